From an optimization exercise on the open Yosys and OpenROAD flow, aimed at small area, a short achievable clock period and few clock cycles per item; shortcuts taken in it are not production practice. RTL that was checked went through simulation tests only; none was proved equivalent to the original. Runs are listed by start time; runs that overlapped did not see each other's results, and the first one shown may already differ from the original design. The series may have gaps, and a smaller design here may also do less where the tests do not look. Function not checked in runs 5 to 9, 12 to 19, 21 to 24, 30 and 31: the RTL went through the layout flow alone. Power figures rest on the tool's default switching activity, not on a simulated workload.

[flow/run.sh]
#!/bin/bash
# synth_recipe.tcl (not shown) runs the flow's synth.tcl, then flattens the netlist and writes it again
# the make line also repeats each setting of config.mk as NAME=value (left out here)
make -C /OpenROAD-flow-scripts/flow DESIGN_CONFIG=/design/flow/config.mk WORK_HOME=/design/flow/orfs CLKGATE_MAP_FILE= SYNTH_SCRIPT=/design/flow/synth_recipe.tcl finish
[flow/config.mk]
export PLATFORM = sky130hd
export DESIGN_NAME = ee457_lab7_P3
export DESIGN_NICKNAME = ee457_lab7_P3
export VERILOG_FILES = /design/flow/design.v
export SDC_FILE = /design/flow/constraint.sdc
export NUM_CORES = 4
export LEC_CHECK = 0
export CAP_MARGIN = 20
export CORE_MARGIN = 2
export CORE_UTILIZATION = 40
export SLEW_MARGIN = 20
[flow/constraint.sdc]
create_clock -name core_clock -period 3.0 [get_ports {CLK}]
set_input_delay 0.6000 -clock core_clock [delete_from_list [all_inputs] [get_ports {CLK}]]
set_output_delay 0.6000 -clock core_clock [all_outputs]
set_load 0.01 [all_outputs]
[flow/design.v]
`timescale 1 ns / 100 ps
module pc (en,clk,rstb,pco);
input en,clk,rstb;
output reg [7:0] pco;
always @ (posedge clk, negedge rstb)
if (rstb == 1'b0)
begin
    pco <= 0;
end 
else if (en)
begin
    pco <= pco + 1;
end
endmodule  
`timescale 1 ns / 100 ps
module pipe_if_id_P3(rstb,clk,en,id_xa,id_ra,add1,add4,sub3,mov,instr_in,instr_out);
    input rstb,clk,en;
    input [31:0]instr_in; output reg [31:0]instr_out;
    output reg [3:0] id_xa,id_ra;
    output reg add1,add4,sub3,mov;
    always @(posedge clk, negedge rstb)
    if (rstb == 1'b0)
    begin
        id_xa<= 4'b0000;
        id_ra<= 4'b0000;
        add1<= 0;add4<= 0;sub3<= 0;mov<= 0;
		instr_out <= 32'h00000000;
    end
    else if (en)
    begin
       id_xa <= instr_in[3:0];
       id_ra <= instr_in[7:4] ;
       add1 <= instr_in[28];  
       add4 <= instr_in[29];  
       sub3 <= instr_in[30];  
	   mov  <= instr_in[31];  
	   instr_out <= {instr_in[31:28],20'h00000,instr_in[7:0]};
    end  
endmodule  
`timescale 1 ns / 100 ps
module register_file (r1a,r2a,r3a,wa,wd,reg_write,r1d,r2d,r3d,clk,rstb);
    input clk,reg_write;
	input [3:0]r1a,r2a,r3a,wa;
	input [15:0] wd;
    output[15:0] r1d,r2d,r3d;
    input rstb;
    reg [15:0] reg_file [0:15] ;
    integer i;
	assign r1d = (reg_write && (wa == r1a)) ? wd : reg_file[r1a];
    assign r2d = (reg_write && (wa == r2a)) ? wd : reg_file[r2a];
    assign r3d = (reg_write && (wa == r3a)) ? wd : reg_file[r3a];
    always @(posedge clk, negedge rstb)
    begin
        if (rstb == 1'b0)
        begin
           for (i = 0; i < 14; i = i + 1)
              reg_file[i] <= 16'h0001 << i;
           reg_file[14] <= 16'hfff8;
           reg_file[15] <= 16'hffff;
        end
        else if (reg_write)
        begin
           reg_file[wa] <= wd;
        end
    end
endmodule  
`timescale 1 ns / 100 ps
module pipe_reg2(rstb,clk,en,
vec16_in1,vec16_in2,vec16_in3,vec16_out1,vec16_out2,vec16_out3,
vec4_in1,vec4_in2,vec4_out1,vec4_out2,
bit_in1,bit_in2,bit_in3,bit_in4,bit_in5,bit_in6,bit_out1,bit_out2,bit_out3,bit_out4,bit_out5,bit_out6,instr_in,instr_out);
input rstb,clk,en;
input [15:0] vec16_in1,vec16_in2,vec16_in3;
input [3:0] vec4_in1,vec4_in2;
input bit_in1,bit_in2,bit_in3,bit_in4,bit_in5,bit_in6;
output reg  [15:0] vec16_out1,vec16_out2,vec16_out3;
output reg [3:0] vec4_out1,vec4_out2;
output reg bit_out1,bit_out2,bit_out3,bit_out4,bit_out5,bit_out6;
input [31:0]instr_in; output reg [31:0]instr_out;
always @ (posedge clk, negedge rstb)
 begin
    if (rstb == 1'b0)
	  begin
		vec16_out1 <= 16'h0000;
		vec16_out2 <= 16'h0000;
		vec16_out3 <= 16'h0000;
		vec4_out1 <= 4'b0000; 
		vec4_out2 <= 4'b0000; 
		bit_out1 <= 1'b0;
		bit_out2 <= 1'b0;
		bit_out3 <= 1'b0;
		bit_out4 <= 1'b0;
		bit_out5 <= 1'b0;
		bit_out6 <= 1'b0;
		instr_out <= 32'h00000000;
      end
    else if (en)
	  begin
		vec16_out1 <= vec16_in1;
		vec16_out2 <= vec16_in2;
		vec16_out3 <= vec16_in3;
		vec4_out1 <= vec4_in1;
		vec4_out2 <= vec4_in2;
		bit_out1 <= bit_in1;
		bit_out2 <= bit_in2;
		bit_out3 <= bit_in3;
		bit_out4 <= bit_in4;
		bit_out5 <= bit_in5;	
		bit_out6 <= bit_in6;
		instr_out <= instr_in;		
	  end
 end
endmodule  
`timescale 1 ns / 100 ps
module comp_station_P3(ex2_ra,ex1_ra,id_xa,xmex2,xmex1);
input [3:0] ex2_ra,ex1_ra,id_xa ;
output reg  xmex2,xmex1;
always @(ex2_ra,ex1_ra,id_xa) 
	begin: combinational_block
		xmex2 <= 1'b0;
		xmex1 <= 1'b0;
		if (ex2_ra == id_xa)	xmex2 <= 1'b1;
		if (ex1_ra == id_xa)	xmex1 <= 1'b1;
	end
endmodule  
`timescale 1 ns / 100 ps
module ee457_lab7_P3 (CLK,RSTB,IMEM_ADDR,IMEM_DATA,WB_WRITE,WB_RA,WB_RD);
input CLK,RSTB;
output [5:0] IMEM_ADDR;
input [31:0] IMEM_DATA;
output WB_WRITE;
output [3:0] WB_RA;
output [15:0] WB_RD;
wire [7:0] PC_OUT;
wire [31:0] IF_INSTR;
wire STALL,STALL_B,ID_MOV,ID_SUB3,ID_ADD4,ID_ADD1,ID_MOV_OUT,ID_SUB3_OUT,ID_ADD4_OUT,ID_ADD1_OUT,ID_XMEX1,ID_XMEX2;
wire [3:0] ID_XA,ID_RA;  
wire [15:0] ID_XD;
wire [31:0] ID_INSTR, ID_INSTR_or_BUBBLE;
wire EX1_MOV,EX1_SUB3,EX1_ADD4,EX1_ADD1,PRIORITY,FORW1,SKIP1,EX1_XMEX1,EX1_XMEX2;
wire [3:0] EX1_RA;  
wire [15:0] EX1_XD,EX1_PRIO_XD,EX1_ADDER_IN,EX1_ADDER_OUT,EX1_XD_OUT;
wire [31:0] EX1_INSTR;
wire EX2_MOV,EX2_SUB3,EX2_ADD4,EX2_ADD1,FORW2,SKIP2,EX2_XMEX1,EX2_WRITE;
wire [3:0] EX2_RA;  
wire [15:0] EX2_XD,EX2_ADDER_IN,EX2_ADDER_OUT,EX2_XD_OUT;
wire [31:0] EX2_INSTR;
wire [31:0] WB_INSTR;
pc PC(.en(STALL_B),.clk(CLK),.rstb(RSTB),.pco(PC_OUT[7:0]));
assign IMEM_ADDR = PC_OUT[5:0];
assign IF_INSTR = IMEM_DATA;
pipe_if_id_P3 IF_ID(.rstb(RSTB),.clk(CLK),.en(STALL_B),.id_xa(ID_XA),.id_ra(ID_RA),
                    .add1(ID_ADD1),.add4(ID_ADD4),.sub3(ID_SUB3),.mov(ID_MOV),.instr_in(IF_INSTR),.instr_out(ID_INSTR));
register_file REG_FILE(.r1a(4'b0000),.r2a(4'b0000),.r3a(ID_XA),.wa(WB_RA),.wd(WB_RD),
                       .reg_write(WB_WRITE),.r1d(),.r2d(),.r3d(ID_XD),.clk(CLK),.rstb(RSTB));
comp_station_P3 COMP_STATION (.ex2_ra(EX2_RA),.ex1_ra(EX1_RA),.id_xa(ID_XA),
                              .xmex2(ID_XMEX2),.xmex1(ID_XMEX1));
assign STALL = ID_XMEX1 & (ID_SUB3 | ID_ADD1) & (EX1_ADD4 | EX1_ADD1);
assign STALL_B = ~ STALL;
assign ID_MOV_OUT  = (STALL_B) & (ID_MOV);
assign ID_SUB3_OUT = (STALL_B) & (ID_SUB3);
assign ID_ADD4_OUT = (STALL_B) & (ID_ADD4);
assign ID_ADD1_OUT = (STALL_B) & (ID_ADD1);
assign ID_INSTR_or_BUBBLE = STALL ? 
		{ID_MOV_OUT,ID_SUB3_OUT,ID_ADD4_OUT,ID_ADD1_OUT,20'hFFFFF,ID_INSTR[7:0]}  
		: 
		{ID_MOV_OUT,ID_SUB3_OUT,ID_ADD4_OUT,ID_ADD1_OUT,ID_INSTR[27:0]};
pipe_reg2 ID_EX1(.rstb(RSTB),.clk(CLK),.en(1'b1),
	.vec16_in1(16'h0000),.vec16_in2(16'h0000),.vec16_in3(ID_XD),.vec16_out1(),.vec16_out2(),.vec16_out3(EX1_XD),
	.vec4_in1(ID_RA),.vec4_in2(4'b0000),.vec4_out1(EX1_RA),.vec4_out2(),
	.bit_in1(ID_MOV_OUT),.bit_in2(ID_SUB3_OUT),.bit_in3(ID_ADD4_OUT),.bit_in4(ID_ADD1_OUT),.bit_in5(ID_XMEX1),.bit_in6(ID_XMEX2),
	.bit_out1(EX1_MOV),.bit_out2(EX1_SUB3),.bit_out3(EX1_ADD4),.bit_out4(EX1_ADD1),.bit_out5(EX1_XMEX1),.bit_out6(EX1_XMEX2),
	.instr_in(ID_INSTR_or_BUBBLE),.instr_out(EX1_INSTR)
	);    
assign PRIORITY =  (EX2_MOV | EX2_SUB3) & EX1_XMEX1;  
assign FORW1 =  (EX1_XMEX2 & WB_WRITE) | PRIORITY;  
assign EX1_PRIO_XD = PRIORITY ? EX2_ADDER_IN : WB_RD;  
assign EX1_ADDER_IN = FORW1 ? EX1_PRIO_XD : EX1_XD;  
assign EX1_ADDER_OUT = EX1_ADDER_IN + (-3);  
assign SKIP1 = EX1_MOV | EX1_ADD4;  
assign EX1_XD_OUT = SKIP1 ? EX1_ADDER_IN : EX1_ADDER_OUT;  
pipe_reg2 EX1_EX2(.rstb(RSTB),.clk(CLK),.en(1'b1),
	.vec16_in1(16'h0000),.vec16_in2(16'h0000),.vec16_in3(EX1_XD_OUT),.vec16_out1(),.vec16_out2(),.vec16_out3(EX2_XD),
	.vec4_in1(EX1_RA),.vec4_in2(4'b0000),.vec4_out1(EX2_RA),.vec4_out2(),
	.bit_in1(EX1_MOV),.bit_in2(EX1_SUB3),.bit_in3(EX1_ADD4),.bit_in4(EX1_ADD1),.bit_in5(EX1_XMEX1),.bit_in6(1'b0),
	.bit_out1(EX2_MOV),.bit_out2(EX2_SUB3),.bit_out3(EX2_ADD4),.bit_out4(EX2_ADD1),.bit_out5(EX2_XMEX1),.bit_out6(),
	.instr_in(EX1_INSTR),.instr_out(EX2_INSTR)
	);    
assign FORW2 = EX2_XMEX1 & WB_WRITE & (EX2_ADD4 | EX2_MOV);   
assign EX2_ADDER_IN = FORW2 ? WB_RD : EX2_XD;   
assign EX2_ADDER_OUT = EX2_ADDER_IN + (+4);      
assign SKIP2 = EX2_SUB3 | EX2_MOV;   
assign EX2_XD_OUT = SKIP2 ? EX2_ADDER_IN : EX2_ADDER_OUT;   
assign EX2_WRITE = EX2_MOV | EX2_SUB3 | EX2_ADD1 | EX2_ADD4;   
pipe_reg2 EX2_WB(.rstb(RSTB),.clk(CLK),.en(1'b1),
	.vec16_in1(16'h0000),.vec16_in2(16'h0000),.vec16_in3(EX2_XD_OUT),.vec16_out1(),.vec16_out2(),.vec16_out3(WB_RD),
	.vec4_in1(EX2_RA),.vec4_in2(4'b0000),.vec4_out1(WB_RA),.vec4_out2(),
	.bit_in1(EX2_WRITE),.bit_in2(1'b0),.bit_in3(1'b0),.bit_in4(1'b0),.bit_in5(1'b0),.bit_in6(1'b0),
	.bit_out1(WB_WRITE),.bit_out2(),.bit_out3(),.bit_out4(),.bit_out5(),.bit_out6(),
	.instr_in(EX2_INSTR),.instr_out(WB_INSTR)
	);    
endmodule  
==> results.rst, run 1 <==
.. list-table::
   :header-rows: 1

   * - Metric
     - Value
   * - Worst-case vdd ir drop
     - about 0.00040 V
   * - Worst min-delay path category
     - primary input to async pin
   * - Final GP Congestion
     - slightly below 0.9
   * - Total Die Area
     - around 42000 um^2
   * - Ratio of routed vias to standard cells
     - between 5 and 6
   * - Largest buffer count on any clock path
     - 3
   * - Headroom to the max-slew limit
     - a little under 30%
   * - Count of standard-cell rows
     - 73
   * - Layout Cells excl Fill
     - 1915
   * - Cell count after synthesis
     - between 1000 and 1500
   * - Fmax
     - ~360 MHz
   * - Type of element launching the critical path
     - flip-flop
   * - WL final
     - approximately 46000 um
   * - Delay-heaviest family, CP
     - flip-flops
   * - Number of max-slew violations in the final report
     - 0
   * - Post-synthesis average cell area
     - around 13 um^2
   * - Slew at the pin closest to its max-slew limit
     - 1050 ps
   * - Delay of the slowest critical-path stage
     - between 900 and 1000 ps
   * - Number of hold violations in the final report
     - 0
   * - Leading cell type in the layout, fill and taps excluded
     - dfrtp_1
   * - Required @ worst endpoint
     - 2400 ps
   * - Path depth of the worst reg2reg path
     - 7
   * - Static Leakage
     - 8.06 nW
   * - Die width
     - 205 um
   * - Routed Antenna Nets
     - 0
   * - Final standard cell area without fillers
     - 18800 um^2
   * - Starting density of the core
     - slightly above 40%
   * - DP HPWL
     - between 30000 and 40000 um
   * - Synth Area in Simple Gates
     - between 8 and 9%
   * - Number of setup violations in the final report
     - 0
   * - Pwr dens
     - ~960 nW/um^2
   * - Top-level port count
     - 61
   * - Number of detailed-routing iterations run before antenna repair
     - 5
   * - Buffers & Inverters on Critical Path
     - 1
   * - Share of the cycle needed by the critical path after routing
     - between 90 and 100%
   * - First-pass GRT wire length
     - between 70000 and 80000 um
   * - Master of the slowest instance on the critical path
     - dfrtp_1
   * - Placed standard-cell area
     - 17600 um^2
   * - Clock edge transition at the registers on the reported setup and hold paths
     - about 60 ps
   * - Wirelength per Cell
     - between 20 and 25 um
   * - Final critical path time including I/O delays and setup
     - 2780 ps
   * - Post-synthesis compound-gate area fraction
     - under 10%
   * - Arrival time worst endpoint
     - between 2000 and 2500 ps
   * - Portion of the post-synthesis area used by sequential elements
     - a little over half
   * - Number of nets in the synthesized netlist
     - 1323
   * - Initial antenna violation count
     - 0
   * - Register bit total from synthesis
     - about 350
   * - Clk latency of the worst-skew pair
     - 530 ps
   * - Synthesized-area fraction occupied by xor and xnor cells
     - under 10%
   * - GRT overflow
     - 0
   * - Residual DRC
     - 0
   * - Die Y-Extent
     - around 200 um
   * - Crit path capture type
     - output port
   * - Main combinational cell family by area after synthesis
     - multiplexers
   * - Number of buffers created by CTS
     - 38
   * - Worst-path maximum fanout
     - 23
   * - Sink Count
     - roughly 350
   * - Total Neg Setup Slack
     - 0 ps
   * - Number of nets in the finished design
     - 1398
   * - Number of buffers inserted by port buffering
     - 40
   * - Clk root buf
     - clkbuf_16
   * - Max-capacitance violation count
     - 0
   * - Top flip-flop cell by instance count after synthesis
     - dfrtp_1
   * - Core area
     - between 30000 and 40000 um^2
   * - H-tree lvl count
     - 2
   * - Warnings from Yosys
     - 6
   * - Total power consumption of the routed design
     - 18.0 mW
   * - Worst-case clock skew
     - between 15 and 20 ps
   * - Area delta synth->final
     - 17.0%
   * - Number of synthesized flops with an enable pin
     - 0
   * - Global-route total usage across every layer
     - 22.3%
   * - Placed cells
     - 1847
   * - Setup Buffers After CTS
     - 0
   * - Worst path cell trace
     - clkdlybuf4s50_1
   * - Cell area after technology mapping
     - 16100 um^2
   * - Vias in the first global route
     - approximately 11000
   * - Adder-cell share of the synthesized area
     - less than 1%
   * - CTS tree
     - done
   * - Share of layout cells above drive strength 1
     - 38.0%
   * - WS Path Type
     - flip-flop to output port
   * - Unrepaired setup endpoints after global routing
     - no
   * - Run status
     - no timing/DRC/antenna violations
   * - Mux contribution to synthesized area
     - about 23%
   * - Diode insertion count for antenna repair
     - 0
   * - Largest net degree at the start of global routing
     - slightly above 80
   * - 1st-iter DRT viols
     - 751
   * - Cell variety after synth
     - between 70 and 80
   * - Vias
     - between 10000 and 15000
   * - Commonest cells after routing, fill and taps aside
     - dfrtp_1 (299), mux2_2 (287), buf_4 (90)
   * - Number of cells on the critical path
     - 1
   * - Fraction of registers with async set or reset after synthesis
     - 100%
## cells in the mapped netlist, types with 11 or more instances
| library cell | n | area, um^2 |
|---|---|---|
| a22o_1 | 11 | 96.3 |
| xor2_1 | 33 | 289 |
| a21oi_1 | 20 | 100 |
| dfstp_2 | 43 | 1130 |
| o22ai_1 | 15 | 93.8 |
| mux2i_1 | 33 | 330 |
| or3_1 | 12 | 75.1 |
| buf_2 | 26 | 130 |
| nand2_1 | 66 | 248 |
| a22oi_1 | 28 | 210 |
| nor2b_1 | 16 | 100 |
| xnor2_1 | 18 | 158 |
| o21ai_0 | 27 | 135 |
| nor3_1 | 22 | 110 |
| nor2_1 | 60 | 225 |
| a221oi_1 | 12 | 105 |
| mux2_2 | 287 | 3230 |
| nand4_1 | 12 | 75.1 |
| clkbuf_1 | 69 | 259 |
| dfrtp_1 | 303 | 7580 |
| nand3_1 | 26 | 130 |
## final cells by class
cell class | instances | area, um^2
Inverter | 5 | 18.8
Multi-Input combinational cell | 832 | 6960
Timing Repair Buffer | 139 | 1260
Clock buffer | 58 | 1120
Sequential cell | 346 | 8720
Clock inverter | 10 | 104
Fill cell | 3536 | 20900
Tap cell | 525 | 657
## cells by family (layout without fill, tap and decap cells)
| kind of cell | Yosys count | in the layout |
|---|---|---|
| AOI/OAI and AO/OA | 193 | 193 |
| xor gates and xnor gates | 51 | 51 |
| muxes | 324 | 324 |
| DFF | 346 | 346 |
| buffers and inverters | 109 | 212 |
| adders and majority gates | 2 | 2 |
| and+or+nand+nor | 262 | 262 |
## per-layer routing
metal	share of wire, %	wire, um	GRT usage, %
met1	44	20200	30.5
met2	47	21500	35.9
met3	5.4	2490	4.04
met4	3.2	1470	7.17
met5	0	0	0
## report_power, final
group	switching, mW	total [mW]	leakage, nW	internal [mW]
Clock	1.86	4.60	0.605	2.74
Combinational	2.19	4.90	3.26	2.71
Sequential	1.56	8.49	4.20	6.93
## through the flow
step	setup slack (ps)	utilization [%]	hold slack, ps
final	215	47.4	118
after global routing	44.7	47.4	146
after floorplan	532	-	304
after CTS	237	47.4	118
after detailed placement	258	44.3	340
after global placement	296	44.3	340
## final timing paths
check | endpoint | slack, ps | from
min | REG_FILE.reg_file[12][3] | 120 | RSTB
max | WB_RD[3] | 220 | EX2_WB.vec16_out3[3]
min reg2reg | EX1_EX2.bit_out2 | 350 | ID_EX1.bit_out2
min in group core_clock | EX1_EX2.bit_out2 | 350 | ID_EX1.bit_out2
max in group asynchronous | REG_FILE.reg_file[2][2] | 2090 | RSTB
max reg2reg | EX1_EX2.vec16_out3[15] | 240 | EX1_EX2.bit_out1
## state kept, by name, indices dropped and copies added (netlist names), 4 cells and up
name and cells:
EX2_WB.vec4_out1 4, ID_EX1.vec16_out3 16, EX1_EX2.vec4_out1 4, EX2_WB.vec16_out3 16, PC.pco 6, ID_EX1.vec4_out1 4
REG_FILE.reg_file 256, EX1_EX2.vec16_out3 16, IF_ID.id_xa 4, IF_ID.id_ra 4
## repair_timing
item                                   CTS  global route
setup endpoints to repair                0             1
endpoints found under the hold margin    0             0
hold buffers                             0             0
resized for setup                        0             1
Testbench counts, summed over its fixed seeds: cycles 14,296, instrs 11,636.
==> run 2, diff against run 1 <==
==> flow/design.v (replaced) <==
`timescale 1 ns / 100 ps
module register_file (ra, rd, wa, wd, we, clk, rstb);
  input clk, rstb, we;
  input [3:0] ra, wa;
  input [15:0] wd;
  output [15:0] rd;
  reg [15:0] regs [0:15];
  reg [15:0] written;
  function [15:0] init_val(input [3:0] k);
    init_val = (k == 4'd15) ? 16'hffff : (k == 4'd14) ? 16'hfff8 : (16'h0001 << k);
  endfunction
  integer k;
  always @(posedge clk, negedge rstb)
    if (!rstb) written <= 16'h0000;
    else if (we) written[wa] <= 1'b1;
  always @(posedge clk)
    if (we) regs[wa] <= wd;
  reg [15:0] r;
  always @* begin
    r = 16'h0000;
    for (k = 0; k < 16; k = k + 1)
      if (ra == k[3:0]) r = r | (written[k] ? regs[k] : init_val(k[3:0]));
  end
  assign rd = r;
endmodule
`timescale 1 ns / 100 ps
module ee457_lab7_P3 (CLK,RSTB,IMEM_ADDR,IMEM_DATA,WB_WRITE,WB_RA,WB_RD);
input CLK,RSTB;
output [5:0] IMEM_ADDR;
input [31:0] IMEM_DATA;
output reg WB_WRITE;
output reg [3:0] WB_RA;
output reg [15:0] WB_RD;
reg [5:0] pc;
assign IMEM_ADDR = pc;
always @(posedge CLK, negedge RSTB)
  if (!RSTB) pc <= 6'd0;
  else pc <= pc + 6'd1;
reg id_v;                  
reg id_sub, id_k2, id_k0;  
reg [3:0] id_rd, id_rx;
always @(posedge CLK, negedge RSTB)
  if (!RSTB) id_v <= 1'b0;
  else id_v <= |IMEM_DATA[31:28];
always @(posedge CLK) begin
  id_sub <= IMEM_DATA[30];
  id_k2  <= IMEM_DATA[30] | IMEM_DATA[29];
  id_k0  <= IMEM_DATA[30] | IMEM_DATA[28];
  id_rd  <= IMEM_DATA[7:4];
  id_rx  <= IMEM_DATA[3:0];
end
wire [15:0] rf_rd;
register_file RF (.ra(id_rx), .rd(rf_rd), .wa(WB_RA), .wd(WB_RD), .we(WB_WRITE),
                  .clk(CLK), .rstb(RSTB));
reg ex_v, ex_hz, ex_sub, ex_k2, ex_k0;
reg [3:0] ex_rd;
reg [15:0] ex_a;
always @(posedge CLK, negedge RSTB)
  if (!RSTB) ex_v <= 1'b0;
  else ex_v <= id_v;
always @(posedge CLK) begin
  ex_a   <= (WB_WRITE && WB_RA == id_rx) ? WB_RD : rf_rd;
  ex_hz  <= ex_v && ex_rd == id_rx;    
  ex_sub <= id_sub; ex_k2 <= id_k2; ex_k0 <= id_k0;
  ex_rd  <= id_rd;
end
wire [15:0] ex_x = ex_hz ? WB_RD : ex_a;
wire [15:0] ex_k = {{13{ex_sub}}, ex_k2, 1'b0, ex_k0};
always @(posedge CLK, negedge RSTB)
  if (!RSTB) WB_WRITE <= 1'b0;
  else WB_WRITE <= ex_v;
always @(posedge CLK) begin
  WB_RD <= ex_x + ex_k;
  WB_RA <= ex_rd;
end
endmodule
==> run 2 against run 1 <==
Net effect: combinational power fell by 61%; core utilization rose by 0.76 points; final area fell by 19%; clock skew grew 3.4 ps; global-route usage is 2.3 points lower; synthesized cell count is 34% lower; total power down 32%; routed wire length fell by 28%; sequential power down 27%; fmax up 5.8%; via count decreased by 30%; clock power is 9.3% lower; largest power group unchanged.
==> results.rst, run 2 <==
.. list-table::
   :header-rows: 1

   * - Metric
     - Value
   * - Run status
     - no timing/DRC/antenna violations
   * - Share of layout cells above drive strength 1
     - 15.8% (-22 points)
   * - Detailed route wirelength on metal3
     - 2200 um (-12%)
   * - Number of nets in the synthesized netlist
     - 900 (-32%)
   * - Number of hold violations in the final report
     - 0 (unchanged)
   * - Core area
     - 31700 um^2 (-20%)
   * - CTS tree
     - done
   * - Worst-case vdd ir drop
     - 0.000367 V (-8.5%)
   * - Die Y-Extent
     - 184 um (-10%)
   * - Largest buffer count on any clock path
     - 3 (unchanged)
   * - Area delta synth->final
     - 17.9%
   * - Unrepaired setup endpoints after global routing
     - no
   * - H-tree lvl count
     - 2 (unchanged)
   * - Uppermost routed layer
     - met4
   * - Leading cell type in the layout, fill and taps excluded
     - edfxtp_1
   * - Post-synthesis average cell area
     - 15.3 um^2 (+23%)
   * - Quantity of gates resized following cts
     - 0 (unchanged)
   * - Layout Cells excl Fill
     - 1366 (-29%)
   * - Sink Count
     - 336 (-2.9%)
   * - Largest net degree at the start of global routing
     - 33 (-60%)
   * - Starting density of the core
     - 40.9% (+0.35 points)
   * - Cell area after technology mapping
     - 13000 um^2 (-19%)
   * - Register bit total from synthesis
     - 336 (-2.9%)
   * - Number of nets in the finished design
     - 994 (-29%)
   * - Diode insertion count for antenna repair
     - 0 (unchanged)
   * - Quantity of hold-fixing buffers added after cts
     - 0 (unchanged)
   * - Clk latency of the worst-skew pair
     - 510 ps (-20 ps)
   * - Arrival time worst endpoint
     - 3040 ps (+860 ps)
   * - Residual DRC
     - 0 (unchanged)
   * - Yosys top cell area share
     - 59.3% (+12 points)
   * - Max FFs per register
     - 256 (unchanged)
   * - Count of standard-cell rows
     - 65 (-11%)
   * - Cell variety after synth
     - 53 (-28%)
   * - Total Die Area
     - 33900 um^2 (-19%)
   * - First-pass GRT wire length
     - 49400 um (-30%)
   * - Clk root buf
     - clkbuf_16
   * - Worst-path maximum fanout
     - 14 (-39%)
   * - Headroom to the max-slew limit
     - 42.4% (+13 points)
   * - Vias
     - 7698 (-30%)
   * - Total Neg Setup Slack
     - 0 ps (unchanged)
   * - Crit path capture type
     - flip-flop
   * - WS Path Type
     - flip-flop to flip-flop
   * - Number of setup violations in the final report
     - 0 (unchanged)
   * - Type of element launching the critical path
     - flip-flop
   * - Placed cells
     - 1304 (-29%)
   * - Number of buffers created by CTS
     - 35 (-7.9%)
   * - Largest register by flop count
     - RF.regs
   * - Global-route total usage across every layer
     - 20.0% (-2.3 points)
   * - Final GP Congestion
     - 0.785 (-9.3%)
   * - Initial antenna violation count
     - 0 (unchanged)
   * - Warnings from Yosys
     - 2 (-4)
   * - Number of buffers inserted by port buffering
     - 40 (unchanged)
   * - GRT overflow
     - 0 (unchanged)
   * - Fmax
     - 380 MHz (+5.8%)
   * - Setup Buffers After CTS
     - 0 (unchanged)
   * - Number of detailed-routing iterations run before antenna repair
     - 5 (unchanged)
   * - Synth area leader
     - edfxtp_1
   * - Top flip-flop cell by instance count after synthesis
     - edfxtp_1
   * - Cell with the most instances after synthesis
     - edfxtp_1
   * - Number of filler instances in the final layout
     - 2729 (-23%)
   * - Cell count after synthesis
     - 845 (-34%)
   * - Slew at the pin closest to its max-slew limit
     - 864 ps (-188 ps)
   * - Wirelength per Cell
     - 24.2 um (+1.4%)
   * - DP HPWL
     - 20900 um (-32%)
   * - Clock edge transition at the registers on the reported setup and hold paths
     - 70 ps (about the same)
   * - Max-capacitance violation count
     - 0 (unchanged)
   * - Routed Antenna Nets
     - 0 (unchanged)
   * - Number of max-slew violations in the final report
     - 0 (unchanged)
   * - Detailed-routing wirelength on met1
     - 14200 um (-30%)
   * - Placed standard-cell area
     - 14200 um^2 (-20%)
   * - Commonest cells after routing, fill and taps aside
     - edfxtp_1 (256), dfxtp_1 (55), buf_4 (54)
   * - Ratio of routed vias to standard cells
     - 5.64 (-1.2%)
   * - Fraction of registers with async set or reset after synthesis
     - 7.44% (-93 points)
   * - Static Leakage
     - 5.27 nW (-35%)
   * - WL final
     - 33000 um (-28%)
   * - Commonest cells in the synthesized netlist
     - edfxtp_1 (256), dfxtp_1 (55), a22oi_1 (52)
   * - Final standard cell area without fillers
     - 15300 um^2 (-19%)
   * - Die width
     - 184 um (-10%)
   * - Vias in the first global route
     - 7653 (-32%)
   * - Worst min-delay path category
     - flip-flop to flip-flop
   * - Top-level port count
     - 61 (unchanged)
   * - Number of synthesized flops with an enable pin
     - 256 (+256)
   * - Top cells by area in the synthesized netlist
     - edfxtp_1 (59%), dfxtp_1 (8.5%), dfrtp_1 (4.8%)
   * - Total power consumption of the routed design
     - 12.2 mW (-32%)
   * - Pwr dens
     - 801 nW/um^2 (-16%)
   * - Met2 routed WL
     - 15900 um (-26%)
   * - 1st-iter DRT viols
     - 760 (+1.2%)
   * - Share of the cycle needed by the critical path after routing
     - 87.7% (-5.1 points)
   * - Final critical path time including I/O delays and setup
     - 2630 ps (-152 ps)
   * - Required @ worst endpoint
     - 3410 ps (+1010 ps)
   * - Worst-case clock skew
     - 19.1 ps (+3.36 ps)
   * - Portion of the post-synthesis area used by sequential elements
     - 72.6% (+19 points)
run 2: cell types whose count changed after synthesis, sizes merged, moves of 16 or more:
| cell | delta |
|---|---|
| edfxtp | +256 |
| mux2i | -31 |
| dfxtp | +55 |
| clkbuf | -62 |
| nor2 | -19 |
| xor2 | -17 |
| a22o | +16 |
| mux2 | -273 |
| dfrtp | -278 |
| dfstp | -43 |
| nand2 | -41 |
| ha | +19 |
| a22oi | +24 |
run 2: worst paths after layout:
kind                            start       endpoint  slack (ps)  cells after the start
worst max-delay path            ex_hz      WB_RD[15]         370                      8
worst min-delay path            id_k0          ex_k0         330                      0
worst max register to register  ex_hz      WB_RD[15]         370                      8
worst min register to register  id_k0          ex_k0         330                      0
max in group asynchronous        RSTB  RF.written[4]        2290                      2
min in group asynchronous        RSTB  RF.written[9]         470                      2
run 2: metrics by stage:
stage | setup slack [ps] | hold slack, ps | utilization, %
6_report | 368 | 326 | 48.2
3_5_place_dp | 421 | 312 | 44.7
3_3_place_gp | 507 | 311 | 44.7
5_1_grt | 211 | 335 | 48.2
4_1_cts | 361 | 325 | 48.2
2_1_floorplan | 362 | 304 | -
run 2: cell type report:
cell class	instances	area [um^2]	area share, %
Clock buffer	55	1070	7.03
Clock inverter	7	36.3	0.237
Inverter	15	56.3	0.368
Multi-Input combinational cell	449	3230	21.1
Sequential cell	336	9410	61.6
Tap cell	402	503	3.29
Timing Repair Buffer	102	966	6.32
run 2: power by group:
part           total (mW)  switching [mW]  internal (mW)  leakage (nW)
clock network        4.17            1.71           2.46         0.547
registers            6.16           0.267           5.89          3.03
logic                1.91            1.18          0.733          1.69
total                12.2            3.16           9.09          5.27
run 2: kinds of logic after synthesis:
family | count (synthesis) | share of synthesized area (%)
AO/OA/AOI/OAI | 202 | 11.2
XOR/XNOR | 29 | 1.96
adder cells (fa/ha/maj) | 21 | 2.03
buffers and inverters | 60 | 2.75
flip-flops | 336 | 72.6
multiplexers | 17 | 1.45
AND/OR/NAND/NOR | 180 | 7.92
run 2: worst max-delay path, cell delays in order, from the launching register on:
cell      delay, ps
dfxtp_1         360
buf_4           240
mux2_2          360
ha_1            360
a211oi_1        300
o211ai_1        140
a21oi_1         430
o211ai_1        160
and3b_1         180
run 2: routing by layer:
metal | vias up | global-route usage (%)
met5 | - | 0
met2 | 261 | 33.0
met4 | 0 | 5.06
met1 | 3888 | 27.7
li1 | 3498 | -
met3 | 51 | 3.21
Testbench counts for the RTL of run 2, summed over its fixed seeds: cycles 12,384, instrs 11,636.
==> run 3, diff against run 2 <==
--- a/flow/config.mk
+++ b/flow/config.mk
@@ -9,3 +9,4 @@
 export CORE_MARGIN = 2
 export CORE_UTILIZATION = 40
+export SETUP_SLACK_MARGIN = 1.4
 export SLEW_MARGIN = 20
==> run 3 against run 2 <==
Net effect: first-iteration DRC count increased by 25%; routed wire length increased by 15%; worst setup slack improved by 450 ps; largest cell class unchanged; cell count increased by 8.6%; core utilization increased by 7.7 points; die area unchanged; via count increased by 12%; synthesized cell count unchanged.
==> results.rst, run 3 <==
.. list-table::
   :header-rows: 1

   * - Metric
     - Value
   * - Run status
     - no timing/DRC/antenna violations
   * - GRT overflow
     - 0 (unchanged)
   * - Unrepaired setup endpoints after global routing
     - yes
   * - Delay-heaviest family, CP
     - compound AO/OA/AOI/OAI gates
   * - Cell with the most instances after synthesis
     - edfxtp_1
   * - Reported net switching power
     - 3.49 mW (+11%)
   * - H-tree lvl count
     - 2 (unchanged)
   * - Max FFs per register
     - 256 (unchanged)
   * - Largest net degree at the start of global routing
     - 33 (unchanged)
   * - Sink Count
     - 336 (unchanged)
   * - Setup slack on the worst flop-to-flop path
     - 820 ps (+450 ps)
   * - Static Leakage
     - 6.26 nW (+19%)
   * - Worst-path maximum fanout
     - 11 (-3)
   * - Sequential cell area in the final layout
     - 9480 um^2 (+0.70%)
   * - Placed cells
     - 1298 (-0.46%)
   * - Clk latency of the worst-skew pair
     - 510 ps (about the same)
   * - Vias in the first global route
     - 8330 (+8.8%)
   * - Count of standard-cell rows
     - 65 (unchanged)
   * - Top-level port count
     - 61 (unchanged)
   * - Routed Antenna Nets
     - 0 (unchanged)
   * - Total Die Area
     - 33900 um^2 (unchanged)
   * - Path depth of the worst reg2reg path
     - 7 (-1)
   * - Share of layout cells above drive strength 1
     - 39.6% (+24 points)
   * - Worst-case vdd ir drop
     - 0.000488 V (+33%)
   * - Buffers & Inverters on Critical Path
     - 1 (unchanged)
   * - Final standard cell area without fillers
     - 17700 um^2 (+16%)
   * - First-pass GRT wire length
     - 54700 um (+11%)
   * - Sequential share of power
     - 45.7% (-4.6 points)
   * - Leading cell type in the layout, fill and taps excluded
     - edfxtp_1
   * - Beginning of the worst hold path
     - id_rd[1]
   * - Yosys top cell area share
     - 59.3% (unchanged)
   * - Quantity of hold-fixing buffers added after cts
     - 0 (unchanged)
   * - Share of the cycle needed by the critical path after routing
     - 72.7% (-15 points)
   * - Fmax
     - 459 MHz (+21%)
   * - Number of max-slew violations in the final report
     - 0 (unchanged)
   * - Logic gate share of total power
     - 21.2% (+5.6 points)
   * - WL final
     - 38000 um (+15%)
   * - Max-capacitance violation count
     - 0 (unchanged)
   * - Ratio of routed vias to standard cells
     - 5.80 (+2.9%)
   * - Main combinational cell family by area after synthesis
     - compound AO/OA/AOI/OAI gates
   * - Synth Area in Simple Gates
     - 7.92% (unchanged)
   * - Largest buffer count on any clock path
     - 3 (unchanged)
   * - Synth area leader
     - edfxtp_1
   * - Master of the slowest instance on the critical path
     - dfxtp_2
   * - Sw frac
     - 26.1% (+0.28 points)
   * - Register bit total from synthesis
     - 336 (unchanged)
   * - 1st-iter DRT viols
     - 947 (+25%)
   * - Top flip-flop cell by instance count after synthesis
     - edfxtp_1
   * - WS Path Type
     - flip-flop to flip-flop
   * - Warnings from Yosys
     - 2 (unchanged)
   * - Die Y-Extent
     - 184 um (unchanged)
   * - End of the worst register-to-register path
     - WB_RD[9]
   * - Number of buffers created by CTS
     - 36 (+2.9%)
   * - Number of synthesized flops with an enable pin
     - 256 (unchanged)
   * - Sink of the worst hold path
     - ex_rd[1]
   * - Portion of the post-synthesis area used by sequential elements
     - 72.6% (unchanged)
   * - Clock edge transition at the registers on the reported setup and hold paths
     - 60 ps (about the same)
   * - Placed standard-cell area
     - 14300 um^2 (+1.1%)
   * - Commonest cells after routing, fill and taps aside
     - edfxtp_1 (256), buf_4 (93), buf_6 (64)
   * - CTS tree
     - done
   * - Internal power contribution
     - 9.91 mW (+9.0%)
   * - Number of nets in the finished design
     - 1111 (+12%)
   * - Residual DRC
     - 0 (unchanged)
   * - Cell area after technology mapping
     - 13000 um^2 (unchanged)
   * - Slew at the pin closest to its max-slew limit
     - 595 ps (-269 ps)
   * - Layout Cells excl Fill
     - 1484 (+8.6%)
   * - Hold Worst Slack
     - 324 ps (-1.90 ps)
   * - Portion of total power attributed to the clock network
     - 33.1% (-1.0 points)
   * - Detailed route wirelength on metal3
     - 2860 um (+30%)
   * - Number of filler instances in the final layout
     - 2472 (-9.4%)
   * - Largest register by flop count
     - RF.regs
   * - Area delta synth->final
     - 36.7%
   * - Uppermost routed layer
     - met4
   * - Adder-cell share of the synthesized area
     - 2.03% (unchanged)
   * - Final GP Congestion
     - 0.818 (+4.2%)
   * - Worst min-delay path category
     - flip-flop to flip-flop
   * - Finished Core Util
     - 55.8% (+7.7 points)
   * - Detailed-routing wirelength on met1
     - 15800 um (+11%)
   * - Type of element launching the critical path
     - flip-flop
   * - Worst-case clock skew
     - 15.0 ps (-4.18 ps)
   * - Headroom to the max-slew limit
     - 60.4% (+18 points)
   * - Starting density of the core
     - 40.9% (unchanged)
   * - Number of nets in the synthesized netlist
     - 900 (unchanged)
   * - DP HPWL
     - 21300 um (+2.2%)
   * - Synthesized-area fraction occupied by xor and xnor cells
     - 1.96% (unchanged)
   * - Pwr dens
     - 756 nW/um^2 (-5.6%)
   * - Fraction of registers with async set or reset after synthesis
     - 7.44% (unchanged)
   * - Number of cells on the critical path
     - 7 (-1)
   * - Delay of the slowest critical-path stage
     - 700 ps (+270 ps)
   * - Wirelength per Cell
     - 25.6 um (+5.7%)
   * - Clk root buf
     - clkbuf_16
   * - Final critical path time including I/O delays and setup
     - 2180 ps (-452 ps)
   * - Number of detailed-routing iterations run before antenna repair
     - 5 (unchanged)
   * - Mux contribution to synthesized area
     - 1.45% (unchanged)
   * - Arrival time worst endpoint
     - 2570 ps (-470 ps)
   * - Crit path capture type
     - flip-flop
   * - Total power consumption of the routed design
     - 13.4 mW (+9.4%)
   * - Required @ worst endpoint
     - 3390 ps (-20 ps)
   * - Global-route total usage across every layer
     - 22.3% (+2.3 points)
   * - Cell variety after synth
     - 53 (unchanged)
   * - Met2 routed WL
     - 18100 um (+14%)
   * - Commonest cells in the synthesized netlist
     - edfxtp_1 (256), dfxtp_1 (55), a22oi_1 (52)
   * - Core area
     - 31700 um^2 (unchanged)
   * - Startpoint of the worst-slack reg-to-reg timing path
     - ex_sub
   * - Die width
     - 184 um (unchanged)
   * - Dpl ws
     - 523 ps (+102 ps)
   * - Total Neg Setup Slack
     - 0 ps (unchanged)
   * - Hold path cells
     - 0 (unchanged)
   * - Number of hold violations in the final report
     - 0 (unchanged)
   * - Initial antenna violation count
     - 0 (unchanged)
   * - Post-synthesis average cell area
     - 15.3 um^2 (unchanged)
   * - Post-route worst setup slack
     - 820 ps (+452 ps)
   * - Number of buffers inserted by port buffering
     - 40 (unchanged)
   * - Vias
     - 8602 (+12%)
   * - Diode insertion count for antenna repair
     - 0 (unchanged)
   * - Cell count after synthesis
     - 845 (unchanged)
   * - Worst path cell trace
     - ha_4 -> a21oi_2 -> o211ai_1 -> buf_4 -> a221oi_4 -> o21ai_1 -> xnor2_1
   * - Post-synthesis compound-gate area fraction
     - 11.2% (unchanged)
   * - Top cells by area in the synthesized netlist
     - edfxtp_1 (59%), dfxtp_1 (8.5%), dfrtp_1 (4.8%)
   * - Number of setup violations in the final report
     - 0 (unchanged)
   * - Multi-input gate area
     - 4170 um^2 (+29%)
## run 3: logic make-up (layout without fill, tap and decap cells)
kind of cell / after synthesis / count (layout)
adders and majority gates: 21 / 21
DFF: 336 / 336
buffers and inverters: 60 / 294
xor gates and xnor gates: 29 / 29
muxes: 17 / 17
AOI/OAI and AO/OA: 202 / 202
and+or+nand+nor: 180 / 183
## run 3: routing by layer
metal | track usage [%] | vias up
li1 | - | 3748
met4 | 6.62 | 0
met5 | 0 | -
met1 | 30.9 | 4426
met3 | 3.39 | 79
met2 | 36.5 | 349
## run 3: cell type report
cell class              instances  area share [%]
flip-flops and latches        336            53.5
inverters                      15           0.360
clock buffers                  51            5.71
repair buffers                215            13.1
clock inverters                13           0.925
well taps                     402            2.84
multi-input cells             452            23.6
## run 3: what timing repair did
item	CTS	global route
pin swaps	77	62
endpoints found under the setup margin	330	254
gates cloned	2	4
resized for setup	307	70
buffers inserted	91	25
## run 3: worst max path at each step
| stage | slack (ps) | end | from |
|---|---|---|---|
| after floorplan | 950 | WB_RD[14] | ex_hz |
| after global placement | 530 | ex_a[2] | id_rx[1] |
| after detailed placement | 520 | ex_a[2] | id_rx[1] |
| after CTS | 850 | WB_RD[15] | ex_hz |
| after global routing | 730 | WB_RD[15] | ex_hz |
| final | 820 | WB_RD[9] | ex_sub |
## run 3: power by group through the flow
stage               clock network, mW  registers, mW  logic [mW]
detailed placement                  0           6.27        2.03
finish                           4.44           6.12        2.83
global placement                    0           6.26        2.00
CTS                              4.49           6.12        2.68
floorplan                           0           6.43       0.860
global route                     4.67           6.16        3.06
==> run 4, diff against run 3 <==
--- a/flow/config.mk
+++ b/flow/config.mk
@@ -9,4 +9,4 @@
 export CORE_MARGIN = 2
 export CORE_UTILIZATION = 40
-export SETUP_SLACK_MARGIN = 1.4
+export SETUP_SLACK_MARGIN = 1.7
 export SLEW_MARGIN = 20
==> run 4 against run 3 <==
Net effect: via count grew 3.3%; sequential power is essentially flat; critical endpoint is now WB_RD[14]; global-route usage grew 1.6 points; total power grew 0.44%; register-to-register slack gained 80 ps; synthesized cell count is the same.
==> results.rst, run 4 <==
.. list-table::
   :header-rows: 1

   * - Metric
     - Value
   * - Number of buffers created by CTS
     - 34 (-5.6%)
   * - Yosys top cell area share
     - 59.3% (unchanged)
   * - Die Y-Extent
     - 184 um (unchanged)
   * - Delay of the slowest critical-path stage
     - 390 ps (-310 ps)
   * - Clk root buf
     - clkbuf_16
   * - Number of nets in the synthesized netlist
     - 900 (unchanged)
   * - Number of filler instances in the final layout
     - 2337 (-5.5%)
   * - Number of synthesized flops with an enable pin
     - 256 (unchanged)
   * - 1st-iter DRT viols
     - 959 (+1.3%)
   * - Delay-heaviest family, CP
     - flip-flops
   * - Max-capacitance violation count
     - 0 (unchanged)
   * - Share of layout cells above drive strength 1
     - 43.5% (+3.8 points)
   * - Sequential cell area in the final layout
     - 9480 um^2 (about the same)
   * - Static Leakage
     - 6.58 nW (+5.2%)
   * - Unrepaired setup endpoints after global routing
     - yes
   * - Register bit total from synthesis
     - 336 (unchanged)
   * - Pwr dens
     - 724 nW/um^2 (-4.3%)
   * - Worst-path maximum fanout
     - 5 (-6)
   * - Quantity of hold-fixing buffers added after cts
     - 0 (unchanged)
   * - Required @ worst endpoint
     - 3440 ps (+50 ps)
   * - Number of hold violations in the final report
     - 0 (unchanged)
   * - Final GP Congestion
     - 0.810 (-0.94%)
   * - WL final
     - 40400 um (+6.5%)
   * - WS Path Type
     - flip-flop to flip-flop
   * - Routed Antenna Nets
     - 0 (unchanged)
   * - Sink Count
     - 336 (unchanged)
   * - DP HPWL
     - 20600 um (-3.5%)
   * - Cell count after synthesis
     - 845 (unchanged)
   * - Ratio of routed vias to standard cells
     - 5.82 (+0.49%)
   * - Layout Cells excl Fill
     - 1525 (+2.8%)
   * - Run status
     - no timing/DRC/antenna violations
   * - Total Die Area
     - 33900 um^2 (unchanged)
   * - Starting density of the core
     - 40.9% (unchanged)
   * - Headroom to the max-slew limit
     - 58.6% (-1.8 points)
   * - CTS tree
     - done
   * - Share of the cycle needed by the critical path after routing
     - 69.9% (-2.8 points)
   * - GRT overflow
     - 0 (unchanged)
   * - Number of max-slew violations in the final report
     - 0 (unchanged)
   * - Dpl ws
     - 548 ps (+24.4 ps)
   * - Crit path capture type
     - flip-flop
   * - Largest net degree at the start of global routing
     - 26 (-21%)
   * - Number of buffers inserted by port buffering
     - 40 (unchanged)
   * - Global-route total usage across every layer
     - 23.9% (+1.6 points)
   * - Worst path cell trace
     - buf_12 -> mux2_2 -> ha_4 -> nand3_1 -> nor2_2 -> a21oi_4 -> o311ai_2 -> xor2_1
   * - First-pass GRT wire length
     - 58100 um (+6.2%)
   * - Portion of the post-synthesis area used by sequential elements
     - 72.6% (unchanged)
   * - Clk latency of the worst-skew pair
     - 520 ps (about the same)
   * - Arrival time worst endpoint
     - 2540 ps (-30 ps)
   * - Placed cells
     - 1287 (-0.85%)
   * - Core area
     - 31700 um^2 (unchanged)
   * - Wirelength per Cell
     - 26.5 um (+3.6%)
   * - Top-level port count
     - 61 (unchanged)
   * - Slew at the pin closest to its max-slew limit
     - 620 ps (+25.6 ps)
   * - Multi-input gate area
     - 4430 um^2 (+6.1%)
   * - Worst-case clock skew
     - 21.1 ps (+6.16 ps)
   * - Vias in the first global route
     - 8699 (+4.4%)
   * - Total Neg Setup Slack
     - 0 ps (unchanged)
   * - Area delta synth->final
     - 43.4%
   * - Cell with the most instances after synthesis
     - edfxtp_1
   * - Placed standard-cell area
     - 14400 um^2 (+0.72%)
   * - Leading cell type in the layout, fill and taps excluded
     - edfxtp_1
   * - Diode insertion count for antenna repair
     - 0 (unchanged)
   * - Clock edge transition at the registers on the reported setup and hold paths
     - 60 ps (about the same)
   * - Post-route worst setup slack
     - 904 ps (+83.8 ps)
   * - Post-synthesis average cell area
     - 15.3 um^2 (unchanged)
   * - Warnings from Yosys
     - 2 (unchanged)
   * - Final standard cell area without fillers
     - 18600 um^2 (+4.9%)
   * - Top cells by area in the synthesized netlist
     - edfxtp_1 (59%), dfxtp_1 (8.5%), dfrtp_1 (4.8%)
   * - Worst-case vdd ir drop
     - 0.000493 V (+1.1%)
   * - Top flip-flop cell by instance count after synthesis
     - edfxtp_1
   * - Cell variety after synth
     - 53 (unchanged)
   * - Master of the slowest instance on the critical path
     - dfxtp_4
   * - Fmax
     - 477 MHz (+4.0%)
   * - Largest buffer count on any clock path
     - 3 (unchanged)
   * - Synth area leader
     - edfxtp_1
   * - Worst min-delay path category
     - flip-flop to flip-flop
   * - Number of setup violations in the final report
     - 0 (unchanged)
   * - Initial antenna violation count
     - 0 (unchanged)
   * - Vias
     - 8883 (+3.3%)
   * - Residual DRC
     - 0 (unchanged)
   * - Number of nets in the finished design
     - 1153 (+3.8%)
   * - H-tree lvl count
     - 2 (unchanged)
   * - Die width
     - 184 um (unchanged)
   * - Commonest cells in the synthesized netlist
     - edfxtp_1 (256), dfxtp_1 (55), a22oi_1 (52)
   * - Type of element launching the critical path
     - flip-flop
   * - Largest register by flop count
     - RF.regs
   * - Buffers & Inverters on Critical Path
     - 1 (unchanged)
   * - Fraction of registers with async set or reset after synthesis
     - 7.44% (unchanged)
   * - Commonest cells after routing, fill and taps aside
     - edfxtp_1 (256), buf_4 (109), buf_6 (69)
   * - Max FFs per register
     - 256 (unchanged)
   * - Cell area after technology mapping
     - 13000 um^2 (unchanged)
   * - Count of standard-cell rows
     - 65 (unchanged)
   * - Number of detailed-routing iterations run before antenna repair
     - 5 (unchanged)
   * - Final critical path time including I/O delays and setup
     - 2100 ps (-83.8 ps)
run 4: cell counts after synthesis:
Identical to the previous run, type by type.
run 4: cell families after synthesis:
group	share of synthesized area, %
flip-flops	72.6
AO/OA/AOI/OAI	11.2
AND/OR/NAND/NOR	7.92
buffers and inverters	2.75
XOR/XNOR	1.96
adder cells (fa/ha/maj)	2.03
multiplexers	1.45
run 4: path summary, 6_finish.rpt:
check	cells after the start	end	from	slack [ps]
min	0	ex_k2	id_k2	320
min in group asynchronous	2	RF.written[0]	RSTB	460
max in group asynchronous	2	RF.written[14]	RSTB	2250
max	8	WB_RD[14]	ex_hz	900
min reg2reg	0	ex_k2	id_k2	320
max reg2reg	8	WB_RD[14]	ex_hz	900
run 4: worst register-to-register path: stages (launching register included):
cell and delay, ps:
dfxtp_4 390, buf_12 130, mux2_2 360, ha_4 320, nand3_1 140, nor2_2 190
a21oi_4 100, o311ai_2 240, xor2_1 170
run 4: area by class of cell:
| class | count | area share, % |
|---|---|---|
| sequential | 336 | 51.0 |
| inverter | 15 | 0.404 |
| clock buffer | 51 | 5.31 |
| timing repair buffer | 258 | 16.0 |
| multi-input combinational | 453 | 23.8 |
| tap | 402 | 2.71 |
| clock inverter | 10 | 0.687 |
run 4: routing by layer:
layer | track usage [%] | share of wire (%)
met1 | 31.0 | 38
met2 | 39.1 | 48
met3 | 5.71 | 10
met4 | 9.18 | 4.3
met5 | 0 | 0
run 4: power by group:
group	internal [mW]	switching, mW	total, mW
combinational	1.44	1.63	3.07
sequential	5.92	0.219	6.14
clock	2.54	1.72	4.25
run 4: per-stage QoR:
stage | total power [mW] | hold WS, ps | util (%)
finish | 13.5 | 324 | 58.6
global route | 13.9 | 328 | 58.6
CTS | 13.2 | 325 | 56.4
detailed placement | 8.31 | 312 | 45.5
global placement | 8.27 | 311 | 45.5
floorplan | 7.33 | 304 | -
run 4: repair_timing:
action                                  4_1_cts  5_1_grt
cloned                                        9        2
resized for setup                           316       95
setup buffers                               140       26
pin swaps                                    95       68
endpoints found under the setup margin      330      331
==> run 5, diff against run 4 <==
==> flow/design.v (replaced) <==
`timescale 1 ns / 100 ps
module register_file (wa, wd, we, regs_flat, written, clk, rstb);
  input clk, rstb, we;
  input [3:0] wa;
  input [15:0] wd;
  output [255:0] regs_flat;
  output reg [15:0] written;
  reg [15:0] regs [0:15];
  always @(posedge clk, negedge rstb)
    if (!rstb) written <= 16'h0000;
    else if (we) written[wa] <= 1'b1;
  always @(posedge clk)
    if (we) regs[wa] <= wd;
  genvar k;
  generate for (k = 0; k < 16; k = k + 1) begin : g
    assign regs_flat[16*k +: 16] = regs[k];
  end endgenerate
endmodule
module rf_read (sel, use_reg, regs_flat, rd);
  input [15:0] sel;
  input use_reg;
  input [255:0] regs_flat;
  output [15:0] rd;
  function [15:0] init_val(input integer k);
    init_val = (k == 15) ? 16'hffff : (k == 14) ? 16'hfff8 : (16'h0001 << k);
  endfunction
  reg [15:0] r, iv;
  integer k;
  always @* begin
    r = 16'h0000; iv = 16'h0000;
    for (k = 0; k < 16; k = k + 1) begin
      r  = r  | ({16{sel[k]}} & regs_flat[16*k +: 16]);
      iv = iv | ({16{sel[k]}} & init_val(k));
    end
  end
  assign rd = use_reg ? r : iv;
endmodule
module addk (x, add1, add4, sub3, y);
  input [15:0] x;
  input add1, add4, sub3;
  output [15:0] y;
  wire a01 = x[1] & x[0];
  wire lo = add1 | sub3;             
  assign y[0] = x[0] ^ lo;
  assign y[1] = x[1] ^ (lo & x[0]);
  wire up = (add1 & a01) | add4;     
  wire dn = sub3 & ~a01;             
  genvar i;
  generate for (i = 2; i < 16; i = i + 1) begin : g
    wire p, z;
    if (i == 2) begin
      assign p = 1'b1; assign z = 1'b1;
    end else begin
      assign p = &x[i-1:2];
      assign z = ~|x[i-1:2];
    end
    assign y[i] = x[i] ^ ((up & p) | (dn & z));
  end endgenerate
endmodule
`timescale 1 ns / 100 ps
module ee457_lab7_P3 (CLK,RSTB,IMEM_ADDR,IMEM_DATA,WB_WRITE,WB_RA,WB_RD);
input CLK,RSTB;
output [5:0] IMEM_ADDR;
input [31:0] IMEM_DATA;
output reg WB_WRITE;
output reg [3:0] WB_RA;
output reg [15:0] WB_RD;
wire [255:0] regs_flat;
wire [15:0] written;
register_file RF (.wa(WB_RA), .wd(WB_RD), .we(WB_WRITE), .regs_flat(regs_flat),
                  .written(written), .clk(CLK), .rstb(RSTB));
reg [5:0] pc;
assign IMEM_ADDR = pc;
always @(posedge CLK, negedge RSTB)
  if (!RSTB) pc <= 6'd0;
  else pc <= pc + 6'd1;
wire [3:0] if_rx = IMEM_DATA[3:0];
wire [15:0] if_sel = 16'h0001 << if_rx;
wire [15:0] wb_dec = WB_WRITE ? (16'h0001 << WB_RA) : 16'h0000;
wire [15:0] written_nx = written | wb_dec;
reg id_v, ex_v;
reg [3:0] id_rd, ex_rd;
reg id_add1, id_add4, id_sub3;
reg [15:0] id_sel;
reg id_use, id_byp, id_hz;
always @(posedge CLK, negedge RSTB)
  if (!RSTB) id_v <= 1'b0;
  else id_v <= |IMEM_DATA[31:28];
always @(posedge CLK) begin
  id_add1 <= IMEM_DATA[28];
  id_add4 <= IMEM_DATA[29];
  id_sub3 <= IMEM_DATA[30];
  id_rd   <= IMEM_DATA[7:4];
  id_sel  <= if_sel;
  id_use  <= |(if_sel & written_nx);
  id_byp  <= ex_v && ex_rd == if_rx;    
  id_hz   <= id_v && id_rd == if_rx;    
end
wire [15:0] rf_rd;
rf_read RR (.sel(id_sel), .use_reg(id_use), .regs_flat(regs_flat), .rd(rf_rd));
reg ex_add1, ex_add4, ex_sub3, ex_hz;
reg [15:0] ex_a;
always @(posedge CLK, negedge RSTB)
  if (!RSTB) ex_v <= 1'b0;
  else ex_v <= id_v;
always @(posedge CLK) begin
  ex_a    <= id_byp ? WB_RD : rf_rd;
  ex_hz   <= id_hz;
  ex_add1 <= id_add1; ex_add4 <= id_add4; ex_sub3 <= id_sub3;
  ex_rd   <= id_rd;
end
wire [15:0] ex_x = ex_hz ? WB_RD : ex_a;
wire [15:0] ex_y;
addk AK (.x(ex_x), .add1(ex_add1), .add4(ex_add4), .sub3(ex_sub3), .y(ex_y));
always @(posedge CLK, negedge RSTB)
  if (!RSTB) WB_WRITE <= 1'b0;
  else WB_WRITE <= ex_v;
always @(posedge CLK) begin
  WB_RD <= ex_y;
  WB_RA <= ex_rd;
end
endmodule
--- a/flow/config.mk
+++ b/flow/config.mk
@@ -9,4 +9,3 @@
 export CORE_MARGIN = 2
 export CORE_UTILIZATION = 40
-export SETUP_SLACK_MARGIN = 1.7
 export SLEW_MARGIN = 20
==> run 5 against run 4 <==
Net effect: first-iteration DRC count down 21%; hold slack improved by 2.6 ps; area after synthesis decreased by 0.28%; routed wire length is 14% lower; global-route usage shrank 3.3 points; cell count decreased by 11%; sequential power rose by 4.1%; fmax shrank 19%; combinational power fell by about 50%; highest routed layer unchanged; critical path type is now flip-flop to output port; die area decreased by 0.27%; clock skew decreased by 6.4 ps; non-clock buffer count shrank 164.
==> results.rst, run 5 <==
.. list-table::
   :header-rows: 1

   * - Metric
     - Value
   * - Sink Count
     - 351 (+4.5%)
   * - Warnings from Yosys
     - 3 (+1)
   * - Commonest cells in the synthesized netlist
     - edfxtp_1 (256), dfxtp_1 (70), a22oi_1 (69)
   * - H-tree lvl count
     - 2 (unchanged)
   * - Diode insertion count for antenna repair
     - 0 (unchanged)
   * - Vias in the first global route
     - 7746 (-11%)
   * - WL final
     - 34600 um (-14%)
   * - Required @ worst endpoint
     - 2400 ps (-1040 ps)
   * - Fraction of registers with async set or reset after synthesis
     - 7.12% (-0.32 points)
   * - GRT overflow
     - 0 (unchanged)
   * - Number of hold violations in the final report
     - 0 (unchanged)
   * - Cell variety after synth
     - 55 (+3.8%)
   * - Number of setup violations in the final report
     - 0 (unchanged)
   * - Register bit total from synthesis
     - 351 (+4.5%)
   * - Yosys top cell area share
     - 59.5% (+0.17 points)
   * - Hold Worst Slack
     - 327 ps (+2.63 ps)
   * - Setup Buffers After CTS
     - 0 (-100%)
   * - Main combinational cell family by area after synthesis
     - compound AO/OA/AOI/OAI gates
   * - Total Neg Setup Slack
     - 0 ps (unchanged)
   * - Slew at the pin closest to its max-slew limit
     - 1150 ps (+527 ps)
   * - Top-level port count
     - 61 (unchanged)
   * - Starting density of the core
     - 40.7% (-0.11 points)
   * - Layout Cells excl Fill
     - 1357 (-11%)
   * - Number of max-slew violations in the final report
     - 0 (unchanged)
   * - Top cells by area in the synthesized netlist
     - edfxtp_1 (59%), dfxtp_1 (11%), dfrtp_1 (4.8%)
   * - Ratio of routed vias to standard cells
     - 5.86 (+0.64%)
   * - Total Die Area
     - 33800 um^2 (-0.27%)
   * - Cell area after technology mapping
     - 12900 um^2 (-0.28%)
   * - Type of element launching the critical path
     - flip-flop
   * - Quantity of hold-fixing buffers added after cts
     - 0 (unchanged)
   * - Share of layout cells above drive strength 1
     - 14.3% (-29 points)
   * - Number of nets in the finished design
     - 970 (-16%)
   * - Max-capacitance violation count
     - 0 (unchanged)
   * - Post-synthesis compound-gate area fraction
     - 11.4% (+0.11 points)
   * - Post-synthesis average cell area
     - 15.3 um^2 (-0.16%)
   * - Routed Antenna Nets
     - 0 (unchanged)
   * - Leading cell type in the layout, fill and taps excluded
     - edfxtp_1
   * - Total power consumption of the routed design
     - 12.2 mW (-9.1%)
   * - Delay of the slowest critical-path stage
     - 750 ps (+360 ps)
   * - Synth area leader
     - edfxtp_1
   * - Number of buffers inserted by port buffering
     - 40 (unchanged)
   * - First-pass GRT wire length
     - 50400 um (-13%)
   * - Number of detailed-routing iterations run before antenna repair
     - 8 (+3)
   * - Number of synthesized flops with an enable pin
     - 256 (unchanged)
   * - Worst-case clock skew
     - 14.7 ps (-6.40 ps)
   * - Pwr dens
     - 803 nW/um^2 (+11%)
   * - Static Leakage
     - 5.13 nW (-22%)
   * - Final GP Congestion
     - 0.835 (+3.1%)
   * - Worst min-delay path category
     - flip-flop to flip-flop
   * - Worst path cell trace
     - clkdlybuf4s50_1
   * - Area delta synth->final
     - 17.9%
   * - Run status
     - no timing/DRC/antenna violations
   * - Largest register by flop count
     - RF.regs
   * - Adder-cell share of the synthesized area
     - 0.871% (-1.2 points)
   * - Buffers & Inverters on Critical Path
     - 1 (unchanged)
   * - Synthesized-area fraction occupied by xor and xnor cells
     - 1.97% (+0.0055 points)
   * - Wirelength per Cell
     - 25.5 um (-3.8%)
   * - Arrival time worst endpoint
     - 1980 ps (-560 ps)
   * - Headroom to the max-slew limit
     - 23.4% (-35 points)
   * - Global-route total usage across every layer
     - 20.6% (-3.3 points)
   * - Master of the slowest instance on the critical path
     - dfxtp_1
   * - Delay-heaviest family, CP
     - flip-flops
   * - Mux contribution to synthesized area
     - 1.37% (-0.083 points)
   * - Vias
     - 7955 (-10%)
   * - Number of buffers created by CTS
     - 36 (+5.9%)
   * - Clk latency of the worst-skew pair
     - 530 ps (about the same)
   * - Largest buffer count on any clock path
     - 3 (unchanged)
   * - Placed cells
     - 1291 (+0.31%)
   * - Clock edge transition at the registers on the reported setup and hold paths
     - 60 ps (about the same)
   * - Initial antenna violation count
     - 0 (unchanged)
   * - 1st-iter DRT viols
     - 759 (-21%)
   * - Residual DRC
     - 0 (unchanged)
   * - Clk root buf
     - clkbuf_16
   * - Cell count after synthesis
     - 844 (-0.12%)
   * - Cell with the most instances after synthesis
     - edfxtp_1
   * - Largest net degree at the start of global routing
     - 33 (+27%)
   * - Synth Area in Simple Gates
     - 7.44% (-0.48 points)
   * - Fmax
     - 388 MHz (-19%)
   * - Core area
     - 31700 um^2 (unchanged)
   * - Unrepaired setup endpoints after global routing
     - no
   * - Quantity of gates resized following cts
     - 0 (-100%)
   * - Worst-case vdd ir drop
     - 0.000460 V (-6.8%)
   * - Commonest cells after routing, fill and taps aside
     - edfxtp_1 (256), dfxtp_1 (70), a22oi_1 (69)
   * - CTS tree
     - done
   * - Worst-path maximum fanout
     - 21 (+16)
   * - Max FFs per register
     - 256 (unchanged)
   * - Final critical path time including I/O delays and setup
     - 2580 ps (+480 ps)
   * - DP HPWL
     - 20800 um (+1.0%)
   * - WS Path Type
     - flip-flop to output port
   * - Share of the cycle needed by the critical path after routing
     - 85.9% (+16 points)
   * - Number of nets in the synthesized netlist
     - 887 (-1.4%)
   * - Top flip-flop cell by instance count after synthesis
     - edfxtp_1
   * - Die Y-Extent
     - 184 um (-0.14%)
   * - Portion of the post-synthesis area used by sequential elements
     - 75.2% (+2.5 points)
   * - Die width
     - 184 um (-0.14%)
   * - Crit path capture type
     - output port
   * - Count of standard-cell rows
     - 65 (unchanged)
[run 5: cell types whose count changed after synthesis, sizes merged, moves of 16 or more]
cell    delta
a22oi     +17
a31oi     -16
and3      -17
buf       -34
clkbuf    +38
nand2     +30
nand4     +26
[run 5: worst paths after layout]
| check | from | to | slack (ps) | cells past startpoint |
|---|---|---|---|---|
| max | WB_RD[7] | WB_RD[7] | 420 | 1 |
| min | id_add1 | ex_add1 | 330 | 0 |
| max reg2reg | ex_hz | WB_RD[12] | 530 | 6 |
| min reg2reg | id_add1 | ex_add1 | 330 | 0 |
| max in group asynchronous | RSTB | pc[1] | 2310 | 2 |
| min in group asynchronous | RSTB | WB_WRITE | 450 | 2 |
[run 5: kinds of logic (layout without fill, tap and decap cells)]
family                   after synthesis  after routing
AO/OA/AOI/OAI                        200            200
XOR/XNOR                              29             29
adder cells (fa/ha/maj)                9              9
buffers and inverters                 54            165
flip-flops                           351            351
multiplexers                          17             17
AND/OR/NAND/NOR                      184            184
[run 5: layout make-up]
cell class,count,area [um^2]
Clock buffer,54,1010
Clock inverter,12,115
Fill cell,2754,16500
Inverter,5,18.8
Multi-Input combinational cell,439,3020
Sequential cell,351,9710
Tap cell,402,503
Timing Repair Buffer,94,856
[run 5: stage by stage]
stage / cell area (um^2) / setup WS [ps] / utilization (%)
after global routing: 15200 / 346 / 48.0
after CTS: 15200 / 399 / 48.0
after global placement: 14100 / 458 / 44.5
final: 15200 / 424 / 48.0
after floorplan: 12900 / 550 / -
after detailed placement: 14100 / 445 / 44.5
[run 5: per-layer routing]
layer  track usage (%)  share of wire (%)  vias up
met5                 0                  0        -
li1                  -                  -     3501
met2              33.7                 48      345
met4              6.72                2.6        0
met3              3.35                7.2       63
met1              28.3                 43     4046
[run 5: power breakdown]
| part | switching [mW] | internal, mW | leakage (nW) | total, mW |
|---|---|---|---|---|
| combinational | 0.943 | 0.594 | 1.42 | 1.54 |
| clock | 1.79 | 2.51 | 0.544 | 4.30 |
| sequential | 0.358 | 6.04 | 3.17 | 6.39 |
==> run 6, diff against run 5 <==
--- a/flow/config.mk
+++ b/flow/config.mk
@@ -6,6 +6,8 @@
 export NUM_CORES = 4
 export LEC_CHECK = 0
+export ABC_CLOCK_PERIOD_IN_PS = 1500
 export CAP_MARGIN = 20
 export CORE_MARGIN = 2
 export CORE_UTILIZATION = 40
+export SETUP_SLACK_MARGIN = 1.3
 export SLEW_MARGIN = 20
==> run 6 against run 5 <==
Net effect: fmax rose by 34%; worst setup slack improved by 650 ps; via count rose by 4.9%; die area unchanged; register-to-register slack improved by 540 ps; flip-flop and latch count is the same; routed wire length grew 6.7%; clock skew grew 14 ps; critical path type is now flip-flop to flip-flop; critical endpoint is now WB_RD[15]; highest routed layer unchanged.
==> results.rst, run 6 <==
.. list-table::
   :header-rows: 1

   * - Metric
     - Value
   * - Top flip-flop cell by instance count after synthesis
     - edfxtp_1
   * - Delay of the slowest critical-path stage
     - 450 ps (-300 ps)
   * - Global-route total usage across every layer
     - 22.0% (+1.3 points)
   * - Vias in the first global route
     - 8183 (+5.6%)
   * - Yosys top cell area share
     - 59.5% (unchanged)
   * - Worst path cell trace
     - buf_12 -> mux2i_4 -> and4_2 -> and3_1 -> a22oi_2 -> xor2_1
   * - Register bit total from synthesis
     - 351 (unchanged)
   * - Finished Core Util
     - 51.4% (+3.4 points)
   * - Top cells by area in the synthesized netlist
     - edfxtp_1 (59%), dfxtp_1 (11%), dfrtp_1 (4.8%)
   * - WL final
     - 36900 um (+6.7%)
   * - Leading cell type in the layout, fill and taps excluded
     - edfxtp_1
   * - Number of buffers created by CTS
     - 37 (+2.8%)
   * - Slew at the pin closest to its max-slew limit
     - 839 ps (-308 ps)
   * - Sink Count
     - 351 (unchanged)
   * - Worst min-delay path category
     - flip-flop to flip-flop
   * - Max FFs per register
     - 256 (unchanged)
   * - Cell with the most instances after synthesis
     - edfxtp_1
   * - Largest net degree at the start of global routing
     - 20 (-39%)
   * - GRT overflow
     - 0 (unchanged)
   * - Top-level port count
     - 61 (unchanged)
   * - Worst-case vdd ir drop
     - 0.000506 V (+10%)
   * - Clock edge transition at the registers on the reported setup and hold paths
     - 60 ps (about the same)
   * - Reported net switching power
     - 3.41 mW (+10%)
   * - Quantity of hold-fixing buffers added after cts
     - 0 (unchanged)
   * - Run status
     - no timing/DRC/antenna violations
   * - Fraction of registers with async set or reset after synthesis
     - 7.12% (unchanged)
   * - Worst-case clock skew
     - 28.2 ps (+13.5 ps)
   * - Type of element launching the critical path
     - flip-flop
   * - Commonest cells after routing, fill and taps aside
     - edfxtp_1 (256), buf_4 (83), a22oi_1 (59)
   * - H-tree lvl count
     - 2 (unchanged)
   * - Sequential share of power
     - 49.8% (-2.5 points)
   * - Cell area after technology mapping
     - 12900 um^2 (unchanged)
   * - Synth area leader
     - edfxtp_1
   * - Logic gate share of total power
     - 16.3% (+3.7 points)
   * - Final critical path time including I/O delays and setup
     - 1930 ps (-650 ps)
   * - Final GP Congestion
     - 0.826 (-1.1%)
   * - Area delta synth->final
     - 26.2%
   * - Fmax
     - 519 MHz (+34%)
   * - Diode insertion count for antenna repair
     - 0 (unchanged)
   * - Number of buffers inserted by port buffering
     - 40 (unchanged)
   * - Internal power contribution
     - 9.29 mW (+1.7%)
   * - Share of layout cells above drive strength 1
     - 31.3% (+17 points)
   * - Worst-path maximum fanout
     - 14 (-33%)
   * - Core area
     - 31700 um^2 (unchanged)
   * - Delay-heaviest family, CP
     - simple AND/OR/NAND/NOR gates
   * - Count of standard-cell rows
     - 65 (unchanged)
   * - WS Path Type
     - flip-flop to flip-flop
   * - Clk root buf
     - clkbuf_16
   * - Largest register by flop count
     - RF.regs
   * - Number of filler instances in the final layout
     - 2583 (-6.2%)
   * - Cell variety after synth
     - 55 (unchanged)
   * - Number of max-slew violations in the final report
     - 0 (unchanged)
   * - Sw frac
     - 26.9% (+1.6 points)
   * - Headroom to the max-slew limit
     - 44.0% (+21 points)
   * - Post-route worst setup slack
     - 1070 ps (+650 ps)
   * - Unrepaired setup endpoints after global routing
     - yes
   * - Total Neg Setup Slack
     - 0 ps (unchanged)
   * - Static Leakage
     - 5.55 nW (+8.3%)
   * - Pwr dens
     - 779 nW/um^2 (-2.9%)
   * - Portion of total power attributed to the clock network
     - 33.9% (-1.2 points)
   * - Residual DRC
     - 0 (unchanged)
   * - Number of setup violations in the final report
     - 0 (unchanged)
   * - Die width
     - 184 um (unchanged)
   * - Master of the slowest instance on the critical path
     - mux2i_4
   * - Warnings from Yosys
     - 3 (unchanged)
   * - Placed cells
     - 1273 (-1.4%)
   * - First-pass GRT wire length
     - 53500 um (+6.0%)
   * - Share of the cycle needed by the critical path after routing
     - 64.2% (-22 points)
   * - Number of nets in the synthesized netlist
     - 887 (unchanged)
   * - Die Y-Extent
     - 184 um (unchanged)
   * - Arrival time worst endpoint
     - 2320 ps (+340 ps)
   * - Buffers & Inverters on Critical Path
     - 1 (unchanged)
   * - Ratio of routed vias to standard cells
     - 5.89 (+0.44%)
   * - Required @ worst endpoint
     - 3390 ps (+990 ps)
   * - Clk latency of the worst-skew pair
     - 540 ps (about the same)
   * - Number of nets in the finished design
     - 1029 (+6.1%)
   * - Layout Cells excl Fill
     - 1417 (+4.4%)
   * - 1st-iter DRT viols
     - 884 (+16%)
   * - Crit path capture type
     - flip-flop
   * - Initial antenna violation count
     - 0 (unchanged)
   * - Max-capacitance violation count
     - 0 (unchanged)
   * - Post-synthesis average cell area
     - 15.3 um^2 (unchanged)
   * - Hold Worst Slack
     - 325 ps (-1.73 ps)
   * - Number of hold violations in the final report
     - 0 (unchanged)
   * - Number of synthesized flops with an enable pin
     - 256 (unchanged)
   * - Starting density of the core
     - 40.7% (unchanged)
   * - Dpl ws
     - 528 ps (+82.5 ps)
   * - Largest buffer count on any clock path
     - 3 (unchanged)
   * - Commonest cells in the synthesized netlist
     - edfxtp_1 (256), dfxtp_1 (70), a22oi_1 (69)
   * - DP HPWL
     - 19600 um (-5.9%)
   * - Vias
     - 8343 (+4.9%)
   * - Number of detailed-routing iterations run before antenna repair
     - 5 (-3)
   * - Portion of the post-synthesis area used by sequential elements
     - 75.2% (unchanged)
   * - Wirelength per Cell
     - 26.0 um (+2.2%)
   * - Total Die Area
     - 33800 um^2 (unchanged)
   * - Setup slack on the worst flop-to-flop path
     - 1070 ps (+540 ps)
   * - CTS tree
     - done
   * - Routed Antenna Nets
     - 0 (unchanged)
   * - Cell count after synthesis
     - 844 (unchanged)
-- run 6: final cells by class --
class	count	area, um^2	area share (%)
clock inverters	22	163	0.997
flip-flops and latches	351	9850	60.4
multi-input cells	439	3430	21.0
repair buffers	152	1380	8.43
clock buffers	46	970	5.95
well taps	402	503	3.08
inverters	5	21.3	0.130
-- run 6: worst register-to-register path, cell delays in order, from the launching register on --
cell     delay (ps)
dfxtp_4         390
buf_12          180
mux2i_4         480
and4_2          340
and3_1          180
a22oi_2          60
xor2_1          150
-- run 6: worst paths after layout --
path | from | end | cells past startpoint
worst max-delay path | ex_hz | WB_RD[15] | 6
worst min-delay path | id_sub3 | ex_sub3 | 0
worst max register to register | ex_hz | WB_RD[15] | 6
worst min register to register | id_sub3 | ex_sub3 | 0
max in group asynchronous | RSTB | RF.written[3] | 2
min in group asynchronous | RSTB | ex_v | 1
-- run 6: metal layers --
metal | vias up | track usage, % | part of all wire (%)
met4 | 0 | 6.21 | 2.6
li1 | 3630 | - | -
met5 | - | 0 | 0
met2 | 378 | 35.3 | 47
met3 | 75 | 4.00 | 7.8
met1 | 4260 | 30.8 | 42
-- run 6: cells by family after synthesis --
kind of cell | count (synthesis) | synth area share [%]
simple gates | 184 | 7.44
compound gates | 200 | 11.4
fa+ha+maj | 9 | 0.871
xor+xnor | 29 | 1.97
mux | 17 | 1.37
buf+inv | 54 | 1.83
flops | 351 | 75.2
-- run 6: what timing repair did --
| item | 4_1_cts | 5_1_grt |
|---|---|---|
| endpoints found under the setup margin | 325 | 123 |
| cloned | 1 | 1 |
| endpoints found under the hold margin | 0 | 0 |
| setup buffers | 67 | 7 |
| pin swaps | 14 | 13 |
| resized for setup | 203 | 68 |
-- run 6: stage by stage --
stage / power [mW] / area (um^2)
after floorplan: 7.24 / 13100
after global placement: 7.96 / 14100
after detailed placement: 7.99 / 14100
after CTS: 12.6 / 16000
after global routing: 13.1 / 16300
final: 12.7 / 16300
-- run 6: power by group through the flow --
stage	sequential [mW]	clock (mW)	combinational, mW
2_1_floorplan	6.60	0	0.640
3_3_place_gp	6.79	0	1.17
3_5_place_dp	6.81	0	1.18
4_1_cts	6.32	4.35	1.98
5_1_grt	6.37	4.54	2.22
6_report	6.33	4.30	2.07
==> run 7, diff against run 6 <==
==> flow/design.v (replaced) <==
`timescale 1 ns / 100 ps
module register_file (ra, rd, wa, wd, we, clk, rstb);
  input clk, rstb, we;
  input [3:0] ra, wa;
  input [15:0] wd;
  output [15:0] rd;
  reg [15:0] regs [0:15];
  reg [15:0] written;
  always @(posedge clk, negedge rstb)
    if (!rstb) written <= 16'h0000;
    else if (we) written[wa] <= 1'b1;
  always @(posedge clk)
    if (we) regs[wa] <= wd;
  function [15:0] init_val(input integer k);
    init_val = (k == 15) ? 16'hffff : (k == 14) ? 16'hfff8 : (16'h0001 << k);
  endfunction
  wire [15:0] sel = 16'h0001 << ra;
  reg [15:0] r;
  integer k;
  always @* begin
    r = 16'h0000;
    for (k = 0; k < 16; k = k + 1)
      r = r | ({16{sel[k] & written[k]}} & regs[k])
            | ({16{sel[k] & ~written[k]}} & init_val(k));
  end
  assign rd = r;
endmodule
module addk (x, add1, add4, sub3, y);
  input [15:0] x;
  input add1, add4, sub3;
  output [15:0] y;
  wire a01 = x[1] & x[0];
  wire lo = add1 | sub3;             
  assign y[0] = x[0] ^ lo;
  assign y[1] = x[1] ^ (lo & x[0]);
  wire up = (add1 & a01) | add4;     
  wire dn = sub3 & ~a01;             
  genvar i;
  generate for (i = 2; i < 16; i = i + 1) begin : g
    wire p, z;
    if (i == 2) begin
      assign p = 1'b1; assign z = 1'b1;
    end else begin
      assign p = &x[i-1:2];
      assign z = ~|x[i-1:2];
    end
    assign y[i] = x[i] ^ ((up & p) | (dn & z));
  end endgenerate
endmodule
`timescale 1 ns / 100 ps
module ee457_lab7_P3 (CLK,RSTB,IMEM_ADDR,IMEM_DATA,WB_WRITE,WB_RA,WB_RD);
input CLK,RSTB;
output [5:0] IMEM_ADDR;
input [31:0] IMEM_DATA;
output reg WB_WRITE;
output reg [3:0] WB_RA;
output reg [15:0] WB_RD;
reg [5:0] pc;
assign IMEM_ADDR = pc;
always @(posedge CLK, negedge RSTB)
  if (!RSTB) pc <= 6'd0;
  else pc <= pc + 6'd1;
wire [3:0] rx = IMEM_DATA[3:0];
wire [15:0] rf_rd;
register_file RF (.ra(rx), .rd(rf_rd), .wa(WB_RA), .wd(WB_RD), .we(WB_WRITE),
                  .clk(CLK), .rstb(RSTB));
reg ex_v, ex_add1, ex_add4, ex_sub3;
reg [3:0] ex_rd;
reg [15:0] ex_a;
wire [15:0] ex_y;
wire hz  = ex_v && ex_rd == rx;        
wire byp = WB_WRITE && WB_RA == rx;    
always @(posedge CLK, negedge RSTB)
  if (!RSTB) ex_v <= 1'b0;
  else ex_v <= |IMEM_DATA[31:28];
always @(posedge CLK) begin
  ex_a    <= hz ? ex_y : byp ? WB_RD : rf_rd;
  ex_add1 <= IMEM_DATA[28];
  ex_add4 <= IMEM_DATA[29];
  ex_sub3 <= IMEM_DATA[30];
  ex_rd   <= IMEM_DATA[7:4];
end
addk AK (.x(ex_a), .add1(ex_add1), .add4(ex_add4), .sub3(ex_sub3), .y(ex_y));
always @(posedge CLK, negedge RSTB)
  if (!RSTB) WB_WRITE <= 1'b0;
  else WB_WRITE <= ex_v;
always @(posedge CLK) begin
  WB_RD <= ex_y;
  WB_RA <= ex_rd;
end
endmodule
--- a/flow/config.mk
+++ b/flow/config.mk
@@ -10,4 +10,4 @@
 export CORE_MARGIN = 2
 export CORE_UTILIZATION = 40
-export SETUP_SLACK_MARGIN = 1.3
+export SETUP_SLACK_MARGIN = 1.4
 export SLEW_MARGIN = 20
==> run 7 against run 6 <==
Net effect: synthesized cell count is 4.3% lower; total power is 4.2% lower; clock skew rose by 1.2 ps; non-clock buffer count is 127 higher; area after synthesis decreased by 4.6%; global-route usage increased by 2.8 points; first-iteration DRC count increased by 2.6%; final area is 10% higher; combinational power increased by 7%; critical endpoint is now ex_a[13]; largest power group unchanged.
==> results.rst, run 7 <==
.. list-table::
   :header-rows: 1

   * - Metric
     - Value
   * - Sink Count
     - 323 (-8.0%)
   * - Post-synthesis average cell area
     - 15.3 um^2 (-0.36%)
   * - Dpl ws
     - 12.1 ps (-516 ps)
   * - Area delta synth->final
     - 45.6%
   * - Type of element launching the critical path
     - primary input
   * - Required @ worst endpoint
     - 3400 ps (about the same)
   * - Share of the cycle needed by the critical path after routing
     - 65.0% (+0.80 points)
   * - Final critical path time including I/O delays and setup
     - 1950 ps (+23.9 ps)
   * - Arrival time worst endpoint
     - 2350 ps (+30 ps)
   * - Pwr dens
     - 678 nW/um^2 (-13%)
   * - Cell with the most instances after synthesis
     - edfxtp_1
   * - Number of setup violations in the final report
     - 0 (unchanged)
   * - Portion of the post-synthesis area used by sequential elements
     - 74.2% (-0.96 points)
   * - Max FFs per register
     - 256 (unchanged)
   * - Number of hold violations in the final report
     - 0 (unchanged)
   * - Die width
     - 180 um (-2.3%)
   * - H-tree lvl count
     - 2 (unchanged)
   * - Run status
     - no timing/DRC/antenna violations
   * - Number of buffers inserted by port buffering
     - 40 (unchanged)
   * - Wirelength per Cell
     - 28.4 um (+9.0%)
   * - Synth area leader
     - edfxtp_1
   * - Largest buffer count on any clock path
     - 3 (unchanged)
   * - Vias in the first global route
     - 8576 (+4.8%)
   * - Quantity of hold-fixing buffers added after cts
     - 0 (unchanged)
   * - Top flip-flop cell by instance count after synthesis
     - edfxtp_1
   * - Post-route worst setup slack
     - 1050 ps (-23.9 ps)
   * - Count of standard-cell rows
     - 64 (-1.5%)
   * - GRT overflow
     - 0 (unchanged)
   * - Slew at the pin closest to its max-slew limit
     - 689 ps (-150 ps)
   * - Cell area after technology mapping
     - 12300 um^2 (-4.6%)
   * - Unrepaired setup endpoints after global routing
     - yes
   * - Clock edge transition at the registers on the reported setup and hold paths
     - 70 ps (about the same)
   * - Static Leakage
     - 6.47 nW (+17%)
   * - Commonest cells in the synthesized netlist
     - edfxtp_1 (256), a22oi_1 (87), dfxtp_1 (43)
   * - Worst-path maximum fanout
     - 5 (-9)
   * - Number of max-slew violations in the final report
     - 0 (unchanged)
   * - Ratio of routed vias to standard cells
     - 5.94 (+0.90%)
   * - Worst-case vdd ir drop
     - 0.000472 V (-6.7%)
   * - Crit path capture type
     - flip-flop
   * - Global-route total usage across every layer
     - 24.7% (+2.8 points)
   * - Worst min-delay path category
     - flip-flop to flip-flop
   * - Headroom to the max-slew limit
     - 52.9% (+8.9 points)
   * - Final standard cell area without fillers
     - 18000 um^2 (+10%)
   * - Commonest cells after routing, fill and taps aside
     - edfxtp_1 (256), buf_4 (135), a22oi_1 (64)
   * - Number of buffers created by CTS
     - 35 (-5.4%)
   * - Number of nets in the synthesized netlist
     - 849 (-4.3%)
   * - Register bit total from synthesis
     - 323 (-8.0%)
   * - 1st-iter DRT viols
     - 907 (+2.6%)
   * - Routed Antenna Nets
     - 0 (unchanged)
   * - Warnings from Yosys
     - 2 (-1)
   * - Fmax
     - 513 MHz (-1.2%)
   * - Share of layout cells above drive strength 1
     - 45.5% (+14 points)
   * - WS Path Type
     - primary input to flip-flop
   * - Cell variety after synth
     - 66 (+20%)
   * - Largest register by flop count
     - RF.regs
   * - Cell count after synthesis
     - 808 (-4.3%)
   * - Starting density of the core
     - 40.5% (-0.23 points)
   * - Top-level port count
     - 61 (unchanged)
   * - Vias
     - 8953 (+7.3%)
   * - Top cells by area in the synthesized netlist
     - edfxtp_1 (62%), dfxtp_1 (7.0%), a22oi_1 (5.3%)
   * - Worst-case clock skew
     - 29.4 ps (+1.18 ps)
   * - WL final
     - 42800 um (+16%)
   * - DP HPWL
     - 22200 um (+13%)
   * - Number of synthesized flops with an enable pin
     - 256 (unchanged)
   * - Number of detailed-routing iterations run before antenna repair
     - 7 (+2)
   * - Clk latency of the worst-skew pair
     - 550 ps (about the same)
   * - Diode insertion count for antenna repair
     - 0 (unchanged)
   * - Yosys top cell area share
     - 62.4% (+2.9 points)
   * - Clk root buf
     - clkbuf_16
   * - First-pass GRT wire length
     - 58100 um (+8.5%)
   * - Max-capacitance violation count
     - 0 (unchanged)
   * - Die Y-Extent
     - 180 um (-2.3%)
   * - Fraction of registers with async set or reset after synthesis
     - 7.43% (+0.31 points)
   * - Total Die Area
     - 32200 um^2 (-4.5%)
   * - Number of nets in the finished design
     - 1125 (+9.3%)
   * - Total power consumption of the routed design
     - 12.2 mW (-4.2%)
   * - Residual DRC
     - 0 (unchanged)
   * - Initial antenna violation count
     - 0 (unchanged)
   * - Total Neg Setup Slack
     - 0 ps (unchanged)
   * - Largest net degree at the start of global routing
     - 25 (+25%)
   * - CTS tree
     - done
   * - Placed standard-cell area
     - 14000 um^2 (-0.51%)
   * - Core area
     - 30400 um^2 (-4.1%)
   * - Leading cell type in the layout, fill and taps excluded
     - edfxtp_1
   * - Final GP Congestion
     - 0.880 (+6.5%)
[run 7: cell types whose count changed after synthesis, moves of 11 or more]
cell	change
a221oi_1	-15
a22oi_1	+18
buf_2	+17
clkbuf_1	-33
dfxtp_1	-27
inv_1	+11
mux2i_1	-11
nand2_1	-20
o21ai_0	-20
[run 7: critical path: stages]
cell and delay, ps:
buf_12 120, buf_12 130, and3b_4 190, and3b_2 270
buf_12 170, a22oi_2 130, nand4_1 190, nor4_2 340
buf_4 150, o2bb2ai_1 70
[run 7: routing by layer]
layer	GRT usage [%]	share of wire, %
met5	0	0
met4	9.50	3.9
met3	5.31	11
met2	38.6	46
met1	34.2	39
[run 7: per-stage QoR]
stage	utilization, %	hold slack (ps)	instances
detailed placement	46.0	355	1283
CTS	55.8	360	1456
global route	59.0	367	1507
global placement	46.0	359	1283
floorplan	-	304	808
finish	59.0	359	1507
[run 7: worst paths after layout]
| kind | start | endpoint | slack [ps] | cells after the start |
|---|---|---|---|---|
| max in group asynchronous | RSTB | WB_WRITE | 2270 | 2 |
| min reg2reg | ex_rd[0] | WB_RA[0] | 360 | 0 |
| max | IMEM_DATA[2] | ex_a[13] | 1050 | 10 |
| min | ex_rd[0] | WB_RA[0] | 360 | 0 |
| min in group asynchronous | RSTB | pc[3] | 430 | 2 |
| max reg2reg | WB_RA[1] | ex_a[0] | 1070 | 8 |
[run 7: power breakdown]
| group | internal [mW] | switching (mW) | total (mW) |
|---|---|---|---|
| sequential | 5.58 | 0.279 | 5.85 |
| clock | 2.32 | 1.78 | 4.11 |
| combinational | 0.977 | 1.23 | 2.21 |
[run 7: repair_timing]
item	in CTS	in global routing
resized for setup	351	100
pin swaps	73	54
setup buffers	102	46
endpoints found under the setup margin	318	219
gates cloned	7	5
[run 7: layout make-up]
cell class                 count  area (um^2)
tap                          396          495
clock buffer                  56          998
timing repair buffer         279         3200
sequential                   323         9240
clock inverter                 8         83.8
fill                        2225        12500
inverter                      17         73.8
multi-input combinational    428         3870
[run 7: kinds of logic after synthesis]
logic type	after synthesis	share of synthesized area, %
fa+ha+maj	7	0.710
buf+inv	57	2.35
xor+xnor	31	2.26
simple gates	196	8.77
compound gates	191	11.4
flops	323	74.2
mux	3	0.244
==> run 8, diff against run 7 <==
--- a/flow/config.mk
+++ b/flow/config.mk
@@ -6,8 +6,8 @@
 export NUM_CORES = 4
 export LEC_CHECK = 0
-export ABC_CLOCK_PERIOD_IN_PS = 1500
+export ABC_CLOCK_PERIOD_IN_PS = 1200
 export CAP_MARGIN = 20
 export CORE_MARGIN = 2
 export CORE_UTILIZATION = 40
-export SETUP_SLACK_MARGIN = 1.4
+export SETUP_SLACK_MARGIN = 1.5
 export SLEW_MARGIN = 20
==> run 8 against run 7 <==
Net effect: highest routed layer unchanged; worst setup slack got worse by 41 ps; flip-flop and latch count unchanged; area after synthesis stayed put; cell count down 1.1%; clock skew fell by 21 ps; total power grew 1.5%; core utilization down 0.79 points; critical path depth increased by 1.
==> results.rst, run 8 <==
.. list-table::
   :header-rows: 1

   * - Metric
     - Value
   * - Type of element launching the critical path
     - primary input
   * - Cell with the most instances after synthesis
     - edfxtp_1
   * - Cell count after synthesis
     - 808 (unchanged)
   * - Top-level port count
     - 61 (unchanged)
   * - Share of layout cells above drive strength 1
     - 43.7% (-1.7 points)
   * - Quantity of hold-fixing buffers added after cts
     - 0 (unchanged)
   * - Portion of the post-synthesis area used by sequential elements
     - 74.2% (unchanged)
   * - Worst min-delay path category
     - flip-flop to flip-flop
   * - Count of standard-cell rows
     - 64 (unchanged)
   * - GRT overflow
     - 0 (unchanged)
   * - Initial antenna violation count
     - 0 (unchanged)
   * - Worst path cell trace
     - buf_8 -> buf_6 -> buf_6 -> nand3b_1 -> buf_4 -> nor3b_4 -> buf_4 -> buf_12 -> a22o_1 -> or4_4 -> a22o_1
   * - Clk root buf
     - clkbuf_16
   * - Vias
     - 8708 (-2.7%)
   * - Required @ worst endpoint
     - 3420 ps (+20 ps)
   * - Largest buffer count on any clock path
     - 3 (unchanged)
   * - WS Path Type
     - primary input to flip-flop
   * - Sink Count
     - 323 (unchanged)
   * - Master of the slowest instance on the critical path
     - or4_4
   * - Final GP Congestion
     - 0.876 (-0.45%)
   * - Number of nets in the finished design
     - 1109 (-1.4%)
   * - Number of detailed-routing iterations run before antenna repair
     - 5 (-2)
   * - Top cells by area in the synthesized netlist
     - edfxtp_1 (62%), dfxtp_1 (7.0%), a22oi_1 (5.3%)
   * - Routed Antenna Nets
     - 0 (unchanged)
   * - CTS tree
     - done
   * - Top flip-flop cell by instance count after synthesis
     - edfxtp_1
   * - Crit path capture type
     - flip-flop
   * - Final critical path time including I/O delays and setup
     - 1990 ps (+40.8 ps)
   * - Number of setup violations in the final report
     - 0 (unchanged)
   * - Cell area after technology mapping
     - 12300 um^2 (unchanged)
   * - Fmax
     - 502 MHz (-2.0%)
   * - Pwr dens
     - 697 nW/um^2 (+2.8%)
   * - Clock edge transition at the registers on the reported setup and hold paths
     - 60 ps (about the same)
   * - Number of buffers created by CTS
     - 35 (unchanged)
   * - WL final
     - 41300 um (-3.4%)
   * - Die width
     - 180 um (unchanged)
   * - First-pass GRT wire length
     - 56800 um (-2.1%)
   * - Largest register by flop count
     - RF.regs
   * - Vias in the first global route
     - 8343 (-2.7%)
   * - Starting density of the core
     - 40.5% (unchanged)
   * - Finished Core Util
     - 58.2% (-0.79 points)
   * - Worst-path maximum fanout
     - 7 (+2)
   * - Core area
     - 30400 um^2 (unchanged)
   * - Warnings from Yosys
     - 2 (unchanged)
   * - Final standard cell area without fillers
     - 17700 um^2 (-1.3%)
   * - Static Leakage
     - 6.38 nW (-1.3%)
   * - Commonest cells in the synthesized netlist
     - edfxtp_1 (256), a22oi_1 (87), dfxtp_1 (43)
   * - Max FFs per register
     - 256 (unchanged)
   * - DP HPWL
     - 22500 um (+1.5%)
   * - Max-capacitance violation count
     - 0 (unchanged)
   * - Total Die Area
     - 32200 um^2 (unchanged)
   * - Area delta synth->final
     - 43.7%
   * - Fraction of registers with async set or reset after synthesis
     - 7.43% (unchanged)
   * - Number of hold violations in the final report
     - 0 (unchanged)
   * - Placed cells
     - 1279 (-0.31%)
   * - Slew at the pin closest to its max-slew limit
     - 673 ps (-16.6 ps)
   * - Largest net degree at the start of global routing
     - 25 (unchanged)
   * - Clk latency of the worst-skew pair
     - 520 ps (-30 ps)
   * - Placed standard-cell area
     - 14000 um^2 (+0.24%)
   * - Residual DRC
     - 0 (unchanged)
   * - Yosys top cell area share
     - 62.4% (unchanged)
   * - Post-synthesis average cell area
     - 15.3 um^2 (unchanged)
   * - Commonest cells after routing, fill and taps aside
     - edfxtp_1 (256), buf_4 (123), a22oi_1 (73)
   * - Global-route total usage across every layer
     - 24.2% (-0.56 points)
   * - Worst-case clock skew
     - 8.67 ps (-20.8 ps)
   * - Number of synthesized flops with an enable pin
     - 256 (unchanged)
   * - Wirelength per Cell
     - 27.7 um (-2.4%)
   * - Number of buffers inserted by port buffering
     - 40 (unchanged)
   * - Delay of the slowest critical-path stage
     - 470 ps (+130 ps)
   * - H-tree lvl count
     - 2 (unchanged)
   * - Run status
     - no timing/DRC/antenna violations
   * - Share of the cycle needed by the critical path after routing
     - 66.4% (+1.4 points)
   * - Register bit total from synthesis
     - 323 (unchanged)
   * - Diode insertion count for antenna repair
     - 0 (unchanged)
   * - Headroom to the max-slew limit
     - 54.0% (+1.1 points)
   * - Cell variety after synth
     - 66 (unchanged)
   * - Layout Cells excl Fill
     - 1491 (-1.1%)
   * - 1st-iter DRT viols
     - 1087 (+20%)
   * - Unrepaired setup endpoints after global routing
     - yes
   * - Leading cell type in the layout, fill and taps excluded
     - edfxtp_1
   * - Worst-case vdd ir drop
     - 0.000365 V (-23%)
   * - Number of nets in the synthesized netlist
     - 849 (unchanged)
   * - Arrival time worst endpoint
     - 2410 ps (+60 ps)
   * - Ratio of routed vias to standard cells
     - 5.84 (-1.7%)
   * - Die Y-Extent
     - 180 um (unchanged)
   * - Synth area leader
     - edfxtp_1
   * - Number of max-slew violations in the final report
     - 0 (unchanged)
## run 8: cell types whose count changed in the layout (fill, tap and decap cells not counted), moves of 6 or more
| cell | change |
|---|---|
| dfxtp_4 | -7 |
| buf_12 | -9 |
| clkbuf_1 | -6 |
| a22oi_2 | -9 |
| buf_6 | +7 |
| a22oi_1 | +9 |
| buf_4 | -12 |
## run 8: where the power goes
group          switching, mW  internal, mW  leakage (nW)
logic                   1.19         0.967          2.86
clock network           1.72          2.66         0.578
registers              0.242          5.56          2.95
## run 8: worst paths after layout
path | start | end | slack [ps] | cells past startpoint
worst min register to register | ex_rd[0] | WB_RA[0] | 370 | 0
worst max register to register | RF.written[1] | ex_a[0] | 1120 | 6
min in group asynchronous | RSTB | RF.written[2] | 450 | 2
worst max-delay path | IMEM_DATA[3] | ex_a[0] | 1010 | 11
max in group asynchronous | RSTB | RF.written[5] | 2280 | 2
worst min-delay path | ex_rd[0] | WB_RA[0] | 370 | 0
## run 8: cell type report
type	count	area, um^2
fill	2230	12700
sequential	323	9210
multi-input combinational	429	3800
timing repair buffer	262	2950
clock buffer	49	991
tap	396	495
clock inverter	15	186
inverter	17	73.8
## run 8: layer usage
metal	wire length, um	up-vias	GRT usage, %	share of wire, %
li1	-	3719	-	-
met1	16400	4413	33.6	40
met2	19600	482	38.8	47
met3	3740	94	3.77	9.1
met4	1620	0	8.72	3.9
met5	0	-	0	0
## run 8: worst max-delay path: cells and delay by family
family	cells	cell delay (ps)
AOI/OAI and AO/OA	2	370
buffers and inverters	6	770
and+or+nand+nor	3	650
## run 8: what timing repair did
item,4_1_cts,5_1_grt
gates resized for setup,316,93
cloned,7,2
pin swaps,55,59
setup endpoints to repair,323,287
buffers inserted,99,40
## run 8: metrics by stage
step                TNS [ps]  setup slack [ps]  power (mW)  hold slack, ps
CTS                        0              1120        12.1             357
floorplan                  0               858        6.54             304
finish                     0              1010        12.3             369
global placement        -152             -74.5        7.30             343
detailed placement      -305              -117        7.32             350
global route               0               968        12.7             370
## run 8: cell families (layout without fill, tap and decap cells)
family | Yosys count | count (layout) | synth area share, %
xor+xnor | 31 | 31 | 2.26
mux | 3 | 3 | 0.244
buf+inv | 57 | 343 | 2.35
simple gates | 196 | 197 | 8.77
compound gates | 191 | 191 | 11.4
flops | 323 | 323 | 74.2
fa+ha+maj | 7 | 7 | 0.710
==> run 9, diff against run 8 <==
==> flow/design.v (replaced) <==
`timescale 1 ns / 100 ps
module register_file (wa, wd, we, regs_flat, written, clk, rstb);
  input clk, rstb, we;
  input [3:0] wa;
  input [15:0] wd;
  output [255:0] regs_flat;
  output reg [15:0] written;
  reg [15:0] regs [0:15];
  always @(posedge clk, negedge rstb)
    if (!rstb) written <= 16'h0000;
    else if (we) written[wa] <= 1'b1;
  always @(posedge clk)
    if (we) regs[wa] <= wd;
  genvar k;
  generate for (k = 0; k < 16; k = k + 1) begin : g
    assign regs_flat[16*k +: 16] = regs[k];
  end endgenerate
endmodule
module addk (x, add1, add4, sub3, y);
  input [15:0] x;
  input add1, add4, sub3;
  output [15:0] y;
  wire a01 = x[1] & x[0];
  wire lo = add1 | sub3;             
  assign y[0] = x[0] ^ lo;
  assign y[1] = x[1] ^ (lo & x[0]);
  wire up = (add1 & a01) | add4;     
  wire dn = sub3 & ~a01;             
  genvar i;
  generate for (i = 2; i < 16; i = i + 1) begin : g
    wire p, z;
    if (i == 2) begin
      assign p = 1'b1; assign z = 1'b1;
    end else begin
      assign p = &x[i-1:2];
      assign z = ~|x[i-1:2];
    end
    assign y[i] = x[i] ^ ((up & p) | (dn & z));
  end endgenerate
endmodule
`timescale 1 ns / 100 ps
module ee457_lab7_P3 (CLK,RSTB,IMEM_ADDR,IMEM_DATA,WB_WRITE,WB_RA,WB_RD);
input CLK,RSTB;
output [5:0] IMEM_ADDR;
input [31:0] IMEM_DATA;
output reg WB_WRITE;
output reg [3:0] WB_RA;
output reg [15:0] WB_RD;
wire [255:0] regs_flat;
wire [15:0] written;
register_file RF (.wa(WB_RA), .wd(WB_RD), .we(WB_WRITE), .regs_flat(regs_flat),
                  .written(written), .clk(CLK), .rstb(RSTB));
function [15:0] init_val(input integer k);
  init_val = (k == 15) ? 16'hffff : (k == 14) ? 16'hfff8 : (16'h0001 << k);
endfunction
reg [5:0] pc;
assign IMEM_ADDR = pc;
always @(posedge CLK, negedge RSTB)
  if (!RSTB) pc <= 6'd0;
  else pc <= pc + 6'd1;
reg id_v, ex_v;
reg [3:0] id_rd, ex_rd;
wire [3:0] if_rx = IMEM_DATA[3:0];
wire [15:0] if_sel = 16'h0001 << if_rx;
wire [15:0] written_nx = written | (WB_WRITE ? (16'h0001 << WB_RA) : 16'h0000);
wire if_hz  = id_v && id_rd == if_rx;             
wire if_byp = ex_v && ex_rd == if_rx && !if_hz;   
wire if_use = written_nx[if_rx];
wire if_rf  = !if_hz && !if_byp;
reg id_add1, id_add4, id_sub3;
reg id_hz, id_byp, id_init;
reg [15:0] id_sel;    
reg [3:0] id_rx;
always @(posedge CLK, negedge RSTB)
  if (!RSTB) id_v <= 1'b0;
  else id_v <= |IMEM_DATA[31:28];
always @(posedge CLK) begin
  id_add1 <= IMEM_DATA[28];
  id_add4 <= IMEM_DATA[29];
  id_sub3 <= IMEM_DATA[30];
  id_rd   <= IMEM_DATA[7:4];
  id_rx   <= if_rx;
  id_hz   <= if_hz;
  id_byp  <= if_byp;
  id_init <= if_rf && !if_use;
  id_sel  <= (if_rf && if_use) ? if_sel : 16'h0000;
end
reg [15:0] rd_val;
integer k;
always @* begin
  rd_val = 16'h0000;
  for (k = 0; k < 16; k = k + 1)
    rd_val = rd_val | ({16{id_sel[k]}} & regs_flat[16*k +: 16]);
end
wire [15:0] ex_y;
wire [15:0] id_x = ({16{id_hz}} & ex_y) | ({16{id_byp}} & WB_RD) | rd_val
                 | ({16{id_init}} & init_val(id_rx));
reg ex_add1, ex_add4, ex_sub3;
reg [15:0] ex_a;
always @(posedge CLK, negedge RSTB)
  if (!RSTB) ex_v <= 1'b0;
  else ex_v <= id_v;
always @(posedge CLK) begin
  ex_a    <= id_x;
  ex_add1 <= id_add1; ex_add4 <= id_add4; ex_sub3 <= id_sub3;
  ex_rd   <= id_rd;
end
addk AK (.x(ex_a), .add1(ex_add1), .add4(ex_add4), .sub3(ex_sub3), .y(ex_y));
always @(posedge CLK, negedge RSTB)
  if (!RSTB) WB_WRITE <= 1'b0;
  else WB_WRITE <= ex_v;
always @(posedge CLK) begin
  WB_RD <= ex_y;
  WB_RA <= ex_rd;
end
endmodule
--- a/flow/config.mk
+++ b/flow/config.mk
@@ -6,8 +6,8 @@
 export NUM_CORES = 4
 export LEC_CHECK = 0
-export ABC_CLOCK_PERIOD_IN_PS = 1200
+export ABC_CLOCK_PERIOD_IN_PS = 1500
 export CAP_MARGIN = 20
 export CORE_MARGIN = 2
 export CORE_UTILIZATION = 40
-export SETUP_SLACK_MARGIN = 1.5
+export SETUP_SLACK_MARGIN = 1.3
 export SLEW_MARGIN = 20
==> run 9 against run 8 <==
Net effect: critical path depth down 3; final area decreased by 5.4%; worst setup slack lost 1.5 ps; register-to-register slack lost 110 ps; combinational power decreased by 26%; synthesized cell count grew 2.1%; sequential share of layout area up 7.1 points; critical endpoint is now id_init.
==> results.rst, run 9 <==
.. list-table::
   :header-rows: 1

   * - Metric
     - Value
   * - Run status
     - no timing/DRC/antenna violations
   * - Largest register by flop count
     - RF.regs
   * - Residual DRC
     - 0 (unchanged)
   * - Crit path capture type
     - flip-flop
   * - Cell area after technology mapping
     - 13200 um^2 (+6.9%)
   * - Worst-case vdd ir drop
     - 0.000396 V (+8.7%)
   * - Cell with the most instances after synthesis
     - edfxtp_1
   * - Clock edge transition at the registers on the reported setup and hold paths
     - 60 ps (about the same)
   * - Met1 demand-to-capacity share in global routing
     - 31.1% (-2.4 points)
   * - Final critical path time including I/O delays and setup
     - 1990 ps (+1.51 ps)
   * - Synth area leader
     - edfxtp_1
   * - Worst-path maximum fanout
     - 7 (unchanged)
   * - Type of element launching the critical path
     - flip-flop
   * - Number of buffers inserted by port buffering
     - 40 (unchanged)
   * - Slew at the pin closest to its max-slew limit
     - 998 ps (+326 ps)
   * - Leading cell type in the layout, fill and taps excluded
     - edfxtp_1
   * - Wirelength per Cell
     - 27.4 um (-1.1%)
   * - Max FFs per register
     - 256 (unchanged)
   * - GRT Max-Usage Layer
     - met2
   * - Register bit total from synthesis
     - 354 (+9.6%)
   * - Cell variety after synth
     - 74 (+12%)
   * - Arrival time worst endpoint
     - 2450 ps (+40 ps)
   * - Final GP Congestion
     - 0.861 (-1.7%)
   * - Number of setup violations in the final report
     - 0 (unchanged)
   * - Top-level port count
     - 61 (unchanged)
   * - DP HPWL
     - 20800 um (-7.4%)
   * - CTS tree
     - done
   * - Total Die Area
     - 34400 um^2 (+6.8%)
   * - Global-route met3 utilization
     - 3.33% (-0.44 points)
   * - Total Neg Setup Slack
     - 0 ps (unchanged)
   * - Worst-case clock skew
     - 21.2 ps (+12.5 ps)
   * - Fmax
     - 502 MHz (about the same)
   * - Warnings from Yosys
     - 2 (unchanged)
   * - 1st-iter DRT viols
     - 915 (-16%)
   * - Largest net degree at the start of global routing
     - 26 (+4.0%)
   * - Fraction of registers with async set or reset after synthesis
     - 7.06% (-0.37 points)
   * - Top flip-flop cell by instance count after synthesis
     - edfxtp_1
   * - Met2 global-route usage
     - 36.9% (-1.9 points)
   * - Diode insertion count for antenna repair
     - 0 (unchanged)
   * - Initial antenna violation count
     - 0 (unchanged)
   * - Commonest cells in the synthesized netlist
     - edfxtp_1 (256), dfxtp_1 (73), a22oi_1 (64)
   * - Vias in the first global route
     - 8292 (-0.61%)
   * - Required @ worst endpoint
     - 3460 ps (+40 ps)
   * - Die width
     - 186 um (+3.3%)
   * - Top cells by area in the synthesized netlist
     - edfxtp_1 (58%), dfxtp_1 (11%), dfrtp_1 (4.7%)
   * - Yosys top cell area share
     - 58.3% (-4.0 points)
   * - Number of max-slew violations in the final report
     - 0 (unchanged)
   * - Clk root buf
     - clkbuf_16
   * - Ratio of routed vias to standard cells
     - 5.96 (+2.0%)
   * - Post-synthesis average cell area
     - 16.0 um^2 (+4.7%)
   * - Routed Antenna Nets
     - 0 (unchanged)
   * - WS Path Type
     - flip-flop to flip-flop
   * - Clk latency of the worst-skew pair
     - 530 ps (about the same)
   * - H-tree lvl count
     - 2 (unchanged)
   * - Sink Count
     - 354 (+9.6%)
   * - Number of buffers created by CTS
     - 37 (+5.7%)
   * - Total power consumption of the routed design
     - 12.3 mW (about the same)
   * - Headroom to the max-slew limit
     - 33.4% (-21 points)
   * - Number of nets in the finished design
     - 1007 (-9.2%)
   * - Starting density of the core
     - 40.5% (about the same)
   * - Unrepaired setup endpoints after global routing
     - yes
   * - Share of layout cells above drive strength 1
     - 35.0% (-8.8 points)
   * - Core area
     - 32500 um^2 (+6.9%)
   * - Max-capacitance violation count
     - 0 (unchanged)
   * - Number of hold violations in the final report
     - 0 (unchanged)
   * - Die Y-Extent
     - 186 um (+3.3%)
   * - Number of filler instances in the final layout
     - 2662 (+19%)
   * - Number of synthesized flops with an enable pin
     - 256 (unchanged)
   * - Number of nets in the synthesized netlist
     - 868 (+2.2%)
   * - Cell count after synthesis
     - 825 (+2.1%)
   * - Count of standard-cell rows
     - 66 (+3.1%)
   * - Pwr dens
     - 736 nW/um^2 (+5.6%)
   * - Largest buffer count on any clock path
     - 3 (unchanged)
   * - First-pass GRT wire length
     - 55300 um (-2.7%)
   * - Share of the cycle needed by the critical path after routing
     - 66.4% (about the same)
   * - Area delta synth->final
     - 27.2%
   * - Global-route total usage across every layer
     - 22.5% (-1.7 points)
   * - WL final
     - 39300 um (-4.9%)
   * - Portion of the post-synthesis area used by sequential elements
     - 74.1% (about the same)
   * - Static Leakage
     - 5.84 nW (-8.5%)
   * - GRT overflow
     - 0 (unchanged)
   * - Number of detailed-routing iterations run before antenna repair
     - 6 (+1)
   * - Commonest cells after routing, fill and taps aside
     - edfxtp_1 (256), buf_4 (77), a22oi_1 (64)
   * - Worst min-delay path category
     - flip-flop to flip-flop
   * - Vias
     - 8543 (-1.9%)
## run 9: cell count changes after synthesis, moves of 8 or more
cell | previous run | this run
nand2_1 | 35 | 18
clkbuf_1 | 11 | 41
a21oi_1 | 16 | 8
o22ai_1 | 9 | 0
dfxtp_1 | 43 | 73
a211o_1 | 1 | 15
a221oi_1 | 2 | 27
a22o_1 | 7 | 24
a222oi_1 | 4 | 15
o21ai_0 | 17 | 4
a22oi_1 | 87 | 64
nor2_1 | 29 | 16
buf_2 | 18 | 7
nor2b_1 | 12 | 1
## run 9: logic make-up (layout without fill, tap and decap cells)
kind of cell               Yosys count  after routing  synth area share, %
and+or+nand+nor                    153            153                 6.90
adders and majority gates            9              9                0.854
buffers and inverters               69            236                 2.20
muxes                                1              1               0.0759
AOI/OAI and AO/OA                  210            210                 13.7
DFF                                354            354                 74.1
xor gates and xnor gates            29             29                 2.10
## run 9: power by group
group / internal (mW) / total [mW] / switching [mW]
sequential: 6.01 / 6.35 / 0.333
clock: 2.55 / 4.40 / 1.85
combinational: 0.654 / 1.59 / 0.937
total: 9.22 / 12.3 / 3.12
## run 9: per-stage QoR
step	std cells	setup slack (ps)	instance area (um^2)	util (%)	hold slack, ps
2_1_floorplan	825	1150	13400	-	304
3_3_place_gp	1290	408	14300	44.1	315
3_5_place_dp	1290	406	14300	44.1	314
4_1_cts	1408	1060	16200	49.9	327
5_1_grt	1434	960	16800	51.5	330
6_report	1434	1010	16800	51.5	326
## run 9: repair_timing
item | 4_1_cts | 5_1_grt
gates cloned | 0 | 2
endpoints found under the setup margin | 277 | 147
pin swaps | 36 | 37
hold buffers | 0 | 0
setup buffers | 51 | 24
endpoints found under the hold margin | 0 | 0
resized for setup | 239 | 66
## run 9: path summary, 6_finish.rpt
| kind | depth (start not counted) | slack (ps) | startpoint | endpoint |
|---|---|---|---|---|
| min | 0 | 330 | id_add4 | ex_add4 |
| max reg2reg | 8 | 1010 | WB_WRITE | id_init |
| min in group asynchronous | 2 | 430 | RSTB | RF.written[6] |
| min reg2reg | 0 | 330 | id_add4 | ex_add4 |
| max in group asynchronous | 2 | 2280 | RSTB | WB_WRITE |
| max | 8 | 1010 | WB_WRITE | id_init |
## run 9: layout make-up
class / count / area, um^2 / share of cell area (%)
Multi-Input combinational cell: 402 / 3640 / 21.7
Timing Repair Buffer: 154 / 1420 / 8.45
Inverter: 15 / 72.6 / 0.433
Sequential cell: 354 / 9910 / 59.1
Clock buffer: 53 / 1060 / 6.31
Clock inverter: 14 / 108 / 0.642
Tap cell: 442 / 553 / 3.30
## run 9: critical path, stage by stage, from the launching register on
cell and delay (ps):
dfrtp_4 470, buf_6 140, buf_6 110, buf_4 130
buf_12 140, a311o_1 320, o311a_1 170, a211o_1 300
a21oi_2 140
## run 9: layer usage
| layer | wire length, um | vias to the layer above |
|---|---|---|
| li1 | - | 3641 |
| met1 | 16000 | 4438 |
| met2 | 19000 | 387 |
| met3 | 3180 | 77 |
| met4 | 1150 | 0 |
| met5 | 0 | - |
==> run 10, diff against run 9 <==
--- a/flow/design.v
+++ b/flow/design.v
@@ -1,15 +1,13 @@
 `timescale 1 ns / 100 ps
-module register_file (wa, wd, we, regs_flat, written, clk, rstb);
-  input clk, rstb, we;
-  input [3:0] wa;
+module register_file (we, wd, regs_flat, clk);
+  input clk;
+  input [15:0] we;
   input [15:0] wd;
   output [255:0] regs_flat;
-  output reg [15:0] written;
   reg [15:0] regs [0:15];
-  always @(posedge clk, negedge rstb)
-    if (!rstb) written <= 16'h0000;
-    else if (we) written[wa] <= 1'b1;
+  integer j;
   always @(posedge clk)
-    if (we) regs[wa] <= wd;
+    for (j = 0; j < 16; j = j + 1)
+      if (we[j]) regs[j] <= wd;
   genvar k;
   generate for (k = 0; k < 16; k = k + 1) begin : g
@@ -47,8 +45,7 @@
 output reg [3:0] WB_RA;
 output reg [15:0] WB_RD;
+reg [15:0] wb_we;
 wire [255:0] regs_flat;
-wire [15:0] written;
-register_file RF (.wa(WB_RA), .wd(WB_RD), .we(WB_WRITE), .regs_flat(regs_flat),
-                  .written(written), .clk(CLK), .rstb(RSTB));
+register_file RF (.we(wb_we), .wd(WB_RD), .regs_flat(regs_flat), .clk(CLK));
 function [15:0] init_val(input integer k);
   init_val = (k == 15) ? 16'hffff : (k == 14) ? 16'hfff8 : (16'h0001 << k);
@@ -63,8 +60,12 @@
 wire [3:0] if_rx = IMEM_DATA[3:0];
 wire [15:0] if_sel = 16'h0001 << if_rx;
-wire [15:0] written_nx = written | (WB_WRITE ? (16'h0001 << WB_RA) : 16'h0000);
+reg [15:0] written;
+wire [15:0] ex_dec = ex_v ? (16'h0001 << ex_rd) : 16'h0000;
+always @(posedge CLK, negedge RSTB)
+  if (!RSTB) written <= 16'h0000;
+  else written <= written | ex_dec;
 wire if_hz  = id_v && id_rd == if_rx;             
 wire if_byp = ex_v && ex_rd == if_rx && !if_hz;   
-wire if_use = written_nx[if_rx];
+wire if_use = written[if_rx];
 wire if_rf  = !if_hz && !if_byp;
 reg id_add1, id_add4, id_sub3;
@@ -84,5 +85,5 @@
   id_byp  <= if_byp;
   id_init <= if_rf && !if_use;
-  id_sel  <= (if_rf && if_use) ? if_sel : 16'h0000;
+  id_sel  <= if_sel & written & {16{if_rf}};
 end
 reg [15:0] rd_val;
@@ -113,4 +114,5 @@
   WB_RD <= ex_y;
   WB_RA <= ex_rd;
+  wb_we <= ex_dec;    
 end
 endmodule
==> run 10 against run 9 <==
Net effect: still clean on timing, DRC and antenna; largest power group unchanged; combinational power shrank 16%; worst setup slack improved by 120 ps; die area is 0.68% lower; largest cell class unchanged; fmax rose by 6.2%; first-iteration DRC count grew 5.4%; sequential power grew 3.5%; synthesized cell count shrank 3.8%; cell count is 5.5% lower.
==> results.rst, run 10 <==
.. list-table::
   :header-rows: 1

   * - Metric
     - Value
   * - WL final
     - 35300 um (-10%)
   * - Beginning of the worst hold path
     - id_add4
   * - Quantity of hold-fixing buffers added after cts
     - 0 (unchanged)
   * - Top cells by area in the synthesized netlist
     - edfxtp_1 (59%), dfxtp_1 (14%), dfrtp_1 (4.8%)
   * - Top-level port count
     - 61 (unchanged)
   * - Fraction of registers with async set or reset after synthesis
     - 6.76% (-0.31 points)
   * - Static Leakage
     - 5.42 nW (-7.2%)
   * - Delay of the slowest critical-path stage
     - 540 ps (+70 ps)
   * - Worst path cell trace
     - or4_4 -> nor3_4 -> buf_6 -> a32oi_2 -> xnor2_2 -> a211o_1
   * - Delay-heaviest family, CP
     - simple AND/OR/NAND/NOR gates
   * - Residual DRC
     - 0 (unchanged)
   * - Number of synthesized flops with an enable pin
     - 256 (unchanged)
   * - Diode insertion count for antenna repair
     - 0 (unchanged)
   * - Final critical path time including I/O delays and setup
     - 1880 ps (-117 ps)
   * - Core area
     - 32400 um^2 (-0.51%)
   * - Number of buffers inserted by port buffering
     - 40 (unchanged)
   * - Max FFs per register
     - 256 (unchanged)
   * - Arrival time worst endpoint
     - 2280 ps (-170 ps)
   * - Largest buffer count on any clock path
     - 3 (unchanged)
   * - Number of buffers created by CTS
     - 37 (unchanged)
   * - Post-synthesis average cell area
     - 16.5 um^2 (+3.2%)
   * - Slew at the pin closest to its max-slew limit
     - 1150 ps (+148 ps)
   * - 1st-iter DRT viols
     - 964 (+5.4%)
   * - Worst-case vdd ir drop
     - 0.000445 V (+12%)
   * - Layout Cells excl Fill
     - 1355 (-5.5%)
   * - Ratio of routed vias to standard cells
     - 5.67 (-4.8%)
   * - Worst-case clock skew
     - 19.1 ps (-2.03 ps)
   * - Sink of the worst hold path
     - ex_add4
   * - Number of max-slew violations in the final report
     - 0 (unchanged)
   * - Max-capacitance violation count
     - 0 (unchanged)
   * - Path depth of the worst reg2reg path
     - 6 (-2)
   * - Area delta synth->final
     - 19.4%
   * - Hold path cells
     - 0 (unchanged)
   * - Worst-path maximum fanout
     - 4 (-3)
   * - Yosys top cell area share
     - 58.7% (+0.41 points)
   * - Startpoint of the worst-slack reg-to-reg timing path
     - ex_a[5]
   * - First-pass GRT wire length
     - 51300 um (-7.2%)
   * - Run status
     - no timing/DRC/antenna violations
   * - Leading cell type in the layout, fill and taps excluded
     - edfxtp_1
   * - Register bit total from synthesis
     - 370 (+4.5%)
   * - Final GP Congestion
     - 0.804 (-6.6%)
   * - Post-route worst setup slack
     - 1120 ps (+117 ps)
   * - Unrepaired setup endpoints after global routing
     - yes
   * - Number of nets in the synthesized netlist
     - 830 (-4.4%)
   * - H-tree lvl count
     - 2 (unchanged)
   * - Pwr dens
     - 784 nW/um^2 (+6.5%)
   * - Headroom to the max-slew limit
     - 23.4% (-9.9 points)
   * - Count of standard-cell rows
     - 66 (unchanged)
   * - Clk root buf
     - clkbuf_16
   * - Total Neg Setup Slack
     - 0 ps (unchanged)
   * - Wirelength per Cell
     - 26.1 um (-4.8%)
   * - Master of the slowest instance on the critical path
     - or4_4
   * - Commonest cells in the synthesized netlist
     - edfxtp_1 (256), dfxtp_1 (89), a22oi_1 (69)
   * - Crit path capture type
     - flip-flop
   * - Die Y-Extent
     - 185 um (-0.34%)
   * - DP HPWL
     - 19900 um (-4.7%)
   * - Initial antenna violation count
     - 0 (unchanged)
   * - Number of filler instances in the final layout
     - 2809 (+5.5%)
   * - Top flip-flop cell by instance count after synthesis
     - edfxtp_1
   * - Clock edge transition at the registers on the reported setup and hold paths
     - 60 ps (about the same)
   * - Vias
     - 7681 (-10%)
   * - Sink Count
     - 370 (+4.5%)
   * - Commonest cells after routing, fill and taps aside
     - edfxtp_1 (256), a22oi_1 (68), buf_4 (56)
   * - Largest register by flop count
     - RF.regs
   * - Vias in the first global route
     - 7758 (-6.4%)
   * - End of the worst register-to-register path
     - ex_a[10]
   * - Synth area leader
     - edfxtp_1
   * - Share of the cycle needed by the critical path after routing
     - 62.5% (-3.9 points)
   * - Share of layout cells above drive strength 1
     - 27.5% (-7.5 points)
   * - Global-route total usage across every layer
     - 21.0% (-1.5 points)
   * - Cell count after synthesis
     - 794 (-3.8%)
   * - Total Die Area
     - 34200 um^2 (-0.68%)
   * - Placed cells
     - 1254 (-2.8%)
   * - Finished Core Util
     - 48.3% (-3.2 points)
   * - GRT overflow
     - 0 (unchanged)
   * - Worst min-delay path category
     - flip-flop to flip-flop
   * - Fmax
     - 533 MHz (+6.2%)
   * - Type of element launching the critical path
     - flip-flop
   * - Buffers & Inverters on Critical Path
     - 1 (-3)
   * - Die width
     - 185 um (-0.34%)
   * - Number of hold violations in the final report
     - 0 (unchanged)
   * - Cell with the most instances after synthesis
     - edfxtp_1
   * - CTS tree
     - done
   * - Hold Worst Slack
     - 328 ps (+1.87 ps)
   * - Largest net degree at the start of global routing
     - 26 (unchanged)
   * - Required @ worst endpoint
     - 3400 ps (-60 ps)
   * - Clk latency of the worst-skew pair
     - 530 ps (about the same)
   * - Number of setup violations in the final report
     - 0 (unchanged)
   * - Portion of the post-synthesis area used by sequential elements
     - 77.1% (+3.0 points)
   * - Routed Antenna Nets
     - 0 (unchanged)
   * - Dpl ws
     - 301 ps (-105 ps)
   * - Cell area after technology mapping
     - 13100 um^2 (-0.69%)
   * - Setup slack on the worst flop-to-flop path
     - 1120 ps (+120 ps)
   * - Number of detailed-routing iterations run before antenna repair
     - 5 (-1)
   * - Warnings from Yosys
     - 3 (+1)
   * - Cell variety after synth
     - 54 (-27%)
   * - Number of nets in the finished design
     - 920 (-8.6%)
   * - Starting density of the core
     - 40.4% (-0.075 points)
   * - WS Path Type
     - flip-flop to flip-flop
-- run 10: routing by layer --
layer  vias to the layer above  GRT usage (%)  part of all wire [%]
met1                      3923           29.3                    43
met3                        70           3.56                   6.8
li1                       3372              -                     -
met5                         -              0                     0
met4                         0           7.33                   2.7
met2                       316           33.2                    48
-- run 10: power breakdown --
group / switching (mW) / internal, mW / leakage (nW) / total [mW]
Clock: 1.85 / 2.50 / 0.561 / 4.35
Combinational: 0.798 / 0.535 / 1.52 / 1.33
Sequential: 0.354 / 6.22 / 3.34 / 6.57
Total: 3.00 / 9.25 / 5.42 / 12.3
-- run 10: how the worst max path moves through the flow --
stage                 start  endpoint  slack, ps  cells past startpoint
2_1_floorplan  IMEM_DATA[0]   id_init       1170                      4
3_3_place_gp   IMEM_DATA[0]   id_init        350                      4
3_5_place_dp   IMEM_DATA[0]   id_init        300                      4
4_1_cts             ex_a[5]  ex_a[10]       1110                      6
5_1_grt             ex_a[5]   ex_a[9]       1080                      7
6_report            ex_a[5]  ex_a[10]       1120                      6
-- run 10: final cells by class --
cell class	instances	area, um^2	share of cell area, %
Inverter	6	22.5	0.144
Clock inverter	12	111	0.713
Timing Repair Buffer	102	764	4.89
Sequential cell	370	10200	65.2
Tap cell	442	553	3.54
Multi-Input combinational cell	367	2950	18.9
Clock buffer	56	1040	6.66
-- run 10: cells by family (layout without fill, tap and decap cells) --
| group | count (synthesis) | count (layout) | share of synthesized area, % |
|---|---|---|---|
| AOI/OAI and AO/OA | 169 | 169 | 10.4 |
| xor gates and xnor gates | 26 | 26 | 1.85 |
| adders and majority gates | 2 | 2 | 0.191 |
| buffers and inverters | 57 | 176 | 2.03 |
| DFF | 370 | 370 | 77.1 |
| muxes | 7 | 7 | 1.01 |
| and+or+nand+nor | 163 | 163 | 7.38 |
-- run 10: what timing repair did --
action                                  4_1_cts  5_1_grt
buffers inserted                             29        4
endpoints found under the setup margin       69       48
gates resized for setup                     168       37
pin swaps                                    14       18
-- run 10: metrics by stage --
step / power (mW) / instance area, um^2
final: 12.3 / 15600
after global routing: 12.7 / 15600
after CTS: 12.3 / 15500
after detailed placement: 7.79 / 14100
after global placement: 7.75 / 14100
after floorplan: 7.17 / 13200
Testbench counts for the RTL of run 10, summed over its fixed seeds: cycles 12,384, instrs 11,636.
==> run 11, diff against run 10 <==
--- a/flow/config.mk
+++ b/flow/config.mk
@@ -6,8 +6,8 @@
 export NUM_CORES = 4
 export LEC_CHECK = 0
-export ABC_CLOCK_PERIOD_IN_PS = 1500
+export ABC_CLOCK_PERIOD_IN_PS = 1000
 export CAP_MARGIN = 20
 export CORE_MARGIN = 2
-export CORE_UTILIZATION = 40
-export SETUP_SLACK_MARGIN = 1.3
+export CORE_UTILIZATION = 65
+export SETUP_SLACK_MARGIN = 1.4
 export SLEW_MARGIN = 20
==> run 11 against run 10 <==
Net effect: routed wire length shrank 0.63%; worst setup slack lost 14 ps; core utilization grew 32 points; sequential share of layout area grew 0.19 points; fmax shrank 0.74%; clock skew shrank 4.7 ps; largest power group unchanged.
==> results.rst, run 11 <==
.. list-table::
   :header-rows: 1

   * - Metric
     - Value
   * - Type of element launching the critical path
     - flip-flop
   * - Commonest cells after routing, fill and taps aside
     - edfxtp_1 (256), a22oi_1 (67), buf_4 (48)
   * - Yosys top cell area share
     - 58.7% (unchanged)
   * - Cell with the most instances after synthesis
     - edfxtp_1
   * - Commonest cells in the synthesized netlist
     - edfxtp_1 (256), dfxtp_1 (89), a22oi_1 (69)
   * - Crit path capture type
     - flip-flop
   * - First-pass GRT wire length
     - 50800 um (-0.95%)
   * - Count of standard-cell rows
     - 51 (-23%)
   * - 1st-iter DRT viols
     - 997 (+3.4%)
   * - Routed Antenna Nets
     - 0 (unchanged)
   * - Share of the cycle needed by the critical path after routing
     - 63.0% (+0.47 points)
   * - Starting density of the core
     - 66.8% (+26 points)
   * - Post-synthesis average cell area
     - 16.5 um^2 (unchanged)
   * - CTS tree
     - done
   * - Worst path cell trace
     - buf_4 -> or4_4 -> nor4_4 -> a22oi_2 -> xnor2_2 -> a211o_1
   * - Global-route total usage across every layer
     - 33.0% (+12 points)
   * - Max FFs per register
     - 256 (unchanged)
   * - Number of max-slew violations in the final report
     - 0 (unchanged)
   * - Worst min-delay path category
     - flip-flop to flip-flop
   * - Total Neg Setup Slack
     - 0 ps (unchanged)
   * - Warnings from Yosys
     - 3 (unchanged)
   * - Number of hold violations in the final report
     - 0 (unchanged)
   * - Vias in the first global route
     - 7984 (+2.9%)
   * - Number of nets in the finished design
     - 917 (-0.33%)
   * - Leading cell type in the layout, fill and taps excluded
     - edfxtp_1
   * - Worst-case vdd ir drop
     - 0.000742 V (+67%)
   * - Arrival time worst endpoint
     - 2300 ps (+20 ps)
   * - Number of setup violations in the final report
     - 0 (unchanged)
   * - Required @ worst endpoint
     - 3410 ps (about the same)
   * - Finished Core Util
     - 79.8% (+32 points)
   * - Run status
     - no timing/DRC/antenna violations
   * - Diode insertion count for antenna repair
     - 0 (unchanged)
   * - Cell area after technology mapping
     - 13100 um^2 (unchanged)
   * - Unrepaired setup endpoints after global routing
     - yes
   * - Number of buffers inserted by port buffering
     - 40 (unchanged)
   * - Portion of the post-synthesis area used by sequential elements
     - 77.1% (unchanged)
   * - Top flip-flop cell by instance count after synthesis
     - edfxtp_1
   * - Number of buffers created by CTS
     - 36 (-2.7%)
   * - Area delta synth->final
     - 19.4% (about the same)
   * - Clk root buf
     - clkbuf_16
   * - Initial antenna violation count
     - 0 (unchanged)
   * - Layout Cells excl Fill
     - 1173 (-13%)
   * - Number of synthesized flops with an enable pin
     - 256 (unchanged)
   * - Fmax
     - 529 MHz (-0.74%)
   * - Wirelength per Cell
     - 29.9 um (+15%)
   * - Max-capacitance violation count
     - 0 (unchanged)
   * - Share of layout cells above drive strength 1
     - 28.9% (+1.4 points)
   * - H-tree lvl count
     - 2 (unchanged)
   * - Cell count after synthesis
     - 794 (unchanged)
   * - Largest buffer count on any clock path
     - 3 (unchanged)
   * - Largest register by flop count
     - RF.regs
   * - Clock edge transition at the registers on the reported setup and hold paths
     - 60 ps (about the same)
   * - Ratio of routed vias to standard cells
     - 6.83 (+20%)
   * - Register bit total from synthesis
     - 370 (unchanged)
   * - Total Die Area
     - 21300 um^2 (-38%)
   * - DP HPWL
     - 18600 um (-6.1%)
   * - Static Leakage
     - 5.48 nW (+1.1%)
   * - Delay of the slowest critical-path stage
     - 530 ps (about the same)
   * - Number of nets in the synthesized netlist
     - 830 (unchanged)
   * - Top cells by area in the synthesized netlist
     - edfxtp_1 (59%), dfxtp_1 (14%), dfrtp_1 (4.8%)
   * - Headroom to the max-slew limit
     - 26.3% (+2.9 points)
   * - Placed cells
     - 1065 (-15%)
   * - Cell variety after synth
     - 54 (unchanged)
   * - Number of detailed-routing iterations run before antenna repair
     - 7 (+2)
   * - Synth area leader
     - edfxtp_1
   * - Fraction of registers with async set or reset after synthesis
     - 6.76% (unchanged)
   * - Final GP Congestion
     - 0.900 (+12%)
   * - Worst-path maximum fanout
     - 4 (unchanged)
   * - Worst-case clock skew
     - 14.5 ps (-4.66 ps)
   * - Core area
     - 19600 um^2 (-39%)
   * - Pwr dens
     - 810 nW/um^2 (+3.3%)
   * - Die Y-Extent
     - 146 um (-21%)
   * - Master of the slowest instance on the critical path
     - or4_4
   * - Top-level port count
     - 61 (unchanged)
   * - Vias
     - 8008 (+4.3%)
   * - Final critical path time including I/O delays and setup
     - 1890 ps (+14.1 ps)
   * - Slew at the pin closest to its max-slew limit
     - 1100 ps (-43.1 ps)
   * - GRT overflow
     - 0 (unchanged)
   * - WS Path Type
     - flip-flop to flip-flop
   * - WL final
     - 35100 um (-0.63%)
   * - Largest net degree at the start of global routing
     - 26 (unchanged)
   * - Clk latency of the worst-skew pair
     - 520 ps (about the same)
   * - Residual DRC
     - 0 (unchanged)
   * - Quantity of hold-fixing buffers added after cts
     - 0 (unchanged)
   * - Die width
     - 146 um (-21%)
   * - Sink Count
     - 370 (unchanged)
==> run 11: cell count changes in the layout (fill, tap and decap cells not counted), sizes merged <==
cell,before,now
buf,85,90
bufinv,1,4
clkinv,9,11
inv,7,8
clkbuf,61,48
clkdlybuf4s15,3,0
==> run 11: worst paths after layout <==
check                        start  cells after the start  slack (ps)          to
min reg2reg                id_add1                      0         330     ex_add1
min                        id_add1                      0         330     ex_add1
min in group asynchronous     RSTB                      2         450  written[2]
max                        ex_a[5]                      6        1110    ex_a[13]
max reg2reg                ex_a[5]                      6        1110    ex_a[13]
max in group asynchronous     RSTB                      2        2290       pc[4]
==> run 11: power by group <==
group	internal (mW)	leakage (nW)	switching [mW]	total (mW)
sequential	6.22	3.34	0.385	6.61
combinational	0.688	1.56	0.834	1.52
clock	2.67	0.579	1.86	4.53
total	9.58	5.48	3.08	12.7
==> run 11: cell type report <==
class | instances | area [um^2]
Clock buffer | 47 | 983
Clock inverter | 18 | 199
Fill cell | 1091 | 3960
Inverter | 6 | 22.5
Multi-Input combinational cell | 367 | 3030
Sequential cell | 370 | 10200
Tap cell | 265 | 332
Timing Repair Buffer | 100 | 852
==> run 11: through the flow <==
stage	setup WS [ps]	hold WS, ps	cell area (um^2)	total power [mW]
detailed placement	293	316	13800	7.71
global route	1040	341	15600	13.0
global placement	388	317	13800	7.65
finish	1110	330	15600	12.7
CTS	1090	331	15400	12.4
floorplan	1170	304	13200	7.18
==> run 11: worst max-delay path, delay by kind of cell (launching register included) <==
kind	cells	cell delay, ps
AO/OA/AOI/OAI	2	380
XOR/XNOR	1	180
buffers and inverters	1	150
flip-flops	1	340
AND/OR/NAND/NOR	2	730
==> run 11: metal layers <==
layer	track usage (%)	share of wire [%]	wire length, um
met5	0	0	0
met4	9.75	2.7	939
met3	5.67	11	3700
met2	53.7	49	17300
met1	46.6	37	13200
==> run 11: what timing repair did <==
item                                    CTS  global route
pin swaps                                15            27
endpoints found under the setup margin   72            64
gates resized for setup                 201            58
gates cloned                              0             0
buffers inserted                         34             9
==> run 11: logic make-up after synthesis <==
group,synth area share (%)
flip-flops,77.1
AND/OR/NAND/NOR,7.38
adder cells (fa/ha/maj),0.191
multiplexers,1.01
buffers and inverters,2.03
XOR/XNOR,1.85
AO/OA/AOI/OAI,10.4
==> run 12, diff against run 11 <==
==> flow/design.v (replaced) <==
`timescale 1 ns / 100 ps
module register_file (we, wd, regs_flat, clk);
  input clk;
  input [15:0] we;
  input [15:0] wd;
  output [255:0] regs_flat;
  reg [15:0] regs [0:15];
  integer j;
  always @(posedge clk)
    for (j = 0; j < 16; j = j + 1)
      if (we[j]) regs[j] <= wd;
  genvar k;
  generate for (k = 0; k < 16; k = k + 1) begin : g
    assign regs_flat[16*k +: 16] = regs[k];
  end endgenerate
endmodule
`timescale 1 ns / 100 ps
module ee457_lab7_P3 (CLK,RSTB,IMEM_ADDR,IMEM_DATA,WB_WRITE,WB_RA,WB_RD);
input CLK,RSTB;
output [5:0] IMEM_ADDR;
input [31:0] IMEM_DATA;
output reg WB_WRITE;
output reg [3:0] WB_RA;
output reg [15:0] WB_RD;
reg [15:0] wb_we;
wire [255:0] regs_flat;
register_file RF (.we(wb_we), .wd(WB_RD), .regs_flat(regs_flat), .clk(CLK));
function [15:0] init_val(input integer k);
  init_val = (k == 15) ? 16'hffff : (k == 14) ? 16'hfff8 : (16'h0001 << k);
endfunction
function [4:0] kval(input [3:0] op);
  kval = op[2] ? 5'b11101 :    
         op[1] ? 5'b00100 :    
         op[0] ? 5'b00001 :    
                 5'b00000;     
endfunction
reg [5:0] pc;
assign IMEM_ADDR = pc;
always @(posedge CLK, negedge RSTB)
  if (!RSTB) pc <= 6'd0;
  else pc <= pc + 6'd1;
reg id_v, ex_v;
reg [3:0] id_rd, ex_rd;
reg [2:0] id_op;       
reg id_hz;             
reg id_wb, id_b;       
reg id_init;           
reg [15:0] id_sel;     
reg [3:0] id_rx;
reg [4:0] id_c;
reg [15:0] written;
wire [15:0] ex_dec = ex_v ? (16'h0001 << ex_rd) : 16'h0000;
always @(posedge CLK, negedge RSTB)
  if (!RSTB) written <= 16'h0000;
  else written <= written | ex_dec;
wire [3:0] if_rx = IMEM_DATA[3:0];
wire [15:0] if_sel = 16'h0001 << if_rx;
wire if_hz  = id_v && id_rd == if_rx;             
wire if_byp = ex_v && ex_rd == if_rx && !if_hz;   
wire if_rf  = !if_hz && !if_byp;
wire [4:0] if_c = kval(IMEM_DATA[31:28]) + (if_hz ? kval({1'b0, id_op}) : 5'd0);
always @(posedge CLK, negedge RSTB)
  if (!RSTB) id_v <= 1'b0;
  else id_v <= |IMEM_DATA[31:28];
always @(posedge CLK) begin
  id_op   <= IMEM_DATA[30:28];
  id_rd   <= IMEM_DATA[7:4];
  id_rx   <= if_rx;
  id_hz   <= if_hz;
  id_wb   <= (if_hz && id_hz) || if_byp;
  id_b    <= if_hz && !id_hz;
  id_init <= if_rf && !written[if_rx];
  id_sel  <= if_sel & written & {16{if_rf}};
  id_c    <= if_c;
end
reg [15:0] rd_val;
integer k;
always @* begin
  rd_val = 16'h0000;
  for (k = 0; k < 16; k = k + 1)
    rd_val = rd_val | ({16{id_sel[k]}} & regs_flat[16*k +: 16]);
end
reg [15:0] ex_b;
reg [4:0] ex_c;
wire [15:0] id_x = ({16{id_wb}} & WB_RD) | ({16{id_b}} & ex_b) | rd_val
                 | ({16{id_init}} & init_val(id_rx));
always @(posedge CLK, negedge RSTB)
  if (!RSTB) ex_v <= 1'b0;
  else ex_v <= id_v;
always @(posedge CLK) begin
  ex_b  <= id_x;
  ex_c  <= id_c;
  ex_rd <= id_rd;
end
wire [15:0] ex_y = ex_b + {{11{ex_c[4]}}, ex_c};
always @(posedge CLK, negedge RSTB)
  if (!RSTB) WB_WRITE <= 1'b0;
  else WB_WRITE <= ex_v;
always @(posedge CLK) begin
  WB_RD <= ex_y;
  WB_RA <= ex_rd;
  wb_we <= ex_dec;    
end
endmodule
--- a/flow/config.mk
+++ b/flow/config.mk
@@ -6,8 +6,8 @@
 export NUM_CORES = 4
 export LEC_CHECK = 0
-export ABC_CLOCK_PERIOD_IN_PS = 1000
+export ABC_CLOCK_PERIOD_IN_PS = 1500
 export CAP_MARGIN = 20
 export CORE_MARGIN = 2
-export CORE_UTILIZATION = 65
+export CORE_UTILIZATION = 40
 export SETUP_SLACK_MARGIN = 1.4
 export SLEW_MARGIN = 20
==> run 12 against run 11 <==
Net effect: largest cell class unchanged; total power rose by 9.1%; critical path type unchanged; via count rose by 3.1%; critical endpoint is now WB_RD[15]; largest power group unchanged; still clean on timing, DRC and antenna; clock power rose by 2%; flip-flop and latch count rose by 8; clock skew rose by 2.0 ps.
==> results.rst, run 12 <==
.. list-table::
   :header-rows: 1

   * - Metric
     - Value
   * - Sink Count
     - 378 (+2.2%)
   * - Leading cell type in the layout, fill and taps excluded
     - edfxtp_1
   * - Routed Antenna Nets
     - 0 (unchanged)
   * - Wirelength per Cell
     - 25.6 um (-14%)
   * - Worst path cell trace
     - buf_6 -> ha_4 -> and3_4 -> a211o_1 -> o22ai_2 -> a21oi_2 -> or4_1 -> and3_4
   * - Initial antenna violation count
     - 0 (unchanged)
   * - Final critical path time including I/O delays and setup
     - 2230 ps (+340 ps)
   * - Vias
     - 8254 (+3.1%)
   * - Number of hold violations in the final report
     - 0 (unchanged)
   * - WS Path Type
     - flip-flop to flip-flop
   * - GRT overflow
     - 0 (unchanged)
   * - Type of element launching the critical path
     - flip-flop
   * - CTS tree
     - done
   * - Worst-case clock skew
     - 16.5 ps (+1.99 ps)
   * - DP HPWL
     - 20500 um (+9.8%)
   * - Number of detailed-routing iterations run before antenna repair
     - 5 (-2)
   * - Top cells by area in the synthesized netlist
     - edfxtp_1 (56%), dfxtp_1 (14%), a22oi_1 (5.9%)
   * - Cell occurring most often along the worst timing path
     - and3_4
   * - Logic gate share of total power
     - 16.6% (+4.6 points)
   * - Max FFs per register
     - 256 (unchanged)
   * - Number of buffers inserted by port buffering
     - 40 (unchanged)
   * - H-tree lvl count
     - 2 (unchanged)
   * - Worst min-delay path category
     - flip-flop to flip-flop
   * - WL final
     - 37200 um (+5.9%)
   * - Top flip-flop cell by instance count after synthesis
     - edfxtp_1
   * - Share of the cycle needed by the critical path after routing
     - 74.3% (+11 points)
   * - Die width
     - 188 um (+29%)
   * - Met2 global-route usage
     - 33.6% (-20 points)
   * - Worst-case vdd ir drop
     - 0.000422 V (-43%)
   * - Unrepaired setup endpoints after global routing
     - yes
   * - Yosys top cell area share
     - 56.5% (-2.3 points)
   * - Post-route worst setup slack
     - 771 ps (-340 ps)
   * - Residual DRC
     - 0 (unchanged)
   * - Total Die Area
     - 35500 um^2 (+67%)
   * - Pwr dens
     - 830 nW/um^2 (+2.4%)
   * - Final GP Congestion
     - 0.797 (-11%)
   * - Number of nets in the synthesized netlist
     - 920 (+11%)
   * - Number of max-slew violations in the final report
     - 0 (unchanged)
   * - Reported net switching power
     - 3.57 mW (+16%)
   * - Warnings from Yosys
     - 3 (unchanged)
   * - Diode insertion count for antenna repair
     - 0 (unchanged)
   * - Number of buffers created by CTS
     - 39 (+8.3%)
   * - Crit path capture type
     - flip-flop
   * - Delay of the slowest critical-path stage
     - 480 ps (-50 ps)
   * - Met1 demand-to-capacity share in global routing
     - 29.1% (-18 points)
   * - Die Y-Extent
     - 188 um (+29%)
   * - Fraction of registers with async set or reset after synthesis
     - 6.61% (-0.14 points)
   * - Vias in the first global route
     - 8106 (+1.5%)
   * - Largest buffer count on any clock path
     - 3 (unchanged)
   * - Sw frac
     - 25.8% (+1.5 points)
   * - Placed standard-cell area
     - 14800 um^2 (+7.7%)
   * - Max-capacitance violation count
     - 0 (unchanged)
   * - Sequential share of power
     - 50.0% (-2.2 points)
   * - Master of the slowest instance on the critical path
     - dfxtp_4
   * - Global-route met3 utilization
     - 3.99% (-1.7 points)
   * - Post-synthesis average cell area
     - 15.7 um^2 (-4.5%)
   * - Portion of the post-synthesis area used by sequential elements
     - 75.3% (-1.8 points)
   * - Largest net degree at the start of global routing
     - 26 (unchanged)
   * - Cell count after synthesis
     - 865 (+8.9%)
   * - Number of filler instances in the final layout
     - 2843 (+160%)
   * - 1st-iter DRT viols
     - 890 (-11%)
   * - Slew at the pin closest to its max-slew limit
     - 648 ps (-456 ps)
   * - Final standard cell area without fillers
     - 16600 um^2 (+6.5%)
   * - Arrival time worst endpoint
     - 2650 ps (+350 ps)
   * - Largest register by flop count
     - RF.regs
   * - First-pass GRT wire length
     - 54100 um (+6.4%)
   * - Required @ worst endpoint
     - 3420 ps (about the same)
   * - Headroom to the max-slew limit
     - 56.8% (+30 points)
   * - Number of synthesized flops with an enable pin
     - 256 (unchanged)
   * - Cell with the most instances after synthesis
     - edfxtp_1
   * - Multi-input gate area
     - 3410 um^2 (+13%)
   * - Clk latency of the worst-skew pair
     - 530 ps (about the same)
   * - Worst-path maximum fanout
     - 8 (+4)
   * - Dpl ws
     - 256 ps (-36.8 ps)
   * - Count of standard-cell rows
     - 67 (+31%)
   * - Core area
     - 33500 um^2 (+71%)
   * - Synth area leader
     - edfxtp_1
   * - Internal power contribution
     - 10.2 mW (+7.0%)
   * - Starting density of the core
     - 40.6% (-26 points)
   * - Clk root buf
     - clkbuf_16
   * - Share of layout cells above drive strength 1
     - 28.1% (-0.79 points)
   * - Commonest cells in the synthesized netlist
     - edfxtp_1 (256), a22oi_1 (107), dfxtp_1 (97)
   * - Top-level port count
     - 61 (unchanged)
   * - Cell area after technology mapping
     - 13600 um^2 (+4.0%)
   * - Area delta synth->final
     - 22.3%
   * - Static Leakage
     - 5.79 nW (+5.5%)
   * - Cell variety after synth
     - 57 (+5.6%)
   * - Ratio of routed vias to standard cells
     - 5.68 (-17%)
   * - Global-route total usage across every layer
     - 20.9% (-12 points)
   * - Total Neg Setup Slack
     - 0 ps (unchanged)
   * - Commonest cells after routing, fill and taps aside
     - edfxtp_1 (256), a22oi_1 (107), buf_4 (64)
   * - Number of setup violations in the final report
     - 0 (unchanged)
   * - Sequential cell area in the final layout
     - 10400 um^2 (+1.5%)
   * - Number of nets in the finished design
     - 1029 (+12%)
   * - Register bit total from synthesis
     - 378 (+2.2%)
   * - Fmax
     - 449 MHz (-15%)
   * - Portion of total power attributed to the clock network
     - 33.4% (-2.4 points)
   * - GRT Max-Usage Layer
     - met2
   * - Clock edge transition at the registers on the reported setup and hold paths
     - 60 ps (about the same)
   * - Run status
     - no timing/DRC/antenna violations
[run 12: cell families after synthesis]
logic type      after synthesis  synth area share [%]
compound gates              205                  11.6
xor+xnor                     20                  1.29
fa+ha+maj                    21                  2.10
buf+inv                      66                  1.86
flops                       378                  75.3
mux                           6                 0.901
simple gates                169                  6.98
[run 12: what timing repair did]
action / 4_1_cts / 5_1_grt
cloned: 0 / 0
buffers inserted: 28 / 9
gates resized for setup: 199 / 43
endpoints found under the setup margin: 76 / 66
hold buffers: 0 / 0
pin swaps: 8 / 7
[run 12: final cells by class]
type	count	share of cell area (%)
Tap cell	448	3.37
Clock inverter	13	0.767
Sequential cell	378	62.3
Multi-Input combinational cell	421	20.5
Inverter	18	0.451
Timing Repair Buffer	116	6.03
Clock buffer	59	6.62
[run 12: per-layer routing]
layer | wire (um) | vias up
li1 | - | 3626
met1 | 15300 | 4151
met2 | 17400 | 404
met3 | 3440 | 73
met4 | 999 | 0
met5 | 0 | -
[run 12: path summary, 6_finish.rpt]
path	startpoint	to	slack (ps)	cells after the start
worst max-delay path	ex_c[4]	WB_RD[15]	770	8
worst min-delay path	id_c[0]	ex_c[0]	330	0
worst max register to register	ex_c[4]	WB_RD[15]	770	8
worst min register to register	id_c[0]	ex_c[0]	330	0
max in group asynchronous	RSTB	pc[0]	2310	2
min in group asynchronous	RSTB	id_v	430	2
[run 12: power by group through the flow]
stage | sequential [mW] | clock (mW) | combinational [mW]
after floorplan | 7.09 | 0 | 0.815
after global placement | 7.08 | 0 | 1.70
after detailed placement | 7.09 | 0 | 1.74
after CTS | 6.92 | 4.69 | 2.14
after global routing | 6.94 | 4.89 | 2.50
final | 6.90 | 4.62 | 2.29
[run 12: metrics by stage]
| step | util, % | instances | power (mW) | hold slack, ps |
|---|---|---|---|---|
| 2_1_floorplan | - | 865 | 7.91 | 304 |
| 3_3_place_gp | 44.3 | 1344 | 8.78 | 313 |
| 3_5_place_dp | 44.3 | 1344 | 8.82 | 312 |
| 4_1_cts | 49.0 | 1444 | 13.8 | 326 |
| 5_1_grt | 49.6 | 1453 | 14.3 | 342 |
| 6_report | 49.6 | 1453 | 13.8 | 326 |
[run 12: critical path: cells and delay by family, from the launching register on]
| kind | cells | cell delay, ps |
|---|---|---|
| AOI/OAI and AO/OA | 3 | 470 |
| adders and majority gates | 1 | 200 |
| buffers and inverters | 1 | 140 |
| DFF | 1 | 480 |
| and+or+nand+nor | 3 | 820 |
==> run 13, diff against run 12 <==
--- a/flow/config.mk
+++ b/flow/config.mk
@@ -10,4 +10,6 @@
 export CORE_MARGIN = 2
 export CORE_UTILIZATION = 40
+export CTS_CLUSTER_DIAMETER = 80
+export CTS_CLUSTER_SIZE = 25
 export SETUP_SLACK_MARGIN = 1.4
 export SLEW_MARGIN = 20
==> run 13 against run 12 <==
Net effect: fmax up 1.6%; routed wire length decreased by 1.2%; area after synthesis did not move; hold slack better by 4.8 ps; combinational power rose by 5%; sequential power is essentially flat; die area stayed put; sequential share of layout area up 1.8 points; core utilization decreased by 1.4 points; count of clock-buffer cells in the layout fell by 28; critical path depth rose by 2.
==> results.rst, run 13 <==
.. list-table::
   :header-rows: 1

   * - Metric
     - Value
   * - Run status
     - no timing/DRC/antenna violations
   * - Hold path cells
     - 0 (unchanged)
   * - Arrival time worst endpoint
     - 2610 ps (-40 ps)
   * - Yosys top cell area share
     - 56.5% (unchanged)
   * - Top cells by area in the synthesized netlist
     - edfxtp_1 (56%), dfxtp_1 (14%), a22oi_1 (5.9%)
   * - Number of max-slew violations in the final report
     - 0 (unchanged)
   * - Number of nets in the finished design
     - 1017 (-1.2%)
   * - Area delta synth->final
     - 18.9%
   * - Final standard cell area without fillers
     - 16200 um^2 (-2.8%)
   * - Routed Antenna Nets
     - 0 (unchanged)
   * - Count of standard-cell rows
     - 67 (unchanged)
   * - Mux contribution to synthesized area
     - 0.901% (unchanged)
   * - Main combinational cell family by area after synthesis
     - compound AO/OA/AOI/OAI gates
   * - Cell area after technology mapping
     - 13600 um^2 (unchanged)
   * - Cell variety after synth
     - 57 (unchanged)
   * - Clk root buf
     - clkbuf_16
   * - Warnings from Yosys
     - 3 (unchanged)
   * - Commonest cells after routing, fill and taps aside
     - edfxtp_1 (256), a22oi_1 (107), buf_4 (68)
   * - Total Die Area
     - 35500 um^2 (unchanged)
   * - Die Y-Extent
     - 188 um (unchanged)
   * - Diode insertion count for antenna repair
     - 0 (unchanged)
   * - Quantity of hold-fixing buffers added after cts
     - 0 (unchanged)
   * - Fmax
     - 456 MHz (+1.6%)
   * - Largest register by flop count
     - RF.regs
   * - Vias
     - 8115 (-1.7%)
   * - Adder-cell share of the synthesized area
     - 2.10% (unchanged)
   * - Share of layout cells above drive strength 1
     - 27.7% (-0.40 points)
   * - Pwr dens
     - 765 nW/um^2 (-7.8%)
   * - Sink Count
     - 378 (unchanged)
   * - Post-synthesis average cell area
     - 15.7 um^2 (unchanged)
   * - Cell with the most instances after synthesis
     - edfxtp_1
   * - Number of hold violations in the final report
     - 0 (unchanged)
   * - Synth Area in Simple Gates
     - 6.98% (unchanged)
   * - GRT overflow
     - 0 (unchanged)
   * - Path depth of the worst reg2reg path
     - 10 (+2)
   * - Max-capacitance violation count
     - 0 (unchanged)
   * - Number of buffers created by CTS
     - 20 (-49%)
   * - DP HPWL
     - 20500 um (unchanged)
   * - Synth area leader
     - edfxtp_1
   * - Crit path capture type
     - flip-flop
   * - Required @ worst endpoint
     - 3410 ps (about the same)
   * - Share of the cycle needed by the critical path after routing
     - 73.1% (-1.2 points)
   * - Placed standard-cell area
     - 14800 um^2 (unchanged)
   * - CTS tree
     - done
   * - Worst-case clock skew
     - 17.2 ps (+0.737 ps)
   * - Setup slack on the worst flop-to-flop path
     - 810 ps (+40 ps)
   * - Clock edge transition at the registers on the reported setup and hold paths
     - 90 ps (+30 ps)
   * - Headroom to the max-slew limit
     - 43.9% (-13 points)
   * - Static Leakage
     - 5.55 nW (-4.1%)
   * - Number of buffers inserted by port buffering
     - 40 (unchanged)
   * - H-tree lvl count
     - 1 (-1)
   * - First-pass GRT wire length
     - 53300 um (-1.4%)
   * - Worst min-delay path category
     - flip-flop to flip-flop
   * - Final critical path time including I/O delays and setup
     - 2190 ps (-36.0 ps)
   * - Vias in the first global route
     - 7907 (-2.5%)
   * - Worst-case vdd ir drop
     - 0.000499 V (+18%)
   * - Top-level port count
     - 61 (unchanged)
   * - Starting density of the core
     - 40.6% (unchanged)
   * - Post-synthesis compound-gate area fraction
     - 11.6% (unchanged)
   * - Number of setup violations in the final report
     - 0 (unchanged)
   * - 1st-iter DRT viols
     - 929 (+4.4%)
   * - Leading cell type in the layout, fill and taps excluded
     - edfxtp_1
   * - Sink of the worst hold path
     - ex_c[0]
   * - Max FFs per register
     - 256 (unchanged)
   * - WS Path Type
     - flip-flop to flip-flop
   * - Number of nets in the synthesized netlist
     - 920 (unchanged)
   * - Core area
     - 33500 um^2 (unchanged)
   * - Register bit total from synthesis
     - 378 (unchanged)
   * - Clk latency of the worst-skew pair
     - 530 ps (about the same)
   * - Type of element launching the critical path
     - flip-flop
   * - Largest net degree at the start of global routing
     - 27 (+3.8%)
   * - Final GP Congestion
     - 0.797 (unchanged)
   * - Total Neg Setup Slack
     - 0 ps (unchanged)
   * - Die width
     - 188 um (unchanged)
   * - Unrepaired setup endpoints after global routing
     - yes
   * - Slew at the pin closest to its max-slew limit
     - 840 ps (+192 ps)
   * - Portion of the post-synthesis area used by sequential elements
     - 75.3% (unchanged)
   * - Largest buffer count on any clock path
     - 3 (unchanged)
   * - End of the worst register-to-register path
     - WB_RD[14]
   * - Wirelength per Cell
     - 25.8 um (+0.83%)
   * - Worst-path maximum fanout
     - 8 (unchanged)
   * - Startpoint of the worst-slack reg-to-reg timing path
     - ex_c[4]
   * - Residual DRC
     - 0 (unchanged)
   * - Initial antenna violation count
     - 0 (unchanged)
   * - Worst setup path start
     - ex_c[4]
   * - Ratio of routed vias to standard cells
     - 5.70 (+0.32%)
   * - Cell count after synthesis
     - 865 (unchanged)
   * - Fraction of registers with async set or reset after synthesis
     - 6.61% (unchanged)
   * - Beginning of the worst hold path
     - id_c[0]
   * - Number of detailed-routing iterations run before antenna repair
     - 5 (unchanged)
   * - WL final
     - 36800 um (-1.2%)
   * - Number of synthesized flops with an enable pin
     - 256 (unchanged)
   * - Top flip-flop cell by instance count after synthesis
     - edfxtp_1
   * - Synthesized-area fraction occupied by xor and xnor cells
     - 1.29% (unchanged)
   * - Global-route total usage across every layer
     - 20.6% (-0.31 points)
   * - Commonest cells in the synthesized netlist
     - edfxtp_1 (256), a22oi_1 (107), dfxtp_1 (97)
-- run 13: cell counts after synthesis --
No cell type changed its count.
-- run 13: worst max-delay path, cell delays in order, from the launching register on --
cell,delay (ps)
dfxtp_4,490
ha_4,250
o21a_1,180
o21ai_2,140
buf_4,130
buf_6,80
buf_6,80
a31oi_4,40
a31o_4,260
o31a_1,260
xor2_2,150
-- run 13: worst max path at each step --
stage / endpoint / slack (ps) / cells after the start
final: WB_RD[14] / 810 / 10
after global routing: WB_RD[14] / 700 / 10
after CTS: WB_RD[15] / 760 / 7
after detailed placement: id_c[3] / 260 / 9
after global placement: id_c[3] / 280 / 9
after floorplan: id_c[3] / 760 / 9
-- run 13: cell families after synthesis --
family | count (synthesis)
buf+inv | 66
simple gates | 169
xor+xnor | 20
flops | 378
compound gates | 205
fa+ha+maj | 21
mux | 6
-- run 13: timing repair --
action                                  in CTS  in global routing
pin swaps                                   20                 11
endpoints found under the setup margin      76                 64
setup buffers                               34                 10
resized for setup                          212                 46
gates cloned                                 0                  0
-- run 13: through the flow --
step,util [%],total power [mW],instances,hold WS [ps],worst slack (ps)
after floorplan,-,7.91,865,304,765
after global placement,44.3,8.78,1344,313,280
after detailed placement,44.3,8.82,1344,312,256
after CTS,47.6,12.3,1414,331,763
after global routing,48.3,12.9,1424,348,699
final,48.3,12.4,1424,331,807
-- run 13: cell type report --
class	count	area, um^2
Fill cell	2878	17300
Sequential cell	378	10400
Multi-Input combinational cell	421	3470
Timing Repair Buffer	123	1070
Clock buffer	31	563
Tap cell	448	561
Clock inverter	5	82.6
Inverter	18	75.1
-- run 13: power by group --
group	internal [mW]	switching [mW]	leakage [nW]	total, mW
Sequential	6.53	0.357	3.39	6.89
Combinational	1.13	1.28	1.85	2.41
Clock	1.43	1.65	0.309	3.08
-- run 13: per-layer routing --
metal	vias to the layer above	track usage, %	wire [um]
li1	3582	-	-
met4	0	5.26	936
met5	-	0	0
met1	4089	28.9	15300
met3	68	3.67	3150
met2	376	33.3	17400
==> run 14, diff against run 13 <==
--- a/flow/design.v
+++ b/flow/design.v
@@ -13,4 +13,24 @@
   generate for (k = 0; k < 16; k = k + 1) begin : g
     assign regs_flat[16*k +: 16] = regs[k];
+  end endgenerate
+endmodule
+module addc (x, c, y);
+  input [15:0] x;
+  input [4:0] c;
+  output [15:0] y;
+  wire [4:0] lo = {1'b0, x[3:0]} + {1'b0, c[3:0]};
+  wire up = lo[4] & ~c[4];
+  wire dn = ~lo[4] & c[4];
+  assign y[3:0] = lo[3:0];
+  genvar i;
+  generate for (i = 4; i < 16; i = i + 1) begin : g
+    wire p, z;
+    if (i == 4) begin
+      assign p = 1'b1; assign z = 1'b1;
+    end else begin
+      assign p = &x[i-1:4];
+      assign z = ~|x[i-1:4];
+    end
+    assign y[i] = x[i] ^ ((up & p) | (dn & z));
   end endgenerate
 endmodule
@@ -59,5 +79,7 @@
 wire if_byp = ex_v && ex_rd == if_rx && !if_hz;   
 wire if_rf  = !if_hz && !if_byp;
-wire [4:0] if_c = kval(IMEM_DATA[31:28]) + (if_hz ? kval({1'b0, id_op}) : 5'd0);
+wire [4:0] if_c0 = kval(IMEM_DATA[31:28]);
+wire [4:0] if_c1 = kval(IMEM_DATA[31:28]) + kval({1'b0, id_op});
+wire [4:0] if_c = if_hz ? if_c1 : if_c0;
 always @(posedge CLK, negedge RSTB)
   if (!RSTB) id_v <= 1'b0;
@@ -93,5 +115,6 @@
   ex_rd <= id_rd;
 end
-wire [15:0] ex_y = ex_b + {{11{ex_c[4]}}, ex_c};
+wire [15:0] ex_y;
+addc AC (.x(ex_b), .c(ex_c), .y(ex_y));
 always @(posedge CLK, negedge RSTB)
   if (!RSTB) WB_WRITE <= 1'b0;
==> run 14 against run 13 <==
Net effect: still clean on timing, DRC and antenna; worst setup slack got worse by 240 ps; non-clock buffer count increased by 2; die area decreased by 1.1%; synthesized cell count decreased by 1.8%; clock skew increased by 6.0 ps; sequential power decreased by 3.2%; combinational power decreased by 36%; largest power group unchanged.
==> results.rst, run 14 <==
.. list-table::
   :header-rows: 1

   * - Metric
     - Value
   * - Detailed-routing wirelength on met1
     - 15300 um (about the same)
   * - Post-synthesis average cell area
     - 15.9 um^2 (+0.70%)
   * - Die width
     - 187 um (-0.57%)
   * - Commonest cells after routing, fill and taps aside
     - edfxtp_1 (256), a22oi_1 (97), buf_4 (73)
   * - H-tree lvl count
     - 1 (unchanged)
   * - Core area
     - 33400 um^2 (-0.50%)
   * - First-pass GRT wire length
     - 51500 um (-3.3%)
   * - Sequential share of power
     - 60.5% (+4.9 points)
   * - Number of nets in the finished design
     - 987 (-2.9%)
   * - Cell variety after synth
     - 47 (-18%)
   * - Met2 routed WL
     - 16600 um (-4.5%)
   * - Final GP Congestion
     - 0.802 (+0.63%)
   * - Number of detailed-routing iterations run before antenna repair
     - 5 (unchanged)
   * - Worst-path maximum fanout
     - 3 (-5)
   * - Yosys top cell area share
     - 57.1% (+0.66 points)
   * - Uppermost routed layer
     - met4
   * - Logic gate share of total power
     - 14.1% (-5.4 points)
   * - Cell count after synthesis
     - 849 (-1.8%)
   * - Required @ worst endpoint
     - 3420 ps (about the same)
   * - Largest net degree at the start of global routing
     - 27 (unchanged)
   * - Type of element launching the critical path
     - flip-flop
   * - Final critical path time including I/O delays and setup
     - 2440 ps (+243 ps)
   * - Number of synthesized flops with an enable pin
     - 256 (unchanged)
   * - Max FFs per register
     - 256 (unchanged)
   * - Hold Worst Slack
     - 335 ps (+4.30 ps)
   * - Top flip-flop cell by instance count after synthesis
     - edfxtp_1
   * - Portion of the post-synthesis area used by sequential elements
     - 76.2% (+0.88 points)
   * - Starting density of the core
     - 40.3% (-0.27 points)
   * - Total Neg Setup Slack
     - 0 ps (unchanged)
   * - Diode insertion count for antenna repair
     - 0 (unchanged)
   * - Headroom to the max-slew limit
     - 57.9% (+14 points)
   * - Quantity of hold-fixing buffers added after cts
     - 0 (unchanged)
   * - Clk root buf
     - clkbuf_16
   * - Top-level port count
     - 61 (unchanged)
   * - 1st-iter DRT viols
     - 819 (-12%)
   * - Fmax
     - 410 MHz (-10%)
   * - Cell with the most instances after synthesis
     - edfxtp_1
   * - Layout Cells excl Fill
     - 1400 (-1.7%)
   * - Ratio of routed vias to standard cells
     - 5.67 (-0.44%)
   * - Wirelength per Cell
     - 25.4 um (-1.7%)
   * - Synth area leader
     - edfxtp_1
   * - Routed Antenna Nets
     - 0 (unchanged)
   * - Portion of total power attributed to the clock network
     - 25.5% (+0.6 points)
   * - Largest buffer count on any clock path
     - 3 (unchanged)
   * - Top cells by area in the synthesized netlist
     - edfxtp_1 (57%), dfxtp_1 (14%), a22oi_1 (5.4%)
   * - Number of hold violations in the final report
     - 0 (unchanged)
   * - Initial antenna violation count
     - 1 (+1)
   * - Sink Count
     - 378 (unchanged)
   * - Static Leakage
     - 5.26 nW (-5.3%)
   * - Pwr dens
     - 706 nW/um^2 (-7.8%)
   * - Placed cells
     - 1322 (-1.6%)
   * - Internal power contribution
     - 8.23 mW (-9.5%)
   * - DP HPWL
     - 19600 um (-4.1%)
   * - Finished Core Util
     - 46.8% (-1.4 points)
   * - Number of nets in the synthesized netlist
     - 895 (-2.7%)
   * - Worst min-delay path category
     - flip-flop to flip-flop
   * - Unrepaired setup endpoints after global routing
     - yes
   * - Area delta synth->final
     - 16.1%
   * - Vias in the first global route
     - 7637 (-3.4%)
   * - WL final
     - 35500 um (-3.3%)
   * - Register bit total from synthesis
     - 378 (unchanged)
   * - Worst-case clock skew
     - 23.2 ps (+5.98 ps)
   * - Slew at the pin closest to its max-slew limit
     - 631 ps (-208 ps)
   * - Count of standard-cell rows
     - 67 (unchanged)
   * - Arrival time worst endpoint
     - 2860 ps (+250 ps)
   * - Number of max-slew violations in the final report
     - 0 (unchanged)
   * - Sw frac
     - 25.4% (-1.2 points)
   * - Number of buffers inserted by port buffering
     - 40 (unchanged)
   * - Crit path capture type
     - flip-flop
   * - Clock edge transition at the registers on the reported setup and hold paths
     - 100 ps (about the same)
   * - Commonest cells in the synthesized netlist
     - edfxtp_1 (256), a22oi_1 (97), dfxtp_1 (97)
   * - Clk latency of the worst-skew pair
     - 530 ps (about the same)
   * - Vias
     - 7943 (-2.1%)
   * - Fraction of registers with async set or reset after synthesis
     - 6.61% (unchanged)
   * - WS Path Type
     - flip-flop to flip-flop
   * - Cell area after technology mapping
     - 13500 um^2 (-1.2%)
   * - Max-capacitance violation count
     - 0 (unchanged)
   * - Reported net switching power
     - 2.80 mW (-15%)
   * - Residual DRC
     - 0 (unchanged)
   * - CTS tree
     - done
   * - GRT overflow
     - 0 (unchanged)
   * - Worst-case vdd ir drop
     - 0.000346 V (-31%)
   * - Number of buffers created by CTS
     - 19 (-5.0%)
   * - Die Y-Extent
     - 187 um (-0.57%)
   * - Number of setup violations in the final report
     - 0 (unchanged)
   * - Warnings from Yosys
     - 3 (unchanged)
   * - Largest register by flop count
     - RF.regs
   * - Share of layout cells above drive strength 1
     - 21.7% (-5.9 points)
   * - Detailed route wirelength on metal3
     - 2730 um (-13%)
   * - Total Die Area
     - 35100 um^2 (-1.1%)
   * - Global-route total usage across every layer
     - 20.0% (-0.59 points)
   * - Share of the cycle needed by the critical path after routing
     - 81.2% (+8.1 points)
   * - Leading cell type in the layout, fill and taps excluded
     - edfxtp_1
   * - Run status
     - no timing/DRC/antenna violations
-- run 14: cell count changes after synthesis, moves of 7 or more --
| cell | previous run | this run |
|---|---|---|
| or2_1 | 0 | 16 |
| and3_1 | 20 | 5 |
| or2_2 | 16 | 1 |
| a22oi_1 | 107 | 97 |
| ha_1 | 18 | 9 |
| nor3_1 | 9 | 18 |
| nand4_1 | 19 | 26 |
| o21ai_0 | 11 | 4 |
| xnor2_1 | 9 | 16 |
-- run 14: stage by stage --
stage / cell area, um^2 / worst slack (ps) / total power [mW]
after floorplan: 13500 / 833 / 7.29
after global placement: 14500 / 512 / 7.94
after detailed placement: 14500 / 504 / 7.98
after CTS: 15400 / 547 / 11.0
after global routing: 15600 / 408 / 11.4
final: 15600 / 564 / 11.0
-- run 14: power by group through the flow --
| stage | sequential [mW] | combinational [mW] | clock (mW) |
|---|---|---|---|
| 2_1_floorplan | 6.83 | 0.459 | 0 |
| 3_3_place_gp | 6.83 | 1.11 | 0 |
| 3_5_place_dp | 6.84 | 1.14 | 0 |
| 4_1_cts | 6.68 | 1.48 | 2.86 |
| 5_1_grt | 6.71 | 1.67 | 3.03 |
| 6_report | 6.67 | 1.55 | 2.81 |
-- run 14: cell families (layout without fill, tap and decap cells) --
logic type,after synthesis,after routing,synth area share (%)
buffers and inverters,67,170,1.99
AO/OA/AOI/OAI,170,170,9.76
XOR/XNOR,26,26,1.69
multiplexers,13,13,1.38
AND/OR/NAND/NOR,183,183,7.70
adder cells (fa/ha/maj),12,12,1.28
flip-flops,378,378,76.2
-- run 14: area by class of cell --
class | instances | area, um^2
clock inverters | 3 | 30.0
flip-flops and latches | 378 | 10400
multi-input cells | 404 | 3070
fillers | 2957 | 17700
clock buffers | 29 | 513
repair buffers | 125 | 1060
well taps | 448 | 561
inverters | 13 | 48.8
-- run 14: metal layers --
layer  vias to the layer above  GRT usage, %
met5                         -             0
met4                         0          5.48
met3                        58          2.87
met1                      4082          28.7
li1                       3487             -
met2                       316          32.0
-- run 14: worst paths after layout --
| check | to | cells after the start | from | slack, ps |
|---|---|---|---|---|
| worst max-delay path | WB_RD[14] | 13 | ex_b[0] | 560 |
| worst max register to register | WB_RD[14] | 13 | ex_b[0] | 560 |
| worst min register to register | ex_c[4] | 0 | id_c[4] | 330 |
| worst min-delay path | ex_c[4] | 0 | id_c[4] | 330 |
| min in group asynchronous | pc[0] | 2 | RSTB | 430 |
| max in group asynchronous | written[13] | 2 | RSTB | 2310 |
-- run 14: repair_timing --
action                     in CTS  in global routing
setup endpoints to repair      79                 49
pin swaps                       7                  6
gates resized for setup       193                 23
buffers inserted               29                 17
-- run 14: critical path, cell delays in order (launching register included) --
cell	delay [ps]
dfxtp_2	350
ha_4	160
inv_2	50
fa_2	190
nor2b_1	50
o21ai_1	120
nand2b_1	120
inv_1	80
ha_2	170
or4b_4	500
buf_4	170
nor4_4	180
a21oi_2	70
xnor2_1	130
==> run 15, diff against run 14 <==
--- a/flow/config.mk
+++ b/flow/config.mk
@@ -6,5 +6,5 @@
 export NUM_CORES = 4
 export LEC_CHECK = 0
-export ABC_CLOCK_PERIOD_IN_PS = 1500
+export ABC_CLOCK_PERIOD_IN_PS = 1200
 export CAP_MARGIN = 20
 export CORE_MARGIN = 2
@@ -12,4 +12,4 @@
 export CTS_CLUSTER_DIAMETER = 80
 export CTS_CLUSTER_SIZE = 25
-export SETUP_SLACK_MARGIN = 1.4
+export SETUP_SLACK_MARGIN = 1.5
 export SLEW_MARGIN = 20
==> run 15 against run 14 <==
Net effect: first-iteration DRC count up 0.61%; register-to-register slack worse by 130 ps; clock power up 2%; sequential share of layout area down 1.4 points; critical path type unchanged; largest power group unchanged.
==> results.rst, run 15 <==
.. list-table::
   :header-rows: 1

   * - Metric
     - Value
   * - Count of standard-cell rows
     - 67 (unchanged)
   * - Top flip-flop cell by instance count after synthesis
     - edfxtp_1
   * - Global-route total usage across every layer
     - 20.3% (+0.28 points)
   * - Vias in the first global route
     - 7815 (+2.3%)
   * - Largest register by flop count
     - RF.regs
   * - Multi-input gate area
     - 3120 um^2 (+1.7%)
   * - Max FFs per register
     - 256 (unchanged)
   * - Share of the cycle needed by the critical path after routing
     - 85.5% (+4.3 points)
   * - Headroom to the max-slew limit
     - 58.6% (+0.70 points)
   * - Die width
     - 187 um (unchanged)
   * - Path depth of the worst reg2reg path
     - 12 (-1)
   * - Slew at the pin closest to its max-slew limit
     - 621 ps (-10.5 ps)
   * - Final GP Congestion
     - 0.773 (-3.6%)
   * - Run status
     - no timing/DRC/antenna violations
   * - Number of buffers created by CTS
     - 19 (unchanged)
   * - Post-synthesis average cell area
     - 15.9 um^2 (unchanged)
   * - Wirelength per Cell
     - 25.4 um (about the same)
   * - Fmax
     - 390 MHz (-5.1%)
   * - Warnings from Yosys
     - 3 (unchanged)
   * - Initial antenna violation count
     - 0 (-1)
   * - Synth area leader
     - edfxtp_1
   * - CTS tree
     - done
   * - Fraction of registers with async set or reset after synthesis
     - 6.61% (unchanged)
   * - Cell with the most instances after synthesis
     - edfxtp_1
   * - Worst-case vdd ir drop
     - 0.000363 V (+5.0%)
   * - Number of buffers inserted by port buffering
     - 40 (unchanged)
   * - Total Die Area
     - 35100 um^2 (unchanged)
   * - Master of the slowest instance on the critical path
     - or4b_4
   * - Number of detailed-routing iterations run before antenna repair
     - 5 (unchanged)
   * - Beginning of the worst hold path
     - IMEM_DATA[30]
   * - Total power consumption of the routed design
     - 11.1 mW (+0.94%)
   * - Synth Area in Simple Gates
     - 7.70% (unchanged)
   * - Number of max-slew violations in the final report
     - 0 (unchanged)
   * - Unrepaired setup endpoints after global routing
     - yes
   * - Sequential cell area in the final layout
     - 10400 um^2 (+0.19%)
   * - WL final
     - 36400 um (+2.3%)
   * - Number of filler instances in the final layout
     - 2950 (-0.24%)
   * - Adder-cell share of the synthesized area
     - 1.28% (unchanged)
   * - Share of layout cells above drive strength 1
     - 26.0% (+4.2 points)
   * - Hold Worst Slack
     - 263 ps (-71.7 ps)
   * - Top-level port count
     - 61 (unchanged)
   * - Delay of the slowest critical-path stage
     - 520 ps (+20 ps)
   * - Post-synthesis compound-gate area fraction
     - 9.76% (unchanged)
   * - Routed Antenna Nets
     - 0 (unchanged)
   * - Ratio of routed vias to standard cells
     - 5.77 (+1.6%)
   * - Residual DRC
     - 0 (unchanged)
   * - Mux contribution to synthesized area
     - 1.38% (unchanged)
   * - Worst-case clock skew
     - 18.8 ps (-4.41 ps)
   * - Area delta synth->final
     - 18.8%
   * - 1st-iter DRT viols
     - 824 (+0.61%)
   * - Number of nets in the finished design
     - 1019 (+3.2%)
   * - Number of setup violations in the final report
     - 0 (unchanged)
   * - WS Path Type
     - flip-flop to flip-flop
   * - Required @ worst endpoint
     - 3410 ps (about the same)
   * - First-pass GRT wire length
     - 52300 um (+1.4%)
   * - Portion of the post-synthesis area used by sequential elements
     - 76.2% (unchanged)
   * - Clk root buf
     - clkbuf_16
   * - Yosys top cell area share
     - 57.1% (unchanged)
   * - DP HPWL
     - 19500 um (-0.33%)
   * - Finished Core Util
     - 47.9% (+1.1 points)
   * - Largest buffer count on any clock path
     - 3 (unchanged)
   * - Die Y-Extent
     - 187 um (unchanged)
   * - Clk latency of the worst-skew pair
     - 520 ps (about the same)
   * - Startpoint of the worst-slack reg-to-reg timing path
     - ex_b[0]
   * - Sink Count
     - 378 (unchanged)
   * - Number of hold violations in the final report
     - 0 (unchanged)
   * - H-tree lvl count
     - 1 (unchanged)
   * - Total Neg Setup Slack
     - 0 ps (unchanged)
   * - Clock edge transition at the registers on the reported setup and hold paths
     - 90 ps (about the same)
   * - Register bit total from synthesis
     - 378 (unchanged)
   * - Arrival time worst endpoint
     - 2970 ps (+110 ps)
   * - Static Leakage
     - 5.46 nW (+3.8%)
   * - Commonest cells in the synthesized netlist
     - edfxtp_1 (256), a22oi_1 (97), dfxtp_1 (97)
   * - Cell count after synthesis
     - 849 (unchanged)
   * - Layout Cells excl Fill
     - 1433 (+2.4%)
   * - Diode insertion count for antenna repair
     - 0 (unchanged)
   * - Type of element launching the critical path
     - flip-flop
   * - Worst setup path start
     - ex_b[0]
   * - Cell variety after synth
     - 47 (unchanged)
   * - Max-capacitance violation count
     - 0 (unchanged)
   * - Worst-path maximum fanout
     - 3 (unchanged)
   * - Worst min-delay path category
     - primary input to flip-flop
   * - Largest net degree at the start of global routing
     - 27 (unchanged)
   * - Main combinational cell family by area after synthesis
     - compound AO/OA/AOI/OAI gates
   * - Vias
     - 8263 (+4.0%)
   * - Pwr dens
     - 696 nW/um^2 (-1.3%)
   * - Number of nets in the synthesized netlist
     - 895 (unchanged)
   * - Crit path capture type
     - flip-flop
   * - Starting density of the core
     - 40.3% (unchanged)
   * - Worst path cell trace
     - ha_4 -> inv_2 -> fa_2 -> nor2b_1 -> o21ai_1 -> nand2b_1 -> inv_1 -> ha_2 -> or4b_4 -> nor3_4 -> mux2i_1 -> xnor2_1
   * - Synthesized-area fraction occupied by xor and xnor cells
     - 1.69% (unchanged)
   * - Top cells by area in the synthesized netlist
     - edfxtp_1 (57%), dfxtp_1 (14%), a22oi_1 (5.4%)
   * - Placed cells
     - 1323 (+0.076%)
   * - Quantity of hold-fixing buffers added after cts
     - 0 (unchanged)
   * - Final critical path time including I/O delays and setup
     - 2570 ps (+130 ps)
   * - Cell area after technology mapping
     - 13500 um^2 (unchanged)
   * - Number of synthesized flops with an enable pin
     - 256 (unchanged)
   * - Commonest cells after routing, fill and taps aside
     - edfxtp_1 (256), buf_4 (98), a22oi_1 (95)
   * - Hold path cells
     - 1 (+1)
   * - Leading cell type in the layout, fill and taps excluded
     - edfxtp_1
   * - GRT overflow
     - 0 (unchanged)
   * - Core area
     - 33400 um^2 (unchanged)
==> run 15: timing repair <==
action	4_1_cts	5_1_grt
endpoints found under the setup margin	80	66
setup buffers	49	25
gates cloned	2	1
resized for setup	213	42
pin swaps	7	21
==> run 15: final cells by class <==
type | instances | area share [%]
Multi-Input combinational cell | 404 | 19.5
Inverter | 13 | 0.305
Clock buffer | 29 | 3.27
Sequential cell | 378 | 64.9
Tap cell | 448 | 3.51
Clock inverter | 4 | 0.274
Timing Repair Buffer | 157 | 8.27
==> run 15: kinds of logic (layout without fill, tap and decap cells) <==
family,Yosys count,count (layout)
flops,378,378
xor+xnor,26,26
simple gates,183,183
compound gates,170,170
mux,13,13
buf+inv,67,203
fa+ha+maj,12,12
==> run 15: power breakdown <==
| part | leakage (nW) | switching, mW | internal [mW] |
|---|---|---|---|
| registers | 3.41 | 0.333 | 6.33 |
| logic | 1.78 | 0.886 | 0.713 |
| clock network | 0.271 | 1.59 | 1.28 |
| total | 5.46 | 2.81 | 8.32 |
==> run 15: critical path, delay by kind of cell, from the launching register on <==
kind	cells	cell delay, ps
and+or+nand+nor	4	900
adders and majority gates	3	520
DFF	1	350
xor gates and xnor gates	1	280
muxes	1	140
buffers and inverters	2	130
AOI/OAI and AO/OA	1	130
==> run 15: stage by stage <==
step	area, um^2	setup WS (ps)
after global routing	16000	357
final	16000	434
after detailed placement	14500	471
after floorplan	13500	833
after CTS	15700	551
after global placement	14500	508
==> run 15: final timing paths <==
check / endpoint / slack, ps
min in group asynchronous: written[12] / 440
max in group asynchronous: WB_WRITE / 2310
max: WB_RD[12] / 430
min: id_op[2] / 260
min reg2reg: ex_c[0] / 330
max reg2reg: WB_RD[12] / 430
==> run 15: routing by layer <==
metal / wire length [um] / vias up / track usage (%) / part of all wire [%]
li1: - / 3561 / - / -
met4: 951 / 0 / 5.18 / 2.6
met1: 15200 / 4238 / 28.6 / 42
met2: 17000 / 396 / 32.7 / 47
met5: 0 / - / 0 / 0
met3: 3270 / 68 / 3.73 / 9.0
==> run 16, diff against run 15 <==
--- a/flow/design.v
+++ b/flow/design.v
@@ -20,17 +20,23 @@
   output [15:0] y;
   wire [4:0] lo = {1'b0, x[3:0]} + {1'b0, c[3:0]};
-  wire up = lo[4] & ~c[4];
-  wire dn = ~lo[4] & c[4];
   assign y[3:0] = lo[3:0];
+  wire [15:0] dx = 16'h0001 << x[3:0];
+  wire [15:0] dc = 16'h0001 << c[3:0];
+  reg c4;
+  integer u, v;
+  always @* begin
+    c4 = 1'b0;
+    for (u = 1; u < 16; u = u + 1)
+      for (v = 16 - u; v < 16; v = v + 1)
+        c4 = c4 | (dx[u] & dc[v]);
+  end
+  wire up = c4 & ~c[4];
+  wire dn = ~c4 & c[4];
+  assign y[4] = x[4] ^ c4 ^ c[4];
   genvar i;
-  generate for (i = 4; i < 16; i = i + 1) begin : g
-    wire p, z;
-    if (i == 4) begin
-      assign p = 1'b1; assign z = 1'b1;
-    end else begin
-      assign p = &x[i-1:4];
-      assign z = ~|x[i-1:4];
-    end
-    assign y[i] = x[i] ^ ((up & p) | (dn & z));
+  generate for (i = 5; i < 16; i = i + 1) begin : gi
+    wire pa = &x[i-1:4];
+    wire za = ~|x[i-1:4];
+    assign y[i] = x[i] ^ ((up & pa) | (dn & za));
   end endgenerate
 endmodule
@@ -76,6 +82,7 @@
 wire [3:0] if_rx = IMEM_DATA[3:0];
 wire [15:0] if_sel = 16'h0001 << if_rx;
-wire if_hz  = id_v && id_rd == if_rx;             
-wire if_byp = ex_v && ex_rd == if_rx && !if_hz;   
+wire [15:0] id_dec = id_v ? (16'h0001 << id_rd) : 16'h0000;
+wire if_hz  = |(id_dec & if_sel);                 
+wire if_byp = |(ex_dec & if_sel) && !if_hz;       
 wire if_rf  = !if_hz && !if_byp;
 wire [4:0] if_c0 = kval(IMEM_DATA[31:28]);
--- a/flow/config.mk
+++ b/flow/config.mk
@@ -6,5 +6,5 @@
 export NUM_CORES = 4
 export LEC_CHECK = 0
-export ABC_CLOCK_PERIOD_IN_PS = 1200
+export ABC_CLOCK_PERIOD_IN_PS = 1000
 export CAP_MARGIN = 20
 export CORE_MARGIN = 2
==> run 16 against run 15 <==
Net effect: clock power is 2% lower; hold slack better by 68 ps; die area rose by 2.3%; routed wire length is 5.5% higher; area after synthesis up 2.3%.
==> results.rst, run 16 <==
.. list-table::
   :header-rows: 1

   * - Metric
     - Value
   * - Area delta synth->final
     - 19.4%
   * - Cell variety after synth
     - 61 (+30%)
   * - Placed standard-cell area
     - 14900 um^2 (+2.4%)
   * - Portion of total power attributed to the clock network
     - 24.5% (-1.3 points)
   * - Number of setup violations in the final report
     - 0 (unchanged)
   * - WL final
     - 38400 um (+5.5%)
   * - Leading cell type in the layout, fill and taps excluded
     - edfxtp_1
   * - Crit path capture
     - id_c[0]
   * - Max FFs per register
     - 256 (unchanged)
   * - Commonest cells after routing, fill and taps aside
     - edfxtp_1 (256), a22oi_1 (100), buf_4 (70)
   * - Number of filler instances in the final layout
     - 2915 (-1.2%)
   * - DP HPWL
     - 21200 um (+8.4%)
   * - Residual DRC
     - 0 (unchanged)
   * - Worst-case clock skew
     - 20.7 ps (+1.96 ps)
   * - Path depth of the worst reg2reg path
     - 6 (-6)
   * - Portion of the post-synthesis area used by sequential elements
     - 74.5% (-1.7 points)
   * - Total power consumption of the routed design
     - 11.5 mW (+3.4%)
   * - Max-capacitance violation count
     - 0 (unchanged)
   * - Uppermost routed layer
     - met4
   * - Share of the cycle needed by the critical path after routing
     - 68.4% (-17 points)
   * - Vias in the first global route
     - 8111 (+3.8%)
   * - Vias
     - 8650 (+4.7%)
   * - Unrepaired setup endpoints after global routing
     - yes
   * - Internal power contribution
     - 8.49 mW (+2.1%)
   * - Reported net switching power
     - 3.01 mW (+7.2%)
   * - Register bit total from synthesis
     - 378 (unchanged)
   * - GRT overflow
     - 0 (unchanged)
   * - H-tree lvl count
     - 1 (unchanged)
   * - Headroom to the max-slew limit
     - 56.8% (-1.8 points)
   * - Synth area leader
     - edfxtp_1
   * - Count of standard-cell rows
     - 67 (unchanged)
   * - Beginning of the worst hold path
     - id_c[1]
   * - Worst setup path start
     - id_rd[0]
   * - Commonest cells in the synthesized netlist
     - edfxtp_1 (256), a22oi_1 (101), dfxtp_1 (97)
   * - Setup slack on the worst flop-to-flop path
     - 950 ps (+520 ps)
   * - Wirelength per Cell
     - 26.2 um (+3.3%)
   * - Detailed-routing wirelength on met1
     - 16100 um (+6.5%)
   * - Ratio of routed vias to standard cells
     - 5.91 (+2.5%)
   * - Fmax
     - 488 MHz (+25%)
   * - Sink Count
     - 378 (unchanged)
   * - Global-route total usage across every layer
     - 20.6% (+0.35 points)
   * - Cell area after technology mapping
     - 13800 um^2 (+2.3%)
   * - CTS tree
     - done
   * - Clock edge transition at the registers on the reported setup and hold paths
     - 100 ps (about the same)
   * - Detailed route wirelength on metal3
     - 3090 um (-5.5%)
   * - Number of buffers created by CTS
     - 19 (unchanged)
   * - Total Neg Setup Slack
     - 0 ps (unchanged)
   * - Total Die Area
     - 35900 um^2 (+2.3%)
   * - Sequential share of power
     - 59.1% (-0.8 points)
   * - Crit path capture type
     - flip-flop
   * - Die Y-Extent
     - 190 um (+1.1%)
   * - Diode insertion count for antenna repair
     - 0 (unchanged)
   * - Slew at the pin closest to its max-slew limit
     - 647 ps (+25.8 ps)
   * - Static Leakage
     - 5.55 nW (+1.8%)
   * - Largest net degree at the start of global routing
     - 27 (unchanged)
   * - Yosys top cell area share
     - 55.8% (-1.3 points)
   * - Warnings from Yosys
     - 4 (+1)
   * - Cell count after synthesis
     - 904 (+6.5%)
   * - Top cells by area in the synthesized netlist
     - edfxtp_1 (56%), dfxtp_1 (14%), a22oi_1 (5.5%)
   * - Number of max-slew violations in the final report
     - 0 (unchanged)
   * - Initial antenna violation count
     - 0 (unchanged)
   * - Worst-case vdd ir drop
     - 0.000372 V (+2.4%)
   * - Post-synthesis average cell area
     - 15.2 um^2 (-3.9%)
   * - WS Path Type
     - flip-flop to flip-flop
   * - First-pass GRT wire length
     - 54200 um (+3.7%)
   * - Pwr dens
     - 700 nW/um^2 (+0.48%)
   * - Sw frac
     - 26.2% (+0.93 points)
   * - Core area
     - 33700 um^2 (+1.0%)
   * - Dpl ws
     - 11.7 ps (-459 ps)
   * - Arrival time worst endpoint
     - 2460 ps (-510 ps)
   * - Type of element launching the critical path
     - flip-flop
   * - Logic gate share of total power
     - 16.4% (+2.0 points)
   * - End of the worst register-to-register path
     - id_c[0]
   * - Final critical path time including I/O delays and setup
     - 2050 ps (-516 ps)
   * - Share of layout cells above drive strength 1
     - 29.1% (+3.1 points)
   * - Top flip-flop cell by instance count after synthesis
     - edfxtp_1
   * - Number of hold violations in the final report
     - 0 (unchanged)
   * - Routed Antenna Nets
     - 0 (unchanged)
   * - Top-level port count
     - 61 (unchanged)
   * - Die width
     - 190 um (+1.1%)
   * - Number of nets in the synthesized netlist
     - 947 (+5.8%)
   * - Largest register by flop count
     - RF.regs
   * - Required @ worst endpoint
     - 3410 ps (about the same)
   * - Clk root buf
     - clkbuf_16
   * - Final GP Congestion
     - 0.821 (+6.1%)
   * - 1st-iter DRT viols
     - 926 (+12%)
   * - Run status
     - no timing/DRC/antenna violations
   * - Largest buffer count on any clock path
     - 3 (unchanged)
   * - Number of buffers inserted by port buffering
     - 40 (unchanged)
   * - Clk latency of the worst-skew pair
     - 520 ps (about the same)
   * - Number of detailed-routing iterations run before antenna repair
     - 5 (unchanged)
   * - Number of nets in the finished design
     - 1047 (+2.7%)
   * - Startpoint of the worst-slack reg-to-reg timing path
     - id_rd[0]
   * - Met2 routed WL
     - 17900 um (+5.3%)
   * - Number of synthesized flops with an enable pin
     - 256 (unchanged)
   * - Worst min-delay path category
     - flip-flop to flip-flop
   * - Starting density of the core
     - 40.9% (+0.52 points)
   * - Cell with the most instances after synthesis
     - edfxtp_1
   * - Worst-path maximum fanout
     - 6 (+3)
   * - Fraction of registers with async set or reset after synthesis
     - 6.61% (unchanged)
   * - Final standard cell area without fillers
     - 16400 um^2 (+2.9%)
   * - Post-route worst setup slack
     - 949 ps (+516 ps)
## run 16: cell types whose count changed in the layout (fill, tap and decap cells not counted), sizes merged, moves of 4 or more
| cell | previous run | this run |
|---|---|---|
| nand3 | 29 | 40 |
| a22o | 22 | 26 |
| clkbuf | 30 | 34 |
| a22oi | 97 | 101 |
| buf | 145 | 125 |
| o21ai | 5 | 14 |
| a221oi | 26 | 22 |
| nor4 | 8 | 2 |
| nor3 | 20 | 27 |
| nor2 | 26 | 30 |
## run 16: power by group through the flow
stage,combinational (mW),sequential (mW),clock (mW)
final,1.88,6.80,2.82
after detailed placement,1.33,6.95,0
after global placement,1.31,6.93,0
after CTS,1.79,6.79,2.87
after floorplan,0.570,6.94,0
after global routing,2.02,6.85,3.04
## run 16: what timing repair did
item | 4_1_cts | 5_1_grt
endpoints found under the setup margin | 80 | 78
pin swaps | 22 | 33
hold buffers | 0 | 0
buffers inserted | 35 | 9
gates cloned | 1 | 6
gates resized for setup | 242 | 81
## run 16: routing by layer
metal | up-vias | global-route usage, %
li1 | 3754 | -
met1 | 4446 | 29.1
met2 | 379 | 33.4
met3 | 71 | 3.30
met4 | 0 | 5.58
met5 | - | 0
## run 16: worst max-delay path: stages (launching register included)
cell       delay [ps]
dfxtp_4           380
or4_4             490
a2111oi_4         320
nor3_2             90
o21ai_2           100
o211a_4           250
mux2_4            300
## run 16: worst min-delay path by stage
stage	to	depth (start not counted)	slack [ps]
CTS	ex_c[1]	0	330
global route	ex_c[3]	0	340
floorplan	WB_WRITE	0	300
global placement	ex_c[1]	0	310
finish	ex_c[1]	0	330
detailed placement	ex_c[1]	0	310
## run 16: kinds of logic after synthesis
logic type               count (synthesis)  synth area share, %
XOR/XNOR                                23                 1.46
AND/OR/NAND/NOR                        208                 8.20
multiplexers                            11                 1.29
adder cells (fa/ha/maj)                  9                0.981
flip-flops                             378                 74.5
AO/OA/AOI/OAI                          201                 11.3
buffers and inverters                   74                 2.30
## run 16: final cells by class
type	instances	area, um^2	share of cell area (%)
clock inverters	2	25.0	0.152
inverters	12	45.0	0.274
flip-flops and latches	378	10400	63.1
clock buffers	31	520	3.16
multi-input cells	453	3620	22.0
repair buffers	140	1290	7.85
well taps	448	561	3.41
## run 16: metrics by stage
stage | utilization [%] | cells | hold slack (ps)
after detailed placement | 44.2 | 1380 | 312
after global routing | 48.8 | 1464 | 340
after global placement | 44.2 | 1380 | 311
final | 48.8 | 1464 | 331
after floorplan | - | 904 | 304
after CTS | 47.4 | 1449 | 332
==> run 17, diff against run 16 <==
--- a/flow/config.mk
+++ b/flow/config.mk
@@ -6,5 +6,5 @@
 export NUM_CORES = 4
 export LEC_CHECK = 0
-export ABC_CLOCK_PERIOD_IN_PS = 1000
+export ABC_CLOCK_PERIOD_IN_PS = 1500
 export CAP_MARGIN = 20
 export CORE_MARGIN = 2
@@ -12,4 +12,4 @@
 export CTS_CLUSTER_DIAMETER = 80
 export CTS_CLUSTER_SIZE = 25
-export SETUP_SLACK_MARGIN = 1.5
+export SETUP_SLACK_MARGIN = 1.4
 export SLEW_MARGIN = 20
==> run 17 against run 16 <==
Net effect: still clean on timing, DRC and antenna; final area shrank 1.9%; register-to-register slack is essentially flat; count of clock-buffer cells in the layout is the same; worst setup slack lost 0.86 ps; hold slack gained 6.4 ps; flip-flop and latch count is the same; sequential power grew 0.6%; total power grew 1.9%; via count shrank 1.4%.
==> results.rst, run 17 <==
.. list-table::
   :header-rows: 1

   * - Metric
     - Value
   * - Run status
     - no timing/DRC/antenna violations
   * - Cell with the most instances after synthesis
     - edfxtp_1
   * - Worst-case clock skew
     - 21.7 ps (+0.976 ps)
   * - Core area
     - 33700 um^2 (unchanged)
   * - Pwr dens
     - 727 nW/um^2 (+3.9%)
   * - Crit path capture type
     - flip-flop
   * - Register bit total from synthesis
     - 378 (unchanged)
   * - Number of buffers inserted by port buffering
     - 40 (unchanged)
   * - Share of the cycle needed by the critical path after routing
     - 68.4% (about the same)
   * - Commonest cells in the synthesized netlist
     - edfxtp_1 (256), a22oi_1 (101), dfxtp_1 (97)
   * - Largest register by flop count
     - RF.regs
   * - Total Die Area
     - 35900 um^2 (unchanged)
   * - Quantity of hold-fixing buffers added after cts
     - 0 (unchanged)
   * - Portion of the post-synthesis area used by sequential elements
     - 74.5% (unchanged)
   * - Global-route total usage across every layer
     - 21.5% (+0.81 points)
   * - WL final
     - 38500 um (+0.28%)
   * - Cell variety after synth
     - 61 (unchanged)
   * - WS Path Type
     - flip-flop to flip-flop
   * - Ratio of routed vias to standard cells
     - 5.88 (-0.47%)
   * - Static Leakage
     - 5.45 nW (-1.8%)
   * - Cell area after technology mapping
     - 13800 um^2 (unchanged)
   * - H-tree lvl count
     - 1 (unchanged)
   * - Number of nets in the synthesized netlist
     - 947 (unchanged)
   * - Diode insertion count for antenna repair
     - 0 (unchanged)
   * - Number of buffers created by CTS
     - 20 (+1)
   * - Die width
     - 190 um (unchanged)
   * - GRT overflow
     - 0 (unchanged)
   * - Max-capacitance violation count
     - 0 (unchanged)
   * - Layout Cells excl Fill
     - 1451 (-0.89%)
   * - Hold Worst Slack
     - 337 ps (+6.41 ps)
   * - Worst min-delay path category
     - flip-flop to flip-flop
   * - Beginning of the worst hold path
     - id_c[0]
   * - Wirelength per Cell
     - 26.5 um (+1.2%)
   * - Starting density of the core
     - 40.9% (unchanged)
   * - Post-route worst setup slack
     - 949 ps (-0.856 ps)
   * - Number of synthesized flops with an enable pin
     - 256 (unchanged)
   * - Commonest cells after routing, fill and taps aside
     - edfxtp_1 (256), a22oi_1 (100), buf_4 (69)
   * - Number of max-slew violations in the final report
     - 0 (unchanged)
   * - Sink Count
     - 378 (unchanged)
   * - Yosys top cell area share
     - 55.8% (unchanged)
   * - Total power consumption of the routed design
     - 11.7 mW (+1.9%)
   * - Final critical path time including I/O delays and setup
     - 2050 ps (+0.856 ps)
   * - Setup slack on the worst flop-to-flop path
     - 950 ps (about the same)
   * - Area delta synth->final
     - 17.2%
   * - Routed Antenna Nets
     - 0 (unchanged)
   * - Dpl ws
     - -39.8 ps (-51.5 ps)
   * - Warnings from Yosys
     - 4 (unchanged)
   * - Hold path cells
     - 0 (unchanged)
   * - Share of layout cells above drive strength 1
     - 24.9% (-4.2 points)
   * - Sink of the worst hold path
     - ex_c[0]
   * - Number of hold violations in the final report
     - 0 (unchanged)
   * - Clock edge transition at the registers on the reported setup and hold paths
     - 90 ps (about the same)
   * - Slew at the pin closest to its max-slew limit
     - 1190 ps (+542 ps)
   * - Top-level port count
     - 61 (unchanged)
   * - Path depth of the worst reg2reg path
     - 6 (unchanged)
   * - Required @ worst endpoint
     - 3430 ps (+20 ps)
   * - Clk latency of the worst-skew pair
     - 540 ps (+20 ps)
   * - Type of element launching the critical path
     - flip-flop
   * - Clk root buf
     - clkbuf_16
   * - Fraction of registers with async set or reset after synthesis
     - 6.61% (unchanged)
   * - Initial antenna violation count
     - 0 (unchanged)
   * - Leading cell type in the layout, fill and taps excluded
     - edfxtp_1
   * - Number of nets in the finished design
     - 1032 (-1.4%)
   * - 1st-iter DRT viols
     - 894 (-3.5%)
   * - Count of standard-cell rows
     - 67 (unchanged)
   * - Post-synthesis average cell area
     - 15.2 um^2 (unchanged)
   * - Arrival time worst endpoint
     - 2480 ps (+20 ps)
   * - Largest net degree at the start of global routing
     - 27 (unchanged)
   * - Total Neg Setup Slack
     - 0 ps (unchanged)
   * - Final GP Congestion
     - 0.800 (-2.5%)
   * - Number of setup violations in the final report
     - 0 (unchanged)
   * - Unrepaired setup endpoints after global routing
     - yes
   * - Worst-case vdd ir drop
     - 0.000419 V (+13%)
   * - Cell count after synthesis
     - 904 (unchanged)
   * - First-pass GRT wire length
     - 55800 um (+3.0%)
   * - Number of detailed-routing iterations run before antenna repair
     - 7 (+2)
   * - Top cells by area in the synthesized netlist
     - edfxtp_1 (56%), dfxtp_1 (14%), a22oi_1 (5.5%)
   * - Placed cells
     - 1377 (-0.22%)
   * - Synth area leader
     - edfxtp_1
   * - Headroom to the max-slew limit
     - 20.7% (-36 points)
   * - CTS tree
     - done
   * - Worst-path maximum fanout
     - 8 (+2)
   * - Top flip-flop cell by instance count after synthesis
     - edfxtp_1
   * - End of the worst register-to-register path
     - id_wb
   * - Die Y-Extent
     - 190 um (unchanged)
   * - Startpoint of the worst-slack reg-to-reg timing path
     - id_rd[0]
   * - Largest buffer count on any clock path
     - 3 (unchanged)
   * - Fmax
     - 487 MHz (about the same)
   * - Residual DRC
     - 0 (unchanged)
   * - Vias
     - 8533 (-1.4%)
   * - Vias in the first global route
     - 8225 (+1.4%)
   * - Max FFs per register
     - 256 (unchanged)
   * - DP HPWL
     - 21300 um (+0.46%)
run 17: metrics by stage:
step | util (%) | area (um^2)
global route | 47.9 | 16100
global placement | 44.1 | 14900
detailed placement | 44.1 | 14900
floorplan | - | 13800
CTS | 47.4 | 16000
finish | 47.9 | 16100
run 17: metal layers:
layer	part of all wire (%)	track usage, %	wire length, um
met1	42	30.1	16200
met2	47	34.3	17900
met3	8.4	4.13	3220
met4	3.0	6.11	1140
met5	0	0	0
run 17: timing repair:
| item | 4_1_cts | 5_1_grt |
|---|---|---|
| pin swaps | 22 | 1 |
| gates resized for setup | 231 | 32 |
| buffers inserted | 29 | 9 |
| hold endpoints to repair | 0 | 0 |
| endpoints found under the setup margin | 79 | 80 |
run 17: how the worst max path moves through the flow:
| stage | start | end | slack [ps] |
|---|---|---|---|
| 2_1_floorplan | IMEM_DATA[0] | id_c[0] | 660 |
| 3_3_place_gp | IMEM_DATA[0] | id_sel[7] | 4 |
| 3_5_place_dp | IMEM_DATA[0] | id_sel[10] | -40 |
| 4_1_cts | id_rd[0] | id_c[0] | 970 |
| 5_1_grt | id_rd[0] | id_wb | 860 |
| 6_report | id_rd[0] | id_wb | 950 |
run 17: critical path: stages (launching register included):
cell and delay (ps):
dfxtp_4 370, or4_4 490, a2111oi_4 310, nor3_2 70, o21ai_1 100, o211a_4 260
mux2_1 330
run 17: cell type report:
type                    count  area [um^2]
inverters                  12         45.0
well taps                 448          561
clock buffers              31          573
fillers                  2933        17600
clock inverters             5         72.6
flip-flops and latches    378        10400
repair buffers            125         1100
multi-input cells         452         3420
run 17: cells by family after synthesis:
| logic type | share of synthesized area (%) |
|---|---|
| xor gates and xnor gates | 1.46 |
| adders and majority gates | 0.981 |
| and+or+nand+nor | 8.20 |
| DFF | 74.5 |
| buffers and inverters | 2.30 |
| muxes | 1.29 |
| AOI/OAI and AO/OA | 11.3 |
run 17: report_power, final:
group | switching, mW | total (mW) | internal [mW]
clock network | 1.67 | 3.09 | 1.41
logic | 1.01 | 1.80 | 0.791
registers | 0.399 | 6.84 | 6.44
==> run 18, diff against run 17 <==
--- a/flow/design.v
+++ b/flow/design.v
@@ -83,7 +83,9 @@
 wire [15:0] if_sel = 16'h0001 << if_rx;
 wire [15:0] id_dec = id_v ? (16'h0001 << id_rd) : 16'h0000;
-wire if_hz  = |(id_dec & if_sel);                 
-wire if_byp = |(ex_dec & if_sel) && !if_hz;       
-wire if_rf  = !if_hz && !if_byp;
+wire [15:0] k_rf   = written & ~id_dec & ~ex_dec;          
+wire [15:0] k_init = ~written & ~id_dec & ~ex_dec;         
+wire [15:0] k_wb   = (id_dec & {16{id_hz}}) | (ex_dec & ~id_dec);   
+wire [15:0] k_b    = id_dec & {16{!id_hz}};                
+wire if_hz = |(if_sel & id_dec);
 wire [4:0] if_c0 = kval(IMEM_DATA[31:28]);
 wire [4:0] if_c1 = kval(IMEM_DATA[31:28]) + kval({1'b0, id_op});
@@ -97,8 +99,8 @@
   id_rx   <= if_rx;
   id_hz   <= if_hz;
-  id_wb   <= (if_hz && id_hz) || if_byp;
-  id_b    <= if_hz && !id_hz;
-  id_init <= if_rf && !written[if_rx];
-  id_sel  <= if_sel & written & {16{if_rf}};
+  id_wb   <= |(if_sel & k_wb);
+  id_b    <= |(if_sel & k_b);
+  id_init <= |(if_sel & k_init);
+  id_sel  <= if_sel & k_rf;
   id_c    <= if_c;
 end
--- a/flow/config.mk
+++ b/flow/config.mk
@@ -12,4 +12,4 @@
 export CTS_CLUSTER_DIAMETER = 80
 export CTS_CLUSTER_SIZE = 25
-export SETUP_SLACK_MARGIN = 1.4
+export SETUP_SLACK_MARGIN = 1.5
 export SLEW_MARGIN = 20
==> run 18 against run 17 <==
Net effect: still clean; critical path depth did not move; hold slack got worse by 5.3 ps; synthesized cell count rose by 2.4%; register-to-register slack barely moved; flip-flop and latch count did not move; area after synthesis rose by 0.82%; first-iteration DRC count rose by 4.6%; via count rose by 2.4%; fmax barely moved; final area rose by 3.8%; critical path type unchanged; highest routed layer unchanged.
==> results.rst, run 18 <==
.. list-table::
   :header-rows: 1

   * - Metric
     - Value
   * - Sink Count
     - 378 (unchanged)
   * - Quantity of hold-fixing buffers added after cts
     - 0 (unchanged)
   * - Crit path capture type
     - flip-flop
   * - Cell with the most instances after synthesis
     - edfxtp_1
   * - Number of setup violations in the final report
     - 0 (unchanged)
   * - Routed Antenna Nets
     - 0 (unchanged)
   * - Worst-case vdd ir drop
     - 0.000477 V (+14%)
   * - Startpoint of the worst-slack reg-to-reg timing path
     - ex_v
   * - Max FFs per register
     - 256 (unchanged)
   * - Top flip-flop cell by instance count after synthesis
     - edfxtp_1
   * - Dpl ws
     - 160 ps (+200 ps)
   * - Area delta synth->final
     - 20.7%
   * - Worst-path maximum fanout
     - 5 (-3)
   * - First-pass GRT wire length
     - 57100 um (+2.2%)
   * - Run status
     - no timing/DRC/antenna violations
   * - Leading cell type in the layout, fill and taps excluded
     - edfxtp_1
   * - Number of hold violations in the final report
     - 0 (unchanged)
   * - Placed cells
     - 1410 (+2.4%)
   * - Beginning of the worst hold path
     - id_c[3]
   * - Required @ worst endpoint
     - 3400 ps (-30 ps)
   * - Die Y-Extent
     - 190 um (+0.40%)
   * - Post-route worst setup slack
     - 950 ps (+1.60 ps)
   * - Delay of the slowest critical-path stage
     - 560 ps (+70 ps)
   * - Top-level port count
     - 61 (unchanged)
   * - 1st-iter DRT viols
     - 935 (+4.6%)
   * - Top cells by area in the synthesized netlist
     - edfxtp_1 (55%), dfxtp_1 (14%), a22oi_1 (5.4%)
   * - Total Neg Setup Slack
     - 0 ps (unchanged)
   * - Worst path cell trace
     - or3b_4 -> nor2_4 -> nor4_2 -> or4_1 -> nor4_2 -> nand3_1
   * - Count of standard-cell rows
     - 68 (+1.5%)
   * - Wirelength per Cell
     - 26.0 um (-1.8%)
   * - Worst min-delay path category
     - flip-flop to flip-flop
   * - Delay-heaviest family, CP
     - simple AND/OR/NAND/NOR gates
   * - Ratio of routed vias to standard cells
     - 5.78 (-1.7%)
   * - Starting density of the core
     - 40.4% (-0.47 points)
   * - Synth area leader
     - edfxtp_1
   * - Vias in the first global route
     - 8410 (+2.2%)
   * - Cell occurring most often along the worst timing path
     - nor4_2
   * - Cell area after technology mapping
     - 13900 um^2 (+0.82%)
   * - Number of nets in the finished design
     - 1086 (+5.2%)
   * - Sink of the worst hold path
     - ex_c[3]
   * - End of the worst register-to-register path
     - id_init
   * - Headroom to the max-slew limit
     - 28.1% (+7.4 points)
   * - Portion of the post-synthesis area used by sequential elements
     - 73.9% (-0.60 points)
   * - Number of synthesized flops with an enable pin
     - 256 (unchanged)
   * - Final GP Congestion
     - 0.895 (+12%)
   * - Commonest cells in the synthesized netlist
     - edfxtp_1 (256), a22oi_1 (100), dfxtp_1 (97)
   * - Path depth of the worst reg2reg path
     - 6 (unchanged)
   * - Largest register by flop count
     - RF.regs
   * - Yosys top cell area share
     - 55.4% (-0.45 points)
   * - Slew at the pin closest to its max-slew limit
     - 1080 ps (-111 ps)
   * - Type of element launching the critical path
     - flip-flop
   * - Number of buffers created by CTS
     - 19 (-5.0%)
   * - WS Path Type
     - flip-flop to flip-flop
   * - Diode insertion count for antenna repair
     - 0 (unchanged)
   * - Warnings from Yosys
     - 4 (unchanged)
   * - Master of the slowest instance on the critical path
     - or4_1
   * - Post-synthesis average cell area
     - 15.0 um^2 (-1.6%)
   * - Commonest cells after routing, fill and taps aside
     - edfxtp_1 (256), a22oi_1 (98), buf_4 (78)
   * - Number of detailed-routing iterations run before antenna repair
     - 5 (-2)
   * - H-tree lvl count
     - 1 (unchanged)
   * - Number of buffers inserted by port buffering
     - 40 (unchanged)
   * - Die width
     - 190 um (+0.40%)
   * - Fmax
     - 488 MHz (about the same)
   * - Clk root buf
     - clkbuf_16
   * - Final critical path time including I/O delays and setup
     - 2050 ps (-1.60 ps)
   * - WL final
     - 39300 um (+2.2%)
   * - Clk latency of the worst-skew pair
     - 540 ps (about the same)
   * - Vias
     - 8736 (+2.4%)
   * - Buffers & Inverters on Critical Path
     - 0 (unchanged)
   * - Number of filler instances in the final layout
     - 2987 (+1.8%)
   * - Pwr dens
     - 677 nW/um^2 (-6.8%)
   * - Hold path cells
     - 0 (unchanged)
   * - Arrival time worst endpoint
     - 2450 ps (-30 ps)
   * - Total Die Area
     - 36200 um^2 (+0.80%)
   * - Max-capacitance violation count
     - 0 (unchanged)
   * - Unrepaired setup endpoints after global routing
     - yes
   * - Core area
     - 34400 um^2 (+2.0%)
   * - CTS tree
     - done
   * - Layout Cells excl Fill
     - 1511 (+4.1%)
   * - GRT overflow
     - 0 (unchanged)
   * - Global-route total usage across every layer
     - 21.8% (+0.33 points)
   * - Cell variety after synth
     - 56 (-8.2%)
   * - Number of nets in the synthesized netlist
     - 969 (+2.3%)
   * - DP HPWL
     - 22400 um (+5.3%)
   * - Setup slack on the worst flop-to-flop path
     - 950 ps (about the same)
   * - Cell count after synthesis
     - 926 (+2.4%)
   * - Fraction of registers with async set or reset after synthesis
     - 6.61% (unchanged)
   * - Clock edge transition at the registers on the reported setup and hold paths
     - 100 ps (about the same)
   * - Largest buffer count on any clock path
     - 3 (unchanged)
   * - Worst-case clock skew
     - 27.6 ps (+5.87 ps)
   * - Static Leakage
     - 5.74 nW (+5.3%)
   * - Share of layout cells above drive strength 1
     - 30.0% (+5.1 points)
   * - Largest net degree at the start of global routing
     - 27 (unchanged)
   * - Number of max-slew violations in the final report
     - 0 (unchanged)
   * - Register bit total from synthesis
     - 378 (unchanged)
   * - Residual DRC
     - 0 (unchanged)
   * - Share of the cycle needed by the critical path after routing
     - 68.3% (about the same)
   * - Initial antenna violation count
     - 0 (unchanged)
run 18: changes by cell type after synthesis, moves of 5 or more:
cell     delta
mux2i_1    +16
nor4_1     +12
o22ai_1    +11
nor4b_1    +10
xnor2_1     -8
nand2_1     +7
nor2_1      +7
mux4_2      -5
nand4_1     -5
run 18: what timing repair did:
item                                    CTS  global route
setup buffers                            48            19
gates resized for setup                 271            59
pin swaps                                21            26
endpoints found under the setup margin   85            71
endpoints found under the hold margin     0             0
run 18: worst reg2reg max path, delay by kind of cell, from the launching register on:
family           cells  cell delay, ps
AND/OR/NAND/NOR      6            1550
flip-flops           1             400
run 18: per-layer routing:
| layer | share of wire (%) | GRT usage, % | up-vias | wire (um) |
|---|---|---|---|---|
| met5 | 0 | 0 | - | 0 |
| met4 | 2.8 | 5.84 | 0 | 1090 |
| met3 | 6.7 | 2.39 | 61 | 2620 |
| met2 | 48 | 35.8 | 328 | 18900 |
| met1 | 43 | 30.9 | 4466 | 16700 |
| li1 | - | - | 3881 | - |
run 18: cell type report:
type	count	area, um^2	share of cell area [%]
Clock buffer	31	573	3.42
Clock inverter	3	26.3	0.157
Inverter	15	56.3	0.336
Multi-Input combinational cell	484	3830	22.9
Sequential cell	378	10400	62.0
Tap cell	455	569	3.40
Timing Repair Buffer	145	1300	7.77
run 18: kinds of logic after synthesis:
group           Yosys count  synth area share (%)
fa+ha+maj                 9                 0.973
mux                      21                  1.54
compound gates          190                  10.5
simple gates            245                  10.1
flops                   378                  73.9
xor+xnor                 19                  1.20
buf+inv                  64                  1.81
run 18: per-stage QoR:
step           power (mW)  hold WS, ps  cell area (um^2)  util [%]
4_1_cts              11.2          332             16400      47.6
3_3_place_gp         7.92          315             15000      43.7
5_1_grt              11.7          337             16800      48.7
6_report             11.3          332             16800      48.7
3_5_place_dp         7.95          314             15000      43.7
2_1_floorplan        7.25          304             14000         -
run 18: power breakdown:
part           internal (mW)  total [mW]  switching [mW]
Sequential              6.33        6.72           0.382
Combinational          0.767        1.66           0.891
Clock                   1.34        2.97            1.63
Total                   8.44        11.3            2.90
run 18: worst max-delay path by stage:
stage / start / endpoint / slack, ps / cells after the start
3_5_place_dp: IMEM_DATA[1] / id_c[4] / 160 / 8
3_3_place_gp: IMEM_DATA[1] / id_c[0] / 140 / 8
5_1_grt: id_v / id_wb / 900 / 7
2_1_floorplan: IMEM_DATA[2] / id_c[0] / 880 / 6
6_report: ex_v / id_init / 950 / 6
4_1_cts: id_v / id_c[4] / 940 / 6
==> run 19, diff against run 18 <==
--- a/flow/config.mk
+++ b/flow/config.mk
@@ -6,5 +6,5 @@
 export NUM_CORES = 4
 export LEC_CHECK = 0
-export ABC_CLOCK_PERIOD_IN_PS = 1500
+export ABC_CLOCK_PERIOD_IN_PS = 1200
 export CAP_MARGIN = 20
 export CORE_MARGIN = 2
@@ -12,4 +12,4 @@
 export CTS_CLUSTER_DIAMETER = 80
 export CTS_CLUSTER_SIZE = 25
-export SETUP_SLACK_MARGIN = 1.5
+export SETUP_SLACK_MARGIN = 1.6
 export SLEW_MARGIN = 20
==> run 19 against run 18 <==
Net effect: still clean; clock power down 4%; hold slack improved by 2.4 ps; first-iteration DRC count down 9.7%; die area unchanged; count of clock-buffer cells in the layout fell by 1; routed wire length up 2.4%; non-clock buffer count up 43; clock skew decreased by 7.7 ps; sequential power barely moved; combinational power grew 18%; sequential share of layout area is 2.2 points lower; critical path type unchanged.
==> results.rst, run 19 <==
.. list-table::
   :header-rows: 1

   * - Metric
     - Value
   * - Share of layout cells above drive strength 1
     - 34.7% (+4.6 points)
   * - Vias
     - 9048 (+3.6%)
   * - GRT overflow
     - 0 (unchanged)
   * - Global-route total usage across every layer
     - 21.9% (+0.14 points)
   * - Number of max-slew violations in the final report
     - 0 (unchanged)
   * - Sink Count
     - 378 (unchanged)
   * - Number of setup violations in the final report
     - 0 (unchanged)
   * - Number of filler instances in the final layout
     - 2939 (-1.6%)
   * - Clk root buf
     - clkbuf_16
   * - Max FFs per register
     - 256 (unchanged)
   * - Delay-heaviest family, CP
     - simple AND/OR/NAND/NOR gates
   * - Final GP Congestion
     - 0.862 (-3.7%)
   * - Worst min-delay path category
     - flip-flop to flip-flop
   * - DP HPWL
     - 22300 um (-0.67%)
   * - CTS tree
     - done
   * - Portion of the post-synthesis area used by sequential elements
     - 73.9% (unchanged)
   * - Largest net degree at the start of global routing
     - 27 (unchanged)
   * - Required @ worst endpoint
     - 3400 ps (about the same)
   * - Warnings from Yosys
     - 4 (unchanged)
   * - Number of detailed-routing iterations run before antenna repair
     - 5 (unchanged)
   * - Crit path capture type
     - flip-flop
   * - Fmax
     - 482 MHz (-1.2%)
   * - Delay of the slowest critical-path stage
     - 440 ps (-120 ps)
   * - Die width
     - 190 um (unchanged)
   * - Type of element launching the critical path
     - flip-flop
   * - First-pass GRT wire length
     - 57500 um (+0.71%)
   * - Headroom to the max-slew limit
     - 47.7% (+20 points)
   * - Sequential cell area in the final layout
     - 10400 um^2 (about the same)
   * - Cell with the most instances after synthesis
     - edfxtp_1
   * - Pwr dens
     - 662 nW/um^2 (-2.2%)
   * - Number of buffers created by CTS
     - 19 (unchanged)
   * - Yosys top cell area share
     - 55.4% (unchanged)
   * - 1st-iter DRT viols
     - 844 (-9.7%)
   * - Ratio of routed vias to standard cells
     - 5.82 (+0.71%)
   * - Wirelength per Cell
     - 25.9 um (-0.39%)
   * - Cell count after synthesis
     - 926 (unchanged)
   * - Unrepaired setup endpoints after global routing
     - yes
   * - Leading cell type in the layout, fill and taps excluded
     - edfxtp_1
   * - Multi-input gate area
     - 4030 um^2 (+5.2%)
   * - Number of synthesized flops with an enable pin
     - 256 (unchanged)
   * - Core area
     - 34400 um^2 (unchanged)
   * - Largest register by flop count
     - RF.regs
   * - Number of nets in the finished design
     - 1129 (+4.0%)
   * - Slew at the pin closest to its max-slew limit
     - 785 ps (-292 ps)
   * - Synth area leader
     - edfxtp_1
   * - WL final
     - 40300 um (+2.4%)
   * - Final critical path time including I/O delays and setup
     - 2070 ps (+24.4 ps)
   * - Share of the cycle needed by the critical path after routing
     - 69.1% (+0.81 points)
   * - Diode insertion count for antenna repair
     - 0 (unchanged)
   * - Total Die Area
     - 36200 um^2 (unchanged)
   * - Number of hold violations in the final report
     - 0 (unchanged)
   * - Sequential share of power
     - 58.2% (-1.0 points)
   * - Top flip-flop cell by instance count after synthesis
     - edfxtp_1
   * - Clk latency of the worst-skew pair
     - 530 ps (about the same)
   * - Run status
     - no timing/DRC/antenna violations
   * - Global-route met3 utilization
     - 3.66% (+1.3 points)
   * - Buffers & Inverters on Critical Path
     - 1 (+1)
   * - Met2 global-route usage
     - 35.9% (+0.14 points)
   * - Met1 demand-to-capacity share in global routing
     - 30.2% (-0.70 points)
   * - Clock edge transition at the registers on the reported setup and hold paths
     - 100 ps (about the same)
   * - Count of standard-cell rows
     - 68 (unchanged)
   * - Worst-case clock skew
     - 19.8 ps (-7.74 ps)
   * - Master of the slowest instance on the critical path
     - or4_4
   * - Cell variety after synth
     - 56 (unchanged)
   * - Die Y-Extent
     - 190 um (unchanged)
   * - Arrival time worst endpoint
     - 2480 ps (+30 ps)
   * - Total Neg Setup Slack
     - 0 ps (unchanged)
   * - Final standard cell area without fillers
     - 17400 um^2 (+3.6%)
   * - Static Leakage
     - 6.02 nW (+4.8%)
   * - Layout Cells excl Fill
     - 1554 (+2.8%)
   * - Largest buffer count on any clock path
     - 3 (unchanged)
   * - Vias in the first global route
     - 8589 (+2.1%)
   * - Sw frac
     - 26.1% (+0.46 points)
   * - GRT Max-Usage Layer
     - met2
   * - H-tree lvl count
     - 1 (unchanged)
   * - Number of buffers inserted by port buffering
     - 40 (unchanged)
   * - Starting density of the core
     - 40.4% (unchanged)
   * - Area delta synth->final
     - 25.1%
   * - Worst-case vdd ir drop
     - 0.000384 V (-19%)
   * - Placed standard-cell area
     - 15000 um^2 (+0.10%)
   * - Placed cells
     - 1410 (unchanged)
   * - Register bit total from synthesis
     - 378 (unchanged)
   * - Max-capacitance violation count
     - 0 (unchanged)
   * - Worst path cell trace
     - or3b_4 -> buf_12 -> nor2_4 -> nor4_2 -> or4_4 -> nor4_4 -> nand3_1
   * - Cell area after technology mapping
     - 13900 um^2 (unchanged)
   * - Internal power contribution
     - 8.50 mW (+0.70%)
   * - Routed Antenna Nets
     - 0 (unchanged)
   * - Residual DRC
     - 0 (unchanged)
   * - Reported net switching power
     - 2.99 mW (+3.2%)
   * - Fraction of registers with async set or reset after synthesis
     - 6.61% (unchanged)
   * - Number of nets in the synthesized netlist
     - 969 (unchanged)
   * - Worst-path maximum fanout
     - 4 (-1)
   * - Post-synthesis average cell area
     - 15.0 um^2 (unchanged)
   * - Initial antenna violation count
     - 0 (unchanged)
   * - Portion of total power attributed to the clock network
     - 24.8% (-1.4 points)
   * - Top-level port count
     - 61 (unchanged)
   * - Commonest cells in the synthesized netlist
     - edfxtp_1 (256), a22oi_1 (100), dfxtp_1 (97)
   * - WS Path Type
     - flip-flop to flip-flop
   * - Logic gate share of total power
     - 17.0% (+2.4 points)
   * - Commonest cells after routing, fill and taps aside
     - edfxtp_1 (256), buf_4 (103), a22oi_1 (89)
   * - Top cells by area in the synthesized netlist
     - edfxtp_1 (55%), dfxtp_1 (14%), a22oi_1 (5.4%)
## run 19: cell counts after synthesis
Identical to the previous run, type by type.
## run 19: worst reg2reg max path, stage by stage, from the launching register on
cell and delay [ps]:
dfrtp_2 410, or3b_4 430, buf_12 150, nor2_4 140, nor4_2 50, or4_4 440, nor4_4 240, nand3_1 90
## run 19: layout make-up
type / instances / area share (%)
Clock buffer: 30 / 2.98
Clock inverter: 4 / 0.209
Inverter: 15 / 0.324
Multi-Input combinational cell: 484 / 23.2
Sequential cell: 378 / 59.8
Tap cell: 455 / 3.28
Timing Repair Buffer: 188 / 10.1
## run 19: final timing paths
| path | from | end | slack, ps | depth (start not counted) |
|---|---|---|---|---|
| min in group asynchronous | RSTB | written[3] | 430 | 2 |
| min reg2reg | id_c[1] | ex_c[1] | 330 | 0 |
| min | id_c[1] | ex_c[1] | 330 | 0 |
| max reg2reg | id_v | id_init | 930 | 7 |
| max in group asynchronous | RSTB | pc[5] | 2280 | 2 |
| max | id_v | id_init | 930 | 7 |
## run 19: cells by family after synthesis
family	synth area share [%]
AOI/OAI and AO/OA	10.5
xor gates and xnor gates	1.20
adders and majority gates	0.973
buffers and inverters	1.81
DFF	73.9
muxes	1.54
and+or+nand+nor	10.1
## run 19: what timing repair did
action                                 4_1_cts  5_1_grt
setup buffers                               78       32
setup endpoints to repair                  119       89
endpoints found under the hold margin        0        0
resized for setup                          284       97
hold buffers                                 0        0
pin swaps                                   32       45
## run 19: metrics by stage
step | worst slack, ps | hold slack [ps] | power [mW] | utilization (%)
2_1_floorplan | 877 | 304 | 7.26 | -
3_3_place_gp | 56.3 | 314 | 7.93 | 43.7
3_5_place_dp | 122 | 312 | 7.96 | 43.7
4_1_cts | 948 | 336 | 11.2 | 48.5
5_1_grt | 854 | 345 | 11.9 | 50.5
6_report | 926 | 334 | 11.5 | 50.5
## run 19: metal layers
layer  vias to the layer above  share of wire [%]
li1                       3960                  -
met3                        62                8.8
met2                       427                 48
met5                         -                  0
met4                         0                2.6
met1                      4599                 40
## run 19: power by group through the flow
stage / registers (mW) / clock network (mW) / logic (mW)
after detailed placement: 6.87 / 0 / 1.09
after global placement: 6.85 / 0 / 1.08
final: 6.69 / 2.85 / 1.96
after CTS: 6.66 / 2.88 / 1.62
after floorplan: 6.82 / 0 / 0.437
after global routing: 6.72 / 3.08 / 2.08
==> run 20, diff against run 19 <==
==> flow/design.v: back to that of run 10 <==
--- a/flow/config.mk
+++ b/flow/config.mk
@@ -6,10 +6,10 @@
 export NUM_CORES = 4
 export LEC_CHECK = 0
-export ABC_CLOCK_PERIOD_IN_PS = 1200
+export ABC_CLOCK_PERIOD_IN_PS = 1500
 export CAP_MARGIN = 20
 export CORE_MARGIN = 2
-export CORE_UTILIZATION = 40
+export CORE_UTILIZATION = 65
 export CTS_CLUSTER_DIAMETER = 80
 export CTS_CLUSTER_SIZE = 25
-export SETUP_SLACK_MARGIN = 1.6
+export SETUP_SLACK_MARGIN = 1.4
 export SLEW_MARGIN = 20
==> run 20 against run 19 <==
Net effect: largest cell class unchanged; count of clock-buffer cells in the layout rose by 1; fmax up 9.2%; clock power fell by 6%; area after synthesis down 5.7%; flip-flop and latch count shrank 8; highest routed layer unchanged; core utilization increased by 26 points; cell count shrank 26%; non-clock buffer count down 83; largest power group unchanged; sequential share of layout area increased by 8.2 points.
==> results.rst, run 20 <==
.. list-table::
   :header-rows: 1

   * - Metric
     - Value
   * - Largest net degree at the start of global routing
     - 27 (unchanged)
   * - Sequential share of power
     - 60.8% (+2.6 points)
   * - Core area
     - 19600 um^2 (-43%)
   * - Routed Antenna Nets
     - 0 (unchanged)
   * - Clock edge transition at the registers on the reported setup and hold paths
     - 100 ps (about the same)
   * - Number of nets in the synthesized netlist
     - 830 (-14%)
   * - Worst min-delay path category
     - flip-flop to flip-flop
   * - CTS tree
     - done
   * - Number of hold violations in the final report
     - 0 (unchanged)
   * - Area delta synth->final
     - 14.8%
   * - Share of layout cells above drive strength 1
     - 26.4% (-8.3 points)
   * - Ratio of routed vias to standard cells
     - 6.89 (+18%)
   * - Cell with the most instances after synthesis
     - edfxtp_1
   * - End of the worst register-to-register path
     - ex_a[14]
   * - Crit path capture type
     - flip-flop
   * - Type of element launching the critical path
     - flip-flop
   * - Cell count after synthesis
     - 794 (-14%)
   * - Setup slack on the worst flop-to-flop path
     - 1100 ps (+170 ps)
   * - Number of filler instances in the final layout
     - 1182 (-60%)
   * - Top cells by area in the synthesized netlist
     - edfxtp_1 (59%), dfxtp_1 (14%), dfrtp_1 (4.8%)
   * - Clk root buf
     - clkbuf_16
   * - Static Leakage
     - 5.17 nW (-14%)
   * - Register bit total from synthesis
     - 370 (-2.1%)
   * - Startpoint of the worst-slack reg-to-reg timing path
     - ex_a[6]
   * - Unrepaired setup endpoints after global routing
     - yes
   * - Number of detailed-routing iterations run before antenna repair
     - 5 (unchanged)
   * - Worst path cell trace
     - buf_4 -> or4_4 -> nor4_4 -> buf_4 -> nand3b_1 -> a211o_1 -> o211ai_1
   * - Number of nets in the finished design
     - 904 (-20%)
   * - Worst-case vdd ir drop
     - 0.000507 V (+32%)
   * - Headroom to the max-slew limit
     - 26.0% (-22 points)
   * - Cell area after technology mapping
     - 13100 um^2 (-5.7%)
   * - Portion of the post-synthesis area used by sequential elements
     - 77.1% (+3.2 points)
   * - Synth area leader
     - edfxtp_1
   * - Number of buffers created by CTS
     - 18 (-1)
   * - Residual DRC
     - 0 (unchanged)
   * - Number of synthesized flops with an enable pin
     - 256 (unchanged)
   * - Quantity of hold-fixing buffers added after cts
     - 0 (unchanged)
   * - Fmax
     - 526 MHz (+9.2%)
   * - Final critical path time including I/O delays and setup
     - 1900 ps (-174 ps)
   * - Sink Count
     - 370 (-2.1%)
   * - Global-route total usage across every layer
     - 32.0% (+10 points)
   * - Sw frac
     - 25.0% (-1.1 points)
   * - Top-level port count
     - 61 (unchanged)
   * - Cell variety after synth
     - 54 (-3.6%)
   * - Worst-case clock skew
     - 20.4 ps (+0.523 ps)
   * - Max FFs per register
     - 256 (unchanged)
   * - Total power consumption of the routed design
     - 10.8 mW (-5.8%)
   * - Clk latency of the worst-skew pair
     - 520 ps (about the same)
   * - Max-capacitance violation count
     - 0 (unchanged)
   * - Largest register by flop count
     - RF.regs
   * - Buffers & Inverters on Critical Path
     - 2 (+1)
   * - Pwr dens
     - 721 nW/um^2 (+8.8%)
   * - Path depth of the worst reg2reg path
     - 7 (unchanged)
   * - Run status
     - no timing/DRC/antenna violations
   * - Fraction of registers with async set or reset after synthesis
     - 6.76% (+0.14 points)
   * - Die width
     - 146 um (-23%)
   * - Beginning of the worst hold path
     - id_add1
   * - Initial antenna violation count
     - 0 (unchanged)
   * - Starting density of the core
     - 66.8% (+26 points)
   * - Top flip-flop cell by instance count after synthesis
     - edfxtp_1
   * - Diode insertion count for antenna repair
     - 0 (unchanged)
   * - Worst-path maximum fanout
     - 3 (-1)
   * - Count of standard-cell rows
     - 51 (-25%)
   * - Share of the cycle needed by the critical path after routing
     - 63.3% (-5.8 points)
   * - Hold path cells
     - 0 (unchanged)
   * - Final GP Congestion
     - 0.900 (+4.5%)
   * - Reported net switching power
     - 2.71 mW (-9.6%)
   * - Post-synthesis average cell area
     - 16.5 um^2 (+10%)
   * - Cell occurring most often along the worst timing path
     - buf_4
   * - Commonest cells after routing, fill and taps aside
     - edfxtp_1 (256), a22oi_1 (67), buf_4 (51)
   * - Yosys top cell area share
     - 58.7% (+3.3 points)
   * - Largest buffer count on any clock path
     - 3 (unchanged)
   * - Number of max-slew violations in the final report
     - 0 (unchanged)
   * - Vias
     - 7889 (-13%)
   * - Number of buffers inserted by port buffering
     - 40 (unchanged)
   * - Delay-heaviest family, CP
     - simple AND/OR/NAND/NOR gates
   * - Internal power contribution
     - 8.13 mW (-4.4%)
   * - Total Neg Setup Slack
     - 0 ps (unchanged)
   * - First-pass GRT wire length
     - 49600 um (-14%)
   * - Warnings from Yosys
     - 3 (-1)
   * - Portion of total power attributed to the clock network
     - 24.8% (about the same)
   * - Total Die Area
     - 21300 um^2 (-41%)
   * - Required @ worst endpoint
     - 3450 ps (+50 ps)
   * - 1st-iter DRT viols
     - 994 (+18%)
   * - Master of the slowest instance on the critical path
     - or4_4
   * - Logic gate share of total power
     - 14.3% (-2.7 points)
   * - Number of setup violations in the final report
     - 0 (unchanged)
   * - WS Path Type
     - flip-flop to flip-flop
   * - WL final
     - 34100 um (-15%)
   * - Sink of the worst hold path
     - ex_add1
   * - H-tree lvl count
     - 1 (unchanged)
   * - DP HPWL
     - 18600 um (-16%)
   * - Delay of the slowest critical-path stage
     - 550 ps (+110 ps)
   * - Wirelength per Cell
     - 29.8 um (+15%)
   * - Arrival time worst endpoint
     - 2350 ps (-130 ps)
   * - Slew at the pin closest to its max-slew limit
     - 1110 ps (+323 ps)
   * - GRT overflow
     - 0 (unchanged)
   * - Leading cell type in the layout, fill and taps excluded
     - edfxtp_1
   * - Vias in the first global route
     - 7744 (-9.8%)
   * - Die Y-Extent
     - 146 um (-23%)
   * - Commonest cells in the synthesized netlist
     - edfxtp_1 (256), dfxtp_1 (89), a22oi_1 (69)
run 20: kinds of logic after synthesis:
group | Yosys count | synth area share, %
flip-flops | 370 | 77.1
AO/OA/AOI/OAI | 169 | 10.4
AND/OR/NAND/NOR | 163 | 7.38
buffers and inverters | 57 | 2.03
XOR/XNOR | 26 | 1.85
multiplexers | 7 | 1.01
adder cells (fa/ha/maj) | 2 | 0.191
run 20: final cells by class:
cell class / instances / area [um^2] / area share, %
multi-input combinational: 367 / 3030 / 20.1
clock buffer: 31 / 520 / 3.46
timing repair buffer: 105 / 897 / 5.97
sequential: 370 / 10200 / 68.0
tap: 265 / 332 / 2.21
inverter: 6 / 22.5 / 0.150
clock inverter: 1 / 7.51 / 0.0499
run 20: worst max-delay path by stage:
stage	start	end	slack (ps)	depth (start not counted)
3_3_place_gp	IMEM_DATA[0]	id_sel[15]	390	6
4_1_cts	ex_a[6]	ex_a[10]	1090	5
2_1_floorplan	IMEM_DATA[0]	id_init	1170	4
5_1_grt	ex_a[6]	ex_a[14]	1020	7
3_5_place_dp	IMEM_DATA[0]	id_sel[15]	290	6
6_report	ex_a[6]	ex_a[14]	1100	7
run 20: through the flow:
step                      hold slack (ps)  area (um^2)  util, %  cells  worst slack [ps]
after floorplan                       304        13200        -    794              1170
after global placement                317        13800     70.4   1065               388
after detailed placement              316        13800     70.4   1065               293
after CTS                             326        14900     76.0   1140              1090
after global routing                  330        15000     76.7   1145              1020
final                                 334        15000     76.7   1145              1100
run 20: repair_timing:
item,CTS,global route
gates cloned,0,0
resized for setup,222,41
pin swaps,24,14
buffers inserted,43,5
setup endpoints to repair,72,63
run 20: routing by layer:
| layer | track usage [%] | wire length (um) | part of all wire [%] |
|---|---|---|---|
| met5 | 0 | 0 | 0 |
| met4 | 9.75 | 1170 | 3.4 |
| met3 | 4.42 | 3860 | 11 |
| met2 | 52.1 | 16400 | 48 |
| met1 | 45.8 | 12700 | 37 |
run 20: power groups by stage:
stage | registers (mW) | clock network (mW) | logic (mW)
6_report | 6.59 | 2.69 | 1.55
5_1_grt | 6.63 | 2.88 | 1.64
4_1_cts | 6.58 | 2.70 | 1.49
3_5_place_dp | 6.86 | 0 | 0.852
3_3_place_gp | 6.82 | 0 | 0.829
2_1_floorplan | 6.68 | 0 | 0.501
Testbench counts for the RTL of run 20, summed over its fixed seeds: cycles 12,384, instrs 11,636.
==> run 21, diff against run 20 <==
==> flow/design.v: back to that of run 18 <==
==> flow/flow/run.sh (new file) <==
#!/bin/bash
# Layout flow: the standard ORFS flow (standard.sh), with two changes:
#  - ADDER_MAP_FILE empty: Yosys does not extract half/full adder cells, so
#    ABC maps all the logic (the registers are the same as the standard
#    synthesis's: this only changes how combinational logic is mapped);
#  - MATCH_CELL_FOOTPRINT=0: timing repair may resize a gate to any cell of
#    the same function, not only one of the same footprint.
# The make output goes to run_make.log in this folder; ORFS's own per-step
# logs are under orfs/logs/.
set -uo pipefail
bash standard.sh ADDER_MAP_FILE= MATCH_CELL_FOOTPRINT=0 finish > run_make.log 2>&1
status=$?
tail -n 40 run_make.log
exit $status
==> flow/standard.sh (new file) <==
#!/bin/bash
# synth_recipe.tcl (not shown) runs the flow's synth.tcl, then flattens the netlist and writes it again
# the make line also repeats each setting of config.mk as NAME=value (left out here)
make -C /OpenROAD-flow-scripts/flow DESIGN_CONFIG=/design/flow/config.mk WORK_HOME=/design/flow/orfs CLKGATE_MAP_FILE= SYNTH_SCRIPT=/design/flow/synth_recipe.tcl "${@:-finish}"
--- a/flow/config.mk
+++ b/flow/config.mk
@@ -9,7 +9,7 @@
 export CAP_MARGIN = 20
 export CORE_MARGIN = 2
-export CORE_UTILIZATION = 65
+export CORE_UTILIZATION = 40
 export CTS_CLUSTER_DIAMETER = 80
 export CTS_CLUSTER_SIZE = 25
-export SETUP_SLACK_MARGIN = 1.4
+export SETUP_SLACK_MARGIN = 1.5
 export SLEW_MARGIN = 20
removed: flow/run.sh
==> run 21 against run 20 <==
Net effect: flip-flop and latch count rose by 8; routed wire length rose by 16%; final area rose by 11%; register-to-register slack got worse by 150 ps; sequential power rose by 2%; highest routed layer is now met5; critical path depth fell by 1; synthesized cell count rose by 17%; largest power group unchanged; via count rose by 12%; first-iteration DRC count fell by 6.2%; largest cell class unchanged; sequential share of layout area fell by 5.7 points; clock skew rose by 6.5 ps.
==> results.rst, run 21 <==
.. list-table::
   :header-rows: 1

   * - Metric
     - Value
   * - Run status
     - no timing/DRC/antenna violations
   * - GRT overflow
     - 0 (unchanged)
   * - H-tree lvl count
     - 1 (unchanged)
   * - Share of the cycle needed by the critical path after routing
     - 68.3% (+5.0 points)
   * - Number of buffers inserted by port buffering
     - 40 (unchanged)
   * - Internal power contribution
     - 8.58 mW (+5.6%)
   * - Max-capacitance violation count
     - 0 (unchanged)
   * - Hold path cells
     - 0 (unchanged)
   * - Total Die Area
     - 36200 um^2 (+70%)
   * - First-pass GRT wire length
     - 56700 um (+14%)
   * - Cell variety after synth
     - 62 (+15%)
   * - Required @ worst endpoint
     - 3420 ps (-30 ps)
   * - Master of the slowest instance on the critical path
     - dfrtp_2
   * - Initial antenna violation count
     - 1 (+1)
   * - Largest buffer count on any clock path
     - 3 (unchanged)
   * - End of the worst register-to-register path
     - id_c[3]
   * - Total power consumption of the routed design
     - 11.6 mW (+7.0%)
   * - Ratio of routed vias to standard cells
     - 5.86 (-15%)
   * - Register bit total from synthesis
     - 378 (+2.2%)
   * - Max FFs per register
     - 256 (unchanged)
   * - Arrival time worst endpoint
     - 2470 ps (+120 ps)
   * - Setup slack on the worst flop-to-flop path
     - 950 ps (-150 ps)
   * - Synth area leader
     - edfxtp_1
   * - DP HPWL
     - 22800 um (+22%)
   * - Final standard cell area without fillers
     - 16700 um^2 (+11%)
   * - Vias in the first global route
     - 8503 (+9.8%)
   * - Sink Count
     - 378 (+2.2%)
   * - Sink of the worst hold path
     - ex_c[1]
   * - Slew at the pin closest to its max-slew limit
     - 1140 ps (+30.5 ps)
   * - Top-level port count
     - 61 (unchanged)
   * - Number of detailed-routing iterations run before antenna repair
     - 5 (unchanged)
   * - Number of nets in the synthesized netlist
     - 963 (+16%)
   * - Die Y-Extent
     - 190 um (+30%)
   * - Final GP Congestion
     - 0.859 (-4.6%)
   * - Core area
     - 34400 um^2 (+75%)
   * - Worst path cell trace
     - nand3b_4 -> nor2_4 -> a31o_1 -> nor4_4 -> a211oi_2 -> a2111o_1
   * - Commonest cells after routing, fill and taps aside
     - edfxtp_1 (256), a22oi_1 (101), buf_4 (81)
   * - Cell count after synthesis
     - 929 (+17%)
   * - Worst-case vdd ir drop
     - 0.000354 V (-30%)
   * - Share of layout cells above drive strength 1
     - 29.4% (+3.0 points)
   * - Largest register by flop count
     - RF.regs
   * - Number of synthesized flops with an enable pin
     - 256 (unchanged)
   * - Fmax
     - 488 MHz (-7.3%)
   * - Total Neg Setup Slack
     - 0 ps (unchanged)
   * - Finished Core Util
     - 48.5% (-28 points)
   * - Final critical path time including I/O delays and setup
     - 2050 ps (+149 ps)
   * - Beginning of the worst hold path
     - id_c[1]
   * - Placed standard-cell area
     - 15100 um^2 (+9.6%)
   * - Clock edge transition at the registers on the reported setup and hold paths
     - 90 ps (about the same)
   * - Clk root buf
     - clkbuf_16
   * - Startpoint of the worst-slack reg-to-reg timing path
     - id_v
   * - Count of standard-cell rows
     - 68 (+33%)
   * - WS Path Type
     - flip-flop to flip-flop
   * - Yosys top cell area share
     - 55.3% (-3.4 points)
   * - Type of element launching the critical path
     - flip-flop
   * - Routed Antenna Nets
     - 0 (unchanged)
   * - WL final
     - 39400 um (+16%)
   * - Portion of total power attributed to the clock network
     - 26.8% (+2.0 points)
   * - Crit path capture type
     - flip-flop
   * - Clk latency of the worst-skew pair
     - 540 ps (+20 ps)
   * - Worst min-delay path category
     - flip-flop to flip-flop
   * - Worst-path maximum fanout
     - 6 (+3)
   * - Cell area after technology mapping
     - 13900 um^2 (+6.1%)
   * - Top flip-flop cell by instance count after synthesis
     - edfxtp_1
   * - Logic gate share of total power
     - 15.0% (+0.7 points)
   * - Headroom to the max-slew limit
     - 24.0% (-2.0 points)
   * - Global-route total usage across every layer
     - 21.5% (-10 points)
   * - Area delta synth->final
     - 20.0%
   * - Die width
     - 190 um (+30%)
   * - Number of buffers created by CTS
     - 20 (+2)
   * - Delay of the slowest critical-path stage
     - 490 ps (-60 ps)
   * - Sequential share of power
     - 58.2% (-2.6 points)
   * - Static Leakage
     - 5.63 nW (+8.9%)
   * - Worst-case clock skew
     - 26.9 ps (+6.54 ps)
   * - Unrepaired setup endpoints after global routing
     - yes
   * - 1st-iter DRT viols
     - 932 (-6.2%)
   * - Portion of the post-synthesis area used by sequential elements
     - 73.8% (-3.3 points)
   * - Sw frac
     - 26.0% (+0.95 points)
   * - Starting density of the core
     - 40.4% (-26 points)
   * - Commonest cells in the synthesized netlist
     - edfxtp_1 (256), a22oi_1 (104), dfxtp_1 (97)
   * - Cell with the most instances after synthesis
     - edfxtp_1
   * - Wirelength per Cell
     - 26.2 um (-12%)
   * - Residual DRC
     - 0 (unchanged)
   * - Number of nets in the finished design
     - 1072 (+19%)
   * - Warnings from Yosys
     - 4 (+1)
   * - Largest net degree at the start of global routing
     - 27 (unchanged)
   * - Top cells by area in the synthesized netlist
     - edfxtp_1 (55%), dfxtp_1 (14%), a22oi_1 (5.6%)
   * - Reported net switching power
     - 3.01 mW (+11%)
   * - Number of setup violations in the final report
     - 0 (unchanged)
   * - Diode insertion count for antenna repair
     - 0 (unchanged)
   * - Pwr dens
     - 695 nW/um^2 (-3.5%)
   * - Vias
     - 8826 (+12%)
   * - Number of max-slew violations in the final report
     - 0 (unchanged)
   * - Leading cell type in the layout, fill and taps excluded
     - edfxtp_1
   * - Post-synthesis average cell area
     - 15.0 um^2 (-9.3%)
   * - CTS tree
     - done
   * - Quantity of hold-fixing buffers added after cts
     - 0 (unchanged)
   * - Fraction of registers with async set or reset after synthesis
     - 6.61% (-0.14 points)
   * - Number of hold violations in the final report
     - 0 (unchanged)
   * - Path depth of the worst reg2reg path
     - 6 (-1)
[run 21: routing by layer]
metal | vias to the layer above | track usage (%) | share of wire, %
met5 | - | 0 | 0.033
met4 | 2 | 6.23 | 2.7
met3 | 65 | 3.79 | 7.4
met2 | 369 | 35.2 | 47
met1 | 4511 | 29.5 | 42
li1 | 3879 | - | -
[run 21: power by group through the flow]
stage          logic [mW]  registers (mW)  clock network, mW
2_1_floorplan       0.491            6.86                  0
5_1_grt              1.85            6.79               3.33
3_5_place_dp         1.13            6.94                  0
3_3_place_gp         1.11            6.92                  0
6_report             1.74            6.75               3.10
4_1_cts              1.60            6.74               3.14
[run 21: worst max-delay path by stage]
| stage | start | end | slack, ps |
|---|---|---|---|
| 3_3_place_gp | IMEM_DATA[3] | id_c[3] | 110 |
| 5_1_grt | id_v | id_c[3] | 840 |
| 6_report | id_v | id_c[3] | 950 |
| 2_1_floorplan | IMEM_DATA[0] | id_c[3] | 880 |
| 3_5_place_dp | IMEM_DATA[3] | id_c[3] | 60 |
| 4_1_cts | id_v | id_c[3] | 960 |
[run 21: logic make-up (layout without fill, tap and decap cells)]
| group | count (synthesis) | count (layout) | share of synthesized area (%) |
|---|---|---|---|
| AO/OA/AOI/OAI | 202 | 202 | 11.2 |
| XOR/XNOR | 27 | 27 | 1.70 |
| buffers and inverters | 64 | 187 | 1.77 |
| flip-flops | 378 | 378 | 73.8 |
| multiplexers | 16 | 16 | 1.15 |
| AND/OR/NAND/NOR | 242 | 242 | 10.3 |
[run 21: what timing repair did]
| item | CTS | global route |
|---|---|---|
| gates resized for setup | 212 | 55 |
| setup endpoints to repair | 78 | 64 |
| buffers inserted | 33 | 19 |
| pin swaps | 31 | 20 |
[run 21: critical path: cells and delay by family, from the launching register on]
family / cells / cell delay (ps)
compound gates: 3 / 750
flops: 1 / 490
simple gates: 3 / 690
[run 21: cell type report]
cell class | count | area, um^2
fillers | 3004 | 17700
flip-flops and latches | 378 | 10400
multi-input cells | 487 | 3810
repair buffers | 138 | 1220
well taps | 455 | 569
clock buffers | 30 | 559
clock inverters | 6 | 80.1
inverters | 13 | 48.8
[run 21: metrics by stage]
| step | hold slack [ps] | setup slack [ps] | cells |
|---|---|---|---|
| 6_report | 344 | 951 | 1507 |
| 5_1_grt | 343 | 839 | 1507 |
| 4_1_cts | 340 | 965 | 1488 |
| 3_5_place_dp | 313 | 57.0 | 1419 |
| 3_3_place_gp | 311 | 107 | 1419 |
| 2_1_floorplan | 304 | 879 | 929 |
==> run 22, diff against run 21 <==
==> flow/design.v (replaced) <==
`timescale 1 ns / 100 ps
module register_file (we, wd, regs_flat, clk);
  input clk;
  input [15:0] we;
  input [15:0] wd;
  output [255:0] regs_flat;
  reg [15:0] regs [0:15];
  integer j;
  always @(posedge clk)
    for (j = 0; j < 16; j = j + 1)
      if (we[j]) regs[j] <= wd;
  genvar k;
  generate for (k = 0; k < 16; k = k + 1) begin : g
    assign regs_flat[16*k +: 16] = regs[k];
  end endgenerate
endmodule
module addk (x, add1, add4, sub3, t);
  input [15:0] x;
  input add1, add4, sub3;
  output [15:0] t;
  wire a01 = x[1] & x[0];
  wire lo = add1 | sub3;             
  assign t[0] = lo;
  assign t[1] = lo & x[0];
  wire up = (add1 & a01) | add4;     
  wire dn = sub3 & ~a01;             
  genvar i;
  generate for (i = 2; i < 16; i = i + 1) begin : g
    wire p, z;
    if (i == 2) begin
      assign p = 1'b1; assign z = 1'b1;
    end else begin
      assign p = &x[i-1:2];
      assign z = ~|x[i-1:2];
    end
    assign t[i] = (up & p) | (dn & z);
  end endgenerate
endmodule
`timescale 1 ns / 100 ps
module ee457_lab7_P3 (CLK,RSTB,IMEM_ADDR,IMEM_DATA,WB_WRITE,WB_RA,WB_RD);
input CLK,RSTB;
output [5:0] IMEM_ADDR;
input [31:0] IMEM_DATA;
output reg WB_WRITE;
output reg [3:0] WB_RA;
output reg [15:0] WB_RD;
reg [15:0] wb_we;
wire [255:0] regs_flat;
register_file RF (.we(wb_we), .wd(WB_RD), .regs_flat(regs_flat), .clk(CLK));
function [15:0] init_val(input integer k);
  init_val = (k == 15) ? 16'hffff : (k == 14) ? 16'hfff8 : (16'h0001 << k);
endfunction
reg [5:0] pc;
assign IMEM_ADDR = pc;
always @(posedge CLK, negedge RSTB)
  if (!RSTB) pc <= 6'd0;
  else pc <= pc + 6'd1;
reg id_v, ex_v;
reg [3:0] id_rd, ex_rd;
wire [3:0] if_rx = IMEM_DATA[3:0];
wire [15:0] if_sel = 16'h0001 << if_rx;
reg [15:0] written;
wire [15:0] ex_dec = ex_v ? (16'h0001 << ex_rd) : 16'h0000;
always @(posedge CLK, negedge RSTB)
  if (!RSTB) written <= 16'h0000;
  else written <= written | ex_dec;
wire [15:0] id_dec = id_v ? (16'h0001 << id_rd) : 16'h0000;
wire [15:0] k_rf   = written & ~id_dec & ~ex_dec;     
wire [15:0] k_init = ~written & ~id_dec & ~ex_dec;    
wire [15:0] k_byp  = ex_dec & ~id_dec;                
reg id_add1, id_add4, id_sub3;
reg id_hz, id_byp, id_init;
reg [15:0] id_sel;    
reg [3:0] id_rx;
always @(posedge CLK, negedge RSTB)
  if (!RSTB) id_v <= 1'b0;
  else id_v <= |IMEM_DATA[31:28];
always @(posedge CLK) begin
  id_add1 <= IMEM_DATA[28];
  id_add4 <= IMEM_DATA[29];
  id_sub3 <= IMEM_DATA[30];
  id_rd   <= IMEM_DATA[7:4];
  id_rx   <= if_rx;
  id_hz   <= |(if_sel & id_dec);
  id_byp  <= |(if_sel & k_byp);
  id_init <= |(if_sel & k_init);
  id_sel  <= if_sel & k_rf;
end
reg [15:0] ex_a;
reg [15:0] rd_val;
integer k;
always @* begin
  rd_val = 16'h0000;
  for (k = 0; k < 16; k = k + 1)
    rd_val = rd_val | ({16{id_sel[k]}} & regs_flat[16*k +: 16]);
end
wire [15:0] ex_t;
wire [15:0] id_x = ({16{id_hz}} & ex_a & ~ex_t) | ({16{id_hz}} & ~ex_a & ex_t)
                 | ({16{id_byp}} & WB_RD) | rd_val
                 | ({16{id_init}} & init_val(id_rx));
reg ex_add1, ex_add4, ex_sub3;
always @(posedge CLK, negedge RSTB)
  if (!RSTB) ex_v <= 1'b0;
  else ex_v <= id_v;
always @(posedge CLK) begin
  ex_a    <= id_x;
  ex_add1 <= id_add1; ex_add4 <= id_add4; ex_sub3 <= id_sub3;
  ex_rd   <= id_rd;
end
addk AK (.x(ex_a), .add1(ex_add1), .add4(ex_add4), .sub3(ex_sub3), .t(ex_t));
always @(posedge CLK, negedge RSTB)
  if (!RSTB) WB_WRITE <= 1'b0;
  else WB_WRITE <= ex_v;
always @(posedge CLK) begin
  WB_RD <= ex_a ^ ex_t;
  WB_RA <= ex_rd;
  wb_we <= ex_dec;    
end
endmodule
==> flow/run.sh (new file) <==
#!/bin/bash
# synth_recipe.tcl (not shown) runs the flow's synth.tcl, then flattens the netlist and writes it again
# the make line also repeats each setting of config.mk as NAME=value (left out here)
make -C /OpenROAD-flow-scripts/flow DESIGN_CONFIG=/design/flow/config.mk WORK_HOME=/design/flow/orfs CLKGATE_MAP_FILE= SYNTH_SCRIPT=/design/flow/synth_recipe.tcl finish
--- a/flow/config.mk
+++ b/flow/config.mk
@@ -9,7 +9,7 @@
 export CAP_MARGIN = 20
 export CORE_MARGIN = 2
-export CORE_UTILIZATION = 40
+export CORE_UTILIZATION = 65
 export CTS_CLUSTER_DIAMETER = 80
 export CTS_CLUSTER_SIZE = 25
-export SETUP_SLACK_MARGIN = 1.5
+export SETUP_SLACK_MARGIN = 1.4
 export SLEW_MARGIN = 20
removed: flow/flow/run.sh
removed: flow/standard.sh
==> run 22 against run 21 <==
Net effect: still clean on timing, DRC and antenna; critical path depth decreased by 1; non-clock buffer count decreased by 4; via count increased by 0.34%; clock skew decreased by 11 ps; flip-flop and latch count decreased by 8; first-iteration DRC count increased by 31%; sequential power decreased by 3.3%; highest routed layer is now met4.
==> results.rst, run 22 <==
.. list-table::
   :header-rows: 1

   * - Metric
     - Value
   * - Run status
     - no timing/DRC/antenna violations
   * - Static Leakage
     - 5.37 nW (-4.6%)
   * - Max-capacitance violation count
     - 0 (unchanged)
   * - Sequential share of power
     - 60.9% (+2.7 points)
   * - Ratio of routed vias to standard cells
     - 7.11 (+21%)
   * - Largest register by flop count
     - RF.regs
   * - Total Die Area
     - 21700 um^2 (-40%)
   * - Share of layout cells above drive strength 1
     - 27.0% (-2.4 points)
   * - Logic gate share of total power
     - 14.0% (-1.0 points)
   * - Top cells by area in the synthesized netlist
     - edfxtp_1 (58%), dfxtp_1 (13%), dfrtp_1 (4.7%)
   * - Type of element launching the critical path
     - flip-flop
   * - WL final
     - 38100 um (-3.2%)
   * - Number of hold violations in the final report
     - 0 (unchanged)
   * - Share of the cycle needed by the critical path after routing
     - 74.5% (+6.2 points)
   * - Sequential cell area in the final layout
     - 10200 um^2 (-1.6%)
   * - Number of synthesized flops with an enable pin
     - 256 (unchanged)
   * - Clock edge transition at the registers on the reported setup and hold paths
     - 100 ps (about the same)
   * - Max FFs per register
     - 256 (unchanged)
   * - Die width
     - 147 um (-23%)
   * - Core area
     - 20200 um^2 (-41%)
   * - Cell variety after synth
     - 62 (unchanged)
   * - Number of max-slew violations in the final report
     - 0 (unchanged)
   * - Clk latency of the worst-skew pair
     - 520 ps (-20 ps)
   * - Register bit total from synthesis
     - 370 (-2.1%)
   * - Number of filler instances in the final layout
     - 1185 (-61%)
   * - Finished Core Util
     - 77.4% (+29 points)
   * - Number of nets in the synthesized netlist
     - 893 (-7.3%)
   * - Top flip-flop cell by instance count after synthesis
     - edfxtp_1
   * - Global-route total usage across every layer
     - 35.3% (+14 points)
   * - H-tree lvl count
     - 1 (unchanged)
   * - CTS tree
     - done
   * - Top-level port count
     - 61 (unchanged)
   * - Yosys top cell area share
     - 57.5% (+2.2 points)
   * - Largest net degree at the start of global routing
     - 27 (unchanged)
   * - Reported net switching power
     - 2.71 mW (-10%)
   * - Worst-case clock skew
     - 16.0 ps (-10.9 ps)
   * - Synth area leader
     - edfxtp_1
   * - Diode insertion count for antenna repair
     - 0 (unchanged)
   * - Unrepaired setup endpoints after global routing
     - yes
   * - Sink Count
     - 370 (-2.1%)
   * - Routed Antenna Nets
     - 0 (unchanged)
   * - Wirelength per Cell
     - 30.6 um (+17%)
   * - Vias in the first global route
     - 8767 (+3.1%)
   * - Initial antenna violation count
     - 0 (-1)
   * - Number of buffers inserted by port buffering
     - 40 (unchanged)
   * - Vias
     - 8856 (+0.34%)
   * - Worst-path maximum fanout
     - 5 (-1)
   * - Fmax
     - 447 MHz (-8.3%)
   * - Number of buffers created by CTS
     - 18 (-10%)
   * - Total Neg Setup Slack
     - 0 ps (unchanged)
   * - Die Y-Extent
     - 147 um (-23%)
   * - Leading cell type in the layout, fill and taps excluded
     - edfxtp_1
   * - Worst-case vdd ir drop
     - 0.000557 V (+57%)
   * - Cell area after technology mapping
     - 13400 um^2 (-3.8%)
   * - Starting density of the core
     - 66.2% (+26 points)
   * - Number of nets in the finished design
     - 999 (-6.8%)
   * - DP HPWL
     - 22200 um (-2.6%)
   * - Post-synthesis average cell area
     - 15.6 um^2 (+4.2%)
   * - Worst min-delay path category
     - flip-flop to flip-flop
   * - Slew at the pin closest to its max-slew limit
     - 1190 ps (+55.3 ps)
   * - Required @ worst endpoint
     - 3400 ps (-20 ps)
   * - Sw frac
     - 25.2% (-0.73 points)
   * - Number of detailed-routing iterations run before antenna repair
     - 6 (+1)
   * - WS Path Type
     - flip-flop to flip-flop
   * - Post-route worst setup slack
     - 765 ps (-186 ps)
   * - Residual DRC
     - 0 (unchanged)
   * - Number of setup violations in the final report
     - 0 (unchanged)
   * - Fraction of registers with async set or reset after synthesis
     - 6.76% (+0.14 points)
   * - Crit path capture type
     - flip-flop
   * - 1st-iter DRT viols
     - 1220 (+31%)
   * - Quantity of hold-fixing buffers added after cts
     - 0 (unchanged)
   * - Largest buffer count on any clock path
     - 3 (unchanged)
   * - Headroom to the max-slew limit
     - 20.3% (-3.7 points)
   * - Arrival time worst endpoint
     - 2640 ps (+170 ps)
   * - Cell with the most instances after synthesis
     - edfxtp_1
   * - Final critical path time including I/O delays and setup
     - 2240 ps (+186 ps)
   * - Cell count after synthesis
     - 857 (-7.8%)
   * - Clk root buf
     - clkbuf_16
   * - Pwr dens
     - 687 nW/um^2 (-1.1%)
   * - Multi-input gate area
     - 3360 um^2 (-12%)
   * - Portion of total power attributed to the clock network
     - 25.1% (-1.7 points)
   * - Commonest cells in the synthesized netlist
     - edfxtp_1 (256), dfxtp_1 (89), a22oi_1 (74)
   * - Area delta synth->final
     - 16.9%
   * - Final GP Congestion
     - 0.914 (+6.4%)
   * - Commonest cells after routing, fill and taps aside
     - edfxtp_1 (256), buf_4 (82), a22oi_1 (72)
   * - First-pass GRT wire length
     - 55500 um (-2.2%)
   * - Count of standard-cell rows
     - 52 (-24%)
   * - GRT overflow
     - 0 (unchanged)
   * - Warnings from Yosys
     - 3 (-1)
   * - Dpl ws
     - 132 ps (+74.9 ps)
   * - Internal power contribution
     - 8.03 mW (-6.5%)
   * - Portion of the post-synthesis area used by sequential elements
     - 75.6% (+1.7 points)
   * - Hold Worst Slack
     - 330 ps (-13.5 ps)
[run 22: changes by cell type after synthesis, moves of 8 or more]
cell,previous run,this run
a211o_1,2,14
a222oi_1,0,16
a22oi_1,104,74
dfxtp_1,97,89
mux2i_1,16,1
nand3_1,33,17
nor2_1,37,28
nor3b_1,2,13
nor4b_1,13,2
o2111ai_1,2,11
o32ai_1,0,9
or2_2,17,4
[run 22: power by group through the flow]
stage               combinational [mW]  sequential (mW)  clock [mW]
floorplan                        0.441             6.62           0
global placement                 0.943             6.66           0
detailed placement               0.968             6.69           0
CTS                               1.32             6.53        2.69
global route                      1.59             6.56        2.87
finish                            1.50             6.53        2.70
[run 22: metrics by stage]
stage | instance area, um^2 | power, mW | std cells
2_1_floorplan | 13500 | 7.06 | 857
4_1_cts | 15300 | 10.5 | 1224
3_5_place_dp | 14300 | 7.66 | 1154
6_report | 15600 | 10.7 | 1245
3_3_place_gp | 14300 | 7.60 | 1154
5_1_grt | 15600 | 11.0 | 1245
[run 22: timing repair]
| action | CTS | global route |
|---|---|---|
| pin swaps | 27 | 21 |
| setup buffers | 38 | 21 |
| gates resized for setup | 225 | 38 |
| endpoints found under the setup margin | 62 | 53 |
[run 22: worst paths after layout]
check | start | to | slack [ps] | depth (start not counted)
max in group asynchronous | RSTB | ex_v | 2210 | 2
min reg2reg | id_add1 | ex_add1 | 330 | 0
min | id_add1 | ex_add1 | 330 | 0
max reg2reg | id_v | id_init | 760 | 5
min in group asynchronous | RSTB | written[13] | 480 | 2
max | id_v | id_init | 760 | 5
[run 22: area by class of cell]
class | instances | share of cell area (%)
repair buffers | 134 | 7.17
inverters | 12 | 0.289
multi-input cells | 427 | 21.5
well taps | 270 | 2.16
clock buffers | 31 | 3.33
flip-flops and latches | 370 | 65.5
clock inverters | 1 | 0.0481
[run 22: logic make-up after synthesis]
logic type | count (synthesis) | share of synthesized area [%]
AND/OR/NAND/NOR | 189 | 7.94
adder cells (fa/ha/maj) | 2 | 0.187
AO/OA/AOI/OAI | 215 | 13.0
XOR/XNOR | 20 | 1.31
buffers and inverters | 60 | 1.87
multiplexers | 1 | 0.0749
flip-flops | 370 | 75.6
[run 22: layer usage]
metal | wire length, um | vias to the layer above | GRT usage, %
met5 | 0 | - | 0
met4 | 1600 | 0 | 13.3
met3 | 4420 | 110 | 6.52
met2 | 18100 | 647 | 56.2
met1 | 14000 | 4434 | 49.5
li1 | - | 3665 | -
[run 22: critical path, cell delays in order (launching register included)]
cell and delay, ps:
dfrtp_2 420, or3b_4 430, o211ai_1 290, nor3_1 70
or4_1 390, or4_1 520
==> run 23, diff against run 22 <==
--- a/flow/config.mk
+++ b/flow/config.mk
@@ -9,7 +9,7 @@
 export CAP_MARGIN = 20
 export CORE_MARGIN = 2
-export CORE_UTILIZATION = 65
+export CORE_UTILIZATION = 50
 export CTS_CLUSTER_DIAMETER = 80
 export CTS_CLUSTER_SIZE = 25
-export SETUP_SLACK_MARGIN = 1.4
+export SETUP_SLACK_MARGIN = 1.5
 export SLEW_MARGIN = 20
==> run 23 against run 22 <==
Net effect: first-iteration DRC count rose by 2.9%; non-clock buffer count rose by 14; clock power rose by 4%; final area rose by 1.9%; count of clock-buffer cells in the layout fell by 2; routed wire length rose by 3.6%; critical path depth did not move; worst setup slack got worse by 77 ps; critical path type unchanged; largest power group unchanged.
==> results.rst, run 23 <==
.. list-table::
   :header-rows: 1

   * - Metric
     - Value
   * - Run status
     - no timing/DRC/antenna violations
   * - Hold path cells
     - 1 (+1)
   * - Clk latency of the worst-skew pair
     - 540 ps (+20 ps)
   * - Sink of the worst hold path
     - id_rx[3]
   * - Number of hold violations in the final report
     - 0 (unchanged)
   * - Core area
     - 26100 um^2 (+30%)
   * - Final GP Congestion
     - 0.849 (-7.1%)
   * - Final critical path time including I/O delays and setup
     - 2310 ps (+77.3 ps)
   * - WS Path Type
     - flip-flop to flip-flop
   * - Synth area leader
     - edfxtp_1
   * - Type of element launching the critical path
     - flip-flop
   * - Static Leakage
     - 5.51 nW (+2.5%)
   * - Number of nets in the finished design
     - 1014 (+1.5%)
   * - Max-capacitance violation count
     - 0 (unchanged)
   * - Slew at the pin closest to its max-slew limit
     - 1110 ps (-88.9 ps)
   * - WL final
     - 39500 um (+3.6%)
   * - Startpoint of the worst-slack reg-to-reg timing path
     - id_v
   * - Final standard cell area without fillers
     - 15900 um^2 (+1.9%)
   * - Dpl ws
     - 83.3 ps (-48.6 ps)
   * - CTS tree
     - done
   * - Die Y-Extent
     - 167 um (+14%)
   * - Sink Count
     - 370 (unchanged)
   * - First-pass GRT wire length
     - 57100 um (+3.0%)
   * - Setup slack on the worst flop-to-flop path
     - 690 ps (-80 ps)
   * - Cell variety after synth
     - 62 (unchanged)
   * - Ratio of routed vias to standard cells
     - 6.54 (-8.1%)
   * - Top-level port count
     - 61 (unchanged)
   * - Die width
     - 167 um (+14%)
   * - Share of the cycle needed by the critical path after routing
     - 77.1% (+2.6 points)
   * - H-tree lvl count
     - 1 (unchanged)
   * - Worst-case vdd ir drop
     - 0.000358 V (-36%)
   * - DP HPWL
     - 23000 um (+3.4%)
   * - Unrepaired setup endpoints after global routing
     - yes
   * - GRT overflow
     - 0 (unchanged)
   * - Number of buffers inserted by port buffering
     - 40 (unchanged)
   * - Number of detailed-routing iterations run before antenna repair
     - 16 (+10)
   * - Share of layout cells above drive strength 1
     - 29.4% (+2.4 points)
   * - Initial antenna violation count
     - 1 (+1)
   * - Vias in the first global route
     - 8593 (-2.0%)
   * - 1st-iter DRT viols
     - 1255 (+2.9%)
   * - Wirelength per Cell
     - 29.8 um (-2.8%)
   * - Crit path capture type
     - flip-flop
   * - Yosys top cell area share
     - 57.5% (unchanged)
   * - Quantity of hold-fixing buffers added after cts
     - 0 (unchanged)
   * - Beginning of the worst hold path
     - IMEM_DATA[3]
   * - Placed standard-cell area
     - 14400 um^2 (+1.1%)
   * - End of the worst register-to-register path
     - id_init
   * - Largest buffer count on any clock path
     - 3 (unchanged)
   * - Total Neg Setup Slack
     - 0 ps (unchanged)
   * - Leading cell type in the layout, fill and taps excluded
     - edfxtp_1
   * - Top flip-flop cell by instance count after synthesis
     - edfxtp_1
   * - Warnings from Yosys
     - 3 (unchanged)
   * - Cell with the most instances after synthesis
     - edfxtp_1
   * - Count of standard-cell rows
     - 59 (+13%)
   * - Commonest cells after routing, fill and taps aside
     - edfxtp_1 (256), buf_4 (91), a22oi_1 (72)
   * - Path depth of the worst reg2reg path
     - 5 (unchanged)
   * - Headroom to the max-slew limit
     - 26.2% (+5.9 points)
   * - Residual DRC
     - 0 (unchanged)
   * - Post-synthesis average cell area
     - 15.6 um^2 (unchanged)
   * - Worst-case clock skew
     - 29.0 ps (+13.0 ps)
   * - Register bit total from synthesis
     - 370 (unchanged)
   * - Worst-path maximum fanout
     - 6 (+1)
   * - Largest register by flop count
     - RF.regs
   * - Top cells by area in the synthesized netlist
     - edfxtp_1 (58%), dfxtp_1 (13%), dfrtp_1 (4.7%)
   * - Clock edge transition at the registers on the reported setup and hold paths
     - 90 ps (about the same)
   * - Fmax
     - 432 MHz (-3.3%)
   * - Cell count after synthesis
     - 857 (unchanged)
   * - Routed Antenna Nets
     - 0 (unchanged)
   * - Vias
     - 8675 (-2.0%)
   * - Max FFs per register
     - 256 (unchanged)
   * - Clk root buf
     - clkbuf_16
   * - Number of setup violations in the final report
     - 0 (unchanged)
   * - Number of nets in the synthesized netlist
     - 893 (unchanged)
   * - Required @ worst endpoint
     - 3410 ps (about the same)
   * - Portion of the post-synthesis area used by sequential elements
     - 75.6% (unchanged)
   * - Number of buffers created by CTS
     - 19 (+1)
   * - Number of max-slew violations in the final report
     - 0 (unchanged)
   * - Commonest cells in the synthesized netlist
     - edfxtp_1 (256), dfxtp_1 (89), a22oi_1 (74)
   * - Arrival time worst endpoint
     - 2720 ps (+80 ps)
   * - Largest net degree at the start of global routing
     - 27 (unchanged)
   * - Cell area after technology mapping
     - 13400 um^2 (unchanged)
   * - Starting density of the core
     - 51.1% (-15 points)
   * - Worst min-delay path category
     - primary input to flip-flop
   * - Total Die Area
     - 28000 um^2 (+29%)
   * - Pwr dens
     - 680 nW/um^2 (-1.1%)
   * - Area delta synth->final
     - 19.1%
   * - Global-route total usage across every layer
     - 27.9% (-7.3 points)
   * - Fraction of registers with async set or reset after synthesis
     - 6.76% (unchanged)
   * - Post-route worst setup slack
     - 688 ps (-77.3 ps)
   * - Number of synthesized flops with an enable pin
     - 256 (unchanged)
## run 23: cell counts after synthesis
Identical to the previous run, type by type.
## run 23: final cells by class
class                      instances  area [um^2]
sequential                       370        10200
fill                            2022        10200
multi-input combinational        427         3400
timing repair buffer             148         1250
clock buffer                      29          513
tap                              335          419
clock inverter                     5         45.0
inverter                          12         45.0
antenna                            1         2.50
## run 23: worst max path at each step
| stage | slack, ps | from | endpoint |
|---|---|---|---|
| floorplan | 850 | IMEM_DATA[0] | id_init |
| global placement | 100 | IMEM_DATA[2] | id_init |
| detailed placement | 80 | IMEM_DATA[2] | id_init |
| CTS | 710 | id_v | id_init |
| global route | 640 | id_rd[3] | id_init |
| finish | 690 | id_v | id_init |
## run 23: logic make-up (layout without fill, tap and decap cells)
family                   Yosys count  in the layout  synth area share, %
adder cells (fa/ha/maj)            2              2                0.187
buffers and inverters             60            194                 1.87
flip-flops                       370            370                 75.6
multiplexers                       1              1               0.0749
AND/OR/NAND/NOR                  189            189                 7.94
XOR/XNOR                          20             20                 1.31
AO/OA/AOI/OAI                    215            215                 13.0
other                              0              1                    0
## run 23: per-layer routing
metal / part of all wire, % / track usage [%]
met1: 41 / 40.1
met2: 47 / 45.6
met3: 8.5 / 3.45
met4: 3.0 / 7.60
met5: 0 / 0
## run 23: timing repair
action	CTS	global route
gates resized for setup	250	40
setup buffers	46	18
pin swaps	35	23
endpoints found under the setup margin	70	62
## run 23: stage by stage
step | hold slack (ps) | util, % | total power, mW | cells
finish | 279 | 60.9 | 10.8 | 1327
global route | 262 | 60.9 | 11.2 | 1326
CTS | 334 | 59.8 | 10.7 | 1308
detailed placement | 317 | 55.2 | 7.67 | 1228
global placement | 320 | 55.2 | 7.61 | 1228
floorplan | 304 | - | 7.06 | 857
## run 23: power breakdown
part | leakage, nW | internal (mW) | switching, mW
logic | 1.89 | 0.647 | 0.834
registers | 3.34 | 6.16 | 0.357
clock network | 0.270 | 1.22 | 1.60
total | 5.51 | 8.03 | 2.79
## run 23: critical path: stages, from the launching register on
cell,delay [ps]
dfrtp_2,440
nand3_1,220
o2111ai_4,320
o22ai_1,140
or4_4,540
or4_4,540
==> run 24, diff against run 23 <==
==> flow/flow/run.sh (new file) <==
#!/bin/bash
# Layout flow: the standard ORFS flow (standard.sh) with these changes:
#  - ADDER_MAP_FILE empty: Yosys does not extract half/full adder cells, so
#    ABC maps all the combinational logic (registers are unchanged);
#  - DONT_USE_CELLS: the platform's list plus the slow 3/4-input OR/NOR
#    cells listed in flow/dont_use_extra.txt;
#  - MATCH_CELL_FOOTPRINT=0: timing repair may resize a gate to any cell of
#    the same function, not only one of the same footprint.
# The make output goes to run_make.log in this folder; ORFS's own per-step
# logs are under orfs/logs/.
set -uo pipefail
here=$(cd "$(dirname "$0")" && pwd)
base="$(grep -o 'sky130_fd_sc_hd__[a-z0-9_]*' "$FLOW_HOME/platforms/sky130hd/config.mk" | grep -e probe -e lpflow | tr '\n' ' ')"
extra="$(tr '\n' ' ' < "$here/dont_use_extra.txt")"
bash standard.sh ADDER_MAP_FILE= MATCH_CELL_FOOTPRINT=0 "DONT_USE_CELLS=$base $extra" finish > run_make.log 2>&1
status=$?
tail -n 40 run_make.log
exit $status
==> flow/flow/dont_use_extra.txt (new file) <==
sky130_fd_sc_hd__or4_1
sky130_fd_sc_hd__or4_2
sky130_fd_sc_hd__or4_4
sky130_fd_sc_hd__or4b_1
sky130_fd_sc_hd__or4b_2
sky130_fd_sc_hd__or4b_4
sky130_fd_sc_hd__or4bb_1
sky130_fd_sc_hd__or4bb_2
sky130_fd_sc_hd__or4bb_4
sky130_fd_sc_hd__nor4_1
sky130_fd_sc_hd__nor4_2
sky130_fd_sc_hd__nor4_4
sky130_fd_sc_hd__nor4b_1
sky130_fd_sc_hd__nor4b_2
sky130_fd_sc_hd__nor4b_4
sky130_fd_sc_hd__nor4bb_1
sky130_fd_sc_hd__nor4bb_2
sky130_fd_sc_hd__nor4bb_4
sky130_fd_sc_hd__or3_1
sky130_fd_sc_hd__or3_2
sky130_fd_sc_hd__or3_4
sky130_fd_sc_hd__or3b_1
sky130_fd_sc_hd__or3b_2
sky130_fd_sc_hd__or3b_4
==> flow/standard.sh (new file) <==
#!/bin/bash
# synth_recipe.tcl (not shown) runs the flow's synth.tcl, then flattens the netlist and writes it again
# the make line also repeats each setting of config.mk as NAME=value (left out here)
make -C /OpenROAD-flow-scripts/flow DESIGN_CONFIG=/design/flow/config.mk WORK_HOME=/design/flow/orfs CLKGATE_MAP_FILE= SYNTH_SCRIPT=/design/flow/synth_recipe.tcl "${@:-finish}"
--- a/flow/config.mk
+++ b/flow/config.mk
@@ -9,7 +9,7 @@
 export CAP_MARGIN = 20
 export CORE_MARGIN = 2
-export CORE_UTILIZATION = 50
+export CORE_UTILIZATION = 65
 export CTS_CLUSTER_DIAMETER = 80
 export CTS_CLUSTER_SIZE = 25
-export SETUP_SLACK_MARGIN = 1.5
+export SETUP_SLACK_MARGIN = 1.4
 export SLEW_MARGIN = 20
removed: flow/run.sh
==> run 24 against run 23 <==
Net effect: final area fell by 1.0%; critical path depth up 2; die area fell by 21%; first-iteration DRC count is 15% higher; area after synthesis up 1.6%.
==> results.rst, run 24 <==
.. list-table::
   :header-rows: 1

   * - Metric
     - Value
   * - Sink Count
     - 370 (unchanged)
   * - Pwr dens
     - 685 nW/um^2 (+0.69%)
   * - Largest net degree at the start of global routing
     - 27 (unchanged)
   * - Final standard cell area without fillers
     - 15800 um^2 (-1.0%)
   * - Hold path cells
     - 0 (-1)
   * - Number of detailed-routing iterations run before antenna repair
     - 8 (-8)
   * - Master of the slowest instance on the critical path
     - dfxtp_4
   * - Final GP Congestion
     - 0.871 (+2.5%)
   * - DP HPWL
     - 21000 um (-8.7%)
   * - Die width
     - 148 um (-11%)
   * - Global-route met3 utilization
     - 6.10% (+2.7 points)
   * - Arrival time worst endpoint
     - 2140 ps (-580 ps)
   * - Worst-case clock skew
     - 12.4 ps (-16.6 ps)
   * - Number of nets in the synthesized netlist
     - 907 (+1.6%)
   * - Number of buffers created by CTS
     - 18 (-1)
   * - Headroom to the max-slew limit
     - 26.6% (+0.34 points)
   * - Diode insertion count for antenna repair
     - 0 (-1)
   * - Share of layout cells above drive strength 1
     - 27.0% (-2.4 points)
   * - GRT overflow
     - 0 (unchanged)
   * - Warnings from Yosys
     - 3 (unchanged)
   * - Number of setup violations in the final report
     - 0 (unchanged)
   * - WL final
     - 38000 um (-3.8%)
   * - Clk root buf
     - clkbuf_16
   * - Number of max-slew violations in the final report
     - 0 (unchanged)
   * - Max-capacitance violation count
     - 0 (unchanged)
   * - Cell count after synthesis
     - 873 (+1.9%)
   * - Dpl ws
     - 446 ps (+363 ps)
   * - Ratio of routed vias to standard cells
     - 7.11 (+8.7%)
   * - Commonest cells after routing, fill and taps aside
     - edfxtp_1 (256), a22oi_1 (77), buf_4 (67)
   * - Placed standard-cell area
     - 14300 um^2 (-0.89%)
   * - 1st-iter DRT viols
     - 1439 (+15%)
   * - Largest buffer count on any clock path
     - 3 (unchanged)
   * - Yosys top cell area share
     - 56.7% (-0.90 points)
   * - Worst-case vdd ir drop
     - 0.000517 V (+44%)
   * - Cell variety after synth
     - 56 (-9.7%)
   * - Quantity of hold-fixing buffers added after cts
     - 0 (unchanged)
   * - Register bit total from synthesis
     - 370 (unchanged)
   * - Delay of the slowest critical-path stage
     - 380 ps (-160 ps)
   * - Number of hold violations in the final report
     - 0 (unchanged)
   * - Count of standard-cell rows
     - 52 (-12%)
   * - Post-synthesis average cell area
     - 15.5 um^2 (-0.28%)
   * - Fraction of registers with async set or reset after synthesis
     - 6.76% (unchanged)
   * - Crit path capture type
     - flip-flop
   * - Top-level port count
     - 61 (unchanged)
   * - Worst min-delay path category
     - flip-flop to flip-flop
   * - Starting density of the core
     - 66.6% (+16 points)
   * - Number of synthesized flops with an enable pin
     - 256 (unchanged)
   * - Cell with the most instances after synthesis
     - edfxtp_1
   * - Type of element launching the critical path
     - flip-flop
   * - Finished Core Util
     - 77.4% (+16 points)
   * - Total Neg Setup Slack
     - 0 ps (unchanged)
   * - Global-route total usage across every layer
     - 34.3% (+6.4 points)
   * - Leading cell type in the layout, fill and taps excluded
     - edfxtp_1
   * - Clock edge transition at the registers on the reported setup and hold paths
     - 100 ps (about the same)
   * - Portion of the post-synthesis area used by sequential elements
     - 74.4% (-1.2 points)
   * - Worst path cell trace
     - nor2_4 -> buf_4 -> nand4b_4 -> buf_4 -> o22ai_2 -> xnor2_1 -> a211o_1
   * - WS Path Type
     - flip-flop to flip-flop
   * - Worst-path maximum fanout
     - 5 (-1)
   * - Top flip-flop cell by instance count after synthesis
     - edfxtp_1
   * - Slew at the pin closest to its max-slew limit
     - 1100 ps (-5.03 ps)
   * - Residual DRC
     - 0 (unchanged)
   * - Core area
     - 20400 um^2 (-22%)
   * - Clk latency of the worst-skew pair
     - 520 ps (-20 ps)
   * - Met1 demand-to-capacity share in global routing
     - 49.2% (+9.0 points)
   * - Met2 global-route usage
     - 55.3% (+9.7 points)
   * - Largest register by flop count
     - RF.regs
   * - CTS tree
     - done
   * - Final critical path time including I/O delays and setup
     - 1720 ps (-590 ps)
   * - Die Y-Extent
     - 148 um (-11%)
   * - Run status
     - no timing/DRC/antenna violations
   * - GRT Max-Usage Layer
     - met2
   * - Number of filler instances in the final layout
     - 1145 (-43%)
   * - Share of the cycle needed by the critical path after routing
     - 57.4% (-20 points)
   * - Static Leakage
     - 5.46 nW (-0.89%)
   * - Required @ worst endpoint
     - 3410 ps (about the same)
   * - Fmax
     - 581 MHz (+34%)
   * - First-pass GRT wire length
     - 54300 um (-4.9%)
   * - Max FFs per register
     - 256 (unchanged)
   * - Number of buffers inserted by port buffering
     - 40 (unchanged)
   * - Total Die Area
     - 22000 um^2 (-21%)
   * - Synth area leader
     - edfxtp_1
   * - Path depth of the worst reg2reg path
     - 7 (+2)
   * - Vias
     - 8791 (+1.3%)
   * - Commonest cells in the synthesized netlist
     - edfxtp_1 (256), dfxtp_1 (89), a22oi_1 (77)
   * - H-tree lvl count
     - 1 (unchanged)
   * - Post-route worst setup slack
     - 1280 ps (+590 ps)
   * - Unrepaired setup endpoints after global routing
     - yes
   * - Hold Worst Slack
     - 339 ps (+59.7 ps)
   * - Vias in the first global route
     - 8321 (-3.2%)
   * - Top cells by area in the synthesized netlist
     - edfxtp_1 (57%), dfxtp_1 (13%), dfrtp_1 (4.6%)
   * - Number of nets in the finished design
     - 990 (-2.4%)
   * - Wirelength per Cell
     - 30.7 um (+3.2%)
   * - Cell occurring most often along the worst timing path
     - buf_4
   * - Cell area after technology mapping
     - 13600 um^2 (+1.6%)
   * - Area delta synth->final
     - 16.1%
   * - Routed Antenna Nets
     - 0 (unchanged)
   * - Initial antenna violation count
     - 0 (-1)
[run 24: cell type report]
class / instances / area [um^2] / share of cell area (%)
clock inverter: 1 / 5.00 / 0.0318
clock buffer: 30 / 517 / 3.28
timing repair buffer: 116 / 1010 / 6.42
sequential: 370 / 10200 / 65.0
tap: 270 / 338 / 2.14
inverter: 25 / 93.8 / 0.596
multi-input combinational: 425 / 3540 / 22.5
[run 24: worst max-delay path, delay by kind of cell (launching register included)]
kind | cells | cell delay (ps)
buf+inv | 2 | 350
compound gates | 2 | 470
simple gates | 2 | 300
xor+xnor | 1 | 130
flops | 1 | 380
[run 24: per-layer routing]
metal  vias up  wire [um]
met5         -          0
met4         0       1430
met3       110       4580
met2       636      18100
met1      4395      13900
li1       3650          -
[run 24: worst paths after layout]
path	from	end	slack, ps
worst max-delay path	ex_a[4]	ex_a[8]	1280
worst min-delay path	id_sub3	ex_sub3	340
worst max register to register	ex_a[4]	ex_a[8]	1280
worst min register to register	id_sub3	ex_sub3	340
max in group asynchronous	RSTB	pc[0]	2240
min in group asynchronous	RSTB	id_v	460
[run 24: logic make-up (layout without fill, tap and decap cells)]
group           after synthesis  count (layout)  synth area share, %
xor+xnor                     22              22                 1.48
simple gates                179             180                 8.05
buf+inv                      79             172                 2.42
compound gates              222             222                 13.6
flops                       370             370                 74.4
mux                           1               1               0.0738
[run 24: timing repair]
action | CTS | global route
cloned | 1 | 0
buffers inserted | 43 | 13
gates resized for setup | 216 | 30
pin swaps | 24 | 17
setup endpoints to repair | 68 | 46
[run 24: per-stage QoR]
| stage | cells | total power, mW |
|---|---|---|
| 6_report | 1237 | 10.8 |
| 5_1_grt | 1237 | 11.1 |
| 4_1_cts | 1224 | 10.6 |
| 3_5_place_dp | 1149 | 7.63 |
| 3_3_place_gp | 1149 | 7.57 |
| 2_1_floorplan | 873 | 7.10 |
[run 24: power breakdown]
part / leakage (nW) / switching, mW / internal [mW]
clock network: 0.251 / 1.49 / 1.19
logic: 1.86 / 0.872 / 0.659
registers: 3.35 / 0.395 / 6.18
==> run 25, diff against run 24 <==
==> flow/design.v: back to that of run 10 <==
==> run 25 against run 24 <==
Net effect: critical endpoint is now ex_a[10]; area after synthesis is 4.0% lower; hold slack hardly changed; non-clock buffer count is 15 lower; global-route usage is 1.8 points lower; register-to-register slack better by 50 ps; total power is 1.1% lower; largest power group unchanged.
==> results.rst, run 25 <==
.. list-table::
   :header-rows: 1

   * - Metric
     - Value
   * - Portion of the post-synthesis area used by sequential elements
     - 77.5% (+3.1 points)
   * - Number of buffers inserted by port buffering
     - 40 (unchanged)
   * - Routed Antenna Nets
     - 0 (unchanged)
   * - Static Leakage
     - 5.17 nW (-5.3%)
   * - Cell count after synthesis
     - 801 (-8.2%)
   * - Commonest cells in the synthesized netlist
     - edfxtp_1 (256), dfxtp_1 (89), a22oi_1 (72)
   * - Crit path capture type
     - flip-flop
   * - Fmax
     - 597 MHz (+2.8%)
   * - Largest buffer count on any clock path
     - 3 (unchanged)
   * - Number of hold violations in the final report
     - 0 (unchanged)
   * - Post-synthesis average cell area
     - 16.3 um^2 (+4.6%)
   * - Synth area leader
     - edfxtp_1
   * - Max-capacitance violation count
     - 0 (unchanged)
   * - Residual DRC
     - 0 (unchanged)
   * - Max FFs per register
     - 256 (unchanged)
   * - Master of the slowest instance on the critical path
     - dfxtp_4
   * - Delay of the slowest critical-path stage
     - 380 ps (about the same)
   * - Headroom to the max-slew limit
     - 47.0% (+20 points)
   * - Worst-path maximum fanout
     - 6 (+1)
   * - Slew at the pin closest to its max-slew limit
     - 794 ps (-306 ps)
   * - Worst path cell trace
     - a21boi_4 -> buf_6 -> and3_4 -> a22oi_2 -> xnor2_2 -> a211o_1
   * - Number of synthesized flops with an enable pin
     - 256 (unchanged)
   * - Path depth of the worst reg2reg path
     - 6 (-1)
   * - Multi-input gate area
     - 2860 um^2 (-19%)
   * - First-pass GRT wire length
     - 50100 um (-7.8%)
   * - Arrival time worst endpoint
     - 2080 ps (-60 ps)
   * - Number of buffers created by CTS
     - 18 (unchanged)
   * - Diode insertion count for antenna repair
     - 0 (unchanged)
   * - Yosys top cell area share
     - 59.0% (+2.4 points)
   * - Top cells by area in the synthesized netlist
     - edfxtp_1 (59%), dfxtp_1 (14%), dfrtp_1 (4.8%)
   * - Number of nets in the synthesized netlist
     - 835 (-7.9%)
   * - Final standard cell area without fillers
     - 14800 um^2 (-5.9%)
   * - WL final
     - 34500 um (-9.3%)
   * - Cell with the most instances after synthesis
     - edfxtp_1
   * - Number of detailed-routing iterations run before antenna repair
     - 8 (unchanged)
   * - Number of nets in the finished design
     - 910 (-8.1%)
   * - Number of cells on the critical path
     - 6 (-1)
   * - Global-route total usage across every layer
     - 32.6% (-1.8 points)
   * - CTS tree
     - done
   * - Final GP Congestion
     - 0.885 (+1.6%)
   * - Number of filler instances in the final layout
     - 1192 (+4.1%)
   * - Cell area after technology mapping
     - 13000 um^2 (-4.0%)
   * - Ratio of routed vias to standard cells
     - 6.82 (-4.0%)
   * - Total Die Area
     - 21200 um^2 (-3.9%)
   * - Register bit total from synthesis
     - 370 (unchanged)
   * - GRT overflow
     - 0 (unchanged)
   * - Worst min-delay path category
     - flip-flop to flip-flop
   * - Number of max-slew violations in the final report
     - 0 (unchanged)
   * - Worst setup path start
     - ex_a[1]
   * - Clock edge transition at the registers on the reported setup and hold paths
     - 90 ps (about the same)
   * - Worst-case vdd ir drop
     - 0.000514 V (-0.67%)
   * - Hold path cells
     - 0 (unchanged)
   * - Setup slack on the worst flop-to-flop path
     - 1320 ps (+50 ps)
   * - Wirelength per Cell
     - 29.9 um (-2.7%)
   * - Run status
     - no timing/DRC/antenna violations
   * - Buffers & Inverters on Critical Path
     - 1 (-1)
   * - Sink Count
     - 370 (unchanged)
   * - Sink of the worst hold path
     - ex_sub3
   * - Warnings from Yosys
     - 3 (unchanged)
   * - Fraction of registers with async set or reset after synthesis
     - 6.76% (unchanged)
   * - Required @ worst endpoint
     - 3400 ps (about the same)
   * - Core area
     - 19600 um^2 (-3.8%)
   * - Top flip-flop cell by instance count after synthesis
     - edfxtp_1
   * - Total Neg Setup Slack
     - 0 ps (unchanged)
   * - Pwr dens
     - 720 nW/um^2 (+5.1%)
   * - Number of setup violations in the final report
     - 0 (unchanged)
   * - Count of standard-cell rows
     - 51 (-1.9%)
   * - Delay-heaviest family, CP
     - compound AO/OA/AOI/OAI gates
   * - Die Y-Extent
     - 146 um (-2.0%)
   * - Top-level port count
     - 61 (unchanged)
   * - 1st-iter DRT viols
     - 1132 (-21%)
   * - Clk root buf
     - clkbuf_16
   * - Startpoint of the worst-slack reg-to-reg timing path
     - ex_a[1]
   * - Commonest cells after routing, fill and taps aside
     - edfxtp_1 (256), a22oi_1 (72), buf_4 (54)
   * - Worst-case clock skew
     - 15.6 ps (+3.21 ps)
   * - Largest register by flop count
     - RF.regs
   * - Die width
     - 146 um (-2.0%)
   * - Placed standard-cell area
     - 13800 um^2 (-3.6%)
   * - Vias in the first global route
     - 7741 (-7.0%)
   * - Final critical path time including I/O delays and setup
     - 1680 ps (-46.7 ps)
   * - Largest net degree at the start of global routing
     - 27 (unchanged)
   * - Clk latency of the worst-skew pair
     - 520 ps (about the same)
   * - Beginning of the worst hold path
     - id_sub3
   * - Vias
     - 7867 (-11%)
   * - Share of the cycle needed by the critical path after routing
     - 55.8% (-1.6 points)
   * - Starting density of the core
     - 66.5% (-0.14 points)
   * - Type of element launching the critical path
     - flip-flop
   * - DP HPWL
     - 19400 um (-7.3%)
   * - WS Path Type
     - flip-flop to flip-flop
   * - Area delta synth->final
     - 13.8%
   * - Initial antenna violation count
     - 0 (unchanged)
   * - End of the worst register-to-register path
     - ex_a[10]
   * - Cell variety after synth
     - 48 (-14%)
   * - Share of layout cells above drive strength 1
     - 23.5% (-3.5 points)
   * - Unrepaired setup endpoints after global routing
     - yes
   * - Sequential cell area in the final layout
     - 10200 um^2 (-0.20%)
   * - H-tree lvl count
     - 1 (unchanged)
   * - Quantity of hold-fixing buffers added after cts
     - 0 (unchanged)
   * - Leading cell type in the layout, fill and taps excluded
     - edfxtp_1
run 25: cell type report:
| cell class | count | share of cell area, % |
|---|---|---|
| Clock buffer | 31 | 3.58 |
| Inverter | 7 | 0.177 |
| Timing Repair Buffer | 101 | 5.66 |
| Sequential cell | 370 | 69.0 |
| Tap cell | 265 | 2.24 |
| Clock inverter | 1 | 0.0338 |
| Multi-Input combinational cell | 378 | 19.3 |
run 25: report_power, final:
group	switching (mW)	internal, mW
registers	0.359	6.21
clock network	1.48	1.22
logic	0.801	0.594
total	2.64	8.02
run 25: worst max path at each step:
stage	endpoint
after floorplan	id_init
after global placement	id_init
after detailed placement	id_init
after CTS	WB_RD[9]
after global routing	ex_a[13]
final	ex_a[10]
run 25: routing by layer:
metal  wire length (um)  global-route usage [%]  share of wire [%]  vias to the layer above
met5                  0                       0                  0                        -
met4                920                    8.97                2.7                        0
met3               4060                    6.05                 12                       73
met2              16100                    51.1                 47                      541
met1              13400                    48.1                 39                     3922
li1                   -                       -                  -                     3331
run 25: what timing repair did:
action                                  4_1_cts  5_1_grt
pin swaps                                    13       13
buffers inserted                             29        5
endpoints found under the setup margin       65       50
resized for setup                           169       33
run 25: stage by stage:
stage / hold slack, ps / std cells / util (%) / total power [mW] / setup slack (ps)
floorplan: 304 / 801 / - / 7.10 / 1220
global placement: 317 / 1087 / 70.3 / 7.62 / 428
detailed placement: 320 / 1087 / 70.3 / 7.69 / 400
CTS: 339 / 1148 / 75.2 / 10.6 / 1200
global route: 343 / 1153 / 75.6 / 10.9 / 1300
finish: 339 / 1153 / 75.6 / 10.7 / 1320
run 25: logic make-up after synthesis:
family          Yosys count  share of synthesized area (%)
mux                       7                           1.11
xor+xnor                 29                           1.95
simple gates            173                           7.29
buf+inv                  53                           1.61
flops                   370                           77.5
compound gates          169                           10.5
Testbench counts for the RTL of run 25, summed over its fixed seeds: cycles 12,384, instrs 11,636.
==> run 26, diff against run 25 <==
--- a/flow/flow/run.sh
+++ b/flow/flow/run.sh
@@ -5,4 +5,5 @@
 #  - DONT_USE_CELLS: the platform's list plus the slow 3/4-input OR/NOR
 #    cells listed in flow/dont_use_extra.txt;
+#  - CTS_ARGS: the clock tree synthesis arguments in flow/cts_args.txt;
 #  - MATCH_CELL_FOOTPRINT=0: timing repair may resize a gate to any cell of
 #    the same function, not only one of the same footprint.
@@ -13,5 +14,5 @@
 base="$(grep -o 'sky130_fd_sc_hd__[a-z0-9_]*' "$FLOW_HOME/platforms/sky130hd/config.mk" | grep -e probe -e lpflow | tr '\n' ' ')"
 extra="$(tr '\n' ' ' < "$here/dont_use_extra.txt")"
-bash standard.sh ADDER_MAP_FILE= MATCH_CELL_FOOTPRINT=0 "DONT_USE_CELLS=$base $extra" finish > run_make.log 2>&1
+bash standard.sh ADDER_MAP_FILE= MATCH_CELL_FOOTPRINT=0 "DONT_USE_CELLS=$base $extra" "CTS_ARGS=$(cat "$here/cts_args.txt")" finish > run_make.log 2>&1
 status=$?
 tail -n 40 run_make.log
==> flow/flow/cts_args.txt (new file) <==
-sink_clustering_enable -repair_clock_nets -sink_clustering_size 25 -sink_clustering_max_diameter 80 -distance_between_buffers 500 -branching_point_buffers_distance 500 -dont_use_dummy_load
--- a/flow/config.mk
+++ b/flow/config.mk
@@ -10,6 +10,4 @@
 export CORE_MARGIN = 2
 export CORE_UTILIZATION = 65
-export CTS_CLUSTER_DIAMETER = 80
-export CTS_CLUSTER_SIZE = 25
 export SETUP_SLACK_MARGIN = 1.4
 export SLEW_MARGIN = 20
==> run 26 against run 25 <==
Net effect: still clean on timing, DRC and antenna; non-clock buffer count increased by 6; count of clock-buffer cells in the layout decreased by 13; core utilization fell by 0.11 points; global-route usage grew 0.084 points; critical path depth shrank 4; final area down 0.14%; combinational power is essentially flat; synthesized cell count did not move; fmax is 0.47% higher; die area unchanged; sequential share of layout area is 0.074 points higher.
==> results.rst, run 26 <==
.. list-table::
   :header-rows: 1

   * - Metric
     - Value
   * - Pwr dens
     - 708 nW/um^2 (-1.6%)
   * - Internal power contribution
     - 7.90 mW (-1.5%)
   * - Cell area after technology mapping
     - 13000 um^2 (unchanged)
   * - Worst-case vdd ir drop
     - 0.000630 V (+23%)
   * - Top cells by area in the synthesized netlist
     - edfxtp_1 (59%), dfxtp_1 (14%), dfrtp_1 (4.8%)
   * - Synth Area in Simple Gates
     - 7.29% (unchanged)
   * - Type of element launching the critical path
     - flip-flop
   * - Final GP Congestion
     - 0.885 (unchanged)
   * - Met2 global-route usage
     - 51.3% (+0.24 points)
   * - Max-capacitance violation count
     - 0 (unchanged)
   * - First-pass GRT wire length
     - 50100 um (about the same)
   * - Sequential share of power
     - 62.5% (+0.9 points)
   * - Quantity of hold-fixing buffers added after cts
     - 0 (unchanged)
   * - CTS tree
     - done
   * - Portion of total power attributed to the clock network
     - 23.9% (-1.4 points)
   * - Placed cells
     - 1087 (unchanged)
   * - Largest register by flop count
     - RF.regs
   * - Leading cell type in the layout, fill and taps excluded
     - edfxtp_1
   * - Required @ worst endpoint
     - 2400 ps (-1000 ps)
   * - Die Y-Extent
     - 146 um (unchanged)
   * - 1st-iter DRT viols
     - 1095 (-3.3%)
   * - Number of buffers created by CTS
     - 18 (unchanged)
   * - Number of synthesized flops with an enable pin
     - 256 (unchanged)
   * - Arrival time worst endpoint
     - 1070 ps (-1010 ps)
   * - Die width
     - 146 um (unchanged)
   * - Commonest cells in the synthesized netlist
     - edfxtp_1 (256), dfxtp_1 (89), a22oi_1 (72)
   * - Static Leakage
     - 5.17 nW (about the same)
   * - Slew at the pin closest to its max-slew limit
     - 1110 ps (+321 ps)
   * - WL final
     - 34200 um (-0.74%)
   * - Starting density of the core
     - 66.5% (unchanged)
   * - Top-level port count
     - 61 (unchanged)
   * - Portion of the post-synthesis area used by sequential elements
     - 77.5% (unchanged)
   * - Number of hold violations in the final report
     - 0 (unchanged)
   * - Vias
     - 7840 (-0.34%)
   * - Sw frac
     - 24.6% (-0.16 points)
   * - Cell occurring most often along the worst timing path
     - buf_6
   * - GRT overflow
     - 0 (unchanged)
   * - Run status
     - no timing/DRC/antenna violations
   * - Total Neg Setup Slack
     - 0 ps (unchanged)
   * - Count of standard-cell rows
     - 51 (unchanged)
   * - Main combinational cell family by area after synthesis
     - compound AO/OA/AOI/OAI gates
   * - Clk root buf
     - clkbuf_16
   * - Master of the slowest instance on the critical path
     - dfxtp_2
   * - Fraction of registers with async set or reset after synthesis
     - 6.76% (unchanged)
   * - Clk latency of the worst-skew pair
     - 520 ps (about the same)
   * - Wirelength per Cell
     - 29.9 um (about the same)
   * - Worst min-delay path category
     - flip-flop to flip-flop
   * - Initial antenna violation count
     - 0 (unchanged)
   * - Startpoint of the worst-slack reg-to-reg timing path
     - ex_a[1]
   * - Worst path cell trace
     - buf_6 -> buf_6
   * - Warnings from Yosys
     - 3 (unchanged)
   * - Met1 demand-to-capacity share in global routing
     - 48.1% (about the same)
   * - Number of detailed-routing iterations run before antenna repair
     - 5 (-3)
   * - Largest buffer count on any clock path
     - 3 (unchanged)
   * - Unrepaired setup endpoints after global routing
     - yes
   * - Residual DRC
     - 0 (unchanged)
   * - Cell variety after synth
     - 48 (unchanged)
   * - End of the worst register-to-register path
     - ex_a[9]
   * - Core area
     - 19600 um^2 (unchanged)
   * - Diode insertion count for antenna repair
     - 0 (unchanged)
   * - GRT Max-Usage Layer
     - met2
   * - Global-route total usage across every layer
     - 32.7% (+0.084 points)
   * - H-tree lvl count
     - 1 (unchanged)
   * - Vias in the first global route
     - 7730 (-0.14%)
   * - Path depth of the worst reg2reg path
     - 6 (unchanged)
   * - Global-route met3 utilization
     - 6.18% (+0.13 points)
   * - Post-synthesis compound-gate area fraction
     - 10.5% (unchanged)
   * - Final critical path time including I/O delays and setup
     - 1670 ps (-7.83 ps)
   * - Number of nets in the synthesized netlist
     - 835 (unchanged)
   * - Top flip-flop cell by instance count after synthesis
     - edfxtp_1
   * - Layout Cells excl Fill
     - 1145 (-0.69%)
   * - Logic gate share of total power
     - 13.6% (+0.5 points)
   * - Cell count after synthesis
     - 801 (unchanged)
   * - Number of max-slew violations in the final report
     - 0 (unchanged)
   * - Commonest cells after routing, fill and taps aside
     - edfxtp_1 (256), a22oi_1 (72), buf_4 (57)
   * - DP HPWL
     - 19400 um (unchanged)
   * - Share of layout cells above drive strength 1
     - 24.0% (+0.44 points)
   * - Number of nets in the finished design
     - 916 (+0.66%)
   * - Synth area leader
     - edfxtp_1
   * - Reported net switching power
     - 2.58 mW (-2.4%)
   * - Total power consumption of the routed design
     - 10.5 mW (-1.8%)
   * - Total Die Area
     - 21200 um^2 (unchanged)
   * - Adder-cell share of the synthesized area
     - 0% (unchanged)
   * - Mux contribution to synthesized area
     - 1.11% (unchanged)
   * - Sink Count
     - 370 (unchanged)
   * - Fmax
     - 600 MHz (+0.47%)
   * - Routed Antenna Nets
     - 0 (unchanged)
   * - Post-synthesis average cell area
     - 16.3 um^2 (unchanged)
   * - Yosys top cell area share
     - 59.0% (unchanged)
   * - Worst-path maximum fanout
     - 2 (-4)
   * - Beginning of the worst hold path
     - id_sub3
   * - Worst-case clock skew
     - 16.4 ps (+0.801 ps)
   * - Worst setup path start
     - WB_RD[8]
   * - Headroom to the max-slew limit
     - 25.6% (-21 points)
   * - Crit path capture type
     - output port
   * - Number of setup violations in the final report
     - 0 (unchanged)
   * - Crit path capture
     - WB_RD[8]
   * - Cell with the most instances after synthesis
     - edfxtp_1
   * - Max FFs per register
     - 256 (unchanged)
   * - Share of the cycle needed by the critical path after routing
     - 55.6% (-0.26 points)
   * - Setup slack on the worst flop-to-flop path
     - 1340 ps (+20 ps)
   * - Ratio of routed vias to standard cells
     - 6.85 (+0.35%)
   * - Clock edge transition at the registers on the reported setup and hold paths
     - 90 ps (about the same)
   * - Area delta synth->final
     - 13.6%
   * - Register bit total from synthesis
     - 370 (unchanged)
   * - Synthesized-area fraction occupied by xor and xnor cells
     - 1.95% (unchanged)
   * - WS Path Type
     - flip-flop to output port
   * - Number of buffers inserted by port buffering
     - 40 (unchanged)
   * - Delay of the slowest critical-path stage
     - 330 ps (-50 ps)
   * - Largest net degree at the start of global routing
     - 26 (-3.7%)
## run 26: cell counts after synthesis
Identical to the previous run, type by type.
## run 26: worst min path at each step
stage / slack (ps) / to / depth (start not counted)
after floorplan: 300 / WB_WRITE / 0
after global placement: 320 / ex_sub3 / 0
after detailed placement: 320 / ex_sub3 / 0
after CTS: 340 / ex_sub3 / 0
after global routing: 340 / ex_sub3 / 0
final: 340 / ex_sub3 / 0
## run 26: metal layers
| layer | share of wire (%) | up-vias |
|---|---|---|
| li1 | - | 3326 |
| met5 | 0 | - |
| met2 | 47 | 488 |
| met3 | 12 | 66 |
| met4 | 2.4 | 0 |
| met1 | 38 | 3960 |
## run 26: worst max-delay path: cells and delay by family, from the launching register on
kind / cells / cell delay, ps
buf+inv: 2 / 230
flops: 1 / 330
## run 26: power groups by stage
stage	registers [mW]	clock network [mW]	logic (mW)
finish	6.55	2.50	1.42
detailed placement	6.80	0	0.883
global placement	6.76	0	0.861
CTS	6.55	2.51	1.34
global route	6.59	2.67	1.52
floorplan	6.68	0	0.422
## run 26: layout make-up
type / instances / area, um^2
flip-flops and latches: 370 / 10200
fillers: 1179 / 4790
multi-input cells: 378 / 2860
repair buffers: 107 / 906
clock buffers: 18 / 450
well taps: 265 / 332
inverters: 7 / 26.3
## run 26: stage by stage
stage                     area, um^2  hold slack (ps)  utilization (%)  worst slack [ps]
after detailed placement       13800              320             70.3               400
after floorplan                13000              304                -              1220
after CTS                      14700              339             74.9              1200
after global placement         13800              317             70.3               428
after global routing           14800              342             75.5              1300
final                          14800              340             75.5              1330
## run 26: cell families (layout without fill, tap and decap cells)
family,after synthesis,after routing
AOI/OAI and AO/OA,169,169
xor gates and xnor gates,29,29
buffers and inverters,53,132
DFF,370,370
muxes,7,7
and+or+nand+nor,173,173
## run 26: what timing repair did
item | 4_1_cts | 5_1_grt
pin swaps | 13 | 16
buffers inserted | 32 | 8
setup endpoints to repair | 64 | 47
gates resized for setup | 169 | 31
==> run 27, diff against run 26 <==
--- a/flow/flow/run.sh
+++ b/flow/flow/run.sh
@@ -5,5 +5,4 @@
 #  - DONT_USE_CELLS: the platform's list plus the slow 3/4-input OR/NOR
 #    cells listed in flow/dont_use_extra.txt;
-#  - CTS_ARGS: the clock tree synthesis arguments in flow/cts_args.txt;
 #  - MATCH_CELL_FOOTPRINT=0: timing repair may resize a gate to any cell of
 #    the same function, not only one of the same footprint.
@@ -14,5 +13,5 @@
 base="$(grep -o 'sky130_fd_sc_hd__[a-z0-9_]*' "$FLOW_HOME/platforms/sky130hd/config.mk" | grep -e probe -e lpflow | tr '\n' ' ')"
 extra="$(tr '\n' ' ' < "$here/dont_use_extra.txt")"
-bash standard.sh ADDER_MAP_FILE= MATCH_CELL_FOOTPRINT=0 "DONT_USE_CELLS=$base $extra" "CTS_ARGS=$(cat "$here/cts_args.txt")" finish > run_make.log 2>&1
+bash standard.sh ADDER_MAP_FILE= MATCH_CELL_FOOTPRINT=0 "DONT_USE_CELLS=$base $extra" finish > run_make.log 2>&1
 status=$?
 tail -n 40 run_make.log
--- a/flow/config.mk
+++ b/flow/config.mk
@@ -6,8 +6,10 @@
 export NUM_CORES = 4
 export LEC_CHECK = 0
-export ABC_CLOCK_PERIOD_IN_PS = 1500
+export ABC_CLOCK_PERIOD_IN_PS = 1200
 export CAP_MARGIN = 20
 export CORE_MARGIN = 2
-export CORE_UTILIZATION = 65
-export SETUP_SLACK_MARGIN = 1.4
+export CORE_UTILIZATION = 70
+export CTS_CLUSTER_DIAMETER = 80
+export CTS_CLUSTER_SIZE = 25
+export SETUP_SLACK_MARGIN = 1.45
 export SLEW_MARGIN = 20
removed: flow/flow/cts_args.txt
==> run 27 against run 26 <==
Net effect: critical path depth unchanged; clock skew increased by 1.9 ps; flip-flop and latch count unchanged; sequential power grew 0.9%; via count increased by 3.7%; total power increased by 2.7%; count of clock-buffer cells in the layout up 12; fmax fell by 1.7%; combinational power increased by 3%; area after synthesis unchanged; register-to-register slack gained 20 ps; hold slack got worse by 7.8 ps; critical path type unchanged.
==> results.rst, run 27 <==
.. list-table::
   :header-rows: 1

   * - Metric
     - Value
   * - Cell area after technology mapping
     - 13000 um^2 (unchanged)
   * - 1st-iter DRT viols
     - 1275 (+16%)
   * - Leading cell type in the layout, fill and taps excluded
     - edfxtp_1
   * - Placed standard-cell area
     - 13700 um^2 (-0.74%)
   * - Worst min-delay path category
     - primary input to flip-flop
   * - Logic gate share of total power
     - 13.6% (about the same)
   * - Number of buffers inserted by port buffering
     - 40 (unchanged)
   * - Number of filler instances in the final layout
     - 887 (-25%)
   * - Cell with the most instances after synthesis
     - edfxtp_1
   * - H-tree lvl count
     - 1 (unchanged)
   * - Portion of the post-synthesis area used by sequential elements
     - 77.5% (unchanged)
   * - First-pass GRT wire length
     - 49700 um (-0.87%)
   * - Top cells by area in the synthesized netlist
     - edfxtp_1 (59%), dfxtp_1 (14%), dfrtp_1 (4.8%)
   * - Final GP Congestion
     - 0.898 (+1.4%)
   * - Number of setup violations in the final report
     - 0 (unchanged)
   * - Final critical path time including I/O delays and setup
     - 1700 ps (+28.5 ps)
   * - Final standard cell area without fillers
     - 15000 um^2 (+1.4%)
   * - Sequential share of power
     - 61.5% (-1.0 points)
   * - Area delta synth->final
     - 15.2%
   * - Number of nets in the finished design
     - 918 (+0.22%)
   * - Number of buffers created by CTS
     - 18 (unchanged)
   * - Starting density of the core
     - 72.0% (+5.5 points)
   * - Residual DRC
     - 0 (unchanged)
   * - Fraction of registers with async set or reset after synthesis
     - 6.76% (unchanged)
   * - Crit path capture type
     - output port
   * - DP HPWL
     - 19100 um (-1.9%)
   * - Sink Count
     - 370 (unchanged)
   * - Warnings from Yosys
     - 3 (unchanged)
   * - Beginning of the worst hold path
     - IMEM_DATA[0]
   * - Clk latency of the worst-skew pair
     - 530 ps (about the same)
   * - Largest buffer count on any clock path
     - 3 (unchanged)
   * - Number of synthesized flops with an enable pin
     - 256 (unchanged)
   * - Path depth of the worst reg2reg path
     - 5 (-1)
   * - Synth area leader
     - edfxtp_1
   * - Yosys top cell area share
     - 59.0% (unchanged)
   * - Top-level port count
     - 61 (unchanged)
   * - GRT overflow
     - 0 (unchanged)
   * - Unrepaired setup endpoints after global routing
     - yes
   * - Register bit total from synthesis
     - 370 (unchanged)
   * - Startpoint of the worst-slack reg-to-reg timing path
     - ex_a[0]
   * - Die width
     - 140 um (-3.5%)
   * - Worst-path maximum fanout
     - 2 (unchanged)
   * - Arrival time worst endpoint
     - 1100 ps (+30 ps)
   * - Share of the cycle needed by the critical path after routing
     - 56.5% (+0.95 points)
   * - CTS tree
     - done
   * - Worst-case vdd ir drop
     - 0.000570 V (-9.6%)
   * - Total Neg Setup Slack
     - 0 ps (unchanged)
   * - Number of max-slew violations in the final report
     - 0 (unchanged)
   * - Top flip-flop cell by instance count after synthesis
     - edfxtp_1
   * - Setup slack on the worst flop-to-flop path
     - 1360 ps (+20 ps)
   * - Largest register by flop count
     - RF.regs
   * - Commonest cells in the synthesized netlist
     - edfxtp_1 (256), dfxtp_1 (89), a22oi_1 (72)
   * - Static Leakage
     - 5.25 nW (+1.6%)
   * - Reported net switching power
     - 2.75 mW (+6.7%)
   * - Cell variety after synth
     - 48 (unchanged)
   * - Routed Antenna Nets
     - 0 (unchanged)
   * - Headroom to the max-slew limit
     - 22.3% (-3.3 points)
   * - Internal power contribution
     - 8.01 mW (+1.4%)
   * - Count of standard-cell rows
     - 49 (-3.9%)
   * - Number of nets in the synthesized netlist
     - 835 (unchanged)
   * - WL final
     - 35200 um (+2.8%)
   * - Total Die Area
     - 19700 um^2 (-7.0%)
   * - Vias
     - 8130 (+3.7%)
   * - Global-route total usage across every layer
     - 34.8% (+2.2 points)
   * - Share of layout cells above drive strength 1
     - 26.8% (+2.8 points)
   * - Run status
     - no timing/DRC/antenna violations
   * - End of the worst register-to-register path
     - ex_a[13]
   * - WS Path Type
     - flip-flop to output port
   * - Clk root buf
     - clkbuf_16
   * - Die Y-Extent
     - 140 um (-3.5%)
   * - Clock edge transition at the registers on the reported setup and hold paths
     - 100 ps (about the same)
   * - Commonest cells after routing, fill and taps aside
     - edfxtp_1 (256), a22oi_1 (72), buf_4 (58)
   * - Max FFs per register
     - 256 (unchanged)
   * - Fmax
     - 590 MHz (-1.7%)
   * - Hold path cells
     - 1 (+1)
   * - Vias in the first global route
     - 7945 (+2.8%)
   * - Quantity of hold-fixing buffers added after cts
     - 0 (unchanged)
   * - Number of hold violations in the final report
     - 0 (unchanged)
   * - Post-synthesis average cell area
     - 16.3 um^2 (unchanged)
   * - Core area
     - 18100 um^2 (-7.7%)
   * - Slew at the pin closest to its max-slew limit
     - 1160 ps (+49.2 ps)
   * - Wirelength per Cell
     - 31.3 um (+4.5%)
   * - Sw frac
     - 25.6% (+0.96 points)
   * - Ratio of routed vias to standard cells
     - 7.22 (+5.4%)
   * - Initial antenna violation count
     - 0 (unchanged)
   * - Pwr dens
     - 717 nW/um^2 (+1.3%)
   * - Largest net degree at the start of global routing
     - 27 (+3.8%)
   * - Type of element launching the critical path
     - flip-flop
   * - Cell count after synthesis
     - 801 (unchanged)
   * - Worst-case clock skew
     - 18.3 ps (+1.91 ps)
   * - Sink of the worst hold path
     - id_rx[0]
   * - Portion of total power attributed to the clock network
     - 24.9% (+1.0 points)
   * - Required @ worst endpoint
     - 2400 ps (about the same)
   * - Max-capacitance violation count
     - 0 (unchanged)
   * - Number of detailed-routing iterations run before antenna repair
     - 6 (+1)
run 27: cell types whose count changed in the layout (fill, tap and decap cells not counted), sizes merged:
cell,previous run,this run
buf,81,89
clkbuf,33,39
clkinv,0,1
diode,0,1
inv,7,8
run 27: cells by family after synthesis:
family | after synthesis | synth area share [%]
flops | 370 | 77.5
simple gates | 173 | 7.29
compound gates | 169 | 10.5
buf+inv | 53 | 1.61
xor+xnor | 29 | 1.95
mux | 7 | 1.11
run 27: power by group through the flow:
stage	registers (mW)	clock network, mW	logic [mW]
after floorplan	6.68	0	0.422
after global placement	6.81	0	0.801
after detailed placement	6.85	0	0.825
after CTS	6.58	2.65	1.31
after global routing	6.64	2.82	1.54
final	6.61	2.69	1.46
run 27: worst max path at each step:
stage	startpoint	to	slack [ps]
final	WB_RD[8]	WB_RD[8]	1300
after global routing	WB_RD[8]	WB_RD[8]	1290
after CTS	WB_RD[8]	WB_RD[8]	1300
after detailed placement	IMEM_DATA[0]	id_init	490
after global placement	IMEM_DATA[0]	id_init	510
after floorplan	IMEM_DATA[0]	id_init	1220
run 27: final cells by class:
cell class / instances / area [um^2] / area share [%]
clock inverters: 2 / 22.5 / 0.150
flip-flops and latches: 370 / 10200 / 68.3
inverters: 7 / 26.3 / 0.175
well taps: 229 / 287 / 1.91
repair buffers: 109 / 956 / 6.37
clock buffers: 30 / 495 / 3.30
diodes: 1 / 2.50 / 0.0167
multi-input cells: 378 / 2980 / 19.8
run 27: layer usage:
metal / vias up / wire length [um] / track usage [%]
met2: 642 / 16700 / 55.7
met1: 4047 / 12500 / 49.2
met4: 0 / 1390 / 12.5
met3: 95 / 4590 / 6.50
li1: 3346 / - / -
met5: - / 0 / 0
run 27: worst max-delay path, cell delays in order, from the launching register on:
cell     delay (ps)
dfxtp_2         330
buf_6           120
buf_6           110
run 27: timing repair:
action,in CTS,in global routing
setup endpoints to repair,69,63
buffers inserted,33,17
pin swaps,18,22
cloned,0,0
resized for setup,192,52
run 27: metrics by stage:
step                      hold WS, ps  total power [mW]  worst slack (ps)  util, %  instances
after floorplan                   304              7.10              1220        -        801
after global placement            315              7.61               510     75.6       1043
after detailed placement          315              7.67               488     75.6       1043
after CTS                         331              10.5              1300     81.2       1108
after global routing              346              11.0              1290     83.0       1125
final                             332              10.8              1300     83.0       1126
==> run 28, diff against run 27 <==
--- a/flow/config.mk
+++ b/flow/config.mk
@@ -6,10 +6,10 @@
 export NUM_CORES = 4
 export LEC_CHECK = 0
-export ABC_CLOCK_PERIOD_IN_PS = 1200
+export ABC_CLOCK_PERIOD_IN_PS = 1500
 export CAP_MARGIN = 20
 export CORE_MARGIN = 2
-export CORE_UTILIZATION = 70
+export CORE_UTILIZATION = 65
 export CTS_CLUSTER_DIAMETER = 80
 export CTS_CLUSTER_SIZE = 25
-export SETUP_SLACK_MARGIN = 1.45
+export SETUP_SLACK_MARGIN = 1.55
 export SLEW_MARGIN = 20
==> run 28 against run 27 <==
Net effect: still clean on timing, DRC and antenna; routed wire length up 6.6%; sequential share of layout area decreased by 3.1 points; register-to-register slack worse by 20 ps; largest cell class unchanged; count of clock-buffer cells in the layout increased by 1; final area is 4.9% higher.
==> results.rst, run 28 <==
.. list-table::
   :header-rows: 1

   * - Metric
     - Value
   * - Run status
     - no timing/DRC/antenna violations
   * - Top cells by area in the synthesized netlist
     - edfxtp_1 (59%), dfxtp_1 (14%), dfrtp_1 (4.8%)
   * - Routed Antenna Nets
     - 0 (unchanged)
   * - Clk root buf
     - clkbuf_16
   * - Die Y-Extent
     - 146 um (+3.7%)
   * - Final GP Congestion
     - 0.908 (+1.2%)
   * - Count of standard-cell rows
     - 51 (+4.1%)
   * - Starting density of the core
     - 66.5% (-5.5 points)
   * - Post-synthesis compound-gate area fraction
     - 10.5% (unchanged)
   * - Crit path capture type
     - output port
   * - Worst-case vdd ir drop
     - 0.000662 V (+16%)
   * - Total Die Area
     - 21200 um^2 (+7.5%)
   * - Worst-path maximum fanout
     - 2 (unchanged)
   * - Adder-cell share of the synthesized area
     - 0% (unchanged)
   * - Fraction of registers with async set or reset after synthesis
     - 6.76% (unchanged)
   * - Initial antenna violation count
     - 1 (+1)
   * - Synth Area in Simple Gates
     - 7.29% (unchanged)
   * - Hold Worst Slack
     - 333 ps (+1.29 ps)
   * - 1st-iter DRT viols
     - 1334 (+4.6%)
   * - Final critical path time including I/O delays and setup
     - 1690 ps (-9.64 ps)
   * - Vias in the first global route
     - 8181 (+3.0%)
   * - Slew at the pin closest to its max-slew limit
     - 1080 ps (-82.5 ps)
   * - Mux contribution to synthesized area
     - 1.11% (unchanged)
   * - Placed cells
     - 1089 (+4.4%)
   * - Logic gate share of total power
     - 15.9% (+2.3 points)
   * - Commonest cells in the synthesized netlist
     - edfxtp_1 (256), dfxtp_1 (89), a22oi_1 (72)
   * - Synthesized-area fraction occupied by xor and xnor cells
     - 1.95% (unchanged)
   * - H-tree lvl count
     - 1 (unchanged)
   * - Arrival time worst endpoint
     - 1090 ps (about the same)
   * - Leading cell type in the layout, fill and taps excluded
     - edfxtp_1
   * - Worst-case clock skew
     - 20.3 ps (+1.95 ps)
   * - Number of synthesized flops with an enable pin
     - 256 (unchanged)
   * - Global-route total usage across every layer
     - 34.8% (-0.072 points)
   * - Share of layout cells above drive strength 1
     - 33.3% (+6.5 points)
   * - Pwr dens
     - 700 nW/um^2 (-2.4%)
   * - Main combinational cell family by area after synthesis
     - compound AO/OA/AOI/OAI gates
   * - Final standard cell area without fillers
     - 15700 um^2 (+4.9%)
   * - Cell with the most instances after synthesis
     - edfxtp_1
   * - WS Path Type
     - flip-flop to output port
   * - Portion of the post-synthesis area used by sequential elements
     - 77.5% (unchanged)
   * - Reported net switching power
     - 2.78 mW (+1.1%)
   * - Top-level port count
     - 61 (unchanged)
   * - DP HPWL
     - 19900 um (+4.1%)
   * - Total Neg Setup Slack
     - 0 ps (unchanged)
   * - Largest net degree at the start of global routing
     - 27 (unchanged)
   * - Yosys top cell area share
     - 59.0% (unchanged)
   * - Residual DRC
     - 0 (unchanged)
   * - Number of nets in the finished design
     - 978 (+6.5%)
   * - Portion of total power attributed to the clock network
     - 24.6% (-0.3 points)
   * - CTS tree
     - done
   * - Number of setup violations in the final report
     - 0 (unchanged)
   * - Number of buffers inserted by port buffering
     - 40 (unchanged)
   * - Ratio of routed vias to standard cells
     - 6.91 (-4.3%)
   * - Max FFs per register
     - 256 (unchanged)
   * - Number of nets in the synthesized netlist
     - 835 (unchanged)
   * - Type of element launching the critical path
     - flip-flop
   * - Sequential share of power
     - 59.5% (-2.0 points)
   * - First-pass GRT wire length
     - 53400 um (+7.6%)
   * - Largest buffer count on any clock path
     - 3 (unchanged)
   * - Core area
     - 19600 um^2 (+8.3%)
   * - Number of detailed-routing iterations run before antenna repair
     - 7 (+1)
   * - Required @ worst endpoint
     - 2400 ps (about the same)
   * - Clock edge transition at the registers on the reported setup and hold paths
     - 100 ps (about the same)
   * - Wirelength per Cell
     - 30.7 um (-1.7%)
   * - Warnings from Yosys
     - 3 (unchanged)
   * - Synth area leader
     - edfxtp_1
   * - Number of buffers created by CTS
     - 18 (unchanged)
   * - GRT overflow
     - 0 (unchanged)
   * - Headroom to the max-slew limit
     - 27.8% (+5.5 points)
   * - Top flip-flop cell by instance count after synthesis
     - edfxtp_1
   * - WL final
     - 37500 um (+6.6%)
   * - Vias
     - 8441 (+3.8%)
   * - Fmax
     - 593 MHz (+0.57%)
   * - Largest register by flop count
     - RF.regs
   * - Share of the cycle needed by the critical path after routing
     - 56.2% (-0.32 points)
   * - Static Leakage
     - 5.61 nW (+6.9%)
   * - Internal power contribution
     - 8.23 mW (+2.8%)
   * - Clk latency of the worst-skew pair
     - 520 ps (about the same)
   * - Diode insertion count for antenna repair
     - 0 (-1)
   * - Sink Count
     - 370 (unchanged)
   * - Cell area after technology mapping
     - 13000 um^2 (unchanged)
   * - Register bit total from synthesis
     - 370 (unchanged)
   * - Commonest cells after routing, fill and taps aside
     - edfxtp_1 (256), buf_4 (99), a22oi_1 (70)
   * - Cell variety after synth
     - 48 (unchanged)
   * - Cell count after synthesis
     - 801 (unchanged)
   * - Layout Cells excl Fill
     - 1221 (+8.4%)
   * - Sw frac
     - 25.3% (-0.31 points)
   * - Max-capacitance violation count
     - 0 (unchanged)
   * - Unrepaired setup endpoints after global routing
     - yes
   * - Placed standard-cell area
     - 13800 um^2 (+0.98%)
   * - Number of hold violations in the final report
     - 0 (unchanged)
   * - Area delta synth->final
     - 20.9%
   * - Quantity of hold-fixing buffers added after cts
     - 0 (unchanged)
   * - Number of max-slew violations in the final report
     - 0 (unchanged)
   * - Worst min-delay path category
     - primary input to flip-flop
   * - Die width
     - 146 um (+3.7%)
   * - Post-synthesis average cell area
     - 16.3 um^2 (unchanged)
-- run 28: cell counts after synthesis --
No cell type changed its count.
-- run 28: logic make-up (layout without fill, tap and decap cells) --
kind of cell	after synthesis	after routing
flip-flops	370	370
AO/OA/AOI/OAI	169	169
buffers and inverters	53	208
XOR/XNOR	29	29
multiplexers	7	7
AND/OR/NAND/NOR	173	173
-- run 28: layer usage --
layer	vias up	track usage, %	wire length (um)
met2	637	55.5	18200
met1	4233	48.9	13200
li1	3465	-	-
met3	104	7.05	4840
met4	2	11.9	1260
met5	-	0	13
-- run 28: power by group through the flow --
stage / combinational, mW / sequential [mW] / clock, mW
3_5_place_dp: 0.991 / 6.74 / 0
4_1_cts: 1.55 / 6.52 / 2.70
5_1_grt: 1.82 / 6.58 / 2.90
6_report: 1.75 / 6.55 / 2.71
3_3_place_gp: 0.955 / 6.70 / 0
2_1_floorplan: 0.427 / 6.68 / 0
-- run 28: path summary, 6_finish.rpt --
check / start / endpoint / slack, ps / cells after the start
min reg2reg: id_sub3 / ex_sub3 / 330 / 0
min: IMEM_DATA[3] / id_rx[3] / 330 / 1
max: WB_RD[13] / WB_RD[13] / 1310 / 2
min in group asynchronous: RSTB / pc[5] / 470 / 2
max in group asynchronous: RSTB / written[5] / 2270 / 2
max reg2reg: ex_sub3 / ex_a[12] / 1340 / 5
-- run 28: critical path, cell delays in order (launching register included) --
cell     delay [ps]
dfxtp_2         330
buf_6           120
buf_6           110
-- run 28: area by class of cell --
type                            instances  area [um^2]
Clock buffer                           31          531
Sequential cell                       370        10300
Timing Repair Buffer                  169         1570
Inverter                                7         26.3
Fill cell                            1048         3850
Clock inverter                          1         5.00
Multi-Input combinational cell        378         3030
Tap cell                              265          332
-- run 28: per-stage QoR --
step	setup slack [ps]	utilization (%)	power, mW
floorplan	1220	-	7.11
global placement	393	70.5	7.65
detailed placement	378	70.5	7.73
CTS	1310	78.8	10.8
global route	1290	80.4	11.3
finish	1310	80.4	11.0
-- run 28: what timing repair did --
item,4_1_cts,5_1_grt
pin swaps,42,36
endpoints found under the setup margin,104,67
resized for setup,238,41
gates cloned,0,1
setup buffers,81,18
==> run 29, diff against run 28 <==
--- a/flow/config.mk
+++ b/flow/config.mk
@@ -12,4 +12,4 @@
 export CTS_CLUSTER_DIAMETER = 80
 export CTS_CLUSTER_SIZE = 25
-export SETUP_SLACK_MARGIN = 1.55
+export SETUP_SLACK_MARGIN = 1.3
 export SLEW_MARGIN = 20
==> run 29 against run 28 <==
Net effect: area after synthesis is the same; worst setup slack lost 30 ps; routed wire length shrank 8.8%; count of clock-buffer cells in the layout is the same; combinational power shrank 24%; sequential power is essentially flat; global-route usage shrank 2.7 points; first-iteration DRC count shrank 15%; critical path depth grew 1; critical path type is now flip-flop to flip-flop; largest power group unchanged; highest routed layer unchanged.
==> results.rst, run 29 <==
.. list-table::
   :header-rows: 1

   * - Metric
     - Value
   * - Commonest cells in the synthesized netlist
     - edfxtp_1 (256), dfxtp_1 (89), a22oi_1 (72)
   * - Slew at the pin closest to its max-slew limit
     - 1090 ps (+8.20 ps)
   * - Register bit total from synthesis
     - 370 (unchanged)
   * - Portion of the post-synthesis area used by sequential elements
     - 77.5% (unchanged)
   * - Final critical path time including I/O delays and setup
     - 1720 ps (+30.2 ps)
   * - Warnings from Yosys
     - 3 (unchanged)
   * - Headroom to the max-slew limit
     - 27.3% (-0.55 points)
   * - Area delta synth->final
     - 13.3%
   * - Core area
     - 19600 um^2 (unchanged)
   * - Total Neg Setup Slack
     - 0 ps (unchanged)
   * - Clk root buf
     - clkbuf_16
   * - Delay of the slowest critical-path stage
     - 660 ps (+330 ps)
   * - Diode insertion count for antenna repair
     - 0 (unchanged)
   * - Total power consumption of the routed design
     - 10.6 mW (-3.7%)
   * - Count of standard-cell rows
     - 51 (unchanged)
   * - Run status
     - no timing/DRC/antenna violations
   * - Fmax
     - 583 MHz (-1.8%)
   * - H-tree lvl count
     - 1 (unchanged)
   * - Cell variety after synth
     - 48 (unchanged)
   * - Leading cell type in the layout, fill and taps excluded
     - edfxtp_1
   * - Number of nets in the synthesized netlist
     - 835 (unchanged)
   * - Cell area after technology mapping
     - 13000 um^2 (unchanged)
   * - Initial antenna violation count
     - 1 (unchanged)
   * - Largest register by flop count
     - RF.regs
   * - Routed Antenna Nets
     - 0 (unchanged)
   * - Synth area leader
     - edfxtp_1
   * - Starting density of the core
     - 66.5% (unchanged)
   * - Total Die Area
     - 21200 um^2 (unchanged)
   * - Unrepaired setup endpoints after global routing
     - yes
   * - Die Y-Extent
     - 146 um (unchanged)
   * - Vias
     - 7822 (-7.3%)
   * - WL final
     - 34200 um (-8.8%)
   * - Post-synthesis average cell area
     - 16.3 um^2 (unchanged)
   * - WS Path Type
     - flip-flop to flip-flop
   * - Buffers & Inverters on Critical Path
     - 0 (-2)
   * - Worst min-delay path category
     - flip-flop to flip-flop
   * - Ratio of routed vias to standard cells
     - 6.79 (-1.8%)
   * - Global-route total usage across every layer
     - 32.0% (-2.7 points)
   * - Max-capacitance violation count
     - 0 (unchanged)
   * - Number of max-slew violations in the final report
     - 0 (unchanged)
   * - First-pass GRT wire length
     - 49300 um (-7.8%)
   * - Commonest cells after routing, fill and taps aside
     - edfxtp_1 (256), a22oi_1 (72), buf_4 (54)
   * - Share of layout cells above drive strength 1
     - 19.5% (-14 points)
   * - Worst path cell trace
     - a222oi_1 -> nand4_1 -> a211o_1
   * - Yosys top cell area share
     - 59.0% (unchanged)
   * - Fraction of registers with async set or reset after synthesis
     - 6.76% (unchanged)
   * - Static Leakage
     - 5.25 nW (-6.3%)
   * - Sink Count
     - 370 (unchanged)
   * - Share of the cycle needed by the critical path after routing
     - 57.2% (+1.0 points)
   * - Delay-heaviest family, CP
     - compound AO/OA/AOI/OAI gates
   * - Required @ worst endpoint
     - 3420 ps (+1020 ps)
   * - Crit path capture type
     - flip-flop
   * - Clock edge transition at the registers on the reported setup and hold paths
     - 100 ps (about the same)
   * - Cell count after synthesis
     - 801 (unchanged)
   * - Placed standard-cell area
     - 13800 um^2 (-0.12%)
   * - Arrival time worst endpoint
     - 2130 ps (+1040 ps)
   * - Number of setup violations in the final report
     - 0 (unchanged)
   * - Top-level port count
     - 61 (unchanged)
   * - DP HPWL
     - 19700 um (-0.96%)
   * - Top flip-flop cell by instance count after synthesis
     - edfxtp_1
   * - Master of the slowest instance on the critical path
     - dfxtp_1
   * - Number of buffers created by CTS
     - 18 (unchanged)
   * - Largest buffer count on any clock path
     - 3 (unchanged)
   * - Cell with the most instances after synthesis
     - edfxtp_1
   * - Number of synthesized flops with an enable pin
     - 256 (unchanged)
   * - Number of buffers inserted by port buffering
     - 40 (unchanged)
   * - Number of nets in the finished design
     - 909 (-7.1%)
   * - Final GP Congestion
     - 0.889 (-2.1%)
   * - Largest net degree at the start of global routing
     - 27 (unchanged)
   * - Wirelength per Cell
     - 29.7 um (-3.4%)
   * - Pwr dens
     - 719 nW/um^2 (+2.7%)
   * - Worst-case vdd ir drop
     - 0.000495 V (-25%)
   * - Residual DRC
     - 0 (unchanged)
   * - Final standard cell area without fillers
     - 14800 um^2 (-6.3%)
   * - Clk latency of the worst-skew pair
     - 520 ps (about the same)
   * - Worst-path maximum fanout
     - 16 (+14)
   * - Number of hold violations in the final report
     - 0 (unchanged)
   * - GRT overflow
     - 0 (unchanged)
   * - 1st-iter DRT viols
     - 1131 (-15%)
   * - Vias in the first global route
     - 7525 (-8.0%)
   * - CTS tree
     - done
   * - Top cells by area in the synthesized netlist
     - edfxtp_1 (59%), dfxtp_1 (14%), dfrtp_1 (4.8%)
   * - Die width
     - 146 um (unchanged)
   * - Number of detailed-routing iterations run before antenna repair
     - 6 (-1)
   * - Type of element launching the critical path
     - flip-flop
   * - Worst-case clock skew
     - 15.0 ps (-5.25 ps)
   * - Max FFs per register
     - 256 (unchanged)
-- run 29: cell counts after synthesis --
Identical to the previous run, type by type.
-- run 29: path summary, 6_finish.rpt --
check                                from           to  slack, ps  cells past startpoint
worst min register to register    id_add1      ex_add1        340                      0
max in group asynchronous            RSTB        pc[4]       2270                      2
worst max register to register  id_sel[0]      ex_a[1]       1280                      3
min in group asynchronous            RSTB  written[12]        440                      2
worst min-delay path              id_add1      ex_add1        340                      0
worst max-delay path            id_sel[0]      ex_a[1]       1280                      3
-- run 29: cell families after synthesis --
kind of cell           after synthesis  share of synthesized area (%)
AO/OA/AOI/OAI                      169                           10.5
XOR/XNOR                            29                           1.95
buffers and inverters               53                           1.61
flip-flops                         370                           77.5
multiplexers                         7                           1.11
AND/OR/NAND/NOR                    173                           7.29
-- run 29: layer usage --
layer	vias up	GRT usage, %	wire (um)
li1	3314	-	-
met1	3943	45.8	13000
met2	484	51.7	16400
met3	79	6.33	3820
met4	2	8.53	982
met5	-	0	13
-- run 29: per-stage QoR --
step	setup WS [ps]	hold WS, ps	cells	utilization [%]
floorplan	1220	304	801	-
global placement	398	315	1089	70.4
detailed placement	400	315	1089	70.4
CTS	1180	344	1142	74.8
global route	1260	350	1152	75.3
finish	1280	338	1152	75.3
-- run 29: what timing repair did --
| item | 4_1_cts | 5_1_grt |
|---|---|---|
| setup endpoints to repair | 62 | 39 |
| hold buffers | 0 | 0 |
| resized for setup | 90 | 35 |
| pin swaps | 3 | 7 |
| buffers inserted | 21 | 10 |
-- run 29: report_power, final --
group | internal, mW | total [mW] | switching [mW]
logic | 0.548 | 1.33 | 0.780
registers | 6.19 | 6.54 | 0.343
clock network | 1.20 | 2.74 | 1.54
total | 7.95 | 10.6 | 2.66
-- run 29: area by class of cell --
type / count / area, um^2
sequential: 370 / 10200
fill: 1205 / 4830
multi-input combinational: 378 / 2810
timing repair buffer: 100 / 880
clock buffer: 31 / 520
tap: 265 / 332
inverter: 7 / 26.3
clock inverter: 1 / 7.51
==> run 30, diff against run 29 <==
--- a/flow/design.v
+++ b/flow/design.v
@@ -45,5 +45,5 @@
 output reg [3:0] WB_RA;
 output reg [15:0] WB_RD;
-reg [15:0] wb_we;
+wire [15:0] wb_we = WB_WRITE ? (16'h0001 << WB_RA) : 16'h0000;
 wire [255:0] regs_flat;
 register_file RF (.we(wb_we), .wd(WB_RD), .regs_flat(regs_flat), .clk(CLK));
@@ -114,5 +114,4 @@
   WB_RD <= ex_y;
   WB_RA <= ex_rd;
-  wb_we <= ex_dec;    
 end
 endmodule
--- a/flow/config.mk
+++ b/flow/config.mk
@@ -12,4 +12,4 @@
 export CTS_CLUSTER_DIAMETER = 80
 export CTS_CLUSTER_SIZE = 25
-export SETUP_SLACK_MARGIN = 1.3
+export SETUP_SLACK_MARGIN = 1.4
 export SLEW_MARGIN = 20
==> run 30 against run 29 <==
Net effect: critical path depth rose by 3; combinational power rose by 9.8%; fmax rose by 2.5%; hold slack got worse by 270 ps; routed wire length rose by 1.0%; non-clock buffer count rose by 28; first-iteration DRC count fell by 3.4%; clock skew rose by 5.3 ps; clock power fell by 2%; worst setup slack improved by 42 ps; critical endpoint is now ex_a[10]; largest cell class unchanged; highest routed layer is now met4.
==> results.rst, run 30 <==
.. list-table::
   :header-rows: 1

   * - Metric
     - Value
   * - Worst-case clock skew
     - 20.3 ps (+5.29 ps)
   * - Residual DRC
     - 0 (unchanged)
   * - Pwr dens
     - 693 nW/um^2 (-3.5%)
   * - Post-synthesis average cell area
     - 16.3 um^2 (about the same)
   * - Largest net degree at the start of global routing
     - 27 (unchanged)
   * - Type of element launching the critical path
     - flip-flop
   * - Warnings from Yosys
     - 3 (unchanged)
   * - Number of hold violations in the final report
     - 0 (unchanged)
   * - Post-synthesis compound-gate area fraction
     - 12.1% (+1.6 points)
   * - Setup slack on the worst flop-to-flop path
     - 1330 ps (+40 ps)
   * - Required @ worst endpoint
     - 3400 ps (-20 ps)
   * - Initial antenna violation count
     - 0 (-1)
   * - Run status
     - no timing/DRC/antenna violations
   * - End of the worst register-to-register path
     - ex_a[10]
   * - Number of buffers inserted by port buffering
     - 40 (unchanged)
   * - Top flip-flop cell by instance count after synthesis
     - edfxtp_1
   * - First-pass GRT wire length
     - 48300 um (-2.0%)
   * - Share of layout cells above drive strength 1
     - 26.9% (+7.4 points)
   * - Portion of total power attributed to the clock network
     - 25.6% (-0.2 points)
   * - DP HPWL
     - 18100 um (-7.8%)
   * - Fraction of registers with async set or reset after synthesis
     - 7.06% (+0.31 points)
   * - Cell with the most instances after synthesis
     - edfxtp_1
   * - WS Path Type
     - flip-flop to flip-flop
   * - Unrepaired setup endpoints after global routing
     - yes
   * - Startpoint of the worst-slack reg-to-reg timing path
     - ex_a[1]
   * - Vias
     - 7976 (+2.0%)
   * - Synth Area in Simple Gates
     - 7.51% (+0.22 points)
   * - Final critical path time including I/O delays and setup
     - 1670 ps (-41.6 ps)
   * - Clk latency of the worst-skew pair
     - 520 ps (about the same)
   * - Largest register by flop count
     - RF.regs
   * - Global-route total usage across every layer
     - 32.9% (+0.87 points)
   * - GRT overflow
     - 0 (unchanged)
   * - Leading cell type in the layout, fill and taps excluded
     - edfxtp_1
   * - Sink Count
     - 354 (-4.3%)
   * - Adder-cell share of the synthesized area
     - 0% (unchanged)
   * - CTS tree
     - done
   * - Register bit total from synthesis
     - 354 (-4.3%)
   * - Static Leakage
     - 5.25 nW (about the same)
   * - Slew at the pin closest to its max-slew limit
     - 988 ps (-101 ps)
   * - Wirelength per Cell
     - 29.6 um (-0.43%)
   * - Vias in the first global route
     - 7554 (+0.39%)
   * - Number of detailed-routing iterations run before antenna repair
     - 5 (-1)
   * - Number of buffers created by CTS
     - 18 (unchanged)
   * - Largest buffer count on any clock path
     - 3 (unchanged)
   * - Reported net switching power
     - 2.64 mW (-0.73%)
   * - Share of the cycle needed by the critical path after routing
     - 55.8% (-1.4 points)
   * - Cell area after technology mapping
     - 12900 um^2 (-1.2%)
   * - Number of nets in the synthesized netlist
     - 826 (-1.1%)
   * - Final GP Congestion
     - 0.875 (-1.6%)
   * - Top-level port count
     - 61 (unchanged)
   * - Ratio of routed vias to standard cells
     - 6.82 (+0.49%)
   * - Cell count after synthesis
     - 792 (-1.1%)
   * - WL final
     - 34600 um (+1.0%)
   * - Sequential share of power
     - 60.5% (-1.2 points)
   * - Max FFs per register
     - 256 (unchanged)
   * - Cell variety after synth
     - 54 (+13%)
   * - Number of max-slew violations in the final report
     - 0 (unchanged)
   * - Synth area leader
     - edfxtp_1
   * - Starting density of the core
     - 66.2% (-0.34 points)
   * - Total Neg Setup Slack
     - 0 ps (unchanged)
   * - Diode insertion count for antenna repair
     - 0 (unchanged)
   * - Top cells by area in the synthesized netlist
     - edfxtp_1 (60%), dfxtp_1 (11%), dfrtp_1 (4.9%)
   * - H-tree lvl count
     - 1 (unchanged)
   * - Internal power contribution
     - 7.85 mW (-1.2%)
   * - Die Y-Extent
     - 145 um (-0.57%)
   * - Number of nets in the finished design
     - 927 (+2.0%)
   * - Clk root buf
     - clkbuf_16
   * - Die width
     - 145 um (-0.57%)
   * - Core area
     - 19500 um^2 (-0.65%)
   * - Sw frac
     - 25.2% (+0.085 points)
   * - Number of synthesized flops with an enable pin
     - 256 (unchanged)
   * - Commonest cells after routing, fill and taps aside
     - edfxtp_1 (256), a22oi_1 (66), buf_4 (64)
   * - Path depth of the worst reg2reg path
     - 6 (+3)
   * - Main combinational cell family by area after synthesis
     - compound AO/OA/AOI/OAI gates
   * - Portion of the post-synthesis area used by sequential elements
     - 75.9% (-1.6 points)
   * - Max-capacitance violation count
     - 0 (unchanged)
   * - Synthesized-area fraction occupied by xor and xnor cells
     - 2.03% (+0.081 points)
   * - Count of standard-cell rows
     - 51 (unchanged)
   * - Fmax
     - 597 MHz (+2.5%)
   * - Arrival time worst endpoint
     - 2080 ps (-50 ps)
   * - Worst-path maximum fanout
     - 5 (-11)
   * - Mux contribution to synthesized area
     - 0.700% (-0.41 points)
   * - Routed Antenna Nets
     - 0 (unchanged)
   * - Yosys top cell area share
     - 59.7% (+0.69 points)
   * - Commonest cells in the synthesized netlist
     - edfxtp_1 (256), dfxtp_1 (73), a22oi_1 (66)
   * - Clock edge transition at the registers on the reported setup and hold paths
     - 100 ps (about the same)
   * - Final standard cell area without fillers
     - 15100 um^2 (+2.6%)
   * - Placed standard-cell area
     - 13600 um^2 (-1.2%)
   * - Crit path capture type
     - flip-flop
   * - Headroom to the max-slew limit
     - 34.0% (+6.8 points)
   * - Total Die Area
     - 20900 um^2 (-1.1%)
   * - 1st-iter DRT viols
     - 1093 (-3.4%)
   * - Logic gate share of total power
     - 13.9% (+1.4 points)
   * - Number of filler instances in the final layout
     - 1116 (-7.4%)
   * - Worst min-delay path category
     - primary input to async pin
   * - Worst-case vdd ir drop
     - 0.000591 V (+19%)
   * - Number of setup violations in the final report
     - 0 (unchanged)
   * - Area delta synth->final
     - 17.5%
[run 30: power by group through the flow]
stage / logic [mW] / clock network (mW) / registers [mW]
floorplan: 0.484 / 0 / 6.41
global placement: 0.832 / 0 / 6.55
detailed placement: 0.856 / 0 / 6.59
CTS: 1.30 / 2.69 / 6.32
global route: 1.56 / 2.87 / 6.37
finish: 1.46 / 2.69 / 6.35
[run 30: final cells by class]
| cell class | count | area [um^2] | share of cell area, % |
|---|---|---|---|
| Multi-Input combinational cell | 383 | 3110 | 20.5 |
| Clock buffer | 30 | 527 | 3.48 |
| Timing Repair Buffer | 128 | 1180 | 7.81 |
| Inverter | 8 | 30.0 | 0.198 |
| Tap cell | 265 | 332 | 2.19 |
| Clock inverter | 1 | 20.0 | 0.132 |
| Sequential cell | 354 | 9940 | 65.7 |
[run 30: worst max path at each step]
stage	start	to	slack [ps]	depth (start not counted)
finish	ex_a[1]	ex_a[10]	1330	6
global route	ex_a[1]	ex_a[14]	1250	6
CTS	ex_a[0]	ex_a[10]	1280	6
detailed placement	IMEM_DATA[0]	id_sel[3]	530	6
global placement	IMEM_DATA[0]	id_init	570	4
floorplan	WB_WRITE	RF.regs[4][0]	1190	3
[run 30: timing repair]
action,CTS,global route
hold buffers,0,0
resized for setup,177,77
hold endpoints to repair,0,0
gates cloned,0,2
pin swaps,12,14
endpoints found under the setup margin,72,206
buffers inserted,36,29
[run 30: layer usage]
layer	vias up	GRT usage, %	routed length, um
met5	-	0	0
met4	0	12.2	1290
met3	98	6.45	3910
met2	468	53.6	16500
met1	4014	44.9	12900
li1	3396	-	-
[run 30: through the flow]
step / power, mW / cells / setup WS (ps) / util, % / hold WS [ps]
after global routing: 10.8 / 1169 / 1250 / 77.7 / 82.7
final: 10.5 / 1169 / 1330 / 77.7 / 63.9
after global placement: 7.38 / 1071 / 565 / 70.0 / 313
after CTS: 10.3 / 1138 / 1280 / 75.0 / 332
after detailed placement: 7.45 / 1071 / 533 / 70.0 / 313
after floorplan: 6.89 / 792 / 1190 / - / 304
[run 30: worst max-delay path, cell delays in order (launching register included)]
cell and delay (ps):
dfxtp_4 370, a21boi_4 200, nand4b_4 180, buf_6 170
o32ai_4 260, xor2_1 120, a211o_1 270
[run 30: cell families after synthesis]
family	Yosys count
buffers and inverters	56
and+or+nand+nor	159
AOI/OAI and AO/OA	190
xor gates and xnor gates	29
muxes	4
DFF	354
==> run 31, diff against run 30 <==
==> flow/design.v: back to that of run 7 <==
==> run 31 against run 30 <==
Net effect: synthesized cell count decreased by 1.3%; non-clock buffer count rose by 109; fmax fell by 12%; count of clock-buffer cells in the layout down 3; worst setup slack got worse by 240 ps; total power fell by 4.1%; clock power down 9.3%; sequential share of layout area down 9.0 points; hold slack better by 290 ps; cell count up 6.3%; critical path type is now primary input to flip-flop; critical endpoint is now ex_a[5]; largest power group unchanged.
==> results.rst, run 31 <==
.. list-table::
   :header-rows: 1

   * - Metric
     - Value
   * - Run status
     - no timing/DRC/antenna violations
   * - Top-level port count
     - 61 (unchanged)
   * - First-pass GRT wire length
     - 55900 um (+16%)
   * - Largest net degree at the start of global routing
     - 27 (unchanged)
   * - GRT overflow
     - 0 (unchanged)
   * - Cell occurring most often along the worst timing path
     - buf_8
   * - Sw frac
     - 26.6% (+1.4 points)
   * - Vias in the first global route
     - 8548 (+13%)
   * - Delay of the slowest critical-path stage
     - 300 ps (-70 ps)
   * - Total power consumption of the routed design
     - 10.1 mW (-4.1%)
   * - Count of standard-cell rows
     - 50 (-2.0%)
   * - Max FFs per register
     - 256 (unchanged)
   * - Share of layout cells above drive strength 1
     - 41.1% (+14 points)
   * - Number of nets in the finished design
     - 1033 (+11%)
   * - Register bit total from synthesis
     - 323 (-8.8%)
   * - Max-capacitance violation count
     - 0 (unchanged)
   * - Number of detailed-routing iterations run before antenna repair
     - 6 (+1)
   * - Pwr dens
     - 619 nW/um^2 (-11%)
   * - Die Y-Extent
     - 141 um (-2.8%)
   * - Delay-heaviest family, CP
     - buffers and inverters
   * - Required @ worst endpoint
     - 3400 ps (about the same)
   * - Number of filler instances in the final layout
     - 704 (-37%)
   * - Portion of the post-synthesis area used by sequential elements
     - 75.3% (-0.66 points)
   * - Largest register by flop count
     - RF.regs
   * - Logic gate share of total power
     - 18.9% (+5.0 points)
   * - Yosys top cell area share
     - 63.2% (+3.5 points)
   * - Slew at the pin closest to its max-slew limit
     - 506 ps (-482 ps)
   * - Commonest cells in the synthesized netlist
     - edfxtp_1 (256), a22oi_1 (85), dfxtp_1 (43)
   * - Clk latency of the worst-skew pair
     - 520 ps (about the same)
   * - Vias
     - 8809 (+10%)
   * - WL final
     - 42400 um (+23%)
   * - Number of setup violations in the final report
     - 0 (unchanged)
   * - Clk root buf
     - clkbuf_16
   * - Area delta synth->final
     - 33.8%
   * - WS Path Type
     - primary input to flip-flop
   * - Residual DRC
     - 0 (unchanged)
   * - 1st-iter DRT viols
     - 1548 (+42%)
   * - Worst-path maximum fanout
     - 6 (+1)
   * - Worst-case clock skew
     - 31.4 ps (+11.1 ps)
   * - Number of max-slew violations in the final report
     - 0 (unchanged)
   * - Number of hold violations in the final report
     - 0 (unchanged)
   * - Warnings from Yosys
     - 2 (-1)
   * - Worst path cell trace
     - buf_8 -> buf_12 -> buf_8 -> nand3b_1 -> nor3b_2 -> buf_6 -> buf_12 -> buf_8 -> a22oi_2 -> nand4_1 -> nor3_2 -> o2bb2ai_1
   * - Worst min-delay path category
     - flip-flop to flip-flop
   * - Placed standard-cell area
     - 13500 um^2 (-1.0%)
   * - Finished Core Util
     - 87.8% (+10 points)
   * - Cell with the most instances after synthesis
     - edfxtp_1
   * - Diode insertion count for antenna repair
     - 0 (unchanged)
   * - Ratio of routed vias to standard cells
     - 7.09 (+3.9%)
   * - Synth area leader
     - edfxtp_1
   * - Sink Count
     - 323 (-8.8%)
   * - Starting density of the core
     - 65.6% (-0.50 points)
   * - Final standard cell area without fillers
     - 16300 um^2 (+7.5%)
   * - Number of nets in the synthesized netlist
     - 816 (-1.2%)
   * - Sequential share of power
     - 56.9% (-3.6 points)
   * - Share of the cycle needed by the critical path after routing
     - 63.7% (+7.9 points)
   * - Number of buffers created by CTS
     - 16 (-2)
   * - Reported net switching power
     - 2.68 mW (+1.4%)
   * - Number of synthesized flops with an enable pin
     - 256 (unchanged)
   * - Quantity of hold-fixing buffers added after cts
     - 0 (unchanged)
   * - Cell area after technology mapping
     - 12200 um^2 (-5.6%)
   * - Routed Antenna Nets
     - 0 (unchanged)
   * - Internal power contribution
     - 7.39 mW (-5.9%)
   * - Fmax
     - 523 MHz (-12%)
   * - Total Die Area
     - 19800 um^2 (-5.4%)
   * - Die width
     - 141 um (-2.8%)
   * - Cell variety after synth
     - 58 (+7.4%)
   * - Top cells by area in the synthesized netlist
     - edfxtp_1 (63%), dfxtp_1 (7.1%), a22oi_1 (5.2%)
   * - Arrival time worst endpoint
     - 2310 ps (+230 ps)
   * - Number of buffers inserted by port buffering
     - 40 (unchanged)
   * - Final GP Congestion
     - 0.932 (+6.5%)
   * - Leading cell type in the layout, fill and taps excluded
     - edfxtp_1
   * - Headroom to the max-slew limit
     - 66.0% (+32 points)
   * - Setup slack on the worst flop-to-flop path
     - 1110 ps (-220 ps)
   * - Commonest cells after routing, fill and taps aside
     - edfxtp_1 (256), buf_4 (104), buf_6 (61)
   * - Final critical path time including I/O delays and setup
     - 1910 ps (+236 ps)
   * - Top flip-flop cell by instance count after synthesis
     - edfxtp_1
   * - Unrepaired setup endpoints after global routing
     - yes
   * - Cell count after synthesis
     - 782 (-1.3%)
   * - Initial antenna violation count
     - 0 (unchanged)
   * - Master of the slowest instance on the critical path
     - nor3_2
   * - Largest buffer count on any clock path
     - 3 (unchanged)
   * - Fraction of registers with async set or reset after synthesis
     - 7.43% (+0.37 points)
   * - Clock edge transition at the registers on the reported setup and hold paths
     - 110 ps (about the same)
   * - Global-route total usage across every layer
     - 39.6% (+6.7 points)
   * - Static Leakage
     - 5.71 nW (+8.8%)
   * - Buffers & Inverters on Critical Path
     - 6 (+5)
   * - Core area
     - 18500 um^2 (-4.9%)
   * - Type of element launching the critical path
     - primary input
   * - Crit path capture type
     - flip-flop
   * - H-tree lvl count
     - 1 (unchanged)
   * - Post-synthesis average cell area
     - 15.5 um^2 (-4.4%)
   * - Wirelength per Cell
     - 34.1 um (+15%)
   * - Worst-case vdd ir drop
     - 0.000580 V (-1.8%)
   * - DP HPWL
     - 20400 um (+13%)
   * - CTS tree
     - done
   * - Portion of total power attributed to the clock network
     - 24.2% (-1.4 points)
[run 31: cell types whose count changed after synthesis, sizes merged, moves of 13 or more]
cell    delta
a22oi     +19
or2       +13
o21ai     +14
and4      -13
a221oi    -17
clkbuf    -35
buf       +25
nor2      +13
dfxtp     -30
[run 31: layout make-up]
type / count / area, um^2 / area share, %
clock buffers: 27 / 463 / 2.85
clock inverters: 1 / 3.75 / 0.0231
inverters: 7 / 26.3 / 0.162
multi-input cells: 414 / 3570 / 22.0
flip-flops and latches: 323 / 9220 / 56.7
well taps: 234 / 293 / 1.80
repair buffers: 237 / 2690 / 16.5
[run 31: repair_timing]
action                                  CTS  global route
setup buffers                           100            26
endpoints found under the setup margin  299           242
gates resized for setup                 269            80
cloned                                    8             3
pin swaps                                70            38
[run 31: cells by family after synthesis]
| group | share of synthesized area (%) |
|---|---|
| AO/OA/AOI/OAI | 10.9 |
| buffers and inverters | 2.11 |
| flip-flops | 75.3 |
| AND/OR/NAND/NOR | 9.54 |
| multiplexers | 0.0823 |
| XOR/XNOR | 2.09 |
[run 31: path summary, 6_finish.rpt]
path                         startpoint        endpoint  cells after the start
hold / removal                 ex_rd[0]        WB_RA[0]                      0
max in group asynchronous          RSTB  RF.written[12]                      2
setup reg to reg               WB_RA[0]         ex_a[1]                      8
hold reg to reg                ex_rd[0]        WB_RA[0]                      0
min in group asynchronous          RSTB   RF.written[7]                      2
setup / recovery           IMEM_DATA[3]         ex_a[5]                     12
[run 31: metal layers]
layer	routed length, um	up-vias	track usage (%)	part of all wire (%)
met5	0	-	0	0
li1	-	3510	-	-
met4	3180	0	19.9	7.5
met3	5950	232	7.30	14
met2	19500	808	63.2	46
met1	13800	4259	53.3	32
[run 31: per-stage QoR]
| stage | hold WS (ps) | instances | setup WS (ps) | TNS [ps] |
|---|---|---|---|---|
| floorplan | 304 | 782 | 1110 | 0 |
| global placement | 358 | 1078 | -4.51 | -6.87 |
| detailed placement | 358 | 1078 | -52.7 | -165 |
| CTS | 358 | 1214 | 1210 | 0 |
| global route | 361 | 1243 | 1040 | 0 |
| finish | 351 | 1243 | 1090 | 0 |
[run 31: power groups by stage]
stage	clock network (mW)	logic, mW	registers, mW
finish	2.44	1.90	5.73
global route	2.58	1.96	5.75
CTS	2.39	1.66	5.69
detailed placement	0	1.15	5.87
global placement	0	1.11	5.84
floorplan	0	0.458	5.90
==> run 32, diff against run 31 <==
==> flow/design.v: back to that of run 10 <==
--- a/flow/config.mk
+++ b/flow/config.mk
@@ -9,5 +9,5 @@
 export CAP_MARGIN = 20
 export CORE_MARGIN = 2
-export CORE_UTILIZATION = 65
+export CORE_UTILIZATION = 55
 export CTS_CLUSTER_DIAMETER = 80
 export CTS_CLUSTER_SIZE = 25
==> run 32 against run 31 <==
Net effect: count of clock-buffer cells in the layout grew 4; clock power rose by 12%; die area up 26%; core utilization shrank 23 points; non-clock buffer count shrank 116; largest cell class unchanged; highest routed layer unchanged.
==> results.rst, run 32 <==
.. list-table::
   :header-rows: 1

   * - Metric
     - Value
   * - Number of buffers created by CTS
     - 18 (+2)
   * - DP HPWL
     - 20400 um (-0.31%)
   * - Commonest cells after routing, fill and taps aside
     - edfxtp_1 (256), a22oi_1 (72), buf_4 (67)
   * - Warnings from Yosys
     - 3 (+1)
   * - Worst min-delay path category
     - flip-flop to flip-flop
   * - Quantity of hold-fixing buffers added after cts
     - 0 (unchanged)
   * - Ratio of routed vias to standard cells
     - 6.42 (-9.4%)
   * - Number of hold violations in the final report
     - 0 (unchanged)
   * - Worst-case clock skew
     - 16.4 ps (-15.0 ps)
   * - Largest register by flop count
     - RF.regs
   * - Cell with the most instances after synthesis
     - edfxtp_1
   * - Top cells by area in the synthesized netlist
     - edfxtp_1 (59%), dfxtp_1 (14%), dfrtp_1 (4.8%)
   * - Sink Count
     - 370 (+15%)
   * - Run status
     - no timing/DRC/antenna violations
   * - End of the worst register-to-register path
     - ex_a[13]
   * - Worst-case vdd ir drop
     - 0.000462 V (-20%)
   * - Number of detailed-routing iterations run before antenna repair
     - 6 (unchanged)
   * - Unrepaired setup endpoints after global routing
     - yes
   * - Final critical path time including I/O delays and setup
     - 1690 ps (-226 ps)
   * - Die width
     - 158 um (+12%)
   * - Cell area after technology mapping
     - 13000 um^2 (+7.2%)
   * - Cell count after synthesis
     - 801 (+2.4%)
   * - Slew at the pin closest to its max-slew limit
     - 1090 ps (+588 ps)
   * - Number of max-slew violations in the final report
     - 0 (unchanged)
   * - Startpoint of the worst-slack reg-to-reg timing path
     - ex_a[0]
   * - Share of layout cells above drive strength 1
     - 25.7% (-15 points)
   * - Share of the cycle needed by the critical path after routing
     - 56.2% (-7.5 points)
   * - Top flip-flop cell by instance count after synthesis
     - edfxtp_1
   * - Area delta synth->final
     - 16.0%
   * - Diode insertion count for antenna repair
     - 0 (unchanged)
   * - Global-route total usage across every layer
     - 29.5% (-10 points)
   * - Synth area leader
     - edfxtp_1
   * - Placed standard-cell area
     - 13900 um^2 (+3.1%)
   * - Number of setup violations in the final report
     - 0 (unchanged)
   * - Routed Antenna Nets
     - 0 (unchanged)
   * - Headroom to the max-slew limit
     - 27.0% (-39 points)
   * - Static Leakage
     - 5.28 nW (-7.6%)
   * - WL final
     - 36500 um (-14%)
   * - Number of synthesized flops with an enable pin
     - 256 (unchanged)
   * - Final standard cell area without fillers
     - 15100 um^2 (-7.1%)
   * - Total Die Area
     - 24900 um^2 (+26%)
   * - H-tree lvl count
     - 1 (unchanged)
   * - Initial antenna violation count
     - 0 (unchanged)
   * - Number of nets in the synthesized netlist
     - 835 (+2.3%)
   * - Leading cell type in the layout, fill and taps excluded
     - edfxtp_1
   * - Vias
     - 7876 (-11%)
   * - Portion of the post-synthesis area used by sequential elements
     - 77.5% (+2.2 points)
   * - Pwr dens
     - 712 nW/um^2 (+15%)
   * - Hold path cells
     - 0 (unchanged)
   * - Largest buffer count on any clock path
     - 3 (unchanged)
   * - First-pass GRT wire length
     - 51600 um (-7.7%)
   * - Top-level port count
     - 61 (unchanged)
   * - CTS tree
     - done
   * - Largest net degree at the start of global routing
     - 27 (unchanged)
   * - WS Path Type
     - flip-flop to output port
   * - Max-capacitance violation count
     - 0 (unchanged)
   * - Crit path capture type
     - output port
   * - Starting density of the core
     - 55.8% (-9.8 points)
   * - GRT overflow
     - 0 (unchanged)
   * - Cell variety after synth
     - 48 (-17%)
   * - Count of standard-cell rows
     - 56 (+12%)
   * - Post-synthesis average cell area
     - 16.3 um^2 (+4.6%)
   * - Vias in the first global route
     - 7529 (-12%)
   * - Path depth of the worst reg2reg path
     - 5 (-3)
   * - Number of filler instances in the final layout
     - 1711 (+140%)
   * - Die Y-Extent
     - 158 um (+12%)
   * - Commonest cells in the synthesized netlist
     - edfxtp_1 (256), dfxtp_1 (89), a22oi_1 (72)
   * - Max FFs per register
     - 256 (unchanged)
   * - Wirelength per Cell
     - 29.7 um (-13%)
   * - Yosys top cell area share
     - 59.0% (-4.2 points)
   * - Clock edge transition at the registers on the reported setup and hold paths
     - 100 ps (about the same)
   * - Type of element launching the critical path
     - flip-flop
   * - Required @ worst endpoint
     - 2400 ps (-1000 ps)
   * - Clk latency of the worst-skew pair
     - 520 ps (about the same)
   * - Register bit total from synthesis
     - 370 (+15%)
   * - Hold Worst Slack
     - 335 ps (-16.3 ps)
   * - Fraction of registers with async set or reset after synthesis
     - 6.76% (-0.67 points)
   * - Beginning of the worst hold path
     - id_sub3
   * - Sink of the worst hold path
     - ex_sub3
   * - Arrival time worst endpoint
     - 1090 ps (-1220 ps)
   * - Setup slack on the worst flop-to-flop path
     - 1320 ps (+210 ps)
   * - Worst-path maximum fanout
     - 2 (-4)
   * - 1st-iter DRT viols
     - 1117 (-28%)
   * - Fmax
     - 593 MHz (+13%)
   * - Number of nets in the finished design
     - 930 (-10%)
   * - Number of buffers inserted by port buffering
     - 40 (unchanged)
   * - Total power consumption of the routed design
     - 10.8 mW (+6.9%)
   * - Clk root buf
     - clkbuf_16
   * - Final GP Congestion
     - 0.815 (-13%)
   * - Total Neg Setup Slack
     - 0 ps (unchanged)
   * - Core area
     - 23300 um^2 (+26%)
   * - Residual DRC
     - 0 (unchanged)
run 32: cell types whose count changed in the layout (fill, tap and decap cells not counted), moves of 11 or more:
cell | before | now
buf_4 | 104 | 67
buf_6 | 61 | 25
buf_12 | 35 | 4
a22oi_2 | 32 | 2
dfxtp_1 | 16 | 38
a22oi_1 | 53 | 72
a211o_1 | 0 | 15
a221oi_1 | 0 | 15
nand3_1 | 4 | 19
dfxtp_4 | 13 | 27
and3_1 | 8 | 20
a222oi_1 | 5 | 16
nor2_4 | 11 | 0
run 32: per-layer routing:
metal | vias to the layer above | global-route usage (%) | wire length (um)
met4 | 0 | 7.45 | 916
met5 | - | 0 | 0
met1 | 4039 | 43.7 | 15300
met3 | 62 | 4.27 | 3130
met2 | 411 | 46.5 | 17200
li1 | 3364 | - | -
run 32: final cells by class:
type,instances,area [um^2],share of cell area [%]
flip-flops and latches,370,10200,67.7
multi-input cells,378,2870,19.0
clock buffers,31,520,3.44
well taps,319,399,2.64
clock inverters,1,7.51,0.0497
repair buffers,121,1060,7.01
inverters,7,26.3,0.174
run 32: kinds of logic (layout without fill, tap and decap cells):
| kind of cell | count (synthesis) | in the layout | share of synthesized area (%) |
|---|---|---|---|
| and+or+nand+nor | 173 | 173 | 7.29 |
| DFF | 370 | 370 | 77.5 |
| AOI/OAI and AO/OA | 169 | 169 | 10.5 |
| muxes | 7 | 7 | 1.11 |
| xor gates and xnor gates | 29 | 29 | 1.95 |
| buffers and inverters | 53 | 160 | 1.61 |
run 32: timing repair:
action,in CTS,in global routing
setup buffers,29,19
endpoints found under the setup margin,66,60
gates resized for setup,163,45
pin swaps,5,12
run 32: power by group:
group / internal [mW] / leakage (nW) / switching, mW / total (mW)
Sequential: 6.20 / 3.35 / 0.343 / 6.55
Combinational: 0.639 / 1.68 / 0.845 / 1.48
Clock: 1.20 / 0.248 / 1.53 / 2.74
run 32: through the flow:
| stage | setup WS (ps) | cells | util (%) |
|---|---|---|---|
| after floorplan | 1220 | 801 | - |
| after global placement | 505 | 1146 | 59.5 |
| after detailed placement | 492 | 1147 | 59.6 |
| after CTS | 1320 | 1208 | 63.7 |
| after global routing | 1290 | 1227 | 64.8 |
| final | 1310 | 1227 | 64.8 |
run 32: worst max-delay path by stage:
stage / start / slack, ps / to
global placement: IMEM_DATA[0] / 500 / id_init
detailed placement: IMEM_DATA[0] / 490 / id_sel[4]
floorplan: IMEM_DATA[0] / 1220 / id_init
finish: WB_RD[13] / 1310 / WB_RD[13]
CTS: WB_RD[14] / 1320 / WB_RD[14]
global route: WB_RD[14] / 1290 / WB_RD[14]
run 32: worst max-delay path: stages (launching register included):
cell and delay, ps:
dfxtp_2 340, buf_6 120, buf_6 110
Testbench counts for the RTL of run 32, summed over its fixed seeds: cycles 12,384, instrs 11,636.
==> run 33, diff against run 32 <==
--- a/flow/config.mk
+++ b/flow/config.mk
@@ -9,7 +9,8 @@
 export CAP_MARGIN = 20
 export CORE_MARGIN = 2
-export CORE_UTILIZATION = 55
+export CORE_UTILIZATION = 65
 export CTS_CLUSTER_DIAMETER = 80
 export CTS_CLUSTER_SIZE = 25
+export GPL_TIMING_DRIVEN = 1
 export SETUP_SLACK_MARGIN = 1.4
 export SLEW_MARGIN = 20
==> run 33 against run 32 <==
Net effect: sequential power is essentially flat; hold slack gained 4.3 ps; critical path depth grew 4; clock power shrank 1%; non-clock buffer count shrank 20; first-iteration DRC count grew 1.3%; flip-flop and latch count is the same; synthesized cell count is the same; count of clock-buffer cells in the layout is the same.
==> results.rst, run 33 <==
.. list-table::
   :header-rows: 1

   * - Metric
     - Value
   * - Placed standard-cell area
     - 13800 um^2 (-0.87%)
   * - Count of standard-cell rows
     - 51 (-8.9%)
   * - Total Neg Setup Slack
     - 0 ps (unchanged)
   * - Fraction of registers with async set or reset after synthesis
     - 6.76% (unchanged)
   * - Share of layout cells above drive strength 1
     - 23.5% (-2.1 points)
   * - Commonest cells in the synthesized netlist
     - edfxtp_1 (256), dfxtp_1 (89), a22oi_1 (72)
   * - Number of synthesized flops with an enable pin
     - 256 (unchanged)
   * - Slew at the pin closest to its max-slew limit
     - 794 ps (-300 ps)
   * - Final critical path time including I/O delays and setup
     - 1680 ps (-9.84 ps)
   * - Commonest cells after routing, fill and taps aside
     - edfxtp_1 (256), a22oi_1 (72), buf_4 (54)
   * - Portion of the post-synthesis area used by sequential elements
     - 77.5% (unchanged)
   * - Final standard cell area without fillers
     - 14800 um^2 (-1.9%)
   * - Largest register by flop count
     - RF.regs
   * - Residual DRC
     - 0 (unchanged)
   * - Number of filler instances in the final layout
     - 1192 (-30%)
   * - Synth area leader
     - edfxtp_1
   * - Wirelength per Cell
     - 29.9 um (+0.57%)
   * - Arrival time worst endpoint
     - 2080 ps (+990 ps)
   * - Run status
     - no timing/DRC/antenna violations
   * - Worst-case vdd ir drop
     - 0.000514 V (+11%)
   * - DP HPWL
     - 19400 um (-4.5%)
   * - H-tree lvl count
     - 1 (unchanged)
   * - Number of buffers created by CTS
     - 18 (unchanged)
   * - First-pass GRT wire length
     - 50100 um (-3.0%)
   * - Worst-case clock skew
     - 15.6 ps (-0.781 ps)
   * - Static Leakage
     - 5.17 nW (-2.1%)
   * - Clk root buf
     - clkbuf_16
   * - Adder-cell share of the synthesized area
     - 0% (unchanged)
   * - Vias in the first global route
     - 7741 (+2.8%)
   * - Number of nets in the finished design
     - 910 (-2.2%)
   * - Type of element launching the critical path
     - flip-flop
   * - Layout Cells excl Fill
     - 1153 (-6.0%)
   * - Final GP Congestion
     - 0.885 (+8.6%)
   * - Sink Count
     - 370 (unchanged)
   * - Share of the cycle needed by the critical path after routing
     - 55.8% (-0.33 points)
   * - WL final
     - 34500 um (-5.5%)
   * - Register bit total from synthesis
     - 370 (unchanged)
   * - Crit path capture type
     - flip-flop
   * - Core area
     - 19600 um^2 (-16%)
   * - Cell count after synthesis
     - 801 (unchanged)
   * - Unrepaired setup endpoints after global routing
     - yes
   * - Die width
     - 146 um (-7.8%)
   * - Headroom to the max-slew limit
     - 47.0% (+20 points)
   * - Vias
     - 7867 (-0.11%)
   * - Number of buffers inserted by port buffering
     - 40 (unchanged)
   * - Number of detailed-routing iterations run before antenna repair
     - 8 (+2)
   * - Ratio of routed vias to standard cells
     - 6.82 (+6.3%)
   * - Placed cells
     - 1087 (-5.2%)
   * - Hold Worst Slack
     - 339 ps (+4.25 ps)
   * - Largest buffer count on any clock path
     - 3 (unchanged)
   * - Pwr dens
     - 720 nW/um^2 (+1.0%)
   * - Diode insertion count for antenna repair
     - 0 (unchanged)
   * - Routed Antenna Nets
     - 0 (unchanged)
   * - GRT overflow
     - 0 (unchanged)
   * - Synthesized-area fraction occupied by xor and xnor cells
     - 1.95% (unchanged)
   * - Starting density of the core
     - 66.5% (+11 points)
   * - Number of setup violations in the final report
     - 0 (unchanged)
   * - Clock edge transition at the registers on the reported setup and hold paths
     - 90 ps (about the same)
   * - 1st-iter DRT viols
     - 1132 (+1.3%)
   * - Area delta synth->final
     - 13.8%
   * - Top cells by area in the synthesized netlist
     - edfxtp_1 (59%), dfxtp_1 (14%), dfrtp_1 (4.8%)
   * - Post-synthesis average cell area
     - 16.3 um^2 (unchanged)
   * - Global-route total usage across every layer
     - 32.6% (+3.1 points)
   * - Die Y-Extent
     - 146 um (-7.8%)
   * - Worst-path maximum fanout
     - 6 (+4)
   * - Worst min-delay path category
     - flip-flop to flip-flop
   * - Largest net degree at the start of global routing
     - 27 (unchanged)
   * - Initial antenna violation count
     - 0 (unchanged)
   * - Cell area after technology mapping
     - 13000 um^2 (unchanged)
   * - Required @ worst endpoint
     - 3400 ps (+1000 ps)
   * - WS Path Type
     - flip-flop to flip-flop
   * - Top flip-flop cell by instance count after synthesis
     - edfxtp_1
   * - Clk latency of the worst-skew pair
     - 520 ps (about the same)
   * - Max-capacitance violation count
     - 0 (unchanged)
   * - Total Die Area
     - 21200 um^2 (-15%)
   * - Mux contribution to synthesized area
     - 1.11% (unchanged)
   * - Max FFs per register
     - 256 (unchanged)
   * - Finished Core Util
     - 75.6% (+11 points)
   * - Post-synthesis compound-gate area fraction
     - 10.5% (unchanged)
   * - Yosys top cell area share
     - 59.0% (unchanged)
   * - Synth Area in Simple Gates
     - 7.29% (unchanged)
   * - Number of nets in the synthesized netlist
     - 835 (unchanged)
   * - CTS tree
     - done
   * - Top-level port count
     - 61 (unchanged)
   * - Number of max-slew violations in the final report
     - 0 (unchanged)
   * - Cell variety after synth
     - 48 (unchanged)
   * - Leading cell type in the layout, fill and taps excluded
     - edfxtp_1
   * - Number of hold violations in the final report
     - 0 (unchanged)
   * - Warnings from Yosys
     - 3 (unchanged)
   * - Cell with the most instances after synthesis
     - edfxtp_1
   * - Fmax
     - 597 MHz (+0.59%)
   * - Main combinational cell family by area after synthesis
     - compound AO/OA/AOI/OAI gates
-- run 33: path summary, 6_finish.rpt --
path,startpoint,endpoint,slack (ps),depth (start not counted)
max,ex_a[1],ex_a[10],1320,6
min,id_sub3,ex_sub3,340,0
max reg2reg,ex_a[1],ex_a[10],1320,6
min reg2reg,id_sub3,ex_sub3,340,0
max in group asynchronous,RSTB,pc[2],2290,2
min in group asynchronous,RSTB,written[8],440,2
-- run 33: critical path: stages (launching register included) --
cell      delay [ps]
dfxtp_4          380
a21boi_4         250
buf_6            150
and3_4           240
a22oi_2          100
xnor2_2          170
a211o_1          260
-- run 33: metal layers --
layer / vias to the layer above / GRT usage (%) / share of wire (%)
met5: - / 0 / 0
met2: 541 / 51.1 / 47
met4: 0 / 8.97 / 2.7
li1: 3331 / - / -
met1: 3922 / 48.1 / 39
met3: 73 / 6.05 / 12
-- run 33: stage by stage --
step           power [mW]  setup WS, ps
6_report             10.7          1320
5_1_grt              10.9          1300
4_1_cts              10.6          1200
3_5_place_dp         7.69           400
3_3_place_gp         7.62           428
2_1_floorplan        7.10          1220
-- run 33: power by group --
part           leakage, nW  switching, mW  internal [mW]
clock                0.258           1.48           1.22
combinational         1.56          0.801          0.594
sequential            3.35          0.359           6.21
-- run 33: final cells by class --
cell class                 instances  area, um^2  area share (%)
multi-input combinational        378        2860            19.3
timing repair buffer             101         838            5.66
clock buffer                      31         531            3.58
sequential                       370       10200            69.0
clock inverter                     1        5.00          0.0338
tap                              265         332            2.24
inverter                           7        26.3           0.177
-- run 33: what timing repair did --
item | in CTS | in global routing
buffers inserted | 29 | 5
resized for setup | 169 | 33
hold endpoints to repair | 0 | 0
hold buffers | 0 | 0
pin swaps | 13 | 13
setup endpoints to repair | 65 | 50
-- run 33: logic make-up (layout without fill, tap and decap cells) --
group	after synthesis	count (layout)
and+or+nand+nor	173	173
buffers and inverters	53	140
xor gates and xnor gates	29	29
DFF	370	370
AOI/OAI and AO/OA	169	169
muxes	7	7

-- port drivers added, routing unchanged --
The results above use ideal ports. As a check the final layouts listed here were re-extracted and re-timed, cells and wires unchanged. Step 1: set_driving_cell puts a clkbuf_16 on CLK and a buf_2 on each other input, an assumption about the parent block. Step 2 also shifts input and output timing later by t, the mid clock arrival at the registers, as if the neighbouring blocks saw the same clock. Three values: no drivers, after step 1, after step 2; two values: the first two.
run	t, ns	slack for setup (ns)	worst setup path after step 2	worst slew at a driven data input, ns
run 1	0.577	0.215 / 0.165 / 0.239	register to register	0.05
run 2	0.550	0.368 / 0.356 / 0.368	register to register	0.03
run 3	0.555	0.820 / 0.820 / 0.820	register to register	0.03
run 4	0.564	0.904 / 0.904 / 0.904	register to register	0.03
run 5	0.569	0.424 / 0.373 / 0.422	input to register	0.03
run 6	0.576	1.074 / 1.074 / 0.761	input to register	0.04
run 7	0.581	1.050 / 1.054 / 0.473	input to register	0.06
run 8	0.564	1.009 / 1.019 / 0.455	input to register	0.05
run 9	0.571	1.007 / 1.007 / 0.631	input to register	0.04
run 10	0.573	1.125 / 1.125 / 0.878	input to register	0.03
run 11	0.559	1.111 / 1.111 / 0.930	input to register	0.04
run 12	0.575	0.771 / 0.771 / 0.626	input to register	0.03
run 13	0.570	0.807 / 0.807 / 0.634	input to register	0.03
run 14	0.570	0.564 / 0.564 / 0.564	register to register	0.03
run 15	0.566	0.434 / 0.434 / 0.434	register to register	0.03
run 16	0.566	0.949 / 0.949 / 0.423	input to register	0.06
run 17	0.582	0.949 / 0.949 / 0.395	input to register	0.04
run 18	0.573	0.950 / 0.950 / 0.438	input to register	0.03
run 19	0.573	0.926 / 0.926 / 0.459	input to register	0.03
run 20	0.552	1.100 / 1.100 / 0.964	input to register	0.04
run 21	0.579	0.951 / 0.951 / 0.498	input to register	0.03
run 22	0.565	0.765 / 0.765 / 0.380	input to register	0.04
run 23	0.570	0.688 / 0.688 / 0.225	input to register	0.03
run 24	0.564	1.278 / 1.262 / 0.747	input to register	0.04
run 25	0.554	1.325 / 1.279 / 0.955	input to register	0.04
run 26	0.555	1.332 / 1.287 / 0.948	input to register	0.04
run 27	0.567	1.304 / 1.258 / 0.987	input to register	0.03
run 28	0.557	1.314 / 1.269 / 0.990	input to register	0.04
run 29	0.562	1.283 / 1.252 / 0.856	input to register	0.04
run 30	0.554	1.325 / 1.277 / 1.092	input to register	0.03
run 31	0.549	1.089 / 1.092 / 0.543	input to register	0.07
run 32	0.562	1.315 / 1.267 / 0.991	input to register	0.04
run 33	0.554	1.325 / 1.279 / 0.955	input to register	0.04
After both steps setup and hold are still met in every run listed. For run 7, which loses most, drivers alone change the setup slack by +0.004 ns; drivers and shift together by -0.577 ns.
